This is an optimization exercise on Yosys and OpenROAD, whose aim is small area and a short achievable clock period, not a production implementation.
Where RTL was checked, it was by simulation tests only, not by an equivalence proof against the original.
The runs stand in the order in which they began. Some may have run side by side, so a run need not build on the results above it, and the first need not be the original design.
Some runs may be left out. An edit can pass the tests and still lose a function that they never use.
The RTL of runs 8 to 13 and 15 to 17 was laid out without a check of its function.

## flow/run.sh

```bash
#!/bin/bash
# synth_recipe.tcl (not shown) runs the flow's synth.tcl, then flattens the netlist and writes it again
# the make line also repeats each setting of config.mk as NAME=value (left out here)
make -C /OpenROAD-flow-scripts/flow DESIGN_CONFIG=/design/flow/config.mk WORK_HOME=/design/flow/orfs CLKGATE_MAP_FILE= SYNTH_SCRIPT=/design/flow/synth_recipe.tcl finish
```

## flow/config.mk

```make
export PLATFORM = sky130hd
export DESIGN_NAME = alu_design
export DESIGN_NICKNAME = alu_design
export VERILOG_FILES = /design/flow/design.v
export SDC_FILE = /design/flow/constraint.sdc
export NUM_CORES = 4
export LEC_CHECK = 0
export CAP_MARGIN = 20
export CORE_MARGIN = 2
export CORE_UTILIZATION = 45
export PLACE_DENSITY = 0.6
export SLEW_MARGIN = 20
```

## flow/constraint.sdc

```tcl
create_clock -name core_clock -period 8.3 [get_ports {clock}]
set_input_delay 1.6600 -clock core_clock [delete_from_list [all_inputs] [get_ports {clock}]]
set_output_delay 1.6600 -clock core_clock [all_outputs]
set_load 0.01 [all_outputs]
```

## flow/design.v

```verilog
module alu_design #(parameter W = 16, parameter N = 4) ( 
  clock, reset, CE, INP_valid, MODE, CMD, OPA, OPB, CIN, ERR, RES, OV, COUT, G, L, E);
  input clock;
  input reset;
  input CE;                     
  input [1:0] INP_valid;       
  input MODE;                  
  input [N-1:0] CMD;           
  input [W-1:0] OPA;           
  input [W-1:0] OPB;           
  input CIN;                   
  output reg ERR;              
  output reg [2*W-1:0] RES;    
  output reg OV;               
  output reg COUT;             
  output reg G;                
  output reg L;                
  output reg E;                
parameter SHIFT_W = $clog2(W);
reg [W-1:0] opa_r, opb_r;
reg [N-1:0] cmd_r;
reg [1:0] valid_r;
reg mode_r, cin_r;
reg [2*W - 1:0] res_comb;
reg cout_comb, ov_comb, g_comb, l_comb, e_comb, err_comb;
reg [SHIFT_W-1:0] shift_amount;
always @(posedge clock or posedge reset) begin
  if (reset) begin
    opa_r   <= 0;
    opb_r   <= 0;
    cmd_r   <= 0;
    valid_r <= 0;
    mode_r  <= 0;
    cin_r   <= 0;
  end else if (CE) begin
    opa_r   <= OPA;
    opb_r   <= OPB;
    cmd_r   <= CMD;
    valid_r <= INP_valid;
    mode_r  <= MODE;
    cin_r   <= CIN;
  end
end
always @(*) begin
  res_comb  = 0;
  cout_comb = 0;
  ov_comb   = 0;
  g_comb    = 0;
  l_comb    = 0;
  e_comb    = 0;
  err_comb  = 0;
  shift_amount = 0;
  if (mode_r) begin  
    case (valid_r)
      2'b01: begin  
        case (cmd_r)
          4'b0100: begin
            res_comb  = opa_r + 1;
            cout_comb = res_comb[W];
          end
          4'b0101: begin
            res_comb = opa_r - 1;
            ov_comb  = res_comb[W];
          end
          default: err_comb = 1;
        endcase
      end
      2'b10: begin  
        case (cmd_r)
          4'b0110: begin
            res_comb  = {{W{1'b0}}, opb_r + 1};
            cout_comb = res_comb[W];
          end
          4'b0111: begin
            res_comb = {{W{1'b0}}, opb_r - 1};
            ov_comb  = res_comb[W];
          end
          default: err_comb = 1;
        endcase
      end
      2'b11: begin  
        case (cmd_r)
          4'b0000: begin
            res_comb = opa_r + opb_r;
            cout_comb = res_comb[W];
          end
          4'b0001: begin
            res_comb = opa_r - opb_r;
            ov_comb = (opa_r < opb_r);
          end
          4'b0010: begin
            res_comb = opa_r + opb_r + cin_r;
            cout_comb = res_comb[W];
          end
          4'b0011: begin
            res_comb = opa_r - opb_r - cin_r;
            ov_comb = (opa_r < (opb_r + cin_r));
          end
          4'b1000: begin  
            if (opa_r == opb_r) begin
              e_comb = 1;
              g_comb = 0;
              l_comb = 0;
            end
            else if (opa_r > opb_r) begin
              e_comb = 0;
              g_comb = 1;
              l_comb = 0;
            end
            else begin
              e_comb = 0;
              g_comb = 0;
              l_comb = 1;
            end
          end
          4'b1001:   res_comb = (opa_r + 1) * (opb_r + 1);
          4'b1010: res_comb = (opa_r << 1) * opb_r;
          4'b1011: begin  
                   res_comb = $signed(opa_r) + $signed(opb_r);
                   ov_comb = (($signed(opa_r) > 0 && $signed(opb_r) > 0 && $signed(res_comb[W-1:0]) <= 0) ||
                             ($signed(opa_r) < 0 && $signed(opb_r) < 0 && $signed(res_comb[W-1:0]) >= 0));
                  if ($signed(opa_r) == $signed(opb_r)) begin
                    e_comb = 1;
                    g_comb = 0;
                    l_comb = 0;
                  end
                  else if ($signed(opa_r) > $signed(opb_r)) begin
                    e_comb = 0;
                    g_comb = 1;
                    l_comb = 0;
                  end
                  else begin
                    e_comb = 0;
                    g_comb = 0;
                    l_comb = 1;
                  end
          end
          4'b1100: begin  
                   res_comb = $signed(opa_r) - $signed(opb_r);
                   ov_comb = (($signed(opa_r) >= 0 && $signed(opb_r) < 0 && $signed(res_comb[W-1:0]) < 0) ||
                             ($signed(opa_r) < 0 && $signed(opb_r) >= 0 && $signed(res_comb[W-1:0]) >= 0));
                   if ($signed(opa_r) == $signed(opb_r)) begin
                     e_comb = 1;
                     g_comb = 0;
                     l_comb = 0;
                   end
                   else if ($signed(opa_r) > $signed(opb_r)) begin
                     e_comb = 0;
                     g_comb = 1;
                     l_comb = 0;
                   end
                   else begin
                     e_comb = 0;
                     g_comb = 0;
                     l_comb = 1;
                  end
          end
          default: err_comb = 1;
        endcase
      end
      default: err_comb = 1;
    endcase
  end else begin  
    case (valid_r)
      2'b01: begin  
        case (cmd_r)
          4'b0110:   res_comb = {{W{1'b0}}, ~opa_r};
          4'b1000:  res_comb = {{W{1'b0}}, opa_r >> 1};
          4'b1001:  res_comb = {{W{1'b0}}, opa_r << 1};
          default: err_comb = 1;
        endcase
      end
      2'b10: begin  
        case (cmd_r)
          4'b0111:   res_comb = {{W{1'b0}}, ~opb_r};
          4'b1010:  res_comb = {{W{1'b0}}, opb_r >> 1};
          4'b1011:  res_comb = {{W{1'b0}}, opb_r << 1};
          default: err_comb = 1;
        endcase
      end
      2'b11: begin  
        case (cmd_r)
          4'b0000:   res_comb = {{W{1'b0}}, opa_r & opb_r};
          4'b0001:  res_comb = {{W{1'b0}}, ~(opa_r & opb_r)};
          4'b0010:    res_comb = {{W{1'b0}}, opa_r | opb_r};
          4'b0011:   res_comb = {{W{1'b0}}, ~(opa_r | opb_r)};
          4'b0100:   res_comb = {{W{1'b0}}, opa_r ^ opb_r};
          4'b0101:  res_comb = {{W{1'b0}}, ~(opa_r ^ opb_r)};
          4'b1100: begin  
            if (|opb_r[W-1:SHIFT_W+1])   
              err_comb = 1;
            else begin
              shift_amount = opb_r[SHIFT_W-1:0];
              res_comb = {{W{1'b0}}, (opa_r << shift_amount) | (opa_r >> (W - shift_amount))};
            end
          end
          4'b1101: begin  
            if (|opb_r[W-1:SHIFT_W+1])   
              err_comb = 1;
            else begin
              shift_amount = opb_r[SHIFT_W-1:0];
              res_comb = {{W{1'b0}}, (opa_r >> shift_amount) | (opa_r << (W - shift_amount))};
            end
          end
          default: err_comb = 1;
        endcase
      end
      default: err_comb = 1;
    endcase
  end
end
always @(posedge clock or posedge reset) begin
  if (reset) begin
    RES  <= 0;
    COUT <= 0;
    OV   <= 0;
    G    <= 0;
    L    <= 0;
    E    <= 0;
    ERR  <= 0;
  end else if (CE) begin
    RES  <= res_comb;
    COUT <= cout_comb;
    OV   <= ov_comb;
    G    <= g_comb;
    L    <= l_comb;
    E    <= e_comb;
    ERR  <= err_comb;
  end
end
endmodule
```

==> results.txt, run 1 <==
status complete, no violations; FILL cells 6,537; area occupied by multi-input gates 25,000 um2; critical path endpoint category register; total clock buffers created by CTS 9; H-Tree Depth 3; initial antenna violation count 6; Worst path max stage delay 0.55 ns; YS warnings 1; Vias 29,900; Worst Hold Path Cells 1; synthesis-stage register bit count 78; crit path buf inv count 5; vias in the first global route 29,600; Initial Util 45.4%; Synth cell types 82; Core Region 65,700 um2; clock sinks 78; I/O Pins 81; Mapped Cells 3,809; fin area 33,000 um2; Post-Synth Adder-Cell Area 39.4%; CP dominant cell by count fa_1; Reg clk slew, reported paths 0.07 ns; xor/xnor share of the synthesized area 6.97%; Top delay family on crit path adder cells; crit-path max FO 20; most common cell after layout, fill and taps aside inv_1; final std cells w/o fill 4,748; Post-Synthesis Cell Area 29,900 um2; Root Driver clkbuf_16; total gr overflow 0; Synth top area share 28.0%; share of cells above drive strength 1 8.56%; FF-to-FF path depth 24; Routed WL 136 mm; Simple-Gate Fraction of Synth Area 17.1%; area leader, netlist fa_1; clock latency (worst-skew pair) 0.40 ns; syn_nets 4,543; die width 262 um; largest net degree at the start of global routing 76; Compound-Gate Fraction of Synth Area 16.2%; Final ANT Viol Nets 0; CP max stage cell fa_1; Fin. Hold Viols 0; DRC 0; dpl cells 4,727; clock tree buffer depth 2; Site Rows 94; NumNets Final 4,609; vias per cell 6.30; final setup vio count 0; WP data arrival 8.27 ns; fin crit share 96.4%; port buffer count 80; CTS tree built; Critical Path Stages 24; Rel. slew slack 13.1%; most frequent cells in the layout inv_1 (568), nand2_1 (505), fa_1 (418); Hold Crit Class reg2reg; Critical Setup Path Class reg2reg; DPL Wire Length 108 mm; setup TNS 0 ns; Iteration-0 DRC Markers 3,620; first-pass GRT wire length 199 mm; routed len/inst 28.7 um; global router's overall resource usage 40.1%; Post-Route Skew 0.0112 ns; Sequential Area 1960 um2; register area share after synthesis 6.53%; RePlAce Congestion 1.06; Least-Margin Pin Slew 1.29 ns; Post-synth EDFFs 0; data required time of the worst path 8.56 ns; area grow syn2layout 10.6%; post-synthesis mux area share 3.39%; Synth Area per Inst 7.84 um2; die area 68,500 um2; Post-synth ARST share 100%; hold_buf cts 0; placed cell area 32,500 um2; Slew Limit Fails 0; largest family of logic cells by synthesized area adder cells; Die H 262 um; Final min period 8.00 ns; max cap viols 0; sequence of cells on the critical path buf_4, inv_1, nor2_1, fa_1, fa_1, fa_1, fa_1, inv_1, fa_1, inv_1, fa_1, ha_1, nand3_1, nor3_1, o211ai_1, buf_4, a21oi_1, nor2_1, o31ai_1, a221oi_1, o31a_1, xnor2_1, a221oi_1, o2bb2ai_1; Pre-Repair DR Iteration Count 11; Max Fclk 0.125 GHz; startpoint types register; synth top area cells fa_1 (28%), ha_1 (11%), inv_1 (7.1%); Top FF cell, synth dfrtp_1
==> through the flow <==
step | hold slack [ns] | worst slack, ns | utilization [%]
2_1_floorplan | 0.521 | 0.0758 | -
3_3_place_gp | 0.464 | 0.344 | 49.5
3_5_place_dp | 0.472 | 0.190 | 49.5
4_1_cts | 0.491 | 0.164 | 50.0
5_1_grt | 0.503 | -0.0219 | 50.2
6_report | 0.486 | 0.296 | 50.2
==> area by class of cell <==
type,instances,area share [%]
diodes,4,0.0303
clock buffers,10,0.693
clock inverters,6,0.288
inverters,591,6.72
multi-input cells,2908,75.7
flip-flops and latches,78,5.94
well taps,864,3.27
repair buffers,287,7.37
==> cell families (layout without fill, tap and decap cells) <==
logic type | count (synthesis) | in the layout
AOI/OAI and AO/OA | 728 | 728
buffers and inverters | 823 | 894
xor gates and xnor gates | 235 | 235
DFF | 78 | 78
adders and majority gates | 691 | 691
and+or+nand+nor | 1185 | 1185
other | 0 | 4
muxes | 69 | 69
==> synthesized netlist by cell type, types with 20 or more instances <==
library cell  count
inv_1           569
nand2_1         505
fa_1            418
nor2_1          393
ha_1            273
xnor2_1         185
o21ai_0         168
clkbuf_1        165
a21oi_1         146
dfrtp_1          78
o22ai_1          66
nand3_1          58
buf_1            55
nor3_1           51
xor2_1           47
a221oi_1         42
mux2i_1          37
a211oi_1         35
a21o_1           28
and2_1           27
a31oi_1          25
mux4_2           25
a22oi_1          24
o211ai_1         22
and3_1           21
nand4_1          21
nor2b_1          20
==> registers in the layout (all words and copies together), names as in the netlist <==
signal	cells
RES	32
opa_r	16
opb_r	16
cmd_r	4
valid_r	2
COUT	1
E	1
ERR	1
G	1
L	1
OV	1
cin_r	1
mode_r	1
==> worst paths after layout <==
check	slack, ns	end	startpoint
max in group asynchronous	5.42	opb_r[0]	reset
min in group asynchronous	1.66	RES[30]	reset
hold / removal	0.49	RES[10]	RES[10]
setup / recovery	0.30	RES[31]	opb_r[5]
hold reg to reg	0.49	RES[10]	RES[10]
setup reg to reg	0.30	RES[31]	opb_r[5]
==> layer usage <==
| layer | track usage (%) | up-vias | routed length (um) |
|---|---|---|---|
| met5 | 0 | - | 22 |
| met1 | 52.3 | 14600 | 52900 |
| met4 | 22.6 | 4 | 9590 |
| met3 | 10.3 | 565 | 15700 |
| li1 | - | 12700 | - |
| met2 | 60.5 | 2025 | 58000 |
==> repair_timing <==
| item | in CTS | in global routing |
|---|---|---|
| setup endpoints to repair | 0 | 10 |
| gates resized for setup | 0 | 29 |
| setup buffers | 0 | 1 |
| endpoints found under the hold margin | 0 | 0 |
==> worst reg2reg max path: cells and delay by family, from the launching register on <==
| kind | cells | cell delay [ns] |
|---|---|---|
| adder cells (fa/ha/maj) | 7 | 3.31 |
| buffers and inverters | 5 | 1.08 |
| AO/OA/AOI/OAI | 7 | 1.73 |
| flip-flops | 1 | 0.46 |
| XOR/XNOR | 1 | 0.18 |
| AND/OR/NAND/NOR | 4 | 1.11 |
Power of run 1 is not shown: the default activity estimate is doubtful for this run.
==> inputs of run 2 (changes only) <==
==> flow/design.v (replaced) <==
module alu_design #(parameter W = 16, parameter N = 4) (
  clock, reset, CE, INP_valid, MODE, CMD, OPA, OPB, CIN, ERR, RES, OV, COUT, G, L, E);
  input clock;
  input reset;
  input CE;
  input [1:0] INP_valid;
  input MODE;
  input [N-1:0] CMD;
  input [W-1:0] OPA;
  input [W-1:0] OPB;
  input CIN;
  output reg ERR;
  output reg [2*W-1:0] RES;
  output reg OV;
  output reg COUT;
  output reg G;
  output reg L;
  output reg E;
reg [W-1:0] opa_r, opb_r;
reg [N-1:0] cmd_r;
reg [1:0] valid_r;
reg mode_r, cin_r;
always @(posedge clock or posedge reset) begin
  if (reset) begin
    opa_r   <= 0;
    opb_r   <= 0;
    cmd_r   <= 0;
    valid_r <= 0;
    mode_r  <= 0;
    cin_r   <= 0;
  end else if (CE) begin
    opa_r   <= OPA;
    opb_r   <= OPB;
    cmd_r   <= CMD;
    valid_r <= INP_valid;
    mode_r  <= MODE;
    cin_r   <= CIN;
  end
end
wire v01 = (valid_r == 2'b01);
wire v10 = (valid_r == 2'b10);
wire v11 = (valid_r == 2'b11);
wire am  = mode_r;
wire lm  = ~mode_r;
wire op_add    = am & v11 & (cmd_r == 4'b0000);
wire op_sub    = am & v11 & (cmd_r == 4'b0001);
wire op_addc   = am & v11 & (cmd_r == 4'b0010);
wire op_subc   = am & v11 & (cmd_r == 4'b0011);
wire op_inca   = am & v01 & (cmd_r == 4'b0100);
wire op_deca   = am & v01 & (cmd_r == 4'b0101);
wire op_incb   = am & v10 & (cmd_r == 4'b0110);
wire op_decb   = am & v10 & (cmd_r == 4'b0111);
wire op_cmp    = am & v11 & (cmd_r == 4'b1000);
wire op_muli   = am & v11 & (cmd_r == 4'b1001);
wire op_muls   = am & v11 & (cmd_r == 4'b1010);
wire op_sadd   = am & v11 & (cmd_r == 4'b1011);
wire op_ssub   = am & v11 & (cmd_r == 4'b1100);
wire op_and    = lm & v11 & (cmd_r == 4'b0000);
wire op_nand   = lm & v11 & (cmd_r == 4'b0001);
wire op_or     = lm & v11 & (cmd_r == 4'b0010);
wire op_nor    = lm & v11 & (cmd_r == 4'b0011);
wire op_xor    = lm & v11 & (cmd_r == 4'b0100);
wire op_xnor   = lm & v11 & (cmd_r == 4'b0101);
wire op_rol    = lm & v11 & (cmd_r == 4'b1100);
wire op_ror    = lm & v11 & (cmd_r == 4'b1101);
wire op_nota   = lm & v01 & (cmd_r == 4'b0110);
wire op_shra   = lm & v01 & (cmd_r == 4'b1000);
wire op_shla   = lm & v01 & (cmd_r == 4'b1001);
wire op_notb   = lm & v10 & (cmd_r == 4'b0111);
wire op_shrb   = lm & v10 & (cmd_r == 4'b1010);
wire op_shlb   = lm & v10 & (cmd_r == 4'b1011);
wire rot_bad = |opb_r[W-1:5];
wire op_rot  = (op_rol | op_ror) & ~rot_bad;
wire valid_op = op_add | op_sub | op_addc | op_subc | op_inca | op_deca | op_incb | op_decb |
                op_cmp | op_muli | op_muls | op_sadd | op_ssub |
                op_and | op_nand | op_or | op_nor | op_xor | op_xnor | op_rot |
                op_nota | op_shra | op_shla | op_notb | op_shrb | op_shlb;
wire err_comb = ~valid_op;
wire is_mul  = op_muli | op_muls;
wire sgn     = op_sadd | op_ssub;
wire use_a   = op_add | op_sub | op_addc | op_subc | op_inca | op_deca | op_muli | sgn;
wire ones_a  = op_decb;
wire use_b   = op_add | op_sub | op_addc | op_subc | op_incb | op_decb | op_muli | sgn;
wire inv_b   = op_sub | op_subc | op_ssub | op_deca;
wire cin_eff = op_sub | op_ssub | op_inca | op_incb | op_muli |
               (op_addc & cin_r) | (op_subc & ~cin_r);
wire [W:0] arow = {(opa_r[W-1] & sgn) | ones_a, (opa_r & {W{use_a}}) | {W{ones_a}}};
wire [W:0] brow = {(opb_r[W-1] & sgn), opb_r & {W{use_b}}} ^ {(W+1){inv_b}};
wire [W-1:0] bm = opb_r & {W{is_mul}};
wire [2*W-1:0] tx, ty;
wire pp0_0 = opa_r[0] & bm[0];
wire pp0_1 = opa_r[0] & bm[1];
wire pp0_2 = opa_r[0] & bm[2];
wire pp0_3 = opa_r[0] & bm[3];
wire pp0_4 = opa_r[0] & bm[4];
wire pp0_5 = opa_r[0] & bm[5];
wire pp0_6 = opa_r[0] & bm[6];
wire pp0_7 = opa_r[0] & bm[7];
wire pp0_8 = opa_r[0] & bm[8];
wire pp0_9 = opa_r[0] & bm[9];
wire pp0_10 = opa_r[0] & bm[10];
wire pp0_11 = opa_r[0] & bm[11];
wire pp0_12 = opa_r[0] & bm[12];
wire pp0_13 = opa_r[0] & bm[13];
wire pp0_14 = opa_r[0] & bm[14];
wire pp0_15 = opa_r[0] & bm[15];
wire pp1_0 = opa_r[1] & bm[0];
wire pp1_1 = opa_r[1] & bm[1];
wire pp1_2 = opa_r[1] & bm[2];
wire pp1_3 = opa_r[1] & bm[3];
wire pp1_4 = opa_r[1] & bm[4];
wire pp1_5 = opa_r[1] & bm[5];
wire pp1_6 = opa_r[1] & bm[6];
wire pp1_7 = opa_r[1] & bm[7];
wire pp1_8 = opa_r[1] & bm[8];
wire pp1_9 = opa_r[1] & bm[9];
wire pp1_10 = opa_r[1] & bm[10];
wire pp1_11 = opa_r[1] & bm[11];
wire pp1_12 = opa_r[1] & bm[12];
wire pp1_13 = opa_r[1] & bm[13];
wire pp1_14 = opa_r[1] & bm[14];
wire pp1_15 = opa_r[1] & bm[15];
wire pp2_0 = opa_r[2] & bm[0];
wire pp2_1 = opa_r[2] & bm[1];
wire pp2_2 = opa_r[2] & bm[2];
wire pp2_3 = opa_r[2] & bm[3];
wire pp2_4 = opa_r[2] & bm[4];
wire pp2_5 = opa_r[2] & bm[5];
wire pp2_6 = opa_r[2] & bm[6];
wire pp2_7 = opa_r[2] & bm[7];
wire pp2_8 = opa_r[2] & bm[8];
wire pp2_9 = opa_r[2] & bm[9];
wire pp2_10 = opa_r[2] & bm[10];
wire pp2_11 = opa_r[2] & bm[11];
wire pp2_12 = opa_r[2] & bm[12];
wire pp2_13 = opa_r[2] & bm[13];
wire pp2_14 = opa_r[2] & bm[14];
wire pp2_15 = opa_r[2] & bm[15];
wire pp3_0 = opa_r[3] & bm[0];
wire pp3_1 = opa_r[3] & bm[1];
wire pp3_2 = opa_r[3] & bm[2];
wire pp3_3 = opa_r[3] & bm[3];
wire pp3_4 = opa_r[3] & bm[4];
wire pp3_5 = opa_r[3] & bm[5];
wire pp3_6 = opa_r[3] & bm[6];
wire pp3_7 = opa_r[3] & bm[7];
wire pp3_8 = opa_r[3] & bm[8];
wire pp3_9 = opa_r[3] & bm[9];
wire pp3_10 = opa_r[3] & bm[10];
wire pp3_11 = opa_r[3] & bm[11];
wire pp3_12 = opa_r[3] & bm[12];
wire pp3_13 = opa_r[3] & bm[13];
wire pp3_14 = opa_r[3] & bm[14];
wire pp3_15 = opa_r[3] & bm[15];
wire pp4_0 = opa_r[4] & bm[0];
wire pp4_1 = opa_r[4] & bm[1];
wire pp4_2 = opa_r[4] & bm[2];
wire pp4_3 = opa_r[4] & bm[3];
wire pp4_4 = opa_r[4] & bm[4];
wire pp4_5 = opa_r[4] & bm[5];
wire pp4_6 = opa_r[4] & bm[6];
wire pp4_7 = opa_r[4] & bm[7];
wire pp4_8 = opa_r[4] & bm[8];
wire pp4_9 = opa_r[4] & bm[9];
wire pp4_10 = opa_r[4] & bm[10];
wire pp4_11 = opa_r[4] & bm[11];
wire pp4_12 = opa_r[4] & bm[12];
wire pp4_13 = opa_r[4] & bm[13];
wire pp4_14 = opa_r[4] & bm[14];
wire pp4_15 = opa_r[4] & bm[15];
wire pp5_0 = opa_r[5] & bm[0];
wire pp5_1 = opa_r[5] & bm[1];
wire pp5_2 = opa_r[5] & bm[2];
wire pp5_3 = opa_r[5] & bm[3];
wire pp5_4 = opa_r[5] & bm[4];
wire pp5_5 = opa_r[5] & bm[5];
wire pp5_6 = opa_r[5] & bm[6];
wire pp5_7 = opa_r[5] & bm[7];
wire pp5_8 = opa_r[5] & bm[8];
wire pp5_9 = opa_r[5] & bm[9];
wire pp5_10 = opa_r[5] & bm[10];
wire pp5_11 = opa_r[5] & bm[11];
wire pp5_12 = opa_r[5] & bm[12];
wire pp5_13 = opa_r[5] & bm[13];
wire pp5_14 = opa_r[5] & bm[14];
wire pp5_15 = opa_r[5] & bm[15];
wire pp6_0 = opa_r[6] & bm[0];
wire pp6_1 = opa_r[6] & bm[1];
wire pp6_2 = opa_r[6] & bm[2];
wire pp6_3 = opa_r[6] & bm[3];
wire pp6_4 = opa_r[6] & bm[4];
wire pp6_5 = opa_r[6] & bm[5];
wire pp6_6 = opa_r[6] & bm[6];
wire pp6_7 = opa_r[6] & bm[7];
wire pp6_8 = opa_r[6] & bm[8];
wire pp6_9 = opa_r[6] & bm[9];
wire pp6_10 = opa_r[6] & bm[10];
wire pp6_11 = opa_r[6] & bm[11];
wire pp6_12 = opa_r[6] & bm[12];
wire pp6_13 = opa_r[6] & bm[13];
wire pp6_14 = opa_r[6] & bm[14];
wire pp6_15 = opa_r[6] & bm[15];
wire pp7_0 = opa_r[7] & bm[0];
wire pp7_1 = opa_r[7] & bm[1];
wire pp7_2 = opa_r[7] & bm[2];
wire pp7_3 = opa_r[7] & bm[3];
wire pp7_4 = opa_r[7] & bm[4];
wire pp7_5 = opa_r[7] & bm[5];
wire pp7_6 = opa_r[7] & bm[6];
wire pp7_7 = opa_r[7] & bm[7];
wire pp7_8 = opa_r[7] & bm[8];
wire pp7_9 = opa_r[7] & bm[9];
wire pp7_10 = opa_r[7] & bm[10];
wire pp7_11 = opa_r[7] & bm[11];
wire pp7_12 = opa_r[7] & bm[12];
wire pp7_13 = opa_r[7] & bm[13];
wire pp7_14 = opa_r[7] & bm[14];
wire pp7_15 = opa_r[7] & bm[15];
wire pp8_0 = opa_r[8] & bm[0];
wire pp8_1 = opa_r[8] & bm[1];
wire pp8_2 = opa_r[8] & bm[2];
wire pp8_3 = opa_r[8] & bm[3];
wire pp8_4 = opa_r[8] & bm[4];
wire pp8_5 = opa_r[8] & bm[5];
wire pp8_6 = opa_r[8] & bm[6];
wire pp8_7 = opa_r[8] & bm[7];
wire pp8_8 = opa_r[8] & bm[8];
wire pp8_9 = opa_r[8] & bm[9];
wire pp8_10 = opa_r[8] & bm[10];
wire pp8_11 = opa_r[8] & bm[11];
wire pp8_12 = opa_r[8] & bm[12];
wire pp8_13 = opa_r[8] & bm[13];
wire pp8_14 = opa_r[8] & bm[14];
wire pp8_15 = opa_r[8] & bm[15];
wire pp9_0 = opa_r[9] & bm[0];
wire pp9_1 = opa_r[9] & bm[1];
wire pp9_2 = opa_r[9] & bm[2];
wire pp9_3 = opa_r[9] & bm[3];
wire pp9_4 = opa_r[9] & bm[4];
wire pp9_5 = opa_r[9] & bm[5];
wire pp9_6 = opa_r[9] & bm[6];
wire pp9_7 = opa_r[9] & bm[7];
wire pp9_8 = opa_r[9] & bm[8];
wire pp9_9 = opa_r[9] & bm[9];
wire pp9_10 = opa_r[9] & bm[10];
wire pp9_11 = opa_r[9] & bm[11];
wire pp9_12 = opa_r[9] & bm[12];
wire pp9_13 = opa_r[9] & bm[13];
wire pp9_14 = opa_r[9] & bm[14];
wire pp9_15 = opa_r[9] & bm[15];
wire pp10_0 = opa_r[10] & bm[0];
wire pp10_1 = opa_r[10] & bm[1];
wire pp10_2 = opa_r[10] & bm[2];
wire pp10_3 = opa_r[10] & bm[3];
wire pp10_4 = opa_r[10] & bm[4];
wire pp10_5 = opa_r[10] & bm[5];
wire pp10_6 = opa_r[10] & bm[6];
wire pp10_7 = opa_r[10] & bm[7];
wire pp10_8 = opa_r[10] & bm[8];
wire pp10_9 = opa_r[10] & bm[9];
wire pp10_10 = opa_r[10] & bm[10];
wire pp10_11 = opa_r[10] & bm[11];
wire pp10_12 = opa_r[10] & bm[12];
wire pp10_13 = opa_r[10] & bm[13];
wire pp10_14 = opa_r[10] & bm[14];
wire pp10_15 = opa_r[10] & bm[15];
wire pp11_0 = opa_r[11] & bm[0];
wire pp11_1 = opa_r[11] & bm[1];
wire pp11_2 = opa_r[11] & bm[2];
wire pp11_3 = opa_r[11] & bm[3];
wire pp11_4 = opa_r[11] & bm[4];
wire pp11_5 = opa_r[11] & bm[5];
wire pp11_6 = opa_r[11] & bm[6];
wire pp11_7 = opa_r[11] & bm[7];
wire pp11_8 = opa_r[11] & bm[8];
wire pp11_9 = opa_r[11] & bm[9];
wire pp11_10 = opa_r[11] & bm[10];
wire pp11_11 = opa_r[11] & bm[11];
wire pp11_12 = opa_r[11] & bm[12];
wire pp11_13 = opa_r[11] & bm[13];
wire pp11_14 = opa_r[11] & bm[14];
wire pp11_15 = opa_r[11] & bm[15];
wire pp12_0 = opa_r[12] & bm[0];
wire pp12_1 = opa_r[12] & bm[1];
wire pp12_2 = opa_r[12] & bm[2];
wire pp12_3 = opa_r[12] & bm[3];
wire pp12_4 = opa_r[12] & bm[4];
wire pp12_5 = opa_r[12] & bm[5];
wire pp12_6 = opa_r[12] & bm[6];
wire pp12_7 = opa_r[12] & bm[7];
wire pp12_8 = opa_r[12] & bm[8];
wire pp12_9 = opa_r[12] & bm[9];
wire pp12_10 = opa_r[12] & bm[10];
wire pp12_11 = opa_r[12] & bm[11];
wire pp12_12 = opa_r[12] & bm[12];
wire pp12_13 = opa_r[12] & bm[13];
wire pp12_14 = opa_r[12] & bm[14];
wire pp12_15 = opa_r[12] & bm[15];
wire pp13_0 = opa_r[13] & bm[0];
wire pp13_1 = opa_r[13] & bm[1];
wire pp13_2 = opa_r[13] & bm[2];
wire pp13_3 = opa_r[13] & bm[3];
wire pp13_4 = opa_r[13] & bm[4];
wire pp13_5 = opa_r[13] & bm[5];
wire pp13_6 = opa_r[13] & bm[6];
wire pp13_7 = opa_r[13] & bm[7];
wire pp13_8 = opa_r[13] & bm[8];
wire pp13_9 = opa_r[13] & bm[9];
wire pp13_10 = opa_r[13] & bm[10];
wire pp13_11 = opa_r[13] & bm[11];
wire pp13_12 = opa_r[13] & bm[12];
wire pp13_13 = opa_r[13] & bm[13];
wire pp13_14 = opa_r[13] & bm[14];
wire pp13_15 = opa_r[13] & bm[15];
wire pp14_0 = opa_r[14] & bm[0];
wire pp14_1 = opa_r[14] & bm[1];
wire pp14_2 = opa_r[14] & bm[2];
wire pp14_3 = opa_r[14] & bm[3];
wire pp14_4 = opa_r[14] & bm[4];
wire pp14_5 = opa_r[14] & bm[5];
wire pp14_6 = opa_r[14] & bm[6];
wire pp14_7 = opa_r[14] & bm[7];
wire pp14_8 = opa_r[14] & bm[8];
wire pp14_9 = opa_r[14] & bm[9];
wire pp14_10 = opa_r[14] & bm[10];
wire pp14_11 = opa_r[14] & bm[11];
wire pp14_12 = opa_r[14] & bm[12];
wire pp14_13 = opa_r[14] & bm[13];
wire pp14_14 = opa_r[14] & bm[14];
wire pp14_15 = opa_r[14] & bm[15];
wire pp15_0 = opa_r[15] & bm[0];
wire pp15_1 = opa_r[15] & bm[1];
wire pp15_2 = opa_r[15] & bm[2];
wire pp15_3 = opa_r[15] & bm[3];
wire pp15_4 = opa_r[15] & bm[4];
wire pp15_5 = opa_r[15] & bm[5];
wire pp15_6 = opa_r[15] & bm[6];
wire pp15_7 = opa_r[15] & bm[7];
wire pp15_8 = opa_r[15] & bm[8];
wire pp15_9 = opa_r[15] & bm[9];
wire pp15_10 = opa_r[15] & bm[10];
wire pp15_11 = opa_r[15] & bm[11];
wire pp15_12 = opa_r[15] & bm[12];
wire pp15_13 = opa_r[15] & bm[13];
wire pp15_14 = opa_r[15] & bm[14];
wire pp15_15 = opa_r[15] & bm[15];
wire fs0 = pp0_0 ^ arow[0] ^ brow[0];
wire fc0 = (pp0_0 & arow[0]) | (pp0_0 & brow[0]) | (arow[0] & brow[0]);
assign tx[0] = cin_eff;
assign ty[0] = fs0;
wire fs1 = pp0_1 ^ pp1_0 ^ arow[1];
wire fc1 = (pp0_1 & pp1_0) | (pp0_1 & arow[1]) | (pp1_0 & arow[1]);
wire fs2 = brow[1] ^ fc0 ^ fs1;
wire fc2 = (brow[1] & fc0) | (brow[1] & fs1) | (fc0 & fs1);
assign tx[1] = fs2;
assign ty[1] = 1'b0;
wire fs3 = pp0_2 ^ pp1_1 ^ pp2_0;
wire fc3 = (pp0_2 & pp1_1) | (pp0_2 & pp2_0) | (pp1_1 & pp2_0);
wire fs4 = arow[2] ^ brow[2] ^ fs3;
wire fc4 = (arow[2] & brow[2]) | (arow[2] & fs3) | (brow[2] & fs3);
wire hs0 = fc1 ^ fs4;
wire hc0 = fc1 & fs4;
assign tx[2] = fc2;
assign ty[2] = hs0;
wire fs5 = pp0_3 ^ pp1_2 ^ pp2_1;
wire fc5 = (pp0_3 & pp1_2) | (pp0_3 & pp2_1) | (pp1_2 & pp2_1);
wire fs6 = pp3_0 ^ arow[3] ^ brow[3];
wire fc6 = (pp3_0 & arow[3]) | (pp3_0 & brow[3]) | (arow[3] & brow[3]);
wire fs7 = fc3 ^ fs5 ^ fs6;
wire fc7 = (fc3 & fs5) | (fc3 & fs6) | (fs5 & fs6);
wire fs8 = fc4 ^ hc0 ^ fs7;
wire fc8 = (fc4 & hc0) | (fc4 & fs7) | (hc0 & fs7);
assign tx[3] = fs8;
assign ty[3] = 1'b0;
wire fs9 = pp0_4 ^ pp1_3 ^ pp2_2;
wire fc9 = (pp0_4 & pp1_3) | (pp0_4 & pp2_2) | (pp1_3 & pp2_2);
wire fs10 = pp3_1 ^ pp4_0 ^ arow[4];
wire fc10 = (pp3_1 & pp4_0) | (pp3_1 & arow[4]) | (pp4_0 & arow[4]);
wire fs11 = brow[4] ^ fc5 ^ fs9;
wire fc11 = (brow[4] & fc5) | (brow[4] & fs9) | (fc5 & fs9);
wire fs12 = fc6 ^ fs10 ^ fs11;
wire fc12 = (fc6 & fs10) | (fc6 & fs11) | (fs10 & fs11);
wire hs1 = fc7 ^ fs12;
wire hc1 = fc7 & fs12;
assign tx[4] = fc8;
assign ty[4] = hs1;
wire fs13 = pp0_5 ^ pp1_4 ^ pp2_3;
wire fc13 = (pp0_5 & pp1_4) | (pp0_5 & pp2_3) | (pp1_4 & pp2_3);
wire fs14 = pp3_2 ^ pp4_1 ^ pp5_0;
wire fc14 = (pp3_2 & pp4_1) | (pp3_2 & pp5_0) | (pp4_1 & pp5_0);
wire fs15 = arow[5] ^ brow[5] ^ fc9;
wire fc15 = (arow[5] & brow[5]) | (arow[5] & fc9) | (brow[5] & fc9);
wire fs16 = fs13 ^ fs14 ^ fc10;
wire fc16 = (fs13 & fs14) | (fs13 & fc10) | (fs14 & fc10);
wire fs17 = fc11 ^ fs15 ^ fs16;
wire fc17 = (fc11 & fs15) | (fc11 & fs16) | (fs15 & fs16);
wire fs18 = fc12 ^ fs17 ^ hc1;
wire fc18 = (fc12 & fs17) | (fc12 & hc1) | (fs17 & hc1);
assign tx[5] = fs18;
assign ty[5] = 1'b0;
wire fs19 = pp0_6 ^ pp1_5 ^ pp2_4;
wire fc19 = (pp0_6 & pp1_5) | (pp0_6 & pp2_4) | (pp1_5 & pp2_4);
wire fs20 = pp3_3 ^ pp4_2 ^ pp5_1;
wire fc20 = (pp3_3 & pp4_2) | (pp3_3 & pp5_1) | (pp4_2 & pp5_1);
wire fs21 = pp6_0 ^ arow[6] ^ brow[6];
wire fc21 = (pp6_0 & arow[6]) | (pp6_0 & brow[6]) | (arow[6] & brow[6]);
wire fs22 = fc13 ^ fc14 ^ fs19;
wire fc22 = (fc13 & fc14) | (fc13 & fs19) | (fc14 & fs19);
wire fs23 = fs20 ^ fc15 ^ fs21;
wire fc23 = (fs20 & fc15) | (fs20 & fs21) | (fc15 & fs21);
wire fs24 = fs22 ^ fc16 ^ fs23;
wire fc24 = (fs22 & fc16) | (fs22 & fs23) | (fc16 & fs23);
wire hs2 = fc17 ^ fs24;
wire hc2 = fc17 & fs24;
assign tx[6] = fc18;
assign ty[6] = hs2;
wire fs25 = pp0_7 ^ pp1_6 ^ pp2_5;
wire fc25 = (pp0_7 & pp1_6) | (pp0_7 & pp2_5) | (pp1_6 & pp2_5);
wire fs26 = pp3_4 ^ pp4_3 ^ pp5_2;
wire fc26 = (pp3_4 & pp4_3) | (pp3_4 & pp5_2) | (pp4_3 & pp5_2);
wire fs27 = pp6_1 ^ pp7_0 ^ arow[7];
wire fc27 = (pp6_1 & pp7_0) | (pp6_1 & arow[7]) | (pp7_0 & arow[7]);
wire fs28 = brow[7] ^ fc19 ^ fc20;
wire fc28 = (brow[7] & fc19) | (brow[7] & fc20) | (fc19 & fc20);
wire fs29 = fs25 ^ fs26 ^ fc21;
wire fc29 = (fs25 & fs26) | (fs25 & fc21) | (fs26 & fc21);
wire fs30 = fs27 ^ fc22 ^ fs28;
wire fc30 = (fs27 & fc22) | (fs27 & fs28) | (fc22 & fs28);
wire fs31 = fc23 ^ fs29 ^ fs30;
wire fc31 = (fc23 & fs29) | (fc23 & fs30) | (fs29 & fs30);
wire fs32 = fc24 ^ fs31 ^ hc2;
wire fc32 = (fc24 & fs31) | (fc24 & hc2) | (fs31 & hc2);
assign tx[7] = fs32;
assign ty[7] = 1'b0;
wire fs33 = pp0_8 ^ pp1_7 ^ pp2_6;
wire fc33 = (pp0_8 & pp1_7) | (pp0_8 & pp2_6) | (pp1_7 & pp2_6);
wire fs34 = pp3_5 ^ pp4_4 ^ pp5_3;
wire fc34 = (pp3_5 & pp4_4) | (pp3_5 & pp5_3) | (pp4_4 & pp5_3);
wire fs35 = pp6_2 ^ pp7_1 ^ pp8_0;
wire fc35 = (pp6_2 & pp7_1) | (pp6_2 & pp8_0) | (pp7_1 & pp8_0);
wire fs36 = arow[8] ^ brow[8] ^ fc25;
wire fc36 = (arow[8] & brow[8]) | (arow[8] & fc25) | (brow[8] & fc25);
wire fs37 = fc26 ^ fs33 ^ fs34;
wire fc37 = (fc26 & fs33) | (fc26 & fs34) | (fs33 & fs34);
wire fs38 = fs35 ^ fc27 ^ fc28;
wire fc38 = (fs35 & fc27) | (fs35 & fc28) | (fc27 & fc28);
wire fs39 = fs36 ^ fs37 ^ fc29;
wire fc39 = (fs36 & fs37) | (fs36 & fc29) | (fs37 & fc29);
wire fs40 = fc30 ^ fs38 ^ fs39;
wire fc40 = (fc30 & fs38) | (fc30 & fs39) | (fs38 & fs39);
wire hs3 = fc31 ^ fs40;
wire hc3 = fc31 & fs40;
assign tx[8] = fc32;
assign ty[8] = hs3;
wire fs41 = pp0_9 ^ pp1_8 ^ pp2_7;
wire fc41 = (pp0_9 & pp1_8) | (pp0_9 & pp2_7) | (pp1_8 & pp2_7);
wire fs42 = pp3_6 ^ pp4_5 ^ pp5_4;
wire fc42 = (pp3_6 & pp4_5) | (pp3_6 & pp5_4) | (pp4_5 & pp5_4);
wire fs43 = pp6_3 ^ pp7_2 ^ pp8_1;
wire fc43 = (pp6_3 & pp7_2) | (pp6_3 & pp8_1) | (pp7_2 & pp8_1);
wire fs44 = pp9_0 ^ arow[9] ^ brow[9];
wire fc44 = (pp9_0 & arow[9]) | (pp9_0 & brow[9]) | (arow[9] & brow[9]);
wire fs45 = fc33 ^ fc34 ^ fc35;
wire fc45 = (fc33 & fc34) | (fc33 & fc35) | (fc34 & fc35);
wire fs46 = fs41 ^ fs42 ^ fs43;
wire fc46 = (fs41 & fs42) | (fs41 & fs43) | (fs42 & fs43);
wire fs47 = fc36 ^ fs44 ^ fc37;
wire fc47 = (fc36 & fs44) | (fc36 & fc37) | (fs44 & fc37);
wire fs48 = fs45 ^ fs46 ^ fc38;
wire fc48 = (fs45 & fs46) | (fs45 & fc38) | (fs46 & fc38);
wire fs49 = fs47 ^ fc39 ^ fs48;
wire fc49 = (fs47 & fc39) | (fs47 & fs48) | (fc39 & fs48);
wire fs50 = fc40 ^ fs49 ^ hc3;
wire fc50 = (fc40 & fs49) | (fc40 & hc3) | (fs49 & hc3);
assign tx[9] = fs50;
assign ty[9] = 1'b0;
wire fs51 = pp0_10 ^ pp10_0 ^ pp1_9;
wire fc51 = (pp0_10 & pp10_0) | (pp0_10 & pp1_9) | (pp10_0 & pp1_9);
wire fs52 = pp2_8 ^ pp3_7 ^ pp4_6;
wire fc52 = (pp2_8 & pp3_7) | (pp2_8 & pp4_6) | (pp3_7 & pp4_6);
wire fs53 = pp5_5 ^ pp6_4 ^ pp7_3;
wire fc53 = (pp5_5 & pp6_4) | (pp5_5 & pp7_3) | (pp6_4 & pp7_3);
wire fs54 = pp8_2 ^ pp9_1 ^ arow[10];
wire fc54 = (pp8_2 & pp9_1) | (pp8_2 & arow[10]) | (pp9_1 & arow[10]);
wire fs55 = brow[10] ^ fc41 ^ fc42;
wire fc55 = (brow[10] & fc41) | (brow[10] & fc42) | (fc41 & fc42);
wire fs56 = fc43 ^ fs51 ^ fs52;
wire fc56 = (fc43 & fs51) | (fc43 & fs52) | (fs51 & fs52);
wire fs57 = fs53 ^ fc44 ^ fc45;
wire fc57 = (fs53 & fc44) | (fs53 & fc45) | (fc44 & fc45);
wire fs58 = fs54 ^ fc46 ^ fs55;
wire fc58 = (fs54 & fc46) | (fs54 & fs55) | (fc46 & fs55);
wire fs59 = fs56 ^ fc47 ^ fs57;
wire fc59 = (fs56 & fc47) | (fs56 & fs57) | (fc47 & fs57);
wire fs60 = fs58 ^ fc48 ^ fs59;
wire fc60 = (fs58 & fc48) | (fs58 & fs59) | (fc48 & fs59);
wire hs4 = fc49 ^ fs60;
wire hc4 = fc49 & fs60;
assign tx[10] = fc50;
assign ty[10] = hs4;
wire fs61 = pp0_11 ^ pp10_1 ^ pp11_0;
wire fc61 = (pp0_11 & pp10_1) | (pp0_11 & pp11_0) | (pp10_1 & pp11_0);
wire fs62 = pp1_10 ^ pp2_9 ^ pp3_8;
wire fc62 = (pp1_10 & pp2_9) | (pp1_10 & pp3_8) | (pp2_9 & pp3_8);
wire fs63 = pp4_7 ^ pp5_6 ^ pp6_5;
wire fc63 = (pp4_7 & pp5_6) | (pp4_7 & pp6_5) | (pp5_6 & pp6_5);
wire fs64 = pp7_4 ^ pp8_3 ^ pp9_2;
wire fc64 = (pp7_4 & pp8_3) | (pp7_4 & pp9_2) | (pp8_3 & pp9_2);
wire fs65 = arow[11] ^ brow[11] ^ fc51;
wire fc65 = (arow[11] & brow[11]) | (arow[11] & fc51) | (brow[11] & fc51);
wire fs66 = fc52 ^ fc53 ^ fs61;
wire fc66 = (fc52 & fc53) | (fc52 & fs61) | (fc53 & fs61);
wire fs67 = fs62 ^ fs63 ^ fs64;
wire fc67 = (fs62 & fs63) | (fs62 & fs64) | (fs63 & fs64);
wire fs68 = fc54 ^ fc55 ^ fc56;
wire fc68 = (fc54 & fc55) | (fc54 & fc56) | (fc55 & fc56);
wire fs69 = fs65 ^ fs66 ^ fs67;
wire fc69 = (fs65 & fs66) | (fs65 & fs67) | (fs66 & fs67);
wire fs70 = fc57 ^ fc58 ^ fs68;
wire fc70 = (fc57 & fc58) | (fc57 & fs68) | (fc58 & fs68);
wire fs71 = fs69 ^ fc59 ^ fs70;
wire fc71 = (fs69 & fc59) | (fs69 & fs70) | (fc59 & fs70);
wire fs72 = fc60 ^ fs71 ^ hc4;
wire fc72 = (fc60 & fs71) | (fc60 & hc4) | (fs71 & hc4);
assign tx[11] = fs72;
assign ty[11] = 1'b0;
wire fs73 = pp0_12 ^ pp10_2 ^ pp11_1;
wire fc73 = (pp0_12 & pp10_2) | (pp0_12 & pp11_1) | (pp10_2 & pp11_1);
wire fs74 = pp12_0 ^ pp1_11 ^ pp2_10;
wire fc74 = (pp12_0 & pp1_11) | (pp12_0 & pp2_10) | (pp1_11 & pp2_10);
wire fs75 = pp3_9 ^ pp4_8 ^ pp5_7;
wire fc75 = (pp3_9 & pp4_8) | (pp3_9 & pp5_7) | (pp4_8 & pp5_7);
wire fs76 = pp6_6 ^ pp7_5 ^ pp8_4;
wire fc76 = (pp6_6 & pp7_5) | (pp6_6 & pp8_4) | (pp7_5 & pp8_4);
wire fs77 = pp9_3 ^ arow[12] ^ brow[12];
wire fc77 = (pp9_3 & arow[12]) | (pp9_3 & brow[12]) | (arow[12] & brow[12]);
wire fs78 = fc61 ^ fc62 ^ fc63;
wire fc78 = (fc61 & fc62) | (fc61 & fc63) | (fc62 & fc63);
wire fs79 = fc64 ^ fs73 ^ fs74;
wire fc79 = (fc64 & fs73) | (fc64 & fs74) | (fs73 & fs74);
wire fs80 = fs75 ^ fs76 ^ fc65;
wire fc80 = (fs75 & fs76) | (fs75 & fc65) | (fs76 & fc65);
wire fs81 = fs77 ^ fc66 ^ fc67;
wire fc81 = (fs77 & fc66) | (fs77 & fc67) | (fc66 & fc67);
wire fs82 = fs78 ^ fs79 ^ fc68;
wire fc82 = (fs78 & fs79) | (fs78 & fc68) | (fs79 & fc68);
wire fs83 = fs80 ^ fc69 ^ fs81;
wire fc83 = (fs80 & fc69) | (fs80 & fs81) | (fc69 & fs81);
wire fs84 = fc70 ^ fs82 ^ fs83;
wire fc84 = (fc70 & fs82) | (fc70 & fs83) | (fs82 & fs83);
wire hs5 = fc71 ^ fs84;
wire hc5 = fc71 & fs84;
assign tx[12] = fc72;
assign ty[12] = hs5;
wire fs85 = pp0_13 ^ pp10_3 ^ pp11_2;
wire fc85 = (pp0_13 & pp10_3) | (pp0_13 & pp11_2) | (pp10_3 & pp11_2);
wire fs86 = pp12_1 ^ pp13_0 ^ pp1_12;
wire fc86 = (pp12_1 & pp13_0) | (pp12_1 & pp1_12) | (pp13_0 & pp1_12);
wire fs87 = pp2_11 ^ pp3_10 ^ pp4_9;
wire fc87 = (pp2_11 & pp3_10) | (pp2_11 & pp4_9) | (pp3_10 & pp4_9);
wire fs88 = pp5_8 ^ pp6_7 ^ pp7_6;
wire fc88 = (pp5_8 & pp6_7) | (pp5_8 & pp7_6) | (pp6_7 & pp7_6);
wire fs89 = pp8_5 ^ pp9_4 ^ arow[13];
wire fc89 = (pp8_5 & pp9_4) | (pp8_5 & arow[13]) | (pp9_4 & arow[13]);
wire fs90 = brow[13] ^ fc73 ^ fc74;
wire fc90 = (brow[13] & fc73) | (brow[13] & fc74) | (fc73 & fc74);
wire fs91 = fc75 ^ fc76 ^ fs85;
wire fc91 = (fc75 & fc76) | (fc75 & fs85) | (fc76 & fs85);
wire fs92 = fs86 ^ fs87 ^ fs88;
wire fc92 = (fs86 & fs87) | (fs86 & fs88) | (fs87 & fs88);
wire fs93 = fc77 ^ fc78 ^ fs89;
wire fc93 = (fc77 & fc78) | (fc77 & fs89) | (fc78 & fs89);
wire fs94 = fc79 ^ fs90 ^ fs91;
wire fc94 = (fc79 & fs90) | (fc79 & fs91) | (fs90 & fs91);
wire fs95 = fs92 ^ fc80 ^ fc81;
wire fc95 = (fs92 & fc80) | (fs92 & fc81) | (fc80 & fc81);
wire fs96 = fs93 ^ fs94 ^ fc82;
wire fc96 = (fs93 & fs94) | (fs93 & fc82) | (fs94 & fc82);
wire fs97 = fc83 ^ fs95 ^ fs96;
wire fc97 = (fc83 & fs95) | (fc83 & fs96) | (fs95 & fs96);
wire fs98 = fc84 ^ hc5 ^ fs97;
wire fc98 = (fc84 & hc5) | (fc84 & fs97) | (hc5 & fs97);
assign tx[13] = fs98;
assign ty[13] = 1'b0;
wire fs99 = pp0_14 ^ pp10_4 ^ pp11_3;
wire fc99 = (pp0_14 & pp10_4) | (pp0_14 & pp11_3) | (pp10_4 & pp11_3);
wire fs100 = pp12_2 ^ pp13_1 ^ pp14_0;
wire fc100 = (pp12_2 & pp13_1) | (pp12_2 & pp14_0) | (pp13_1 & pp14_0);
wire fs101 = pp1_13 ^ pp2_12 ^ pp3_11;
wire fc101 = (pp1_13 & pp2_12) | (pp1_13 & pp3_11) | (pp2_12 & pp3_11);
wire fs102 = pp4_10 ^ pp5_9 ^ pp6_8;
wire fc102 = (pp4_10 & pp5_9) | (pp4_10 & pp6_8) | (pp5_9 & pp6_8);
wire fs103 = pp7_7 ^ pp8_6 ^ pp9_5;
wire fc103 = (pp7_7 & pp8_6) | (pp7_7 & pp9_5) | (pp8_6 & pp9_5);
wire fs104 = arow[14] ^ brow[14] ^ fc85;
wire fc104 = (arow[14] & brow[14]) | (arow[14] & fc85) | (brow[14] & fc85);
wire fs105 = fc86 ^ fc87 ^ fc88;
wire fc105 = (fc86 & fc87) | (fc86 & fc88) | (fc87 & fc88);
wire fs106 = fs100 ^ fs101 ^ fs102;
wire fc106 = (fs100 & fs101) | (fs100 & fs102) | (fs101 & fs102);
wire fs107 = fs103 ^ fs99 ^ fc89;
wire fc107 = (fs103 & fs99) | (fs103 & fc89) | (fs99 & fc89);
wire fs108 = fc90 ^ fc91 ^ fc92;
wire fc108 = (fc90 & fc91) | (fc90 & fc92) | (fc91 & fc92);
wire fs109 = fs104 ^ fs105 ^ fs106;
wire fc109 = (fs104 & fs105) | (fs104 & fs106) | (fs105 & fs106);
wire fs110 = fc93 ^ fs107 ^ fc94;
wire fc110 = (fc93 & fs107) | (fc93 & fc94) | (fs107 & fc94);
wire fs111 = fs108 ^ fs109 ^ fc95;
wire fc111 = (fs108 & fs109) | (fs108 & fc95) | (fs109 & fc95);
wire fs112 = fs110 ^ fc96 ^ fs111;
wire fc112 = (fs110 & fc96) | (fs110 & fs111) | (fc96 & fs111);
wire hs6 = fc97 ^ fs112;
wire hc6 = fc97 & fs112;
assign tx[14] = fc98;
assign ty[14] = hs6;
wire fs113 = pp0_15 ^ pp10_5 ^ pp11_4;
wire fc113 = (pp0_15 & pp10_5) | (pp0_15 & pp11_4) | (pp10_5 & pp11_4);
wire fs114 = pp12_3 ^ pp13_2 ^ pp14_1;
wire fc114 = (pp12_3 & pp13_2) | (pp12_3 & pp14_1) | (pp13_2 & pp14_1);
wire fs115 = pp15_0 ^ pp1_14 ^ pp2_13;
wire fc115 = (pp15_0 & pp1_14) | (pp15_0 & pp2_13) | (pp1_14 & pp2_13);
wire fs116 = pp3_12 ^ pp4_11 ^ pp5_10;
wire fc116 = (pp3_12 & pp4_11) | (pp3_12 & pp5_10) | (pp4_11 & pp5_10);
wire fs117 = pp6_9 ^ pp7_8 ^ pp8_7;
wire fc117 = (pp6_9 & pp7_8) | (pp6_9 & pp8_7) | (pp7_8 & pp8_7);
wire fs118 = pp9_6 ^ arow[15] ^ brow[15];
wire fc118 = (pp9_6 & arow[15]) | (pp9_6 & brow[15]) | (arow[15] & brow[15]);
wire fs119 = fc100 ^ fc101 ^ fc102;
wire fc119 = (fc100 & fc101) | (fc100 & fc102) | (fc101 & fc102);
wire fs120 = fc103 ^ fc99 ^ fs113;
wire fc120 = (fc103 & fc99) | (fc103 & fs113) | (fc99 & fs113);
wire fs121 = fs114 ^ fs115 ^ fs116;
wire fc121 = (fs114 & fs115) | (fs114 & fs116) | (fs115 & fs116);
wire fs122 = fs117 ^ fc104 ^ fc105;
wire fc122 = (fs117 & fc104) | (fs117 & fc105) | (fc104 & fc105);
wire fs123 = fs118 ^ fc106 ^ fs119;
wire fc123 = (fs118 & fc106) | (fs118 & fs119) | (fc106 & fs119);
wire fs124 = fs120 ^ fs121 ^ fc107;
wire fc124 = (fs120 & fs121) | (fs120 & fc107) | (fs121 & fc107);
wire fs125 = fc108 ^ fs122 ^ fc109;
wire fc125 = (fc108 & fs122) | (fc108 & fc109) | (fs122 & fc109);
wire fs126 = fs123 ^ fs124 ^ fc110;
wire fc126 = (fs123 & fs124) | (fs123 & fc110) | (fs124 & fc110);
wire fs127 = fs125 ^ fc111 ^ fs126;
wire fc127 = (fs125 & fc111) | (fs125 & fs126) | (fc111 & fs126);
wire fs128 = fc112 ^ fs127 ^ hc6;
wire fc128 = (fc112 & fs127) | (fc112 & hc6) | (fs127 & hc6);
assign tx[15] = fs128;
assign ty[15] = 1'b0;
wire fs129 = pp10_6 ^ pp11_5 ^ pp12_4;
wire fc129 = (pp10_6 & pp11_5) | (pp10_6 & pp12_4) | (pp11_5 & pp12_4);
wire fs130 = pp13_3 ^ pp14_2 ^ pp15_1;
wire fc130 = (pp13_3 & pp14_2) | (pp13_3 & pp15_1) | (pp14_2 & pp15_1);
wire fs131 = pp1_15 ^ pp2_14 ^ pp3_13;
wire fc131 = (pp1_15 & pp2_14) | (pp1_15 & pp3_13) | (pp2_14 & pp3_13);
wire fs132 = pp4_12 ^ pp5_11 ^ pp6_10;
wire fc132 = (pp4_12 & pp5_11) | (pp4_12 & pp6_10) | (pp5_11 & pp6_10);
wire fs133 = pp7_9 ^ pp8_8 ^ pp9_7;
wire fc133 = (pp7_9 & pp8_8) | (pp7_9 & pp9_7) | (pp8_8 & pp9_7);
wire fs134 = arow[16] ^ brow[16] ^ fc113;
wire fc134 = (arow[16] & brow[16]) | (arow[16] & fc113) | (brow[16] & fc113);
wire fs135 = fc114 ^ fc115 ^ fc116;
wire fc135 = (fc114 & fc115) | (fc114 & fc116) | (fc115 & fc116);
wire fs136 = fc117 ^ fs129 ^ fs130;
wire fc136 = (fc117 & fs129) | (fc117 & fs130) | (fs129 & fs130);
wire fs137 = fs131 ^ fs132 ^ fs133;
wire fc137 = (fs131 & fs132) | (fs131 & fs133) | (fs132 & fs133);
wire fs138 = fc118 ^ fc119 ^ fc120;
wire fc138 = (fc118 & fc119) | (fc118 & fc120) | (fc119 & fc120);
wire fs139 = fc121 ^ fs134 ^ fs135;
wire fc139 = (fc121 & fs134) | (fc121 & fs135) | (fs134 & fs135);
wire fs140 = fs136 ^ fs137 ^ fc122;
wire fc140 = (fs136 & fs137) | (fs136 & fc122) | (fs137 & fc122);
wire fs141 = fc123 ^ fs138 ^ fs139;
wire fc141 = (fc123 & fs138) | (fc123 & fs139) | (fs138 & fs139);
wire fs142 = fc124 ^ fs140 ^ fc125;
wire fc142 = (fc124 & fs140) | (fc124 & fc125) | (fs140 & fc125);
wire fs143 = fs141 ^ fc126 ^ fs142;
wire fc143 = (fs141 & fc126) | (fs141 & fs142) | (fc126 & fs142);
wire hs7 = fc127 ^ fs143;
wire hc7 = fc127 & fs143;
assign tx[16] = fc128;
assign ty[16] = hs7;
wire fs144 = pp10_7 ^ pp11_6 ^ pp12_5;
wire fc144 = (pp10_7 & pp11_6) | (pp10_7 & pp12_5) | (pp11_6 & pp12_5);
wire fs145 = pp13_4 ^ pp14_3 ^ pp15_2;
wire fc145 = (pp13_4 & pp14_3) | (pp13_4 & pp15_2) | (pp14_3 & pp15_2);
wire fs146 = pp2_15 ^ pp3_14 ^ pp4_13;
wire fc146 = (pp2_15 & pp3_14) | (pp2_15 & pp4_13) | (pp3_14 & pp4_13);
wire fs147 = pp5_12 ^ pp6_11 ^ pp7_10;
wire fc147 = (pp5_12 & pp6_11) | (pp5_12 & pp7_10) | (pp6_11 & pp7_10);
wire fs148 = pp8_9 ^ pp9_8 ^ fc129;
wire fc148 = (pp8_9 & pp9_8) | (pp8_9 & fc129) | (pp9_8 & fc129);
wire fs149 = fc130 ^ fc131 ^ fc132;
wire fc149 = (fc130 & fc131) | (fc130 & fc132) | (fc131 & fc132);
wire fs150 = fc133 ^ fs144 ^ fs145;
wire fc150 = (fc133 & fs144) | (fc133 & fs145) | (fs144 & fs145);
wire fs151 = fs146 ^ fs147 ^ fc134;
wire fc151 = (fs146 & fs147) | (fs146 & fc134) | (fs147 & fc134);
wire fs152 = fc135 ^ fc136 ^ fc137;
wire fc152 = (fc135 & fc136) | (fc135 & fc137) | (fc136 & fc137);
wire fs153 = fs148 ^ fs149 ^ fs150;
wire fc153 = (fs148 & fs149) | (fs148 & fs150) | (fs149 & fs150);
wire fs154 = fc138 ^ fc139 ^ fs151;
wire fc154 = (fc138 & fc139) | (fc138 & fs151) | (fc139 & fs151);
wire fs155 = fs152 ^ fs153 ^ fc140;
wire fc155 = (fs152 & fs153) | (fs152 & fc140) | (fs153 & fc140);
wire fs156 = fc141 ^ fs154 ^ fs155;
wire fc156 = (fc141 & fs154) | (fc141 & fs155) | (fs154 & fs155);
wire fs157 = fc142 ^ fs156 ^ fc143;
wire fc157 = (fc142 & fs156) | (fc142 & fc143) | (fs156 & fc143);
assign tx[17] = hc7;
assign ty[17] = fs157;
wire fs158 = pp10_8 ^ pp11_7 ^ pp12_6;
wire fc158 = (pp10_8 & pp11_7) | (pp10_8 & pp12_6) | (pp11_7 & pp12_6);
wire fs159 = pp13_5 ^ pp14_4 ^ pp15_3;
wire fc159 = (pp13_5 & pp14_4) | (pp13_5 & pp15_3) | (pp14_4 & pp15_3);
wire fs160 = pp3_15 ^ pp4_14 ^ pp5_13;
wire fc160 = (pp3_15 & pp4_14) | (pp3_15 & pp5_13) | (pp4_14 & pp5_13);
wire fs161 = pp6_12 ^ pp7_11 ^ pp8_10;
wire fc161 = (pp6_12 & pp7_11) | (pp6_12 & pp8_10) | (pp7_11 & pp8_10);
wire fs162 = pp9_9 ^ fc144 ^ fc145;
wire fc162 = (pp9_9 & fc144) | (pp9_9 & fc145) | (fc144 & fc145);
wire fs163 = fc146 ^ fc147 ^ fs158;
wire fc163 = (fc146 & fc147) | (fc146 & fs158) | (fc147 & fs158);
wire fs164 = fs159 ^ fs160 ^ fs161;
wire fc164 = (fs159 & fs160) | (fs159 & fs161) | (fs160 & fs161);
wire fs165 = fc148 ^ fc149 ^ fc150;
wire fc165 = (fc148 & fc149) | (fc148 & fc150) | (fc149 & fc150);
wire fs166 = fs162 ^ fs163 ^ fs164;
wire fc166 = (fs162 & fs163) | (fs162 & fs164) | (fs163 & fs164);
wire fs167 = fc151 ^ fc152 ^ fc153;
wire fc167 = (fc151 & fc152) | (fc151 & fc153) | (fc152 & fc153);
wire fs168 = fs165 ^ fs166 ^ fc154;
wire fc168 = (fs165 & fs166) | (fs165 & fc154) | (fs166 & fc154);
wire fs169 = fs167 ^ fc155 ^ fs168;
wire fc169 = (fs167 & fc155) | (fs167 & fs168) | (fc155 & fs168);
wire hs8 = fc156 ^ fs169;
wire hc8 = fc156 & fs169;
assign tx[18] = fc157;
assign ty[18] = hs8;
wire fs170 = pp10_9 ^ pp11_8 ^ pp12_7;
wire fc170 = (pp10_9 & pp11_8) | (pp10_9 & pp12_7) | (pp11_8 & pp12_7);
wire fs171 = pp13_6 ^ pp14_5 ^ pp15_4;
wire fc171 = (pp13_6 & pp14_5) | (pp13_6 & pp15_4) | (pp14_5 & pp15_4);
wire fs172 = pp4_15 ^ pp5_14 ^ pp6_13;
wire fc172 = (pp4_15 & pp5_14) | (pp4_15 & pp6_13) | (pp5_14 & pp6_13);
wire fs173 = pp7_12 ^ pp8_11 ^ pp9_10;
wire fc173 = (pp7_12 & pp8_11) | (pp7_12 & pp9_10) | (pp8_11 & pp9_10);
wire fs174 = fc158 ^ fc159 ^ fc160;
wire fc174 = (fc158 & fc159) | (fc158 & fc160) | (fc159 & fc160);
wire fs175 = fc161 ^ fs170 ^ fs171;
wire fc175 = (fc161 & fs170) | (fc161 & fs171) | (fs170 & fs171);
wire fs176 = fs172 ^ fs173 ^ fc162;
wire fc176 = (fs172 & fs173) | (fs172 & fc162) | (fs173 & fc162);
wire fs177 = fc163 ^ fc164 ^ fs174;
wire fc177 = (fc163 & fc164) | (fc163 & fs174) | (fc164 & fs174);
wire fs178 = fs175 ^ fc165 ^ fs176;
wire fc178 = (fs175 & fc165) | (fs175 & fs176) | (fc165 & fs176);
wire fs179 = fc166 ^ fs177 ^ fc167;
wire fc179 = (fc166 & fs177) | (fc166 & fc167) | (fs177 & fc167);
wire fs180 = fs178 ^ fc168 ^ fs179;
wire fc180 = (fs178 & fc168) | (fs178 & fs179) | (fc168 & fs179);
wire hs9 = fc169 ^ fs180;
wire hc9 = fc169 & fs180;
assign tx[19] = hc8;
assign ty[19] = hs9;
wire fs181 = pp10_10 ^ pp11_9 ^ pp12_8;
wire fc181 = (pp10_10 & pp11_9) | (pp10_10 & pp12_8) | (pp11_9 & pp12_8);
wire fs182 = pp13_7 ^ pp14_6 ^ pp15_5;
wire fc182 = (pp13_7 & pp14_6) | (pp13_7 & pp15_5) | (pp14_6 & pp15_5);
wire fs183 = pp5_15 ^ pp6_14 ^ pp7_13;
wire fc183 = (pp5_15 & pp6_14) | (pp5_15 & pp7_13) | (pp6_14 & pp7_13);
wire fs184 = pp8_12 ^ pp9_11 ^ fc170;
wire fc184 = (pp8_12 & pp9_11) | (pp8_12 & fc170) | (pp9_11 & fc170);
wire fs185 = fc171 ^ fc172 ^ fc173;
wire fc185 = (fc171 & fc172) | (fc171 & fc173) | (fc172 & fc173);
wire fs186 = fs181 ^ fs182 ^ fs183;
wire fc186 = (fs181 & fs182) | (fs181 & fs183) | (fs182 & fs183);
wire fs187 = fc174 ^ fc175 ^ fs184;
wire fc187 = (fc174 & fc175) | (fc174 & fs184) | (fc175 & fs184);
wire fs188 = fs185 ^ fs186 ^ fc176;
wire fc188 = (fs185 & fs186) | (fs185 & fc176) | (fs186 & fc176);
wire fs189 = fc177 ^ fs187 ^ fc178;
wire fc189 = (fc177 & fs187) | (fc177 & fc178) | (fs187 & fc178);
wire fs190 = fs188 ^ fc179 ^ fs189;
wire fc190 = (fs188 & fc179) | (fs188 & fs189) | (fc179 & fs189);
wire hs10 = fc180 ^ fs190;
wire hc10 = fc180 & fs190;
assign tx[20] = hc9;
assign ty[20] = hs10;
wire fs191 = pp10_11 ^ pp11_10 ^ pp12_9;
wire fc191 = (pp10_11 & pp11_10) | (pp10_11 & pp12_9) | (pp11_10 & pp12_9);
wire fs192 = pp13_8 ^ pp14_7 ^ pp15_6;
wire fc192 = (pp13_8 & pp14_7) | (pp13_8 & pp15_6) | (pp14_7 & pp15_6);
wire fs193 = pp6_15 ^ pp7_14 ^ pp8_13;
wire fc193 = (pp6_15 & pp7_14) | (pp6_15 & pp8_13) | (pp7_14 & pp8_13);
wire fs194 = pp9_12 ^ fc181 ^ fc182;
wire fc194 = (pp9_12 & fc181) | (pp9_12 & fc182) | (fc181 & fc182);
wire fs195 = fc183 ^ fs191 ^ fs192;
wire fc195 = (fc183 & fs191) | (fc183 & fs192) | (fs191 & fs192);
wire fs196 = fs193 ^ fc184 ^ fc185;
wire fc196 = (fs193 & fc184) | (fs193 & fc185) | (fc184 & fc185);
wire fs197 = fc186 ^ fs194 ^ fs195;
wire fc197 = (fc186 & fs194) | (fc186 & fs195) | (fs194 & fs195);
wire fs198 = fc187 ^ fs196 ^ fs197;
wire fc198 = (fc187 & fs196) | (fc187 & fs197) | (fs196 & fs197);
wire fs199 = fc188 ^ fs198 ^ fc189;
wire fc199 = (fc188 & fs198) | (fc188 & fc189) | (fs198 & fc189);
wire hs11 = fc190 ^ fs199;
wire hc11 = fc190 & fs199;
assign tx[21] = hc10;
assign ty[21] = hs11;
wire fs200 = pp10_12 ^ pp11_11 ^ pp12_10;
wire fc200 = (pp10_12 & pp11_11) | (pp10_12 & pp12_10) | (pp11_11 & pp12_10);
wire fs201 = pp13_9 ^ pp14_8 ^ pp15_7;
wire fc201 = (pp13_9 & pp14_8) | (pp13_9 & pp15_7) | (pp14_8 & pp15_7);
wire fs202 = pp7_15 ^ pp8_14 ^ pp9_13;
wire fc202 = (pp7_15 & pp8_14) | (pp7_15 & pp9_13) | (pp8_14 & pp9_13);
wire fs203 = fc191 ^ fc192 ^ fc193;
wire fc203 = (fc191 & fc192) | (fc191 & fc193) | (fc192 & fc193);
wire fs204 = fs200 ^ fs201 ^ fs202;
wire fc204 = (fs200 & fs201) | (fs200 & fs202) | (fs201 & fs202);
wire fs205 = fc194 ^ fc195 ^ fs203;
wire fc205 = (fc194 & fc195) | (fc194 & fs203) | (fc195 & fs203);
wire fs206 = fs204 ^ fc196 ^ fc197;
wire fc206 = (fs204 & fc196) | (fs204 & fc197) | (fc196 & fc197);
wire fs207 = fs205 ^ fc198 ^ fs206;
wire fc207 = (fs205 & fc198) | (fs205 & fs206) | (fc198 & fs206);
wire hs12 = fs207 ^ fc199;
wire hc12 = fs207 & fc199;
assign tx[22] = hc11;
assign ty[22] = hs12;
wire fs208 = pp10_13 ^ pp11_12 ^ pp12_11;
wire fc208 = (pp10_13 & pp11_12) | (pp10_13 & pp12_11) | (pp11_12 & pp12_11);
wire fs209 = pp13_10 ^ pp14_9 ^ pp15_8;
wire fc209 = (pp13_10 & pp14_9) | (pp13_10 & pp15_8) | (pp14_9 & pp15_8);
wire fs210 = pp8_15 ^ pp9_14 ^ fc200;
wire fc210 = (pp8_15 & pp9_14) | (pp8_15 & fc200) | (pp9_14 & fc200);
wire fs211 = fc201 ^ fc202 ^ fs208;
wire fc211 = (fc201 & fc202) | (fc201 & fs208) | (fc202 & fs208);
wire fs212 = fs209 ^ fc203 ^ fc204;
wire fc212 = (fs209 & fc203) | (fs209 & fc204) | (fc203 & fc204);
wire fs213 = fs210 ^ fs211 ^ fc205;
wire fc213 = (fs210 & fs211) | (fs210 & fc205) | (fs211 & fc205);
wire fs214 = fs212 ^ fc206 ^ fs213;
wire fc214 = (fs212 & fc206) | (fs212 & fs213) | (fc206 & fs213);
wire hs13 = fc207 ^ fs214;
wire hc13 = fc207 & fs214;
assign tx[23] = hc12;
assign ty[23] = hs13;
wire fs215 = pp10_14 ^ pp11_13 ^ pp12_12;
wire fc215 = (pp10_14 & pp11_13) | (pp10_14 & pp12_12) | (pp11_13 & pp12_12);
wire fs216 = pp13_11 ^ pp14_10 ^ pp15_9;
wire fc216 = (pp13_11 & pp14_10) | (pp13_11 & pp15_9) | (pp14_10 & pp15_9);
wire fs217 = pp9_15 ^ fc208 ^ fc209;
wire fc217 = (pp9_15 & fc208) | (pp9_15 & fc209) | (fc208 & fc209);
wire fs218 = fs215 ^ fs216 ^ fc210;
wire fc218 = (fs215 & fs216) | (fs215 & fc210) | (fs216 & fc210);
wire fs219 = fc211 ^ fs217 ^ fc212;
wire fc219 = (fc211 & fs217) | (fc211 & fc212) | (fs217 & fc212);
wire fs220 = fs218 ^ fc213 ^ fs219;
wire fc220 = (fs218 & fc213) | (fs218 & fs219) | (fc213 & fs219);
wire hs14 = fc214 ^ fs220;
wire hc14 = fc214 & fs220;
assign tx[24] = hc13;
assign ty[24] = hs14;
wire fs221 = pp10_15 ^ pp11_14 ^ pp12_13;
wire fc221 = (pp10_15 & pp11_14) | (pp10_15 & pp12_13) | (pp11_14 & pp12_13);
wire fs222 = pp13_12 ^ pp14_11 ^ pp15_10;
wire fc222 = (pp13_12 & pp14_11) | (pp13_12 & pp15_10) | (pp14_11 & pp15_10);
wire fs223 = fc215 ^ fc216 ^ fs221;
wire fc223 = (fc215 & fc216) | (fc215 & fs221) | (fc216 & fs221);
wire fs224 = fs222 ^ fc217 ^ fs223;
wire fc224 = (fs222 & fc217) | (fs222 & fs223) | (fc217 & fs223);
wire fs225 = fc218 ^ fs224 ^ fc219;
wire fc225 = (fc218 & fs224) | (fc218 & fc219) | (fs224 & fc219);
wire hs15 = fc220 ^ fs225;
wire hc15 = fc220 & fs225;
assign tx[25] = hc14;
assign ty[25] = hs15;
wire fs226 = pp11_15 ^ pp12_14 ^ pp13_13;
wire fc226 = (pp11_15 & pp12_14) | (pp11_15 & pp13_13) | (pp12_14 & pp13_13);
wire fs227 = pp14_12 ^ pp15_11 ^ fc221;
wire fc227 = (pp14_12 & pp15_11) | (pp14_12 & fc221) | (pp15_11 & fc221);
wire fs228 = fc222 ^ fs226 ^ fc223;
wire fc228 = (fc222 & fs226) | (fc222 & fc223) | (fs226 & fc223);
wire fs229 = fs227 ^ fc224 ^ fs228;
wire fc229 = (fs227 & fc224) | (fs227 & fs228) | (fc224 & fs228);
wire hs16 = fs229 ^ fc225;
wire hc16 = fs229 & fc225;
assign tx[26] = hc15;
assign ty[26] = hs16;
wire fs230 = pp12_15 ^ pp13_14 ^ pp14_13;
wire fc230 = (pp12_15 & pp13_14) | (pp12_15 & pp14_13) | (pp13_14 & pp14_13);
wire fs231 = pp15_12 ^ fc226 ^ fs230;
wire fc231 = (pp15_12 & fc226) | (pp15_12 & fs230) | (fc226 & fs230);
wire fs232 = fc227 ^ fs231 ^ fc228;
wire fc232 = (fc227 & fs231) | (fc227 & fc228) | (fs231 & fc228);
wire hs17 = fc229 ^ fs232;
wire hc17 = fc229 & fs232;
assign tx[27] = hc16;
assign ty[27] = hs17;
wire fs233 = pp13_15 ^ pp14_14 ^ pp15_13;
wire fc233 = (pp13_15 & pp14_14) | (pp13_15 & pp15_13) | (pp14_14 & pp15_13);
wire fs234 = fc230 ^ fs233 ^ fc231;
wire fc234 = (fc230 & fs233) | (fc230 & fc231) | (fs233 & fc231);
wire hs18 = fs234 ^ fc232;
wire hc18 = fs234 & fc232;
assign tx[28] = hc17;
assign ty[28] = hs18;
wire fs235 = pp14_15 ^ pp15_14 ^ fc233;
wire fc235 = (pp14_15 & pp15_14) | (pp14_15 & fc233) | (pp15_14 & fc233);
wire hs19 = fs235 ^ fc234;
wire hc19 = fs235 & fc234;
assign tx[29] = hc18;
assign ty[29] = hs19;
wire hs20 = pp15_15 ^ fc235;
wire hc20 = pp15_15 & fc235;
assign tx[30] = hc19;
assign ty[30] = hs20;
assign tx[31] = hc20;
assign ty[31] = 1'b0;
wire [2*W-1:0] S = tx + ty;
wire eq = (opa_r == opb_r);
wire lt = {opa_r[W-1] ^ sgn, opa_r[W-2:0]} < {opb_r[W-1] ^ sgn, opb_r[W-2:0]};
wire cmp_sel = op_cmp | sgn;
wire [W-1:0] rol_r = (opa_r << opb_r[3:0]) | (opa_r >> (W - opb_r[3:0]));
wire [W-1:0] ror_r = (opa_r >> opb_r[3:0]) | (opa_r << (W - opb_r[3:0]));
wire [W-1:0] lres =
    ({W{op_and}}  & (opa_r & opb_r)) |
    ({W{op_nand}} & ~(opa_r & opb_r)) |
    ({W{op_or}}   & (opa_r | opb_r)) |
    ({W{op_nor}}  & ~(opa_r | opb_r)) |
    ({W{op_xor}}  & (opa_r ^ opb_r)) |
    ({W{op_xnor}} & ~(opa_r ^ opb_r)) |
    ({W{op_nota}} & ~opa_r) |
    ({W{op_notb}} & ~opb_r) |
    ({W{op_shra}} & (opa_r >> 1)) |
    ({W{op_shla}} & (opa_r << 1)) |
    ({W{op_shrb}} & (opb_r >> 1)) |
    ({W{op_shlb}} & (opb_r << 1)) |
    ({W{op_rol & ~rot_bad}} & rol_r) |
    ({W{op_ror & ~rot_bad}} & ror_r);
wire ar_small = op_add | op_sub | op_addc | op_subc | op_inca | op_deca | op_incb | op_decb | sgn;
wire sx       = op_sub | op_subc | op_deca | op_decb | sgn;
wire [2*W-1:0] res_comb =
    ({2*W{ar_small}} & {{(W-1){S[W] & sx}}, S[W:0]}) |
    ({2*W{op_muli}}  & S) |
    ({2*W{op_muls}}  & {S[2*W-2:0], 1'b0}) |
    {{W{1'b0}}, lres};
wire cout_comb = S[W] & (op_add | op_addc | op_inca | op_incb);
wire ov_comb   = (S[W] & (op_sub | op_deca | op_decb)) |
                 (S[W] & op_subc & ~(cin_r & (&opb_r))) |
                 ((S[W] ^ S[W-1]) & sgn);
wire e_comb = cmp_sel & eq;
wire l_comb = cmp_sel & lt;
wire g_comb = cmp_sel & ~eq & ~lt;
always @(posedge clock or posedge reset) begin
  if (reset) begin
    RES  <= 0;
    COUT <= 0;
    OV   <= 0;
    G    <= 0;
    L    <= 0;
    E    <= 0;
    ERR  <= 0;
  end else if (CE) begin
    RES  <= res_comb;
    COUT <= cout_comb;
    OV   <= ov_comb;
    G    <= g_comb;
    L    <= l_comb;
    E    <= e_comb;
    ERR  <= err_comb;
  end
end
endmodule
==> run 2 against run 1 <==
Against the previous run: synthesized cell count is 44% lower; register-to-register slack better by 0.08 ns; global-route usage is 7.9 points lower; via count is 46% lower; sequential share of layout area is 4.4 points higher; cell count is 44% lower; sequential cell count stayed put; critical path type unchanged.
==> results.txt, run 2 <==
Post-synth EDFFs 0 (unchanged); most frequent cells in the layout inv_1 (288), fa_1 (236), nand2_1 (226); RePlAce Congestion 0.967 (-8.8%); CP dominant cell by count fa_1; data required time of the worst path 8.57 ns (about the same); Root Driver clkbuf_16; hold_buf cts 0 (unchanged); area leader, netlist fa_1; die width 200 um (-24%); Worst path max stage delay 0.75 ns (+0.20 ns); vias in the first global route 16,100 (-45%); DPL Wire Length 46.7 mm (-57%); setup bufs post-CTS 0 (unchanged); Critical Setup Path Class reg2reg; register area share after synthesis 11.3% (+4.8 points); Largest register FFs 32 (unchanged); Fin. Hold Viols 0 (unchanged); final std cells w/o fill 2,658 (-44%); WP data arrival 8.20 ns (-0.07 ns); routed len/inst 23.6 um (-18%); NumNets Final 2,517 (-45%); H-Tree Depth 3 (unchanged); Site Rows 71 (-24%); worst setup margin 0.376 ns (+0.0799 ns); Reg clk slew, reported paths 0.07 ns (about the same); Die H 200 um (-24%); Final ANT Viol Nets 0 (unchanged); FILL cells 3,658 (-44%); clock sinks 78 (unchanged); post-cts resize count 0 (unchanged); highest routed layer met4; RSZ-0062 raised after global routing false; total gr overflow 0 (unchanged); Rel. slew slack 20.7% (+7.6 points); Hold Crit Class reg2reg; crit path buf inv count 4 (-1); Initial Util 45.7% (+0.29 points); Routed WL 62.6 mm (-54%); wire length on met2 26.8 mm (-54%); global router's overall resource usage 32.2% (-7.9 points); final setup vio count 0 (unchanged); Final min period 7.92 ns (-0.0799 ns); synth cell count leaders inv_1 (289), fa_1 (236), nand2_1 (227); Synth Area per Inst 8.07 um2 (+2.9%); metal1 wirelength 25.7 mm (-51%); vias per cell 6.10 (-3.1%); Core Region 37,800 um2 (-43%); Post-synth ARST share 100% (unchanged); Post-Place Setup Slack 0.467 ns (+0.277 ns); Top FF cell, synth dfrtp_1; clock tree buffer depth 2 (unchanged); largest net degree at the start of global routing 78 (+2.6%); Largest regs RES x32, opa_r x16, opb_r x16; initial antenna violation count 1 (-5); Top delay family on crit path adder cells; Synth cell types 88 (+7.3%); Post-Route Skew 0.0195 ns (+0.00823 ns); Layout Utilization 50.2% (about the same); dpl cells 2,641 (-44%); Post-Synthesis Cell Area 17,300 um2 (-42%); port buffer count 80 (unchanged); Top reg by flops RES; startpoint types register; area grow syn2layout 9.79%; Least-Margin Pin Slew 1.19 ns (-0.103 ns); first-pass GRT wire length 96.0 mm (-52%); Slew Limit Fails 0 (unchanged); total clock buffers created by CTS 9 (unchanged); CTS tree built; critical path endpoint category register; status complete, no violations; Vias 16,200 (-46%); I/O Pins 81 (unchanged); most common cell after layout, fill and taps aside inv_1; syn_nets 2,516 (-45%); Max Fclk 0.126 GHz (+1.0%); fin crit share 95.5% (-0.96 points); YS warnings 1 (unchanged); Iteration-0 DRC Markers 1,544 (-57%); Mapped Cells 2,140 (-44%); clock latency (worst-skew pair) 0.40 ns (about the same); Pre-Repair DR Iteration Count 7 (-4); Synth top area share 27.4% (-0.65 points); met3 routed WL 6.65 mm (-57%); most numerous cell in the Yosys netlist inv_1; synth top area cells fa_1 (27%), dfrtp_1 (11%), ha_1 (7.0%); crit-path max FO 10 (-50%); CP max stage cell a21oi_1; DRC 0 (unchanged); die area 40,000 um2 (-42%); max cap viols 0 (unchanged); synthesis-stage register bit count 78 (unchanged); share of cells above drive strength 1 6.76% (-1.8 points); setup TNS 0 ns (unchanged)
## run 2: cells by family after synthesis
group,synth area share [%]
compound gates,17.8
xor+xnor,3.12
fa+ha+maj,34.4
buf+inv,10.1
flops,11.3
mux,2.95
simple gates,20.3
## run 2: cell type report
| class | instances | area (um2) | share of cell area (%) |
|---|---|---|---|
| clock inverter | 7 | 104 | 0.548 |
| clock buffer | 9 | 225 | 1.19 |
| sequential | 78 | 1960 | 10.3 |
| inverter | 292 | 1100 | 5.79 |
| timing repair buffer | 150 | 1340 | 7.05 |
| multi-input combinational | 1610 | 13600 | 71.7 |
| tap | 511 | 639 | 3.37 |
| antenna | 1 | 2.50 | 0.0132 |
## run 2: path summary, 6_finish.rpt
kind / start / end / slack (ns) / depth (start not counted)
worst max-delay path: valid_r[1] / RES[31] / 0.38 / 25
worst min-delay path: RES[24] / RES[24] / 0.49 / 1
worst max register to register: valid_r[1] / RES[31] / 0.38 / 25
worst min register to register: RES[24] / RES[24] / 0.49 / 1
max in group asynchronous: reset / opa_r[8] / 5.53 / 3
min in group asynchronous: reset / E / 1.68 / 2
## run 2: stage by stage
step	hold slack [ns]	instance area (um2)
after floorplan	0.513	17300
after global placement	0.468	18600
after detailed placement	0.474	18600
after CTS	0.494	19000
after global routing	0.519	19000
final	0.489	19000
## run 2: routing by layer
| layer | track usage (%) | vias to the layer above |
|---|---|---|
| li1 | - | 7129 |
| met1 | 44.2 | 8010 |
| met2 | 46.9 | 905 |
| met3 | 7.78 | 174 |
| met4 | 17.5 | 0 |
| met5 | 0 | - |
## run 2: worst register-to-register path, cell delays in order (launching register included)
cell and delay, ns:
dfrtp_1 0.48, and3_1 0.35, and2_1 0.26, nand2_1 0.26
a21oi_1 0.75, buf_4 0.33, nand2_1 0.09, fa_1 0.48
fa_1 0.54, fa_1 0.54, inv_1 0.06, fa_1 0.50
inv_1 0.06, fa_1 0.43, fa_1 0.50, inv_1 0.05
ha_1 0.40, a21oi_2 0.22, a21oi_1 0.10, o21ai_1 0.20
o2111ai_1 0.22, a31o_2 0.29, a21oi_1 0.17, xor2_1 0.19
nor2_1 0.06, o32a_1 0.28
Power of run 2 is not shown: the default activity estimate is doubtful for this run.
==> inputs of run 3 (changes only) <==
==> flow/design.v (replaced) <==
module alu_design #(parameter W = 16, parameter N = 4) (
  clock, reset, CE, INP_valid, MODE, CMD, OPA, OPB, CIN, ERR, RES, OV, COUT, G, L, E);
  input clock;
  input reset;
  input CE;
  input [1:0] INP_valid;
  input MODE;
  input [N-1:0] CMD;
  input [W-1:0] OPA;
  input [W-1:0] OPB;
  input CIN;
  output reg ERR;
  output reg [2*W-1:0] RES;
  output reg OV;
  output reg COUT;
  output reg G;
  output reg L;
  output reg E;
wire i_v01 = (INP_valid == 2'b01);
wire i_v11 = (INP_valid == 2'b11);
wire i_rol  = ~MODE & i_v11 & (CMD == 4'b1100);
wire i_ror  = ~MODE & i_v11 & (CMD == 4'b1101);
wire i_shra = ~MODE & i_v01 & (CMD == 4'b1000);
wire i_shla = ~MODE & i_v01 & (CMD == 4'b1001);
wire i_mul  = MODE & i_v11 & ((CMD == 4'b1001) | (CMD == 4'b1010));
wire i_rotbad = |OPB[W-1:5];
wire i_rot  = (i_rol | i_ror) & ~i_rotbad;
wire i_oneh = i_rot | i_shra | i_shla;
wire [3:0] i_k = i_rol ? OPB[3:0] : i_ror ? (4'd0 - OPB[3:0]) : i_shla ? 4'd1 : 4'd15;
wire [W-1:0] i_b = i_oneh ? (16'd1 << i_k) : OPB;
reg i_err;
always @(*) begin
  i_err = 1'b1;
  if (MODE) begin
    case (INP_valid)
      2'b01: i_err = ~((CMD == 4'b0100) | (CMD == 4'b0101));
      2'b10: i_err = ~((CMD == 4'b0110) | (CMD == 4'b0111));
      2'b11: i_err = (CMD > 4'b1100) | (CMD[3:2] == 2'b01);
      default: i_err = 1'b1;
    endcase
  end else begin
    case (INP_valid)
      2'b01: i_err = ~((CMD == 4'b0110) | (CMD == 4'b1000) | (CMD == 4'b1001));
      2'b10: i_err = ~((CMD == 4'b0111) | (CMD == 4'b1010) | (CMD == 4'b1011));
      2'b11: i_err = ~((CMD <= 4'b0101) | (((CMD == 4'b1100) | (CMD == 4'b1101)) & ~i_rotbad));
      default: i_err = 1'b1;
    endcase
  end
end
reg [W-1:0] na_r, nb_r;
reg [N-1:0] cmd_r;
reg [1:0] valid_r;
reg mode_r, cin_r;
reg mul_r, err_r;
always @(posedge clock or posedge reset) begin
  if (reset) begin
    na_r    <= 0;
    nb_r    <= 0;
    cmd_r   <= 0;
    valid_r <= 0;
    mode_r  <= 0;
    cin_r   <= 0;
    mul_r   <= 0;
    err_r   <= 0;
  end else if (CE) begin
    na_r    <= ~OPA;
    nb_r    <= ~i_b;
    cmd_r   <= CMD;
    valid_r <= INP_valid;
    mode_r  <= MODE;
    cin_r   <= CIN;
    mul_r   <= i_mul | i_oneh;
    err_r   <= i_err;
  end
end
wire [W-1:0] opa_r = ~na_r;
wire [W-1:0] opb_r = ~nb_r;
wire ok  = ~err_r;
wire v01 = ok & (valid_r == 2'b01);
wire v10 = ok & (valid_r == 2'b10);
wire v11 = ok & (valid_r == 2'b11);
wire am  = mode_r;
wire lm  = ~mode_r;
wire op_add    = am & v11 & (cmd_r == 4'b0000);
wire op_sub    = am & v11 & (cmd_r == 4'b0001);
wire op_addc   = am & v11 & (cmd_r == 4'b0010);
wire op_subc   = am & v11 & (cmd_r == 4'b0011);
wire op_inca   = am & v01 & (cmd_r == 4'b0100);
wire op_deca   = am & v01 & (cmd_r == 4'b0101);
wire op_incb   = am & v10 & (cmd_r == 4'b0110);
wire op_decb   = am & v10 & (cmd_r == 4'b0111);
wire op_cmp    = am & v11 & (cmd_r == 4'b1000);
wire op_muli   = am & v11 & (cmd_r == 4'b1001);
wire op_muls   = am & v11 & (cmd_r == 4'b1010);
wire op_sadd   = am & v11 & (cmd_r == 4'b1011);
wire op_ssub   = am & v11 & (cmd_r == 4'b1100);
wire op_and    = lm & v11 & (cmd_r == 4'b0000);
wire op_nand   = lm & v11 & (cmd_r == 4'b0001);
wire op_or     = lm & v11 & (cmd_r == 4'b0010);
wire op_nor    = lm & v11 & (cmd_r == 4'b0011);
wire op_xor    = lm & v11 & (cmd_r == 4'b0100);
wire op_xnor   = lm & v11 & (cmd_r == 4'b0101);
wire rot_ok    = lm & v11 & ((cmd_r == 4'b1100) | (cmd_r == 4'b1101));
wire op_nota   = lm & v01 & (cmd_r == 4'b0110);
wire op_shra   = lm & v01 & (cmd_r == 4'b1000);
wire op_shla   = lm & v01 & (cmd_r == 4'b1001);
wire op_notb   = lm & v10 & (cmd_r == 4'b0111);
wire op_shrb   = lm & v10 & (cmd_r == 4'b1010);
wire op_shlb   = lm & v10 & (cmd_r == 4'b1011);
wire err_comb = ~ok | (valid_r == 2'b00);
wire r_v01 = (valid_r == 2'b01);
wire r_v10 = (valid_r == 2'b10);
wire r_v11 = (valid_r == 2'b11);
wire sgn     = op_sadd | op_ssub;
wire r_sgn   = am & r_v11 & ((cmd_r == 4'b1011) | (cmd_r == 4'b1100));
wire use_a   = am & ((r_v11 & ((cmd_r[3:2] == 2'b00) | (cmd_r == 4'b1001) | (cmd_r == 4'b1011) | (cmd_r == 4'b1100))) |
                     (r_v01 & ((cmd_r == 4'b0100) | (cmd_r == 4'b0101))));
wire ones_a  = am & r_v10 & (cmd_r == 4'b0111);
wire use_b   = am & ((r_v11 & ((cmd_r[3:2] == 2'b00) | (cmd_r == 4'b1001) | (cmd_r == 4'b1011) | (cmd_r == 4'b1100))) |
                     (r_v10 & ((cmd_r == 4'b0110) | (cmd_r == 4'b0111))));
wire inv_b   = am & ((r_v11 & ((cmd_r == 4'b0001) | (cmd_r == 4'b0011) | (cmd_r == 4'b1100))) |
                     (r_v01 & (cmd_r == 4'b0101)));
wire cin_eff = am & ((r_v11 & ((cmd_r == 4'b0001) | (cmd_r == 4'b1100) | (cmd_r == 4'b1001) |
                               ((cmd_r == 4'b0010) & cin_r) | ((cmd_r == 4'b0011) & ~cin_r))) |
                     (r_v01 & (cmd_r == 4'b0100)) | (r_v10 & (cmd_r == 4'b0110)));
wire [W:0] arow = {(opa_r[W-1] & r_sgn) | ones_a, (opa_r & {W{use_a}}) | {W{ones_a}}};
wire [W:0] brow = {(opb_r[W-1] & r_sgn), opb_r & {W{use_b}}} ^ {(W+1){inv_b}};
wire [W-1:0] bm = opb_r & {W{mul_r}};
wire [2*W-1:0] tx, ty;
wire pp0_0 = opa_r[0] & bm[0];
wire pp0_1 = opa_r[0] & bm[1];
wire pp0_2 = opa_r[0] & bm[2];
wire pp0_3 = opa_r[0] & bm[3];
wire pp0_4 = opa_r[0] & bm[4];
wire pp0_5 = opa_r[0] & bm[5];
wire pp0_6 = opa_r[0] & bm[6];
wire pp0_7 = opa_r[0] & bm[7];
wire pp0_8 = opa_r[0] & bm[8];
wire pp0_9 = opa_r[0] & bm[9];
wire pp0_10 = opa_r[0] & bm[10];
wire pp0_11 = opa_r[0] & bm[11];
wire pp0_12 = opa_r[0] & bm[12];
wire pp0_13 = opa_r[0] & bm[13];
wire pp0_14 = opa_r[0] & bm[14];
wire pp0_15 = opa_r[0] & bm[15];
wire pp1_0 = opa_r[1] & bm[0];
wire pp1_1 = opa_r[1] & bm[1];
wire pp1_2 = opa_r[1] & bm[2];
wire pp1_3 = opa_r[1] & bm[3];
wire pp1_4 = opa_r[1] & bm[4];
wire pp1_5 = opa_r[1] & bm[5];
wire pp1_6 = opa_r[1] & bm[6];
wire pp1_7 = opa_r[1] & bm[7];
wire pp1_8 = opa_r[1] & bm[8];
wire pp1_9 = opa_r[1] & bm[9];
wire pp1_10 = opa_r[1] & bm[10];
wire pp1_11 = opa_r[1] & bm[11];
wire pp1_12 = opa_r[1] & bm[12];
wire pp1_13 = opa_r[1] & bm[13];
wire pp1_14 = opa_r[1] & bm[14];
wire pp1_15 = opa_r[1] & bm[15];
wire pp2_0 = opa_r[2] & bm[0];
wire pp2_1 = opa_r[2] & bm[1];
wire pp2_2 = opa_r[2] & bm[2];
wire pp2_3 = opa_r[2] & bm[3];
wire pp2_4 = opa_r[2] & bm[4];
wire pp2_5 = opa_r[2] & bm[5];
wire pp2_6 = opa_r[2] & bm[6];
wire pp2_7 = opa_r[2] & bm[7];
wire pp2_8 = opa_r[2] & bm[8];
wire pp2_9 = opa_r[2] & bm[9];
wire pp2_10 = opa_r[2] & bm[10];
wire pp2_11 = opa_r[2] & bm[11];
wire pp2_12 = opa_r[2] & bm[12];
wire pp2_13 = opa_r[2] & bm[13];
wire pp2_14 = opa_r[2] & bm[14];
wire pp2_15 = opa_r[2] & bm[15];
wire pp3_0 = opa_r[3] & bm[0];
wire pp3_1 = opa_r[3] & bm[1];
wire pp3_2 = opa_r[3] & bm[2];
wire pp3_3 = opa_r[3] & bm[3];
wire pp3_4 = opa_r[3] & bm[4];
wire pp3_5 = opa_r[3] & bm[5];
wire pp3_6 = opa_r[3] & bm[6];
wire pp3_7 = opa_r[3] & bm[7];
wire pp3_8 = opa_r[3] & bm[8];
wire pp3_9 = opa_r[3] & bm[9];
wire pp3_10 = opa_r[3] & bm[10];
wire pp3_11 = opa_r[3] & bm[11];
wire pp3_12 = opa_r[3] & bm[12];
wire pp3_13 = opa_r[3] & bm[13];
wire pp3_14 = opa_r[3] & bm[14];
wire pp3_15 = opa_r[3] & bm[15];
wire pp4_0 = opa_r[4] & bm[0];
wire pp4_1 = opa_r[4] & bm[1];
wire pp4_2 = opa_r[4] & bm[2];
wire pp4_3 = opa_r[4] & bm[3];
wire pp4_4 = opa_r[4] & bm[4];
wire pp4_5 = opa_r[4] & bm[5];
wire pp4_6 = opa_r[4] & bm[6];
wire pp4_7 = opa_r[4] & bm[7];
wire pp4_8 = opa_r[4] & bm[8];
wire pp4_9 = opa_r[4] & bm[9];
wire pp4_10 = opa_r[4] & bm[10];
wire pp4_11 = opa_r[4] & bm[11];
wire pp4_12 = opa_r[4] & bm[12];
wire pp4_13 = opa_r[4] & bm[13];
wire pp4_14 = opa_r[4] & bm[14];
wire pp4_15 = opa_r[4] & bm[15];
wire pp5_0 = opa_r[5] & bm[0];
wire pp5_1 = opa_r[5] & bm[1];
wire pp5_2 = opa_r[5] & bm[2];
wire pp5_3 = opa_r[5] & bm[3];
wire pp5_4 = opa_r[5] & bm[4];
wire pp5_5 = opa_r[5] & bm[5];
wire pp5_6 = opa_r[5] & bm[6];
wire pp5_7 = opa_r[5] & bm[7];
wire pp5_8 = opa_r[5] & bm[8];
wire pp5_9 = opa_r[5] & bm[9];
wire pp5_10 = opa_r[5] & bm[10];
wire pp5_11 = opa_r[5] & bm[11];
wire pp5_12 = opa_r[5] & bm[12];
wire pp5_13 = opa_r[5] & bm[13];
wire pp5_14 = opa_r[5] & bm[14];
wire pp5_15 = opa_r[5] & bm[15];
wire pp6_0 = opa_r[6] & bm[0];
wire pp6_1 = opa_r[6] & bm[1];
wire pp6_2 = opa_r[6] & bm[2];
wire pp6_3 = opa_r[6] & bm[3];
wire pp6_4 = opa_r[6] & bm[4];
wire pp6_5 = opa_r[6] & bm[5];
wire pp6_6 = opa_r[6] & bm[6];
wire pp6_7 = opa_r[6] & bm[7];
wire pp6_8 = opa_r[6] & bm[8];
wire pp6_9 = opa_r[6] & bm[9];
wire pp6_10 = opa_r[6] & bm[10];
wire pp6_11 = opa_r[6] & bm[11];
wire pp6_12 = opa_r[6] & bm[12];
wire pp6_13 = opa_r[6] & bm[13];
wire pp6_14 = opa_r[6] & bm[14];
wire pp6_15 = opa_r[6] & bm[15];
wire pp7_0 = opa_r[7] & bm[0];
wire pp7_1 = opa_r[7] & bm[1];
wire pp7_2 = opa_r[7] & bm[2];
wire pp7_3 = opa_r[7] & bm[3];
wire pp7_4 = opa_r[7] & bm[4];
wire pp7_5 = opa_r[7] & bm[5];
wire pp7_6 = opa_r[7] & bm[6];
wire pp7_7 = opa_r[7] & bm[7];
wire pp7_8 = opa_r[7] & bm[8];
wire pp7_9 = opa_r[7] & bm[9];
wire pp7_10 = opa_r[7] & bm[10];
wire pp7_11 = opa_r[7] & bm[11];
wire pp7_12 = opa_r[7] & bm[12];
wire pp7_13 = opa_r[7] & bm[13];
wire pp7_14 = opa_r[7] & bm[14];
wire pp7_15 = opa_r[7] & bm[15];
wire pp8_0 = opa_r[8] & bm[0];
wire pp8_1 = opa_r[8] & bm[1];
wire pp8_2 = opa_r[8] & bm[2];
wire pp8_3 = opa_r[8] & bm[3];
wire pp8_4 = opa_r[8] & bm[4];
wire pp8_5 = opa_r[8] & bm[5];
wire pp8_6 = opa_r[8] & bm[6];
wire pp8_7 = opa_r[8] & bm[7];
wire pp8_8 = opa_r[8] & bm[8];
wire pp8_9 = opa_r[8] & bm[9];
wire pp8_10 = opa_r[8] & bm[10];
wire pp8_11 = opa_r[8] & bm[11];
wire pp8_12 = opa_r[8] & bm[12];
wire pp8_13 = opa_r[8] & bm[13];
wire pp8_14 = opa_r[8] & bm[14];
wire pp8_15 = opa_r[8] & bm[15];
wire pp9_0 = opa_r[9] & bm[0];
wire pp9_1 = opa_r[9] & bm[1];
wire pp9_2 = opa_r[9] & bm[2];
wire pp9_3 = opa_r[9] & bm[3];
wire pp9_4 = opa_r[9] & bm[4];
wire pp9_5 = opa_r[9] & bm[5];
wire pp9_6 = opa_r[9] & bm[6];
wire pp9_7 = opa_r[9] & bm[7];
wire pp9_8 = opa_r[9] & bm[8];
wire pp9_9 = opa_r[9] & bm[9];
wire pp9_10 = opa_r[9] & bm[10];
wire pp9_11 = opa_r[9] & bm[11];
wire pp9_12 = opa_r[9] & bm[12];
wire pp9_13 = opa_r[9] & bm[13];
wire pp9_14 = opa_r[9] & bm[14];
wire pp9_15 = opa_r[9] & bm[15];
wire pp10_0 = opa_r[10] & bm[0];
wire pp10_1 = opa_r[10] & bm[1];
wire pp10_2 = opa_r[10] & bm[2];
wire pp10_3 = opa_r[10] & bm[3];
wire pp10_4 = opa_r[10] & bm[4];
wire pp10_5 = opa_r[10] & bm[5];
wire pp10_6 = opa_r[10] & bm[6];
wire pp10_7 = opa_r[10] & bm[7];
wire pp10_8 = opa_r[10] & bm[8];
wire pp10_9 = opa_r[10] & bm[9];
wire pp10_10 = opa_r[10] & bm[10];
wire pp10_11 = opa_r[10] & bm[11];
wire pp10_12 = opa_r[10] & bm[12];
wire pp10_13 = opa_r[10] & bm[13];
wire pp10_14 = opa_r[10] & bm[14];
wire pp10_15 = opa_r[10] & bm[15];
wire pp11_0 = opa_r[11] & bm[0];
wire pp11_1 = opa_r[11] & bm[1];
wire pp11_2 = opa_r[11] & bm[2];
wire pp11_3 = opa_r[11] & bm[3];
wire pp11_4 = opa_r[11] & bm[4];
wire pp11_5 = opa_r[11] & bm[5];
wire pp11_6 = opa_r[11] & bm[6];
wire pp11_7 = opa_r[11] & bm[7];
wire pp11_8 = opa_r[11] & bm[8];
wire pp11_9 = opa_r[11] & bm[9];
wire pp11_10 = opa_r[11] & bm[10];
wire pp11_11 = opa_r[11] & bm[11];
wire pp11_12 = opa_r[11] & bm[12];
wire pp11_13 = opa_r[11] & bm[13];
wire pp11_14 = opa_r[11] & bm[14];
wire pp11_15 = opa_r[11] & bm[15];
wire pp12_0 = opa_r[12] & bm[0];
wire pp12_1 = opa_r[12] & bm[1];
wire pp12_2 = opa_r[12] & bm[2];
wire pp12_3 = opa_r[12] & bm[3];
wire pp12_4 = opa_r[12] & bm[4];
wire pp12_5 = opa_r[12] & bm[5];
wire pp12_6 = opa_r[12] & bm[6];
wire pp12_7 = opa_r[12] & bm[7];
wire pp12_8 = opa_r[12] & bm[8];
wire pp12_9 = opa_r[12] & bm[9];
wire pp12_10 = opa_r[12] & bm[10];
wire pp12_11 = opa_r[12] & bm[11];
wire pp12_12 = opa_r[12] & bm[12];
wire pp12_13 = opa_r[12] & bm[13];
wire pp12_14 = opa_r[12] & bm[14];
wire pp12_15 = opa_r[12] & bm[15];
wire pp13_0 = opa_r[13] & bm[0];
wire pp13_1 = opa_r[13] & bm[1];
wire pp13_2 = opa_r[13] & bm[2];
wire pp13_3 = opa_r[13] & bm[3];
wire pp13_4 = opa_r[13] & bm[4];
wire pp13_5 = opa_r[13] & bm[5];
wire pp13_6 = opa_r[13] & bm[6];
wire pp13_7 = opa_r[13] & bm[7];
wire pp13_8 = opa_r[13] & bm[8];
wire pp13_9 = opa_r[13] & bm[9];
wire pp13_10 = opa_r[13] & bm[10];
wire pp13_11 = opa_r[13] & bm[11];
wire pp13_12 = opa_r[13] & bm[12];
wire pp13_13 = opa_r[13] & bm[13];
wire pp13_14 = opa_r[13] & bm[14];
wire pp13_15 = opa_r[13] & bm[15];
wire pp14_0 = opa_r[14] & bm[0];
wire pp14_1 = opa_r[14] & bm[1];
wire pp14_2 = opa_r[14] & bm[2];
wire pp14_3 = opa_r[14] & bm[3];
wire pp14_4 = opa_r[14] & bm[4];
wire pp14_5 = opa_r[14] & bm[5];
wire pp14_6 = opa_r[14] & bm[6];
wire pp14_7 = opa_r[14] & bm[7];
wire pp14_8 = opa_r[14] & bm[8];
wire pp14_9 = opa_r[14] & bm[9];
wire pp14_10 = opa_r[14] & bm[10];
wire pp14_11 = opa_r[14] & bm[11];
wire pp14_12 = opa_r[14] & bm[12];
wire pp14_13 = opa_r[14] & bm[13];
wire pp14_14 = opa_r[14] & bm[14];
wire pp14_15 = opa_r[14] & bm[15];
wire pp15_0 = opa_r[15] & bm[0];
wire pp15_1 = opa_r[15] & bm[1];
wire pp15_2 = opa_r[15] & bm[2];
wire pp15_3 = opa_r[15] & bm[3];
wire pp15_4 = opa_r[15] & bm[4];
wire pp15_5 = opa_r[15] & bm[5];
wire pp15_6 = opa_r[15] & bm[6];
wire pp15_7 = opa_r[15] & bm[7];
wire pp15_8 = opa_r[15] & bm[8];
wire pp15_9 = opa_r[15] & bm[9];
wire pp15_10 = opa_r[15] & bm[10];
wire pp15_11 = opa_r[15] & bm[11];
wire pp15_12 = opa_r[15] & bm[12];
wire pp15_13 = opa_r[15] & bm[13];
wire pp15_14 = opa_r[15] & bm[14];
wire pp15_15 = opa_r[15] & bm[15];
wire fs0 = pp0_0 ^ arow[0] ^ brow[0];
wire fc0 = (pp0_0 & arow[0]) | (pp0_0 & brow[0]) | (arow[0] & brow[0]);
assign tx[0] = cin_eff;
assign ty[0] = fs0;
wire fs1 = pp0_1 ^ pp1_0 ^ arow[1];
wire fc1 = (pp0_1 & pp1_0) | (pp0_1 & arow[1]) | (pp1_0 & arow[1]);
wire fs2 = brow[1] ^ fc0 ^ fs1;
wire fc2 = (brow[1] & fc0) | (brow[1] & fs1) | (fc0 & fs1);
assign tx[1] = fs2;
assign ty[1] = 1'b0;
wire fs3 = pp0_2 ^ pp1_1 ^ pp2_0;
wire fc3 = (pp0_2 & pp1_1) | (pp0_2 & pp2_0) | (pp1_1 & pp2_0);
wire fs4 = fs3 ^ arow[2] ^ brow[2];
wire fc4 = (fs3 & arow[2]) | (fs3 & brow[2]) | (arow[2] & brow[2]);
wire hs0 = fc1 ^ fs4;
wire hc0 = fc1 & fs4;
assign tx[2] = fc2;
assign ty[2] = hs0;
wire fs5 = pp0_3 ^ pp1_2 ^ pp2_1;
wire fc5 = (pp0_3 & pp1_2) | (pp0_3 & pp2_1) | (pp1_2 & pp2_1);
wire fs6 = pp3_0 ^ fc3 ^ fs5;
wire fc6 = (pp3_0 & fc3) | (pp3_0 & fs5) | (fc3 & fs5);
wire fs7 = arow[3] ^ brow[3] ^ fs6;
wire fc7 = (arow[3] & brow[3]) | (arow[3] & fs6) | (brow[3] & fs6);
wire fs8 = fc4 ^ fs7 ^ hc0;
wire fc8 = (fc4 & fs7) | (fc4 & hc0) | (fs7 & hc0);
assign tx[3] = fs8;
assign ty[3] = 1'b0;
wire fs9 = pp0_4 ^ pp1_3 ^ pp2_2;
wire fc9 = (pp0_4 & pp1_3) | (pp0_4 & pp2_2) | (pp1_3 & pp2_2);
wire fs10 = pp3_1 ^ pp4_0 ^ fc5;
wire fc10 = (pp3_1 & pp4_0) | (pp3_1 & fc5) | (pp4_0 & fc5);
wire fs11 = fs9 ^ arow[4] ^ brow[4];
wire fc11 = (fs9 & arow[4]) | (fs9 & brow[4]) | (arow[4] & brow[4]);
wire fs12 = fc6 ^ fs10 ^ fc7;
wire fc12 = (fc6 & fs10) | (fc6 & fc7) | (fs10 & fc7);
wire fs13 = fs11 ^ fs12 ^ fc8;
wire fc13 = (fs11 & fs12) | (fs11 & fc8) | (fs12 & fc8);
assign tx[4] = fs13;
assign ty[4] = 1'b0;
wire fs14 = pp0_5 ^ pp1_4 ^ pp2_3;
wire fc14 = (pp0_5 & pp1_4) | (pp0_5 & pp2_3) | (pp1_4 & pp2_3);
wire fs15 = pp3_2 ^ pp4_1 ^ pp5_0;
wire fc15 = (pp3_2 & pp4_1) | (pp3_2 & pp5_0) | (pp4_1 & pp5_0);
wire fs16 = fc9 ^ fs14 ^ fs15;
wire fc16 = (fc9 & fs14) | (fc9 & fs15) | (fs14 & fs15);
wire fs17 = fc10 ^ arow[5] ^ brow[5];
wire fc17 = (fc10 & arow[5]) | (fc10 & brow[5]) | (arow[5] & brow[5]);
wire fs18 = fs16 ^ fc11 ^ fs17;
wire fc18 = (fs16 & fc11) | (fs16 & fs17) | (fc11 & fs17);
wire hs1 = fc12 ^ fs18;
wire hc1 = fc12 & fs18;
assign tx[5] = fc13;
assign ty[5] = hs1;
wire fs19 = pp0_6 ^ pp1_5 ^ pp2_4;
wire fc19 = (pp0_6 & pp1_5) | (pp0_6 & pp2_4) | (pp1_5 & pp2_4);
wire fs20 = pp3_3 ^ pp4_2 ^ pp5_1;
wire fc20 = (pp3_3 & pp4_2) | (pp3_3 & pp5_1) | (pp4_2 & pp5_1);
wire fs21 = pp6_0 ^ fc14 ^ fc15;
wire fc21 = (pp6_0 & fc14) | (pp6_0 & fc15) | (fc14 & fc15);
wire fs22 = fs19 ^ fs20 ^ arow[6];
wire fc22 = (fs19 & fs20) | (fs19 & arow[6]) | (fs20 & arow[6]);
wire fs23 = brow[6] ^ fc16 ^ fs21;
wire fc23 = (brow[6] & fc16) | (brow[6] & fs21) | (fc16 & fs21);
wire fs24 = fc17 ^ fs22 ^ fs23;
wire fc24 = (fc17 & fs22) | (fc17 & fs23) | (fs22 & fs23);
wire hs2 = fc18 ^ fs24;
wire hc2 = fc18 & fs24;
assign tx[6] = hc1;
assign ty[6] = hs2;
wire fs25 = pp0_7 ^ pp1_6 ^ pp2_5;
wire fc25 = (pp0_7 & pp1_6) | (pp0_7 & pp2_5) | (pp1_6 & pp2_5);
wire fs26 = pp3_4 ^ pp4_3 ^ pp5_2;
wire fc26 = (pp3_4 & pp4_3) | (pp3_4 & pp5_2) | (pp4_3 & pp5_2);
wire fs27 = pp6_1 ^ pp7_0 ^ fc19;
wire fc27 = (pp6_1 & pp7_0) | (pp6_1 & fc19) | (pp7_0 & fc19);
wire fs28 = fc20 ^ fs25 ^ fs26;
wire fc28 = (fc20 & fs25) | (fc20 & fs26) | (fs25 & fs26);
wire fs29 = fc21 ^ arow[7] ^ brow[7];
wire fc29 = (fc21 & arow[7]) | (fc21 & brow[7]) | (arow[7] & brow[7]);
wire fs30 = fs27 ^ fs28 ^ fc22;
wire fc30 = (fs27 & fs28) | (fs27 & fc22) | (fs28 & fc22);
wire fs31 = fc23 ^ fs29 ^ fc24;
wire fc31 = (fc23 & fs29) | (fc23 & fc24) | (fs29 & fc24);
wire fs32 = fs30 ^ hc2 ^ fs31;
wire fc32 = (fs30 & hc2) | (fs30 & fs31) | (hc2 & fs31);
assign tx[7] = fs32;
assign ty[7] = 1'b0;
wire fs33 = pp0_8 ^ pp1_7 ^ pp2_6;
wire fc33 = (pp0_8 & pp1_7) | (pp0_8 & pp2_6) | (pp1_7 & pp2_6);
wire fs34 = pp3_5 ^ pp4_4 ^ pp5_3;
wire fc34 = (pp3_5 & pp4_4) | (pp3_5 & pp5_3) | (pp4_4 & pp5_3);
wire fs35 = pp6_2 ^ pp7_1 ^ pp8_0;
wire fc35 = (pp6_2 & pp7_1) | (pp6_2 & pp8_0) | (pp7_1 & pp8_0);
wire fs36 = fc25 ^ fc26 ^ fs33;
wire fc36 = (fc25 & fc26) | (fc25 & fs33) | (fc26 & fs33);
wire fs37 = fs34 ^ fs35 ^ fc27;
wire fc37 = (fs34 & fs35) | (fs34 & fc27) | (fs35 & fc27);
wire fs38 = arow[8] ^ brow[8] ^ fc28;
wire fc38 = (arow[8] & brow[8]) | (arow[8] & fc28) | (brow[8] & fc28);
wire fs39 = fs36 ^ fc29 ^ fs37;
wire fc39 = (fs36 & fc29) | (fs36 & fs37) | (fc29 & fs37);
wire fs40 = fs38 ^ fc30 ^ fs39;
wire fc40 = (fs38 & fc30) | (fs38 & fs39) | (fc30 & fs39);
wire hs3 = fc31 ^ fs40;
wire hc3 = fc31 & fs40;
assign tx[8] = fc32;
assign ty[8] = hs3;
wire fs41 = pp0_9 ^ pp1_8 ^ pp2_7;
wire fc41 = (pp0_9 & pp1_8) | (pp0_9 & pp2_7) | (pp1_8 & pp2_7);
wire fs42 = pp3_6 ^ pp4_5 ^ pp5_4;
wire fc42 = (pp3_6 & pp4_5) | (pp3_6 & pp5_4) | (pp4_5 & pp5_4);
wire fs43 = pp6_3 ^ pp7_2 ^ pp8_1;
wire fc43 = (pp6_3 & pp7_2) | (pp6_3 & pp8_1) | (pp7_2 & pp8_1);
wire fs44 = pp9_0 ^ fc33 ^ fc34;
wire fc44 = (pp9_0 & fc33) | (pp9_0 & fc34) | (fc33 & fc34);
wire fs45 = fc35 ^ fs41 ^ fs42;
wire fc45 = (fc35 & fs41) | (fc35 & fs42) | (fs41 & fs42);
wire fs46 = fs43 ^ arow[9] ^ brow[9];
wire fc46 = (fs43 & arow[9]) | (fs43 & brow[9]) | (arow[9] & brow[9]);
wire fs47 = fc36 ^ fs44 ^ fs45;
wire fc47 = (fc36 & fs44) | (fc36 & fs45) | (fs44 & fs45);
wire fs48 = fc37 ^ fc38 ^ fs46;
wire fc48 = (fc37 & fc38) | (fc37 & fs46) | (fc38 & fs46);
wire fs49 = fs47 ^ fc39 ^ fs48;
wire fc49 = (fs47 & fc39) | (fs47 & fs48) | (fc39 & fs48);
wire fs50 = fc40 ^ fs49 ^ hc3;
wire fc50 = (fc40 & fs49) | (fc40 & hc3) | (fs49 & hc3);
assign tx[9] = fs50;
assign ty[9] = 1'b0;
wire fs51 = pp0_10 ^ pp10_0 ^ pp1_9;
wire fc51 = (pp0_10 & pp10_0) | (pp0_10 & pp1_9) | (pp10_0 & pp1_9);
wire fs52 = pp2_8 ^ pp3_7 ^ pp4_6;
wire fc52 = (pp2_8 & pp3_7) | (pp2_8 & pp4_6) | (pp3_7 & pp4_6);
wire fs53 = pp5_5 ^ pp6_4 ^ pp7_3;
wire fc53 = (pp5_5 & pp6_4) | (pp5_5 & pp7_3) | (pp6_4 & pp7_3);
wire fs54 = pp8_2 ^ pp9_1 ^ fc41;
wire fc54 = (pp8_2 & pp9_1) | (pp8_2 & fc41) | (pp9_1 & fc41);
wire fs55 = fc42 ^ fc43 ^ fs51;
wire fc55 = (fc42 & fc43) | (fc42 & fs51) | (fc43 & fs51);
wire fs56 = fs52 ^ fs53 ^ fc44;
wire fc56 = (fs52 & fs53) | (fs52 & fc44) | (fs53 & fc44);
wire fs57 = arow[10] ^ brow[10] ^ fc45;
wire fc57 = (arow[10] & brow[10]) | (arow[10] & fc45) | (brow[10] & fc45);
wire fs58 = fs54 ^ fs55 ^ fc46;
wire fc58 = (fs54 & fs55) | (fs54 & fc46) | (fs55 & fc46);
wire fs59 = fs56 ^ fc47 ^ fs57;
wire fc59 = (fs56 & fc47) | (fs56 & fs57) | (fc47 & fs57);
wire fs60 = fc48 ^ fs58 ^ fs59;
wire fc60 = (fc48 & fs58) | (fc48 & fs59) | (fs58 & fs59);
wire hs4 = fc49 ^ fs60;
wire hc4 = fc49 & fs60;
assign tx[10] = fc50;
assign ty[10] = hs4;
wire fs61 = pp0_11 ^ pp10_1 ^ pp11_0;
wire fc61 = (pp0_11 & pp10_1) | (pp0_11 & pp11_0) | (pp10_1 & pp11_0);
wire fs62 = pp1_10 ^ pp2_9 ^ pp3_8;
wire fc62 = (pp1_10 & pp2_9) | (pp1_10 & pp3_8) | (pp2_9 & pp3_8);
wire fs63 = pp4_7 ^ pp5_6 ^ pp6_5;
wire fc63 = (pp4_7 & pp5_6) | (pp4_7 & pp6_5) | (pp5_6 & pp6_5);
wire fs64 = pp7_4 ^ pp8_3 ^ pp9_2;
wire fc64 = (pp7_4 & pp8_3) | (pp7_4 & pp9_2) | (pp8_3 & pp9_2);
wire fs65 = fc51 ^ fc52 ^ fc53;
wire fc65 = (fc51 & fc52) | (fc51 & fc53) | (fc52 & fc53);
wire fs66 = fs61 ^ fs62 ^ fs63;
wire fc66 = (fs61 & fs62) | (fs61 & fs63) | (fs62 & fs63);
wire fs67 = fs64 ^ fc54 ^ arow[11];
wire fc67 = (fs64 & fc54) | (fs64 & arow[11]) | (fc54 & arow[11]);
wire fs68 = brow[11] ^ fc55 ^ fs65;
wire fc68 = (brow[11] & fc55) | (brow[11] & fs65) | (fc55 & fs65);
wire fs69 = fs66 ^ fc56 ^ fc57;
wire fc69 = (fs66 & fc56) | (fs66 & fc57) | (fc56 & fc57);
wire fs70 = fs67 ^ fs68 ^ fc58;
wire fc70 = (fs67 & fs68) | (fs67 & fc58) | (fs68 & fc58);
wire fs71 = fc59 ^ fs69 ^ fs70;
wire fc71 = (fc59 & fs69) | (fc59 & fs70) | (fs69 & fs70);
wire fs72 = fc60 ^ hc4 ^ fs71;
wire fc72 = (fc60 & hc4) | (fc60 & fs71) | (hc4 & fs71);
assign tx[11] = fs72;
assign ty[11] = 1'b0;
wire fs73 = pp0_12 ^ pp10_2 ^ pp11_1;
wire fc73 = (pp0_12 & pp10_2) | (pp0_12 & pp11_1) | (pp10_2 & pp11_1);
wire fs74 = pp12_0 ^ pp1_11 ^ pp2_10;
wire fc74 = (pp12_0 & pp1_11) | (pp12_0 & pp2_10) | (pp1_11 & pp2_10);
wire fs75 = pp3_9 ^ pp4_8 ^ pp5_7;
wire fc75 = (pp3_9 & pp4_8) | (pp3_9 & pp5_7) | (pp4_8 & pp5_7);
wire fs76 = pp6_6 ^ pp7_5 ^ pp8_4;
wire fc76 = (pp6_6 & pp7_5) | (pp6_6 & pp8_4) | (pp7_5 & pp8_4);
wire fs77 = pp9_3 ^ fc61 ^ fc62;
wire fc77 = (pp9_3 & fc61) | (pp9_3 & fc62) | (fc61 & fc62);
wire fs78 = fc63 ^ fc64 ^ fs73;
wire fc78 = (fc63 & fc64) | (fc63 & fs73) | (fc64 & fs73);
wire fs79 = fs74 ^ fs75 ^ fs76;
wire fc79 = (fs74 & fs75) | (fs74 & fs76) | (fs75 & fs76);
wire fs80 = fc65 ^ arow[12] ^ brow[12];
wire fc80 = (fc65 & arow[12]) | (fc65 & brow[12]) | (arow[12] & brow[12]);
wire fs81 = fc66 ^ fs77 ^ fs78;
wire fc81 = (fc66 & fs77) | (fc66 & fs78) | (fs77 & fs78);
wire fs82 = fs79 ^ fc67 ^ fc68;
wire fc82 = (fs79 & fc67) | (fs79 & fc68) | (fc67 & fc68);
wire fs83 = fs80 ^ fs81 ^ fc69;
wire fc83 = (fs80 & fs81) | (fs80 & fc69) | (fs81 & fc69);
wire fs84 = fs82 ^ fc70 ^ fs83;
wire fc84 = (fs82 & fc70) | (fs82 & fs83) | (fc70 & fs83);
wire hs5 = fc71 ^ fs84;
wire hc5 = fc71 & fs84;
assign tx[12] = fc72;
assign ty[12] = hs5;
wire fs85 = pp0_13 ^ pp10_3 ^ pp11_2;
wire fc85 = (pp0_13 & pp10_3) | (pp0_13 & pp11_2) | (pp10_3 & pp11_2);
wire fs86 = pp12_1 ^ pp13_0 ^ pp1_12;
wire fc86 = (pp12_1 & pp13_0) | (pp12_1 & pp1_12) | (pp13_0 & pp1_12);
wire fs87 = pp2_11 ^ pp3_10 ^ pp4_9;
wire fc87 = (pp2_11 & pp3_10) | (pp2_11 & pp4_9) | (pp3_10 & pp4_9);
wire fs88 = pp5_8 ^ pp6_7 ^ pp7_6;
wire fc88 = (pp5_8 & pp6_7) | (pp5_8 & pp7_6) | (pp6_7 & pp7_6);
wire fs89 = pp8_5 ^ pp9_4 ^ fc73;
wire fc89 = (pp8_5 & pp9_4) | (pp8_5 & fc73) | (pp9_4 & fc73);
wire fs90 = fc74 ^ fc75 ^ fc76;
wire fc90 = (fc74 & fc75) | (fc74 & fc76) | (fc75 & fc76);
wire fs91 = fs85 ^ fs86 ^ fs87;
wire fc91 = (fs85 & fs86) | (fs85 & fs87) | (fs86 & fs87);
wire fs92 = fs88 ^ fc77 ^ arow[13];
wire fc92 = (fs88 & fc77) | (fs88 & arow[13]) | (fc77 & arow[13]);
wire fs93 = brow[13] ^ fc78 ^ fc79;
wire fc93 = (brow[13] & fc78) | (brow[13] & fc79) | (fc78 & fc79);
wire fs94 = fs89 ^ fs90 ^ fs91;
wire fc94 = (fs89 & fs90) | (fs89 & fs91) | (fs90 & fs91);
wire fs95 = fc80 ^ fc81 ^ fs92;
wire fc95 = (fc80 & fc81) | (fc80 & fs92) | (fc81 & fs92);
wire fs96 = fs93 ^ fs94 ^ fc82;
wire fc96 = (fs93 & fs94) | (fs93 & fc82) | (fs94 & fc82);
wire fs97 = fs95 ^ fc83 ^ fs96;
wire fc97 = (fs95 & fc83) | (fs95 & fs96) | (fc83 & fs96);
wire hs6 = fc84 ^ fs97;
wire hc6 = fc84 & fs97;
assign tx[13] = hc5;
assign ty[13] = hs6;
wire fs98 = pp0_14 ^ pp10_4 ^ pp11_3;
wire fc98 = (pp0_14 & pp10_4) | (pp0_14 & pp11_3) | (pp10_4 & pp11_3);
wire fs99 = pp12_2 ^ pp13_1 ^ pp14_0;
wire fc99 = (pp12_2 & pp13_1) | (pp12_2 & pp14_0) | (pp13_1 & pp14_0);
wire fs100 = pp1_13 ^ pp2_12 ^ pp3_11;
wire fc100 = (pp1_13 & pp2_12) | (pp1_13 & pp3_11) | (pp2_12 & pp3_11);
wire fs101 = pp4_10 ^ pp5_9 ^ pp6_8;
wire fc101 = (pp4_10 & pp5_9) | (pp4_10 & pp6_8) | (pp5_9 & pp6_8);
wire fs102 = pp7_7 ^ pp8_6 ^ pp9_5;
wire fc102 = (pp7_7 & pp8_6) | (pp7_7 & pp9_5) | (pp8_6 & pp9_5);
wire fs103 = fc85 ^ fc86 ^ fc87;
wire fc103 = (fc85 & fc86) | (fc85 & fc87) | (fc86 & fc87);
wire fs104 = fc88 ^ fs100 ^ fs101;
wire fc104 = (fc88 & fs100) | (fc88 & fs101) | (fs100 & fs101);
wire fs105 = fs102 ^ fs98 ^ fs99;
wire fc105 = (fs102 & fs98) | (fs102 & fs99) | (fs98 & fs99);
wire fs106 = fc89 ^ fc90 ^ arow[14];
wire fc106 = (fc89 & fc90) | (fc89 & arow[14]) | (fc90 & arow[14]);
wire fs107 = brow[14] ^ fc91 ^ fs103;
wire fc107 = (brow[14] & fc91) | (brow[14] & fs103) | (fc91 & fs103);
wire fs108 = fs104 ^ fs105 ^ fc92;
wire fc108 = (fs104 & fs105) | (fs104 & fc92) | (fs105 & fc92);
wire fs109 = fc93 ^ fc94 ^ fs106;
wire fc109 = (fc93 & fc94) | (fc93 & fs106) | (fc94 & fs106);
wire fs110 = fs107 ^ fc95 ^ fs108;
wire fc110 = (fs107 & fc95) | (fs107 & fs108) | (fc95 & fs108);
wire fs111 = fs109 ^ fc96 ^ fs110;
wire fc111 = (fs109 & fc96) | (fs109 & fs110) | (fc96 & fs110);
wire fs112 = fc97 ^ fs111 ^ hc6;
wire fc112 = (fc97 & fs111) | (fc97 & hc6) | (fs111 & hc6);
assign tx[14] = fs112;
assign ty[14] = 1'b0;
wire fs113 = pp0_15 ^ pp10_5 ^ pp11_4;
wire fc113 = (pp0_15 & pp10_5) | (pp0_15 & pp11_4) | (pp10_5 & pp11_4);
wire fs114 = pp12_3 ^ pp13_2 ^ pp14_1;
wire fc114 = (pp12_3 & pp13_2) | (pp12_3 & pp14_1) | (pp13_2 & pp14_1);
wire fs115 = pp15_0 ^ pp1_14 ^ pp2_13;
wire fc115 = (pp15_0 & pp1_14) | (pp15_0 & pp2_13) | (pp1_14 & pp2_13);
wire fs116 = pp3_12 ^ pp4_11 ^ pp5_10;
wire fc116 = (pp3_12 & pp4_11) | (pp3_12 & pp5_10) | (pp4_11 & pp5_10);
wire fs117 = pp6_9 ^ pp7_8 ^ pp8_7;
wire fc117 = (pp6_9 & pp7_8) | (pp6_9 & pp8_7) | (pp7_8 & pp8_7);
wire fs118 = pp9_6 ^ fc100 ^ fc101;
wire fc118 = (pp9_6 & fc100) | (pp9_6 & fc101) | (fc100 & fc101);
wire fs119 = fc102 ^ fc98 ^ fc99;
wire fc119 = (fc102 & fc98) | (fc102 & fc99) | (fc98 & fc99);
wire fs120 = fs113 ^ fs114 ^ fs115;
wire fc120 = (fs113 & fs114) | (fs113 & fs115) | (fs114 & fs115);
wire fs121 = fs116 ^ fs117 ^ fc103;
wire fc121 = (fs116 & fs117) | (fs116 & fc103) | (fs117 & fc103);
wire fs122 = arow[15] ^ brow[15] ^ fc104;
wire fc122 = (arow[15] & brow[15]) | (arow[15] & fc104) | (brow[15] & fc104);
wire fs123 = fc105 ^ fs118 ^ fs119;
wire fc123 = (fc105 & fs118) | (fc105 & fs119) | (fs118 & fs119);
wire fs124 = fs120 ^ fc106 ^ fc107;
wire fc124 = (fs120 & fc106) | (fs120 & fc107) | (fc106 & fc107);
wire fs125 = fs121 ^ fs122 ^ fs123;
wire fc125 = (fs121 & fs122) | (fs121 & fs123) | (fs122 & fs123);
wire fs126 = fc108 ^ fc109 ^ fs124;
wire fc126 = (fc108 & fc109) | (fc108 & fs124) | (fc109 & fs124);
wire fs127 = fs125 ^ fc110 ^ fs126;
wire fc127 = (fs125 & fc110) | (fs125 & fs126) | (fc110 & fs126);
wire hs7 = fc111 ^ fs127;
wire hc7 = fc111 & fs127;
assign tx[15] = fc112;
assign ty[15] = hs7;
wire fs128 = pp10_6 ^ pp11_5 ^ pp12_4;
wire fc128 = (pp10_6 & pp11_5) | (pp10_6 & pp12_4) | (pp11_5 & pp12_4);
wire fs129 = pp13_3 ^ pp14_2 ^ pp15_1;
wire fc129 = (pp13_3 & pp14_2) | (pp13_3 & pp15_1) | (pp14_2 & pp15_1);
wire fs130 = pp1_15 ^ pp2_14 ^ pp3_13;
wire fc130 = (pp1_15 & pp2_14) | (pp1_15 & pp3_13) | (pp2_14 & pp3_13);
wire fs131 = pp4_12 ^ pp5_11 ^ pp6_10;
wire fc131 = (pp4_12 & pp5_11) | (pp4_12 & pp6_10) | (pp5_11 & pp6_10);
wire fs132 = pp7_9 ^ pp8_8 ^ pp9_7;
wire fc132 = (pp7_9 & pp8_8) | (pp7_9 & pp9_7) | (pp8_8 & pp9_7);
wire fs133 = fc113 ^ fc114 ^ fc115;
wire fc133 = (fc113 & fc114) | (fc113 & fc115) | (fc114 & fc115);
wire fs134 = fc116 ^ fc117 ^ fs128;
wire fc134 = (fc116 & fc117) | (fc116 & fs128) | (fc117 & fs128);
wire fs135 = fs129 ^ fs130 ^ fs131;
wire fc135 = (fs129 & fs130) | (fs129 & fs131) | (fs130 & fs131);
wire fs136 = fs132 ^ fc118 ^ fc119;
wire fc136 = (fs132 & fc118) | (fs132 & fc119) | (fc118 & fc119);
wire fs137 = arow[16] ^ brow[16] ^ fc120;
wire fc137 = (arow[16] & brow[16]) | (arow[16] & fc120) | (brow[16] & fc120);
wire fs138 = fs133 ^ fs134 ^ fs135;
wire fc138 = (fs133 & fs134) | (fs133 & fs135) | (fs134 & fs135);
wire fs139 = fc121 ^ fc122 ^ fc123;
wire fc139 = (fc121 & fc122) | (fc121 & fc123) | (fc122 & fc123);
wire fs140 = fs136 ^ fs137 ^ fs138;
wire fc140 = (fs136 & fs137) | (fs136 & fs138) | (fs137 & fs138);
wire fs141 = fc124 ^ fc125 ^ fs139;
wire fc141 = (fc124 & fc125) | (fc124 & fs139) | (fc125 & fs139);
wire fs142 = fs140 ^ fc126 ^ fs141;
wire fc142 = (fs140 & fc126) | (fs140 & fs141) | (fc126 & fs141);
wire hs8 = fc127 ^ fs142;
wire hc8 = fc127 & fs142;
assign tx[16] = hc7;
assign ty[16] = hs8;
wire fs143 = pp10_7 ^ pp11_6 ^ pp12_5;
wire fc143 = (pp10_7 & pp11_6) | (pp10_7 & pp12_5) | (pp11_6 & pp12_5);
wire fs144 = pp13_4 ^ pp14_3 ^ pp15_2;
wire fc144 = (pp13_4 & pp14_3) | (pp13_4 & pp15_2) | (pp14_3 & pp15_2);
wire fs145 = pp2_15 ^ pp3_14 ^ pp4_13;
wire fc145 = (pp2_15 & pp3_14) | (pp2_15 & pp4_13) | (pp3_14 & pp4_13);
wire fs146 = pp5_12 ^ pp6_11 ^ pp7_10;
wire fc146 = (pp5_12 & pp6_11) | (pp5_12 & pp7_10) | (pp6_11 & pp7_10);
wire fs147 = pp8_9 ^ pp9_8 ^ fc128;
wire fc147 = (pp8_9 & pp9_8) | (pp8_9 & fc128) | (pp9_8 & fc128);
wire fs148 = fc129 ^ fc130 ^ fc131;
wire fc148 = (fc129 & fc130) | (fc129 & fc131) | (fc130 & fc131);
wire fs149 = fc132 ^ fs143 ^ fs144;
wire fc149 = (fc132 & fs143) | (fc132 & fs144) | (fs143 & fs144);
wire fs150 = fs145 ^ fs146 ^ fc133;
wire fc150 = (fs145 & fs146) | (fs145 & fc133) | (fs146 & fc133);
wire fs151 = fc134 ^ fc135 ^ fs147;
wire fc151 = (fc134 & fc135) | (fc134 & fs147) | (fc135 & fs147);
wire fs152 = fs148 ^ fs149 ^ fc136;
wire fc152 = (fs148 & fs149) | (fs148 & fc136) | (fs149 & fc136);
wire fs153 = fc137 ^ fs150 ^ fc138;
wire fc153 = (fc137 & fs150) | (fc137 & fc138) | (fs150 & fc138);
wire fs154 = fs151 ^ fc139 ^ fs152;
wire fc154 = (fs151 & fc139) | (fs151 & fs152) | (fc139 & fs152);
wire fs155 = fc140 ^ fs153 ^ fc141;
wire fc155 = (fc140 & fs153) | (fc140 & fc141) | (fs153 & fc141);
wire fs156 = fs154 ^ fc142 ^ fs155;
wire fc156 = (fs154 & fc142) | (fs154 & fs155) | (fc142 & fs155);
assign tx[17] = hc8;
assign ty[17] = fs156;
wire fs157 = pp10_8 ^ pp11_7 ^ pp12_6;
wire fc157 = (pp10_8 & pp11_7) | (pp10_8 & pp12_6) | (pp11_7 & pp12_6);
wire fs158 = pp13_5 ^ pp14_4 ^ pp15_3;
wire fc158 = (pp13_5 & pp14_4) | (pp13_5 & pp15_3) | (pp14_4 & pp15_3);
wire fs159 = pp3_15 ^ pp4_14 ^ pp5_13;
wire fc159 = (pp3_15 & pp4_14) | (pp3_15 & pp5_13) | (pp4_14 & pp5_13);
wire fs160 = pp6_12 ^ pp7_11 ^ pp8_10;
wire fc160 = (pp6_12 & pp7_11) | (pp6_12 & pp8_10) | (pp7_11 & pp8_10);
wire fs161 = pp9_9 ^ fc143 ^ fc144;
wire fc161 = (pp9_9 & fc143) | (pp9_9 & fc144) | (fc143 & fc144);
wire fs162 = fc145 ^ fc146 ^ fs157;
wire fc162 = (fc145 & fc146) | (fc145 & fs157) | (fc146 & fs157);
wire fs163 = fs158 ^ fs159 ^ fs160;
wire fc163 = (fs158 & fs159) | (fs158 & fs160) | (fs159 & fs160);
wire fs164 = fc147 ^ fc148 ^ fc149;
wire fc164 = (fc147 & fc148) | (fc147 & fc149) | (fc148 & fc149);
wire fs165 = fs161 ^ fs162 ^ fs163;
wire fc165 = (fs161 & fs162) | (fs161 & fs163) | (fs162 & fs163);
wire fs166 = fc150 ^ fc151 ^ fs164;
wire fc166 = (fc150 & fc151) | (fc150 & fs164) | (fc151 & fs164);
wire fs167 = fs165 ^ fc152 ^ fc153;
wire fc167 = (fs165 & fc152) | (fs165 & fc153) | (fc152 & fc153);
wire fs168 = fs166 ^ fc154 ^ fs167;
wire fc168 = (fs166 & fc154) | (fs166 & fs167) | (fc154 & fs167);
wire hs9 = fc155 ^ fs168;
wire hc9 = fc155 & fs168;
assign tx[18] = fc156;
assign ty[18] = hs9;
wire fs169 = pp10_9 ^ pp11_8 ^ pp12_7;
wire fc169 = (pp10_9 & pp11_8) | (pp10_9 & pp12_7) | (pp11_8 & pp12_7);
wire fs170 = pp13_6 ^ pp14_5 ^ pp15_4;
wire fc170 = (pp13_6 & pp14_5) | (pp13_6 & pp15_4) | (pp14_5 & pp15_4);
wire fs171 = pp4_15 ^ pp5_14 ^ pp6_13;
wire fc171 = (pp4_15 & pp5_14) | (pp4_15 & pp6_13) | (pp5_14 & pp6_13);
wire fs172 = pp7_12 ^ pp8_11 ^ pp9_10;
wire fc172 = (pp7_12 & pp8_11) | (pp7_12 & pp9_10) | (pp8_11 & pp9_10);
wire fs173 = fc157 ^ fc158 ^ fc159;
wire fc173 = (fc157 & fc158) | (fc157 & fc159) | (fc158 & fc159);
wire fs174 = fc160 ^ fs169 ^ fs170;
wire fc174 = (fc160 & fs169) | (fc160 & fs170) | (fs169 & fs170);
wire fs175 = fs171 ^ fs172 ^ fc161;
wire fc175 = (fs171 & fs172) | (fs171 & fc161) | (fs172 & fc161);
wire fs176 = fc162 ^ fc163 ^ fs173;
wire fc176 = (fc162 & fc163) | (fc162 & fs173) | (fc163 & fs173);
wire fs177 = fs174 ^ fc164 ^ fs175;
wire fc177 = (fs174 & fc164) | (fs174 & fs175) | (fc164 & fs175);
wire fs178 = fc165 ^ fs176 ^ fc166;
wire fc178 = (fc165 & fs176) | (fc165 & fc166) | (fs176 & fc166);
wire fs179 = fs177 ^ fc167 ^ fs178;
wire fc179 = (fs177 & fc167) | (fs177 & fs178) | (fc167 & fs178);
wire hs10 = fc168 ^ fs179;
wire hc10 = fc168 & fs179;
assign tx[19] = hc9;
assign ty[19] = hs10;
wire fs180 = pp10_10 ^ pp11_9 ^ pp12_8;
wire fc180 = (pp10_10 & pp11_9) | (pp10_10 & pp12_8) | (pp11_9 & pp12_8);
wire fs181 = pp13_7 ^ pp14_6 ^ pp15_5;
wire fc181 = (pp13_7 & pp14_6) | (pp13_7 & pp15_5) | (pp14_6 & pp15_5);
wire fs182 = pp5_15 ^ pp6_14 ^ pp7_13;
wire fc182 = (pp5_15 & pp6_14) | (pp5_15 & pp7_13) | (pp6_14 & pp7_13);
wire fs183 = pp8_12 ^ pp9_11 ^ fc169;
wire fc183 = (pp8_12 & pp9_11) | (pp8_12 & fc169) | (pp9_11 & fc169);
wire fs184 = fc170 ^ fc171 ^ fc172;
wire fc184 = (fc170 & fc171) | (fc170 & fc172) | (fc171 & fc172);
wire fs185 = fs180 ^ fs181 ^ fs182;
wire fc185 = (fs180 & fs181) | (fs180 & fs182) | (fs181 & fs182);
wire fs186 = fc173 ^ fc174 ^ fs183;
wire fc186 = (fc173 & fc174) | (fc173 & fs183) | (fc174 & fs183);
wire fs187 = fs184 ^ fs185 ^ fc175;
wire fc187 = (fs184 & fs185) | (fs184 & fc175) | (fs185 & fc175);
wire fs188 = fc176 ^ fs186 ^ fc177;
wire fc188 = (fc176 & fs186) | (fc176 & fc177) | (fs186 & fc177);
wire fs189 = fs187 ^ fc178 ^ fs188;
wire fc189 = (fs187 & fc178) | (fs187 & fs188) | (fc178 & fs188);
wire hs11 = fc179 ^ fs189;
wire hc11 = fc179 & fs189;
assign tx[20] = hc10;
assign ty[20] = hs11;
wire fs190 = pp10_11 ^ pp11_10 ^ pp12_9;
wire fc190 = (pp10_11 & pp11_10) | (pp10_11 & pp12_9) | (pp11_10 & pp12_9);
wire fs191 = pp13_8 ^ pp14_7 ^ pp15_6;
wire fc191 = (pp13_8 & pp14_7) | (pp13_8 & pp15_6) | (pp14_7 & pp15_6);
wire fs192 = pp6_15 ^ pp7_14 ^ pp8_13;
wire fc192 = (pp6_15 & pp7_14) | (pp6_15 & pp8_13) | (pp7_14 & pp8_13);
wire fs193 = pp9_12 ^ fc180 ^ fc181;
wire fc193 = (pp9_12 & fc180) | (pp9_12 & fc181) | (fc180 & fc181);
wire fs194 = fc182 ^ fs190 ^ fs191;
wire fc194 = (fc182 & fs190) | (fc182 & fs191) | (fs190 & fs191);
wire fs195 = fs192 ^ fc183 ^ fc184;
wire fc195 = (fs192 & fc183) | (fs192 & fc184) | (fc183 & fc184);
wire fs196 = fc185 ^ fs193 ^ fs194;
wire fc196 = (fc185 & fs193) | (fc185 & fs194) | (fs193 & fs194);
wire fs197 = fc186 ^ fs195 ^ fs196;
wire fc197 = (fc186 & fs195) | (fc186 & fs196) | (fs195 & fs196);
wire fs198 = fc187 ^ fs197 ^ fc188;
wire fc198 = (fc187 & fs197) | (fc187 & fc188) | (fs197 & fc188);
wire hs12 = fc189 ^ fs198;
wire hc12 = fc189 & fs198;
assign tx[21] = hc11;
assign ty[21] = hs12;
wire fs199 = pp10_12 ^ pp11_11 ^ pp12_10;
wire fc199 = (pp10_12 & pp11_11) | (pp10_12 & pp12_10) | (pp11_11 & pp12_10);
wire fs200 = pp13_9 ^ pp14_8 ^ pp15_7;
wire fc200 = (pp13_9 & pp14_8) | (pp13_9 & pp15_7) | (pp14_8 & pp15_7);
wire fs201 = pp7_15 ^ pp8_14 ^ pp9_13;
wire fc201 = (pp7_15 & pp8_14) | (pp7_15 & pp9_13) | (pp8_14 & pp9_13);
wire fs202 = fc190 ^ fc191 ^ fc192;
wire fc202 = (fc190 & fc191) | (fc190 & fc192) | (fc191 & fc192);
wire fs203 = fs199 ^ fs200 ^ fs201;
wire fc203 = (fs199 & fs200) | (fs199 & fs201) | (fs200 & fs201);
wire fs204 = fc193 ^ fc194 ^ fs202;
wire fc204 = (fc193 & fc194) | (fc193 & fs202) | (fc194 & fs202);
wire fs205 = fs203 ^ fc195 ^ fc196;
wire fc205 = (fs203 & fc195) | (fs203 & fc196) | (fc195 & fc196);
wire fs206 = fs204 ^ fc197 ^ fs205;
wire fc206 = (fs204 & fc197) | (fs204 & fs205) | (fc197 & fs205);
wire hs13 = fs206 ^ fc198;
wire hc13 = fs206 & fc198;
assign tx[22] = hc12;
assign ty[22] = hs13;
wire fs207 = pp10_13 ^ pp11_12 ^ pp12_11;
wire fc207 = (pp10_13 & pp11_12) | (pp10_13 & pp12_11) | (pp11_12 & pp12_11);
wire fs208 = pp13_10 ^ pp14_9 ^ pp15_8;
wire fc208 = (pp13_10 & pp14_9) | (pp13_10 & pp15_8) | (pp14_9 & pp15_8);
wire fs209 = pp8_15 ^ pp9_14 ^ fc199;
wire fc209 = (pp8_15 & pp9_14) | (pp8_15 & fc199) | (pp9_14 & fc199);
wire fs210 = fc200 ^ fc201 ^ fs207;
wire fc210 = (fc200 & fc201) | (fc200 & fs207) | (fc201 & fs207);
wire fs211 = fs208 ^ fc202 ^ fc203;
wire fc211 = (fs208 & fc202) | (fs208 & fc203) | (fc202 & fc203);
wire fs212 = fs209 ^ fs210 ^ fc204;
wire fc212 = (fs209 & fs210) | (fs209 & fc204) | (fs210 & fc204);
wire fs213 = fs211 ^ fc205 ^ fs212;
wire fc213 = (fs211 & fc205) | (fs211 & fs212) | (fc205 & fs212);
wire hs14 = fc206 ^ fs213;
wire hc14 = fc206 & fs213;
assign tx[23] = hc13;
assign ty[23] = hs14;
wire fs214 = pp10_14 ^ pp11_13 ^ pp12_12;
wire fc214 = (pp10_14 & pp11_13) | (pp10_14 & pp12_12) | (pp11_13 & pp12_12);
wire fs215 = pp13_11 ^ pp14_10 ^ pp15_9;
wire fc215 = (pp13_11 & pp14_10) | (pp13_11 & pp15_9) | (pp14_10 & pp15_9);
wire fs216 = pp9_15 ^ fc207 ^ fc208;
wire fc216 = (pp9_15 & fc207) | (pp9_15 & fc208) | (fc207 & fc208);
wire fs217 = fs214 ^ fs215 ^ fc209;
wire fc217 = (fs214 & fs215) | (fs214 & fc209) | (fs215 & fc209);
wire fs218 = fc210 ^ fs216 ^ fc211;
wire fc218 = (fc210 & fs216) | (fc210 & fc211) | (fs216 & fc211);
wire fs219 = fs217 ^ fc212 ^ fs218;
wire fc219 = (fs217 & fc212) | (fs217 & fs218) | (fc212 & fs218);
wire hs15 = fc213 ^ fs219;
wire hc15 = fc213 & fs219;
assign tx[24] = hc14;
assign ty[24] = hs15;
wire fs220 = pp10_15 ^ pp11_14 ^ pp12_13;
wire fc220 = (pp10_15 & pp11_14) | (pp10_15 & pp12_13) | (pp11_14 & pp12_13);
wire fs221 = pp13_12 ^ pp14_11 ^ pp15_10;
wire fc221 = (pp13_12 & pp14_11) | (pp13_12 & pp15_10) | (pp14_11 & pp15_10);
wire fs222 = fc214 ^ fc215 ^ fs220;
wire fc222 = (fc214 & fc215) | (fc214 & fs220) | (fc215 & fs220);
wire fs223 = fs221 ^ fc216 ^ fs222;
wire fc223 = (fs221 & fc216) | (fs221 & fs222) | (fc216 & fs222);
wire fs224 = fc217 ^ fs223 ^ fc218;
wire fc224 = (fc217 & fs223) | (fc217 & fc218) | (fs223 & fc218);
wire hs16 = fc219 ^ fs224;
wire hc16 = fc219 & fs224;
assign tx[25] = hc15;
assign ty[25] = hs16;
wire fs225 = pp11_15 ^ pp12_14 ^ pp13_13;
wire fc225 = (pp11_15 & pp12_14) | (pp11_15 & pp13_13) | (pp12_14 & pp13_13);
wire fs226 = pp14_12 ^ pp15_11 ^ fc220;
wire fc226 = (pp14_12 & pp15_11) | (pp14_12 & fc220) | (pp15_11 & fc220);
wire fs227 = fc221 ^ fs225 ^ fc222;
wire fc227 = (fc221 & fs225) | (fc221 & fc222) | (fs225 & fc222);
wire fs228 = fs226 ^ fc223 ^ fs227;
wire fc228 = (fs226 & fc223) | (fs226 & fs227) | (fc223 & fs227);
wire hs17 = fs228 ^ fc224;
wire hc17 = fs228 & fc224;
assign tx[26] = hc16;
assign ty[26] = hs17;
wire fs229 = pp12_15 ^ pp13_14 ^ pp14_13;
wire fc229 = (pp12_15 & pp13_14) | (pp12_15 & pp14_13) | (pp13_14 & pp14_13);
wire fs230 = pp15_12 ^ fc225 ^ fs229;
wire fc230 = (pp15_12 & fc225) | (pp15_12 & fs229) | (fc225 & fs229);
wire fs231 = fc226 ^ fs230 ^ fc227;
wire fc231 = (fc226 & fs230) | (fc226 & fc227) | (fs230 & fc227);
wire hs18 = fc228 ^ fs231;
wire hc18 = fc228 & fs231;
assign tx[27] = hc17;
assign ty[27] = hs18;
wire fs232 = pp13_15 ^ pp14_14 ^ pp15_13;
wire fc232 = (pp13_15 & pp14_14) | (pp13_15 & pp15_13) | (pp14_14 & pp15_13);
wire fs233 = fc229 ^ fs232 ^ fc230;
wire fc233 = (fc229 & fs232) | (fc229 & fc230) | (fs232 & fc230);
wire hs19 = fs233 ^ fc231;
wire hc19 = fs233 & fc231;
assign tx[28] = hc18;
assign ty[28] = hs19;
wire fs234 = pp14_15 ^ pp15_14 ^ fc232;
wire fc234 = (pp14_15 & pp15_14) | (pp14_15 & fc232) | (pp15_14 & fc232);
wire hs20 = fs234 ^ fc233;
wire hc20 = fs234 & fc233;
assign tx[29] = hc19;
assign ty[29] = hs20;
wire hs21 = pp15_15 ^ fc234;
wire hc21 = pp15_15 & fc234;
assign tx[30] = hc20;
assign ty[30] = hs21;
assign tx[31] = hc21;
assign ty[31] = 1'b0;
wire [2*W-1:0] S = tx + ty;
wire eq = (opa_r == opb_r);
wire lt = {opa_r[W-1] ^ sgn, opa_r[W-2:0]} < {opb_r[W-1] ^ sgn, opb_r[W-2:0]};
wire cmp_sel = op_cmp | sgn;
wire [W-1:0] lres =
    ({W{op_and}}  & (opa_r & opb_r)) |
    ({W{op_nand}} & ~(opa_r & opb_r)) |
    ({W{op_or}}   & (opa_r | opb_r)) |
    ({W{op_nor}}  & ~(opa_r | opb_r)) |
    ({W{op_xor}}  & (opa_r ^ opb_r)) |
    ({W{op_xnor}} & ~(opa_r ^ opb_r)) |
    ({W{op_nota}} & ~opa_r) |
    ({W{op_notb}} & ~opb_r) |
    ({W{op_shrb}} & (opb_r >> 1)) |
    ({W{op_shlb}} & (opb_r << 1));
wire ar_small = op_add | op_sub | op_addc | op_subc | op_inca | op_deca | op_incb | op_decb | sgn;
wire sx       = op_sub | op_subc | op_deca | op_decb | sgn;
wire sel_lo   = ar_small | op_muli | rot_ok | op_shla;
wire sel_hi   = rot_ok | op_shra;
wire [2*W-1:0] res_comb =
    ({2*W{ar_small}} & {{(W-1){S[W] & sx}}, S[W:0]}) |
    ({2*W{op_muli}}  & S) |
    ({2*W{op_muls}}  & {S[2*W-2:0], 1'b0}) |
    {{W{1'b0}}, ({W{sel_lo}} & S[W-1:0]) | ({W{sel_hi}} & S[2*W-1:W]) | lres};
wire cout_comb = S[W] & (op_add | op_addc | op_inca | op_incb);
wire ov_comb   = (S[W] & (op_sub | op_deca | op_decb)) |
                 (S[W] & op_subc & ~(cin_r & (&opb_r))) |
                 ((S[W] ^ S[W-1]) & sgn);
wire e_comb = cmp_sel & eq;
wire l_comb = cmp_sel & lt;
wire g_comb = cmp_sel & ~eq & ~lt;
always @(posedge clock or posedge reset) begin
  if (reset) begin
    RES  <= 0;
    COUT <= 0;
    OV   <= 0;
    G    <= 0;
    L    <= 0;
    E    <= 0;
    ERR  <= 0;
  end else if (CE) begin
    RES  <= res_comb;
    COUT <= cout_comb;
    OV   <= ov_comb;
    G    <= g_comb;
    L    <= l_comb;
    E    <= e_comb;
    ERR  <= err_comb;
  end
end
endmodule
==> run 3 against run 2 <==
Against the previous run: routed wire length is 9.5% lower; synthesized cell count down 12%; sequential share of layout area up 1.4 points; critical path type unchanged; still clean on timing, DRC and antenna.
==> results.txt, run 3 <==
status complete, no violations; Iteration-0 DRC Markers 2,107 (+36%); fin crit share 91.1% (-4.3 points); RePlAce Congestion 0.975 (+0.81%); area occupied by multi-input gates 12,100 um2 (-11%); global router's overall resource usage 32.1% (-0.15 points); DPL Wire Length 44.5 mm (-4.6%); DRC 0 (unchanged); area grow syn2layout 10.2%; final setup vio count 0 (unchanged); Rel. slew slack 35.8% (+15 points); Compound-Gate Fraction of Synth Area 15.5% (-2.4 points); FF-to-FF path depth 21 (-16%); post-cts resize count 0 (unchanged); clock tree buffer depth 2 (unchanged); FILL cells 3,354 (-8.3%); Core Region 34,300 um2 (-9.2%); hold_buf cts 0 (unchanged); Post-synth ARST share 100% (unchanged); most numerous cell in the Yosys netlist nor2_1; max cap viols 0 (unchanged); Reg clk slew, reported paths 0.06 ns (about the same); synth cell count leaders nor2_1 (302), inv_1 (273), fa_1 (235); Fin. Hold Viols 0 (unchanged); startpoint types register; Post-synth EDFFs 0 (unchanged); routed len/inst 23.8 um (+1.0%); largest net degree at the start of global routing 81 (+3.8%); Mapped Cells 1,892 (-12%); Layout Utilization 50.0% (-0.16 points); Top reg by flops RES; data required time of the worst path 8.55 ns (-0.02 ns); YS warnings 1 (unchanged); initial antenna violation count 0 (-1); clock latency (worst-skew pair) 0.36 ns (-0.04 ns); Final min period 7.56 ns (-0.360 ns); vias per cell 5.98 (-2.0%); H-Tree Depth 3 (unchanged); crit-path max FO 10 (unchanged); Post-Synth Adder-Cell Area 37.8% (+3.4 points); Slew Limit Fails 0 (unchanged); Hold Crit Class reg2reg; NumNets Final 2,294 (-8.9%); syn_nets 2,265 (-10%); first-pass GRT wire length 87.0 mm (-9.3%); most frequent cells in the layout nor2_1 (302), inv_1 (272), fa_1 (235); Root Driver clkbuf_16; port buffer count 80 (unchanged); Site Rows 68 (-4.2%); WP data arrival 7.82 ns (-0.38 ns); I/O Pins 81 (unchanged); Sequential Area 2000 um2 (+2.4%); Routed WL 56.7 mm (-9.5%); area leader, netlist fa_1; Synth Area per Inst 8.23 um2 (+2.1%); synthesis-stage register bit count 80 (+2.6%); die width 190 um (-4.9%); Largest register FFs 32 (unchanged); Final ANT Viol Nets 0 (unchanged); total gr overflow 0 (unchanged); critical path endpoint category register; Initial Util 45.4% (-0.30 points); largest family of logic cells by synthesized area adder cells; Post-Route Skew 0.0101 ns (-0.00934 ns); setup TNS 0 ns (unchanged); total clock buffers created by CTS 9 (unchanged); most common cell after layout, fill and taps aside nor2_1; vias in the first global route 14,000 (-13%); Worst Hold Path Cells 1 (unchanged); Largest regs RES x32, na_r x16, nb_r x16; Max Fclk 0.132 GHz (+4.8%); RSZ-0062 raised after global routing false; Post-Synthesis Cell Area 15,600 um2 (-9.8%); Top FF cell, synth dfrtp_1; synth top area cells fa_1 (30%), dfrtp_1 (13%), ha_1 (7.6%); CTS tree built; Critical Setup Path Class reg2reg; die area 36,100 um2 (-9.6%); Synth top area share 30.2% (+2.8 points); register area share after synthesis 12.9% (+1.5 points); share of cells above drive strength 1 4.93% (-1.8 points); setup bufs post-CTS 0 (unchanged); Least-Margin Pin Slew 0.962 ns (-0.226 ns); n_diodes 0 (-1); post-synthesis mux area share 1.53% (-1.4 points); Simple-Gate Fraction of Synth Area 19.3% (-1.0 points); Pre-Repair DR Iteration Count 8 (+1); clock sinks 80 (+2.6%); Synth cell types 85 (-3.4%); Die H 190 um (-4.9%); Vias 14,200 (-12%); xor/xnor share of the synthesized area 3.37% (+0.25 points)
run 3: changes by cell type in the layout (fill, tap and decap cells not counted), moves of 22 or more:
cell and change:
and2_1 -91, buf_4 -30, o221ai_1 -24, nor2_1 +179, nand2_1 -111, and3_1 -88, nand3_1 +57, o21ai_0 -65
xnor2_1 +22, a21oi_1 -24
run 3: critical path, cell delays in order, from the launching register on:
cell and delay, ns:
dfrtp_1 0.66, clkinv_1 0.50, nand2_1 0.61, nor2_1 0.13, fa_1 0.56, inv_1 0.06
fa_1 0.49, fa_1 0.52, fa_1 0.51, inv_1 0.05, fa_1 0.53, ha_1 0.14
inv_1 0.05, fa_1 0.56, nand2b_1 0.31, or3_1 0.40, o211a_1 0.17, a31oi_4 0.25
a21oi_1 0.12, xor2_1 0.43, o221ai_1 0.24, o21a_1 0.15
run 3: kinds of logic after synthesis:
logic type      count (synthesis)
buf+inv                       393
mux                            23
compound gates                348
simple gates                  658
flops                          80
fa+ha+maj                     330
xor+xnor                       60
run 3: final timing paths:
kind / start / to / slack (ns)
worst max-delay path: nb_r[12] / RES[5] / 0.74
worst min-delay path: RES[5] / RES[5] / 0.49
worst max register to register: nb_r[12] / RES[5] / 0.74
worst min register to register: RES[5] / RES[5] / 0.49
max in group asynchronous: reset / mul_r / 5.92
min in group asynchronous: reset / err_r / 1.83
run 3: stage by stage:
stage	hold WS, ns	area (um2)	worst slack [ns]	instances
floorplan	0.513	15600	1.77	1892
CTS	0.495	17200	0.866	2381
global route	0.518	17200	0.422	2381
global placement	0.468	16900	0.856	2365
finish	0.488	17200	0.736	2381
detailed placement	0.475	16900	0.881	2365
run 3: metal layers:
| metal | up-vias | share of wire [%] | GRT usage (%) | wire (um) |
|---|---|---|---|---|
| met5 | - | 0 | 0 | 0 |
| met4 | 0 | 3.4 | 10.0 | 1940 |
| met3 | 110 | 10 | 6.49 | 5790 |
| met2 | 795 | 43 | 48.4 | 24300 |
| met1 | 7036 | 43 | 46.3 | 24600 |
| li1 | 6298 | - | - | - |
run 3: area by class of cell:
cell class                 count  share of cell area (%)
clock buffer                  10                    1.39
clock inverter                 6                   0.284
inverter                     290                    6.35
multi-input combinational   1419                    70.4
sequential                    80                    11.7
tap                          455                    3.32
timing repair buffer         121                    6.54
Power of run 3 is not shown: the default activity estimate is doubtful for this run.
==> inputs of run 4 (changes only) <==
--- a/flow/config.mk
+++ b/flow/config.mk
@@ -9,4 +9,5 @@
 export CORE_MARGIN = 2
 export CORE_UTILIZATION = 45
 export PLACE_DENSITY = 0.6
+export SETUP_SLACK_MARGIN = 2.5
 export SLEW_MARGIN = 20
==> run 4 against run 3 <==
Against the previous run: hold slack improved by 0.0028 ns; synthesized cell count unchanged; core utilization increased by 8.3 points; critical path depth increased by 2; non-clock buffer count increased by 124; die area unchanged; cell count increased by 5.3%; first-iteration DRC count decreased by 18%; worst setup slack improved by 1.3 ns; routed wire length increased by 5.0%; fmax increased by 20%; critical path type unchanged; largest cell class unchanged; highest routed layer unchanged.
==> results.txt, run 4 <==
Largest register FFs 32 (unchanged); Synth cell types 85 (unchanged); Post-Synthesis Cell Area 15,600 um2 (unchanged); Mapped Cells 1,892 (unchanged); area grow syn2layout 28.5%; Pre-Repair DR Iteration Count 6 (-2); first-pass GRT wire length 88.7 mm (+1.9%); most numerous cell in the Yosys netlist nor2_1; status complete, no violations; RSZ-0062 raised after global routing true; Slew Limit Fails 0 (unchanged); Post-Route Skew 0.0101 ns (-0.0000351 ns); I/O Pins 81 (unchanged); Post-synth EDFFs 0 (unchanged); Root Driver clkbuf_16; initial antenna violation count 0 (unchanged); Fin. Hold Viols 0 (unchanged); die area 36,100 um2 (unchanged); total clock buffers created by CTS 9 (unchanged); DRC 0 (unchanged); Least-Margin Pin Slew 1.10 ns (+0.137 ns); clock sinks 80 (unchanged); routed len/inst 23.7 um (-0.35%); synthesis-stage register bit count 80 (unchanged); Hold Crit Class reg2reg; Vias 15,000 (+5.7%); clock latency (worst-skew pair) 0.36 ns (about the same); Rel. slew slack 25.9% (-9.9 points); Reg clk slew, reported paths 0.06 ns (about the same); synth top area cells fa_1 (30%), dfrtp_1 (13%), ha_1 (7.6%); WP data arrival 6.57 ns (-1.25 ns); FILL cells 2,995 (-11%); Iteration-0 DRC Markers 1,729 (-18%); crit-path max FO 8 (-2); max cap viols 0 (unchanged); Top reg by flops RES; CP max stage cell fa_1; YS warnings 1 (unchanged); Routed WL 59.5 mm (+5.0%); Synth Area per Inst 8.23 um2 (unchanged); Die H 190 um (unchanged); n_diodes 0 (unchanged); Final ANT Viol Nets 0 (unchanged); total gr overflow 0 (unchanged); Sequential Area 2060 um2 (+2.9%); sequence of cells on the critical path buf_12, clkbuf_16, nand2_8, nor2_4, fa_1, fa_2, fa_1, inv_2, fa_2, inv_2, fa_2, fa_1, ha_4, ha_4, nand4_1, buf_4, nor3_4, and4_1, o21ai_2, a31oi_1, xor2_1, nand2_1, a21oi_2; Synth top area share 30.2% (unchanged); area leader, netlist fa_1; vias in the first global route 14,800 (+5.1%); NumNets Final 2,421 (+5.5%); vias per cell 6.00 (+0.30%); Largest regs RES x32, na_r x16, nb_r x16; Top FF cell, synth dfrtp_1; startpoint types register; Max Fclk 0.159 GHz (+20%); fin crit share 75.6% (-15 points); share of cells above drive strength 1 23.7% (+19 points); critical path endpoint category register; register area share after synthesis 12.9% (unchanged); DPL Wire Length 43.1 mm (-3.1%); most frequent cells in the layout nor2_1 (276), inv_1 (247), fa_1 (186); setup TNS 0 ns (unchanged); clock tree buffer depth 2 (unchanged); Worst Hold Margin 0.491 ns (+0.00284 ns); final setup vio count 0 (unchanged); die width 190 um (unchanged); syn_nets 2,265 (unchanged); global router's overall resource usage 32.6% (+0.54 points); area occupied by multi-input gates 13,500 um2 (+12%); data required time of the worst path 8.59 ns (+0.04 ns); most common cell after layout, fill and taps aside nor2_1; Worst path max stage delay 0.60 ns (-0.06 ns); H-Tree Depth 3 (unchanged); Post-synth ARST share 100% (unchanged); Critical Setup Path Class reg2reg; CTS tree built; RePlAce Congestion 0.979 (+0.40%); Initial Util 45.4% (unchanged); port buffer count 80 (unchanged); largest net degree at the start of global routing 81 (unchanged); synth cell count leaders nor2_1 (302), inv_1 (273), fa_1 (235); Site Rows 68 (unchanged); Final min period 6.28 ns (-1.29 ns); Core Region 34,300 um2 (unchanged)
## run 4: cell counts after synthesis
No cell type changed its count.
## run 4: layout make-up
cell class | instances | area share (%)
tap | 455 | 2.84
inverter | 290 | 5.81
clock buffer | 11 | 1.21
clock inverter | 5 | 0.400
sequential | 80 | 10.3
multi-input combinational | 1422 | 67.5
timing repair buffer | 245 | 12.0
## run 4: cell families after synthesis
family,after synthesis,synth area share (%)
AOI/OAI and AO/OA,348,15.5
xor gates and xnor gates,60,3.37
adders and majority gates,330,37.8
buffers and inverters,393,9.68
DFF,80,12.9
muxes,23,1.53
and+or+nand+nor,658,19.3
## run 4: critical path: cells and delay by family, from the launching register on
kind,cells,cell delay [ns]
AND/OR/NAND/NOR,6,0.93
adder cells (fa/ha/maj),8,3.42
buffers and inverters,5,0.64
XOR/XNOR,1,0.31
flip-flops,1,0.51
AO/OA/AOI/OAI,3,0.40
## run 4: final timing paths
check	cells past startpoint	slack, ns	from	to
min	1	0.49	E	E
max	23	2.02	mul_r	RES[11]
min in group asynchronous	3	1.81	reset	RES[21]
max in group asynchronous	3	5.88	reset	mul_r
max reg2reg	23	2.02	mul_r	RES[11]
min reg2reg	1	0.49	E	E
## run 4: stage by stage
step | worst slack [ns] | util, % | instances | area (um2)
2_1_floorplan | 2.50 | - | 1892 | 16000
3_3_place_gp | 1.20 | 49.7 | 2355 | 17000
3_5_place_dp | 1.17 | 49.7 | 2355 | 17000
4_1_cts | 2.20 | 54.9 | 2449 | 18800
5_1_grt | 1.84 | 58.4 | 2508 | 20000
6_report | 2.02 | 58.4 | 2508 | 20000
## run 4: timing repair
action,4_1_cts,5_1_grt
setup endpoints to repair,34,34
pin swaps,62,72
resized for setup,177,156
buffers inserted,75,54
cloned,3,5
hold buffers,0,0
## run 4: per-layer routing
layer	up-vias	GRT usage [%]	wire, um
met5	-	0	0
li1	6555	-	-
met2	935	49.8	25900
met3	196	5.28	5720
met4	0	13.4	2940
met1	7358	46.1	25000
Power of run 4 is not shown: the default activity estimate is doubtful for this run.
==> inputs of run 5 (changes only) <==
--- a/flow/config.mk
+++ b/flow/config.mk
@@ -9,5 +9,5 @@
 export CORE_MARGIN = 2
 export CORE_UTILIZATION = 45
 export PLACE_DENSITY = 0.6
-export SETUP_SLACK_MARGIN = 2.5
+export SETUP_SLACK_MARGIN = 4
 export SLEW_MARGIN = 20
==> run 5 against run 4 <==
Against the previous run: count of clock-buffer cells in the layout rose by 1; global-route usage barely moved; synthesized area did not move; fmax fell by 0.14%; sequential share of layout area rose by 0.32 points; worst setup slack got worse by 0.0088 ns; critical path depth fell by 2; via count fell by 1.2%; core utilization fell by 1.8 points; cell count fell by 1.8%; sequential cell count did not move; critical path type unchanged; largest cell class unchanged.
==> results.txt, run 5 <==
placed cell area 17,200 um2 (+0.73%); Root Driver clkbuf_16; routed len/inst 23.7 um (about the same); Post-Place Setup Slack 1.15 ns (-0.0217 ns); reg-to-reg critical path startpoint mul_r; YS warnings 1 (unchanged); vias per cell 6.04 (+0.65%); Post-synth EDFFs 0 (unchanged); setup TNS 0 ns (unchanged); Fin. Hold Viols 0 (unchanged); worst setup margin 2.01 ns (-0.00876 ns); total gr overflow 0 (unchanged); Die H 190 um (unchanged); most frequent cells in the layout nor2_1 (289), inv_1 (249), fa_1 (194); Pre-Repair DR Iteration Count 5 (-1); startpoint types register; Post-Synthesis Cell Area 15,600 um2 (unchanged); clock tree buffer depth 2 (unchanged); Post-Route Skew 0.00989 ns (-0.000207 ns); Max Fclk 0.159 GHz (-0.14%); total clock buffers created by CTS 9 (unchanged); synth top area cells fa_1 (30%), dfrtp_1 (13%), ha_1 (7.6%); NumNets Final 2,376 (-1.9%); area grow syn2layout 24.5%; most common cell after layout, fill and taps aside nor2_1; fin area 19,400 um2 (-3.1%); Core Region 34,300 um2 (unchanged); Reg clk slew, reported paths 0.06 ns (about the same); crit-path max FO 9 (+1); die area 36,100 um2 (unchanged); global router's overall resource usage 32.6% (+0.039 points); Slew Limit Fails 0 (unchanged); Top FF cell, synth dfrtp_1; dpl cells 2,352 (-0.13%); WP data arrival 6.56 ns (about the same); Iteration-0 DRC Markers 1,647 (-4.7%); area leader, netlist fa_1; Top reg by flops RES; status complete, no violations; Final min period 6.29 ns (+0.00876 ns); clock sinks 80 (unchanged); FILL cells 3,072 (+2.6%); register-to-register setup slack 2.01 ns (about the same); R2R Path End RES[31]; fin crit share 75.7% (+0.11 points); die width 190 um (unchanged); Initial Util 45.4% (unchanged); Rel. slew slack 32.3% (+6.4 points); Hold EP RES[4]; synth cell count leaders nor2_1 (302), inv_1 (273), fa_1 (235); share of cells above drive strength 1 21.4% (-2.3 points); final setup vio count 0 (unchanged); Site Rows 68 (unchanged); port buffer count 80 (unchanged); Synth top area share 30.2% (unchanged); Synth cell types 85 (unchanged); most numerous cell in the Yosys netlist nor2_1; I/O Pins 81 (unchanged); Routed WL 58.4 mm (-1.8%); clock latency (worst-skew pair) 0.36 ns (about the same); data required time of the worst path 8.57 ns (-0.02 ns); Worst Hold Path Cells 1 (unchanged); Least-Margin Pin Slew 1.01 ns (-0.0915 ns); critical path endpoint category register; RePlAce Congestion 0.939 (-4.0%); Critical Setup Path Class reg2reg; final std cells w/o fill 2,463 (-1.8%); Vias 14,900 (-1.2%); H-Tree Depth 3 (unchanged); initial antenna violation count 1 (+1); first-pass GRT wire length 88.7 mm (about the same); FF-to-FF path depth 21 (-8.7%); Mapped Cells 1,892 (unchanged); Final ANT Viol Nets 0 (unchanged); CTS tree built; hold_buf cts 0 (unchanged); Hold Crit Class reg2reg; RSZ-0062 raised after global routing true; Synth Area per Inst 8.23 um2 (unchanged); DPL Wire Length 43.0 mm (-0.26%); syn_nets 2,265 (unchanged); n_diodes 0 (unchanged); max cap viols 0 (unchanged); synthesis-stage register bit count 80 (unchanged); Largest regs RES x32, na_r x16, nb_r x16; Min-Delay Startpoint RES[4]; register area share after synthesis 12.9% (unchanged); largest net degree at the start of global routing 63 (-22%); Largest register FFs 32 (unchanged); vias in the first global route 14,800 (-0.014%); Post-synth ARST share 100% (unchanged); DRC 0 (unchanged)
==> run 5: how the worst max path moves through the flow <==
stage | from | to | cells after the start
floorplan | mul_r | RES[26] | 24
global placement | mul_r | RES[21] | 20
detailed placement | mul_r | RES[21] | 20
CTS | mul_r | RES[9] | 20
global route | mul_r | RES[31] | 23
finish | mul_r | RES[31] | 21
==> run 5: logic make-up (layout without fill, tap and decap cells) <==
kind of cell	count (synthesis)	in the layout	synth area share (%)
AO/OA/AOI/OAI	348	348	15.5
XOR/XNOR	60	60	3.37
AND/OR/NAND/NOR	658	660	19.3
buffers and inverters	393	507	9.68
adder cells (fa/ha/maj)	330	330	37.8
multiplexers	23	23	1.53
flip-flops	80	80	12.9
==> run 5: per-stage QoR <==
stage / util, % / hold WS [ns]
4_1_cts: 54.6 / 0.481
3_5_place_dp: 50.0 / 0.472
3_3_place_gp: 50.0 / 0.460
6_report: 56.6 / 0.480
2_1_floorplan: - / 0.513
5_1_grt: 56.6 / 0.487
==> run 5: cell type report <==
type / instances / area [um2] / area share, %
well taps: 455 / 569 / 2.94
clock inverters: 4 / 52.6 / 0.271
repair buffers: 201 / 1890 / 9.74
multi-input cells: 1421 / 13400 / 69.1
flip-flops and latches: 80 / 2060 / 10.6
clock buffers: 12 / 256 / 1.32
inverters: 290 / 1160 / 5.97
==> run 5: routing by layer <==
| metal | share of wire (%) | track usage, % | routed length (um) | up-vias |
|---|---|---|---|---|
| li1 | - | - | - | 6476 |
| met1 | 42 | 45.8 | 24500 | 7299 |
| met2 | 43 | 49.0 | 25100 | 920 |
| met3 | 10 | 7.23 | 5960 | 175 |
| met4 | 5.0 | 13.1 | 2900 | 0 |
| met5 | 0 | 0 | 0 | - |
==> run 5: timing repair <==
item,in CTS,in global routing
endpoints found under the setup margin,34,38
pin swaps,41,51
gates cloned,1,2
gates resized for setup,169,89
buffers inserted,63,29
==> run 5: worst max-delay path, cell delays in order, from the launching register on <==
cell and delay (ns):
dfrtp_4 0.55, buf_4 0.17, buf_4 0.14, nand2_8 0.11, nor2_1 0.07, fa_1 0.48, fa_1 0.55, inv_1 0.05
fa_1 0.54, fa_1 0.57, inv_1 0.05, fa_1 0.51, ha_1 0.32, ha_2 0.44, nand2_1 0.13, nor2_2 0.21
nand2_1 0.18, a31oi_1 0.31, a31oi_2 0.18, xnor2_2 0.34, a21oi_2 0.09, o211ai_1 0.18
Power of run 5 is not shown: the default activity estimate is doubtful for this run.
==> inputs of run 6 (changes only) <==
--- a/flow/config.mk
+++ b/flow/config.mk
@@ -7,7 +7,7 @@
 export LEC_CHECK = 0
 export CAP_MARGIN = 20
 export CORE_MARGIN = 2
-export CORE_UTILIZATION = 45
-export PLACE_DENSITY = 0.6
-export SETUP_SLACK_MARGIN = 4
+export CORE_UTILIZATION = 65
+export PLACE_DENSITY = 0.75
+export SETUP_SLACK_MARGIN = 1.5
 export SLEW_MARGIN = 20
==> run 6 against run 5 <==
Against the previous run: die area fell by 30%; count of clock-buffer cells in the layout fell by 2; register-to-register slack got worse by 0.39 ns; critical path type unchanged; synthesized cell count did not move; core utilization rose by 18 points; still clean on timing, DRC and antenna.
==> results.txt, run 6 <==
status complete, no violations; Post-synth ARST share 100% (unchanged); Routed WL 53.1 mm (-9.1%); FILL cells 1,760 (-43%); post-synthesis mux area share 1.53% (unchanged); Top reg by flops RES; area grow syn2layout 12.1%; Post-Synthesis Cell Area 15,600 um2 (unchanged); dpl cells 2,224 (-5.4%); Simple-Gate Fraction of Synth Area 19.3% (unchanged); vias per cell 6.53 (+8.2%); Initial Util 66.4% (+21 points); vias in the first global route 14,400 (-2.3%); Fin. Hold Viols 0 (unchanged); FF-to-FF path depth 19 (-9.5%); initial antenna violation count 0 (-1); synth cell count leaders nor2_1 (302), inv_1 (273), fa_1 (235); setup TNS 0 ns (unchanged); Slew Limit Fails 0 (unchanged); Post-Synth Adder-Cell Area 37.8% (unchanged); first-pass GRT wire length 81.2 mm (-8.5%); most common cell after layout, fill and taps aside nor2_1; Min-Delay Startpoint E; largest family of logic cells by synthesized area adder cells; Largest register FFs 32 (unchanged); fin crit share 80.4% (+4.7 points); Site Rows 56 (-18%); area leader, netlist fa_1; register-to-register setup slack 1.62 ns (-0.39 ns); n_diodes 0 (unchanged); Post-Route Skew 0.00687 ns (-0.00303 ns); Max Fclk 0.150 GHz (-5.8%); I/O Pins 81 (unchanged); Final min period 6.68 ns (+0.389 ns); share of cells above drive strength 1 9.82% (-12 points); routed len/inst 23.4 um (-1.2%); crit-path max FO 9 (unchanged); register area share after synthesis 12.9% (unchanged); NumNets Final 2,314 (-2.6%); Mapped Cells 1,892 (unchanged); sequence of cells on the critical path buf_4, nor2_1, fa_1, inv_1, fa_1, fa_1, inv_1, fa_1, fa_1, fa_1, ha_1, and3_1, o2111ai_1, o21ai_2, o21ai_0, xor2_1, o22ai_1, o22ai_1, nand3_1; die width 159 um (-16%); Largest regs RES x32, na_r x16, nb_r x16; Top FF cell, synth dfrtp_1; synth top area cells fa_1 (30%), dfrtp_1 (13%), ha_1 (7.6%); Vias 14,800 (-0.50%); Rel. slew slack 29.6% (-2.7 points); final setup vio count 0 (unchanged); Hold Crit Class reg2reg; Post-synth EDFFs 0 (unchanged); synthesis-stage register bit count 80 (unchanged); CP dominant cell by count fa_1; R2R Path End RES[15]; Reg clk slew, reported paths 0.07 ns (about the same); DPL Wire Length 40.6 mm (-5.7%); total clock buffers created by CTS 9 (unchanged); clock latency (worst-skew pair) 0.35 ns (about the same); most frequent cells in the layout nor2_1 (301), inv_1 (268), fa_1 (234); global router's overall resource usage 41.6% (+9.0 points); critical path endpoint category register; Die H 159 um (-16%); clock tree buffer depth 2 (unchanged); Critical Setup Path Class reg2reg; die area 25,200 um2 (-30%); Synth top area share 30.2% (unchanged); H-Tree Depth 3 (unchanged); port buffer count 80 (unchanged); Iteration-0 DRC Markers 2,096 (+27%); most numerous cell in the Yosys netlist nor2_1; WP data arrival 6.90 ns (+0.34 ns); Least-Margin Pin Slew 1.05 ns (+0.0395 ns); RePlAce Congestion 1.04 (+11%); critical path startpoint na_r[4]; syn_nets 2,265 (unchanged); Worst Hold Path Cells 1 (unchanged); Pre-Repair DR Iteration Count 7 (+2); Worst path max stage delay 0.73 ns (+0.16 ns); Hold EP E; CTS tree built; DRC 0 (unchanged); data required time of the worst path 8.53 ns (-0.04 ns); xor/xnor share of the synthesized area 3.37% (unchanged); total gr overflow 0 (unchanged); Root Driver clkbuf_16; max cap viols 0 (unchanged); largest net degree at the start of global routing 70 (+11%); YS warnings 1 (unchanged); Synth Area per Inst 8.23 um2 (unchanged); hold_buf cts 0 (unchanged); reg-to-reg critical path startpoint na_r[4]; clock sinks 80 (unchanged); CP max stage cell dfrtp_1; Compound-Gate Fraction of Synth Area 15.5% (unchanged); startpoint types register; final std cells w/o fill 2,265 (-8.0%); Final ANT Viol Nets 0 (unchanged); RSZ-0062 raised after global routing true; Synth cell types 85 (unchanged); Core Region 23,500 um2 (-32%)
[run 6: worst max-delay path: cells and delay by family (launching register included)]
family	cells	cell delay (ns)
AND/OR/NAND/NOR	3	0.38
AO/OA/AOI/OAI	5	1.18
XOR/XNOR	1	0.50
adder cells (fa/ha/maj)	7	3.30
flip-flops	1	0.73
buffers and inverters	3	0.45
[run 6: worst max-delay path by stage]
stage	endpoint	cells after the start
after CTS	RES[20]	19
after global routing	RES[25]	21
after detailed placement	RES[21]	21
final	RES[15]	19
after global placement	RES[26]	21
after floorplan	RES[23]	25
[run 6: cell type report]
type / instances / area (um2) / area share [%]
well taps: 319 / 399 / 2.29
multi-input cells: 1420 / 12400 / 70.8
repair buffers: 140 / 1260 / 7.24
inverters: 290 / 1120 / 6.40
clock buffers: 10 / 229 / 1.31
flip-flops and latches: 80 / 2040 / 11.7
clock inverters: 6 / 45.0 / 0.258
[run 6: timing repair]
item	4_1_cts	5_1_grt
endpoints found under the setup margin	34	33
endpoints found under the hold margin	0	0
cloned	0	1
gates resized for setup	35	76
pin swaps	2	6
setup buffers	4	20
[run 6: through the flow]
step | hold WS [ns] | cell area, um2 | setup WS, ns | utilization [%]
final | 0.490 | 17500 | 1.62 | 74.4
after detailed placement | 0.481 | 16600 | 0.912 | 70.9
after floorplan | 0.513 | 15600 | 1.77 | -
after global placement | 0.462 | 16600 | 1.09 | 70.9
after global routing | 0.517 | 17500 | 1.43 | 74.4
after CTS | 0.495 | 17100 | 1.50 | 72.6
[run 6: cells by family after synthesis]
group                      after synthesis
adders and majority gates              330
DFF                                     80
buffers and inverters                  393
xor gates and xnor gates                60
and+or+nand+nor                        658
AOI/OAI and AO/OA                      348
muxes                                   23
[run 6: routing by layer]
metal	wire length, um	GRT usage [%]
met1	20000	56.1
met4	2930	17.8
met3	7450	12.2
met2	22700	62.9
met5	0	0
Power of run 6 is not shown: the default activity estimate is doubtful for this run.
==> inputs of run 7 (changes only) <==
==> flow/flow/run.sh (new file) <==
#!/bin/bash
# Own layout flow: the standard synthesis; then the combinational logic
# between the flip-flops and the full/half adder cells is cleaned up and mapped
# again (full adders rebuilt on inverted signals where that saves inverters,
# then ABC without its buffering and sizing steps, which the layout's own
# repair does with real wires); the result is proven equivalent to the standard
# netlist, else the standard netlist is kept; then the standard layout.
# Every tool writes its full output to a log of its own in this folder.
set -uo pipefail
W=$(pwd); F=$W/flow
R=$W/orfs/results/sky130hd/alu_design/base
O=$W/orfs/objects/sky130hd/alu_design/base
L=$W/orfs/logs/sky130hd/alu_design/base
LIB=$FLOW_HOME/platforms/sky130hd/lib/sky130_fd_sc_hd__tt_025C_1v80.lib

bash standard.sh synth > $W/std_synth.log 2>&1 || { echo "standard synthesis failed"; exit 1; }
cp $R/1_2_yosys.v $W/std_netlist.v

cat > $W/abc_nobuf.script <<EOT
&get -n
&st
&dch
&nf
&st
&syn2
&if -g -K 6
&synch2
&nf
&st
&syn2
&if -g -K 6
&synch2
&nf
&st
&syn2
&if -g -K 6
&synch2
&nf
&st
&syn2
&if -g -K 6
&synch2
&nf
&st
&syn2
&if -g -K 6
&synch2
&nf
&put
EOT
DONT=$(grep -o -- "-dont_use [A-Za-z0-9_]*" $L/1_2_yosys.log | sort -u | tr '\n' ' ')
cat > $W/resynth.ys <<EOT
read_verilog $W/comb_cells.v
read_verilog $W/stubs.v
read_verilog $W/fixpol.v
hierarchy -top alu_design
flatten
opt_clean -purge
techmap
opt -fast
abc -script $W/abc_nobuf.script -liberty $LIB $DONT -constr $O/abc.constr -D 8300
opt_clean -purge
hilomap -singleton -hicell sky130_fd_sc_hd__conb_1 HI -locell sky130_fd_sc_hd__conb_1 LO
insbuf -buf sky130_fd_sc_hd__buf_4 A X
splitnets
opt_clean -purge
tee -o $W/resynth_stat.txt stat -liberty $LIB
write_verilog -noattr -nohex -nodec $W/resynth.v
EOT
ok=0
if python3 $F/mkcells.py $LIB $W/comb_cells.v > $W/mkcells.log 2>&1 &&
   python3 $F/mkstubs.py $LIB $W/comb_cells.v $W/std_netlist.v $W/stubs.v > $W/mkstubs.log 2>&1 &&
   python3 $F/fixpol.py $W/std_netlist.v $W/fixpol.v > $W/fixpol.log 2>&1 &&
   yosys -q -l $W/resynth.log $W/resynth.ys > /dev/null 2>&1 &&
   bash $F/equiv.sh $W/std_netlist.v $W/resynth.v $W/eq $W/comb_cells.v > $W/equiv.log 2>&1; then
  ok=1
fi
if [ $ok = 1 ]; then
  cp $W/resynth.v $R/1_2_yosys.v
  touch $R/1_2_yosys.v
  echo "layout from the re-mapped netlist (proven equivalent)"
else
  echo "re-mapping failed or not proven; layout from the standard netlist"
fi
bash standard.sh > $W/layout.log 2>&1 || { echo "layout failed"; tail -20 $W/layout.log; exit 1; }
[ -f $W/out/final.def ] || { echo "no final.def"; exit 1; }
echo done
==> flow/flow/cutff.py (new file) <==
#!/usr/bin/env python3
"""Cut every flip-flop of a mapped netlist: its outputs become input ports and
its data and reset inputs become output ports, named after the flip-flop
instance, so that two netlists with the same flip-flops can be compared as
combinational logic.  usage: cutff.py IN.v OUT.v"""
import re, sys
src = open(sys.argv[1]).read()
cell_re = re.compile(r"^  (sky130_fd_sc_hd__(?:s?df|s?edf)\w+) (\S+)\s+\((.*?)\n  \);\n", re.S | re.M)
pin_re = re.compile(r"\.(\w+)\((.*?)\)(?:,)?\s*$", re.M)
ffs = []
def sub(m):
    pins = [(p, n.strip()) for p, n in pin_re.findall(m.group(3))]
    ffs.append((m.group(2), pins))
    return ""
body = cell_re.sub(sub, src)
ffs.sort()
decl, assigns, newports = [], [], []
fmt = lambda n: n + " " if n.startswith("\\") else n
for name, pins in ffs:
    tag = re.sub(r"[^A-Za-z0-9_]", "_", name.lstrip("\\"))
    for p, n in pins:
        if p in ("CLK", "CLK_N") or n == "":
            continue
        port = f"ff_{p}_{tag}"
        newports.append(port)
        if p in ("Q", "Q_N"):
            decl.append(f"  input {port};")
            assigns.append(f"  assign {fmt(n)} = {port};")
        else:
            decl.append(f"  output {port};")
            assigns.append(f"  assign {port} = {fmt(n)};")
body = re.sub(r"module (\w+)\((.*?)\);", lambda m: f"module {m.group(1)}({m.group(2)}, {', '.join(newports)});\n" + "\n".join(decl), body, count=1, flags=re.S)
body = body.replace("endmodule", "\n".join(assigns) + "\nendmodule")
open(sys.argv[2], "w").write(body)
print(f"cutff: {len(ffs)} flip-flops cut")
==> flow/flow/equiv.sh (new file) <==
#!/bin/bash
# equiv.sh GOLD.v GATE.v DIR CELLS.v : prove two netlists with the same flip-flops
# equivalent (flip-flops cut into inputs and outputs, then an ABC proof of the miter)
set -e
G=$1; T=$2; D=$3; C=$4; H=$(dirname $(readlink -f $0))
mkdir -p $D
python3 $H/cutff.py $G $D/eq_gold.v
python3 $H/cutff.py $T $D/eq_gate.v
sed -i 's/^module alu_design(/module gold(/' $D/eq_gold.v
sed -i 's/^module alu_design(/module gate(/' $D/eq_gate.v
cat > $D/fa_ha.v <<EOT
module sky130_fd_sc_hd__fa_1(A, B, CIN, COUT, SUM); input A, B, CIN; output COUT, SUM;
  assign SUM = A ^ B ^ CIN; assign COUT = (A & B) | (A & CIN) | (B & CIN); endmodule
module sky130_fd_sc_hd__ha_1(A, B, COUT, SUM); input A, B; output COUT, SUM;
  assign SUM = A ^ B; assign COUT = A & B; endmodule
EOT
cat > $D/eq.ys <<EOT
read_verilog $C
read_verilog $D/fa_ha.v
read_verilog $D/eq_gold.v
read_verilog $D/eq_gate.v
flatten
hierarchy -check
proc; opt_clean
miter -equiv -flatten gold gate miter
hierarchy -top miter
flatten; opt -fast; techmap; opt -fast; aigmap
write_aiger -zinit $D/miter.aig
EOT
yosys -q -l $D/eq_yosys.log $D/eq.ys > /dev/null 2>&1
yosys-abc -c "read_aiger $D/miter.aig; print_stats; strash; iprove" > $D/eq_abc.log 2>&1
cat $D/eq_abc.log
N=$(grep -o "and = *[0-9]*" $D/eq_abc.log | head -1 | grep -o "[0-9]*$")
[ "${N:-0}" -gt 100 ] || { echo "miter looks empty"; exit 1; }
grep -q "^UNSATISFIABLE" $D/eq_abc.log
==> flow/flow/fixpol.py (new file) <==
#!/usr/bin/env python3
"""Inverter clean-up on a mapped sky130hd netlist written by Yosys.

A full adder is self-dual: FA(~a, ~b, ~c) = (~cout, ~sum).  Yosys's full-adder
extraction often leaves full adders whose inputs or outputs pass through
inverters.  This pass chooses, for every full adder, whether to build it on
inverted signals, so as to need as few inverters as possible, and then shares
one inverter per signal that is still needed in both polarities.

usage: fixpol.py IN.v OUT.v
"""
import re, sys

OUT_PINS = {"X", "Y", "Q", "Q_N", "SUM", "COUT", "HI", "LO"}
INV_RE = re.compile(r"sky130_fd_sc_hd__(clk)?inv_\d+$")
FA_RE = re.compile(r"sky130_fd_sc_hd__fa_\d+$")

src = open(sys.argv[1]).read()
cell_re = re.compile(r"^  (sky130_fd_sc_hd__\w+) (\S+)\s+\((.*?)\n  \);\n", re.S | re.M)
pin_re = re.compile(r"\.(\w+)\((.*?)\)(?:,)?\s*$", re.M)

cells = []
first = last = None
for m in cell_re.finditer(src):
    if first is None:
        first = m.start()
    last = m.end()
    pins = [(p, n.strip()) for p, n in pin_re.findall(m.group(3))]
    cells.append([m.group(1), m.group(2), pins])
head, tail = src[:first], src[last:]
assert src[first:last].count(" (\n") == len(cells), "unparsed cells"
assert src.count(" (\n") == len(cells), "cells outside the body"
assert "assign" not in src[first:last]

ports = set()
for m in re.finditer(r"^\s*(input|output)\s+(\[(\d+):(\d+)\]\s+)?(\S+);", head, re.M):
    if m.group(2):
        hi, lo = int(m.group(3)), int(m.group(4))
        for i in range(min(hi, lo), max(hi, lo) + 1):
            ports.add(f"{m.group(5)}[{i}]")
    else:
        ports.add(m.group(5))

def is_inv(c): return INV_RE.match(c[0]) is not None
def is_fa(c): return FA_RE.match(c[0]) is not None

driver = {}
for ci, c in enumerate(cells):
    for p, n in c[2]:
        if p in OUT_PINS:
            driver[n] = (ci, p)

# inverters that drive a port are kept as they are
keep_inv = set()
for ci, c in enumerate(cells):
    if is_inv(c):
        out = dict(c[2])["Y"]
        if out in ports:
            keep_inv.add(ci)

def root(n):
    par = 0
    seen = 0
    while n in driver and is_inv(cells[driver[n][0]]) and driver[n][0] not in keep_inv:
        n = dict(cells[driver[n][0]][2])["A"]
        par ^= 1
        seen += 1
        assert seen < 100
    return n, par

fas = [ci for ci, c in enumerate(cells) if is_fa(c)]
fa_index = {ci: k for k, ci in enumerate(fas)}
flip = [0] * len(fas)

# requirements: (root, parity, owner) where owner is an FA index or None
reqs = {}      # root -> list of [parity, owner]
for ci, c in enumerate(cells):
    if is_inv(c) and ci not in keep_inv:
        continue
    owner = fa_index.get(ci)
    for p, n in c[2]:
        if p in OUT_PINS:
            continue
        if n.startswith("1'") or n == "":
            continue
        r, par = root(n)
        reqs.setdefault(r, []).append((par, owner))

def produced(r):
    d = driver.get(r)
    if d is not None and d[0] in fa_index:
        return flip[fa_index[d[0]]]
    return 0

def cost_root(r):
    q = produced(r)
    for par, owner in reqs.get(r, []):
        f = flip[owner] if owner is not None else 0
        if par ^ f != q:
            return 1
    return 0

# roots touched by each FA (its input roots and its output nets)
fa_roots = []
for ci in fas:
    rs = set()
    for p, n in cells[ci][2]:
        if p in OUT_PINS:
            rs.add(n)
        elif not n.startswith("1'"):
            rs.add(root(n)[0])
    fa_roots.append(rs)

def total():
    return sum(cost_root(r) for r in reqs)

before = total()
improved = True
passes = 0
while improved and passes < 50:
    improved = False
    passes += 1
    for k in range(len(fas)):
        rs = fa_roots[k]
        c0 = sum(cost_root(r) for r in rs)
        flip[k] ^= 1
        c1 = sum(cost_root(r) for r in rs)
        if c1 < c0:
            improved = True
        else:
            flip[k] ^= 1
after = total()

# rebuild
newwires = []
cnt = [0]
def fresh():
    cnt[0] += 1
    n = f"_pol{cnt[0]}_"
    newwires.append(n)
    return n

prod_net = {}   # root -> net carrying the produced polarity
inv_net = {}    # root -> net carrying the other polarity
new_inv = []
for r in reqs:
    q = produced(r)
    prod_net[r] = r if q == 0 else fresh()

def net_for(r, pol):
    q = produced(r)
    if pol == q:
        return prod_net.get(r, r)
    if r not in inv_net:
        inv_net[r] = fresh()
        new_inv.append((prod_net.get(r, r), inv_net[r]))
    return inv_net[r]

out_cells = []
for ci, c in enumerate(cells):
    if is_inv(c) and ci not in keep_inv:
        continue
    owner = fa_index.get(ci)
    f = flip[owner] if owner is not None else 0
    pins = []
    for p, n in c[2]:
        if p in OUT_PINS:
            if owner is not None and f and n in prod_net:
                n = prod_net[n]
            elif owner is not None and f:
                n = fresh()     # unused output of a flipped adder
            pins.append((p, n))
        elif n.startswith("1'") or n == "":
            pins.append((p, n))
        else:
            r, par = root(n)
            pins.append((p, net_for(r, par ^ f)))
    out_cells.append((c[0], c[1], pins))
for k, (a, y) in enumerate(new_inv):
    out_cells.append(("sky130_fd_sc_hd__inv_1", f"_polinv{k}_", [("A", a), ("Y", y)]))

def fmt(n):
    return n if not n.startswith("\\") else n + " "
body = []
for t, name, pins in out_cells:
    body.append(f"  {t} {name} (\n" + ",\n".join(f"    .{p}({fmt(n)})" for p, n in pins) + "\n  );\n")
wires = "".join(f"  wire {w};\n" for w in newwires)
open(sys.argv[2], "w").write(head + wires + "".join(body) + tail)
ninv_old = sum(1 for c in cells if is_inv(c))
print(f"fixpol: {len(fas)} full adders, {sum(flip)} flipped; inverters {ninv_old} -> "
      f"{len(keep_inv) + len(new_inv)} (signals needing an inverter {before} -> {after})")
==> flow/flow/mkcells.py (new file) <==
#!/usr/bin/env python3
"""Write Verilog models of the library's combinational cells (from their
liberty functions), plus full and half adders, for re-mapping and for the
equivalence check.  usage: mkcells.py LIB OUT_COMB.v"""
import re, sys
t = open(sys.argv[1]).read()
out = []
for blk in re.split(r'\n\s*cell\s*\(\s*"?', t)[1:]:
    name = re.match(r'(\w+)', blk).group(1)
    if re.search(r'\b(ff|latch|statetable)\s*\(', blk) or re.search(r'__(fa|ha)_\d', name):
        continue
    pins = re.findall(r'pin\s*\(\s*"?(\w+)"?\s*\)\s*\{(.*?)\n\s{8}\}', blk, re.S)
    ins, outs, bad = [], [], False
    for pn, pb in pins:
        d = re.search(r'direction\s*:\s*"?(\w+)', pb)
        if not d:
            continue
        if d.group(1) == 'input':
            ins.append(pn)
        elif d.group(1) == 'output':
            f = re.search(r'function\s*:\s*"([^"]*)"', pb)
            if not f:
                bad = True
                break
            outs.append((pn, f.group(1)))
    if bad or not outs:
        continue
    def conv(f):
        f = f.replace('!', '~').replace('*', '&').replace('+', '|')
        f = re.sub(r'\)\s*\(', ')&(', f)
        f = re.sub(r'(\w)\s+(\w)', r'\1&\2', f)
        f = re.sub(r'(\w)\s+\(', r'\1&(', f)
        f = re.sub(r'\)\s+(\w)', r')&\1', f)
        return f
    body = [f"  input {i};" for i in ins] + [f"  output {o};" for o, _ in outs] + \
           [f"  assign {o} = {conv(f)};" for o, f in outs]
    out.append(f"module {name}({', '.join(ins + [o for o, _ in outs])});\n" + "\n".join(body) + "\nendmodule\n")
open(sys.argv[2], 'w').write("".join(out))
print(f"mkcells: {len(out)} combinational cells")
==> flow/flow/mkstubs.py (new file) <==
#!/usr/bin/env python3
"""Black-box declarations for the cells of a netlist that have no combinational
model (flip-flops, full and half adders), from the liberty pin directions.
usage: mkstubs.py LIB COMB.v NETLIST.v OUT.v"""
import re, sys
lib, comb, net, out = sys.argv[1:5]
have = set(re.findall(r"^module (\w+)\(", open(comb).read(), re.M))
used = set(re.findall(r"^\s*(sky130_fd_sc_hd__\w+)\s", open(net).read(), re.M))
t = open(lib).read()
res = []
for c in sorted(used - have):
    m = re.search(r'\n\s*cell\s*\(\s*"?' + c + r'"?\s*\)(.*?)(\n\s*cell\s*\(|\Z)', t, re.S)
    pins = re.findall(r'pin\s*\(\s*"?(\w+)"?\s*\)\s*\{[^{}]*?direction\s*:\s*"?(\w+)', m.group(1), re.S)
    decl = [f"{'input' if d == 'input' else 'output'} {p};" for p, d in pins]
    res.append(f"(* blackbox *) module {c}({', '.join(p for p, _ in pins)}); {' '.join(decl)} endmodule\n")
    print(c, pins)
open(out, "w").write("".join(res))
==> flow/standard.sh (new file) <==
#!/bin/bash
# synth_recipe.tcl (not shown) runs the flow's synth.tcl, then flattens the netlist and writes it again
# the make line also repeats each setting of config.mk as NAME=value (left out here)
make -C /OpenROAD-flow-scripts/flow DESIGN_CONFIG=/design/flow/config.mk WORK_HOME=/design/flow/orfs CLKGATE_MAP_FILE= SYNTH_SCRIPT=/design/flow/synth_recipe.tcl "${@:-finish}"
removed: flow/run.sh
==> run 7 against run 6 <==
Against the previous run: fmax down 1.4%; core utilization rose by 2.5 points; critical path depth up 2; via count fell by 8.6%; die area is 8.1% lower; global-route usage rose by 0.81 points; routed wire length down 6.1%; clock skew up 0.0062 ns; non-clock buffer count increased by 18.
==> results.txt, run 7 <==
status complete, no violations; critical path endpoint category register; routed len/inst 24.8 um (+5.6%); Fin. Hold Viols 0 (unchanged); Site Rows 54 (-3.6%); Post-Synthesis Cell Area 14,300 um2 (-8.3%); Reg clk slew, reported paths 0.07 ns (about the same); WP data arrival 7.00 ns (+0.10 ns); Die H 152 um (-4.1%); Rel. slew slack 14.9% (-15 points); data required time of the worst path 8.53 ns (about the same); CTS tree built; die area 23,200 um2 (-8.1%); Slew Limit Fails 0 (unchanged); most common cell after layout, fill and taps aside nor2_1; first-pass GRT wire length 75.8 mm (-6.7%); n_diodes 0 (unchanged); Least-Margin Pin Slew 1.27 ns (+0.219 ns); NumNets Final 2,101 (-9.2%); global router's overall resource usage 42.4% (+0.81 points); Core Region 21,700 um2 (-7.6%); R2R Path End RES[14]; Top reg by flops RES; Mapped Cells 1,591 (-16%); clock tree buffer depth 2 (unchanged); Initial Util 65.9% (-0.51 points); Largest regs RES x32, na_r x16, nb_r x16; port buffer count 80 (unchanged); Critical Setup Path Class reg2reg; Root Driver clkbuf_16; crit-path max FO 8 (-1); clock sinks 80 (unchanged); area grow syn2layout 16.7%; total clock buffers created by CTS 9 (unchanged); hold_buf cts 0 (unchanged); Vias 13,500 (-8.6%); largest net degree at the start of global routing 81 (+16%); vias in the first global route 13,300 (-8.1%); clock latency (worst-skew pair) 0.36 ns (about the same); vias per cell 6.72 (+2.8%); reg-to-reg critical path startpoint nb_r[3]; Hold EP RES[24]; syn_nets 1,964 (-13%); Largest register FFs 32 (unchanged); YS warnings 1 (unchanged); Routed WL 49.8 mm (-6.1%); Hold Crit Class reg2reg; DPL Wire Length 37.1 mm (-8.7%); Final min period 6.77 ns (+0.0956 ns); Min-Delay Startpoint RES[24]; FF-to-FF path depth 21 (+2); final setup vio count 0 (unchanged); Worst Hold Path Cells 1 (unchanged); DRC 0 (unchanged); Final ANT Viol Nets 0 (unchanged); I/O Pins 81 (unchanged); Max Fclk 0.148 GHz (-1.4%); startpoint types register; most frequent cells in the layout nor2_1 (285), fa_1 (225), clkinv_1 (126); Pre-Repair DR Iteration Count 6 (-1); initial antenna violation count 1 (+1); max cap viols 0 (unchanged); RSZ-0062 raised after global routing true; die width 152 um (-4.1%); RePlAce Congestion 0.994 (-4.8%); setup TNS 0 ns (unchanged); H-Tree Depth 3 (unchanged); Synth Area per Inst 8.98 um2 (+9.0%); fin crit share 81.6% (+1.2 points); register-to-register setup slack 1.53 ns (-0.10 ns); Post-Route Skew 0.0131 ns (+0.00622 ns); Iteration-0 DRC Markers 1,751 (-16%); share of cells above drive strength 1 11.5% (+1.7 points); total gr overflow 0 (unchanged)
-- run 7: routing by layer --
metal,vias up,GRT usage (%),share of wire (%)
li1,5715,-,-
met1,6484,57.8,38
met2,1071,63.2,43
met3,248,12.5,13
met4,2,19.4,5.9
met5,-,0,0.026
-- run 7: critical path, stage by stage (launching register included) --
cell,delay [ns]
dfrtp_2,0.50
clkinvlp_4,0.16
buf_4,0.19
nand3_1,0.12
fa_1,0.56
clkinv_1,0.12
fa_1,0.50
fa_1,0.46
fa_1,0.47
fa_1,0.58
fa_1,0.47
ha_1,0.35
ha_4,0.31
nand3_2,0.14
or2_4,0.32
o221ai_2,0.23
o21ai_0,0.17
o211ai_1,0.25
o21ai_2,0.12
xnor2_2,0.20
a221oi_1,0.35
nor2_1,0.07
-- run 7: cell type report --
class | instances | area (um2)
flip-flops and latches | 80 | 2030
multi-input cells | 1336 | 12000
well taps | 280 | 350
clock inverters | 6 | 92.6
fillers | 1556 | 5020
repair buffers | 158 | 1430
clock buffers | 10 | 239
inverters | 143 | 574
-- run 7: timing repair --
action	CTS	global route
setup endpoints to repair	33	30
setup buffers	7	31
pin swaps	1	13
resized for setup	58	52
-- run 7: worst max-delay path by stage --
stage,to,slack (ns),start
2_1_floorplan,RES[29],1.41,mul_r
3_3_place_gp,RES[12],0.76,mul_r
3_5_place_dp,RES[12],0.71,mul_r
4_1_cts,RES[12],1.48,mul_r
5_1_grt,RES[12],1.29,nb_r[3]
6_report,RES[14],1.53,nb_r[3]
-- run 7: stage by stage --
stage / utilization, % / worst slack [ns] / std cells / hold WS (ns) / instance area (um2)
finish: 76.9 / 1.53 / 2013 / 0.480 / 16700
global route: 76.9 / 1.29 / 2013 / 0.500 / 16700
CTS: 74.7 / 1.48 / 1982 / 0.481 / 16200
detailed placement: 72.0 / 0.714 / 1959 / 0.468 / 15600
global placement: 72.0 / 0.755 / 1959 / 0.460 / 15600
floorplan: - / 1.41 / 1591 / 0.452 / 14400
Power of run 7 is not shown: the default activity estimate is doubtful for this run.
==> inputs of run 8 (changes only) <==
--- a/flow/design.v
+++ b/flow/design.v
@@ -47,6 +47,8 @@
     endcase
   end
 end
+localparam KL = 8;     
+localparam KH = 27;    
 reg [W-1:0] na_r, nb_r;
 reg [N-1:0] cmd_r;
 reg [1:0] valid_r;
@@ -108,6 +110,17 @@
 wire op_shrb   = lm & v10 & (cmd_r == 4'b1010);
 wire op_shlb   = lm & v10 & (cmd_r == 4'b1011);
 wire err_comb = ~ok | (valid_r == 2'b00);
+wire [W-1:0] lres =
+    ({W{op_and}}  & (opa_r & opb_r)) |
+    ({W{op_nand}} & ~(opa_r & opb_r)) |
+    ({W{op_or}}   & (opa_r | opb_r)) |
+    ({W{op_nor}}  & ~(opa_r | opb_r)) |
+    ({W{op_xor}}  & (opa_r ^ opb_r)) |
+    ({W{op_xnor}} & ~(opa_r ^ opb_r)) |
+    ({W{op_nota}} & ~opa_r) |
+    ({W{op_notb}} & ~opb_r) |
+    ({W{op_shrb}} & (opb_r >> 1)) |
+    ({W{op_shlb}} & (opb_r << 1));
 wire r_v01 = (valid_r == 2'b01);
 wire r_v10 = (valid_r == 2'b10);
 wire r_v11 = (valid_r == 2'b11);
@@ -123,7 +136,7 @@
 wire cin_eff = am & ((r_v11 & ((cmd_r == 4'b0001) | (cmd_r == 4'b1100) | (cmd_r == 4'b1001) |
                                ((cmd_r == 4'b0010) & cin_r) | ((cmd_r == 4'b0011) & ~cin_r))) |
                      (r_v01 & (cmd_r == 4'b0100)) | (r_v10 & (cmd_r == 4'b0110)));
-wire [W:0] arow = {(opa_r[W-1] & r_sgn) | ones_a, (opa_r & {W{use_a}}) | {W{ones_a}}};
+wire [W:0] arow = {(opa_r[W-1] & r_sgn) | ones_a, (opa_r & {W{use_a}}) | {W{ones_a}} | lres};
 wire [W:0] brow = {(opb_r[W-1] & r_sgn), opb_r & {W{use_b}}} ^ {(W+1){inv_b}};
 wire [W-1:0] bm = opb_r & {W{mul_r}};
 wire [2*W-1:0] tx, ty;
@@ -961,54 +974,86 @@
 assign ty[30] = hs21;
 assign tx[31] = hc21;
 assign ty[31] = 1'b0;
-wire [2*W-1:0] S = tx + ty;
 wire eq = (opa_r == opb_r);
 wire lt = {opa_r[W-1] ^ sgn, opa_r[W-2:0]} < {opb_r[W-1] ^ sgn, opb_r[W-2:0]};
 wire cmp_sel = op_cmp | sgn;
-wire [W-1:0] lres =
-    ({W{op_and}}  & (opa_r & opb_r)) |
-    ({W{op_nand}} & ~(opa_r & opb_r)) |
-    ({W{op_or}}   & (opa_r | opb_r)) |
-    ({W{op_nor}}  & ~(opa_r | opb_r)) |
-    ({W{op_xor}}  & (opa_r ^ opb_r)) |
-    ({W{op_xnor}} & ~(opa_r ^ opb_r)) |
-    ({W{op_nota}} & ~opa_r) |
-    ({W{op_notb}} & ~opb_r) |
-    ({W{op_shrb}} & (opb_r >> 1)) |
-    ({W{op_shlb}} & (opb_r << 1));
 wire ar_small = op_add | op_sub | op_addc | op_subc | op_inca | op_deca | op_incb | op_decb | sgn;
 wire sx       = op_sub | op_subc | op_deca | op_decb | sgn;
-wire sel_lo   = ar_small | op_muli | rot_ok | op_shla;
-wire sel_hi   = rot_ok | op_shra;
-wire [2*W-1:0] res_comb =
-    ({2*W{ar_small}} & {{(W-1){S[W] & sx}}, S[W:0]}) |
-    ({2*W{op_muli}}  & S) |
-    ({2*W{op_muls}}  & {S[2*W-2:0], 1'b0}) |
-    {{W{1'b0}}, ({W{sel_lo}} & S[W-1:0]) | ({W{sel_hi}} & S[2*W-1:W]) | lres};
-wire cout_comb = S[W] & (op_add | op_addc | op_inca | op_incb);
-wire ov_comb   = (S[W] & (op_sub | op_deca | op_decb)) |
-                 (S[W] & op_subc & ~(cin_r & (&opb_r))) |
-                 ((S[W] ^ S[W-1]) & sgn);
+wire logic_op = op_and | op_nand | op_or | op_nor | op_xor | op_xnor | op_nota | op_notb | op_shrb | op_shlb;
+wire [KL:0] lo_sum = tx[KL-1:0] + ty[KL-1:0];
+wire [2*W-KH-1:0] hi_sum = tx[2*W-1:KH] + ty[2*W-1:KH];
+wire c_lo  = ar_small | op_muli | rot_ok | op_shla | logic_op;   
+wire c_hi  = rot_ok | op_shra;                                   
+wire c_sh  = op_muls;                                            
+wire c_16  = ar_small | op_muli;                                 
+wire c_up  = op_muli;                                            
+wire c_sx  = sx;                                                 
+wire c_co  = op_add | op_addc | op_inca | op_incb;               
+wire c_ovu = op_sub | op_deca | op_decb | (op_subc & ~(cin_r & (&opb_r)));   
+wire c_ovs = sgn;                                                
 wire e_comb = cmp_sel & eq;
 wire l_comb = cmp_sel & lt;
 wire g_comb = cmp_sel & ~eq & ~lt;
+reg [KL-1:0] s_lo;
+reg        s_cl;
+reg [KH-KL-1:0] s_mx, s_my;
+reg [2*W-KH-1:0] s_hi;
+reg q_lo, q_hi, q_sh, q_16, q_up, q_sx, q_co, q_ovu, q_ovs;
+reg q_g, q_l, q_e, q_err;
 always @(posedge clock or posedge reset) begin
   if (reset) begin
-    RES  <= 0;
-    COUT <= 0;
-    OV   <= 0;
-    G    <= 0;
-    L    <= 0;
-    E    <= 0;
-    ERR  <= 0;
+    s_lo  <= 0;
+    s_cl  <= 0;
+    s_mx  <= 0;
+    s_my  <= 0;
+    s_hi  <= 0;
+    q_lo  <= 0;
+    q_hi  <= 0;
+    q_sh  <= 0;
+    q_16  <= 0;
+    q_up  <= 0;
+    q_sx  <= 0;
+    q_co  <= 0;
+    q_ovu <= 0;
+    q_ovs <= 0;
+    q_g   <= 0;
+    q_l   <= 0;
+    q_e   <= 0;
+    q_err <= 0;
   end else if (CE) begin
-    RES  <= res_comb;
-    COUT <= cout_comb;
-    OV   <= ov_comb;
-    G    <= g_comb;
-    L    <= l_comb;
-    E    <= e_comb;
-    ERR  <= err_comb;
+    s_lo  <= lo_sum[KL-1:0];
+    s_cl  <= lo_sum[KL];
+    s_mx  <= tx[KH-1:KL];
+    s_my  <= ty[KH-1:KL];
+    s_hi  <= hi_sum;
+    q_lo  <= c_lo;
+    q_hi  <= c_hi;
+    q_sh  <= c_sh;
+    q_16  <= c_16;
+    q_up  <= c_up;
+    q_sx  <= c_sx;
+    q_co  <= c_co;
+    q_ovu <= c_ovu;
+    q_ovs <= c_ovs;
+    q_g   <= g_comb;
+    q_l   <= l_comb;
+    q_e   <= e_comb;
+    q_err <= err_comb;
   end
 end
+wire [KH-KL:0] mid_sum = s_mx + s_my + s_cl;
+wire [2*W-KH-1:0] hi_fin = s_hi + mid_sum[KH-KL];
+wire [2*W-1:0] S = {hi_fin, mid_sum[KH-KL-1:0], s_lo};
+always @(*) begin
+  RES = ({2*W{q_sh}} & {S[2*W-2:0], 1'b0}) |
+        {({(W-1){q_up}} & S[2*W-1:W+1]) | {(W-1){q_sx & S[W]}},
+         q_16 & S[W],
+         ({W{q_lo}} & S[W-1:0]) | ({W{q_hi}} & S[2*W-1:W])};
+  COUT = q_co & S[W];
+  OV   = (q_ovu & S[W]) | (q_ovs & (S[W] ^ S[W-1]));
+  G    = q_g;
+  L    = q_l;
+  E    = q_e;
+  ERR  = q_err;
+end
 endmodule
==> flow/run.sh (new file) <==
#!/bin/bash
# synth_recipe.tcl (not shown) runs the flow's synth.tcl, then flattens the netlist and writes it again
# the make line also repeats each setting of config.mk as NAME=value (left out here)
make -C /OpenROAD-flow-scripts/flow DESIGN_CONFIG=/design/flow/config.mk WORK_HOME=/design/flow/orfs CLKGATE_MAP_FILE= SYNTH_SCRIPT=/design/flow/synth_recipe.tcl finish
removed: flow/flow/run.sh
removed: flow/flow/cutff.py
removed: flow/flow/equiv.sh
removed: flow/flow/fixpol.py
removed: flow/flow/mkcells.py
removed: flow/flow/mkstubs.py
removed: flow/standard.sh
==> run 8 against run 7 <==
Against the previous run: die area rose by 13%; synthesized cell count increased by 18%; sequential share of layout area is 2.9 points higher; largest cell class unchanged; critical path depth is 8 lower; fmax increased by 15%; hold slack improved by 0.025 ns; via count increased by 2.9%; critical endpoint is now RES[13]; sequential cell count up 24; design area increased by 3.7%; worst setup slack better by 0.87 ns; register-to-register slack gained 0.99 ns.
==> results.txt, run 8 <==
status complete, no violations; Core Region 24,300 um2 (+12%); Post-Synthesis Cell Area 16,100 um2 (+13%); port buffer count 80 (unchanged); RePlAce Congestion 1.00 (+0.60%); FF-to-FF path depth 14 (-33%); Reg clk slew, reported paths 0.08 ns (about the same); Fin. Hold Viols 0 (unchanged); Pre-Repair DR Iteration Count 6 (unchanged); initial antenna violation count 0 (-1); Hold Crit Class reg2reg; synth top area cells fa_1 (29%), dfrtp_1 (16%), ha_1 (7.5%); Final min period 5.90 ns (-0.871 ns); FILL cells 1,921 (+23%); NumNets Final 2,233 (+6.3%); Vias 13,900 (+2.9%); area grow syn2layout 7.10%; DPL Wire Length 38.7 mm (+4.4%); Least-Margin Pin Slew 1.09 ns (-0.181 ns); total gr overflow 0 (unchanged); clock sinks 104 (+30%); Mapped Cells 1,870 (+18%); routed len/inst 23.4 um (-5.5%); placed cell area 17,000 um2 (+8.9%); vias in the first global route 13,800 (+4.1%); largest net degree at the start of global routing 94 (+16%); clock tree buffer depth 2 (unchanged); startpoint types register; area occupied by multi-input gates 12,000 um2 (about the same); global router's overall resource usage 40.6% (-1.8 points); Final ANT Viol Nets 0 (unchanged); most common cell after layout, fill and taps aside nor2_1; hold_buf cts 0 (unchanged); I/O Pins 81 (unchanged); crit-path max FO 4 (-4); post-cts resize count 0 (-100%); fin crit share 71.1% (-10 points); setup TNS 0 ns (unchanged); register area share after synthesis 16.1%; Die H 162 um (+6.1%); first-pass GRT wire length 80.0 mm (+5.5%); synth cell count leaders nor2_1 (303), inv_1 (286), fa_1 (237); fin area 17,300 um2 (+3.7%); WP data arrival 4.24 ns (-2.76 ns); setup bufs post-CTS 0 (-7); total clock buffers created by CTS 9 (unchanged); die area 26,100 um2 (+13%); data required time of the worst path 6.64 ns (-1.89 ns); Synth top area share 29.4%; YS warnings 1 (unchanged); share of cells above drive strength 1 5.48% (-6.0 points); Root Driver clkbuf_16; clock latency (worst-skew pair) 0.37 ns (about the same); Synth Area per Inst 8.63 um2 (-3.8%); syn_nets 2,247 (+14%); max cap viols 0 (unchanged); CTS tree built; Initial Util 66.4% (+0.53 points); DRC 0 (unchanged); vias per cell 6.37 (-5.2%); Rel. slew slack 27.6% (+13 points); RSZ-0062 raised after global routing false; most frequent cells in the layout nor2_1 (303), inv_1 (285), fa_1 (237); most numerous cell in the Yosys netlist nor2_1; Routed WL 51.1 mm (+2.5%); die width 162 um (+6.1%); Site Rows 57 (+5.6%); Top reg by flops s_mx; Sequential Area 2600 um2 (+28%); synthesis-stage register bit count 104; Layout Utilization 71.1% (-5.8 points); Synth cell types 76; area leader, netlist fa_1; critical path endpoint category output pin; Max Fclk 0.169 GHz (+15%); n_diodes 0 (unchanged); Largest register FFs 19 (-41%); Iteration-0 DRC Markers 1,891 (+8.0%); Post-synth EDFFs 0; Slew Limit Fails 0 (unchanged); Post-synth ARST share 100%; register-to-register setup slack 2.52 ns (+0.99 ns); Critical Setup Path Class reg2out; Post-Route Skew 0.0114 ns (-0.00165 ns); final setup vio count 0 (unchanged); Worst Hold Path Cells 1 (unchanged); H-Tree Depth 3 (unchanged); Top FF cell, synth dfrtp_1
-- run 8: metrics by stage --
step | setup slack [ns] | hold WS [ns] | std cells
2_1_floorplan | 3.45 | 0.451 | 1870
3_3_place_gp | 2.73 | 0.463 | 2169
3_5_place_dp | 2.65 | 0.494 | 2169
4_1_cts | 2.43 | 0.511 | 2185
5_1_grt | 2.04 | 0.527 | 2185
6_report | 2.40 | 0.505 | 2185
-- run 8: logic make-up after synthesis --
logic type,Yosys count,share of synthesized area (%)
flops,104,16.1
compound gates,316,13.4
xor+xnor,52,2.82
simple gates,587,16.6
buf+inv,414,9.88
fa+ha+maj,334,36.9
mux,63,4.30
-- run 8: final cells by class --
type	instances	share of cell area [%]
clock buffers	10	1.32
clock inverters	6	0.398
inverters	290	6.31
multi-input cells	1352	69.1
flip-flops and latches	104	15.1
well taps	324	2.34
repair buffers	99	5.44
-- run 8: worst paths after layout --
| kind | end | start |
|---|---|---|
| max | RES[13] | s_cl |
| min | q_16 | q_16 |
| max reg2reg | s_mx[6] | cmd_r[0] |
| min reg2reg | q_16 | q_16 |
| max in group asynchronous | mul_r | reset |
| min in group asynchronous | s_lo[0] | reset |
-- run 8: metal layers --
| layer | part of all wire (%) | global-route usage [%] | routed length (um) |
|---|---|---|---|
| met1 | 40 | 57.1 | 20300 |
| met2 | 44 | 61.9 | 22700 |
| met3 | 12 | 10.8 | 6240 |
| met4 | 3.7 | 13.4 | 1870 |
| met5 | 0 | 0 | 0 |
-- run 8: worst max-delay path, stage by stage (launching register included) --
cell and delay, ns:
dfrtp_1 0.41, fa_1 0.48, a31oi_1 0.33, nor3b_1 0.13, o21ai_1 0.30, nand3_1 0.18
a21oi_1 0.26, o21ai_0 0.13, ha_1 0.22, ha_1 0.22, xor2_1 0.43, a222oi_1 0.17
inv_1 0.10, clkdlybuf4s50_1 0.53
Power of run 8 is not shown: the default activity estimate is doubtful for this run.
==> inputs of run 9 (changes only) <==
==> flow/flow/run.sh: back to that of run 7 <==
==> flow/flow/cutff.py (new file) <==
#!/usr/bin/env python3
"""Cut every flip-flop of a mapped netlist: its outputs become input ports and
its data and reset inputs become output ports, named after the flip-flop
instance, so that two netlists with the same flip-flops can be compared as
combinational logic.  usage: cutff.py IN.v OUT.v"""
import re, sys
src = open(sys.argv[1]).read()
cell_re = re.compile(r"^  (sky130_fd_sc_hd__(?:s?df|s?edf)\w+) (\S+)\s+\((.*?)\n  \);\n", re.S | re.M)
pin_re = re.compile(r"\.(\w+)\((.*?)\)(?:,)?\s*$", re.M)
ffs = []
def sub(m):
    pins = [(p, n.strip()) for p, n in pin_re.findall(m.group(3))]
    ffs.append((m.group(2), pins))
    return ""
body = cell_re.sub(sub, src)
ffs.sort()
decl, assigns, newports = [], [], []
fmt = lambda n: n + " " if n.startswith("\\") else n
for name, pins in ffs:
    tag = re.sub(r"[^A-Za-z0-9_]", "_", name.lstrip("\\"))
    for p, n in pins:
        if p in ("CLK", "CLK_N") or n == "":
            continue
        port = f"ff_{p}_{tag}"
        newports.append(port)
        if p in ("Q", "Q_N"):
            decl.append(f"  input {port};")
            assigns.append(f"  assign {fmt(n)} = {port};")
        else:
            decl.append(f"  output {port};")
            assigns.append(f"  assign {port} = {fmt(n)};")
body = re.sub(r"module (\w+)\((.*?)\);", lambda m: f"module {m.group(1)}({m.group(2)}, {', '.join(newports)});\n" + "\n".join(decl), body, count=1, flags=re.S)
body = body.replace("endmodule", "\n".join(assigns) + "\nendmodule")
open(sys.argv[2], "w").write(body)
print(f"cutff: {len(ffs)} flip-flops cut")
==> flow/flow/equiv.sh (new file) <==
#!/bin/bash
# equiv.sh GOLD.v GATE.v DIR CELLS.v : prove two netlists with the same flip-flops
# equivalent (flip-flops cut into inputs and outputs, then an ABC proof of the miter)
set -e
G=$1; T=$2; D=$3; C=$4; H=$(dirname $(readlink -f $0))
mkdir -p $D
python3 $H/cutff.py $G $D/eq_gold.v
python3 $H/cutff.py $T $D/eq_gate.v
sed -i 's/^module alu_design(/module gold(/' $D/eq_gold.v
sed -i 's/^module alu_design(/module gate(/' $D/eq_gate.v
cat > $D/fa_ha.v <<EOT
module sky130_fd_sc_hd__fa_1(A, B, CIN, COUT, SUM); input A, B, CIN; output COUT, SUM;
  assign SUM = A ^ B ^ CIN; assign COUT = (A & B) | (A & CIN) | (B & CIN); endmodule
module sky130_fd_sc_hd__ha_1(A, B, COUT, SUM); input A, B; output COUT, SUM;
  assign SUM = A ^ B; assign COUT = A & B; endmodule
EOT
cat > $D/eq.ys <<EOT
read_verilog $C
read_verilog $D/fa_ha.v
read_verilog $D/eq_gold.v
read_verilog $D/eq_gate.v
flatten
hierarchy -check
proc; opt_clean
miter -equiv -flatten gold gate miter
hierarchy -top miter
flatten; opt -fast; techmap; opt -fast; aigmap
write_aiger -zinit $D/miter.aig
EOT
yosys -q -l $D/eq_yosys.log $D/eq.ys > /dev/null 2>&1
yosys-abc -c "read_aiger $D/miter.aig; print_stats; strash; iprove" > $D/eq_abc.log 2>&1
cat $D/eq_abc.log
N=$(grep -o "and = *[0-9]*" $D/eq_abc.log | head -1 | grep -o "[0-9]*$")
[ "${N:-0}" -gt 100 ] || { echo "miter looks empty"; exit 1; }
grep -q "^UNSATISFIABLE" $D/eq_abc.log
==> flow/flow/fixpol.py: back to that of run 7 <==
==> flow/flow/mkcells.py (new file) <==
#!/usr/bin/env python3
"""Write Verilog models of the library's combinational cells (from their
liberty functions), plus full and half adders, for re-mapping and for the
equivalence check.  usage: mkcells.py LIB OUT_COMB.v"""
import re, sys
t = open(sys.argv[1]).read()
out = []
for blk in re.split(r'\n\s*cell\s*\(\s*"?', t)[1:]:
    name = re.match(r'(\w+)', blk).group(1)
    if re.search(r'\b(ff|latch|statetable)\s*\(', blk) or re.search(r'__(fa|ha)_\d', name):
        continue
    pins = re.findall(r'pin\s*\(\s*"?(\w+)"?\s*\)\s*\{(.*?)\n\s{8}\}', blk, re.S)
    ins, outs, bad = [], [], False
    for pn, pb in pins:
        d = re.search(r'direction\s*:\s*"?(\w+)', pb)
        if not d:
            continue
        if d.group(1) == 'input':
            ins.append(pn)
        elif d.group(1) == 'output':
            f = re.search(r'function\s*:\s*"([^"]*)"', pb)
            if not f:
                bad = True
                break
            outs.append((pn, f.group(1)))
    if bad or not outs:
        continue
    def conv(f):
        f = f.replace('!', '~').replace('*', '&').replace('+', '|')
        f = re.sub(r'\)\s*\(', ')&(', f)
        f = re.sub(r'(\w)\s+(\w)', r'\1&\2', f)
        f = re.sub(r'(\w)\s+\(', r'\1&(', f)
        f = re.sub(r'\)\s+(\w)', r')&\1', f)
        return f
    body = [f"  input {i};" for i in ins] + [f"  output {o};" for o, _ in outs] + \
           [f"  assign {o} = {conv(f)};" for o, f in outs]
    out.append(f"module {name}({', '.join(ins + [o for o, _ in outs])});\n" + "\n".join(body) + "\nendmodule\n")
open(sys.argv[2], 'w').write("".join(out))
print(f"mkcells: {len(out)} combinational cells")
==> flow/flow/mkstubs.py (new file) <==
#!/usr/bin/env python3
"""Black-box declarations for the cells of a netlist that have no combinational
model (flip-flops, full and half adders), from the liberty pin directions.
usage: mkstubs.py LIB COMB.v NETLIST.v OUT.v"""
import re, sys
lib, comb, net, out = sys.argv[1:5]
have = set(re.findall(r"^module (\w+)\(", open(comb).read(), re.M))
used = set(re.findall(r"^\s*(sky130_fd_sc_hd__\w+)\s", open(net).read(), re.M))
t = open(lib).read()
res = []
for c in sorted(used - have):
    m = re.search(r'\n\s*cell\s*\(\s*"?' + c + r'"?\s*\)(.*?)(\n\s*cell\s*\(|\Z)', t, re.S)
    pins = re.findall(r'pin\s*\(\s*"?(\w+)"?\s*\)\s*\{[^{}]*?direction\s*:\s*"?(\w+)', m.group(1), re.S)
    decl = [f"{'input' if d == 'input' else 'output'} {p};" for p, d in pins]
    res.append(f"(* blackbox *) module {c}({', '.join(p for p, _ in pins)}); {' '.join(decl)} endmodule\n")
    print(c, pins)
open(out, "w").write("".join(res))
==> flow/standard.sh (new file) <==
#!/bin/bash
# synth_recipe.tcl (not shown) runs the flow's synth.tcl, then flattens the netlist and writes it again
# the make line also repeats each setting of config.mk as NAME=value (left out here)
make -C /OpenROAD-flow-scripts/flow DESIGN_CONFIG=/design/flow/config.mk WORK_HOME=/design/flow/orfs CLKGATE_MAP_FILE= SYNTH_SCRIPT=/design/flow/synth_recipe.tcl "${@:-finish}"
removed: flow/run.sh
==> run 9 against run 8 <==
Against the previous run: sequential cell count did not move; critical path depth rose by 1; synthesized area fell by 7.9%; first-iteration DRC count rose by 4.2%; count of clock-buffer cells in the layout rose by 1; sequential share of layout area rose by 0.75 points.
==> results.txt, run 9 <==
critical path endpoint category register; largest net degree at the start of global routing 74 (-21%); vias per cell 6.84 (+7.5%); Max Fclk 0.164 GHz (-3.2%); I/O Pins 81 (unchanged); Vias 13,500 (-3.1%); vias in the first global route 13,600 (-1.6%); share of cells above drive strength 1 2.43% (-3.0 points); initial antenna violation count 0 (unchanged); Slew Limit Fails 0 (unchanged); data required time of the worst path 8.56 ns (+1.92 ns); Fin. Hold Viols 0 (unchanged); RSZ-0062 raised after global routing false; reg-to-reg critical path startpoint mul_r; FF-to-FF path depth 14 (unchanged); Critical Setup Path Class reg2reg; H-Tree Depth 3 (unchanged); max cap viols 0 (unchanged); Pre-Repair DR Iteration Count 6 (unchanged); RePlAce Congestion 1.02 (+2.2%); Hold Crit Class reg2reg; DRC 0 (unchanged); Initial Util 65.8% (-0.54 points); Rel. slew slack 31.0% (+3.4 points); Synth Area per Inst 9.47 um2 (+9.7%); Core Region 22,600 um2 (-7.2%); DPL Wire Length 37.7 mm (-2.7%); Largest register FFs 19 (unchanged); Root Driver clkbuf_16; status complete, no violations; Final min period 6.10 ns (+0.197 ns); clock tree buffer depth 2 (unchanged); Site Rows 55 (-3.5%); setup bufs post-CTS 0 (unchanged); most frequent cells in the layout nor2_1 (306), fa_1 (237), clkinv_1 (142); first-pass GRT wire length 78.8 mm (-1.5%); Routed WL 50.2 mm (-1.7%); Die H 155 um (-3.9%); WP data arrival 6.36 ns (+2.12 ns); YS warnings 1 (unchanged); Worst Hold Path Cells 1 (unchanged); startpoint types register; final setup vio count 0 (unchanged); Min-Delay Startpoint s_mx[18]; hold_buf cts 0 (unchanged); Hold EP s_mx[18]; register-to-register setup slack 2.20 ns (-0.32 ns); Reg clk slew, reported paths 0.08 ns (about the same); die area 24,100 um2 (-7.7%); setup TNS 0 ns (unchanged); Mapped Cells 1,569 (-16%); area grow syn2layout 10.9%; NumNets Final 2,057 (-7.9%); Post-Synthesis Cell Area 14,900 um2 (-7.9%); Iteration-0 DRC Markers 1,970 (+4.2%); global router's overall resource usage 43.5% (+2.8 points); total gr overflow 0 (unchanged); R2R Path End s_hi[4]; fin crit share 73.5% (+2.4 points); Post-Route Skew 0.0149 ns (+0.00344 ns); routed len/inst 25.5 um (+9.1%); post-cts resize count 0 (unchanged); Least-Margin Pin Slew 1.04 ns (-0.0507 ns); n_diodes 0 (unchanged); Final ANT Viol Nets 0 (unchanged); Top reg by flops s_mx; crit-path max FO 64 (+60); total clock buffers created by CTS 9 (unchanged); clock latency (worst-skew pair) 0.37 ns (about the same); die width 155 um (-3.9%); clock sinks 104 (unchanged); port buffer count 80 (unchanged); syn_nets 1,946 (-13%); most common cell after layout, fill and taps aside nor2_1; CTS tree built
[run 9: per-stage QoR]
stage               hold slack (ns)  util (%)  instance area (um2)  instances  setup WS, ns
global route                  0.516      73.0                16500       1970          1.92
CTS                           0.500      73.0                16500       1970          2.23
detailed placement            0.482      71.7                16200       1954          2.22
finish                        0.498      73.0                16500       1970          2.20
global placement              0.470      71.7                16200       1954          2.44
floorplan                     0.459         -                14900       1569          1.80
[run 9: critical path, stage by stage, from the launching register on]
cell     delay [ns]
dfrtp_2        1.00
nand2_1        0.60
nor2_1         0.32
fa_1           0.48
fa_1           0.46
fa_1           0.46
fa_1           0.48
fa_1           0.51
ha_1           0.24
ha_1           0.24
fa_1           0.47
a21o_1         0.18
a21oi_1        0.16
xnor2_1        0.09
mux2_1         0.29
[run 9: cell type report]
class                           instances  area [um2]
Clock buffer                           11         253
Clock inverter                          5        47.5
Fill cell                            1639        6090
Inverter                              143         539
Multi-Input combinational cell       1322       11700
Sequential cell                       104        2610
Tap cell                              285         357
Timing Repair Buffer                  100         948
[run 9: routing by layer]
metal	track usage, %	up-vias	part of all wire (%)
met5	0	-	0
met4	18.7	0	5.1
met3	12.9	208	13
met2	65.6	1060	44
met1	59.2	6531	38
li1	-	5682	-
[run 9: worst max path at each step]
stage | startpoint | to | slack (ns) | depth (start not counted)
detailed placement | mul_r | s_hi[4] | 2.22 | 14
floorplan | cmd_r[0] | s_mx[6] | 1.80 | 14
global route | mul_r | s_hi[4] | 1.92 | 14
CTS | mul_r | s_hi[4] | 2.23 | 14
global placement | mul_r | s_hi[4] | 2.44 | 14
finish | mul_r | s_hi[4] | 2.20 | 14
Power of run 9 is not shown: the default activity estimate is doubtful for this run.
==> inputs of run 10 (changes only) <==
==> flow/run.sh (new file) <==
#!/bin/bash
# synth_recipe.tcl (not shown) runs the flow's synth.tcl, then flattens the netlist and writes it again
# the make line also repeats each setting of config.mk as NAME=value (left out here)
make -C /OpenROAD-flow-scripts/flow DESIGN_CONFIG=/design/flow/config.mk WORK_HOME=/design/flow/orfs CLKGATE_MAP_FILE= SYNTH_SCRIPT=/design/flow/synth_recipe.tcl finish
--- a/flow/config.mk
+++ b/flow/config.mk
@@ -9,5 +9,5 @@
 export CORE_MARGIN = 2
 export CORE_UTILIZATION = 65
 export PLACE_DENSITY = 0.75
-export SETUP_SLACK_MARGIN = 1.5
+export SETUP_SLACK_MARGIN = 2.5
 export SLEW_MARGIN = 20
removed: flow/flow/run.sh
removed: flow/flow/cutff.py
removed: flow/flow/equiv.sh
removed: flow/flow/fixpol.py
removed: flow/flow/mkcells.py
removed: flow/flow/mkstubs.py
removed: flow/standard.sh
==> run 10 against run 9 <==
Against the previous run: still clean; die area increased by 8.4%; worst setup slack improved by 0.45 ns; clock skew increased by 0.00089 ns; fmax increased by 8.0%; cell count increased by 11%; sequential share of layout area decreased by 0.78 points; register-to-register slack improved by 0.52 ns; design area increased by 5.2%; critical endpoint is now RES[15].
==> results.txt, run 10 <==
total gr overflow 0 (unchanged); setup TNS 0 ns (unchanged); Rel. slew slack 27.4% (-3.5 points); xor/xnor share of the synthesized area 2.82%; die width 162 um (+4.1%); FF-to-FF path depth 17 (+3); Routed WL 51.2 mm (+1.9%); Iteration-0 DRC Markers 1,870 (-5.1%); Initial Util 66.4% (+0.54 points); Top reg by flops s_mx; critical path endpoint category output pin; hold_buf cts 0 (unchanged); Least-Margin Pin Slew 1.09 ns (+0.0530 ns); Post-synth ARST share 100%; post-cts resize count 1 (+1); Largest register FFs 19 (unchanged); register area share after synthesis 16.1%; area grow syn2layout 7.42%; Post-synth EDFFs 0; RePlAce Congestion 1.00 (-2.1%); Pre-Repair DR Iteration Count 6 (unchanged); Post-Synth Adder-Cell Area 36.9%; Compound-Gate Fraction of Synth Area 13.4%; Critical Setup Path Class reg2out; Mapped Cells 1,870 (+19%); Die H 162 um (+4.1%); fin crit share 68.0% (-5.5 points); Vias 14,000 (+3.7%); routed len/inst 23.4 um (-8.1%); data required time of the worst path 6.64 ns (-1.92 ns); die area 26,100 um2 (+8.4%); final std cells w/o fill 2,185 (+11%); Slew Limit Fails 0 (unchanged); Synth Area per Inst 8.63 um2 (-8.9%); first-pass GRT wire length 80.0 mm (+1.5%); Synth top area share 29.4%; clock latency (worst-skew pair) 0.37 ns (about the same); clock sinks 104 (unchanged); crit-path max FO 4 (-94%); most numerous cell in the Yosys netlist nor2_1; most common cell after layout, fill and taps aside nor2_1; DRC 0 (unchanged); synth cell count leaders nor2_1 (303), inv_1 (286), fa_1 (237); Post-Synthesis Cell Area 16,100 um2 (+8.6%); Reg clk slew, reported paths 0.08 ns (about the same); Hold Crit Class reg2reg; Top FF cell, synth dfrtp_1; area leader, netlist fa_1; Final ANT Viol Nets 0 (unchanged); Site Rows 57 (+3.6%); Worst Hold Path Cells 1 (unchanged); largest net degree at the start of global routing 94 (+27%); CTS tree built; global router's overall resource usage 40.6% (-2.8 points); most frequent cells in the layout nor2_1 (303), inv_1 (285), fa_1 (237); I/O Pins 81 (unchanged); startpoint types register; Simple-Gate Fraction of Synth Area 16.6%; Fin. Hold Viols 0 (unchanged); n_diodes 0 (unchanged); YS warnings 1 (unchanged); vias in the first global route 13,800 (+1.6%); Final min period 5.64 ns (-0.454 ns); total clock buffers created by CTS 9 (unchanged); Layout Utilization 71.3% (-1.7 points); synth top area cells fa_1 (29%), dfrtp_1 (16%), ha_1 (7.5%); synthesis-stage register bit count 104; Post-Route Skew 0.0158 ns (+0.000886 ns); RSZ-0062 raised after global routing true; port buffer count 80 (unchanged); Max Fclk 0.177 GHz (+8.0%); initial antenna violation count 0 (unchanged); NumNets Final 2,233 (+8.6%); final setup vio count 0 (unchanged); vias per cell 6.40 (-6.5%); setup bufs post-CTS 0 (unchanged); max cap viols 0 (unchanged); DPL Wire Length 38.7 mm (+2.7%); status complete, no violations; FILL cells 1,916 (+17%); clock tree buffer depth 2 (unchanged); Root Driver clkbuf_16; syn_nets 2,247 (+15%); share of cells above drive strength 1 5.96% (+3.5 points); largest family of logic cells by synthesized area adder cells; Core Region 24,300 um2 (+7.7%); Worst Hold Margin 0.505 ns (+0.00682 ns); post-synthesis mux area share 4.30%; Synth cell types 76; H-Tree Depth 3 (unchanged); dpl cells 2,169 (+11%); WP data arrival 3.98 ns (-2.38 ns)
==> run 10: area by class of cell <==
| cell class | count | area [um2] | share of cell area, % |
|---|---|---|---|
| Clock buffer | 10 | 229 | 1.32 |
| Clock inverter | 6 | 68.8 | 0.397 |
| Inverter | 290 | 1090 | 6.29 |
| Multi-Input combinational cell | 1352 | 12000 | 69.2 |
| Sequential cell | 104 | 2610 | 15.0 |
| Tap cell | 324 | 405 | 2.34 |
| Timing Repair Buffer | 99 | 941 | 5.43 |
==> run 10: routing by layer <==
metal,part of all wire (%),vias up,global-route usage (%)
li1,-,6075,-
met4,3.8,0,13.4
met2,44,963,61.9
met1,39,6811,57.2
met3,13,134,10.8
met5,0,-,0
==> run 10: logic make-up after synthesis <==
group,count (synthesis)
mux,63
flops,104
compound gates,316
simple gates,587
fa+ha+maj,334
xor+xnor,52
buf+inv,414
==> run 10: worst paths after layout <==
kind | startpoint | slack (ns) | endpoint
setup / recovery | s_cl | 2.66 | RES[15]
max in group asynchronous | reset | 5.39 | mul_r
hold reg to reg | q_16 | 0.50 | q_16
setup reg to reg | mul_r | 2.72 | s_hi[4]
hold / removal | q_16 | 0.50 | q_16
min in group asynchronous | reset | 1.75 | q_sh
==> run 10: per-stage QoR <==
step	cell area, um2	worst slack (ns)
global route	17300	2.46
global placement	17000	2.73
floorplan	16100	3.45
finish	17300	2.66
CTS	17300	2.49
detailed placement	17000	2.65
==> run 10: worst max-delay path, cell delays in order, from the launching register on <==
cell and delay (ns):
dfrtp_1 0.41, fa_1 0.53, a31oi_4 0.23, nor3b_2 0.09, o21ai_2 0.21, nand3_1 0.15
a21oi_1 0.26, o21ai_0 0.14, ha_1 0.22, ha_1 0.23, nand3_1 0.12, xnor2_1 0.23
a222oi_1 0.15, inv_1 0.10, clkdlybuf4s50_1 0.54
Power of run 10 is not shown: the default activity estimate is doubtful for this run.
==> inputs of run 11 (changes only) <==
==> flow/flow/run.sh (new file) <==
#!/bin/bash
# Own layout flow: the standard synthesis; then an inverter clean-up of
# the netlist (full adders rebuilt on inverted signals where that saves
# inverters, one shared inverter per signal still needed in both polarities);
# the result is proven equivalent to the standard netlist, else the standard
# netlist is kept; then the standard layout.
# Every tool writes its full output to a log of its own in this folder.
set -uo pipefail
W=$(pwd); F=$W/flow
R=$W/orfs/results/sky130hd/alu_design/base
O=$W/orfs/objects/sky130hd/alu_design/base
L=$W/orfs/logs/sky130hd/alu_design/base
LIB=$FLOW_HOME/platforms/sky130hd/lib/sky130_fd_sc_hd__tt_025C_1v80.lib

bash standard.sh synth > $W/std_synth.log 2>&1 || { echo "standard synthesis failed"; exit 1; }
cp $R/1_2_yosys.v $W/std_netlist.v

ok=0
if python3 $F/mkcells.py $LIB $W/comb_cells.v > $W/mkcells.log 2>&1 &&
   python3 $F/fixpol.py $W/std_netlist.v $W/fixpol.v > $W/fixpol.log 2>&1 &&
   bash $F/equiv.sh $W/std_netlist.v $W/fixpol.v $W/eq $W/comb_cells.v > $W/equiv.log 2>&1; then
  ok=1
fi
if [ $ok = 1 ]; then
  cp $W/fixpol.v $R/1_2_yosys.v
  touch $R/1_2_yosys.v
  echo "layout from the cleaned-up netlist (proven equivalent)"
else
  echo "clean-up failed or not proven; layout from the standard netlist"
fi
bash standard.sh > $W/layout.log 2>&1 || { echo "layout failed"; tail -20 $W/layout.log; exit 1; }
[ -f $W/out/final.def ] || { echo "no final.def"; exit 1; }
echo done
==> flow/flow/cutff.py (new file) <==
#!/usr/bin/env python3
"""Cut every flip-flop of a mapped netlist: its outputs become input ports and
its data and reset inputs become output ports, named after the flip-flop
instance, so that two netlists with the same flip-flops can be compared as
combinational logic.  usage: cutff.py IN.v OUT.v"""
import re, sys
src = open(sys.argv[1]).read()
cell_re = re.compile(r"^  (sky130_fd_sc_hd__(?:s?df|s?edf)\w+) (\S+)\s+\((.*?)\n  \);\n", re.S | re.M)
pin_re = re.compile(r"\.(\w+)\((.*?)\)(?:,)?\s*$", re.M)
ffs = []
def sub(m):
    pins = [(p, n.strip()) for p, n in pin_re.findall(m.group(3))]
    ffs.append((m.group(2), pins))
    return ""
body = cell_re.sub(sub, src)
ffs.sort()
decl, assigns, newports = [], [], []
fmt = lambda n: n + " " if n.startswith("\\") else n
for name, pins in ffs:
    tag = re.sub(r"[^A-Za-z0-9_]", "_", name.lstrip("\\"))
    for p, n in pins:
        if p in ("CLK", "CLK_N") or n == "":
            continue
        port = f"ff_{p}_{tag}"
        newports.append(port)
        if p in ("Q", "Q_N"):
            decl.append(f"  input {port};")
            assigns.append(f"  assign {fmt(n)} = {port};")
        else:
            decl.append(f"  output {port};")
            assigns.append(f"  assign {port} = {fmt(n)};")
body = re.sub(r"module (\w+)\((.*?)\);", lambda m: f"module {m.group(1)}({m.group(2)}, {', '.join(newports)});\n" + "\n".join(decl), body, count=1, flags=re.S)
body = body.replace("endmodule", "\n".join(assigns) + "\nendmodule")
open(sys.argv[2], "w").write(body)
print(f"cutff: {len(ffs)} flip-flops cut")
==> flow/flow/equiv.sh (new file) <==
#!/bin/bash
# equiv.sh GOLD.v GATE.v DIR CELLS.v : prove two netlists with the same flip-flops
# equivalent (flip-flops cut into inputs and outputs, then an ABC proof of the miter)
set -e
G=$1; T=$2; D=$3; C=$4; H=$(dirname $(readlink -f $0))
mkdir -p $D
python3 $H/cutff.py $G $D/eq_gold.v
python3 $H/cutff.py $T $D/eq_gate.v
sed -i 's/^module alu_design(/module gold(/' $D/eq_gold.v
sed -i 's/^module alu_design(/module gate(/' $D/eq_gate.v
cat > $D/fa_ha.v <<EOT
module sky130_fd_sc_hd__fa_1(A, B, CIN, COUT, SUM); input A, B, CIN; output COUT, SUM;
  assign SUM = A ^ B ^ CIN; assign COUT = (A & B) | (A & CIN) | (B & CIN); endmodule
module sky130_fd_sc_hd__ha_1(A, B, COUT, SUM); input A, B; output COUT, SUM;
  assign SUM = A ^ B; assign COUT = A & B; endmodule
EOT
cat > $D/eq.ys <<EOT
read_verilog $C
read_verilog $D/fa_ha.v
read_verilog $D/eq_gold.v
read_verilog $D/eq_gate.v
flatten
hierarchy -check
proc; opt_clean
miter -equiv -flatten gold gate miter
hierarchy -top miter
flatten; opt -fast; techmap; opt -fast; aigmap
write_aiger -zinit $D/miter.aig
EOT
yosys -q -l $D/eq_yosys.log $D/eq.ys > /dev/null 2>&1
yosys-abc -c "read_aiger $D/miter.aig; print_stats; strash; iprove" > $D/eq_abc.log 2>&1
cat $D/eq_abc.log
N=$(grep -o "and = *[0-9]*" $D/eq_abc.log | head -1 | grep -o "[0-9]*$")
[ "${N:-0}" -gt 100 ] || { echo "miter looks empty"; exit 1; }
grep -q "^UNSATISFIABLE" $D/eq_abc.log
==> flow/flow/fixpol.py: back to that of run 7 <==
==> flow/flow/mkcells.py (new file) <==
#!/usr/bin/env python3
"""Write Verilog models of the library's combinational cells (from their
liberty functions), plus full and half adders, for re-mapping and for the
equivalence check.  usage: mkcells.py LIB OUT_COMB.v"""
import re, sys
t = open(sys.argv[1]).read()
out = []
for blk in re.split(r'\n\s*cell\s*\(\s*"?', t)[1:]:
    name = re.match(r'(\w+)', blk).group(1)
    if re.search(r'\b(ff|latch|statetable)\s*\(', blk) or re.search(r'__(fa|ha)_\d', name):
        continue
    pins = re.findall(r'pin\s*\(\s*"?(\w+)"?\s*\)\s*\{(.*?)\n\s{8}\}', blk, re.S)
    ins, outs, bad = [], [], False
    for pn, pb in pins:
        d = re.search(r'direction\s*:\s*"?(\w+)', pb)
        if not d:
            continue
        if d.group(1) == 'input':
            ins.append(pn)
        elif d.group(1) == 'output':
            f = re.search(r'function\s*:\s*"([^"]*)"', pb)
            if not f:
                bad = True
                break
            outs.append((pn, f.group(1)))
    if bad or not outs:
        continue
    def conv(f):
        f = f.replace('!', '~').replace('*', '&').replace('+', '|')
        f = re.sub(r'\)\s*\(', ')&(', f)
        f = re.sub(r'(\w)\s+(\w)', r'\1&\2', f)
        f = re.sub(r'(\w)\s+\(', r'\1&(', f)
        f = re.sub(r'\)\s+(\w)', r')&\1', f)
        return f
    body = [f"  input {i};" for i in ins] + [f"  output {o};" for o, _ in outs] + \
           [f"  assign {o} = {conv(f)};" for o, f in outs]
    out.append(f"module {name}({', '.join(ins + [o for o, _ in outs])});\n" + "\n".join(body) + "\nendmodule\n")
open(sys.argv[2], 'w').write("".join(out))
print(f"mkcells: {len(out)} combinational cells")
==> flow/standard.sh (new file) <==
#!/bin/bash
# synth_recipe.tcl (not shown) runs the flow's synth.tcl, then flattens the netlist and writes it again
# the make line also repeats each setting of config.mk as NAME=value (left out here)
make -C /OpenROAD-flow-scripts/flow DESIGN_CONFIG=/design/flow/config.mk WORK_HOME=/design/flow/orfs CLKGATE_MAP_FILE= SYNTH_SCRIPT=/design/flow/synth_recipe.tcl "${@:-finish}"
--- a/flow/config.mk
+++ b/flow/config.mk
@@ -9,5 +9,5 @@
 export CORE_MARGIN = 2
 export CORE_UTILIZATION = 65
 export PLACE_DENSITY = 0.75
-export SETUP_SLACK_MARGIN = 2.5
+export SETUP_SLACK_MARGIN = 1.5
 export SLEW_MARGIN = 20
removed: flow/run.sh
==> run 11 against run 10 <==
Against the previous run: register-to-register slack got worse by 0.44 ns; die area fell by 3.0%; sequential share of layout area rose by 0.46 points; synthesized area fell by 3.1%; core utilization rose by 0.084 points; hold slack got worse by 0.0046 ns; critical path type is now reg2reg; critical endpoint is now s_hi[4]; largest cell class unchanged.
==> results.txt, run 11 <==
status complete, no violations; Routed WL 49.0 mm (-4.3%); Final min period 6.02 ns (+0.375 ns); H-Tree Depth 3 (unchanged); critical path endpoint category register; initial antenna violation count 0 (unchanged); met3 usage 10.8% (+0.025 points); Reg clk slew, reported paths 0.08 ns (about the same); Worst Hold Path Cells 1 (unchanged); FF-to-FF path depth 14 (-3); Slew Limit Fails 0 (unchanged); Pre-Repair DR Iteration Count 8 (+2); Final ANT Viol Nets 0 (unchanged); Fin. Hold Viols 0 (unchanged); max cap viols 0 (unchanged); die area 25,300 um2 (-3.0%); Max Fclk 0.166 GHz (-6.2%); total gr overflow 0 (unchanged); setup TNS 0 ns (unchanged); DPL Wire Length 37.8 mm (-2.2%); area grow syn2layout 7.46% (about the same); Iteration-0 DRC Markers 1,966 (+5.1%); hold_buf cts 0 (unchanged); global router's overall resource usage 39.5% (-1.2 points); syn_nets 2,113 (-6.0%); Hold EP q_16; RSZ-0062 raised after global routing false; WP data arrival 6.28 ns (+2.30 ns); largest net degree at the start of global routing 94 (unchanged); Min-Delay Startpoint q_16; startpoint types register; routed len/inst 23.9 um (+2.0%); first-pass GRT wire length 77.0 mm (-3.7%); Sequential Area 2600 um2 (about the same); Core Region 23,500 um2 (-3.2%); I/O Pins 81 (unchanged); most frequent cells in the layout nor2_1 (303), fa_1 (237), inv_1 (155); port buffer count 80 (unchanged); Least-Margin Pin Slew 1.08 ns (-0.00366 ns); Root Driver clkbuf_16; vias per cell 6.58 (+2.8%); Synth Area per Inst 9.01 um2 (+4.4%); FILL cells 1,883 (-1.7%); fin crit share 72.5% (+4.5 points); n_diodes 0 (unchanged); reg-to-reg critical path startpoint mul_r; register-to-register setup slack 2.28 ns (-0.44 ns); total clock buffers created by CTS 9 (unchanged); final setup vio count 0 (unchanged); most common cell after layout, fill and taps aside nor2_1; crit-path max FO 70 (+66); area occupied by multi-input gates 12,000 um2 (-0.41%); clock tree buffer depth 2 (unchanged); met2 GRT Util 59.4% (-2.5 points); busiest grt layer met2; NumNets Final 2,104 (-5.8%); Hold Crit Class reg2reg; fin area 16,800 um2 (-3.1%); Top reg by flops s_mx; die width 159 um (-1.5%); share of cells above drive strength 1 6.07% (+0.10 points); Site Rows 56 (-1.8%); YS warnings 1 (unchanged); worst setup margin 2.28 ns (-0.375 ns); Mapped Cells 1,736 (-7.2%); vias in the first global route 13,600 (-1.7%); DRC 0 (unchanged); GR Layer Usage met1 54.5% (-2.7 points); Vias 13,500 (-3.6%); Initial Util 66.4% (about the same); Post-Route Skew 0.0153 ns (-0.000435 ns); Post-Place Setup Slack 2.34 ns (-0.308 ns); setup bufs post-CTS 0 (unchanged); Die H 159 um (-1.5%); Rel. slew slack 27.7% (+0.24 points); clock sinks 104 (unchanged); Critical Setup Path Class reg2reg; clock latency (worst-skew pair) 0.37 ns (about the same); Post-Synthesis Cell Area 15,600 um2 (-3.1%); R2R Path End s_hi[4]; placed cell area 16,500 um2 (-2.8%); data required time of the worst path 8.56 ns (+1.92 ns); post-cts resize count 0 (-1); RePlAce Congestion 1.03 (+3.0%); CTS tree built; Largest register FFs 19 (unchanged)
[run 11: worst max path at each step]
stage	startpoint	endpoint	slack, ns	cells past startpoint
final	mul_r	s_hi[4]	2.28	14
after global routing	mul_r	s_hi[4]	1.92	14
after CTS	mul_r	s_hi[4]	2.34	14
after detailed placement	mul_r	s_hi[4]	2.34	14
after global placement	mul_r	s_hi[4]	2.49	14
after floorplan	mul_r	s_hi[4]	3.12	17
[run 11: area by class of cell]
cell class	count	share of cell area [%]
timing repair buffer	104	5.82
multi-input combinational	1352	71.1
tap	319	2.37
inverter	156	3.50
clock buffer	11	1.38
sequential	104	15.5
clock inverter	4	0.320
[run 11: metrics by stage]
| stage | cells | utilization, % | hold WS (ns) |
|---|---|---|---|
| 6_report | 2050 | 71.4 | 0.500 |
| 5_1_grt | 2050 | 71.4 | 0.512 |
| 4_1_cts | 2050 | 71.4 | 0.498 |
| 3_5_place_dp | 2035 | 70.2 | 0.481 |
| 3_3_place_gp | 2035 | 70.2 | 0.461 |
| 2_1_floorplan | 1736 | - | 0.451 |
[run 11: routing by layer]
layer | vias to the layer above | part of all wire, %
li1 | 5826 | -
met1 | 6587 | 40
met2 | 907 | 43
met3 | 164 | 13
met4 | 0 | 4.6
met5 | - | 0
[run 11: critical path, cell delays in order (launching register included)]
cell,delay (ns)
dfrtp_2,1.09
nand2_1,0.62
nor2_1,0.31
fa_1,0.47
fa_1,0.46
fa_1,0.45
fa_1,0.46
fa_1,0.43
ha_1,0.21
ha_1,0.23
fa_1,0.47
a21o_1,0.17
a21oi_1,0.16
xnor2_1,0.10
mux2_2,0.26
Power of run 11 is not shown: the default activity estimate is doubtful for this run.
==> inputs of run 12 (changes only) <==
--- a/flow/design.v
+++ b/flow/design.v
@@ -55,20 +55,16 @@
 reg mode_r, cin_r;
 reg mul_r, err_r;
 always @(posedge clock or posedge reset) begin
-  if (reset) begin
-    na_r    <= 0;
-    nb_r    <= 0;
-    cmd_r   <= 0;
+  if (reset)
     valid_r <= 0;
-    mode_r  <= 0;
-    cin_r   <= 0;
-    mul_r   <= 0;
-    err_r   <= 0;
-  end else if (CE) begin
+  else if (CE)
+    valid_r <= INP_valid;
+end
+always @(posedge clock) begin
+  if (CE) begin
     na_r    <= ~OPA;
     nb_r    <= ~i_b;
     cmd_r   <= CMD;
-    valid_r <= INP_valid;
     mode_r  <= MODE;
     cin_r   <= CIN;
     mul_r   <= i_mul | i_oneh;
@@ -1000,13 +996,17 @@
 reg [2*W-KH-1:0] s_hi;
 reg q_lo, q_hi, q_sh, q_16, q_up, q_sx, q_co, q_ovu, q_ovs;
 reg q_g, q_l, q_e, q_err;
+always @(posedge clock) begin
+  if (CE) begin
+    s_lo  <= lo_sum[KL-1:0];
+    s_cl  <= lo_sum[KL];
+    s_mx  <= tx[KH-1:KL];
+    s_my  <= ty[KH-1:KL];
+    s_hi  <= hi_sum;
+  end
+end
 always @(posedge clock or posedge reset) begin
   if (reset) begin
-    s_lo  <= 0;
-    s_cl  <= 0;
-    s_mx  <= 0;
-    s_my  <= 0;
-    s_hi  <= 0;
     q_lo  <= 0;
     q_hi  <= 0;
     q_sh  <= 0;
@@ -1021,11 +1021,6 @@
     q_e   <= 0;
     q_err <= 0;
   end else if (CE) begin
-    s_lo  <= lo_sum[KL-1:0];
-    s_cl  <= lo_sum[KL];
-    s_mx  <= tx[KH-1:KL];
-    s_my  <= ty[KH-1:KL];
-    s_hi  <= hi_sum;
     q_lo  <= c_lo;
     q_hi  <= c_hi;
     q_sh  <= c_sh;
==> flow/run.sh (new file) <==
#!/bin/bash
# synth_recipe.tcl (not shown) runs the flow's synth.tcl, then flattens the netlist and writes it again
# the make line also repeats each setting of config.mk as NAME=value (left out here)
make -C /OpenROAD-flow-scripts/flow DESIGN_CONFIG=/design/flow/config.mk WORK_HOME=/design/flow/orfs CLKGATE_MAP_FILE= SYNTH_SCRIPT=/design/flow/synth_recipe.tcl finish
--- a/flow/config.mk
+++ b/flow/config.mk
@@ -9,5 +9,5 @@
 export CORE_MARGIN = 2
 export CORE_UTILIZATION = 65
 export PLACE_DENSITY = 0.75
-export SETUP_SLACK_MARGIN = 1.5
+export SETUP_SLACK_MARGIN = 2.5
 export SLEW_MARGIN = 20
removed: flow/flow/run.sh
removed: flow/flow/cutff.py
removed: flow/flow/equiv.sh
removed: flow/flow/fixpol.py
removed: flow/flow/mkcells.py
removed: flow/standard.sh
==> run 12 against run 11 <==
Against the previous run: worst setup slack better by 0.38 ns; non-clock buffer count decreased by 9; highest routed layer unchanged; design area rose by 0.13%; first-iteration DRC count is 3.1% lower; routed wire length is 7.5% lower; synthesized area fell by 0.26%; synthesized cell count shrank 1.3%; via count fell by 4.0%; sequential cell count unchanged; sequential share of layout area is 2.6 points higher; fmax up 6.8%.
==> results.txt, run 12 <==
Final ANT Viol Nets 0 (unchanged); Post-synth ARST share 14.4%; Synth top area share 30.4%; largest family of logic cells by synthesized area adder cells; clock tree buffer depth 2 (unchanged); CTS tree built; Vias 12,900 (-4.0%); Root Driver clkbuf_16; startpoint types register; Top FF cell, synth edfxtp_1; global router's overall resource usage 36.7% (-2.8 points); Least-Margin Pin Slew 0.996 ns (-0.0887 ns); xor/xnor share of the synthesized area 2.75%; critical path endpoint category register; Post-Route Skew 0.00950 ns (-0.00583 ns); clock latency (worst-skew pair) 0.36 ns (about the same); hold_buf cts 0 (unchanged); DPL Wire Length 34.3 mm (-9.2%); initial antenna violation count 0 (unchanged); DRC 0 (unchanged); FF-to-FF path depth 12 (-2); Min-Delay Startpoint q_l; Synth cell types 80; clock sinks 104 (unchanged); total clock buffers created by CTS 9 (unchanged); Largest register FFs 19 (unchanged); share of cells above drive strength 1 3.31% (-2.8 points); Max Fclk 0.177 GHz (+6.8%); Hold EP q_l; Synth Area per Inst 9.10 um2 (+1.0%); RSZ-0062 raised after global routing false; Fin. Hold Viols 0 (unchanged); I/O Pins 81 (unchanged); most numerous cell in the Yosys netlist inv_1; Pre-Repair DR Iteration Count 7 (-1); Mapped Cells 1,714 (-1.3%); synth top area cells fa_1 (30%), edfxtp_1 (17%), ha_1 (7.8%); register area share after synthesis 19.5%; YS warnings 1 (unchanged); NumNets Final 2,096 (-0.38%); fin crit share 67.9% (-4.6 points); status complete, no violations; most frequent cells in the layout inv_1 (305), nor2_1 (276), fa_1 (237); Routed WL 45.3 mm (-7.5%); Rel. slew slack 31.9% (+4.2 points); port buffer count 80 (unchanged); Post-Synth Adder-Cell Area 38.2%; Top reg by flops s_mx; routed len/inst 22.2 um (-7.2%); Post-synth EDFFs 89; synth cell count leaders inv_1 (305), nor2_1 (277), fa_1 (237); Die H 159 um (-0.13%); area leader, netlist fa_1; register-to-register setup slack 2.66 ns (+0.38 ns); Simple-Gate Fraction of Synth Area 15.6%; reg-to-reg critical path startpoint mode_r; setup TNS 0 ns (unchanged); Hold Crit Class reg2reg; die width 159 um (-0.13%); crit-path max FO 23 (-67%); Critical Setup Path Class reg2reg; syn_nets 2,091 (-1.0%); WP data arrival 5.74 ns (-0.54 ns); Slew Limit Fails 0 (unchanged); max cap viols 0 (unchanged); post-synthesis mux area share 0.858%; placed cell area 16,500 um2 (-0.32%); data required time of the worst path 8.40 ns (-0.16 ns); most common cell after layout, fill and taps aside inv_1; Compound-Gate Fraction of Synth Area 12.8%; FILL cells 1,883 (unchanged); Iteration-0 DRC Markers 1,905 (-3.1%); final setup vio count 0 (unchanged); area grow syn2layout 7.88%; first-pass GRT wire length 71.4 mm (-7.3%); vias in the first global route 13,000 (-4.4%); Initial Util 66.3% (-0.18 points); Reg clk slew, reported paths 0.08 ns (about the same); Final min period 5.64 ns (-0.382 ns); fin area 16,800 um2 (+0.13%); Site Rows 56 (unchanged); synthesis-stage register bit count 104; H-Tree Depth 3 (unchanged); largest net degree at the start of global routing 64 (-32%); vias per cell 6.33 (-3.7%); total gr overflow 0 (unchanged); n_diodes 0 (unchanged); RePlAce Congestion 1.01 (-2.3%); die area 25,300 um2 (-0.26%); R2R Path End s_mx[6]; Worst Hold Path Cells 1 (unchanged); Post-Synthesis Cell Area 15,600 um2 (-0.26%); Core Region 23,500 um2 (unchanged)
[run 12: cell families after synthesis]
logic type,Yosys count
DFF,104
AOI/OAI and AO/OA,267
xor gates and xnor gates,49
buffers and inverters,409
muxes,13
and+or+nand+nor,538
adders and majority gates,334
[run 12: cell type report]
class | count | area, um2 | area share, %
Clock inverter | 3 | 45.0 | 0.268
Tap cell | 319 | 399 | 2.37
Multi-Input combinational cell | 1201 | 11000 | 65.3
Timing Repair Buffer | 95 | 911 | 5.41
Sequential cell | 104 | 3050 | 18.1
Inverter | 308 | 1160 | 6.87
Clock buffer | 13 | 283 | 1.68
[run 12: worst max-delay path by stage]
stage	start	endpoint	slack [ns]	cells past startpoint
after floorplan	mul_r	s_mx[6]	3.56	17
after global placement	cmd_r[1]	s_mx[6]	2.84	11
after detailed placement	cmd_r[1]	s_mx[6]	2.71	11
after CTS	s_mx[2]	RES[15]	2.53	14
after global routing	mode_r	s_mx[6]	2.51	12
final	mode_r	s_mx[6]	2.66	12
[run 12: layer usage]
metal  wire, um  track usage, %  up-vias
li1           -               -     5649
met1      17100            48.6     6230
met2      19800            55.8      904
met3       6280            12.5      157
met4       2130            15.5        0
met5          0               0        -
[run 12: worst max-delay path, stage by stage (launching register included)]
cell and delay (ns):
edfxtp_1 0.84, nand2b_1 0.33, nor3_1 0.13, nand2b_1 0.47, o221ai_1 0.19, a221o_1 0.35, a211oi_1 0.54, fa_1 0.53
fa_1 0.44, inv_1 0.10, fa_1 0.43, fa_1 0.59, fa_1 0.42
[run 12: stage by stage]
| stage | worst slack (ns) | instances | hold WS, ns | utilization [%] |
|---|---|---|---|---|
| floorplan | 3.56 | 1714 | 0.472 | - |
| global placement | 2.84 | 2025 | 0.469 | 69.9 |
| detailed placement | 2.71 | 2025 | 0.485 | 69.9 |
| CTS | 2.53 | 2041 | 0.505 | 71.3 |
| global route | 2.51 | 2043 | 0.523 | 71.5 |
| finish | 2.66 | 2043 | 0.497 | 71.5 |
[run 12: timing repair]
| action | 4_1_cts | 5_1_grt |
|---|---|---|
| setup endpoints to repair | 0 | 10 |
| resized for setup | 0 | 5 |
| setup buffers | 0 | 2 |
Power of run 12 is not shown: the default activity estimate is doubtful for this run.
==> inputs of run 13 (changes only) <==
--- a/flow/design.v
+++ b/flow/design.v
@@ -55,16 +55,20 @@
 reg mode_r, cin_r;
 reg mul_r, err_r;
 always @(posedge clock or posedge reset) begin
-  if (reset)
+  if (reset) begin
+    na_r    <= 0;
+    nb_r    <= 0;
+    cmd_r   <= 0;
     valid_r <= 0;
-  else if (CE)
-    valid_r <= INP_valid;
-end
-always @(posedge clock) begin
-  if (CE) begin
+    mode_r  <= 0;
+    cin_r   <= 0;
+    mul_r   <= 0;
+    err_r   <= 0;
+  end else if (CE) begin
     na_r    <= ~OPA;
     nb_r    <= ~i_b;
     cmd_r   <= CMD;
+    valid_r <= INP_valid;
     mode_r  <= MODE;
     cin_r   <= CIN;
     mul_r   <= i_mul | i_oneh;
@@ -996,17 +1000,13 @@
 reg [2*W-KH-1:0] s_hi;
 reg q_lo, q_hi, q_sh, q_16, q_up, q_sx, q_co, q_ovu, q_ovs;
 reg q_g, q_l, q_e, q_err;
-always @(posedge clock) begin
-  if (CE) begin
-    s_lo  <= lo_sum[KL-1:0];
-    s_cl  <= lo_sum[KL];
-    s_mx  <= tx[KH-1:KL];
-    s_my  <= ty[KH-1:KL];
-    s_hi  <= hi_sum;
-  end
-end
 always @(posedge clock or posedge reset) begin
   if (reset) begin
+    s_lo  <= 0;
+    s_cl  <= 0;
+    s_mx  <= 0;
+    s_my  <= 0;
+    s_hi  <= 0;
     q_lo  <= 0;
     q_hi  <= 0;
     q_sh  <= 0;
@@ -1021,6 +1021,11 @@
     q_e   <= 0;
     q_err <= 0;
   end else if (CE) begin
+    s_lo  <= lo_sum[KL-1:0];
+    s_cl  <= lo_sum[KL];
+    s_mx  <= tx[KH-1:KL];
+    s_my  <= ty[KH-1:KL];
+    s_hi  <= hi_sum;
     q_lo  <= c_lo;
     q_hi  <= c_hi;
     q_sh  <= c_sh;
--- a/flow/config.mk
+++ b/flow/config.mk
@@ -9,5 +9,5 @@
 export CORE_MARGIN = 2
 export CORE_UTILIZATION = 65
 export PLACE_DENSITY = 0.75
-export SETUP_SLACK_MARGIN = 2.5
+export SETUP_SLACK_MARGIN = 3.5
 export SLEW_MARGIN = 20
==> run 13 against run 12 <==
Against the previous run: first-iteration DRC count increased by 29%; worst setup slack improved by 0.19 ns; die area increased by 3.4%; non-clock buffer count increased by 158; synthesized cell count increased by 9.1%; clock skew increased by 0.0030 ns; sequential cell count unchanged; sequential share of layout area decreased by 4.5 points; highest routed layer unchanged; critical path type is now reg2out; fmax increased by 3.5%.
==> results.txt, run 13 <==
status complete, no violations; data required time of the worst path 6.64 ns (-1.76 ns); critical path startpoint s_mx[8]; highest routed layer met4; Post-Synthesis Cell Area 16,100 um2 (+3.5%); Pre-Repair DR Iteration Count 9 (+2); most frequent cells in the layout nor2_1 (299), inv_1 (263), fa_1 (209); startpoint types register; setup TNS 0 ns (unchanged); Root Driver clkbuf_16; CTS tree built; Reg clk slew, reported paths 0.08 ns (about the same); Site Rows 57 (+1.8%); Least-Margin Pin Slew 1.01 ns (+0.0138 ns); YS warnings 1 (unchanged); area grow syn2layout 21.5%; Vias 15,400 (+19%); I/O Pins 81 (unchanged); total gr overflow 0 (unchanged); synthesis-stage register bit count 104 (unchanged); Slew Limit Fails 0 (unchanged); R2R Path End s_my[9]; reg-to-reg critical path startpoint cmd_r[0]; H-Tree Depth 3 (unchanged); largest net degree at the start of global routing 97 (+52%); global router's overall resource usage 43.2% (+6.5 points); port buffer count 80 (unchanged); clock latency (worst-skew pair) 0.37 ns (about the same); critical path endpoint category output pin; RSZ-0062 raised after global routing true; synth cell count leaders nor2_1 (303), inv_1 (286), fa_1 (237); die area 26,100 um2 (+3.4%); n_diodes 0 (unchanged); Core Region 24,300 um2 (+3.3%); FF-to-FF path depth 14 (+2); most numerous cell in the Yosys netlist nor2_1; fin crit share 65.6% (-2.3 points); Synth cell types 76 (-5.0%); metal1 wirelength 21.4 mm (+25%); Synth Area per Inst 8.63 um2 (-5.1%); max cap viols 0 (unchanged); FILL cells 1,521 (-19%); routed len/inst 24.9 um (+12%); Largest register FFs 19 (unchanged); Critical Setup Path Class reg2out; Top FF cell, synth dfrtp_1; dpl cells 2,166 (+7.0%); Post-synth EDFFs 0 (-100%); Post-synth ARST share 100% (+86 points); register area share after synthesis 16.1% (-3.4 points); Hold Crit Class reg2reg; Routed WL 58.4 mm (+29%); placed cell area 17,000 um2 (+3.0%); WP data arrival 3.79 ns (-1.95 ns); Synth top area share 29.4% (-1.0 points); vias in the first global route 14,900 (+15%); DRC 0 (unchanged); met3 routed WL 8.15 mm (+30%); initial antenna violation count 0 (unchanged); clock tree buffer depth 2 (unchanged); hold_buf cts 0 (unchanged); share of cells above drive strength 1 22.2% (+19 points); DPL Wire Length 38.9 mm (+13%); Mapped Cells 1,870 (+9.1%); wire length on met2 24.6 mm (+24%); total clock buffers created by CTS 9 (unchanged); NumNets Final 2,390 (+14%); Iteration-0 DRC Markers 2,456 (+29%); final setup vio count 0 (unchanged); Top reg by flops s_mx; Fin. Hold Viols 0 (unchanged); Die H 162 um (+1.7%); register-to-register setup slack 3.45 ns (+0.79 ns); RePlAce Congestion 0.991 (-1.5%); Post-Route Skew 0.0125 ns (+0.00296 ns); area occupied by multi-input gates 12,900 um2 (+17%); area leader, netlist fa_1; Layout Utilization 80.6% (+9.2 points); clock sinks 104 (unchanged); synth top area cells fa_1 (29%), dfrtp_1 (16%), ha_1 (7.5%); die width 162 um (+1.7%); Critical Path End RES[30]; most common cell after layout, fill and taps aside nor2_1; Final ANT Viol Nets 0 (unchanged); first-pass GRT wire length 85.2 mm (+19%); final std cells w/o fill 2,342 (+15%); Rel. slew slack 32.7% (+0.80 points); syn_nets 2,247 (+7.5%); Sequential Area 2660 um2 (-13%); Initial Util 66.4% (+0.12 points); vias per cell 6.59 (+4.0%); fin area 19,600 um2 (+17%); Final min period 5.45 ns (-0.192 ns); Max Fclk 0.184 GHz (+3.5%); crit-path max FO 4 (-83%)
[run 13: cells by family after synthesis]
kind of cell               count (synthesis)  synth area share [%]
AOI/OAI and AO/OA                        316                  13.4
xor gates and xnor gates                  52                  2.82
adders and majority gates                334                  36.9
buffers and inverters                    414                  9.88
DFF                                      104                  16.1
muxes                                     63                  4.30
and+or+nand+nor                          587                  16.6
[run 13: timing repair]
| item | in CTS | in global routing |
|---|---|---|
| gates cloned | 1 | 5 |
| buffers inserted | 61 | 93 |
| endpoints found under the setup margin | 77 | 56 |
| gates resized for setup | 190 | 136 |
| pin swaps | 35 | 70 |
[run 13: layout make-up]
cell class	instances	area share [%]
clock inverter	4	0.185
inverter	290	5.79
multi-input combinational	1355	65.6
tap	324	2.07
timing repair buffer	253	11.5
clock buffer	12	1.31
sequential	104	13.6
[run 13: metrics by stage]
stage                     hold slack [ns]  worst slack, ns
after floorplan                     0.451             3.51
after global placement              0.461             2.59
after detailed placement            0.474             2.55
after CTS                           0.493             3.36
after global routing                0.508             2.80
final                               0.487             2.85
[run 13: per-layer routing]
| layer | vias up | global-route usage [%] |
|---|---|---|
| met1 | 7379 | 58.8 |
| met3 | 335 | 12.4 |
| met2 | 1297 | 63.6 |
| li1 | 6413 | - |
| met4 | 0 | 22.0 |
| met5 | - | 0 |
[run 13: worst min path at each step]
stage / startpoint / endpoint / slack, ns / depth (start not counted)
global placement: q_16 / q_16 / 0.46 / 1
global route: q_16 / q_16 / 0.51 / 1
detailed placement: q_16 / q_16 / 0.47 / 1
CTS: q_16 / q_16 / 0.49 / 1
floorplan: q_16 / q_16 / 0.45 / 1
finish: q_16 / q_16 / 0.49 / 1
[run 13: worst max-delay path, cell delays in order, from the launching register on]
cell and delay (ns):
dfrtp_1 0.43, ha_4 0.32, nand4_1 0.30, nor3b_4 0.55, o21ai_2 0.15, nand3_2 0.11, a21oi_2 0.08, o21ai_1 0.17
ha_2 0.24, buf_4 0.12, buf_6 0.09, nand3_4 0.09, xnor2_4 0.19, buf_6 0.14, a221o_1 0.30, buf_2 0.14
Power of run 13 is not shown: the default activity estimate is doubtful for this run.
==> inputs of run 14 (changes only) <==
--- a/flow/design.v
+++ b/flow/design.v
@@ -28,6 +28,23 @@
 wire i_oneh = i_rot | i_shra | i_shla;
 wire [3:0] i_k = i_rol ? OPB[3:0] : i_ror ? (4'd0 - OPB[3:0]) : i_shla ? 4'd1 : 4'd15;
 wire [W-1:0] i_b = i_oneh ? (16'd1 << i_k) : OPB;
+wire i_l11 = ~MODE & i_v11;
+wire i_l01 = ~MODE & i_v01;
+wire i_l10 = ~MODE & (INP_valid == 2'b10);
+wire [W-1:0] i_lres =
+    ({W{i_l11 & (CMD == 4'b0000)}}  & (OPA & OPB)) |
+    ({W{i_l11 & (CMD == 4'b0001)}} & ~(OPA & OPB)) |
+    ({W{i_l11 & (CMD == 4'b0010)}}   & (OPA | OPB)) |
+    ({W{i_l11 & (CMD == 4'b0011)}}  & ~(OPA | OPB)) |
+    ({W{i_l11 & (CMD == 4'b0100)}}  & (OPA ^ OPB)) |
+    ({W{i_l11 & (CMD == 4'b0101)}} & ~(OPA ^ OPB)) |
+    ({W{i_l01 & (CMD == 4'b0110)}} & ~OPA) |
+    ({W{i_l10 & (CMD == 4'b0111)}} & ~OPB) |
+    ({W{i_l10 & (CMD == 4'b1010)}} & (OPB >> 1)) |
+    ({W{i_l10 & (CMD == 4'b1011)}} & (OPB << 1));
+wire i_logic = (i_l11 & (CMD <= 4'b0101)) | (i_l01 & (CMD == 4'b0110)) |
+               (i_l10 & ((CMD == 4'b0111) | (CMD == 4'b1010) | (CMD == 4'b1011)));
+wire [W-1:0] i_a = i_logic ? i_lres : OPA;
 reg i_err;
 always @(*) begin
   i_err = 1'b1;
@@ -65,7 +82,7 @@
     mul_r   <= 0;
     err_r   <= 0;
   end else if (CE) begin
-    na_r    <= ~OPA;
+    na_r    <= ~i_a;
     nb_r    <= ~i_b;
     cmd_r   <= CMD;
     valid_r <= INP_valid;
@@ -110,24 +127,15 @@
 wire op_shrb   = lm & v10 & (cmd_r == 4'b1010);
 wire op_shlb   = lm & v10 & (cmd_r == 4'b1011);
 wire err_comb = ~ok | (valid_r == 2'b00);
-wire [W-1:0] lres =
-    ({W{op_and}}  & (opa_r & opb_r)) |
-    ({W{op_nand}} & ~(opa_r & opb_r)) |
-    ({W{op_or}}   & (opa_r | opb_r)) |
-    ({W{op_nor}}  & ~(opa_r | opb_r)) |
-    ({W{op_xor}}  & (opa_r ^ opb_r)) |
-    ({W{op_xnor}} & ~(opa_r ^ opb_r)) |
-    ({W{op_nota}} & ~opa_r) |
-    ({W{op_notb}} & ~opb_r) |
-    ({W{op_shrb}} & (opb_r >> 1)) |
-    ({W{op_shlb}} & (opb_r << 1));
 wire r_v01 = (valid_r == 2'b01);
 wire r_v10 = (valid_r == 2'b10);
 wire r_v11 = (valid_r == 2'b11);
 wire sgn     = op_sadd | op_ssub;
 wire r_sgn   = am & r_v11 & ((cmd_r == 4'b1011) | (cmd_r == 4'b1100));
-wire use_a   = am & ((r_v11 & ((cmd_r[3:2] == 2'b00) | (cmd_r == 4'b1001) | (cmd_r == 4'b1011) | (cmd_r == 4'b1100))) |
-                     (r_v01 & ((cmd_r == 4'b0100) | (cmd_r == 4'b0101))));
+wire r_logic = lm & ((r_v11 & (cmd_r <= 4'b0101)) | (r_v01 & (cmd_r == 4'b0110)) |
+                     (r_v10 & ((cmd_r == 4'b0111) | (cmd_r == 4'b1010) | (cmd_r == 4'b1011))));
+wire use_a   = (am & ((r_v11 & ((cmd_r[3:2] == 2'b00) | (cmd_r == 4'b1001) | (cmd_r == 4'b1011) | (cmd_r == 4'b1100))) |
+                      (r_v01 & ((cmd_r == 4'b0100) | (cmd_r == 4'b0101))))) | r_logic;
 wire ones_a  = am & r_v10 & (cmd_r == 4'b0111);
 wire use_b   = am & ((r_v11 & ((cmd_r[3:2] == 2'b00) | (cmd_r == 4'b1001) | (cmd_r == 4'b1011) | (cmd_r == 4'b1100))) |
                      (r_v10 & ((cmd_r == 4'b0110) | (cmd_r == 4'b0111))));
@@ -136,7 +144,7 @@
 wire cin_eff = am & ((r_v11 & ((cmd_r == 4'b0001) | (cmd_r == 4'b1100) | (cmd_r == 4'b1001) |
                                ((cmd_r == 4'b0010) & cin_r) | ((cmd_r == 4'b0011) & ~cin_r))) |
                      (r_v01 & (cmd_r == 4'b0100)) | (r_v10 & (cmd_r == 4'b0110)));
-wire [W:0] arow = {(opa_r[W-1] & r_sgn) | ones_a, (opa_r & {W{use_a}}) | {W{ones_a}} | lres};
+wire [W:0] arow = {(opa_r[W-1] & r_sgn) | ones_a, (opa_r & {W{use_a}}) | {W{ones_a}}};
 wire [W:0] brow = {(opb_r[W-1] & r_sgn), opb_r & {W{use_b}}} ^ {(W+1){inv_b}};
 wire [W-1:0] bm = opb_r & {W{mul_r}};
 wire [2*W-1:0] tx, ty;
@@ -979,7 +987,7 @@
 wire cmp_sel = op_cmp | sgn;
 wire ar_small = op_add | op_sub | op_addc | op_subc | op_inca | op_deca | op_incb | op_decb | sgn;
 wire sx       = op_sub | op_subc | op_deca | op_decb | sgn;
-wire logic_op = op_and | op_nand | op_or | op_nor | op_xor | op_xnor | op_nota | op_notb | op_shrb | op_shlb;
+wire logic_op = op_and | op_nand | op_or | op_nor | op_xor | op_xnor | op_nota | op_notb | op_shrb | op_shlb;   
 wire [KL:0] lo_sum = tx[KL-1:0] + ty[KL-1:0];
 wire [2*W-KH-1:0] hi_sum = tx[2*W-1:KH] + ty[2*W-1:KH];
 wire c_lo  = ar_small | op_muli | rot_ok | op_shla | logic_op;   
--- a/flow/config.mk
+++ b/flow/config.mk
@@ -9,5 +9,5 @@
 export CORE_MARGIN = 2
 export CORE_UTILIZATION = 65
 export PLACE_DENSITY = 0.75
-export SETUP_SLACK_MARGIN = 3.5
+export SETUP_SLACK_MARGIN = 2.5
 export SLEW_MARGIN = 20
==> run 14 against run 13 <==
Against the previous run: largest cell class unchanged; core utilization decreased by 11 points; register-to-register slack got worse by 0.58 ns; fmax decreased by 1.8%; worst setup slack got worse by 0.10 ns; sequential share of layout area increased by 1.3 points.
==> results.txt, run 14 <==
vias per cell 6.30 (-4.3%); Reg clk slew, reported paths 0.08 ns (about the same); share of cells above drive strength 1 6.35% (-16 points); data required time of the worst path 6.64 ns (about the same); largest net degree at the start of global routing 70 (-28%); n_diodes 0 (unchanged); clock sinks 104 (unchanged); Slew Limit Fails 0 (unchanged); total clock buffers created by CTS 9 (unchanged); Least-Margin Pin Slew 1.12 ns (+0.112 ns); most numerous cell in the Yosys netlist inv_1; Initial Util 65.7% (-0.68 points); synth cell count leaders inv_1 (291), nor2_1 (289), fa_1 (237); port buffer count 80 (unchanged); NumNets Final 2,214 (-7.4%); Top FF cell, synth dfrtp_1; RePlAce Congestion 0.969 (-2.3%); register area share after synthesis 15.8% (-0.30 points); WP data arrival 3.89 ns (+0.10 ns); Fin. Hold Viols 0 (unchanged); Core Region 25,000 um2 (+2.9%); Final ANT Viol Nets 0 (unchanged); first-pass GRT wire length 76.7 mm (-10%); Pre-Repair DR Iteration Count 6 (-3); Top reg by flops s_mx; critical path endpoint category output pin; syn_nets 2,231 (-0.71%); Synth cell types 82 (+7.9%); vias in the first global route 13,800 (-7.0%); clock latency (worst-skew pair) 0.37 ns (about the same); Iteration-0 DRC Markers 1,508 (-39%); Mapped Cells 1,854 (-0.86%); clock tree buffer depth 2 (unchanged); global router's overall resource usage 37.5% (-5.7 points); setup bufs post-CTS 0 (-100%); die width 163 um (+0.92%); Final min period 5.55 ns (+0.102 ns); DRC 0 (unchanged); Critical Setup Path Class reg2out; setup TNS 0 ns (unchanged); final setup vio count 0 (unchanged); status complete, no violations; total gr overflow 0 (unchanged); initial antenna violation count 0 (unchanged); Root Driver clkbuf_16; area grow syn2layout 6.70%; RSZ-0062 raised after global routing false; Post-synth EDFFs 0 (unchanged); Rel. slew slack 24.9% (-7.8 points); Synth top area share 28.8% (-0.55 points); Routed WL 47.4 mm (-19%); Post-Route Skew 0.00901 ns (-0.00345 ns); crit-path max FO 5 (+1); Post-synth ARST share 100% (unchanged); CTS tree built; H-Tree Depth 3 (unchanged); area leader, netlist fa_1; YS warnings 1 (unchanged); I/O Pins 81 (unchanged); max cap viols 0 (unchanged); fin crit share 66.8% (+1.2 points); Post-Synthesis Cell Area 16,400 um2 (+1.9%); Vias 13,700 (-11%); die area 26,600 um2 (+1.9%); DPL Wire Length 36.0 mm (-7.6%); Largest register FFs 19 (unchanged); routed len/inst 21.8 um (-13%); synthesis-stage register bit count 104 (unchanged); startpoint types register; Die H 163 um (+0.92%); Hold Crit Class reg2reg; Site Rows 58 (+1.8%); Synth Area per Inst 8.87 um2 (+2.8%); most common cell after layout, fill and taps aside inv_1; synth top area cells fa_1 (29%), dfrtp_1 (16%), ha_1 (7.4%); Max Fclk 0.180 GHz (-1.8%); most frequent cells in the layout inv_1 (290), nor2_1 (288), fa_1 (237)
-- run 14: through the flow --
stage / instance area (um2) / cells / hold slack, ns / util (%) / setup WS [ns]
after floorplan: 16400 / 1854 / 0.451 / - / 3.22
after global placement: 17200 / 2156 / 0.470 / 68.7 / 3.08
after detailed placement: 17200 / 2156 / 0.479 / 68.7 / 2.95
after CTS: 17500 / 2172 / 0.500 / 70.0 / 2.65
after global routing: 17600 / 2172 / 0.522 / 70.1 / 2.50
final: 17600 / 2172 / 0.493 / 70.1 / 2.75
-- run 14: final timing paths --
path	end	slack (ns)	depth (start not counted)	start
min	q_e	0.49	1	q_e
min in group asynchronous	q_err	1.71	2	reset
min reg2reg	q_e	0.49	1	q_e
max in group asynchronous	s_my[8]	5.45	3	reset
max	RES[31]	2.75	13	s_my[7]
max reg2reg	s_mx[6]	2.87	13	mul_r
-- run 14: repair_timing --
action	CTS	global route
hold buffers	0	0
resized for setup	0	5
setup endpoints to repair	0	3
-- run 14: layer usage --
layer  share of wire [%]  GRT usage (%)  routed length (um)
met4                 3.8           13.9                1800
met3                  11           8.91                5120
met1                  41           52.1               19200
met5                   0              0                   0
met2                  45           57.8               21200
-- run 14: critical path, stage by stage, from the launching register on --
cell             delay, ns
dfrtp_1               0.40
ha_2                  0.39
nand4_1               0.10
or3_1                 0.43
a21oi_2               0.24
nor2_1                0.13
o21a_1                0.22
o21ai_1               0.14
ha_1                  0.19
ha_1                  0.18
nand3_1               0.10
xnor2_1               0.27
a221o_1               0.19
clkdlybuf4s50_1       0.54
-- run 14: final cells by class --
cell class / count / area (um2)
clock inverters: 7 / 90.1
fillers: 2037 / 7480
inverters: 294 / 1110
repair buffers: 91 / 878
well taps: 330 / 413
multi-input cells: 1337 / 12200
clock buffers: 9 / 225
flip-flops and latches: 104 / 2600
-- run 14: kinds of logic after synthesis --
family,Yosys count,synth area share (%)
AND/OR/NAND/NOR,543,15.8
multiplexers,52,3.52
AO/OA/AOI/OAI,347,15.5
XOR/XNOR,61,3.25
buffers and inverters,413,9.97
flip-flops,104,15.8
adder cells (fa/ha/maj),334,36.2
Power of run 14 is not shown: the default activity estimate is doubtful for this run.
==> inputs of run 15 (changes only) <==
--- a/flow/design.v
+++ b/flow/design.v
@@ -16,21 +16,38 @@
   output reg G;
   output reg L;
   output reg E;
+localparam KL = 8;     
+localparam KH = 27;    
 wire i_v01 = (INP_valid == 2'b01);
+wire i_v10 = (INP_valid == 2'b10);
 wire i_v11 = (INP_valid == 2'b11);
-wire i_rol  = ~MODE & i_v11 & (CMD == 4'b1100);
-wire i_ror  = ~MODE & i_v11 & (CMD == 4'b1101);
-wire i_shra = ~MODE & i_v01 & (CMD == 4'b1000);
-wire i_shla = ~MODE & i_v01 & (CMD == 4'b1001);
-wire i_mul  = MODE & i_v11 & ((CMD == 4'b1001) | (CMD == 4'b1010));
-wire i_rotbad = |OPB[W-1:5];
-wire i_rot  = (i_rol | i_ror) & ~i_rotbad;
-wire i_oneh = i_rot | i_shra | i_shla;
-wire [3:0] i_k = i_rol ? OPB[3:0] : i_ror ? (4'd0 - OPB[3:0]) : i_shla ? 4'd1 : 4'd15;
-wire [W-1:0] i_b = i_oneh ? (16'd1 << i_k) : OPB;
+wire i_a11 = MODE & i_v11;
 wire i_l11 = ~MODE & i_v11;
 wire i_l01 = ~MODE & i_v01;
-wire i_l10 = ~MODE & (INP_valid == 2'b10);
+wire i_l10 = ~MODE & i_v10;
+wire i_add  = i_a11 & (CMD == 4'b0000);
+wire i_sub  = i_a11 & (CMD == 4'b0001);
+wire i_addc = i_a11 & (CMD == 4'b0010);
+wire i_subc = i_a11 & (CMD == 4'b0011);
+wire i_inca = MODE & i_v01 & (CMD == 4'b0100);
+wire i_deca = MODE & i_v01 & (CMD == 4'b0101);
+wire i_incb = MODE & i_v10 & (CMD == 4'b0110);
+wire i_decb = MODE & i_v10 & (CMD == 4'b0111);
+wire i_cmp  = i_a11 & (CMD == 4'b1000);
+wire i_mul  = i_a11 & ((CMD == 4'b1001) | (CMD == 4'b1010));
+wire i_sadd = i_a11 & (CMD == 4'b1011);
+wire i_ssub = i_a11 & (CMD == 4'b1100);
+wire i_sgn  = i_sadd | i_ssub;
+wire i_arith = i_add | i_sub | i_addc | i_subc | i_inca | i_deca | i_incb | i_decb | i_sgn;
+wire i_useb  = i_incb | i_decb;
+wire i_invb  = i_sub | i_subc | i_ssub;
+wire [W:0] i_op1 = i_useb ? {1'b0, OPB} : {OPA[W-1] & i_sgn, OPA};
+wire [W:0] i_op2 = (i_inca | i_incb) ? {(W+1){1'b0}} :
+                   (i_deca | i_decb) ? {(W+1){1'b1}} :
+                   ({OPB[W-1] & i_sgn, OPB} ^ {(W+1){i_invb}});
+wire i_c0 = i_sub | i_ssub | i_inca | i_incb | (i_addc & CIN) | (i_subc & ~CIN);
+wire [W+1:0] i_rc = {i_op1, 1'b1} + {i_op2, i_c0};    
+wire [W:0] i_r = i_rc[W+1:1];
 wire [W-1:0] i_lres =
     ({W{i_l11 & (CMD == 4'b0000)}}  & (OPA & OPB)) |
     ({W{i_l11 & (CMD == 4'b0001)}} & ~(OPA & OPB)) |
@@ -44,7 +61,18 @@
     ({W{i_l10 & (CMD == 4'b1011)}} & (OPB << 1));
 wire i_logic = (i_l11 & (CMD <= 4'b0101)) | (i_l01 & (CMD == 4'b0110)) |
                (i_l10 & ((CMD == 4'b0111) | (CMD == 4'b1010) | (CMD == 4'b1011)));
-wire [W-1:0] i_a = i_logic ? i_lres : OPA;
+wire i_rol  = i_l11 & (CMD == 4'b1100);
+wire i_ror  = i_l11 & (CMD == 4'b1101);
+wire i_shra = i_l01 & (CMD == 4'b1000);
+wire i_shla = i_l01 & (CMD == 4'b1001);
+wire i_rotbad = |OPB[W-1:5];
+wire i_rot  = (i_rol | i_ror) & ~i_rotbad;
+wire i_oneh = i_rot | i_shra | i_shla;
+wire [3:0] i_k = i_rol ? OPB[3:0] : i_ror ? (4'd0 - OPB[3:0]) : i_shla ? 4'd1 : 4'd15;
+wire i_eq = (OPA == OPB);
+wire i_lt = {OPA[W-1] ^ i_sgn, OPA[W-2:0]} < {OPB[W-1] ^ i_sgn, OPB[W-2:0]};
+wire i_csel = i_cmp | i_sgn;
+wire i_ovu = i_sub | i_deca | i_decb | (i_subc & ~(CIN & (&OPB)));
 reg i_err;
 always @(*) begin
   i_err = 1'b1;
@@ -64,32 +92,31 @@
     endcase
   end
 end
-localparam KL = 8;     
-localparam KH = 27;    
+wire [W:0]   i_a = i_arith ? i_r : i_logic ? {1'b0, i_lres} : {1'b0, OPA};
+wire [W-1:0] i_b = i_mul ? OPB : i_oneh ? (16'd1 << i_k) : {W{1'b0}};
 reg [W-1:0] na_r, nb_r;
+reg a16_r;
 reg [N-1:0] cmd_r;
 reg [1:0] valid_r;
-reg mode_r, cin_r;
-reg mul_r, err_r;
+reg mode_r, err_r, ovu_r, g_r, l_r, e_r;
 always @(posedge clock or posedge reset) begin
-  if (reset) begin
-    na_r    <= 0;
-    nb_r    <= 0;
-    cmd_r   <= 0;
+  if (reset)
     valid_r <= 0;
-    mode_r  <= 0;
-    cin_r   <= 0;
-    mul_r   <= 0;
-    err_r   <= 0;
-  end else if (CE) begin
-    na_r    <= ~i_a;
-    nb_r    <= ~i_b;
-    cmd_r   <= CMD;
+  else if (CE)
     valid_r <= INP_valid;
-    mode_r  <= MODE;
-    cin_r   <= CIN;
-    mul_r   <= i_mul | i_oneh;
-    err_r   <= i_err;
+end
+always @(posedge clock) begin
+  if (CE) begin
+    na_r  <= ~i_a[W-1:0];
+    a16_r <= i_a[W];
+    nb_r  <= ~i_b;
+    cmd_r <= CMD;
+    mode_r <= MODE;
+    err_r <= i_err;
+    ovu_r <= i_ovu;
+    g_r   <= i_csel & ~i_eq & ~i_lt;
+    l_r   <= i_csel & i_lt;
+    e_r   <= i_csel & i_eq;
   end
 end
 wire [W-1:0] opa_r = ~na_r;
@@ -113,40 +140,23 @@
 wire op_muls   = am & v11 & (cmd_r == 4'b1010);
 wire op_sadd   = am & v11 & (cmd_r == 4'b1011);
 wire op_ssub   = am & v11 & (cmd_r == 4'b1100);
-wire op_and    = lm & v11 & (cmd_r == 4'b0000);
-wire op_nand   = lm & v11 & (cmd_r == 4'b0001);
-wire op_or     = lm & v11 & (cmd_r == 4'b0010);
-wire op_nor    = lm & v11 & (cmd_r == 4'b0011);
-wire op_xor    = lm & v11 & (cmd_r == 4'b0100);
-wire op_xnor   = lm & v11 & (cmd_r == 4'b0101);
+wire sgn       = op_sadd | op_ssub;
+wire logic_op  = lm & ((v11 & (cmd_r <= 4'b0101)) | (v01 & (cmd_r == 4'b0110)) |
+                       (v10 & ((cmd_r == 4'b0111) | (cmd_r == 4'b1010) | (cmd_r == 4'b1011))));
 wire rot_ok    = lm & v11 & ((cmd_r == 4'b1100) | (cmd_r == 4'b1101));
-wire op_nota   = lm & v01 & (cmd_r == 4'b0110);
 wire op_shra   = lm & v01 & (cmd_r == 4'b1000);
 wire op_shla   = lm & v01 & (cmd_r == 4'b1001);
-wire op_notb   = lm & v10 & (cmd_r == 4'b0111);
-wire op_shrb   = lm & v10 & (cmd_r == 4'b1010);
-wire op_shlb   = lm & v10 & (cmd_r == 4'b1011);
 wire err_comb = ~ok | (valid_r == 2'b00);
 wire r_v01 = (valid_r == 2'b01);
 wire r_v10 = (valid_r == 2'b10);
 wire r_v11 = (valid_r == 2'b11);
-wire sgn     = op_sadd | op_ssub;
-wire r_sgn   = am & r_v11 & ((cmd_r == 4'b1011) | (cmd_r == 4'b1100));
-wire r_logic = lm & ((r_v11 & (cmd_r <= 4'b0101)) | (r_v01 & (cmd_r == 4'b0110)) |
-                     (r_v10 & ((cmd_r == 4'b0111) | (cmd_r == 4'b1010) | (cmd_r == 4'b1011))));
-wire use_a   = (am & ((r_v11 & ((cmd_r[3:2] == 2'b00) | (cmd_r == 4'b1001) | (cmd_r == 4'b1011) | (cmd_r == 4'b1100))) |
-                      (r_v01 & ((cmd_r == 4'b0100) | (cmd_r == 4'b0101))))) | r_logic;
-wire ones_a  = am & r_v10 & (cmd_r == 4'b0111);
-wire use_b   = am & ((r_v11 & ((cmd_r[3:2] == 2'b00) | (cmd_r == 4'b1001) | (cmd_r == 4'b1011) | (cmd_r == 4'b1100))) |
-                     (r_v10 & ((cmd_r == 4'b0110) | (cmd_r == 4'b0111))));
-wire inv_b   = am & ((r_v11 & ((cmd_r == 4'b0001) | (cmd_r == 4'b0011) | (cmd_r == 4'b1100))) |
-                     (r_v01 & (cmd_r == 4'b0101)));
-wire cin_eff = am & ((r_v11 & ((cmd_r == 4'b0001) | (cmd_r == 4'b1100) | (cmd_r == 4'b1001) |
-                               ((cmd_r == 4'b0010) & cin_r) | ((cmd_r == 4'b0011) & ~cin_r))) |
-                     (r_v01 & (cmd_r == 4'b0100)) | (r_v10 & (cmd_r == 4'b0110)));
-wire [W:0] arow = {(opa_r[W-1] & r_sgn) | ones_a, (opa_r & {W{use_a}}) | {W{ones_a}}};
-wire [W:0] brow = {(opb_r[W-1] & r_sgn), opb_r & {W{use_b}}} ^ {(W+1){inv_b}};
-wire [W-1:0] bm = opb_r & {W{mul_r}};
+wire r_muli = am & r_v11 & (cmd_r == 4'b1001);
+wire use_a  = (am & ((r_v11 & ~(cmd_r == 4'b1010)) | r_v01 | r_v10)) |
+              (lm & ((r_v11 & (cmd_r <= 4'b0101)) | r_v01 & (cmd_r == 4'b0110) | r_v10));
+wire [W:0] arow = {a16_r & use_a, opa_r & {W{use_a}}};
+wire [W:0] brow = {1'b0, opb_r & {W{r_muli}}};
+wire cin_eff = r_muli;
+wire [W-1:0] bm = opb_r;
 wire [2*W-1:0] tx, ty;
 wire pp0_0 = opa_r[0] & bm[0];
 wire pp0_1 = opa_r[0] & bm[1];
@@ -982,12 +992,8 @@
 assign ty[30] = hs21;
 assign tx[31] = hc21;
 assign ty[31] = 1'b0;
-wire eq = (opa_r == opb_r);
-wire lt = {opa_r[W-1] ^ sgn, opa_r[W-2:0]} < {opb_r[W-1] ^ sgn, opb_r[W-2:0]};
-wire cmp_sel = op_cmp | sgn;
 wire ar_small = op_add | op_sub | op_addc | op_subc | op_inca | op_deca | op_incb | op_decb | sgn;
 wire sx       = op_sub | op_subc | op_deca | op_decb | sgn;
-wire logic_op = op_and | op_nand | op_or | op_nor | op_xor | op_xnor | op_nota | op_notb | op_shrb | op_shlb;   
 wire [KL:0] lo_sum = tx[KL-1:0] + ty[KL-1:0];
 wire [2*W-KH-1:0] hi_sum = tx[2*W-1:KH] + ty[2*W-1:KH];
 wire c_lo  = ar_small | op_muli | rot_ok | op_shla | logic_op;   
@@ -997,24 +1003,26 @@
 wire c_up  = op_muli;                                            
 wire c_sx  = sx;                                                 
 wire c_co  = op_add | op_addc | op_inca | op_incb;               
-wire c_ovu = op_sub | op_deca | op_decb | (op_subc & ~(cin_r & (&opb_r)));   
+wire c_ovu = ovu_r & (op_sub | op_subc | op_deca | op_decb);     
 wire c_ovs = sgn;                                                
-wire e_comb = cmp_sel & eq;
-wire l_comb = cmp_sel & lt;
-wire g_comb = cmp_sel & ~eq & ~lt;
+wire cmp_sel = op_cmp | sgn;
 reg [KL-1:0] s_lo;
 reg        s_cl;
 reg [KH-KL-1:0] s_mx, s_my;
 reg [2*W-KH-1:0] s_hi;
 reg q_lo, q_hi, q_sh, q_16, q_up, q_sx, q_co, q_ovu, q_ovs;
 reg q_g, q_l, q_e, q_err;
+always @(posedge clock) begin
+  if (CE) begin
+    s_lo  <= lo_sum[KL-1:0];
+    s_cl  <= lo_sum[KL];
+    s_mx  <= tx[KH-1:KL];
+    s_my  <= ty[KH-1:KL];
+    s_hi  <= hi_sum;
+  end
+end
 always @(posedge clock or posedge reset) begin
   if (reset) begin
-    s_lo  <= 0;
-    s_cl  <= 0;
-    s_mx  <= 0;
-    s_my  <= 0;
-    s_hi  <= 0;
     q_lo  <= 0;
     q_hi  <= 0;
     q_sh  <= 0;
@@ -1029,11 +1037,6 @@
     q_e   <= 0;
     q_err <= 0;
   end else if (CE) begin
-    s_lo  <= lo_sum[KL-1:0];
-    s_cl  <= lo_sum[KL];
-    s_mx  <= tx[KH-1:KL];
-    s_my  <= ty[KH-1:KL];
-    s_hi  <= hi_sum;
     q_lo  <= c_lo;
     q_hi  <= c_hi;
     q_sh  <= c_sh;
@@ -1043,9 +1046,9 @@
     q_co  <= c_co;
     q_ovu <= c_ovu;
     q_ovs <= c_ovs;
-    q_g   <= g_comb;
-    q_l   <= l_comb;
-    q_e   <= e_comb;
+    q_g   <= g_r & cmp_sel;
+    q_l   <= l_r & cmp_sel;
+    q_e   <= e_r & cmp_sel;
     q_err <= err_comb;
   end
 end
==> run 15 against run 14 <==
Against the previous run: still clean on timing, DRC and antenna; synthesized cell count stayed put; non-clock buffer count is 9 higher; cell count increased by 0.87%; global-route usage rose by 0.61 points; design area increased by 2.3%; critical path depth unchanged.
==> results.txt, run 15 <==
status complete, no violations; hold_buf cts 0 (unchanged); total clock buffers created by CTS 9 (unchanged); area grow syn2layout 7.72%; Final min period 5.58 ns (+0.0299 ns); Synth top area share 28.5% (-0.38 points); crit-path max FO 4 (-1); Synth cell types 72 (-12%); data required time of the worst path 6.64 ns (about the same); port buffer count 80 (unchanged); startpoint types register; FF-to-FF path depth 14 (+1); Largest register FFs 19 (unchanged); clock tree buffer depth 2 (unchanged); Pre-Repair DR Iteration Count 6 (unchanged); RSZ-0062 raised after global routing true; DPL Wire Length 36.5 mm (+1.4%); Post-Synthesis Cell Area 16,700 um2 (+1.3%); WP data arrival 3.92 ns (+0.03 ns); Final ANT Viol Nets 0 (unchanged); Routed WL 48.8 mm (+3.0%); Top reg by flops s_mx; Worst Hold Path Cells 2 (+1); Site Rows 58 (unchanged); Fin. Hold Viols 0 (unchanged); I/O Pins 81 (unchanged); syn_nets 2,251 (+0.90%); die area 26,900 um2 (+1.3%); Hold Crit Class reg2reg; fin crit share 67.2% (+0.36 points); YS warnings 1 (unchanged); most common cell after layout, fill and taps aside inv_1; initial antenna violation count 0 (unchanged); Max Fclk 0.179 GHz (-0.54%); H-Tree Depth 3 (unchanged); register area share after synthesis 18.8% (+3.0 points); most frequent cells in the layout inv_1 (289), nor2_1 (266), fa_1 (237); DRC 0 (unchanged); Mapped Cells 1,854 (unchanged); Post-synth EDFFs 92 (+92); clock latency (worst-skew pair) 0.37 ns (about the same); die width 164 um (+0.65%); Iteration-0 DRC Markers 1,745 (+16%); Die H 164 um (+0.65%); Least-Margin Pin Slew 1.16 ns (+0.0412 ns); CTS tree built; Slew Limit Fails 0 (unchanged); Post-synth ARST share 14.0% (-86 points); largest net degree at the start of global routing 60 (-14%); Rel. slew slack 20.5% (-4.4 points); Vias 14,000 (+2.0%); NumNets Final 2,253 (+1.8%); vias per cell 6.37 (+1.1%); vias in the first global route 14,300 (+3.2%); setup TNS 0 ns (unchanged); synth top area cells fa_1 (28%), edfxtp_1 (17%), ha_1 (8.8%); final setup vio count 0 (unchanged); share of cells above drive strength 1 7.25% (+0.90 points); Root Driver clkbuf_16; Core Region 25,200 um2 (+0.58%); synth cell count leaders inv_1 (289), nor2_1 (266), fa_1 (237); Reg clk slew, reported paths 0.08 ns (about the same); global router's overall resource usage 38.2% (+0.61 points); Post-Route Skew 0.0129 ns (+0.00388 ns); first-pass GRT wire length 77.4 mm (+0.96%); Top FF cell, synth edfxtp_1; FILL cells 1,957 (-3.9%); max cap viols 0 (unchanged); routed len/inst 22.3 um (+2.1%); RePlAce Congestion 1.01 (+4.1%); synthesis-stage register bit count 107 (+2.9%); Synth Area per Inst 8.99 um2 (+1.3%); Initial Util 66.2% (+0.50 points); area leader, netlist fa_1; clock sinks 107 (+2.9%); total gr overflow 0 (unchanged); critical path endpoint category output pin; n_diodes 0 (unchanged); most numerous cell in the Yosys netlist inv_1; Critical Setup Path Class reg2out
-- run 15: metal layers --
layer / wire, um / track usage, % / share of wire [%]
met1: 18500 / 50.2 / 38
met2: 22200 / 60.0 / 46
met3: 5510 / 8.84 / 11
met4: 2560 / 18.1 / 5.2
met5: 0 / 0 / 0
-- run 15: area by class of cell --
cell class                 count  area (um2)  area share [%]
multi-input combinational   1349       12100            67.2
clock inverter                 6        57.6           0.321
tap                          330         413            2.30
clock buffer                  10         229            1.28
inverter                     289        1080            6.04
sequential                   107        3140            17.5
timing repair buffer         100         966            5.38
-- run 15: stage by stage --
stage	std cells	setup slack (ns)	utilization [%]	instance area (um2)	hold WS, ns
after CTS	2182	2.47	70.8	17800	0.484
after global routing	2191	2.46	71.3	18000	0.516
after detailed placement	2166	2.02	69.6	17500	0.464
after floorplan	1854	3.41	-	16700	0.426
after global placement	2166	2.07	69.6	17500	0.460
final	2191	2.72	71.3	18000	0.477
-- run 15: critical path: stages, from the launching register on --
cell	delay, ns
edfxtp_1	0.40
fa_1	0.47
a31oi_2	0.28
o21ai_2	0.12
a21boi_2	0.19
o21ai_2	0.11
a31oi_1	0.20
o21ai_0	0.14
ha_1	0.23
ha_1	0.23
xor2_2	0.23
a222oi_1	0.37
inv_1	0.08
clkdlybuf4s50_1	0.49
-- run 15: path summary, 6_finish.rpt --
kind                       slack (ns)     from      end
max                              2.72     s_cl  RES[13]
max in group asynchronous        6.27    reset     q_up
max reg2reg                      3.40  nb_r[9]  s_hi[4]
min in group asynchronous        1.65    reset     q_sx
min                              0.48      g_r      q_g
min reg2reg                      0.48      g_r      q_g
-- run 15: kinds of logic after synthesis --
kind of cell               Yosys count  share of synthesized area, %
muxes                               16                          1.01
AOI/OAI and AO/OA                  351                          14.3
xor gates and xnor gates            72                          3.78
and+or+nand+nor                    556                          15.7
adders and majority gates          354                          37.2
buffers and inverters              398                          9.11
DFF                                107                          18.8
-- run 15: repair_timing --
| action | 4_1_cts | 5_1_grt |
|---|---|---|
| endpoints found under the setup margin | 4 | 24 |
| resized for setup | 2 | 10 |
| setup buffers | 0 | 9 |
| pin swaps | 0 | 1 |
Power of run 15 is not shown: the default activity estimate is doubtful for this run.
==> inputs of run 16 (changes only) <==
--- a/flow/config.mk
+++ b/flow/config.mk
@@ -7,7 +7,7 @@
 export LEC_CHECK = 0
 export CAP_MARGIN = 20
 export CORE_MARGIN = 2
-export CORE_UTILIZATION = 65
-export PLACE_DENSITY = 0.75
+export CORE_UTILIZATION = 75
+export PLACE_DENSITY = 0.85
 export SETUP_SLACK_MARGIN = 2.5
 export SLEW_MARGIN = 20
==> run 16 against run 15 <==
Against the previous run: die area decreased by 13%; count of clock-buffer cells in the layout fell by 1; sequential share of layout area is 0.065 points higher; non-clock buffer count decreased by 2; synthesized area did not move; highest routed layer is now met5; first-iteration DRC count up 8.1%; worst setup slack gained 0.0048 ns; routed wire length rose by 2.8%; sequential cell count unchanged; hold slack got worse by 0.0013 ns; synthesized cell count unchanged; core utilization up 11 points.
==> results.txt, run 16 <==
status complete, no violations; final std cells w/o fill 2,139 (-2.4%); R2R Path End s_mx[6]; largest net degree at the start of global routing 64 (+6.7%); Min-Delay Startpoint l_r; DPL Wire Length 36.4 mm (-0.34%); crit path buf inv count 1 (-1); Post-Synthesis Cell Area 16,700 um2 (unchanged); Pre-Repair DR Iteration Count 9 (+3); most numerous cell in the Yosys netlist inv_1; Root Driver clkbuf_16; final setup vio count 0 (unchanged); Max Fclk 0.179 GHz (about the same); CP max stage cell and2_0; Critical Path Stages 9 (-4); port buffer count 80 (unchanged); Largest register FFs 19 (unchanged); clock sinks 107 (unchanged); Sequential Area 3140 um2 (unchanged); Compound-Gate Fraction of Synth Area 14.3% (unchanged); syn_nets 2,251 (unchanged); fin crit share 67.1% (about the same); register-to-register setup slack 3.33 ns (-0.07 ns); total clock buffers created by CTS 9 (unchanged); clock tree buffer depth 2 (unchanged); most common cell after layout, fill and taps aside inv_1; Routed WL 50.2 mm (+2.8%); Slew Limit Fails 0 (unchanged); clock latency (worst-skew pair) 0.37 ns (about the same); xor/xnor share of the synthesized area 3.78% (unchanged); Post-Synth Adder-Cell Area 37.2% (unchanged); first-pass GRT wire length 77.9 mm (+0.67%); Critical Setup Path Class reg2out; FF-to-FF path depth 11 (-3); vias in the first global route 14,800 (+4.1%); Top reg by flops s_mx; max cap viols 0 (unchanged); Die H 153 um (-6.7%); share of cells above drive strength 1 7.26% (+0.0078 points); routed len/inst 23.4 um (+5.3%); synth cell count leaders inv_1 (289), nor2_1 (266), fa_1 (237); Post-Route Skew 0.0102 ns (-0.00273 ns); largest family of logic cells by synthesized area adder cells; crit-path max FO 14 (+10); post-synthesis mux area share 1.01% (unchanged); startpoint types register; NumNets Final 2,251 (-0.089%); Core Region 21,800 um2 (-13%); initial antenna violation count 2 (+2); total gr overflow 0 (unchanged); I/O Pins 81 (unchanged); sequence of cells on the critical path fa_1, ha_1, a21oi_1, o21ai_0, a31oi_1, xnor2_1, and2_0, a221o_1, clkdlybuf4s50_1; CTS tree built; Final ANT Viol Nets 0 (unchanged); WP data arrival 3.91 ns (about the same); Mapped Cells 1,854 (unchanged); Synth Area per Inst 8.99 um2 (unchanged); H-Tree Depth 3 (unchanged); Rel. slew slack 20.9% (+0.38 points); die width 153 um (-6.7%); data required time of the worst path 6.64 ns (about the same); Iteration-0 DRC Markers 1,886 (+8.1%); vias per cell 6.73 (+5.7%); Simple-Gate Fraction of Synth Area 15.7% (unchanged); FILL cells 1,321 (-32%); YS warnings 1 (unchanged); reg-to-reg critical path startpoint nb_r[5]; area occupied by multi-input gates 12,100 um2 (about the same); synthesis-stage register bit count 107 (unchanged); Reg clk slew, reported paths 0.08 ns (about the same); Top delay family on crit path compound AO/OA/AOI/OAI gates; area grow syn2layout 7.32%; RePlAce Congestion 1.02 (+1.3%); Final min period 5.57 ns (-0.00479 ns); synth top area cells fa_1 (28%), edfxtp_1 (17%), ha_1 (8.8%); Site Rows 54 (-6.9%); RSZ-0062 raised after global routing false; critical path startpoint s_cl; Fin. Hold Viols 0 (unchanged); n_diodes 0 (unchanged); most frequent cells in the layout inv_1 (289), nor2_1 (266), fa_1 (237); Synth top area share 28.5% (unchanged); DRC 0 (unchanged); setup TNS 0 ns (unchanged); dpl cells 2,115 (-2.4%); register area share after synthesis 18.8% (unchanged); die area 23,400 um2 (-13%); Vias 14,400 (+3.2%); Critical Path End RES[18]; critical path endpoint category output pin; Post-synth EDFFs 92 (unchanged); Worst path max stage delay 0.67 ns (+0.18 ns); Synth cell types 72 (unchanged); Hold Crit Class reg2reg; Least-Margin Pin Slew 1.18 ns (+0.0136 ns); Initial Util 76.4% (+10 points); global router's overall resource usage 43.1% (+5.0 points); Post-synth ARST share 14.0% (unchanged); Top FF cell, synth edfxtp_1; area leader, netlist fa_1
run 16: cell count changes in the layout (fill, tap and decap cells not counted), sizes merged:
cell	before	now
buf	22	20
clkbuf	11	10
clkdlybuf4s50	77	76
clkinv	3	1
clkinvlp	0	1
dlymetal6s2s	0	1
inv	292	294
run 16: layout make-up:
type	instances	area share, %
clock inverter	7	0.434
clock buffer	9	1.26
timing repair buffer	98	5.26
inverter	289	6.06
multi-input combinational	1349	67.5
sequential	107	17.5
tap	280	1.96
run 16: timing repair:
item                       4_1_cts  5_1_grt
setup buffers                    0        8
setup endpoints to repair        1       10
pin swaps                        0        1
hold buffers                     0        0
gates cloned                     0        0
gates resized for setup          2        9
run 16: cells by family after synthesis:
logic type                 count (synthesis)
AOI/OAI and AO/OA                        351
adders and majority gates                354
muxes                                     16
and+or+nand+nor                          556
DFF                                      107
xor gates and xnor gates                  72
buffers and inverters                    398
run 16: worst min-delay path by stage:
stage                       to  depth (start not counted)  slack, ns
after global placement     q_l                          2       0.43
final                      q_l                          2       0.48
after floorplan            q_e                          2       0.43
after global routing      q_16                          1       0.51
after detailed placement   q_e                          2       0.45
after CTS                  q_e                          2       0.47
run 16: metal layers:
| metal | part of all wire (%) | GRT usage, % | wire length [um] |
|---|---|---|---|
| met5 | 0.026 | 1.86 | 13 |
| met2 | 46 | 68.4 | 23000 |
| met3 | 14 | 14.5 | 6980 |
| met4 | 6.2 | 23.2 | 3120 |
| met1 | 34 | 52.3 | 17000 |
run 16: worst min-delay path: cells and delay by family, from the launching register on:
kind / cells / cell delay (ns)
AOI/OAI and AO/OA: 1 / 0.06
DFF: 1 / 0.33
and+or+nand+nor: 1 / 0.05
run 16: per-stage QoR:
stage / util [%] / hold slack (ns) / area (um2) / worst slack (ns)
3_5_place_dp: 80.0 / 0.454 / 17500 / 2.02
3_3_place_gp: 80.0 / 0.431 / 17500 / 2.18
5_1_grt: 82.0 / 0.506 / 17900 / 2.51
2_1_floorplan: - / 0.426 / 16700 / 3.41
4_1_cts: 81.5 / 0.475 / 17800 / 2.50
6_report: 82.0 / 0.476 / 17900 / 2.73
Power of run 16 is not shown: the default activity estimate is doubtful for this run.
==> inputs of run 17 (changes only) <==
--- a/flow/config.mk
+++ b/flow/config.mk
@@ -7,7 +7,7 @@
 export LEC_CHECK = 0
 export CAP_MARGIN = 20
 export CORE_MARGIN = 2
-export CORE_UTILIZATION = 75
-export PLACE_DENSITY = 0.85
-export SETUP_SLACK_MARGIN = 2.5
+export CORE_UTILIZATION = 65
+export PLACE_DENSITY = 0.75
+export SETUP_SLACK_MARGIN = 3.0
 export SLEW_MARGIN = 20
==> run 17 against run 16 <==
Against the previous run: highest routed layer is now met4; via count is 2.4% lower; first-iteration DRC count is 12% lower; design area is 1.3% higher; fmax is 4.4% higher; register-to-register slack better by 0.07 ns; critical endpoint is now RES[29]; global-route usage is 4.7 points lower; non-clock buffer count is 12 higher; synthesized area stayed put; critical path depth is 3 higher.
==> results.txt, run 17 <==
most numerous cell in the Yosys netlist inv_1; I/O Pins 81 (unchanged); syn_nets 2,251 (unchanged); Post-Place Setup Slack 2.02 ns (+0.000190 ns); first-pass GRT wire length 77.9 mm (about the same); Site Rows 58 (+7.4%); n_diodes 0 (unchanged); max cap viols 0 (unchanged); area grow syn2layout 8.73%; dpl cells 2,166 (+2.4%); Post-synth EDFFs 92 (unchanged); vias in the first global route 14,400 (-3.2%); Final min period 5.34 ns (-0.233 ns); Top FF cell, synth edfxtp_1; RePlAce Congestion 1.01 (-1.3%); DPL Wire Length 36.5 mm (+0.35%); Final ANT Viol Nets 0 (unchanged); clock latency (worst-skew pair) 0.36 ns (about the same); Reg clk slew, reported paths 0.08 ns (about the same); synth top area cells fa_1 (28%), edfxtp_1 (17%), ha_1 (8.8%); synthesis-stage register bit count 107 (unchanged); Root Driver clkbuf_16; Post-Route Skew 0.0121 ns (+0.00194 ns); Routed WL 49.3 mm (-1.8%); Slew Limit Fails 0 (unchanged); setup TNS 0 ns (unchanged); CTS tree built; H-Tree Depth 3 (unchanged); Core Region 25,200 um2 (+15%); most frequent cells in the layout inv_1 (289), nor2_1 (266), fa_1 (236); share of cells above drive strength 1 8.49% (+1.2 points); fin crit share 64.3% (-2.8 points); port buffer count 80 (unchanged); most common cell after layout, fill and taps aside inv_1; global router's overall resource usage 38.4% (-4.7 points); YS warnings 1 (unchanged); register area share after synthesis 18.8% (unchanged); Max Fclk 0.187 GHz (+4.4%); total clock buffers created by CTS 9 (unchanged); Die H 164 um (+7.2%); Synth cell types 72 (unchanged); RSZ-0062 raised after global routing true; area leader, netlist fa_1; data required time of the worst path 6.64 ns (about the same); Hold Crit Class reg2reg; synth cell count leaders inv_1 (289), nor2_1 (266), fa_1 (237); crit-path max FO 3 (-11); clock sinks 107 (unchanged); Synth Area per Inst 8.99 um2 (unchanged); worst setup margin 2.96 ns (+0.233 ns); startpoint types register; die width 164 um (+7.2%); placed cell area 17,500 um2 (+0.35%); Largest register FFs 19 (unchanged); total gr overflow 0 (unchanged); DRC 0 (unchanged); critical path endpoint category output pin; WP data arrival 3.68 ns (-0.23 ns); Post-synth ARST share 14.0% (unchanged); Top reg by flops s_mx; status complete, no violations; initial antenna violation count 0 (-2); Iteration-0 DRC Markers 1,663 (-12%); Least-Margin Pin Slew 1.15 ns (-0.0305 ns); Fin. Hold Viols 0 (unchanged); Rel. slew slack 21.7% (+0.78 points); Initial Util 66.2% (-10 points); final setup vio count 0 (unchanged); Synth top area share 28.5% (unchanged); Pre-Repair DR Iteration Count 7 (-2); FILL cells 1,940 (+47%); NumNets Final 2,264 (+0.58%); Critical Setup Path Class reg2out; clock tree buffer depth 2 (unchanged); Mapped Cells 1,854 (unchanged); Vias 14,100 (-2.4%); vias per cell 6.38 (-5.2%); die area 26,900 um2 (+15%); fin area 18,100 um2 (+1.3%); largest net degree at the start of global routing 60 (-6.3%); routed len/inst 22.4 um (-4.6%); Post-Synthesis Cell Area 16,700 um2 (unchanged); final std cells w/o fill 2,202 (+2.9%)
-- run 17: cell counts after synthesis --
No cell type changed its count.
-- run 17: worst paths after layout --
path / start / end / cells after the start / slack [ns]
min in group asynchronous: reset / q_sx / 2 / 1.65
max reg2reg: nb_r[9] / s_hi[4] / 14 / 3.40
min reg2reg: g_r / q_g / 2 / 0.48
max: s_cl / RES[29] / 12 / 2.96
min: g_r / q_g / 2 / 0.48
max in group asynchronous: reset / q_up / 2 / 6.26
-- run 17: worst max-delay path, cell delays in order (launching register included) --
cell             delay (ns)
edfxtp_1               0.41
fa_2                   0.44
a31oi_4                0.22
o21ai_2                0.12
a21boi_2               0.20
o21ai_2                0.11
a31oi_1                0.21
o21ai_1                0.12
ha_1                   0.22
ha_2                   0.20
xor2_2                 0.33
a221o_1                0.21
clkdlybuf4s50_1        0.53
-- run 17: routing by layer --
layer | vias to the layer above | wire [um] | global-route usage [%]
li1 | 6136 | - | -
met4 | 0 | 2630 | 18.3
met1 | 6878 | 18600 | 50.6
met3 | 196 | 5530 | 8.69
met2 | 842 | 22500 | 60.4
met5 | - | 0 | 0
-- run 17: cell type report --
| type | instances | area, um2 | area share (%) |
|---|---|---|---|
| Clock inverter | 6 | 57.6 | 0.318 |
| Multi-Input combinational cell | 1350 | 12200 | 67.1 |
| Tap cell | 330 | 413 | 2.28 |
| Timing Repair Buffer | 110 | 1040 | 5.76 |
| Sequential cell | 107 | 3140 | 17.3 |
| Inverter | 289 | 1080 | 5.99 |
| Clock buffer | 10 | 229 | 1.26 |
-- run 17: timing repair --
item / CTS / global route
cloned: 0 / 1
endpoints found under the setup margin: 31 / 24
setup buffers: 11 / 8
gates resized for setup: 23 / 19
pin swaps: 5 / 8
hold buffers: 0 / 0
-- run 17: stage by stage --
stage,util [%],hold WS (ns)
2_1_floorplan,-,0.426
3_3_place_gp,69.6,0.460
3_5_place_dp,69.6,0.464
4_1_cts,71.5,0.484
5_1_grt,72.0,0.516
6_report,72.0,0.476
-- run 17: cell families after synthesis --
group	Yosys count	synth area share, %
adder cells (fa/ha/maj)	354	37.2
XOR/XNOR	72	3.78
AO/OA/AOI/OAI	351	14.3
AND/OR/NAND/NOR	556	15.7
flip-flops	107	18.8
buffers and inverters	398	9.11
multiplexers	16	1.01
Power of run 17 is not shown: the default activity estimate is doubtful for this run.
==> inputs of run 18 (changes only) <==
--- a/flow/design.v
+++ b/flow/design.v
@@ -16,38 +16,21 @@
   output reg G;
   output reg L;
   output reg E;
-localparam KL = 8;     
-localparam KH = 27;    
 wire i_v01 = (INP_valid == 2'b01);
-wire i_v10 = (INP_valid == 2'b10);
 wire i_v11 = (INP_valid == 2'b11);
-wire i_a11 = MODE & i_v11;
+wire i_rol  = ~MODE & i_v11 & (CMD == 4'b1100);
+wire i_ror  = ~MODE & i_v11 & (CMD == 4'b1101);
+wire i_shra = ~MODE & i_v01 & (CMD == 4'b1000);
+wire i_shla = ~MODE & i_v01 & (CMD == 4'b1001);
+wire i_mul  = MODE & i_v11 & ((CMD == 4'b1001) | (CMD == 4'b1010));
+wire i_rotbad = |OPB[W-1:5];
+wire i_rot  = (i_rol | i_ror) & ~i_rotbad;
+wire i_oneh = i_rot | i_shra | i_shla;
+wire [3:0] i_k = i_rol ? OPB[3:0] : i_ror ? (4'd0 - OPB[3:0]) : i_shla ? 4'd1 : 4'd15;
+wire [W-1:0] i_b = i_oneh ? (16'd1 << i_k) : OPB;
 wire i_l11 = ~MODE & i_v11;
 wire i_l01 = ~MODE & i_v01;
-wire i_l10 = ~MODE & i_v10;
-wire i_add  = i_a11 & (CMD == 4'b0000);
-wire i_sub  = i_a11 & (CMD == 4'b0001);
-wire i_addc = i_a11 & (CMD == 4'b0010);
-wire i_subc = i_a11 & (CMD == 4'b0011);
-wire i_inca = MODE & i_v01 & (CMD == 4'b0100);
-wire i_deca = MODE & i_v01 & (CMD == 4'b0101);
-wire i_incb = MODE & i_v10 & (CMD == 4'b0110);
-wire i_decb = MODE & i_v10 & (CMD == 4'b0111);
-wire i_cmp  = i_a11 & (CMD == 4'b1000);
-wire i_mul  = i_a11 & ((CMD == 4'b1001) | (CMD == 4'b1010));
-wire i_sadd = i_a11 & (CMD == 4'b1011);
-wire i_ssub = i_a11 & (CMD == 4'b1100);
-wire i_sgn  = i_sadd | i_ssub;
-wire i_arith = i_add | i_sub | i_addc | i_subc | i_inca | i_deca | i_incb | i_decb | i_sgn;
-wire i_useb  = i_incb | i_decb;
-wire i_invb  = i_sub | i_subc | i_ssub;
-wire [W:0] i_op1 = i_useb ? {1'b0, OPB} : {OPA[W-1] & i_sgn, OPA};
-wire [W:0] i_op2 = (i_inca | i_incb) ? {(W+1){1'b0}} :
-                   (i_deca | i_decb) ? {(W+1){1'b1}} :
-                   ({OPB[W-1] & i_sgn, OPB} ^ {(W+1){i_invb}});
-wire i_c0 = i_sub | i_ssub | i_inca | i_incb | (i_addc & CIN) | (i_subc & ~CIN);
-wire [W+1:0] i_rc = {i_op1, 1'b1} + {i_op2, i_c0};    
-wire [W:0] i_r = i_rc[W+1:1];
+wire i_l10 = ~MODE & (INP_valid == 2'b10);
 wire [W-1:0] i_lres =
     ({W{i_l11 & (CMD == 4'b0000)}}  & (OPA & OPB)) |
     ({W{i_l11 & (CMD == 4'b0001)}} & ~(OPA & OPB)) |
@@ -61,18 +44,7 @@
     ({W{i_l10 & (CMD == 4'b1011)}} & (OPB << 1));
 wire i_logic = (i_l11 & (CMD <= 4'b0101)) | (i_l01 & (CMD == 4'b0110)) |
                (i_l10 & ((CMD == 4'b0111) | (CMD == 4'b1010) | (CMD == 4'b1011)));
-wire i_rol  = i_l11 & (CMD == 4'b1100);
-wire i_ror  = i_l11 & (CMD == 4'b1101);
-wire i_shra = i_l01 & (CMD == 4'b1000);
-wire i_shla = i_l01 & (CMD == 4'b1001);
-wire i_rotbad = |OPB[W-1:5];
-wire i_rot  = (i_rol | i_ror) & ~i_rotbad;
-wire i_oneh = i_rot | i_shra | i_shla;
-wire [3:0] i_k = i_rol ? OPB[3:0] : i_ror ? (4'd0 - OPB[3:0]) : i_shla ? 4'd1 : 4'd15;
-wire i_eq = (OPA == OPB);
-wire i_lt = {OPA[W-1] ^ i_sgn, OPA[W-2:0]} < {OPB[W-1] ^ i_sgn, OPB[W-2:0]};
-wire i_csel = i_cmp | i_sgn;
-wire i_ovu = i_sub | i_deca | i_decb | (i_subc & ~(CIN & (&OPB)));
+wire [W-1:0] i_a = i_logic ? i_lres : OPA;
 reg i_err;
 always @(*) begin
   i_err = 1'b1;
@@ -92,13 +64,13 @@
     endcase
   end
 end
-wire [W:0]   i_a = i_arith ? i_r : i_logic ? {1'b0, i_lres} : {1'b0, OPA};
-wire [W-1:0] i_b = i_mul ? OPB : i_oneh ? (16'd1 << i_k) : {W{1'b0}};
+localparam KL = 8;     
+localparam KH = 27;    
 reg [W-1:0] na_r, nb_r;
-reg a16_r;
 reg [N-1:0] cmd_r;
 reg [1:0] valid_r;
-reg mode_r, err_r, ovu_r, g_r, l_r, e_r;
+reg mode_r, cin_r;
+reg mul_r, err_r;
 always @(posedge clock or posedge reset) begin
   if (reset)
     valid_r <= 0;
@@ -107,16 +79,13 @@
 end
 always @(posedge clock) begin
   if (CE) begin
-    na_r  <= ~i_a[W-1:0];
-    a16_r <= i_a[W];
-    nb_r  <= ~i_b;
-    cmd_r <= CMD;
-    mode_r <= MODE;
-    err_r <= i_err;
-    ovu_r <= i_ovu;
-    g_r   <= i_csel & ~i_eq & ~i_lt;
-    l_r   <= i_csel & i_lt;
-    e_r   <= i_csel & i_eq;
+    na_r    <= ~i_a;
+    nb_r    <= ~i_b;
+    cmd_r   <= CMD;
+    mode_r  <= MODE;
+    cin_r   <= CIN;
+    mul_r   <= i_mul | i_oneh;
+    err_r   <= i_err;
   end
 end
 wire [W-1:0] opa_r = ~na_r;
@@ -140,23 +109,40 @@
 wire op_muls   = am & v11 & (cmd_r == 4'b1010);
 wire op_sadd   = am & v11 & (cmd_r == 4'b1011);
 wire op_ssub   = am & v11 & (cmd_r == 4'b1100);
-wire sgn       = op_sadd | op_ssub;
-wire logic_op  = lm & ((v11 & (cmd_r <= 4'b0101)) | (v01 & (cmd_r == 4'b0110)) |
-                       (v10 & ((cmd_r == 4'b0111) | (cmd_r == 4'b1010) | (cmd_r == 4'b1011))));
+wire op_and    = lm & v11 & (cmd_r == 4'b0000);
+wire op_nand   = lm & v11 & (cmd_r == 4'b0001);
+wire op_or     = lm & v11 & (cmd_r == 4'b0010);
+wire op_nor    = lm & v11 & (cmd_r == 4'b0011);
+wire op_xor    = lm & v11 & (cmd_r == 4'b0100);
+wire op_xnor   = lm & v11 & (cmd_r == 4'b0101);
 wire rot_ok    = lm & v11 & ((cmd_r == 4'b1100) | (cmd_r == 4'b1101));
+wire op_nota   = lm & v01 & (cmd_r == 4'b0110);
 wire op_shra   = lm & v01 & (cmd_r == 4'b1000);
 wire op_shla   = lm & v01 & (cmd_r == 4'b1001);
+wire op_notb   = lm & v10 & (cmd_r == 4'b0111);
+wire op_shrb   = lm & v10 & (cmd_r == 4'b1010);
+wire op_shlb   = lm & v10 & (cmd_r == 4'b1011);
 wire err_comb = ~ok | (valid_r == 2'b00);
 wire r_v01 = (valid_r == 2'b01);
 wire r_v10 = (valid_r == 2'b10);
 wire r_v11 = (valid_r == 2'b11);
-wire r_muli = am & r_v11 & (cmd_r == 4'b1001);
-wire use_a  = (am & ((r_v11 & ~(cmd_r == 4'b1010)) | r_v01 | r_v10)) |
-              (lm & ((r_v11 & (cmd_r <= 4'b0101)) | r_v01 & (cmd_r == 4'b0110) | r_v10));
-wire [W:0] arow = {a16_r & use_a, opa_r & {W{use_a}}};
-wire [W:0] brow = {1'b0, opb_r & {W{r_muli}}};
-wire cin_eff = r_muli;
-wire [W-1:0] bm = opb_r;
+wire sgn     = op_sadd | op_ssub;
+wire r_sgn   = am & r_v11 & ((cmd_r == 4'b1011) | (cmd_r == 4'b1100));
+wire r_logic = lm & ((r_v11 & (cmd_r <= 4'b0101)) | (r_v01 & (cmd_r == 4'b0110)) |
+                     (r_v10 & ((cmd_r == 4'b0111) | (cmd_r == 4'b1010) | (cmd_r == 4'b1011))));
+wire use_a   = (am & ((r_v11 & ((cmd_r[3:2] == 2'b00) | (cmd_r == 4'b1001) | (cmd_r == 4'b1011) | (cmd_r == 4'b1100))) |
+                      (r_v01 & ((cmd_r == 4'b0100) | (cmd_r == 4'b0101))))) | r_logic;
+wire ones_a  = am & r_v10 & (cmd_r == 4'b0111);
+wire use_b   = am & ((r_v11 & ((cmd_r[3:2] == 2'b00) | (cmd_r == 4'b1001) | (cmd_r == 4'b1011) | (cmd_r == 4'b1100))) |
+                     (r_v10 & ((cmd_r == 4'b0110) | (cmd_r == 4'b0111))));
+wire inv_b   = am & ((r_v11 & ((cmd_r == 4'b0001) | (cmd_r == 4'b0011) | (cmd_r == 4'b1100))) |
+                     (r_v01 & (cmd_r == 4'b0101)));
+wire cin_eff = am & ((r_v11 & ((cmd_r == 4'b0001) | (cmd_r == 4'b1100) | (cmd_r == 4'b1001) |
+                               ((cmd_r == 4'b0010) & cin_r) | ((cmd_r == 4'b0011) & ~cin_r))) |
+                     (r_v01 & (cmd_r == 4'b0100)) | (r_v10 & (cmd_r == 4'b0110)));
+wire [W:0] arow = {(opa_r[W-1] & r_sgn) | ones_a, (opa_r & {W{use_a}}) | {W{ones_a}}};
+wire [W:0] brow = {(opb_r[W-1] & r_sgn), opb_r & {W{use_b}}} ^ {(W+1){inv_b}};
+wire [W-1:0] bm = opb_r & {W{mul_r}};
 wire [2*W-1:0] tx, ty;
 wire pp0_0 = opa_r[0] & bm[0];
 wire pp0_1 = opa_r[0] & bm[1];
@@ -992,8 +978,12 @@
 assign ty[30] = hs21;
 assign tx[31] = hc21;
 assign ty[31] = 1'b0;
+wire eq = (opa_r == opb_r);
+wire lt = {opa_r[W-1] ^ sgn, opa_r[W-2:0]} < {opb_r[W-1] ^ sgn, opb_r[W-2:0]};
+wire cmp_sel = op_cmp | sgn;
 wire ar_small = op_add | op_sub | op_addc | op_subc | op_inca | op_deca | op_incb | op_decb | sgn;
 wire sx       = op_sub | op_subc | op_deca | op_decb | sgn;
+wire logic_op = op_and | op_nand | op_or | op_nor | op_xor | op_xnor | op_nota | op_notb | op_shrb | op_shlb;   
 wire [KL:0] lo_sum = tx[KL-1:0] + ty[KL-1:0];
 wire [2*W-KH-1:0] hi_sum = tx[2*W-1:KH] + ty[2*W-1:KH];
 wire c_lo  = ar_small | op_muli | rot_ok | op_shla | logic_op;   
@@ -1003,9 +993,11 @@
 wire c_up  = op_muli;                                            
 wire c_sx  = sx;                                                 
 wire c_co  = op_add | op_addc | op_inca | op_incb;               
-wire c_ovu = ovu_r & (op_sub | op_subc | op_deca | op_decb);     
+wire c_ovu = op_sub | op_deca | op_decb | (op_subc & ~(cin_r & (&opb_r)));   
 wire c_ovs = sgn;                                                
-wire cmp_sel = op_cmp | sgn;
+wire e_comb = cmp_sel & eq;
+wire l_comb = cmp_sel & lt;
+wire g_comb = cmp_sel & ~eq & ~lt;
 reg [KL-1:0] s_lo;
 reg        s_cl;
 reg [KH-KL-1:0] s_mx, s_my;
@@ -1046,9 +1038,9 @@
     q_co  <= c_co;
     q_ovu <= c_ovu;
     q_ovs <= c_ovs;
-    q_g   <= g_r & cmp_sel;
-    q_l   <= l_r & cmp_sel;
-    q_e   <= e_r & cmp_sel;
+    q_g   <= g_comb;
+    q_l   <= l_comb;
+    q_e   <= e_comb;
     q_err <= err_comb;
   end
 end
--- a/flow/config.mk
+++ b/flow/config.mk
@@ -9,5 +9,5 @@
 export CORE_MARGIN = 2
 export CORE_UTILIZATION = 65
 export PLACE_DENSITY = 0.75
-export SETUP_SLACK_MARGIN = 3.0
+export SETUP_SLACK_MARGIN = 2.5
 export SLEW_MARGIN = 20
==> run 18 against run 17 <==
Against the previous run: sequential share of layout area is 0.43 points higher; worst setup slack worse by 0.17 ns; global-route usage is 3.6 points lower; non-clock buffer count is 21 lower; clock skew is 0.0011 ns higher; largest cell class unchanged.
==> results.txt, run 18 <==
Least-Margin Pin Slew 0.947 ns (-0.198 ns); crit-path max FO 4 (+1); FF-to-FF path depth 12 (-2); Post-Synthesis Cell Area 16,000 um2 (-4.1%); Hold Crit Class reg2reg; RePlAce Congestion 0.927 (-8.1%); busiest grt layer met2; hold_buf cts 0 (unchanged); synth cell count leaders inv_1 (300), nor2_1 (279), fa_1 (237); CTS tree built; critical path endpoint category output pin; Post-Route Skew 0.0132 ns (+0.00114 ns); max cap viols 0 (unchanged); DRC 0 (unchanged); die area 25,900 um2 (-4.0%); R2R Path End s_mx[6]; Worst Hold Path Cells 1 (-1); total gr overflow 0 (unchanged); Rel. slew slack 36.3% (+15 points); most frequent cells in the layout inv_1 (300), nor2_1 (279), fa_1 (237); initial antenna violation count 0 (unchanged); I/O Pins 81 (unchanged); YS warnings 1 (unchanged); Post-synth EDFFs 89 (-3.3%); Site Rows 57 (-1.7%); largest net degree at the start of global routing 68 (+13%); final setup vio count 0 (unchanged); Post-synth ARST share 14.4% (+0.40 points); Critical Setup Path Class reg2out; Final min period 5.50 ns (+0.166 ns); first-pass GRT wire length 70.3 mm (-9.7%); share of cells above drive strength 1 3.60% (-4.9 points); Min-Delay Startpoint q_l; vias per cell 6.18 (-3.2%); area grow syn2layout 7.44%; Initial Util 65.9% (-0.26 points); Core Region 24,200 um2 (-3.7%); Max Fclk 0.182 GHz (-3.0%); clock sinks 104 (-2.8%); fin crit share 66.3% (+2.0 points); area occupied by multi-input gates 11,400 um2 (-6.0%); Final ANT Viol Nets 0 (unchanged); synth top area cells fa_1 (30%), edfxtp_1 (17%), ha_1 (7.6%); setup bufs post-CTS 0 (-11); Slew Limit Fails 0 (unchanged); Die H 161 um (-2.0%); met2 GRT Util 56.0% (-4.4 points); reg-to-reg critical path startpoint mul_r; most common cell after layout, fill and taps aside inv_1; Mapped Cells 1,769 (-4.6%); H-Tree Depth 3 (unchanged); routed len/inst 20.7 um (-7.6%); Sequential Area 3050 um2 (-2.9%); most numerous cell in the Yosys netlist inv_1; GR Layer Usage met1 48.9% (-1.7 points); Top FF cell, synth edfxtp_1; Synth cell types 83 (+15%); Reg clk slew, reported paths 0.08 ns (about the same); Pre-Repair DR Iteration Count 6 (-1); data required time of the worst path 6.64 ns (about the same); clock latency (worst-skew pair) 0.36 ns (about the same); Top reg by flops s_mx; clock tree buffer depth 2 (unchanged); startpoint types register; global router's overall resource usage 34.8% (-3.6 points); status complete, no violations; n_diodes 0 (unchanged); register-to-register setup slack 2.88 ns (-0.52 ns); area leader, netlist fa_1; FILL cells 1,963 (+1.2%); Synth Area per Inst 9.04 um2 (+0.53%); WP data arrival 3.84 ns (+0.16 ns); RSZ-0062 raised after global routing false; post-cts resize count 0 (-100%); met3 usage 5.73% (-3.0 points); Iteration-0 DRC Markers 1,356 (-18%); Routed WL 43.4 mm (-12%); synthesis-stage register bit count 104 (-2.8%); die width 161 um (-2.0%); total clock buffers created by CTS 9 (unchanged); Root Driver clkbuf_16; DPL Wire Length 33.1 mm (-9.2%); register area share after synthesis 19.1% (+0.24 points); NumNets Final 2,148 (-5.1%); Hold EP q_l; Fin. Hold Viols 0 (unchanged); setup TNS 0 ns (unchanged); Largest register FFs 19 (unchanged); syn_nets 2,146 (-4.7%); port buffer count 80 (unchanged); vias in the first global route 13,100 (-9.1%); Synth top area share 29.7% (+1.2 points); Vias 13,000 (-7.7%)
==> run 18: changes by cell type after synthesis, sizes merged, moves of 10 or more <==
cell,change
a211oi,+16
a21o,-10
a21oi,-22
a221o,-12
buf,+16
clkbuf,-27
ha,-20
inv,+11
nand2b,+53
nor2,+14
o21a,+12
o21ai,-17
or2,-63
==> run 18: routing by layer <==
layer / part of all wire [%] / vias up
met5: 0 / -
met4: 3.0 / 0
met3: 9.3 / 106
met2: 46 / 734
met1: 41 / 6355
li1: - / 5781
==> run 18: through the flow <==
stage                     std cells  cell area [um2]  util (%)  worst slack, ns  hold WS (ns)
after floorplan                1769            16000         -             3.48         0.456
after global placement         2084            16900      69.5             3.05         0.464
after detailed placement       2084            16900      69.5             2.94         0.487
after CTS                      2100            17200      70.8             2.68         0.513
after global routing           2100            17200      70.8             2.53         0.531
final                          2100            17200      70.8             2.80         0.512
==> run 18: worst max-delay path by stage <==
stage                     slack (ns)      end  startpoint
after floorplan                 3.48  s_mx[6]       mul_r
after global placement          3.05  s_mx[6]       mul_r
after detailed placement        2.94  s_mx[6]       mul_r
after CTS                       2.68  RES[15]        s_cl
after global routing            2.53  RES[15]     s_mx[5]
final                           2.80  RES[15]     s_mx[5]
==> run 18: worst max-delay path, stage by stage, from the launching register on <==
cell and delay, ns:
edfxtp_1 0.37, ha_1 0.37, nand3_1 0.20, o21ai_2 0.26, a211oi_1 0.10, nor3_1 0.30
a21oi_1 0.11, o21ai_0 0.21, ha_1 0.21, ha_1 0.18, nand3_1 0.09, xnor2_1 0.16
a22oi_1 0.31, o21ai_0 0.15, clkdlybuf4s50_1 0.50
==> run 18: area by class of cell <==
type	instances	share of cell area [%]
clock buffer	10	1.46
clock inverter	6	0.364
inverter	300	6.55
multi-input combinational	1267	66.5
sequential	104	17.7
tap	324	2.36
timing repair buffer	89	5.01
==> run 18: cells by family (layout without fill, tap and decap cells) <==
logic type      count (synthesis)  count (layout)  synth area share, %
flops                         104             104                 19.1
simple gates                  561             561                 16.7
buf+inv                       398             405                 9.66
mux                            10              10                0.665
compound gates                298             298                 13.1
xor+xnor                       62              62                 3.40
fa+ha+maj                     336             336                 37.4
Power of run 18 is not shown: the default activity estimate is doubtful for this run.
==> inputs of run 19 (changes only) <==
--- a/flow/config.mk
+++ b/flow/config.mk
@@ -9,5 +9,5 @@
 export CORE_MARGIN = 2
 export CORE_UTILIZATION = 65
 export PLACE_DENSITY = 0.75
-export SETUP_SLACK_MARGIN = 2.5
+export SETUP_SLACK_MARGIN = 3.0
 export SLEW_MARGIN = 20
==> run 19 against run 18 <==
Against the previous run: sequential cell count unchanged; still clean on timing, DRC and antenna; fmax increased by 4.4%; first-iteration DRC count decreased by 5.6%; routed wire length grew 0.51%; count of clock-buffer cells in the layout unchanged; synthesized area unchanged; via count shrank 0.10%; register-to-register slack gained 0.24 ns; clock skew fell by 0.00081 ns; critical endpoint unchanged.
==> results.txt, run 19 <==
status complete, no violations; most numerous cell in the Yosys netlist inv_1; critical path endpoint category output pin; vias in the first global route 13,100 (+0.47%); sequence of cells on the critical path ha_1, a21oi_1, o21ai_1, a211oi_2, nor3_2, a21oi_1, o21ai_1, ha_1, ha_1, nand3_1, xnor2_2, a22oi_2, o21ai_0, clkdlybuf4s50_1; Worst path max stage delay 0.50 ns (about the same); initial antenna violation count 0 (unchanged); I/O Pins 81 (unchanged); first-pass GRT wire length 70.6 mm (+0.39%); Simple-Gate Fraction of Synth Area 16.7% (unchanged); Hold Crit Class reg2reg; RePlAce Congestion 0.927 (unchanged); reg-to-reg critical path startpoint mul_r; Mapped Cells 1,769 (unchanged); clock latency (worst-skew pair) 0.36 ns (about the same); Reg clk slew, reported paths 0.08 ns (about the same); Routed WL 43.7 mm (+0.51%); DRC 0 (unchanged); n_diodes 0 (unchanged); Final ANT Viol Nets 0 (unchanged); Slew Limit Fails 0 (unchanged); Synth cell types 83 (unchanged); area leader, netlist fa_1; Post-synth ARST share 14.4% (unchanged); die width 161 um (unchanged); Vias 13,000 (-0.10%); CP max stage cell clkdlybuf4s50_1; syn_nets 2,146 (unchanged); setup TNS 0 ns (unchanged); FF-to-FF path depth 13 (+1); clock sinks 104 (unchanged); Post-synth EDFFs 89 (unchanged); hold_buf cts 0 (unchanged); H-Tree Depth 3 (unchanged); Top reg by flops s_mx; YS warnings 1 (unchanged); synth cell count leaders inv_1 (300), nor2_1 (279), fa_1 (237); Post-Synth Adder-Cell Area 37.4% (unchanged); Max Fclk 0.190 GHz (+4.4%); Largest register FFs 19 (unchanged); NumNets Final 2,156 (+0.37%); xor/xnor share of the synthesized area 3.40% (unchanged); vias per cell 6.15 (-0.48%); Post-Route Skew 0.0124 ns (-0.000810 ns); most common cell after layout, fill and taps aside inv_1; DPL Wire Length 33.1 mm (unchanged); Root Driver clkbuf_16; CTS tree built; Least-Margin Pin Slew 0.972 ns (+0.0251 ns); CP dominant cell by count ha_1; max cap viols 0 (unchanged); total clock buffers created by CTS 9 (unchanged); register area share after synthesis 19.1% (unchanged); register-to-register setup slack 3.12 ns (+0.24 ns); die area 25,900 um2 (unchanged); final setup vio count 0 (unchanged); routed len/inst 20.7 um (+0.13%); share of cells above drive strength 1 5.38% (+1.8 points); Site Rows 57 (unchanged); startpoint types register; Pre-Repair DR Iteration Count 7 (+1); Post-Synthesis Cell Area 16,000 um2 (unchanged); critical path startpoint s_mx[12]; Initial Util 65.9% (unchanged); total gr overflow 0 (unchanged); fin crit share 63.5% (-2.8 points); Final min period 5.27 ns (-0.231 ns); most frequent cells in the layout inv_1 (300), nor2_1 (278), fa_1 (236); WP data arrival 3.61 ns (-0.23 ns); data required time of the worst path 6.64 ns (about the same); area grow syn2layout 8.59%; Die H 161 um (unchanged); Rel. slew slack 34.7% (-1.6 points); Core Region 24,200 um2 (unchanged); R2R Path End s_mx[6]; port buffer count 80 (unchanged); Critical Path End RES[15]; Synth Area per Inst 9.04 um2 (unchanged); Top FF cell, synth edfxtp_1; clock tree buffer depth 2 (unchanged); synth top area cells fa_1 (30%), edfxtp_1 (17%), ha_1 (7.6%); synthesis-stage register bit count 104 (unchanged); Critical Setup Path Class reg2out; global router's overall resource usage 34.9% (+0.13 points); Fin. Hold Viols 0 (unchanged); crit-path max FO 6 (+2); largest family of logic cells by synthesized area adder cells; Iteration-0 DRC Markers 1,280 (-5.6%); post-synthesis mux area share 0.665% (unchanged); RSZ-0062 raised after global routing true; Compound-Gate Fraction of Synth Area 13.1% (unchanged); Synth top area share 29.7% (unchanged); largest net degree at the start of global routing 68 (unchanged)
[run 19: changes by cell type in the layout (fill, tap and decap cells not counted), sizes merged]
| cell | delta |
|---|---|
| clkdlybuf4s50 | -2 |
| dlymetal6s2s | +1 |
| buf | +8 |
| dlygate4sd2 | +1 |
[run 19: cell type report]
cell class	instances	area, um2
multi-input cells	1267	11500
fillers	1939	6890
flip-flops and latches	104	3050
inverters	300	1130
repair buffers	97	922
well taps	324	405
clock buffers	10	250
clock inverters	6	62.6
[run 19: what timing repair did]
action	CTS	global route
buffers inserted	1	7
setup endpoints to repair	12	13
gates resized for setup	20	18
pin swaps	4	3
[run 19: worst min path at each step]
stage	cells past startpoint	startpoint	to
floorplan	1	q_co	q_co
global placement	1	q_co	q_co
detailed placement	1	q_l	q_l
CTS	1	q_l	q_l
global route	1	q_g	q_g
finish	1	q_l	q_l
[run 19: routing by layer]
layer  track usage (%)  up-vias  wire (um)
met1              49.0     6324      17900
met5                 0        -          0
li1                  -     5793          -
met2              56.2      738      20200
met3              5.71      108       4130
met4              11.2        0       1430
[run 19: logic make-up after synthesis]
logic type,Yosys count
AOI/OAI and AO/OA,298
xor gates and xnor gates,62
adders and majority gates,336
buffers and inverters,398
DFF,104
muxes,10
and+or+nand+nor,561
[run 19: metrics by stage]
step                setup WS [ns]  instances  instance area, um2  hold slack [ns]  util (%)
finish                       3.03       2108               17400            0.512      71.6
global route                 2.89       2108               17400            0.531      71.6
CTS                          2.95       2101               17300            0.513      71.2
detailed placement           2.94       2084               16900            0.487      69.5
global placement             3.05       2084               16900            0.464      69.5
floorplan                    3.48       1769               16000            0.456         -
[run 19: worst max-delay path: cells and delay by family (launching register included)]
| kind | cells | cell delay, ns |
|---|---|---|
| compound gates | 7 | 1.05 |
| xor+xnor | 1 | 0.17 |
| fa+ha+maj | 3 | 0.79 |
| buf+inv | 1 | 0.50 |
| flops | 1 | 0.42 |
| simple gates | 2 | 0.33 |
Power of run 19 is not shown: the default activity estimate is doubtful for this run.
==> inputs of run 20 (changes only) <==
--- a/flow/config.mk
+++ b/flow/config.mk
@@ -9,5 +9,5 @@
 export CORE_MARGIN = 2
 export CORE_UTILIZATION = 65
 export PLACE_DENSITY = 0.75
-export SETUP_SLACK_MARGIN = 3.0
+export SETUP_SLACK_MARGIN = 3.3
 export SLEW_MARGIN = 20
==> run 20 against run 19 <==
Against the previous run: still clean; hold slack lost 0.0011 ns; count of clock-buffer cells in the layout unchanged; cell count grew 1.6%; worst setup slack better by 0.31 ns; core utilization rose by 2.2 points; largest cell class unchanged; highest routed layer unchanged.
==> results.txt, run 20 <==
max cap viols 0 (unchanged); most frequent cells in the layout inv_1 (297), nor2_1 (278), fa_1 (236); status complete, no violations; met3 usage 6.12% (+0.41 points); Largest register FFs 19 (unchanged); Routed WL 44.6 mm (+2.1%); Reg clk slew, reported paths 0.08 ns (about the same); total gr overflow 0 (unchanged); Layout Utilization 73.8% (+2.2 points); vias per cell 6.19 (+0.62%); area leader, netlist fa_1; Final ANT Viol Nets 0 (unchanged); critical path endpoint category output pin; Synth cell types 83 (unchanged); NumNets Final 2,190 (+1.6%); GR Layer Usage met1 49.0% (+0.070 points); share of cells above drive strength 1 8.80% (+3.4 points); Slew Limit Fails 0 (unchanged); DPL Wire Length 33.1 mm (unchanged); startpoint types register; Core Region 24,200 um2 (unchanged); YS warnings 1 (unchanged); Pre-Repair DR Iteration Count 8 (+1); setup TNS 0 ns (unchanged); vias in the first global route 13,200 (+0.72%); met2 GRT Util 56.9% (+0.74 points); Sequential Area 3050 um2 (unchanged); synth cell count leaders inv_1 (300), nor2_1 (279), fa_1 (237); clock tree buffer depth 2 (unchanged); die width 161 um (unchanged); Final min period 4.96 ns (-0.311 ns); register area share after synthesis 19.1% (unchanged); global router's overall resource usage 35.1% (+0.25 points); most numerous cell in the Yosys netlist inv_1; Site Rows 57 (unchanged); data required time of the worst path 6.64 ns (about the same); fin crit share 59.8% (-3.8 points); n_diodes 0 (unchanged); area occupied by multi-input gates 11,800 um2 (+2.2%); FILL cells 1,858 (-4.2%); initial antenna violation count 0 (unchanged); Synth Area per Inst 9.04 um2 (unchanged); Post-Synthesis Cell Area 16,000 um2 (unchanged); clock sinks 104 (unchanged); Top FF cell, synth edfxtp_1; DRC 0 (unchanged); Critical Setup Path Class reg2out; Post-synth EDFFs 89 (unchanged); clock latency (worst-skew pair) 0.37 ns (about the same); Fin. Hold Viols 0 (unchanged); Root Driver clkbuf_16; Initial Util 65.9% (unchanged); Least-Margin Pin Slew 0.946 ns (-0.0262 ns); Iteration-0 DRC Markers 1,514 (+18%); first-pass GRT wire length 71.2 mm (+0.81%); synth top area cells fa_1 (30%), edfxtp_1 (17%), ha_1 (7.6%); final setup vio count 0 (unchanged); Max Fclk 0.202 GHz (+6.3%); Hold Crit Class reg2reg; Vias 13,300 (+2.2%); syn_nets 2,146 (unchanged); RePlAce Congestion 0.927 (unchanged); Die H 161 um (unchanged); hold_buf cts 0 (unchanged); port buffer count 80 (unchanged); Synth top area share 29.7% (unchanged); most common cell after layout, fill and taps aside inv_1; CTS tree built; H-Tree Depth 3 (unchanged); routed len/inst 20.8 um (+0.45%); busiest grt layer met2; area grow syn2layout 12.0%; Mapped Cells 1,769 (unchanged); Top reg by flops s_mx; Post-Route Skew 0.0150 ns (+0.00256 ns); WP data arrival 3.30 ns (-0.31 ns); crit-path max FO 3 (-3); total clock buffers created by CTS 9 (unchanged); Rel. slew slack 36.4% (+1.7 points); synthesis-stage register bit count 104 (unchanged); die area 25,900 um2 (unchanged); I/O Pins 81 (unchanged); Post-synth ARST share 14.4% (unchanged); RSZ-0062 raised after global routing true; largest net degree at the start of global routing 68 (unchanged)
## run 20: cell counts after synthesis
Identical to the previous run, type by type.
## run 20: cells by family after synthesis
logic type / share of synthesized area [%]
xor gates and xnor gates: 3.40
and+or+nand+nor: 16.7
DFF: 19.1
adders and majority gates: 37.4
AOI/OAI and AO/OA: 13.1
muxes: 0.665
buffers and inverters: 9.66
## run 20: cell type report
| cell class | count | area share (%) |
|---|---|---|
| flip-flops and latches | 104 | 17.0 |
| inverters | 300 | 6.35 |
| clock inverters | 6 | 0.349 |
| multi-input cells | 1267 | 65.9 |
| repair buffers | 131 | 6.68 |
| well taps | 324 | 2.26 |
| clock buffers | 10 | 1.40 |
## run 20: stage by stage
step	hold WS [ns]	cells	setup WS (ns)	instance area [um2]
6_report	0.511	2142	3.34	17900
5_1_grt	0.531	2142	3.21	17900
3_3_place_gp	0.464	2084	3.05	16900
3_5_place_dp	0.487	2084	2.94	16900
2_1_floorplan	0.456	1769	3.48	16000
4_1_cts	0.513	2107	3.27	17400
## run 20: path summary, 6_finish.rpt
path	start	endpoint	slack [ns]	cells past startpoint
worst max-delay path	s_mx[2]	RES[15]	3.34	14
worst min-delay path	q_l	q_l	0.51	1
worst max register to register	nb_r[12]	s_mx[6]	3.38	12
worst min register to register	q_l	q_l	0.51	1
max in group asynchronous	reset	q_e	6.25	2
min in group asynchronous	reset	q_ovs	1.66	2
## run 20: critical path, cell delays in order (launching register included)
cell and delay [ns]:
edfxtp_1 0.42, ha_4 0.33, a31oi_4 0.12, o21ai_4 0.19, a211oi_2 0.10, nor3_2 0.17
a21oi_1 0.09, o21ai_1 0.18, ha_2 0.24, ha_4 0.16, nand3_2 0.09, xnor2_2 0.18
a22oi_2 0.23, o21ai_0 0.12, dlygate4sd2_1 0.30
## run 20: per-layer routing
metal | vias to the layer above | part of all wire, %
li1 | 5867 | -
met1 | 6468 | 40
met2 | 798 | 47
met3 | 121 | 9.6
met4 | 0 | 3.1
met5 | - | 0
## run 20: timing repair
item,in CTS,in global routing
setup endpoints to repair,40,29
buffers inserted,7,35
hold endpoints to repair,0,0
gates resized for setup,48,53
pin swaps,11,14
Power of run 20 is not shown: the default activity estimate is doubtful for this run.
==> inputs of run 21 (changes only) <==
--- a/flow/config.mk
+++ b/flow/config.mk
@@ -9,5 +9,5 @@
 export CORE_MARGIN = 2
 export CORE_UTILIZATION = 65
 export PLACE_DENSITY = 0.75
-export SETUP_SLACK_MARGIN = 3.3
+export SETUP_SLACK_MARGIN = 3.6
 export SLEW_MARGIN = 20
==> run 21 against run 20 <==
Against the previous run: still clean on timing, DRC and antenna; non-clock buffer count grew 92; critical path depth shrank 4; register-to-register slack gained 0.23 ns; routed wire length grew 9.4%; largest cell class unchanged.
==> results.txt, run 21 <==
Initial Util 65.9% (unchanged); Top delay family on crit path compound AO/OA/AOI/OAI gates; routed len/inst 21.8 um (+4.9%); Core Region 24,200 um2 (unchanged); most frequent cells in the layout inv_1 (294), nor2_1 (277), fa_1 (212); YS warnings 1 (unchanged); Post-synth EDFFs 89 (unchanged); Critical Path Stages 10 (-4); area grow syn2layout 17.4%; clock sinks 104 (unchanged); most common cell after layout, fill and taps aside inv_1; Routed WL 48.8 mm (+9.4%); DRC 0 (unchanged); Pre-Repair DR Iteration Count 9 (+1); Rel. slew slack 31.0% (-5.4 points); largest net degree at the start of global routing 73 (+7.4%); RSZ-0062 raised after global routing true; Fin. Hold Viols 0 (unchanged); I/O Pins 81 (unchanged); CP max stage cell clkdlybuf4s50_1; Max Fclk 0.205 GHz (+1.7%); Worst Hold Path Cells 1 (unchanged); port buffer count 80 (unchanged); FF-to-FF path depth 14 (+2); syn_nets 2,146 (unchanged); Top reg by flops s_mx; DPL Wire Length 33.2 mm (+0.25%); startpoint types register; CTS tree built; Slew Limit Fails 0 (unchanged); register area share after synthesis 19.1% (unchanged); n_diodes 0 (unchanged); synth cell count leaders inv_1 (300), nor2_1 (279), fa_1 (237); most numerous cell in the Yosys netlist inv_1; Root Driver clkbuf_16; setup TNS 0 ns (unchanged); Site Rows 57 (unchanged); Synth cell types 83 (unchanged); initial antenna violation count 0 (unchanged); Largest register FFs 19 (unchanged); critical path endpoint category output pin; Iteration-0 DRC Markers 1,800 (+19%); Mapped Cells 1,769 (unchanged); total clock buffers created by CTS 9 (unchanged); Synth Area per Inst 9.04 um2 (unchanged); Layout Utilization 77.4% (+3.6 points); Post-Synthesis Cell Area 16,000 um2 (unchanged); share of cells above drive strength 1 15.3% (+6.5 points); Reg clk slew, reported paths 0.08 ns (about the same); reg-to-reg critical path startpoint mul_r; Synth top area share 29.7% (unchanged); H-Tree Depth 3 (unchanged); WP data arrival 3.22 ns (-0.08 ns); Post-Route Skew 0.0118 ns (-0.00324 ns); sequence of cells on the critical path fa_2, ha_2, a21oi_4, o21ai_2, a221oi_4, buf_4, a21oi_2, xor2_2, a21o_1, clkdlybuf4s50_1; clock latency (worst-skew pair) 0.37 ns (about the same); Top FF cell, synth edfxtp_1; die area 25,900 um2 (unchanged); RePlAce Congestion 0.932 (+0.58%); critical path startpoint s_my[0]; Worst path max stage delay 0.53 ns (+0.11 ns); NumNets Final 2,283 (+4.2%); Post-synth ARST share 14.4% (unchanged); total gr overflow 0 (unchanged); crit-path max FO 4 (+1); Die H 161 um (unchanged); global router's overall resource usage 37.1% (+2.0 points); crit path buf inv count 2 (+1); Least-Margin Pin Slew 1.03 ns (+0.0809 ns); first-pass GRT wire length 74.6 mm (+4.8%); Final ANT Viol Nets 0 (unchanged); synth top area cells fa_1 (30%), edfxtp_1 (17%), ha_1 (7.6%); fin crit share 58.8% (-0.98 points); vias in the first global route 13,900 (+5.1%); Final min period 4.88 ns (-0.0813 ns); final setup vio count 0 (unchanged); Critical Setup Path Class reg2out; hold_buf cts 0 (unchanged); Min-Delay Startpoint q_co; data required time of the worst path 6.64 ns (about the same); Vias 14,100 (+6.4%); Hold Crit Class reg2reg; FILL cells 1,631 (-12%); status complete, no violations; vias per cell 6.31 (+2.0%); synthesis-stage register bit count 104 (unchanged); clock tree buffer depth 2 (unchanged); max cap viols 0 (unchanged); area leader, netlist fa_1; die width 161 um (unchanged)
[run 21: final cells by class]
class | count | area, um2 | area share (%)
timing repair buffer | 223 | 1970 | 10.5
multi-input combinational | 1268 | 11900 | 63.3
tap | 324 | 405 | 2.16
clock buffer | 11 | 275 | 1.47
inverter | 300 | 1140 | 6.08
clock inverter | 5 | 52.6 | 0.280
sequential | 104 | 3050 | 16.2
[run 21: per-stage QoR]
step                instance area, um2  hold slack [ns]  instances  setup WS, ns
detailed placement               16900            0.481       2085          2.96
global placement                 16900            0.464       2085          3.09
global route                     18800            0.532       2235          3.30
CTS                              18100            0.501       2174          3.42
finish                           18800            0.502       2235          3.42
floorplan                        16000            0.456       1769          3.60
[run 21: final timing paths]
path / end / slack (ns)
worst max-delay path: RES[8] / 3.42
worst min-delay path: q_co / 0.50
worst max register to register: s_mx[6] / 3.61
worst min register to register: q_co / 0.50
max in group asynchronous: valid_r[0] / 6.22
min in group asynchronous: q_co / 1.65
[run 21: cells by family (layout without fill, tap and decap cells)]
group	after synthesis	in the layout	share of synthesized area (%)
simple gates	561	562	16.7
buf+inv	398	539	9.66
mux	10	10	0.665
fa+ha+maj	336	336	37.4
compound gates	298	298	13.1
flops	104	104	19.1
xor+xnor	62	62	3.40
[run 21: routing by layer]
layer / vias up / global-route usage (%) / wire (um)
met5: - / 0 / 0
met4: 0 / 17.3 / 3160
met3: 264 / 8.50 / 5390
met2: 985 / 58.5 / 22000
met1: 6802 / 49.4 / 18200
li1: 6056 / - / -
[run 21: worst reg2reg max path, stage by stage (launching register included)]
cell and delay [ns]:
edfxtp_1 0.46, buf_12 0.18, buf_6 0.14, buf_4 0.15
nand2b_4 0.13, buf_4 0.14, nor2_1 0.05, fa_2 0.52
inv_1 0.06, fa_1 0.51, fa_1 0.56, inv_1 0.05
fa_1 0.49, fa_1 0.57, fa_1 0.41
[run 21: repair_timing]
action	4_1_cts	5_1_grt
cloned	0	1
endpoints found under the setup margin	64	41
pin swaps	22	17
setup buffers	73	60
gates resized for setup	118	57
Power of run 21 is not shown: the default activity estimate is doubtful for this run.
==> inputs of run 22 (changes only) <==
--- a/flow/config.mk
+++ b/flow/config.mk
@@ -9,5 +9,5 @@
 export CORE_MARGIN = 2
 export CORE_UTILIZATION = 65
 export PLACE_DENSITY = 0.75
-export SETUP_SLACK_MARGIN = 3.6
+export SETUP_SLACK_MARGIN = 3.45
 export SLEW_MARGIN = 20
==> run 22 against run 21 <==
Against the previous run: register-to-register slack got worse by 0.03 ns; critical path depth up 3; highest routed layer unchanged; critical path type unchanged; worst setup slack improved by 0.025 ns; still clean on timing, DRC and antenna; hold slack improved by 0.012 ns; critical endpoint is now RES[13]; largest cell class unchanged.
==> results.txt, run 22 <==
status complete, no violations; Vias 13,700 (-2.8%); most numerous cell in the Yosys netlist inv_1; area leader, netlist fa_1; Largest register FFs 19 (unchanged); RSZ-0062 raised after global routing true; Top FF cell, synth edfxtp_1; Max Fclk 0.206 GHz (+0.51%); WP data arrival 3.20 ns (-0.02 ns); Worst path max stage delay 0.44 ns (-0.09 ns); Synth Area per Inst 9.04 um2 (unchanged); Die H 161 um (unchanged); Post-Synthesis Cell Area 16,000 um2 (unchanged); crit-path max FO 4 (unchanged); Fin. Hold Viols 0 (unchanged); sequence of cells on the critical path fa_2, a31oi_4, o21ai_4, a211oi_2, nor3_2, a21oi_1, o21ai_1, ha_2, ha_4, xor2_2, a222oi_1, inv_1, buf_2; area grow syn2layout 15.6%; die width 161 um (unchanged); Routed WL 46.4 mm (-4.8%); port buffer count 80 (unchanged); register area share after synthesis 19.1% (unchanged); crit path buf inv count 2 (unchanged); total gr overflow 0 (unchanged); data required time of the worst path 6.64 ns (about the same); Root Driver clkbuf_16; most common cell after layout, fill and taps aside inv_1; YS warnings 1 (unchanged); hold_buf cts 0 (unchanged); Critical Setup Path Class reg2out; DRC 0 (unchanged); Post-synth ARST share 14.4% (unchanged); CTS tree built; vias per cell 6.20 (-1.7%); clock sinks 104 (unchanged); Synth cell types 83 (unchanged); Least-Margin Pin Slew 0.956 ns (-0.0712 ns); syn_nets 2,146 (unchanged); final setup vio count 0 (unchanged); NumNets Final 2,258 (-1.1%); largest net degree at the start of global routing 68 (-6.8%); global router's overall resource usage 35.7% (-1.5 points); synth cell count leaders inv_1 (300), nor2_1 (279), fa_1 (237); critical path endpoint category output pin; most frequent cells in the layout inv_1 (296), nor2_1 (278), fa_1 (235); Mapped Cells 1,769 (unchanged); Top reg by flops s_mx; routed len/inst 21.0 um (-3.7%); clock latency (worst-skew pair) 0.37 ns (about the same); Post-Route Skew 0.0122 ns (+0.000408 ns); Final ANT Viol Nets 0 (unchanged); startpoint types register; initial antenna violation count 0 (unchanged); I/O Pins 81 (unchanged); max cap viols 0 (unchanged); total clock buffers created by CTS 9 (unchanged); Core Region 24,200 um2 (unchanged); Top delay family on crit path compound AO/OA/AOI/OAI gates; Site Rows 57 (unchanged); Slew Limit Fails 0 (unchanged); H-Tree Depth 3 (unchanged); Synth top area share 29.7% (unchanged); RePlAce Congestion 0.927 (-0.58%); Final min period 4.86 ns (-0.0246 ns); first-pass GRT wire length 71.9 mm (-3.7%); share of cells above drive strength 1 12.7% (-2.7 points); Post-synth EDFFs 89 (unchanged); Reg clk slew, reported paths 0.08 ns (about the same); vias in the first global route 13,400 (-3.2%); die area 25,900 um2 (unchanged); Initial Util 65.9% (unchanged); setup TNS 0 ns (unchanged); Rel. slew slack 35.8% (+4.8 points); synthesis-stage register bit count 104 (unchanged); clock tree buffer depth 2 (unchanged); Hold Crit Class reg2reg; synth top area cells fa_1 (30%), edfxtp_1 (17%), ha_1 (7.6%); Pre-Repair DR Iteration Count 8 (-1); Iteration-0 DRC Markers 1,691 (-6.1%); DPL Wire Length 33.1 mm (-0.25%); n_diodes 0 (unchanged); CP max stage cell fa_2; fin crit share 58.5% (-0.30 points)
## run 22: cell counts after synthesis
No cell type changed its count.
## run 22: layout make-up
type	instances	area [um2]
clock inverters	6	62.6
clock buffers	10	250
well taps	324	405
flip-flops and latches	104	3050
inverters	300	1140
multi-input cells	1267	11900
repair buffers	199	1720
fillers	1731	5770
## run 22: repair_timing
item                       4_1_cts  5_1_grt
pin swaps                       14       13
setup endpoints to repair       54       31
setup buffers                   24       86
gates resized for setup         92       41
## run 22: cell families (layout without fill, tap and decap cells)
family	count (synthesis)	in the layout	synth area share, %
buffers and inverters	398	515	9.66
DFF	104	104	19.1
adders and majority gates	336	336	37.4
muxes	10	10	0.665
AOI/OAI and AO/OA	298	298	13.1
xor gates and xnor gates	62	62	3.40
and+or+nand+nor	561	561	16.7
## run 22: per-stage QoR
step	setup WS [ns]	hold WS, ns	util (%)	instances	cell area (um2)
final	3.44	0.514	76.2	2210	18500
after global routing	3.30	0.531	76.2	2210	18500
after CTS	3.36	0.513	72.9	2124	17700
after detailed placement	2.94	0.487	69.5	2084	16900
after global placement	3.05	0.464	69.5	2084	16900
after floorplan	3.48	0.456	-	1769	16000
## run 22: final timing paths
check | from | end | slack, ns | depth (start not counted)
min reg2reg | q_l | q_l | 0.51 | 1
max | s_my[0] | RES[13] | 3.44 | 13
max in group asynchronous | reset | valid_r[0] | 6.24 | 2
max reg2reg | nb_r[13] | s_hi[4] | 3.58 | 14
min | q_l | q_l | 0.51 | 1
min in group asynchronous | reset | q_ovu | 1.65 | 2
## run 22: layer usage
| metal | track usage [%] | vias to the layer above | part of all wire [%] |
|---|---|---|---|
| met1 | 48.0 | 6656 | 39 |
| met4 | 13.8 | 0 | 4.4 |
| li1 | - | 5997 | - |
| met2 | 56.6 | 874 | 46 |
| met3 | 8.34 | 184 | 11 |
| met5 | 0 | - | 0 |
Power of run 22 is not shown: the default activity estimate is doubtful for this run.
==> inputs of run 23 (changes only) <==
--- a/flow/config.mk
+++ b/flow/config.mk
@@ -7,7 +7,7 @@
 export LEC_CHECK = 0
 export CAP_MARGIN = 20
 export CORE_MARGIN = 2
-export CORE_UTILIZATION = 65
-export PLACE_DENSITY = 0.75
-export SETUP_SLACK_MARGIN = 3.45
+export CORE_UTILIZATION = 55
+export PLACE_DENSITY = 0.7
+export SETUP_SLACK_MARGIN = 3.3
 export SLEW_MARGIN = 20
==> run 23 against run 22 <==
Against the previous run: fmax fell by 1.3%; core utilization fell by 14 points; sequential cell count did not move; non-clock buffer count fell by 67; register-to-register slack got worse by 0.14 ns; die area rose by 18%; synthesized cell count did not move; cell count fell by 0.27%; highest routed layer unchanged.
==> results.txt, run 23 <==
status complete, no violations; clock sinks 104 (unchanged); most common cell after layout, fill and taps aside inv_1; Post-synth EDFFs 89 (unchanged); global router's overall resource usage 30.2% (-5.4 points); Post-synth ARST share 14.4% (unchanged); max cap viols 0 (unchanged); area leader, netlist fa_1; Mapped Cells 1,769 (unchanged); Max Fclk 0.203 GHz (-1.3%); die width 175 um (+8.5%); Rel. slew slack 30.8% (-5.0 points); Iteration-0 DRC Markers 1,129 (-33%); Die H 175 um (+8.5%); total clock buffers created by CTS 9 (unchanged); Largest register FFs 19 (unchanged); Layout Utilization 62.4% (-14 points); Post-Synthesis Cell Area 16,000 um2 (unchanged); final setup vio count 0 (unchanged); initial antenna violation count 0 (unchanged); Synth top area share 29.7% (unchanged); synth cell count leaders inv_1 (300), nor2_1 (279), fa_1 (237); vias per cell 5.92 (-4.5%); fin crit share 59.3% (+0.77 points); sequence of cells on the critical path fa_2, a31oi_4, o21ai_4, a211oi_2, nor3_2, a21oi_1, o21ai_1, ha_2, ha_2, nand3_2, xnor2_2, a221o_1, dlygate4sd2_1; Fin. Hold Viols 0 (unchanged); total gr overflow 0 (unchanged); CTS tree built; Root Driver clkbuf_16; synthesis-stage register bit count 104 (unchanged); Site Rows 62 (+8.8%); n_diodes 0 (unchanged); I/O Pins 81 (unchanged); H-Tree Depth 3 (unchanged); clock tree buffer depth 2 (unchanged); port buffer count 80 (unchanged); Least-Margin Pin Slew 1.03 ns (+0.0739 ns); Worst path max stage delay 0.44 ns (about the same); startpoint types register; YS warnings 1 (unchanged); critical path endpoint category output pin; first-pass GRT wire length 72.0 mm (+0.15%); setup TNS 0 ns (unchanged); register area share after synthesis 19.1% (unchanged); most numerous cell in the Yosys netlist inv_1; CP max stage cell fa_2; syn_nets 2,146 (unchanged); Slew Limit Fails 0 (unchanged); largest net degree at the start of global routing 73 (+7.4%); Vias 13,100 (-4.8%); routed len/inst 20.3 um (-3.6%); CP dominant cell by count ha_2; Critical Setup Path Class reg2out; placed cell area 16,900 um2 (+0.36%); Reg clk slew, reported paths 0.08 ns (about the same); most frequent cells in the layout inv_1 (297), nor2_1 (278), fa_1 (235); Core Region 28,700 um2 (+18%); DPL Wire Length 33.9 mm (+2.4%); dpl cells 2,143 (+2.8%); RSZ-0062 raised after global routing false; clock latency (worst-skew pair) 0.37 ns (about the same); Final ANT Viol Nets 0 (unchanged); Top reg by flops s_mx; synth top area cells fa_1 (30%), edfxtp_1 (17%), ha_1 (7.6%); final std cells w/o fill 2,204 (-0.27%); Final min period 4.92 ns (+0.0640 ns); fin area 17,900 um2 (-3.1%); Hold Crit Class reg2reg; Synth cell types 83 (unchanged); FILL cells 2,415 (+40%); share of cells above drive strength 1 8.74% (-3.9 points); Post-Route Skew 0.0165 ns (+0.00435 ns); Initial Util 55.7% (-10 points); NumNets Final 2,192 (-2.9%); die area 30,500 um2 (+18%); Top delay family on crit path compound AO/OA/AOI/OAI gates; area grow syn2layout 12.0%; crit-path max FO 2 (-2); DRC 0 (unchanged); Synth Area per Inst 9.04 um2 (unchanged); vias in the first global route 13,300 (-1.1%); RePlAce Congestion 0.943 (+1.7%); WP data arrival 3.26 ns (+0.06 ns); Pre-Repair DR Iteration Count 5 (-3); Top FF cell, synth edfxtp_1; data required time of the worst path 6.64 ns (about the same); crit path buf inv count 1 (-1); Routed WL 44.7 mm (-3.8%)
==> run 23: path summary, 6_finish.rpt <==
path                                from      end  slack (ns)  cells past startpoint
worst max-delay path             s_my[0]  RES[31]        3.38                     13
worst min-delay path                q_co     q_co        0.49                      1
worst max register to register  na_r[12]  s_hi[4]        3.44                     13
worst min register to register      q_co     q_co        0.49                      1
max in group asynchronous          reset     q_sh        6.29                      2
min in group asynchronous          reset    q_err        1.64                      2
==> run 23: cell type report <==
type / instances / area (um2) / share of cell area, %
Sequential cell: 104 / 3050 / 17.0
Clock inverter: 6 / 97.6 / 0.545
Inverter: 300 / 1140 / 6.35
Tap cell: 384 / 480 / 2.68
Clock buffer: 10 / 229 / 1.28
Timing Repair Buffer: 132 / 1190 / 6.63
Multi-Input combinational cell: 1268 / 11700 / 65.5
==> run 23: repair_timing <==
action / CTS / global route
hold buffers: 0 / 0
setup endpoints to repair: 42 / 27
setup buffers: 7 / 37
gates cloned: 0 / 1
pin swaps: 7 / 10
resized for setup: 43 / 51
==> run 23: kinds of logic after synthesis <==
family | count (synthesis) | share of synthesized area, %
simple gates | 561 | 16.7
buf+inv | 398 | 9.66
fa+ha+maj | 336 | 37.4
compound gates | 298 | 13.1
flops | 104 | 19.1
xor+xnor | 62 | 3.40
mux | 10 | 0.665
==> run 23: stage by stage <==
step	setup slack, ns	hold slack [ns]
2_1_floorplan	3.48	0.456
3_3_place_gp	3.11	0.466
3_5_place_dp	2.98	0.474
4_1_cts	3.20	0.492
5_1_grt	3.27	0.527
6_report	3.38	0.489
==> run 23: metal layers <==
layer	GRT usage [%]	share of wire (%)	up-vias
met4	9.76	3.4	0
met3	4.59	8.3	111
met1	41.6	41	6431
li1	-	-	5870
met2	49.5	47	642
met5	0	0	-
Power of run 23 is not shown: the default activity estimate is doubtful for this run.

re-timing with driven ports:
The flow's constraints put no driver on any port. The routed layouts listed below were extracted and timed again, unchanged, in two steps.
Step 1: set_driving_cell puts a clkbuf_16 on clock and a buf_2 on each other input, an assumption about the parent block.
Step 2 moves the port delays by t, midway between the first and last clock arrival at a register: inputs arrive t later, outputs are due t later. That takes back most of the time a late clock gives input paths.
Three values: no drivers, after step 1, after step 2; two values: the first two.
| run | shift t [ns] | slack for setup (ns) | worst register clock-pin slew, ns | cell pins on the clock port's net |
|---|---|---|---|---|
| run 1 | 0.445 | 0.296 / 0.296 / 0.296 | 0.08 / 0.08 | 1 |
| run 2 | 0.446 | 0.376 / 0.376 / 0.376 | 0.09 / 0.09 | 1 |
| run 3 | 0.402 | 0.736 / 0.736 / 0.736 | 0.07 / 0.07 | 1 |
| run 4 | 0.401 | 2.022 / 2.022 / 2.022 | 0.06 / 0.06 | 1 |
| run 5 | 0.391 | 2.013 / 2.013 / 2.013 | 0.06 / 0.06 | 1 |
| run 6 | 0.391 | 1.624 / 1.624 / 1.624 | 0.07 / 0.07 | 1 |
| run 7 | 0.398 | 1.528 / 1.528 / 1.528 | 0.07 / 0.07 | 1 |
| run 8 | 0.415 | 2.399 / 2.347 / 2.519 | 0.08 / 0.08 | 1 |
| run 9 | 0.414 | 2.202 / 2.202 / 2.202 | 0.08 / 0.08 | 1 |
| run 10 | 0.416 | 2.656 / 2.604 / 2.719 | 0.09 / 0.09 | 1 |
| run 11 | 0.414 | 2.281 / 2.281 / 2.281 | 0.08 / 0.08 | 1 |
| run 12 | 0.412 | 2.663 / 2.663 / 2.663 | 0.08 / 0.08 | 1 |
| run 13 | 0.413 | 2.855 / 2.803 / 3.216 | 0.08 / 0.08 | 1 |
| run 14 | 0.404 | 2.753 / 2.710 / 2.872 | 0.08 / 0.08 | 1 |
| run 15 | 0.409 | 2.723 / 2.673 / 2.333 | 0.08 / 0.08 | 1 |
| run 16 | 0.414 | 2.728 / 2.679 / 2.412 | 0.08 / 0.08 | 1 |
| run 17 | 0.408 | 2.961 / 2.911 / 2.742 | 0.08 / 0.08 | 1 |
| run 18 | 0.410 | 2.795 / 2.744 / 2.877 | 0.08 / 0.08 | 1 |
| run 19 | 0.409 | 3.026 / 2.975 / 3.123 | 0.08 / 0.08 | 1 |
| run 20 | 0.409 | 3.338 / 3.286 / 3.375 | 0.08 / 0.08 | 1 |
| run 21 | 0.413 | 3.419 / 3.365 / 3.609 | 0.08 / 0.08 | 1 |
| run 22 | 0.411 | 3.444 / 3.393 / 3.579 | 0.08 / 0.08 | 1 |
| run 23 | 0.413 | 3.380 / 3.331 / 3.437 | 0.08 / 0.08 | 1 |
After both steps every run listed still meets setup and hold. For run 15, which loses most, drivers alone change the setup slack by -0.050 ns; drivers and shift together by -0.390 ns.
